This is an optimization exercise on Yosys and OpenROAD, whose aim is small area, a short achievable clock period and few clock cycles per item, not a production implementation. Where RTL was checked, it was by simulation tests only, not by an equivalence proof against the original. Runs are listed by start time; runs that overlapped did not see each other's results, and the first one shown may already differ from the original design. The series may have gaps, and a smaller design here may also do less where the tests do not look. Function not checked in runs 3 to 6 and 9: the RTL went through the layout flow alone. Power and IR drop assume default switching activity.

==> design/flow/design.v <==
parameter DCT8_N          = 8;
parameter DCT8_IN_W       = 16;
parameter DCT8_COEFF_W    = 16;
parameter DCT8_OUT_W      = 18;
parameter DCT8_FRAC_BITS  = 15;
module dct8_kernel_comb #(
    parameter int N         = 8,
    parameter int IN_W      = 16,    
    parameter int COEFF_W   = 16,    
    parameter int OUT_W     = 16,    
    parameter int FRAC_BITS = 15     
)(
    input  logic signed [IN_W-1:0] x0,
    input  logic signed [IN_W-1:0] x1,
    input  logic signed [IN_W-1:0] x2,
    input  logic signed [IN_W-1:0] x3,
    input  logic signed [IN_W-1:0] x4,
    input  logic signed [IN_W-1:0] x5,
    input  logic signed [IN_W-1:0] x6,
    input  logic signed [IN_W-1:0] x7,
    output logic signed [OUT_W-1:0] X0,
    output logic signed [OUT_W-1:0] X1,
    output logic signed [OUT_W-1:0] X2,
    output logic signed [OUT_W-1:0] X3,
    output logic signed [OUT_W-1:0] X4,
    output logic signed [OUT_W-1:0] X5,
    output logic signed [OUT_W-1:0] X6,
    output logic signed [OUT_W-1:0] X7
);
    logic signed [IN_W-1:0] x   [0:N-1];
    localparam int ACC_W = IN_W + COEFF_W + $clog2(N);
    logic signed [ACC_W-1:0] acc [0:N-1];
    logic signed [OUT_W-1:0] X_int [0:N-1];
    localparam logic [N*N*COEFF_W-1:0] COS_LUT = {
        16'hf384, 16'h238e, 16'hcac9, 16'h3ec5, 16'hc13b, 16'h3537, 16'hdc72, 16'h0c7c,
        16'h187e, 16'hc4df, 16'h3b21, 16'he782, 16'he782, 16'h3b21, 16'hc4df, 16'h187e,
        16'hdc72, 16'h3ec5, 16'hf384, 16'hcac9, 16'h3537, 16'h0c7c, 16'hc13b, 16'h238e,
        16'h2d41, 16'hd2bf, 16'hd2bf, 16'h2d41, 16'h2d41, 16'hd2bf, 16'hd2bf, 16'h2d41,
        16'hcac9, 16'h0c7c, 16'h3ec5, 16'h238e, 16'hdc72, 16'hc13b, 16'hf384, 16'h3537,
        16'h3b21, 16'h187e, 16'he782, 16'hc4df, 16'hc4df, 16'he782, 16'h187e, 16'h3b21,
        16'hc13b, 16'hcac9, 16'hdc72, 16'hf384, 16'h0c7c, 16'h238e, 16'h3537, 16'h3ec5,
        16'h2d41, 16'h2d41, 16'h2d41, 16'h2d41, 16'h2d41, 16'h2d41, 16'h2d41, 16'h2d41
    };
    integer k, n;
    always_comb begin
        x[0] = x0;
        x[1] = x1;
        x[2] = x2;
        x[3] = x3;
        x[4] = x4;
        x[5] = x5;
        x[6] = x6;
        x[7] = x7;
        for (k = 0; k < N; k++) begin
            acc[k] = '0;
        end
        for (k = 0; k < N; k++) begin
            for (n = 0; n < N; n++) begin
                acc[k] += $signed(x[n]) * $signed(COS_LUT[(k*N+n)*COEFF_W +: COEFF_W]);
            end
        end
        for (k = 0; k < N; k++) begin
            X_int[k] = acc[k] >>> FRAC_BITS;
        end
    end
    assign X0 = X_int[0];
    assign X1 = X_int[1];
    assign X2 = X_int[2];
    assign X3 = X_int[3];
    assign X4 = X_int[4];
    assign X5 = X_int[5];
    assign X6 = X_int[6];
    assign X7 = X_int[7];
endmodule
module dct8_block #(
    parameter int N         = 8,
    parameter int IN_W      = 16,
    parameter int COEFF_W   = 16,
    parameter int OUT_W     = 16,
    parameter int FRAC_BITS = 15
)(
    input  logic                         clk,
    input  logic                         rst_n,
    input  logic                         start,
    input  logic signed [IN_W-1:0]       x0,
    input  logic signed [IN_W-1:0]       x1,
    input  logic signed [IN_W-1:0]       x2,
    input  logic signed [IN_W-1:0]       x3,
    input  logic signed [IN_W-1:0]       x4,
    input  logic signed [IN_W-1:0]       x5,
    input  logic signed [IN_W-1:0]       x6,
    input  logic signed [IN_W-1:0]       x7,
    output logic signed [OUT_W-1:0]      X0,
    output logic signed [OUT_W-1:0]      X1,
    output logic signed [OUT_W-1:0]      X2,
    output logic signed [OUT_W-1:0]      X3,
    output logic signed [OUT_W-1:0]      X4,
    output logic signed [OUT_W-1:0]      X5,
    output logic signed [OUT_W-1:0]      X6,
    output logic signed [OUT_W-1:0]      X7,
    output logic                         done
);
    logic signed [IN_W-1:0] x_reg[0:N-1];
    logic signed [OUT_W-1:0] X0_w, X1_w, X2_w, X3_w;
    logic signed [OUT_W-1:0] X4_w, X5_w, X6_w, X7_w;
    dct8_kernel_comb #(
        .N(N),
        .IN_W(IN_W),
        .COEFF_W(COEFF_W),
        .OUT_W(OUT_W),
        .FRAC_BITS(FRAC_BITS)
    ) u_kernel (
        .x0(x_reg[0]),
        .x1(x_reg[1]),
        .x2(x_reg[2]),
        .x3(x_reg[3]),
        .x4(x_reg[4]),
        .x5(x_reg[5]),
        .x6(x_reg[6]),
        .x7(x_reg[7]),
        .X0(X0_w),
        .X1(X1_w),
        .X2(X2_w),
        .X3(X3_w),
        .X4(X4_w),
        .X5(X5_w),
        .X6(X6_w),
        .X7(X7_w)
    );
    always_ff @(posedge clk or negedge rst_n) begin
        if (!rst_n) begin
            x_reg[0] <= '0;
            x_reg[1] <= '0;
            x_reg[2] <= '0;
            x_reg[3] <= '0;
            x_reg[4] <= '0;
            x_reg[5] <= '0;
            x_reg[6] <= '0;
            x_reg[7] <= '0;
            X0      <= '0;
            X1      <= '0;
            X2      <= '0;
            X3      <= '0;
            X4      <= '0;
            X5      <= '0;
            X6      <= '0;
            X7      <= '0;
            done    <= 1'b0;
        end else begin
            done <= 1'b0;
            if (start) begin
                x_reg[0] <= x0;
                x_reg[1] <= x1;
                x_reg[2] <= x2;
                x_reg[3] <= x3;
                x_reg[4] <= x4;
                x_reg[5] <= x5;
                x_reg[6] <= x6;
                x_reg[7] <= x7;
            end
            X0 <= X0_w;
            X1 <= X1_w;
            X2 <= X2_w;
            X3 <= X3_w;
            X4 <= X4_w;
            X5 <= X5_w;
            X6 <= X6_w;
            X7 <= X7_w;
            if (start)
                done <= 1'b1;
        end
    end
endmodule
module dct8_stream #(
    parameter int N         = 8,
    parameter int IN_W      = 16,
    parameter int COEFF_W   = 16,
    parameter int OUT_W     = 16,
    parameter int FRAC_BITS = 15
)(
    input  logic                    clk,
    input  logic                    rst_n,
    input  logic                    din_valid,
    input  logic signed [IN_W-1:0]  din,
    output logic                    din_ready,
    output logic                    dout_valid,
    output logic signed [OUT_W-1:0] dout,
    input  logic                    dout_ready
);
    typedef enum logic [1:0] {
        S_IDLE,
        S_LOAD,
        S_COMPUTE,
        S_OUTPUT
    } state_t;
    state_t state, state_next;
    logic signed [IN_W-1:0] sbuf [0:N-1];
    logic [2:0]             in_idx;
    logic [2:0]             out_idx;
    logic                   start_block;
    logic                   done_block;
    logic signed [OUT_W-1:0] X0, X1, X2, X3, X4, X5, X6, X7;
    dct8_block #(
        .N(N),
        .IN_W(IN_W),
        .COEFF_W(COEFF_W),
        .OUT_W(OUT_W),
        .FRAC_BITS(FRAC_BITS)
    ) u_block (
        .clk (clk),
        .rst_n (rst_n),
        .start (start_block),
        .x0 (sbuf[0]),
        .x1 (sbuf[1]),
        .x2 (sbuf[2]),
        .x3 (sbuf[3]),
        .x4 (sbuf[4]),
        .x5 (sbuf[5]),
        .x6 (sbuf[6]),
        .x7 (din),
        .X0 (X0),
        .X1 (X1),
        .X2 (X2),
        .X3 (X3),
        .X4 (X4),
        .X5 (X5),
        .X6 (X6),
        .X7 (X7),
        .done (done_block)
    );
    always_comb begin
        state_next  = state;
        din_ready   = 1'b0;
        start_block = 1'b0;
        dout_valid  = 1'b0;
        case (state)
            S_IDLE: begin
                din_ready  = 1'b1;
                if (din_valid) begin
                    state_next = S_LOAD;
                end
            end
            S_LOAD: begin
                din_ready = 1'b1;
                if (din_valid) begin
                    if (in_idx == 3'd7) begin
                        state_next  = S_COMPUTE;
                        start_block = 1'b1;
                    end
                end
            end
            S_COMPUTE: begin
                if (done_block) begin
                    state_next = S_OUTPUT;
                end
            end
            S_OUTPUT: begin
                if (dout_ready) begin
                    dout_valid = 1'b1;
                    if (out_idx == 3'd7) begin
                        state_next = S_IDLE;
                    end
                end
            end
            default: state_next = S_IDLE;
        endcase
    end
    always_comb begin
        case (out_idx)
            3'd0: dout = X0;
            3'd1: dout = X1;
            3'd2: dout = X2;
            3'd3: dout = X3;
            3'd4: dout = X4;
            3'd5: dout = X5;
            3'd6: dout = X6;
            3'd7: dout = X7;
            default: dout = '0;
        endcase
    end
    always_ff @(posedge clk or negedge rst_n) begin
        if (!rst_n) begin
            state   <= S_IDLE;
            in_idx  <= 3'd0;
            out_idx <= 3'd0;
            sbuf[0]  <= '0;
            sbuf[1]  <= '0;
            sbuf[2]  <= '0;
            sbuf[3]  <= '0;
            sbuf[4]  <= '0;
            sbuf[5]  <= '0;
            sbuf[6]  <= '0;
            sbuf[7]  <= '0;
        end else begin
            state <= state_next;
            case (state)
                S_IDLE: begin
                    in_idx  <= 3'd0;
                    out_idx <= 3'd0;
                    if (din_valid & din_ready) begin
                        sbuf[0] <= din;
                        in_idx <= 3'd1;
                    end
                end
                S_LOAD: begin
                    if (din_valid & din_ready) begin
                        sbuf[in_idx] <= din;
                        in_idx      <= in_idx + 3'd1;
                    end
                end
                S_COMPUTE: begin
                    out_idx <= 3'd0;
                end
                S_OUTPUT: begin
                    if (dout_ready) begin
                        out_idx <= out_idx + 3'd1;
                    end
                end
            endcase
        end
    end
endmodule
module dct8_top #(
    parameter N         = DCT8_N,
    parameter IN_W      = DCT8_IN_W,
    parameter COEFF_W   = DCT8_COEFF_W,
    parameter OUT_W     = DCT8_OUT_W,
    parameter FRAC_BITS = DCT8_FRAC_BITS
)(
    input  wire                    clk,
    input  wire                    rst_n,
    input  wire                    din_valid,
    input  wire signed [IN_W-1:0]  din,
    output wire                    din_ready,
    output wire                    dout_valid,
    output wire signed [OUT_W-1:0] dout,
    input  wire                    dout_ready
);
    dct8_stream #(
        .N        (N),
        .IN_W     (IN_W),
        .COEFF_W  (COEFF_W),
        .OUT_W    (OUT_W),
        .FRAC_BITS(FRAC_BITS)
    ) u_stream (
        .clk        (clk),
        .rst_n      (rst_n),
        .din_valid  (din_valid),
        .din        (din),
        .din_ready  (din_ready),
        .dout_valid (dout_valid),
        .dout       (dout),
        .dout_ready (dout_ready)
    );
endmodule
==> design/flow/run.sh <==
#!/bin/bash
# synth_recipe.tcl (not shown) runs the flow's synth.tcl, then flattens the netlist and writes it again
# the make line also repeats each setting of config.mk as NAME=value (left out here)
make -C /OpenROAD-flow-scripts/flow DESIGN_CONFIG=/design/flow/config.mk WORK_HOME=/design/flow/orfs CLKGATE_MAP_FILE= SYNTH_SCRIPT=/design/flow/synth_recipe.tcl finish
==> design/flow/config.mk <==
export PLATFORM = sky130hd
export DESIGN_NAME = dct8_top
export DESIGN_NICKNAME = dct8_top
export VERILOG_FILES = /design/flow/design.v
export SDC_FILE = /design/flow/constraint.sdc
export NUM_CORES = 4
export LEC_CHECK = 0
export CAP_MARGIN = 20
export CORE_MARGIN = 2
export CORE_UTILIZATION = 40
export SLEW_MARGIN = 20
==> design/flow/constraint.sdc <==
create_clock -name core_clock -period 14.0 [get_ports {clk}]
set_input_delay 2.8000 -clock core_clock [delete_from_list [all_inputs] [get_ports {clk}]]
set_output_delay 2.8000 -clock core_clock [all_outputs]
set_load 0.01 [all_outputs]
==> summary.txt, run 1 <==
Area Growth Syn to Fin = 9.38%
Power Dens Cells = 52.3 nW/um^2
Initial Utilization = 40.1%
clock skew = 0.131 ns
share of layout cells above drive strength 1 = 7.07%
drt pass-1 iters = 7
largest net degree at the start of global routing = 87
Synth Instances = 28.8k
post-synthesis async set-or-reset flop share = 100%
first-pass GRT wire length = 2190000 microns
DIE HEIGHT = 841 microns
total wire length = 1690000 microns
H-Tree Depth = 3
synth cell count leaders = 8598 x inv_1, 5672 x fa_1, 5418 x ha_1
wire per inst = 43.1 microns
Yosys top cell by area = fa_1
Post-DP Area = 303000 sq um
Finished Cell Area = 307000 sq um
Die Area = 707000 sq um
Post-synth EDFFs = 0
worst-margin pin slew = 1.35 ns
mapped cell area = 280000 sq um
run status = finished clean
fin. max-slew vios = 0
cell family with most CP delay = adder cells
via count = 223k
RR Startpoint = u_stream.u_block.x_reg[0][2]
Setup TNS Final = 0 ns
number of global-route vias before repair = 228k
Via-to-Cell Ratio = 5.67
final net count = 41.0k
HP Class = flop to flop
detailed placement HPWL = 1540000 microns
root buf cell = clkbuf_16
clock tree sinks = 393
sequential area share after synthesis = 3.51%
CTS clk-pin slew, worst paths = 0.06 ns
num ports = 40
PortBufs = 39
PnR Total Power = 16.0 mW
CTS tree = done
flops & latches, synth = 393
Yosys Warn Count = 10
routability cong. = 1.14
main area contributors after synthesis = fa_1 41%, ha_1 24%, inv_1 12%, xnor2_1 3.7%, dfrtp_1 3.5%
row count = 307
Fmax achieved = 0.0732 GHz
min-delay src = u_stream.sbuf[1][9]
Crit Path Class = flop to flop
die width = 841 microns
Netlist cell types = 100
Crit. Startpoint = u_stream.u_block.x_reg[0][2]
total CTS buffers = 82
Setup crit start kind = flop
later-pin clock latency in the skew report = 1.00 ns
largest fanout on the critical path = 6
CP required = 14.80 ns
Total Routing Usage GR = 47.7%
Max clock buf depth = 4
grt ovf = 0
Lkg Pwr = 173 nW
VDD IR-drop max = 164 uV
final hold violation count = 0
max incr delay on CP = 1.04 ns
syn_area_per_cell = 9.72 sq um
most common cell in the netlist = inv_1
Detail Route Antenna Nets = 0
Worst slew margin = 9.27%
Worst EP arrival = 14.46 ns
max reg flops = 128
initial antenna violation count = 167
DRC = 0
Period minus WS final = 13.66 ns
unrepaired setup endpoints after global routing = false
endpoints failing setup = 0
core footprint = 698000 sq um
Setup Buffers After CTS = 0
Buf/Inv on CP = 10
slowest stage cell, crit path = nor2_2
Final Cycle Share = 97.6%
top-area cell type share of the netlist area = 40.5%
Most common cell on crit path = fa_1
maxcap violations = 0
DRT iter0 DRCs = 24.0k
Worst setup EP type = flop
Main synth FF type = dfrtp_1
[kinds of logic (layout without fill, tap and decap cells)]
kind of cell             after synthesis  in the layout  synth area share, %
AO/OA/AOI/OAI                       3368           3368                 7.72
multiplexers                         351            351                 1.37
XOR/XNOR                            1845           1845                 5.77
adder cells (fa/ha/maj)            11100          11100                 64.7
buffers and inverters               8743           9839                 11.7
AND/OR/NAND/NOR                     3038           3038                 5.21
other                                  0            130                    0
flip-flops                           393            393                 3.51
[worst paths after layout]
kind                                            endpoint  slack, ns  depth (start not counted)
setup / recovery                 u_stream.u_block.X4[17]       0.34                         48
hold / removal              u_stream.u_block.x_reg[1][9]       0.49                          1
setup reg to reg                 u_stream.u_block.X4[17]       0.34                         48
hold reg to reg             u_stream.u_block.x_reg[1][9]       0.49                          1
max in group asynchronous   u_stream.u_block.x_reg[7][9]       9.92                          3
min in group asynchronous  u_stream.u_block.x_reg[2][13]       1.79                          1
[cells in the final DEF (no fill, tap or decap), drive strengths merged, types with 71 or more instances in the layout]
cell type,n
o21bai,126
clkbuf,109
o21ai,730
a21oi,1039
buf,1069
a21boi,74
nor3,297
a31oi,113
mux2,269
inv,8603
or3,106
fa,5672
and2,83
or2,71
dfrtp,393
nor2b,167
ha,5418
xnor2,1177
a21o,417
o21a,170
nor2,796
nand3,290
xor2,667
and3,128
nand2,743
a211oi,109
nand2b,205
mux2i,82
diode,130
[per-stage QoR]
stage | util (%) | setup slack (ns) | hold WS, ns | instances
floorplan | - | 1.48 | 0.474 | 28800
finish | 43.9 | 0.337 | 0.490 | 39300
CTS | 43.8 | 0.0612 | 0.493 | 39200
global route | 43.9 | 0.0573 | 0.503 | 39200
detailed placement | 43.4 | 0.218 | 0.487 | 39000
global placement | 43.3 | -0.0641 | 0.480 | 39000
[repair_timing]
action	4_1_cts	5_1_grt
endpoints found under the setup margin	0	5
hold buffers	0	0
resized for setup	0	6
[routing by layer]
layer  global-route usage, %  routed length [microns]  share of wire (%)  vias up
met5                       0                      827              0.049        -
met4                    43.8                   197000                 12       78
met3                    16.5                   181000                 11     3311
met2                    66.9                   680000                 40    11600
met1                    57.3                   634000                 37   116000
li1                        -                        -                  -    91500
[cell type report]
cell class                 count  area, sq um
fill                       68800       392000
multi-input combinational  19700       241000
inverter                    8602        32300
tap                         9270        11600
sequential                   393         9890
timing repair buffer        1094         8580
clock buffer                 108         2320
clock inverter                35          459
antenna                      130          325
[report_power, final]
group / leakage, nW / switching (mW) / internal (mW)
combinational: 166 / 7.98 / 4.13
clock: 1.35 / 1.01 / 1.31
sequential: 5.32 / 0.204 / 1.40
total: 173 / 9.19 / 6.84
Testbench counts, summed over its fixed seeds: cycles 13,056, items 768.
==> run 2: changes to the inputs <==
==> design/flow/design.v (replaced) <==
parameter DCT8_N          = 8;
parameter DCT8_IN_W       = 16;
parameter DCT8_COEFF_W    = 16;
parameter DCT8_OUT_W      = 18;
parameter DCT8_FRAC_BITS  = 15;
module dct8_fa (
    input  wire a,
    input  wire b,
    input  wire c,
    output wire s,
    output wire co
);
    assign s  = a ^ b ^ c;
    assign co = (a & b) | (a & c) | (b & c);
endmodule
module dct8_top #(
    parameter N         = DCT8_N,
    parameter IN_W      = DCT8_IN_W,
    parameter COEFF_W   = DCT8_COEFF_W,
    parameter OUT_W     = DCT8_OUT_W,
    parameter FRAC_BITS = DCT8_FRAC_BITS
)(
    input  wire                    clk,
    input  wire                    rst_n,
    input  wire                    din_valid,
    input  wire signed [IN_W-1:0]  din,
    output wire                    din_ready,
    output wire                    dout_valid,
    output wire signed [OUT_W-1:0] dout,
    input  wire                    dout_ready
);
    reg  [2:0] in_cnt;       
    reg        pend;         
    reg  [1:0] pi;           
    reg        o_v;          
    reg  [2:0] o_k;          
    reg        p1v, p2v;     
    reg  [2:0] cnt;          
    reg        dv;           
    reg  [15:0] xin;
    reg  [15:0] ws0;                   
    reg  [17:0] ws1;                   
    reg  [17:0] ws2;                   
    reg  [16:0] ws3;                   
    reg  [16:0] wd1, wd2, wd3;         
    reg  [16:0] od0, od1, od2, od3;    
    reg  [17:0] oa0, oa1, ob0, ob1;
    reg  [17:0] q0, q1, q2, q3;        
    reg        dr;           
    wire issue  = o_v & ((cnt + {2'b0, p1v} + {2'b0, p2v}) <= 3'd3);
    wire o_free = ~o_v | ((o_k == 3'd7) & issue);
    wire last   = pend & (pi == 2'd0);
    wire o_load = last & o_free;
    wire pdo    = pend & (~last | o_free);    
    assign din_ready  = dr;
    assign dout_valid = dv;
    assign dout       = q0;
    wire acc_in = din_valid & din_ready;
    wire pop    = dv & dout_ready;
    reg  [16:0] xp;
    always @(*) begin
        case (pi)
            2'd0: xp = {ws0[15], ws0};
            2'd1: xp = ws1[16:0];
            2'd2: xp = ws2[16:0];
            default: xp = ws3;
        endcase
    end
    wire [16:0] xinx = {xin[15], xin};
    wire [16:0] ps = xp + xinx;
    wire [16:0] pd = xp - xinx;
    wire [17:0] xpx  = {xp[16], xp};
    wire [17:0] xinw = {{2{xin[15]}}, xin};
    wire [17:0] pe   = pi[0] ? {ws2[16], ws2[16:0]} : {ws3[16], ws3};
    wire [17:0] psx  = {ps[16], ps};
    wire [17:0] fs_a, fc_a, fs_b, fc_b;
    genvar gi;
    generate for (gi = 0; gi < 18; gi = gi + 1) begin : g_e
        dct8_fa u_a (.a(xpx[gi]), .b(xinw[gi]), .c(pe[gi]),  .s(fs_a[gi]), .co(fc_a[gi]));
        dct8_fa u_b (.a(xpx[gi]), .b(xinw[gi]), .c(~pe[gi]), .s(fs_b[gi]), .co(fc_b[gi]));
    end endgenerate
    wire [17:0] ea   = fs_a + {fc_a[16:0], 1'b0};
    wire [17:0] eb   = fs_b + {fc_b[16:0], 1'b1};
    always @(posedge clk) begin
        if (acc_in) begin
            if (!in_cnt[2]) begin
                case (in_cnt[1:0])
                    2'd0: ws0 <= din;
                    2'd1: ws1 <= {{2{din[15]}}, din};
                    2'd2: ws2 <= {{2{din[15]}}, din};
                    default: ws3 <= {din[15], din};
                endcase
            end else begin
                xin <= din;
            end
        end
        if (pdo) begin
            case (pi)
                2'd3: begin ws3 <= ps; wd3 <= pd; end
                2'd2: begin ws2 <= psx; wd2 <= pd; end
                2'd1: begin ws1 <= ea; ws2 <= eb; wd1 <= pd; end
                default: ;
            endcase
        end
        if (o_load) begin
            od0 <= pd;  od1 <= wd1; od2 <= wd2; od3 <= wd3;
            oa0 <= ea;  oa1 <= ws1; ob0 <= eb;  ob1 <= ws2;
        end
    end
    wire [18:0] a0x = {oa0[17], oa0};
    wire [18:0] a1x = {oa1[17], oa1};
    wire [18:0] u   = o_k[2] ? a0x - a1x : a0x + a1x;
    wire [18:0] b0x = {ob0[17], ob0};
    wire [18:0] b1x = {ob1[17], ob1};
    reg  [18:0] la0;
    reg  [17:0] la1;
    reg  [18:0] la2;
    reg  [18:0] la3;
    always @(*) begin
        la0 = 19'd0; la1 = 18'd0; la2 = 19'd0; la3 = 19'd0;
        if (o_k[0]) begin
            case (o_k[2:1])
                2'd0: begin la0 = {{2{od0[16]}}, od0}; la1 = {od1[16], od1}; la2 = {{2{od2[16]}}, od2}; la3 = {{2{od3[16]}}, od3}; end
                2'd1: begin la0 = {{2{od2[16]}}, od2}; la1 = {od0[16], od0}; la2 = {{2{od3[16]}}, od3}; la3 = {{2{od1[16]}}, od1}; end
                2'd2: begin la0 = {{2{od1[16]}}, od1}; la1 = {od3[16], od3}; la2 = {{2{od0[16]}}, od0}; la3 = {{2{od2[16]}}, od2}; end
                default: begin la0 = {{2{od3[16]}}, od3}; la1 = {od2[16], od2}; la2 = {{2{od1[16]}}, od1}; la3 = {{2{od0[16]}}, od0}; end
            endcase
        end else if (!o_k[1]) begin
            la0 = u; la3 = u;
        end else if (!o_k[2]) begin
            la0 = b1x; la1 = ob1; la2 = {ob0, 1'b0}; la3 = b0x;
        end else begin
            la0 = b0x; la1 = ob0; la2 = {ob1, 1'b0}; la3 = b1x;
        end
    end
    wire an0 = (o_k == 3'd3) | (o_k == 3'd5) | (o_k == 3'd7);
    wire an1 = (o_k == 3'd2) | (o_k == 3'd6);
    wire an2 = (o_k == 3'd3) | (o_k == 3'd7) | (o_k == 3'd6);
    wire an3 = (o_k == 3'd3) | (o_k == 3'd2);
    reg  [2:0]  p1k;
    reg         e04, e26;
    reg  [18:0] lx0;
    reg  [17:0] lx1;
    reg  [18:0] lx2;
    reg  [18:0] lx3;
    always @(posedge clk) begin
        p1k <= o_k;
        e04 <= ~o_k[0] & ~o_k[1];
        e26 <= ~o_k[0] &  o_k[1];
        lx0 <= la0 ^ {19{an0}};
        lx1 <= la1 ^ {18{an1}};
        lx2 <= la2 ^ {19{an2}};
        lx3 <= la3 ^ {19{an3}};
    end
    reg  [32:0] kcv;
    always @(*) begin
        case (p1k)
            3'd0: kcv = 33'd3825350095;
            3'd1: kcv = 33'd6107043279;
            3'd2: kcv = 33'd4928198802;
            3'd3: kcv = 33'd6107071646;
            3'd4: kcv = 33'd3825350095;
            3'd5: kcv = 33'd6107059348;
            3'd6: kcv = 33'd4928204837;
            3'd7: kcv = 33'd6107068450;
            default: kcv = 33'd0;
        endcase
    end
    wire _s0_0 = (e26 & ~lx3[0]);
    wire _s0_1 = (e26 & ~lx3[1]);
    wire _s0_2 = (e26 & ~lx3[2]);
    wire _s0_3 = (e26 & ~lx3[3]);
    wire _s0_4 = (e26 & ~lx3[4]);
    wire _s0_5 = (e26 & ~lx3[5]);
    wire _s0_6 = (e26 & ~lx3[6]);
    wire _s0_7 = (e26 & ~lx3[7]);
    wire _s0_8 = (e26 & ~lx3[8]);
    wire _s0_9 = (e04 & lx0[0]) | (e26 & ~lx3[9]);
    wire _s0_10 = (e04 & lx0[1]) | (e26 & ~lx3[10]);
    wire _s0_11 = (e04 & lx0[2]) | (e26 & ~lx3[11]);
    wire _s0_12 = (e04 & lx0[3]) | (e26 & ~lx3[12]);
    wire _s0_13 = (e04 & lx0[4]) | (e26 & ~lx3[13]);
    wire _s0_14 = (e04 & lx0[5]) | (e26 & ~lx3[14]);
    wire _s0_15 = (e04 & lx0[6]) | (e26 & ~lx3[15]);
    wire _s0_16 = (e04 & lx0[7]) | (e26 & ~lx3[16]);
    wire _s0_17 = (e04 & lx0[8]) | (e26 & ~lx3[17]);
    wire _s0_18 = (e04 & lx0[9]) | (e26 & lx3[18]);
    wire _s0_19 = (e04 & lx0[10]);
    wire _s0_20 = (e04 & lx0[11]);
    wire _s0_21 = (e04 & lx0[12]);
    wire _s0_22 = (e04 & lx0[13]);
    wire _s0_23 = (e04 & lx0[14]);
    wire _s0_24 = (e04 & lx0[15]);
    wire _s0_25 = (e04 & lx0[16]);
    wire _s0_26 = (e04 & lx0[17]);
    wire _s0_27 = (e04 & ~lx0[18]);
    wire _s1_7 = (e26 & ~lx3[0]);
    wire _s1_8 = (e26 & ~lx3[1]);
    wire _s1_9 = (e26 & ~lx3[2]);
    wire _s1_10 = (e26 & ~lx3[3]);
    wire _s1_11 = (e26 & ~lx3[4]);
    wire _s1_12 = (e26 & ~lx3[5]);
    wire _s1_13 = (e04 & ~lx0[0]) | (e26 & ~lx3[6]);
    wire _s1_14 = (e04 & ~lx0[1]) | (e26 & ~lx3[7]);
    wire _s1_15 = (e04 & ~lx0[2]) | (e26 & ~lx3[8]);
    wire _s1_16 = (e04 & ~lx0[3]) | (e26 & ~lx3[9]);
    wire _s1_17 = (e04 & ~lx0[4]) | (e26 & ~lx3[10]);
    wire _s1_18 = (e04 & ~lx0[5]) | (e26 & ~lx3[11]);
    wire _s1_19 = (e04 & ~lx0[6]) | (e26 & ~lx3[12]);
    wire _s1_20 = (e04 & ~lx0[7]) | (e26 & ~lx3[13]);
    wire _s1_21 = (e04 & ~lx0[8]) | (e26 & ~lx3[14]);
    wire _s1_22 = (e04 & ~lx0[9]) | (e26 & ~lx3[15]);
    wire _s1_23 = (e04 & ~lx0[10]) | (e26 & ~lx3[16]);
    wire _s1_24 = (e04 & ~lx0[11]) | (e26 & ~lx3[17]);
    wire _s1_25 = (e04 & ~lx0[12]) | (e26 & lx3[18]);
    wire _s1_26 = (e04 & ~lx0[13]);
    wire _s1_27 = (e04 & ~lx0[14]);
    wire _s1_28 = (e04 & ~lx0[15]);
    wire _s1_29 = (e04 & ~lx0[16]);
    wire _s1_30 = (e04 & ~lx0[17]);
    wire _s1_31 = (e04 & lx0[18]);
    wire _s2_4 = (e26 & ~lx0[0]);
    wire _s2_5 = (e26 & ~lx0[1]);
    wire _s2_6 = (e26 & ~lx0[2]);
    wire _s2_7 = (e26 & ~lx0[3]);
    wire _s2_8 = (e26 & ~lx0[4]);
    wire _s2_9 = (e26 & ~lx0[5]);
    wire _s2_10 = (e26 & ~lx0[6]);
    wire _s2_11 = (e26 & ~lx0[7]);
    wire _s2_12 = (e26 & ~lx0[8]);
    wire _s2_13 = (e26 & ~lx0[9]);
    wire _s2_14 = (e26 & ~lx0[10]);
    wire _s2_15 = (e26 & ~lx0[11]);
    wire _s2_16 = (e26 & ~lx0[12]);
    wire _s2_17 = (e26 & ~lx0[13]);
    wire _s2_18 = (e26 & ~lx0[14]);
    wire _s2_19 = (e26 & ~lx0[15]);
    wire _s2_20 = (e26 & ~lx0[16]);
    wire _s2_21 = (e26 & ~lx0[17]);
    wire _s2_22 = (e26 & lx0[18]);
    wire _s3_8 = (e26 & ~lx0[0]);
    wire _s3_9 = (e26 & ~lx0[1]);
    wire _s3_10 = (e26 & ~lx0[2]);
    wire _s3_11 = (e26 & ~lx0[3]);
    wire _s3_12 = (e26 & ~lx0[4]);
    wire _s3_13 = (e26 & ~lx0[5]);
    wire _s3_14 = (e26 & ~lx0[6]);
    wire _s3_15 = (e26 & ~lx0[7]);
    wire _s3_16 = (e26 & ~lx0[8]);
    wire _s3_17 = (e26 & ~lx0[9]);
    wire _s3_18 = (e26 & ~lx0[10]);
    wire _s3_19 = (e26 & ~lx0[11]);
    wire _s3_20 = (e26 & ~lx0[12]);
    wire _s3_21 = (e26 & ~lx0[13]);
    wire _s3_22 = (e26 & ~lx0[14]);
    wire _s3_23 = (e26 & ~lx0[15]);
    wire _s3_24 = (e26 & ~lx0[16]);
    wire _s3_25 = (e26 & ~lx0[17]);
    wire _s3_26 = (e26 & lx0[18]);
    wire _s4_12 = (e26 & lx0[0]);
    wire _s4_13 = (e26 & lx0[1]);
    wire _s4_14 = (e26 & lx0[2]);
    wire _s4_15 = (e26 & lx0[3]);
    wire _s4_16 = (e26 & lx0[4]);
    wire _s4_17 = (e26 & lx0[5]);
    wire _s4_18 = (e26 & lx0[6]);
    wire _s4_19 = (e26 & lx0[7]);
    wire _s4_20 = (e26 & lx0[8]);
    wire _s4_21 = (e26 & lx0[9]);
    wire _s4_22 = (e26 & lx0[10]);
    wire _s4_23 = (e26 & lx0[11]);
    wire _s4_24 = (e26 & lx0[12]);
    wire _s4_25 = (e26 & lx0[13]);
    wire _s4_26 = (e26 & lx0[14]);
    wire _s4_27 = (e26 & lx0[15]);
    wire _s4_28 = (e26 & lx0[16]);
    wire _s4_29 = (e26 & lx0[17]);
    wire _s4_30 = (e26 & ~lx0[18]);
    wire _c1, _c2;
    dct8_fa u_c1 (.a(lx0[4]), .b(lx0[2]), .c(lx1[10]), .s(_c1), .co(_c2));
    wire _c3, _c4;
    dct8_fa u_c3 (.a(lx0[5]), .b(lx0[3]), .c(lx1[11]), .s(_c3), .co(_c4));
    wire _c5 = lx0[11] ^ lx0[9];
    wire _c6 = lx0[11] & lx0[9];
    wire _c7, _c8;
    dct8_fa u_c7 (.a(lx0[6]), .b(lx0[4]), .c(lx1[12]), .s(_c7), .co(_c8));
    wire _c9, _c10;
    dct8_fa u_c9 (.a(lx0[12]), .b(lx0[10]), .c(lx1[6]), .s(_c9), .co(_c10));
    wire _c11, _c12;
    dct8_fa u_c11 (.a(lx1[9]), .b(lx1[0]), .c(lx2[11]), .s(_c11), .co(_c12));
    wire _c13 = lx1[4] ^ lx1[2];
    wire _c14 = lx1[4] & lx1[2];
    wire _c15, _c16;
    dct8_fa u_c15 (.a(lx0[13]), .b(lx0[11]), .c(lx1[7]), .s(_c15), .co(_c16));
    wire _c17, _c18;
    dct8_fa u_c17 (.a(lx0[7]), .b(lx0[5]), .c(lx1[13]), .s(_c17), .co(_c18));
    wire _c19, _c20;
    dct8_fa u_c19 (.a(lx1[5]), .b(lx1[3]), .c(lx2[9]), .s(_c19), .co(_c20));
    wire _c21, _c22;
    dct8_fa u_c21 (.a(lx1[10]), .b(lx1[1]), .c(lx2[12]), .s(_c21), .co(_c22));
    wire _c23, _c24;
    dct8_fa u_c23 (.a(lx2[3]), .b(lx2[0]), .c(lx3[6]), .s(_c23), .co(_c24));
    wire _c25, _c26;
    dct8_fa u_c25 (.a(lx0[14]), .b(lx0[12]), .c(lx0[0]), .s(_c25), .co(_c26));
    wire _c27, _c28;
    dct8_fa u_c27 (.a(lx0[8]), .b(lx0[6]), .c(lx1[14]), .s(_c27), .co(_c28));
    wire _c29, _c30;
    dct8_fa u_c29 (.a(lx1[8]), .b(lx1[6]), .c(lx1[4]), .s(_c29), .co(_c30));
    wire _c31, _c32;
    dct8_fa u_c31 (.a(lx1[11]), .b(lx1[2]), .c(lx2[13]), .s(_c31), .co(_c32));
    wire _c33, _c34;
    dct8_fa u_c33 (.a(lx1[0]), .b(lx2[10]), .c(lx2[4]), .s(_c33), .co(_c34));
    wire _c35, _c36;
    dct8_fa u_c35 (.a(lx2[7]), .b(lx3[12]), .c(lx3[4]), .s(_c35), .co(_c36));
    wire _c37 = lx2[1] ^ lx3[7];
    wire _c38 = lx2[1] & lx3[7];
    wire _c39, _c40;
    dct8_fa u_c39 (.a(lx0[15]), .b(lx0[13]), .c(lx0[1]), .s(_c39), .co(_c40));
    wire _c41, _c42;
    dct8_fa u_c41 (.a(lx0[9]), .b(lx0[7]), .c(lx1[15]), .s(_c41), .co(_c42));
    wire _c43, _c44;
    dct8_fa u_c43 (.a(lx1[9]), .b(lx1[7]), .c(lx1[5]), .s(_c43), .co(_c44));
    wire _c45, _c46;
    dct8_fa u_c45 (.a(lx1[12]), .b(lx1[3]), .c(lx2[14]), .s(_c45), .co(_c46));
    wire _c47, _c48;
    dct8_fa u_c47 (.a(lx1[1]), .b(lx2[11]), .c(lx2[5]), .s(_c47), .co(_c48));
    wire _c49, _c50;
    dct8_fa u_c49 (.a(lx2[8]), .b(lx3[13]), .c(lx3[5]), .s(_c49), .co(_c50));
    wire _c51, _c52;
    dct8_fa u_c51 (.a(lx2[2]), .b(lx3[8]), .c(lx3[3]), .s(_c51), .co(_c52));
    wire _c53 = _s0_15 ^ _s1_15;
    wire _c54 = _s0_15 & _s1_15;
    wire _c55, _c56;
    dct8_fa u_c55 (.a(lx0[16]), .b(lx0[14]), .c(lx0[2]), .s(_c55), .co(_c56));
    wire _c57, _c58;
    dct8_fa u_c57 (.a(lx0[10]), .b(lx0[8]), .c(lx1[16]), .s(_c57), .co(_c58));
    wire _c59, _c60;
    dct8_fa u_c59 (.a(lx1[10]), .b(lx1[8]), .c(lx1[6]), .s(_c59), .co(_c60));
    wire _c61, _c62;
    dct8_fa u_c61 (.a(lx1[13]), .b(lx1[4]), .c(lx2[15]), .s(_c61), .co(_c62));
    wire _c63, _c64;
    dct8_fa u_c63 (.a(lx1[2]), .b(lx2[12]), .c(lx2[6]), .s(_c63), .co(_c64));
    wire _c65, _c66;
    dct8_fa u_c65 (.a(lx2[9]), .b(lx3[14]), .c(lx3[6]), .s(_c65), .co(_c66));
    wire _c67, _c68;
    dct8_fa u_c67 (.a(lx2[3]), .b(lx3[9]), .c(lx3[4]), .s(_c67), .co(_c68));
    wire _c69 = _s0_16 ^ _s1_16;
    wire _c70 = _s0_16 & _s1_16;
    wire _c71, _c72;
    dct8_fa u_c71 (.a(lx0[17]), .b(lx0[15]), .c(lx0[3]), .s(_c71), .co(_c72));
    wire _c73, _c74;
    dct8_fa u_c73 (.a(lx1[17]), .b(lx1[11]), .c(lx1[9]), .s(_c73), .co(_c74));
    wire _c75, _c76;
    dct8_fa u_c75 (.a(lx0[11]), .b(lx0[9]), .c(lx1[14]), .s(_c75), .co(_c76));
    wire _c77, _c78;
    dct8_fa u_c77 (.a(lx1[7]), .b(lx1[3]), .c(lx2[13]), .s(_c77), .co(_c78));
    wire _c79, _c80;
    dct8_fa u_c79 (.a(lx1[5]), .b(lx2[16]), .c(lx2[10]), .s(_c79), .co(_c80));
    wire _c81, _c82;
    dct8_fa u_c81 (.a(lx2[7]), .b(lx2[4]), .c(lx3[10]), .s(_c81), .co(_c82));
    wire _c83, _c84;
    dct8_fa u_c83 (.a(lx3[15]), .b(lx3[7]), .c(~lx3[5]), .s(_c83), .co(_c84));
    wire _c85, _c86;
    dct8_fa u_c85 (.a(1'b1), .b(_s0_17), .c(_s1_17), .s(_c85), .co(_c86));
    wire _c87, _c88;
    dct8_fa u_c87 (.a(lx0[16]), .b(lx0[4]), .c(lx1[12]), .s(_c87), .co(_c88));
    wire _c89, _c90;
    dct8_fa u_c89 (.a(lx0[18]), .b(lx0[12]), .c(lx0[10]), .s(_c89), .co(_c90));
    wire _c91, _c92;
    dct8_fa u_c91 (.a(lx1[10]), .b(lx1[8]), .c(lx1[4]), .s(_c91), .co(_c92));
    wire _c93, _c94;
    dct8_fa u_c93 (.a(lx1[15]), .b(lx1[6]), .c(lx2[17]), .s(_c93), .co(_c94));
    wire _c95, _c96;
    dct8_fa u_c95 (.a(lx2[14]), .b(lx2[8]), .c(lx2[5]), .s(_c95), .co(_c96));
    wire _c97, _c98;
    dct8_fa u_c97 (.a(lx2[11]), .b(lx3[16]), .c(lx3[8]), .s(_c97), .co(_c98));
    wire _c99, _c100;
    dct8_fa u_c99 (.a(lx3[11]), .b(lx3[6]), .c(_s0_18), .s(_c99), .co(_c100));
    wire _c101 = _s1_18 ^ _s2_18;
    wire _c102 = _s1_18 & _s2_18;
    wire _c103, _c104;
    dct8_fa u_c103 (.a(lx0[17]), .b(lx0[5]), .c(lx1[13]), .s(_c103), .co(_c104));
    wire _c105, _c106;
    dct8_fa u_c105 (.a(lx1[11]), .b(lx1[9]), .c(lx1[5]), .s(_c105), .co(_c106));
    wire _c107, _c108;
    dct8_fa u_c107 (.a(lx0[13]), .b(lx0[11]), .c(lx1[16]), .s(_c107), .co(_c108));
    wire _c109, _c110;
    dct8_fa u_c109 (.a(lx2[18]), .b(lx2[15]), .c(lx2[9]), .s(_c109), .co(_c110));
    wire _c111, _c112;
    dct8_fa u_c111 (.a(lx1[7]), .b(lx2[12]), .c(lx3[17]), .s(_c111), .co(_c112));
    wire _c113, _c114;
    dct8_fa u_c113 (.a(lx2[6]), .b(lx3[12]), .c(lx3[7]), .s(_c113), .co(_c114));
    wire _c115, _c116;
    dct8_fa u_c115 (.a(~lx3[9]), .b(_s0_19), .c(_s1_19), .s(_c115), .co(_c116));
    wire _c117, _c118;
    dct8_fa u_c117 (.a(lx0[6]), .b(lx1[17]), .c(lx1[14]), .s(_c117), .co(_c118));
    wire _c119, _c120;
    dct8_fa u_c119 (.a(lx1[12]), .b(lx1[10]), .c(lx1[6]), .s(_c119), .co(_c120));
    wire _c121, _c122;
    dct8_fa u_c121 (.a(lx0[18]), .b(lx0[14]), .c(lx0[12]), .s(_c121), .co(_c122));
    wire _c123, _c124;
    dct8_fa u_c123 (.a(lx2[16]), .b(lx2[10]), .c(lx2[7]), .s(_c123), .co(_c124));
    wire _c125, _c126;
    dct8_fa u_c125 (.a(lx1[8]), .b(lx2[13]), .c(lx3[10]), .s(_c125), .co(_c126));
    wire _c127, _c128;
    dct8_fa u_c127 (.a(lx3[18]), .b(lx3[13]), .c(lx3[8]), .s(_c127), .co(_c128));
    wire _c129, _c130;
    dct8_fa u_c129 (.a(lx0[7]), .b(lx1[15]), .c(lx1[13]), .s(_c129), .co(_c130));
    wire _c131, _c132;
    dct8_fa u_c131 (.a(lx1[11]), .b(lx1[7]), .c(lx2[17]), .s(_c131), .co(_c132));
    wire _c133, _c134;
    dct8_fa u_c133 (.a(lx0[15]), .b(lx0[13]), .c(lx1[9]), .s(_c133), .co(_c134));
    wire _c135, _c136;
    dct8_fa u_c135 (.a(lx2[11]), .b(lx2[8]), .c(lx3[14]), .s(_c135), .co(_c136));
    wire _c137, _c138;
    dct8_fa u_c137 (.a(lx0[8]), .b(lx1[16]), .c(lx1[14]), .s(_c137), .co(_c138));
    wire _c139, _c140;
    dct8_fa u_c139 (.a(lx0[16]), .b(lx0[14]), .c(lx1[10]), .s(_c139), .co(_c140));
    wire _c141 = lx1[12] ^ lx1[8];
    wire _c142 = lx1[12] & lx1[8];
    wire _c143, _c144;
    dct8_fa u_c143 (.a(lx0[9]), .b(lx1[15]), .c(lx1[13]), .s(_c143), .co(_c144));
    wire _c145 = lx1[9] ^ lx2[13];
    wire _c146 = lx1[9] & lx2[13];
    wire _c147 = lx0[18] ^ lx0[10];
    wire _c148 = lx0[18] & lx0[10];
    wire _c149, _c150;
    dct8_fa u_c149 (.a(lx0[1]), .b(lx1[7]), .c(lx1[4]), .s(_c149), .co(_c150));
    wire _c151, _c152;
    dct8_fa u_c151 (.a(lx0[2]), .b(lx0[0]), .c(lx1[8]), .s(_c151), .co(_c152));
    wire _c153, _c154;
    dct8_fa u_c153 (.a(lx0[8]), .b(lx0[6]), .c(lx1[2]), .s(_c153), .co(_c154));
    wire _c155, _c156;
    dct8_fa u_c155 (.a(lx1[5]), .b(lx2[7]), .c(lx2[1]), .s(_c155), .co(_c156));
    wire _c157, _c158;
    dct8_fa u_c157 (.a(lx0[3]), .b(lx0[1]), .c(lx1[9]), .s(_c157), .co(_c158));
    wire _c159, _c160;
    dct8_fa u_c159 (.a(lx0[9]), .b(lx0[7]), .c(lx1[3]), .s(_c159), .co(_c160));
    wire _c161, _c162;
    dct8_fa u_c161 (.a(lx1[6]), .b(lx2[8]), .c(lx2[2]), .s(_c161), .co(_c162));
    wire _c163 = lx1[1] ^ lx2[5];
    wire _c164 = lx1[1] & lx2[5];
    wire _c165, _c166;
    dct8_fa u_c165 (.a(lx0[10]), .b(lx0[8]), .c(lx1[4]), .s(_c165), .co(_c166));
    wire _c167, _c168;
    dct8_fa u_c167 (.a(lx1[7]), .b(lx2[9]), .c(lx2[3]), .s(_c167), .co(_c168));
    wire _c169, _c170;
    dct8_fa u_c169 (.a(lx1[2]), .b(lx1[0]), .c(lx2[6]), .s(_c169), .co(_c170));
    wire _c171, _c172;
    dct8_fa u_c171 (.a(lx3[8]), .b(lx3[0]), .c(~lx2[0]), .s(_c171), .co(_c172));
    wire _c173, _c174;
    dct8_fa u_c173 (.a(lx3[3]), .b(_s0_10), .c(_s1_10), .s(_c173), .co(_c174));
    wire _c175, _c176;
    dct8_fa u_c175 (.a(lx1[5]), .b(lx1[3]), .c(lx1[1]), .s(_c175), .co(_c176));
    wire _c177, _c178;
    dct8_fa u_c177 (.a(lx1[8]), .b(lx2[10]), .c(lx2[4]), .s(_c177), .co(_c178));
    wire _c179, _c180;
    dct8_fa u_c179 (.a(lx2[7]), .b(lx2[1]), .c(lx3[4]), .s(_c179), .co(_c180));
    wire _c181, _c182;
    dct8_fa u_c181 (.a(lx3[9]), .b(lx3[1]), .c(~_s0_11), .s(_c181), .co(_c182));
    wire _c183, _c184;
    dct8_fa u_c183 (.a(_s1_11), .b(_s2_11), .c(_s3_11), .s(_c183), .co(_c184));
    wire _c185 = kcv[11] ^ _c5;
    wire _c186 = kcv[11] & _c5;
    wire _c187, _c188;
    dct8_fa u_c187 (.a(lx2[8]), .b(lx2[2]), .c(lx3[5]), .s(_c187), .co(_c188));
    wire _c189, _c190;
    dct8_fa u_c189 (.a(lx2[5]), .b(lx3[10]), .c(lx3[2]), .s(_c189), .co(_c190));
    wire _c191, _c192;
    dct8_fa u_c191 (.a(lx3[0]), .b(_s0_12), .c(_s1_12), .s(_c191), .co(_c192));
    wire _c193, _c194;
    dct8_fa u_c193 (.a(_s2_12), .b(_s3_12), .c(_s4_12), .s(_c193), .co(_c194));
    wire _c195, _c196;
    dct8_fa u_c195 (.a(kcv[12]), .b(_c13), .c(_c6), .s(_c195), .co(_c196));
    wire _c197, _c198;
    dct8_fa u_c197 (.a(_c7), .b(_c11), .c(_c4), .s(_c197), .co(_c198));
    wire _c199, _c200;
    dct8_fa u_c199 (.a(lx2[6]), .b(lx3[11]), .c(lx3[3]), .s(_c199), .co(_c200));
    wire _c201, _c202;
    dct8_fa u_c201 (.a(lx3[1]), .b(_s0_13), .c(_s1_13), .s(_c201), .co(_c202));
    wire _c203, _c204;
    dct8_fa u_c203 (.a(_s2_13), .b(_s3_13), .c(_s4_13), .s(_c203), .co(_c204));
    wire _c205, _c206;
    dct8_fa u_c205 (.a(kcv[13]), .b(_c14), .c(_c15), .s(_c205), .co(_c206));
    wire _c207, _c208;
    dct8_fa u_c207 (.a(_c17), .b(_c21), .c(_c8), .s(_c207), .co(_c208));
    wire _c209, _c210;
    dct8_fa u_c209 (.a(_c19), .b(_c23), .c(_c10), .s(_c209), .co(_c210));
    wire _c211, _c212;
    dct8_fa u_c211 (.a(lx3[2]), .b(_s0_14), .c(_s1_14), .s(_c211), .co(_c212));
    wire _c213, _c214;
    dct8_fa u_c213 (.a(_s2_14), .b(_s3_14), .c(_s4_14), .s(_c213), .co(_c214));
    wire _c215, _c216;
    dct8_fa u_c215 (.a(kcv[14]), .b(_c37), .c(_c25), .s(_c215), .co(_c216));
    wire _c217, _c218;
    dct8_fa u_c217 (.a(_c27), .b(_c31), .c(_c35), .s(_c217), .co(_c218));
    wire _c219, _c220;
    dct8_fa u_c219 (.a(_c29), .b(_c33), .c(_c16), .s(_c219), .co(_c220));
    wire _c221, _c222;
    dct8_fa u_c221 (.a(_c18), .b(_c22), .c(~_c20), .s(_c221), .co(_c222));
    wire _c223, _c224;
    dct8_fa u_c223 (.a(_s2_15), .b(_s3_15), .c(_s4_15), .s(_c223), .co(_c224));
    wire _c225, _c226;
    dct8_fa u_c225 (.a(kcv[15]), .b(_c38), .c(_c39), .s(_c225), .co(_c226));
    wire _c227, _c228;
    dct8_fa u_c227 (.a(_c41), .b(_c45), .c(_c49), .s(_c227), .co(_c228));
    wire _c229, _c230;
    dct8_fa u_c229 (.a(_c43), .b(_c47), .c(_c51), .s(_c229), .co(_c230));
    wire _c231, _c232;
    dct8_fa u_c231 (.a(_c28), .b(_c32), .c(_c36), .s(_c231), .co(_c232));
    wire _c233, _c234;
    dct8_fa u_c233 (.a(_c26), .b(_c30), .c(_c34), .s(_c233), .co(_c234));
    wire _c235, _c236;
    dct8_fa u_c235 (.a(_s2_16), .b(_s3_16), .c(_s4_16), .s(_c235), .co(_c236));
    wire _c237, _c238;
    dct8_fa u_c237 (.a(_c55), .b(_c59), .c(_c63), .s(_c237), .co(_c238));
    wire _c239, _c240;
    dct8_fa u_c239 (.a(_c57), .b(_c61), .c(_c65), .s(_c239), .co(_c240));
    wire _c241, _c242;
    dct8_fa u_c241 (.a(_c67), .b(_c40), .c(_c44), .s(_c241), .co(_c242));
    wire _c243, _c244;
    dct8_fa u_c243 (.a(_c42), .b(_c46), .c(_c50), .s(_c243), .co(_c244));
    wire _c245, _c246;
    dct8_fa u_c245 (.a(_c48), .b(_c52), .c(_c69), .s(_c245), .co(_c246));
    wire _c247, _c248;
    dct8_fa u_c247 (.a(_s2_17), .b(_s3_17), .c(_s4_17), .s(_c247), .co(_c248));
    wire _c249, _c250;
    dct8_fa u_c249 (.a(_c71), .b(_c73), .c(_c77), .s(_c249), .co(_c250));
    wire _c251, _c252;
    dct8_fa u_c251 (.a(_c75), .b(_c79), .c(_c83), .s(_c251), .co(_c252));
    wire _c253, _c254;
    dct8_fa u_c253 (.a(_c81), .b(_c56), .c(_c60), .s(_c253), .co(_c254));
    wire _c255, _c256;
    dct8_fa u_c255 (.a(_c58), .b(_c62), .c(_c66), .s(_c255), .co(_c256));
    wire _c257, _c258;
    dct8_fa u_c257 (.a(_c64), .b(_c68), .c(_c70), .s(_c257), .co(_c258));
    wire _c259, _c260;
    dct8_fa u_c259 (.a(_s3_18), .b(_s4_18), .c(kcv[18]), .s(_c259), .co(_c260));
    wire _c261, _c262;
    dct8_fa u_c261 (.a(_c87), .b(_c91), .c(_c95), .s(_c261), .co(_c262));
    wire _c263, _c264;
    dct8_fa u_c263 (.a(_c89), .b(_c93), .c(_c97), .s(_c263), .co(_c264));
    wire _c265, _c266;
    dct8_fa u_c265 (.a(_c72), .b(_c74), .c(_c78), .s(_c265), .co(_c266));
    wire _c267, _c268;
    dct8_fa u_c267 (.a(_c76), .b(_c80), .c(_c84), .s(_c267), .co(_c268));
    wire _c269, _c270;
    dct8_fa u_c269 (.a(_c82), .b(_c101), .c(_c99), .s(_c269), .co(_c270));
    wire _c271, _c272;
    dct8_fa u_c271 (.a(_s2_19), .b(_s3_19), .c(_s4_19), .s(_c271), .co(_c272));
    wire _c273, _c274;
    dct8_fa u_c273 (.a(kcv[19]), .b(_c103), .c(_c105), .s(_c273), .co(_c274));
    wire _c275, _c276;
    dct8_fa u_c275 (.a(_c107), .b(_c111), .c(_c90), .s(_c275), .co(_c276));
    wire _c277, _c278;
    dct8_fa u_c277 (.a(_c109), .b(_c113), .c(_c88), .s(_c277), .co(_c278));
    wire _c279, _c280;
    dct8_fa u_c279 (.a(_c94), .b(_c98), .c(~_c92), .s(_c279), .co(_c280));
    wire _c281, _c282;
    dct8_fa u_c281 (.a(_c96), .b(_c102), .c(_c115), .s(_c281), .co(_c282));
    wire _c283, _c284;
    dct8_fa u_c283 (.a(_s0_20), .b(_s1_20), .c(_s2_20), .s(_c283), .co(_c284));
    wire _c285, _c286;
    dct8_fa u_c285 (.a(_s3_20), .b(_s4_20), .c(kcv[20]), .s(_c285), .co(_c286));
    wire _c287, _c288;
    dct8_fa u_c287 (.a(_c117), .b(_c119), .c(_c123), .s(_c287), .co(_c288));
    wire _c289, _c290;
    dct8_fa u_c289 (.a(_c127), .b(_c104), .c(_c106), .s(_c289), .co(_c290));
    wire _c291, _c292;
    dct8_fa u_c291 (.a(_c121), .b(_c125), .c(_c108), .s(_c291), .co(_c292));
    wire _c293, _c294;
    dct8_fa u_c293 (.a(_c110), .b(_c114), .c(~_c112), .s(_c293), .co(_c294));
    wire _c295, _c296;
    dct8_fa u_c295 (.a(lx2[14]), .b(lx3[11]), .c(~lx3[9]), .s(_c295), .co(_c296));
    wire _c297, _c298;
    dct8_fa u_c297 (.a(_s0_21), .b(_s1_21), .c(_s2_21), .s(_c297), .co(_c298));
    wire _c299, _c300;
    dct8_fa u_c299 (.a(_s3_21), .b(_s4_21), .c(kcv[21]), .s(_c299), .co(_c300));
    wire _c301, _c302;
    dct8_fa u_c301 (.a(_c129), .b(_c131), .c(_c135), .s(_c301), .co(_c302));
    wire _c303, _c304;
    dct8_fa u_c303 (.a(_c118), .b(_c120), .c(_c124), .s(_c303), .co(_c304));
    wire _c305, _c306;
    dct8_fa u_c305 (.a(_c133), .b(_c122), .c(_c126), .s(_c305), .co(_c306));
    wire _c307, _c308;
    dct8_fa u_c307 (.a(lx2[12]), .b(lx2[9]), .c(lx3[15]), .s(_c307), .co(_c308));
    wire _c309, _c310;
    dct8_fa u_c309 (.a(lx2[18]), .b(lx2[15]), .c(lx3[12]), .s(_c309), .co(_c310));
    wire _c311, _c312;
    dct8_fa u_c311 (.a(lx3[10]), .b(_s0_22), .c(_s1_22), .s(_c311), .co(_c312));
    wire _c313, _c314;
    dct8_fa u_c313 (.a(_s2_22), .b(_s3_22), .c(_s4_22), .s(_c313), .co(_c314));
    wire _c315, _c316;
    dct8_fa u_c315 (.a(_c141), .b(_c137), .c(_c130), .s(_c315), .co(_c316));
    wire _c317, _c318;
    dct8_fa u_c317 (.a(_c139), .b(_c134), .c(~_c132), .s(_c317), .co(_c318));
    wire _c319, _c320;
    dct8_fa u_c319 (.a(lx0[17]), .b(lx0[15]), .c(lx1[17]), .s(_c319), .co(_c320));
    wire _c321, _c322;
    dct8_fa u_c321 (.a(lx1[11]), .b(lx2[16]), .c(lx3[13]), .s(_c321), .co(_c322));
    wire _c323, _c324;
    dct8_fa u_c323 (.a(lx2[10]), .b(lx3[16]), .c(lx3[11]), .s(_c323), .co(_c324));
    wire _c325, _c326;
    dct8_fa u_c325 (.a(_s0_23), .b(_s1_23), .c(_s3_23), .s(_c325), .co(_c326));
    wire _c327, _c328;
    dct8_fa u_c327 (.a(_s4_23), .b(kcv[23]), .c(_c145), .s(_c327), .co(_c328));
    wire _c329, _c330;
    dct8_fa u_c329 (.a(_c142), .b(_c143), .c(_c138), .s(_c329), .co(_c330));
    wire _c331, _c332;
    dct8_fa u_c331 (.a(lx1[16]), .b(lx1[14]), .c(lx1[10]), .s(_c331), .co(_c332));
    wire _c333, _c334;
    dct8_fa u_c333 (.a(lx0[16]), .b(lx1[12]), .c(lx2[17]), .s(_c333), .co(_c334));
    wire _c335, _c336;
    dct8_fa u_c335 (.a(lx2[14]), .b(lx2[11]), .c(lx3[17]), .s(_c335), .co(_c336));
    wire _c337, _c338;
    dct8_fa u_c337 (.a(lx3[12]), .b(~lx3[14]), .c(_s0_24), .s(_c337), .co(_c338));
    wire _c339, _c340;
    dct8_fa u_c339 (.a(_s1_24), .b(_s3_24), .c(_s4_24), .s(_c339), .co(_c340));
    wire _c341, _c342;
    dct8_fa u_c341 (.a(kcv[24]), .b(_c147), .c(_c146), .s(_c341), .co(_c342));
    wire _c343, _c344;
    dct8_fa u_c343 (.a(lx0[11]), .b(lx1[15]), .c(lx1[11]), .s(_c343), .co(_c344));
    wire _c345, _c346;
    dct8_fa u_c345 (.a(lx0[17]), .b(lx1[17]), .c(lx1[13]), .s(_c345), .co(_c346));
    wire _c347, _c348;
    dct8_fa u_c347 (.a(lx2[18]), .b(lx2[15]), .c(lx2[12]), .s(_c347), .co(_c348));
    wire _c349, _c350;
    dct8_fa u_c349 (.a(lx3[18]), .b(lx3[15]), .c(~lx3[13]), .s(_c349), .co(_c350));
    wire _c351, _c352;
    dct8_fa u_c351 (.a(_s0_25), .b(_s1_25), .c(_s3_25), .s(_c351), .co(_c352));
    wire _c353, _c354;
    dct8_fa u_c353 (.a(lx0[18]), .b(lx0[12]), .c(lx1[16]), .s(_c353), .co(_c354));
    wire _c355, _c356;
    dct8_fa u_c355 (.a(lx1[12]), .b(lx2[16]), .c(lx2[13]), .s(_c355), .co(_c356));
    wire _c357, _c358;
    dct8_fa u_c357 (.a(lx1[14]), .b(lx3[16]), .c(~lx3[14]), .s(_c357), .co(_c358));
    wire _c359, _c360;
    dct8_fa u_c359 (.a(lx0[13]), .b(lx1[13]), .c(lx2[17]), .s(_c359), .co(_c360));
    wire _c361 = lx0[4] ^ lx0[2];
    wire _c362 = lx0[4] & lx0[2];
    wire _c363, _c364;
    dct8_fa u_c363 (.a(lx1[5]), .b(lx1[2]), .c(lx2[4]), .s(_c363), .co(_c364));
    wire _c365, _c366;
    dct8_fa u_c365 (.a(lx0[0]), .b(lx1[6]), .c(lx1[3]), .s(_c365), .co(_c366));
    wire _c367, _c368;
    dct8_fa u_c367 (.a(lx0[6]), .b(lx0[4]), .c(lx1[0]), .s(_c367), .co(_c368));
    wire _c369, _c370;
    dct8_fa u_c369 (.a(lx0[7]), .b(lx0[5]), .c(lx1[1]), .s(_c369), .co(_c370));
    wire _c371, _c372;
    dct8_fa u_c371 (.a(lx2[6]), .b(lx2[0]), .c(lx3[5]), .s(_c371), .co(_c372));
    wire _c373, _c374;
    dct8_fa u_c373 (.a(lx2[3]), .b(lx3[0]), .c(_s0_7), .s(_c373), .co(_c374));
    wire _c375, _c376;
    dct8_fa u_c375 (.a(lx1[0]), .b(lx2[4]), .c(lx3[1]), .s(_c375), .co(_c376));
    wire _c377, _c378;
    dct8_fa u_c377 (.a(~lx3[6]), .b(_s0_8), .c(_s1_8), .s(_c377), .co(_c378));
    wire _c379, _c380;
    dct8_fa u_c379 (.a(_s2_8), .b(_s3_8), .c(kcv[8]), .s(_c379), .co(_c380));
    wire _c381 = _c153 ^ ~_c151;
    wire _c382 = _c153 & ~_c151;
    wire _c383, _c384;
    dct8_fa u_c383 (.a(lx3[2]), .b(~lx3[7]), .c(_s0_9), .s(_c383), .co(_c384));
    wire _c385, _c386;
    dct8_fa u_c385 (.a(_s1_9), .b(_s2_9), .c(_s3_9), .s(_c385), .co(_c386));
    wire _c387, _c388;
    dct8_fa u_c387 (.a(_c163), .b(_c159), .c(_c154), .s(_c387), .co(_c388));
    wire _c389, _c390;
    dct8_fa u_c389 (.a(_c157), .b(_c161), .c(_c152), .s(_c389), .co(_c390));
    wire _c391, _c392;
    dct8_fa u_c391 (.a(_s2_10), .b(_s3_10), .c(kcv[10]), .s(_c391), .co(_c392));
    wire _c393, _c394;
    dct8_fa u_c393 (.a(_c164), .b(_c165), .c(_c169), .s(_c393), .co(_c394));
    wire _c395, _c396;
    dct8_fa u_c395 (.a(_c1), .b(_c167), .c(_c171), .s(_c395), .co(_c396));
    wire _c397, _c398;
    dct8_fa u_c397 (.a(_c158), .b(_c162), .c(~_c160), .s(_c397), .co(_c398));
    wire _c399, _c400;
    dct8_fa u_c399 (.a(_c3), .b(_c2), .c(_c177), .s(_c399), .co(_c400));
    wire _c401, _c402;
    dct8_fa u_c401 (.a(_c175), .b(_c179), .c(_c166), .s(_c401), .co(_c402));
    wire _c403, _c404;
    dct8_fa u_c403 (.a(_c168), .b(_c172), .c(~_c170), .s(_c403), .co(_c404));
    wire _c405, _c406;
    dct8_fa u_c405 (.a(_c185), .b(_c183), .c(_c174), .s(_c405), .co(_c406));
    wire _c407, _c408;
    dct8_fa u_c407 (.a(_c9), .b(_c187), .c(_c176), .s(_c407), .co(_c408));
    wire _c409, _c410;
    dct8_fa u_c409 (.a(_c189), .b(_c178), .c(~_c180), .s(_c409), .co(_c410));
    wire _c411, _c412;
    dct8_fa u_c411 (.a(_c186), .b(_c191), .c(_c193), .s(_c411), .co(_c412));
    wire _c413, _c414;
    dct8_fa u_c413 (.a(_c184), .b(~_c182), .c(_c195), .s(_c413), .co(_c414));
    wire _c415, _c416;
    dct8_fa u_c415 (.a(_c12), .b(_c199), .c(_c190), .s(_c415), .co(_c416));
    wire _c417, _c418;
    dct8_fa u_c417 (.a(_c188), .b(_c201), .c(_c203), .s(_c417), .co(_c418));
    wire _c419, _c420;
    dct8_fa u_c419 (.a(_c192), .b(_c194), .c(_c196), .s(_c419), .co(_c420));
    wire _c421, _c422;
    dct8_fa u_c421 (.a(_c207), .b(_c198), .c(~_c205), .s(_c421), .co(_c422));
    wire _c423, _c424;
    dct8_fa u_c423 (.a(_c24), .b(~_c200), .c(_c211), .s(_c423), .co(_c424));
    wire _c425, _c426;
    dct8_fa u_c425 (.a(_c213), .b(_c202), .c(_c204), .s(_c425), .co(_c426));
    wire _c427, _c428;
    dct8_fa u_c427 (.a(_c215), .b(_c219), .c(_c206), .s(_c427), .co(_c428));
    wire _c429, _c430;
    dct8_fa u_c429 (.a(_c217), .b(_c221), .c(_c208), .s(_c429), .co(_c430));
    wire _c431, _c432;
    dct8_fa u_c431 (.a(_c53), .b(_c223), .c(_c212), .s(_c431), .co(_c432));
    wire _c433, _c434;
    dct8_fa u_c433 (.a(_c214), .b(_c225), .c(_c229), .s(_c433), .co(_c434));
    wire _c435, _c436;
    dct8_fa u_c435 (.a(_c227), .b(_c231), .c(_c218), .s(_c435), .co(_c436));
    wire _c437, _c438;
    dct8_fa u_c437 (.a(_c233), .b(_c216), .c(_c220), .s(_c437), .co(_c438));
    wire _c439, _c440;
    dct8_fa u_c439 (.a(_c54), .b(_c235), .c(_c224), .s(_c439), .co(_c440));
    wire _c441, _c442;
    dct8_fa u_c441 (.a(_c237), .b(_c241), .c(_c226), .s(_c441), .co(_c442));
    wire _c443, _c444;
    dct8_fa u_c443 (.a(_c239), .b(_c243), .c(_c228), .s(_c443), .co(_c444));
    wire _c445, _c446;
    dct8_fa u_c445 (.a(_c230), .b(_c234), .c(~_c232), .s(_c445), .co(_c446));
    wire _c447, _c448;
    dct8_fa u_c447 (.a(_c85), .b(_c247), .c(_c236), .s(_c447), .co(_c448));
    wire _c449, _c450;
    dct8_fa u_c449 (.a(_c251), .b(_c255), .c(_c240), .s(_c449), .co(_c450));
    wire _c451, _c452;
    dct8_fa u_c451 (.a(_c249), .b(_c253), .c(_c238), .s(_c451), .co(_c452));
    wire _c453, _c454;
    dct8_fa u_c453 (.a(_c242), .b(~_c244), .c(_c257), .s(_c453), .co(_c454));
    wire _c455, _c456;
    dct8_fa u_c455 (.a(_c86), .b(_c259), .c(_c248), .s(_c455), .co(_c456));
    wire _c457, _c458;
    dct8_fa u_c457 (.a(_c263), .b(_c267), .c(_c252), .s(_c457), .co(_c458));
    wire _c459, _c460;
    dct8_fa u_c459 (.a(_c261), .b(_c265), .c(_c250), .s(_c459), .co(_c460));
    wire _c461, _c462;
    dct8_fa u_c461 (.a(_c254), .b(~_c256), .c(_c258), .s(_c461), .co(_c462));
    wire _c463, _c464;
    dct8_fa u_c463 (.a(_c100), .b(_c271), .c(_c260), .s(_c463), .co(_c464));
    wire _c465, _c466;
    dct8_fa u_c465 (.a(_c275), .b(_c279), .c(_c264), .s(_c465), .co(_c466));
    wire _c467, _c468;
    dct8_fa u_c467 (.a(_c273), .b(_c277), .c(_c262), .s(_c467), .co(_c468));
    wire _c469, _c470;
    dct8_fa u_c469 (.a(_c266), .b(~_c268), .c(_c281), .s(_c469), .co(_c470));
    wire _c471, _c472;
    dct8_fa u_c471 (.a(_c116), .b(_c283), .c(_c285), .s(_c471), .co(_c472));
    wire _c473, _c474;
    dct8_fa u_c473 (.a(_c272), .b(_c287), .c(_c289), .s(_c473), .co(_c474));
    wire _c475, _c476;
    dct8_fa u_c475 (.a(_c291), .b(_c276), .c(_c280), .s(_c475), .co(_c476));
    wire _c477, _c478;
    dct8_fa u_c477 (.a(_c293), .b(_c274), .c(_c278), .s(_c477), .co(_c478));
    wire _c479, _c480;
    dct8_fa u_c479 (.a(_c128), .b(~_c295), .c(_c297), .s(_c479), .co(_c480));
    wire _c481, _c482;
    dct8_fa u_c481 (.a(_c299), .b(_c284), .c(_c286), .s(_c481), .co(_c482));
    wire _c483, _c484;
    dct8_fa u_c483 (.a(_c301), .b(_c303), .c(_c288), .s(_c483), .co(_c484));
    wire _c485, _c486;
    dct8_fa u_c485 (.a(_c305), .b(_c292), .c(~_c290), .s(_c485), .co(_c486));
    wire _c487, _c488;
    dct8_fa u_c487 (.a(_c309), .b(_c296), .c(~_c136), .s(_c487), .co(_c488));
    wire _c489, _c490;
    dct8_fa u_c489 (.a(_c307), .b(_c311), .c(_c313), .s(_c489), .co(_c490));
    wire _c491, _c492;
    dct8_fa u_c491 (.a(_c298), .b(_c300), .c(_c315), .s(_c491), .co(_c492));
    wire _c493, _c494;
    dct8_fa u_c493 (.a(_c317), .b(_c306), .c(~_c302), .s(_c493), .co(_c494));
    wire _c495, _c496;
    dct8_fa u_c495 (.a(_c140), .b(_c319), .c(_c321), .s(_c495), .co(_c496));
    wire _c497, _c498;
    dct8_fa u_c497 (.a(_c323), .b(_c308), .c(~_c310), .s(_c497), .co(_c498));
    wire _c499, _c500;
    dct8_fa u_c499 (.a(_c325), .b(_c312), .c(_c314), .s(_c499), .co(_c500));
    wire _c501, _c502;
    dct8_fa u_c501 (.a(_c327), .b(_c329), .c(_c316), .s(_c501), .co(_c502));
    wire _c503, _c504;
    dct8_fa u_c503 (.a(_c144), .b(_c331), .c(_c335), .s(_c503), .co(_c504));
    wire _c505, _c506;
    dct8_fa u_c505 (.a(_c333), .b(_c320), .c(_c322), .s(_c505), .co(_c506));
    wire _c507, _c508;
    dct8_fa u_c507 (.a(_c324), .b(_c337), .c(_c339), .s(_c507), .co(_c508));
    wire _c509, _c510;
    dct8_fa u_c509 (.a(_c326), .b(_c341), .c(_c328), .s(_c509), .co(_c510));
    wire _c511, _c512;
    dct8_fa u_c511 (.a(_s4_25), .b(_c148), .c(_c343), .s(_c511), .co(_c512));
    wire _c513, _c514;
    dct8_fa u_c513 (.a(_c345), .b(_c349), .c(_c334), .s(_c513), .co(_c514));
    wire _c515, _c516;
    dct8_fa u_c515 (.a(_c347), .b(_c332), .c(_c336), .s(_c515), .co(_c516));
    wire _c517, _c518;
    dct8_fa u_c517 (.a(_c351), .b(_c338), .c(_c340), .s(_c517), .co(_c518));
    wire _c519, _c520;
    dct8_fa u_c519 (.a(1'b1), .b(_s0_26), .c(_s1_26), .s(_c519), .co(_c520));
    wire _c521, _c522;
    dct8_fa u_c521 (.a(_s3_26), .b(_s4_26), .c(_c353), .s(_c521), .co(_c522));
    wire _c523, _c524;
    dct8_fa u_c523 (.a(_c357), .b(_c346), .c(_c350), .s(_c523), .co(_c524));
    wire _c525, _c526;
    dct8_fa u_c525 (.a(_c355), .b(_c344), .c(_c348), .s(_c525), .co(_c526));
    wire _c527, _c528;
    dct8_fa u_c527 (.a(lx1[17]), .b(lx1[15]), .c(lx3[17]), .s(_c527), .co(_c528));
    wire _c529, _c530;
    dct8_fa u_c529 (.a(lx2[14]), .b(lx3[15]), .c(_s0_27), .s(_c529), .co(_c530));
    wire _c531, _c532;
    dct8_fa u_c531 (.a(_s1_27), .b(_s4_27), .c(kcv[27]), .s(_c531), .co(_c532));
    wire _c533, _c534;
    dct8_fa u_c533 (.a(_c359), .b(_c354), .c(_c356), .s(_c533), .co(_c534));
    wire _c535, _c536;
    dct8_fa u_c535 (.a(lx0[14]), .b(lx1[14]), .c(lx2[15]), .s(_c535), .co(_c536));
    wire _c537, _c538;
    dct8_fa u_c537 (.a(lx1[16]), .b(lx2[18]), .c(~lx3[18]), .s(_c537), .co(_c538));
    wire _c539 = lx3[16] ^ _s1_28;
    wire _c540 = lx3[16] & _s1_28;
    wire _c541, _c542;
    dct8_fa u_c541 (.a(lx0[15]), .b(lx1[17]), .c(lx1[15]), .s(_c541), .co(_c542));
    wire _c543 = lx0[2] ^ lx0[0];
    wire _c544 = lx0[2] & lx0[0];
    wire _c545, _c546;
    dct8_fa u_c545 (.a(lx1[3]), .b(lx1[0]), .c(lx2[2]), .s(_c545), .co(_c546));
    wire _c547 = lx0[3] ^ lx0[1];
    wire _c548 = lx0[3] & lx0[1];
    wire _c549, _c550;
    dct8_fa u_c549 (.a(lx1[4]), .b(lx1[1]), .c(lx2[3]), .s(_c549), .co(_c550));
    wire _c551, _c552;
    dct8_fa u_c551 (.a(lx2[0]), .b(~lx3[2]), .c(_s0_4), .s(_c551), .co(_c552));
    wire _c553 = _s2_4 ^ kcv[4];
    wire _c554 = _s2_4 & kcv[4];
    wire _c555, _c556;
    dct8_fa u_c555 (.a(lx0[5]), .b(lx0[3]), .c(lx2[1]), .s(_c555), .co(_c556));
    wire _c557, _c558;
    dct8_fa u_c557 (.a(~lx3[3]), .b(_s0_5), .c(_s2_5), .s(_c557), .co(_c558));
    wire _c559, _c560;
    dct8_fa u_c559 (.a(kcv[5]), .b(_c362), .c(~_c363), .s(_c559), .co(_c560));
    wire _c561, _c562;
    dct8_fa u_c561 (.a(lx2[5]), .b(lx3[4]), .c(~lx2[2]), .s(_c561), .co(_c562));
    wire _c563, _c564;
    dct8_fa u_c563 (.a(_s0_6), .b(_s2_6), .c(kcv[6]), .s(_c563), .co(_c564));
    wire _c565, _c566;
    dct8_fa u_c565 (.a(_c365), .b(_c364), .c(~_c367), .s(_c565), .co(_c566));
    wire _c567, _c568;
    dct8_fa u_c567 (.a(_s1_7), .b(_s2_7), .c(kcv[7]), .s(_c567), .co(_c568));
    wire _c569, _c570;
    dct8_fa u_c569 (.a(_c149), .b(_c371), .c(_c366), .s(_c569), .co(_c570));
    wire _c571, _c572;
    dct8_fa u_c571 (.a(_c369), .b(_c368), .c(_c373), .s(_c571), .co(_c572));
    wire _c573, _c574;
    dct8_fa u_c573 (.a(_c155), .b(_c150), .c(_c372), .s(_c573), .co(_c574));
    wire _c575, _c576;
    dct8_fa u_c575 (.a(_c375), .b(_c370), .c(_c377), .s(_c575), .co(_c576));
    wire _c577, _c578;
    dct8_fa u_c577 (.a(_c379), .b(_c374), .c(_c381), .s(_c577), .co(_c578));
    wire _c579, _c580;
    dct8_fa u_c579 (.a(_c376), .b(~_c156), .c(_c383), .s(_c579), .co(_c580));
    wire _c581, _c582;
    dct8_fa u_c581 (.a(_c385), .b(_c378), .c(_c380), .s(_c581), .co(_c582));
    wire _c583, _c584;
    dct8_fa u_c583 (.a(_c382), .b(_c387), .c(~_c389), .s(_c583), .co(_c584));
    wire _c585, _c586;
    dct8_fa u_c585 (.a(_c173), .b(_c391), .c(_c384), .s(_c585), .co(_c586));
    wire _c587, _c588;
    dct8_fa u_c587 (.a(_c386), .b(_c393), .c(_c388), .s(_c587), .co(_c588));
    wire _c589, _c590;
    dct8_fa u_c589 (.a(_c395), .b(_c397), .c(_c390), .s(_c589), .co(_c590));
    wire _c591, _c592;
    dct8_fa u_c591 (.a(_c392), .b(~_c181), .c(_c401), .s(_c591), .co(_c592));
    wire _c593, _c594;
    dct8_fa u_c593 (.a(_c399), .b(_c403), .c(_c396), .s(_c593), .co(_c594));
    wire _c595, _c596;
    dct8_fa u_c595 (.a(_c394), .b(~_c398), .c(_c405), .s(_c595), .co(_c596));
    wire _c597, _c598;
    dct8_fa u_c597 (.a(_c197), .b(_c409), .c(_c400), .s(_c597), .co(_c598));
    wire _c599, _c600;
    dct8_fa u_c599 (.a(_c407), .b(_c402), .c(~_c404), .s(_c599), .co(_c600));
    wire _c601, _c602;
    dct8_fa u_c601 (.a(_c411), .b(_c406), .c(_c413), .s(_c601), .co(_c602));
    wire _c603, _c604;
    dct8_fa u_c603 (.a(_c415), .b(_c410), .c(~_c209), .s(_c603), .co(_c604));
    wire _c605, _c606;
    dct8_fa u_c605 (.a(_c408), .b(_c417), .c(_c412), .s(_c605), .co(_c606));
    wire _c607, _c608;
    dct8_fa u_c607 (.a(_c419), .b(_c414), .c(~_c421), .s(_c607), .co(_c608));
    wire _c609, _c610;
    dct8_fa u_c609 (.a(_c210), .b(~_c416), .c(_c423), .s(_c609), .co(_c610));
    wire _c611, _c612;
    dct8_fa u_c611 (.a(_c425), .b(_c418), .c(_c420), .s(_c611), .co(_c612));
    wire _c613, _c614;
    dct8_fa u_c613 (.a(_c429), .b(_c422), .c(~_c427), .s(_c613), .co(_c614));
    wire _c615, _c616;
    dct8_fa u_c615 (.a(~_c222), .b(_c431), .c(_c424), .s(_c615), .co(_c616));
    wire _c617, _c618;
    dct8_fa u_c617 (.a(_c426), .b(_c433), .c(_c437), .s(_c617), .co(_c618));
    wire _c619, _c620;
    dct8_fa u_c619 (.a(_c435), .b(_c430), .c(~_c428), .s(_c619), .co(_c620));
    wire _c621, _c622;
    dct8_fa u_c621 (.a(_c245), .b(_c439), .c(_c432), .s(_c621), .co(_c622));
    wire _c623, _c624;
    dct8_fa u_c623 (.a(_c441), .b(_c445), .c(_c434), .s(_c623), .co(_c624));
    wire _c625, _c626;
    dct8_fa u_c625 (.a(_c443), .b(_c436), .c(~_c438), .s(_c625), .co(_c626));
    wire _c627, _c628;
    dct8_fa u_c627 (.a(_c246), .b(_c447), .c(_c440), .s(_c627), .co(_c628));
    wire _c629, _c630;
    dct8_fa u_c629 (.a(_c451), .b(_c442), .c(_c446), .s(_c629), .co(_c630));
    wire _c631, _c632;
    dct8_fa u_c631 (.a(_c449), .b(_c444), .c(~_c453), .s(_c631), .co(_c632));
    wire _c633, _c634;
    dct8_fa u_c633 (.a(_c269), .b(_c455), .c(_c448), .s(_c633), .co(_c634));
    wire _c635, _c636;
    dct8_fa u_c635 (.a(_c457), .b(_c450), .c(~_c459), .s(_c635), .co(_c636));
    wire _c637, _c638;
    dct8_fa u_c637 (.a(_c452), .b(_c461), .c(_c454), .s(_c637), .co(_c638));
    wire _c639, _c640;
    dct8_fa u_c639 (.a(_c270), .b(_c463), .c(_c456), .s(_c639), .co(_c640));
    wire _c641, _c642;
    dct8_fa u_c641 (.a(_c465), .b(_c458), .c(~_c467), .s(_c641), .co(_c642));
    wire _c643, _c644;
    dct8_fa u_c643 (.a(_c460), .b(_c462), .c(_c469), .s(_c643), .co(_c644));
    wire _c645, _c646;
    dct8_fa u_c645 (.a(_c282), .b(_c471), .c(_c464), .s(_c645), .co(_c646));
    wire _c647, _c648;
    dct8_fa u_c647 (.a(_c473), .b(_c477), .c(_c468), .s(_c647), .co(_c648));
    wire _c649, _c650;
    dct8_fa u_c649 (.a(_c475), .b(_c466), .c(~_c470), .s(_c649), .co(_c650));
    wire _c651, _c652;
    dct8_fa u_c651 (.a(_c294), .b(_c479), .c(_c481), .s(_c651), .co(_c652));
    wire _c653, _c654;
    dct8_fa u_c653 (.a(_c472), .b(_c483), .c(_c474), .s(_c653), .co(_c654));
    wire _c655, _c656;
    dct8_fa u_c655 (.a(_c485), .b(_c476), .c(~_c478), .s(_c655), .co(_c656));
    wire _c657, _c658;
    dct8_fa u_c657 (.a(_c304), .b(~_c487), .c(_c489), .s(_c657), .co(_c658));
    wire _c659, _c660;
    dct8_fa u_c659 (.a(_c480), .b(_c482), .c(_c491), .s(_c659), .co(_c660));
    wire _c661, _c662;
    dct8_fa u_c661 (.a(_c493), .b(_c486), .c(~_c484), .s(_c661), .co(_c662));
    wire _c663, _c664;
    dct8_fa u_c663 (.a(_c318), .b(_c495), .c(_c488), .s(_c663), .co(_c664));
    wire _c665, _c666;
    dct8_fa u_c665 (.a(_c497), .b(_c499), .c(_c490), .s(_c665), .co(_c666));
    wire _c667, _c668;
    dct8_fa u_c667 (.a(_c501), .b(_c492), .c(~_c494), .s(_c667), .co(_c668));
    wire _c669, _c670;
    dct8_fa u_c669 (.a(_c330), .b(_c503), .c(_c498), .s(_c669), .co(_c670));
    wire _c671, _c672;
    dct8_fa u_c671 (.a(_c505), .b(_c496), .c(~_c507), .s(_c671), .co(_c672));
    wire _c673, _c674;
    dct8_fa u_c673 (.a(_c500), .b(_c509), .c(_c502), .s(_c673), .co(_c674));
    wire _c675, _c676;
    dct8_fa u_c675 (.a(_c342), .b(_c511), .c(_c515), .s(_c675), .co(_c676));
    wire _c677, _c678;
    dct8_fa u_c677 (.a(_c513), .b(_c506), .c(~_c504), .s(_c677), .co(_c678));
    wire _c679, _c680;
    dct8_fa u_c679 (.a(_c517), .b(_c508), .c(_c510), .s(_c679), .co(_c680));
    wire _c681, _c682;
    dct8_fa u_c681 (.a(_c352), .b(_c519), .c(_c521), .s(_c681), .co(_c682));
    wire _c683, _c684;
    dct8_fa u_c683 (.a(_c525), .b(_c512), .c(_c516), .s(_c683), .co(_c684));
    wire _c685, _c686;
    dct8_fa u_c685 (.a(_c523), .b(_c514), .c(~_c518), .s(_c685), .co(_c686));
    wire _c687, _c688;
    dct8_fa u_c687 (.a(_c358), .b(_c527), .c(~_c529), .s(_c687), .co(_c688));
    wire _c689, _c690;
    dct8_fa u_c689 (.a(_c531), .b(_c520), .c(_c533), .s(_c689), .co(_c690));
    wire _c691, _c692;
    dct8_fa u_c691 (.a(_c522), .b(_c526), .c(~_c524), .s(_c691), .co(_c692));
    wire _c693, _c694;
    dct8_fa u_c693 (.a(_s4_28), .b(_c360), .c(_c535), .s(_c693), .co(_c694));
    wire _c695, _c696;
    dct8_fa u_c695 (.a(_c537), .b(_c528), .c(~_c539), .s(_c695), .co(_c696));
    wire _c697, _c698;
    dct8_fa u_c697 (.a(_c530), .b(_c532), .c(_c534), .s(_c697), .co(_c698));
    wire _c699, _c700;
    dct8_fa u_c699 (.a(lx2[16]), .b(lx3[17]), .c(1'b1), .s(_c699), .co(_c700));
    wire _c701, _c702;
    dct8_fa u_c701 (.a(_s1_29), .b(_s4_29), .c(_c541), .s(_c701), .co(_c702));
    wire _c703, _c704;
    dct8_fa u_c703 (.a(_c536), .b(~_c538), .c(_c540), .s(_c703), .co(_c704));
    wire _c705, _c706;
    dct8_fa u_c705 (.a(lx0[16]), .b(lx1[16]), .c(lx2[17]), .s(_c705), .co(_c706));
    wire _c707, _c708;
    dct8_fa u_c707 (.a(~lx3[18]), .b(_s1_30), .c(_s4_30), .s(_c707), .co(_c708));
    wire _c709 = kcv[30] ^ _c542;
    wire _c710 = kcv[30] & _c542;
    wire _c711, _c712;
    dct8_fa u_c711 (.a(lx1[17]), .b(lx2[18]), .c(~lx0[17]), .s(_c711), .co(_c712));
    wire _c713 = lx0[1] ^ ~lx1[1];
    wire _c714 = lx0[1] & ~lx1[1];
    wire _c715, _c716;
    dct8_fa u_c715 (.a(lx1[2]), .b(lx2[1]), .c(lx3[0]), .s(_c715), .co(_c716));
    wire _c717 = _s0_2 ^ kcv[2];
    wire _c718 = _s0_2 & kcv[2];
    wire _c719, _c720;
    dct8_fa u_c719 (.a(~lx3[1]), .b(_s0_3), .c(kcv[3]), .s(_c719), .co(_c720));
    wire _c721, _c722;
    dct8_fa u_c721 (.a(_c547), .b(_c544), .c(~_c545), .s(_c721), .co(_c722));
    wire _c723, _c724;
    dct8_fa u_c723 (.a(_c361), .b(_c548), .c(~_c549), .s(_c723), .co(_c724));
    wire _c725, _c726;
    dct8_fa u_c725 (.a(~_c546), .b(_c553), .c(_c551), .s(_c725), .co(_c726));
    wire _c727, _c728;
    dct8_fa u_c727 (.a(_c555), .b(~_c550), .c(_c554), .s(_c727), .co(_c728));
    wire _c729, _c730;
    dct8_fa u_c729 (.a(_c557), .b(_c552), .c(_c559), .s(_c729), .co(_c730));
    wire _c731, _c732;
    dct8_fa u_c731 (.a(_c556), .b(~_c561), .c(_c563), .s(_c731), .co(_c732));
    wire _c733, _c734;
    dct8_fa u_c733 (.a(_c558), .b(_c560), .c(~_c565), .s(_c733), .co(_c734));
    wire _c735, _c736;
    dct8_fa u_c735 (.a(~_c562), .b(_c567), .c(_c564), .s(_c735), .co(_c736));
    wire _c737, _c738;
    dct8_fa u_c737 (.a(_c569), .b(_c566), .c(~_c571), .s(_c737), .co(_c738));
    wire _c739, _c740;
    dct8_fa u_c739 (.a(~_c568), .b(_c573), .c(_c570), .s(_c739), .co(_c740));
    wire _c741, _c742;
    dct8_fa u_c741 (.a(_c575), .b(_c572), .c(_c577), .s(_c741), .co(_c742));
    wire _c743, _c744;
    dct8_fa u_c743 (.a(~_c574), .b(_c579), .c(_c581), .s(_c743), .co(_c744));
    wire _c745, _c746;
    dct8_fa u_c745 (.a(_c576), .b(_c578), .c(_c583), .s(_c745), .co(_c746));
    wire _c747, _c748;
    dct8_fa u_c747 (.a(_c585), .b(_c580), .c(_c582), .s(_c747), .co(_c748));
    wire _c749, _c750;
    dct8_fa u_c749 (.a(_c587), .b(_c584), .c(~_c589), .s(_c749), .co(_c750));
    wire _c751, _c752;
    dct8_fa u_c751 (.a(_c586), .b(_c591), .c(_c588), .s(_c751), .co(_c752));
    wire _c753, _c754;
    dct8_fa u_c753 (.a(_c593), .b(_c590), .c(~_c595), .s(_c753), .co(_c754));
    wire _c755, _c756;
    dct8_fa u_c755 (.a(_c597), .b(_c594), .c(~_c599), .s(_c755), .co(_c756));
    wire _c757, _c758;
    dct8_fa u_c757 (.a(_c592), .b(_c596), .c(_c601), .s(_c757), .co(_c758));
    wire _c759, _c760;
    dct8_fa u_c759 (.a(_c603), .b(_c598), .c(~_c600), .s(_c759), .co(_c760));
    wire _c761, _c762;
    dct8_fa u_c761 (.a(_c605), .b(_c602), .c(_c607), .s(_c761), .co(_c762));
    wire _c763, _c764;
    dct8_fa u_c763 (.a(~_c604), .b(_c609), .c(_c606), .s(_c763), .co(_c764));
    wire _c765, _c766;
    dct8_fa u_c765 (.a(_c611), .b(_c608), .c(~_c613), .s(_c765), .co(_c766));
    wire _c767, _c768;
    dct8_fa u_c767 (.a(_c615), .b(_c610), .c(_c612), .s(_c767), .co(_c768));
    wire _c769, _c770;
    dct8_fa u_c769 (.a(_c619), .b(_c614), .c(~_c617), .s(_c769), .co(_c770));
    wire _c771, _c772;
    dct8_fa u_c771 (.a(_c621), .b(_c616), .c(_c623), .s(_c771), .co(_c772));
    wire _c773, _c774;
    dct8_fa u_c773 (.a(_c625), .b(_c620), .c(~_c618), .s(_c773), .co(_c774));
    wire _c775, _c776;
    dct8_fa u_c775 (.a(_c627), .b(_c622), .c(_c629), .s(_c775), .co(_c776));
    wire _c777, _c778;
    dct8_fa u_c777 (.a(~_c624), .b(_c626), .c(_c631), .s(_c777), .co(_c778));
    wire _c779, _c780;
    dct8_fa u_c779 (.a(_c633), .b(_c628), .c(_c630), .s(_c779), .co(_c780));
    wire _c781, _c782;
    dct8_fa u_c781 (.a(_c635), .b(_c632), .c(~_c637), .s(_c781), .co(_c782));
    wire _c783, _c784;
    dct8_fa u_c783 (.a(_c639), .b(_c634), .c(~_c641), .s(_c783), .co(_c784));
    wire _c785, _c786;
    dct8_fa u_c785 (.a(~_c636), .b(_c638), .c(_c643), .s(_c785), .co(_c786));
    wire _c787, _c788;
    dct8_fa u_c787 (.a(_c645), .b(_c640), .c(_c647), .s(_c787), .co(_c788));
    wire _c789, _c790;
    dct8_fa u_c789 (.a(_c642), .b(_c649), .c(~_c644), .s(_c789), .co(_c790));
    wire _c791, _c792;
    dct8_fa u_c791 (.a(_c651), .b(_c646), .c(_c653), .s(_c791), .co(_c792));
    wire _c793, _c794;
    dct8_fa u_c793 (.a(~_c648), .b(_c655), .c(_c650), .s(_c793), .co(_c794));
    wire _c795, _c796;
    dct8_fa u_c795 (.a(_c657), .b(_c652), .c(_c659), .s(_c795), .co(_c796));
    wire _c797, _c798;
    dct8_fa u_c797 (.a(_c661), .b(_c656), .c(~_c654), .s(_c797), .co(_c798));
    wire _c799, _c800;
    dct8_fa u_c799 (.a(~_c663), .b(_c665), .c(_c658), .s(_c799), .co(_c800));
    wire _c801, _c802;
    dct8_fa u_c801 (.a(_c667), .b(_c660), .c(~_c662), .s(_c801), .co(_c802));
    wire _c803, _c804;
    dct8_fa u_c803 (.a(_c669), .b(~_c664), .c(_c666), .s(_c803), .co(_c804));
    wire _c805, _c806;
    dct8_fa u_c805 (.a(~_c671), .b(_c673), .c(_c668), .s(_c805), .co(_c806));
    wire _c807, _c808;
    dct8_fa u_c807 (.a(_c675), .b(_c670), .c(~_c677), .s(_c807), .co(_c808));
    wire _c809, _c810;
    dct8_fa u_c809 (.a(~_c672), .b(_c679), .c(_c674), .s(_c809), .co(_c810));
    wire _c811, _c812;
    dct8_fa u_c811 (.a(_c681), .b(_c683), .c(_c676), .s(_c811), .co(_c812));
    wire _c813, _c814;
    dct8_fa u_c813 (.a(_c678), .b(_c685), .c(~_c680), .s(_c813), .co(_c814));
    wire _c815, _c816;
    dct8_fa u_c815 (.a(~_c687), .b(_c689), .c(_c691), .s(_c815), .co(_c816));
    wire _c817, _c818;
    dct8_fa u_c817 (.a(_c682), .b(_c684), .c(~_c686), .s(_c817), .co(_c818));
    wire _c819, _c820;
    dct8_fa u_c819 (.a(~_c693), .b(_c695), .c(_c688), .s(_c819), .co(_c820));
    wire _c821, _c822;
    dct8_fa u_c821 (.a(_c697), .b(_c690), .c(_c692), .s(_c821), .co(_c822));
    wire _c823, _c824;
    dct8_fa u_c823 (.a(_c699), .b(_c701), .c(_c694), .s(_c823), .co(_c824));
    wire _c825, _c826;
    dct8_fa u_c825 (.a(_c703), .b(~_c696), .c(_c698), .s(_c825), .co(_c826));
    wire _c827, _c828;
    dct8_fa u_c827 (.a(_c705), .b(_c700), .c(_c707), .s(_c827), .co(_c828));
    wire _c829, _c830;
    dct8_fa u_c829 (.a(_c709), .b(_c702), .c(_c704), .s(_c829), .co(_c830));
    wire _c831, _c832;
    dct8_fa u_c831 (.a(_s1_31), .b(kcv[31]), .c(_c706), .s(_c831), .co(_c832));
    wire _c833, _c834;
    dct8_fa u_c833 (.a(~_c711), .b(_c708), .c(_c710), .s(_c833), .co(_c834));
    wire _c835 = ~lx0[18] ^ kcv[32];
    wire _c836 = ~lx0[18] & kcv[32];
    wire _c837 = lx0[0] ^ ~lx1[0];
    wire _c838 = lx0[0] & ~lx1[0];
    wire _c839, _c840;
    dct8_fa u_c839 (.a(~lx2[0]), .b(_s0_1), .c(kcv[1]), .s(_c839), .co(_c840));
    wire _c841, _c842;
    dct8_fa u_c841 (.a(_c543), .b(_c714), .c(~_c715), .s(_c841), .co(_c842));
    wire _c843, _c844;
    dct8_fa u_c843 (.a(~_c716), .b(_c718), .c(_c719), .s(_c843), .co(_c844));
    wire _c845, _c846;
    dct8_fa u_c845 (.a(_c720), .b(_c723), .c(_c722), .s(_c845), .co(_c846));
    wire _c847, _c848;
    dct8_fa u_c847 (.a(_c724), .b(_c727), .c(_c726), .s(_c847), .co(_c848));
    wire _c849, _c850;
    dct8_fa u_c849 (.a(_c728), .b(_c731), .c(_c733), .s(_c849), .co(_c850));
    wire _c851, _c852;
    dct8_fa u_c851 (.a(_c735), .b(_c732), .c(_c734), .s(_c851), .co(_c852));
    wire _c853, _c854;
    dct8_fa u_c853 (.a(~_c736), .b(_c739), .c(_c738), .s(_c853), .co(_c854));
    wire _c855, _c856;
    dct8_fa u_c855 (.a(~_c740), .b(_c743), .c(_c742), .s(_c855), .co(_c856));
    wire _c857, _c858;
    dct8_fa u_c857 (.a(_c747), .b(_c744), .c(_c749), .s(_c857), .co(_c858));
    wire _c859, _c860;
    dct8_fa u_c859 (.a(_c748), .b(_c751), .c(_c750), .s(_c859), .co(_c860));
    wire _c861, _c862;
    dct8_fa u_c861 (.a(~_c752), .b(_c755), .c(_c754), .s(_c861), .co(_c862));
    wire _c863, _c864;
    dct8_fa u_c863 (.a(_c759), .b(_c756), .c(~_c758), .s(_c863), .co(_c864));
    wire _c865, _c866;
    dct8_fa u_c865 (.a(~_c760), .b(_c763), .c(_c765), .s(_c865), .co(_c866));
    wire _c867, _c868;
    dct8_fa u_c867 (.a(_c764), .b(_c767), .c(_c766), .s(_c867), .co(_c868));
    wire _c869, _c870;
    dct8_fa u_c869 (.a(_c768), .b(_c771), .c(~_c773), .s(_c869), .co(_c870));
    wire _c871, _c872;
    dct8_fa u_c871 (.a(_c775), .b(_c772), .c(~_c774), .s(_c871), .co(_c872));
    wire _c873, _c874;
    dct8_fa u_c873 (.a(_c779), .b(_c776), .c(~_c781), .s(_c873), .co(_c874));
    wire _c875, _c876;
    dct8_fa u_c875 (.a(_c783), .b(_c780), .c(~_c782), .s(_c875), .co(_c876));
    wire _c877, _c878;
    dct8_fa u_c877 (.a(_c787), .b(_c784), .c(_c786), .s(_c877), .co(_c878));
    wire _c879, _c880;
    dct8_fa u_c879 (.a(_c791), .b(_c788), .c(~_c793), .s(_c879), .co(_c880));
    wire _c881, _c882;
    dct8_fa u_c881 (.a(_c795), .b(_c792), .c(~_c797), .s(_c881), .co(_c882));
    wire _c883, _c884;
    dct8_fa u_c883 (.a(_c799), .b(_c801), .c(_c796), .s(_c883), .co(_c884));
    wire _c885, _c886;
    dct8_fa u_c885 (.a(_c803), .b(_c800), .c(_c805), .s(_c885), .co(_c886));
    wire _c887, _c888;
    dct8_fa u_c887 (.a(_c807), .b(_c804), .c(_c809), .s(_c887), .co(_c888));
    wire _c889, _c890;
    dct8_fa u_c889 (.a(_c811), .b(_c808), .c(~_c813), .s(_c889), .co(_c890));
    wire _c891, _c892;
    dct8_fa u_c891 (.a(_c815), .b(_c812), .c(_c817), .s(_c891), .co(_c892));
    wire _c893, _c894;
    dct8_fa u_c893 (.a(~_c819), .b(_c821), .c(_c816), .s(_c893), .co(_c894));
    wire _c895, _c896;
    dct8_fa u_c895 (.a(_c823), .b(~_c820), .c(_c825), .s(_c895), .co(_c896));
    wire _c897, _c898;
    dct8_fa u_c897 (.a(_c827), .b(_c824), .c(_c829), .s(_c897), .co(_c898));
    wire _c899, _c900;
    dct8_fa u_c899 (.a(_c831), .b(_c828), .c(_c833), .s(_c899), .co(_c900));
    wire _c901, _c902;
    dct8_fa u_c901 (.a(~_c712), .b(_c835), .c(_c832), .s(_c901), .co(_c902));
    wire _c903 = _s0_0 ^ kcv[0];
    wire _c904 = _s0_0 & kcv[0];
    wire _c905, _c906;
    dct8_fa u_c905 (.a(_c713), .b(_c838), .c(_c839), .s(_c905), .co(_c906));
    wire _c907, _c908;
    dct8_fa u_c907 (.a(_c717), .b(_c840), .c(_c841), .s(_c907), .co(_c908));
    wire _c909, _c910;
    dct8_fa u_c909 (.a(_c721), .b(_c842), .c(_c843), .s(_c909), .co(_c910));
    wire _c911, _c912;
    dct8_fa u_c911 (.a(_c725), .b(_c844), .c(_c845), .s(_c911), .co(_c912));
    wire _c913, _c914;
    dct8_fa u_c913 (.a(_c729), .b(_c846), .c(_c847), .s(_c913), .co(_c914));
    wire _c915, _c916;
    dct8_fa u_c915 (.a(_c730), .b(_c848), .c(_c849), .s(_c915), .co(_c916));
    wire _c917, _c918;
    dct8_fa u_c917 (.a(~_c737), .b(_c851), .c(_c850), .s(_c917), .co(_c918));
    wire _c919, _c920;
    dct8_fa u_c919 (.a(_c741), .b(_c852), .c(~_c853), .s(_c919), .co(_c920));
    wire _c921, _c922;
    dct8_fa u_c921 (.a(_c745), .b(~_c854), .c(_c855), .s(_c921), .co(_c922));
    wire _c923, _c924;
    dct8_fa u_c923 (.a(_c746), .b(_c856), .c(_c857), .s(_c923), .co(_c924));
    wire _c925, _c926;
    dct8_fa u_c925 (.a(~_c753), .b(_c859), .c(_c858), .s(_c925), .co(_c926));
    wire _c927, _c928;
    dct8_fa u_c927 (.a(_c757), .b(_c860), .c(~_c861), .s(_c927), .co(_c928));
    wire _c929, _c930;
    dct8_fa u_c929 (.a(~_c761), .b(_c862), .c(_c863), .s(_c929), .co(_c930));
    wire _c931, _c932;
    dct8_fa u_c931 (.a(_c762), .b(~_c864), .c(_c865), .s(_c931), .co(_c932));
    wire _c933, _c934;
    dct8_fa u_c933 (.a(~_c769), .b(_c867), .c(_c866), .s(_c933), .co(_c934));
    wire _c935, _c936;
    dct8_fa u_c935 (.a(~_c770), .b(_c869), .c(_c868), .s(_c935), .co(_c936));
    wire _c937, _c938;
    dct8_fa u_c937 (.a(~_c777), .b(_c871), .c(_c870), .s(_c937), .co(_c938));
    wire _c939, _c940;
    dct8_fa u_c939 (.a(~_c778), .b(_c872), .c(_c873), .s(_c939), .co(_c940));
    wire _c941, _c942;
    dct8_fa u_c941 (.a(_c785), .b(_c875), .c(_c874), .s(_c941), .co(_c942));
    wire _c943, _c944;
    dct8_fa u_c943 (.a(~_c789), .b(_c876), .c(_c877), .s(_c943), .co(_c944));
    wire _c945, _c946;
    dct8_fa u_c945 (.a(~_c790), .b(_c879), .c(_c878), .s(_c945), .co(_c946));
    wire _c947, _c948;
    dct8_fa u_c947 (.a(~_c794), .b(_c881), .c(_c880), .s(_c947), .co(_c948));
    wire _c949, _c950;
    dct8_fa u_c949 (.a(~_c798), .b(_c883), .c(_c882), .s(_c949), .co(_c950));
    wire _c951, _c952;
    dct8_fa u_c951 (.a(_c802), .b(_c885), .c(_c884), .s(_c951), .co(_c952));
    wire _c953, _c954;
    dct8_fa u_c953 (.a(_c806), .b(_c887), .c(_c886), .s(_c953), .co(_c954));
    wire _c955, _c956;
    dct8_fa u_c955 (.a(_c810), .b(_c889), .c(_c888), .s(_c955), .co(_c956));
    wire _c957, _c958;
    dct8_fa u_c957 (.a(~_c814), .b(_c891), .c(_c890), .s(_c957), .co(_c958));
    wire _c959, _c960;
    dct8_fa u_c959 (.a(_c818), .b(_c893), .c(_c892), .s(_c959), .co(_c960));
    wire _c961, _c962;
    dct8_fa u_c961 (.a(_c822), .b(_c895), .c(_c894), .s(_c961), .co(_c962));
    wire _c963, _c964;
    dct8_fa u_c963 (.a(_c826), .b(_c897), .c(_c896), .s(_c963), .co(_c964));
    wire _c965, _c966;
    dct8_fa u_c965 (.a(_c830), .b(_c899), .c(_c898), .s(_c965), .co(_c966));
    wire _c967, _c968;
    dct8_fa u_c967 (.a(_c834), .b(_c901), .c(_c900), .s(_c967), .co(_c968));
    reg  [32:0] r2a, r2b;
    always @(posedge clk) begin
        r2a <= {_c967, _c965, _c963, _c961, _c959, _c957, _c955, _c953, _c951, _c949, _c947, _c945, _c943, _c941, _c939, _c937, _c935, _c933, _c931, ~_c929, _c927, _c925, _c923, _c921, _c919, _c917, _c915, _c913, _c911, _c909, _c907, _c905, _c837};
        r2b <= {_c966, _c964, _c962, _c960, _c958, _c956, _c954, _c952, _c950, _c948, _c946, _c944, _c942, _c940, _c938, _c936, _c934, _c932, ~_c930, _c928, _c926, _c924, _c922, _c920, _c918, _c916, _c914, _c912, _c910, _c908, _c906, _c904, _c903};
    end
    wire [32:0] acc = r2a + r2b;
    wire [17:0] res = acc[32:15];
    wire [2:0] cnt_p = cnt - {2'b0, pop};
    wire [2:0] cnt_n = cnt_p + {2'b0, p2v};
    wire       pend_n  = (acc_in & in_cnt[2]) | (pend & ~pdo);
    wire [1:0] pi_n    = (acc_in & in_cnt[2]) ? ~in_cnt[1:0] : pi;
    wire       o_v_n   = o_load | (o_v & ~(issue & (o_k == 3'd7)));
    wire [2:0] o_k_n   = o_load ? 3'd0 : (issue ? o_k + 3'd1 : o_k);
    wire       issue_n = o_v_n & ((cnt_n + {2'b0, issue} + {2'b0, p1v}) <= 3'd3);
    wire       dr_n    = ~(pend_n & (pi_n == 2'd0)) | ~o_v_n | ((o_k_n == 3'd7) & issue_n);
    always @(posedge clk) begin
        if (pop) begin
            q0 <= q1;
            q1 <= q2;
            q2 <= q3;
        end
        if (p2v) begin
            case (cnt_p[1:0])
                2'd0: q0 <= res;
                2'd1: q1 <= res;
                2'd2: q2 <= res;
                default: q3 <= res;
            endcase
        end
    end
    always @(posedge clk or negedge rst_n) begin
        if (!rst_n) begin
            in_cnt <= 3'd0;
            pend   <= 1'b0;
            pi     <= 2'd0;
            o_v    <= 1'b0;
            o_k    <= 3'd0;
            p1v    <= 1'b0;
            p2v    <= 1'b0;
            cnt    <= 3'd0;
            dv     <= 1'b0;
            dr     <= 1'b1;
        end else begin
            if (acc_in) in_cnt <= in_cnt + 3'd1;
            if (acc_in & in_cnt[2]) begin
                pend <= 1'b1;
                pi   <= ~in_cnt[1:0];
            end else if (pdo) begin
                pend <= 1'b0;
            end
            if (o_load) begin
                o_v <= 1'b1;
                o_k <= 3'd0;
            end else if (issue) begin
                o_k <= o_k + 3'd1;
                if (o_k == 3'd7) o_v <= 1'b0;
            end
            p1v <= issue;
            p2v <= p1v;
            cnt <= cnt_n;
            dv  <= (cnt_n != 3'd0);
            dr  <= dr_n;
        end
    end
endmodule
==> design/flow/flow/run.sh (new file) <==
#!/bin/bash
set -euo pipefail
export SETUP_SLACK_MARGIN=9.8
export DONT_USE_CELLS="sky130_fd_sc_hd__clkdlybuf4s15_1 sky130_fd_sc_hd__clkdlybuf4s15_2 sky130_fd_sc_hd__clkdlybuf4s18_1 sky130_fd_sc_hd__clkdlybuf4s18_2 sky130_fd_sc_hd__clkdlybuf4s25_1 sky130_fd_sc_hd__clkdlybuf4s25_2 sky130_fd_sc_hd__clkdlybuf4s50_1 sky130_fd_sc_hd__clkdlybuf4s50_2"
bash standard.sh > standard.log 2>&1
==> design/flow/standard.sh (new file) <==
#!/bin/bash
# synth_recipe.tcl (not shown) runs the flow's synth.tcl, then flattens the netlist and writes it again
# the make line also repeats each setting of config.mk as NAME=value (left out here)
make -C /OpenROAD-flow-scripts/flow DESIGN_CONFIG=/design/flow/config.mk WORK_HOME=/design/flow/orfs CLKGATE_MAP_FILE= SYNTH_SCRIPT=/design/flow/synth_recipe.tcl "${@:-finish}"
--- a/design/flow/config.mk
+++ b/design/flow/config.mk
@@ -9,3 +9,4 @@
 export CORE_MARGIN = 2
 export CORE_UTILIZATION = 40
 export SLEW_MARGIN = 20
+export SYNTH_HIERARCHICAL = 1
removed: design/flow/run.sh
==> run 2 against run 1 <==
  * Still clean on timing, DRC and antenna
  * Cell area fell by 86%
  * Non-clock buffer count fell by 867
  * Maximum frequency rose to 3.1 times the previous value
  * Critical path type unchanged
  * Largest cell class unchanged
==> summary.txt, run 2 <==
endpoints failing setup = 0
Worst Hold Depth = 0
Period minus WS final = 4.41 ns
clock tree sinks = 527
final hold violation count = 0
Synth Instances = 3089
Setup crit start kind = flop
CTS clk-pin slew, worst paths = 0.06 ns
worst-margin pin slew = 0.941 ns
r2r worst-path depth = 14
most common cell in the netlist = fa_1
Worst slew margin = 35.5%
top-area cell type share of the netlist area = 27.2%
row count = 111
root buf cell = clkbuf_16
num ports = 40
Area Growth Syn to Fin = 17.2%
DRC = 0
die width = 309 microns
PortBufs = 39
Fmax achieved = 0.227 GHz
post-synthesis async set-or-reset flop share = 3.23%
# diodes = 0
clock skew = 0.0331 ns
Initial Utilization = 40.4%
hold bufs inserted after CTS = 0
Worst EP arrival = 4.79 ns
first-pass GRT wire length = 153000 microns
Post-synth EDFFs = 241
flops & latches, synth = 527
sequential area share after synthesis = 35.2%
Post-DP Area = 39000 sq um
Die Area = 95200 sq um
final net count = 3946
Main synth FF type = dfxtp_1
Final Cycle Share = 31.5%
most frequent cells in the layout = 482 x fa_1, 258 x inv_1, 241 x edfxtp_1, 228 x nand2_1, 198 x dfxtp_1
wire per inst = 22.2 microns
grt ovf = 0
Filler cells = 8230
main area contributors after synthesis = fa_1 27%, edfxtp_1 19%, dfxtp_1 15%, ha_1 5.3%, mux4_2 3.9%
Yosys Warn Count = 7
total CTS buffers = 57
Finished Cell Area = 43500 sq um
number of global-route vias before repair = 25.2k
CP required = 14.38 ns
detailed placement HPWL = 74900 microns
synth cell count leaders = 504 x fa_1, 271 x inv_1, 269 x dfxtp_1
Yosys top cell by area = fa_1
initial antenna violation count = 0
via count = 24.4k
run status = finished clean
drt pass-1 iters = 7
H-Tree Depth = 2
HP Class = flop to flop
routability cong. = 0.916
maxcap violations = 0
CTS tree = done
core footprint = 91800 sq um
Setup TNS Final = 0 ns
Via-to-Cell Ratio = 5.35
syn_area_per_cell = 12.0 sq um
Worst setup EP type = flop
Netlist cell types = 76
unrepaired setup endpoints after global routing = true
Detail Route Antenna Nets = 0
mapped cell area = 37100 sq um
largest net degree at the start of global routing = 76
later-pin clock latency in the skew report = 0.65 ns
hold_ws = 0.415 ns
Max clock buf depth = 3
largest fanout on the critical path = 9
most common cell after layout, fill and taps aside = fa_1
DIE HEIGHT = 309 microns
total wire length = 101000 microns
fin. max-slew vios = 0
Crit Path Class = flop to flop
share of layout cells above drive strength 1 = 20.4%
Total Routing Usage GR = 21.4%
DRT iter0 DRCs = 1902
-- run 2: cell type report --
class / count / area [sq um] / area share (%)
tap: 1243 / 1560 / 3.58
sequential: 527 / 13300 / 30.6
timing repair buffer: 227 / 2070 / 4.77
inverter: 275 / 1050 / 2.42
clock buffer: 84 / 1640 / 3.77
multi-input combinational: 2176 / 23600 / 54.4
timing repair inverter: 1 / 7.51 / 0.0173
clock inverter: 22 / 220 / 0.506
-- run 2: worst max-delay path: stages, from the launching register on --
cell and delay (ns):
dfrtp_2 0.42, buf_12 0.14, ha_4 0.16, buf_12 0.15, buf_12 0.14, a222oi_1 0.50
mux2i_2 0.23, fa_1 0.54, ha_1 0.25, or3_1 0.40, a2111oi_4 0.42, nor3_2 0.08
a2111oi_2 0.27, mux2i_1 0.33, nor2b_1 0.10
-- run 2: logic make-up (layout without fill, tap and decap cells) --
logic type / after synthesis / after routing / synth area share, %
AOI/OAI and AO/OA: 533 / 533 / 8.90
other: 1 / 3 / 0.0101
muxes: 221 / 221 / 8.38
and+or+nand+nor: 580 / 582 / 6.94
adders and majority gates: 661 / 661 / 32.5
buffers and inverters: 390 / 609 / 3.98
xor gates and xnor gates: 176 / 176 / 4.15
DFF: 527 / 527 / 35.2
-- run 2: through the flow --
step | setup WS (ns) | utilization [%] | instances
finish | 9.59 | 47.4 | 4555
global placement | 8.12 | 42.5 | 4285
detailed placement | 8.07 | 42.5 | 4285
global route | 9.47 | 47.4 | 4555
CTS | 9.46 | 46.1 | 4481
floorplan | 9.39 | - | 3091
-- run 2: what timing repair did --
| action | in CTS | in global routing |
|---|---|---|
| cloned | 6 | 2 |
| pin swaps | 44 | 127 |
| setup endpoints to repair | 343 | 257 |
| setup buffers | 84 | 72 |
| gates resized for setup | 262 | 133 |
-- run 2: layer usage --
metal / share of wire, % / vias up / track usage, %
met1: 42 / 12300 / 28.8
met5: 0 / - / 0
met4: 3.7 / 0 / 7.23
li1: - / 11000 / -
met2: 48 / 873 / 35.4
met3: 6.8 / 213 / 3.38
-- run 2: path summary, 6_finish.rpt --
kind / startpoint / to / slack, ns
max in group asynchronous: rst_n / o_k[1] / 11.43
worst max-delay path: pi[0] / oa0[17] / 9.59
min in group asynchronous: rst_n / in_cnt[0] / 2.15
worst min register to register: wd1[12] / od1[12] / 0.42
worst max register to register: pi[0] / oa0[17] / 9.59
worst min-delay path: wd1[12] / od1[12] / 0.42
-- run 2: Yosys stat by module (local to each module, per instance) --
| module | area (sq um) | copies in the design | flip-flops and latches | cells |
|---|---|---|---|---|
| dct8_fa | 20.0 | 497 | 0 | 1 |
| dct8_top | 27200 | 1 | 527 | 2592 |
Testbench counts for the RTL of run 2, summed over its fixed seeds: cycles 6,240, items 768.
Power of run 2 is left out: the tool's default activity adds up to more than one toggle a clock period on the data nets, which glitch-free logic cannot reach.
==> run 3: changes to the inputs <==
--- a/design/flow/design.v
+++ b/design/flow/design.v
@@ -1178,78 +1178,17 @@
     dct8_fa u_c899 (.a(_c831), .b(_c828), .c(_c833), .s(_c899), .co(_c900));
     wire _c901, _c902;
     dct8_fa u_c901 (.a(~_c712), .b(_c835), .c(_c832), .s(_c901), .co(_c902));
-    wire _c903 = _s0_0 ^ kcv[0];
-    wire _c904 = _s0_0 & kcv[0];
-    wire _c905, _c906;
-    dct8_fa u_c905 (.a(_c713), .b(_c838), .c(_c839), .s(_c905), .co(_c906));
-    wire _c907, _c908;
-    dct8_fa u_c907 (.a(_c717), .b(_c840), .c(_c841), .s(_c907), .co(_c908));
-    wire _c909, _c910;
-    dct8_fa u_c909 (.a(_c721), .b(_c842), .c(_c843), .s(_c909), .co(_c910));
-    wire _c911, _c912;
-    dct8_fa u_c911 (.a(_c725), .b(_c844), .c(_c845), .s(_c911), .co(_c912));
-    wire _c913, _c914;
-    dct8_fa u_c913 (.a(_c729), .b(_c846), .c(_c847), .s(_c913), .co(_c914));
-    wire _c915, _c916;
-    dct8_fa u_c915 (.a(_c730), .b(_c848), .c(_c849), .s(_c915), .co(_c916));
-    wire _c917, _c918;
-    dct8_fa u_c917 (.a(~_c737), .b(_c851), .c(_c850), .s(_c917), .co(_c918));
-    wire _c919, _c920;
-    dct8_fa u_c919 (.a(_c741), .b(_c852), .c(~_c853), .s(_c919), .co(_c920));
-    wire _c921, _c922;
-    dct8_fa u_c921 (.a(_c745), .b(~_c854), .c(_c855), .s(_c921), .co(_c922));
-    wire _c923, _c924;
-    dct8_fa u_c923 (.a(_c746), .b(_c856), .c(_c857), .s(_c923), .co(_c924));
-    wire _c925, _c926;
-    dct8_fa u_c925 (.a(~_c753), .b(_c859), .c(_c858), .s(_c925), .co(_c926));
-    wire _c927, _c928;
-    dct8_fa u_c927 (.a(_c757), .b(_c860), .c(~_c861), .s(_c927), .co(_c928));
-    wire _c929, _c930;
-    dct8_fa u_c929 (.a(~_c761), .b(_c862), .c(_c863), .s(_c929), .co(_c930));
-    wire _c931, _c932;
-    dct8_fa u_c931 (.a(_c762), .b(~_c864), .c(_c865), .s(_c931), .co(_c932));
-    wire _c933, _c934;
-    dct8_fa u_c933 (.a(~_c769), .b(_c867), .c(_c866), .s(_c933), .co(_c934));
-    wire _c935, _c936;
-    dct8_fa u_c935 (.a(~_c770), .b(_c869), .c(_c868), .s(_c935), .co(_c936));
-    wire _c937, _c938;
-    dct8_fa u_c937 (.a(~_c777), .b(_c871), .c(_c870), .s(_c937), .co(_c938));
-    wire _c939, _c940;
-    dct8_fa u_c939 (.a(~_c778), .b(_c872), .c(_c873), .s(_c939), .co(_c940));
-    wire _c941, _c942;
-    dct8_fa u_c941 (.a(_c785), .b(_c875), .c(_c874), .s(_c941), .co(_c942));
-    wire _c943, _c944;
-    dct8_fa u_c943 (.a(~_c789), .b(_c876), .c(_c877), .s(_c943), .co(_c944));
-    wire _c945, _c946;
-    dct8_fa u_c945 (.a(~_c790), .b(_c879), .c(_c878), .s(_c945), .co(_c946));
-    wire _c947, _c948;
-    dct8_fa u_c947 (.a(~_c794), .b(_c881), .c(_c880), .s(_c947), .co(_c948));
-    wire _c949, _c950;
-    dct8_fa u_c949 (.a(~_c798), .b(_c883), .c(_c882), .s(_c949), .co(_c950));
-    wire _c951, _c952;
-    dct8_fa u_c951 (.a(_c802), .b(_c885), .c(_c884), .s(_c951), .co(_c952));
-    wire _c953, _c954;
-    dct8_fa u_c953 (.a(_c806), .b(_c887), .c(_c886), .s(_c953), .co(_c954));
-    wire _c955, _c956;
-    dct8_fa u_c955 (.a(_c810), .b(_c889), .c(_c888), .s(_c955), .co(_c956));
-    wire _c957, _c958;
-    dct8_fa u_c957 (.a(~_c814), .b(_c891), .c(_c890), .s(_c957), .co(_c958));
-    wire _c959, _c960;
-    dct8_fa u_c959 (.a(_c818), .b(_c893), .c(_c892), .s(_c959), .co(_c960));
-    wire _c961, _c962;
-    dct8_fa u_c961 (.a(_c822), .b(_c895), .c(_c894), .s(_c961), .co(_c962));
-    wire _c963, _c964;
-    dct8_fa u_c963 (.a(_c826), .b(_c897), .c(_c896), .s(_c963), .co(_c964));
-    wire _c965, _c966;
-    dct8_fa u_c965 (.a(_c830), .b(_c899), .c(_c898), .s(_c965), .co(_c966));
-    wire _c967, _c968;
-    dct8_fa u_c967 (.a(_c834), .b(_c901), .c(_c900), .s(_c967), .co(_c968));
-    reg  [32:0] r2a, r2b;
+    reg  [32:0] r2a, r2b, r2c;
     always @(posedge clk) begin
-        r2a <= {_c967, _c965, _c963, _c961, _c959, _c957, _c955, _c953, _c951, _c949, _c947, _c945, _c943, _c941, _c939, _c937, _c935, _c933, _c931, ~_c929, _c927, _c925, _c923, _c921, _c919, _c917, _c915, _c913, _c911, _c909, _c907, _c905, _c837};
-        r2b <= {_c966, _c964, _c962, _c960, _c958, _c956, _c954, _c952, _c950, _c948, _c946, _c944, _c942, _c940, _c938, _c936, _c934, _c932, ~_c930, _c928, _c926, _c924, _c922, _c920, _c918, _c916, _c914, _c912, _c910, _c908, _c906, _c904, _c903};
+        r2a <= {_c834, _c830, _c826, _c822, _c818, ~_c814, _c810, _c806, _c802, ~_c798, ~_c794, ~_c790, ~_c789, _c785, ~_c778, ~_c777, ~_c770, ~_c769, _c762, _c761, _c757, ~_c753, _c746, _c745, _c741, ~_c737, _c730, _c729, _c725, _c721, _c717, _c713, _s0_0};
+        r2b <= {_c901, _c899, _c897, _c895, _c893, _c891, _c889, _c887, _c885, _c883, _c881, _c879, _c877, _c875, _c873, _c871, _c869, _c867, _c865, ~_c863, ~_c861, _c859, _c857, _c855, ~_c853, _c851, _c849, _c847, _c845, _c843, _c841, _c839, kcv[0]};
+        r2c <= {_c900, _c898, _c896, _c894, _c892, _c890, _c888, _c886, _c884, _c882, _c880, _c878, _c876, _c874, _c872, _c870, _c868, _c866, ~_c864, ~_c862, _c860, _c858, _c856, ~_c854, _c852, _c850, _c848, _c846, _c844, _c842, _c840, _c838, _c837};
     end
-    wire [32:0] acc = r2a + r2b;
+    wire [32:0] cs_s, cs_c;
+    generate for (gi = 0; gi < 33; gi = gi + 1) begin : g_c
+        dct8_fa u_c (.a(r2a[gi]), .b(r2b[gi]), .c(r2c[gi]), .s(cs_s[gi]), .co(cs_c[gi]));
+    end endgenerate
+    wire [32:0] acc = cs_s + {cs_c[31:0], 1'b0};
     wire [17:0] res = acc[32:15];
     wire [2:0] cnt_p = cnt - {2'b0, pop};
     wire [2:0] cnt_n = cnt_p + {2'b0, p2v};
==> run 3 against run 2 <==
  * Clock skew up 0.0013 ns
  * Still clean on timing, DRC and antenna
  * Utilization down 0.95 points
  * Critical path type unchanged
  * Sequential share of layout area up 1.1 points
  * Global-route usage down 0.61 points
  * Synthesized area up 1.4%
  * Die area up 1.4%
  * Via count down 2.0%
  * Hold slack worse by 0.074 ns
  * Maximum frequency up 2.4%
  * Count of clock-buffer cells in the layout up 8
  * Cell area down 0.38%
==> summary.txt, run 3 <==
HP Class = flop to flop
slowest stage cell, crit path = fa_2
Worst slew margin = 37.3%
synth cell count leaders = 505 x fa_1, 302 x dfxtp_1, 269 x inv_1
clock skew = 0.0344 ns
total wire length = 100000 microns
final net count = 3861
clock tree sinks = 560
max incr delay on CP = 0.45 ns
share of layout cells above drive strength 1 = 16.7%
Yosys Warn Count = 7
CTS clk-pin slew, worst paths = 0.06 ns
syn_area_per_cell = 12.2 sq um
Main synth FF type = dfxtp_1
routability cong. = 0.933
Area Growth Syn to Fin = 15.1%
Yosys top cell by area = fa_1
Synth Instances = 3076
unrepaired setup endpoints after global routing = true
post-synthesis compound-gate area fraction = 8.83%
crit path cell chain = buf_12 > clkinvlp_4 > buf_6 > ha_4 > buf_6 > nand2_1 > nand2_1 > mux2_4 > buf_4 > fa_2 > fa_2 > a21o_1 > a21oi_2 > o21bai_4 > a22o_4 > o41ai_4 > o21ai_2 > xor2_1 > buf_4
synthesized-area fraction occupied by and/or/nand/nor cells = 6.58%
most common cell after layout, fill and taps aside = fa_1
Setup TNS Final = 0 ns
drt pass-1 iters = 8
grt ovf = 0
Die Area = 96600 sq um
Period minus WS final = 4.31 ns
number of global-route vias before repair = 24.6k
Setup crit start kind = flop
Max clock buf depth = 3
CTS tree = done
flops & latches, synth = 560
Via-to-Cell Ratio = 5.32
fin. max-slew vios = 0
wire per inst = 22.3 microns
run status = finished clean
initial antenna violation count = 3
via count = 23.9k
final hold violation count = 0
endpoints failing setup = 0
Fmax achieved = 0.232 GHz
largest family of logic cells by synthesized area = adder cells
most frequent cells in the layout = 499 x fa_1, 287 x dfxtp_1, 258 x inv_1, 241 x edfxtp_1, 197 x nor2_1
Filler cells = 8482
die width = 311 microns
Synth Area in XOR/XNOR = 4.14%
Crit Path Class = flop to flop
Worst setup EP type = flop
maxcap violations = 0
Synth Area in Adders = 32.0%
Initial Utilization = 40.3%
H-Tree Depth = 3
sequential area share after synthesis = 36.4%
Netlist cell types = 88
Total Routing Usage GR = 20.8%
Final Cycle Share = 30.8%
root buf cell = clkbuf_16
mapped cell area = 37600 sq um
PortBufs = 39
row count = 112
top-area cell type share of the netlist area = 26.9%
DIE HEIGHT = 311 microns
later-pin clock latency in the skew report = 0.63 ns
Detail Route Antenna Nets = 0
largest net degree at the start of global routing = 75
Post-synth EDFFs = 241
DRT iter0 DRCs = 1879
DRC = 0
detailed placement HPWL = 75400 microns
largest fanout on the critical path = 6
most common cell in the netlist = fa_1
Worst EP arrival = 4.67 ns
core footprint = 93300 sq um
# diodes = 0
main area contributors after synthesis = fa_1 27%, edfxtp_1 19%, dfxtp_1 16%, ha_1 5.2%, mux4_2 4.0%
total CTS buffers = 66
post-synthesis async set-or-reset flop share = 3.04%
num ports = 40
first-pass GRT wire length = 153000 microns
worst-margin pin slew = 0.940 ns
CP required = 14.36 ns
post-synthesis mux area share = 8.19%
[run 3: cell count changes in the layout (fill, tap and decap cells not counted), sizes merged, moves of 16 or more]
cell,delta
buf,-87
nor2,+41
dfxtp,+33
nand2,-31
o21ai,-16
[run 3: kinds of logic after synthesis]
logic type / Yosys count
XOR/XNOR: 177
buffers and inverters: 379
AO/OA/AOI/OAI: 518
flip-flops: 560
AND/OR/NAND/NOR: 565
multiplexers: 216
other: 1
adder cells (fa/ha/maj): 660
[run 3: cell type report]
type	count	area [sq um]	share of cell area [%]
repair inverters	1	7.51	0.0173
flip-flops and latches	560	13700	31.7
well taps	1254	1570	3.62
clock inverters	29	374	0.863
inverters	272	1050	2.42
repair buffers	139	1280	2.95
multi-input cells	2141	23400	54.1
clock buffers	92	1870	4.31
[run 3: per-stage QoR]
stage | utilization (%) | hold slack, ns | setup WS, ns | instances | instance area [sq um]
2_1_floorplan | - | 0.310 | 9.53 | 3078 | 37800
3_3_place_gp | 42.4 | 0.312 | 8.34 | 4292 | 39500
3_5_place_dp | 42.4 | 0.328 | 8.28 | 4292 | 39600
4_1_cts | 45.8 | 0.342 | 9.64 | 4459 | 42700
5_1_grt | 46.4 | 0.355 | 9.49 | 4488 | 43300
6_report | 46.4 | 0.342 | 9.69 | 4488 | 43300
[run 3: what timing repair did]
| action | in CTS | in global routing |
|---|---|---|
| setup buffers | 40 | 29 |
| setup endpoints to repair | 387 | 169 |
| hold buffers | 0 | 0 |
| pin swaps | 41 | 60 |
| resized for setup | 138 | 94 |
| gates cloned | 6 | 0 |
[run 3: final timing paths]
kind / from / to / slack [ns] / cells after the start
worst max-delay path: pi[0] / ob0[16] / 9.69 / 19
worst max register to register: pi[0] / ob0[16] / 9.69 / 19
worst min-delay path: kcv[0] / r2b[0] / 0.34 / 0
min in group asynchronous: rst_n / p1v / 2.56 / 2
max in group asynchronous: rst_n / dr / 11.13 / 2
worst min register to register: kcv[0] / r2b[0] / 0.34 / 0
[run 3: routing by layer]
| layer | vias to the layer above | global-route usage [%] | part of all wire (%) | wire length, microns |
|---|---|---|---|---|
| met5 | - | 0 | 0 | 0 |
| met4 | 0 | 6.04 | 3.1 | 3150 |
| met3 | 188 | 3.61 | 6.8 | 6800 |
| met2 | 798 | 34.0 | 48 | 47600 |
| met1 | 12200 | 28.5 | 42 | 42500 |
| li1 | 10700 | - | - | - |
[run 3: modules after synthesis, one instance, submodules excluded]
module / cell area [sq um] / copies in the design / cells inside
dct8_fa: 20.0 / 498 / 1
dct8_top: 27700 / 1 / 2578
[run 3: critical path: cells and delay by family (launching register included)]
family,cells,cell delay (ns)
AOI/OAI and AO/OA,6,1.17
adders and majority gates,3,1.05
buffers and inverters,6,0.84
DFF,1,0.38
muxes,1,0.29
xor gates and xnor gates,1,0.17
and+or+nand+nor,2,0.13
Power of run 3 is left out for the same reason.
==> run 4: changes to the inputs <==
==> design/flow/design.v (replaced) <==
parameter DCT8_N          = 8;
parameter DCT8_IN_W       = 16;
parameter DCT8_COEFF_W    = 16;
parameter DCT8_OUT_W      = 18;
parameter DCT8_FRAC_BITS  = 15;
module dct8_fa (
    input  wire a,
    input  wire b,
    input  wire c,
    output wire s,
    output wire co
);
    assign s  = a ^ b ^ c;
    assign co = (a & b) | (a & c) | (b & c);
endmodule
module dct8_top #(
    parameter N         = DCT8_N,
    parameter IN_W      = DCT8_IN_W,
    parameter COEFF_W   = DCT8_COEFF_W,
    parameter OUT_W     = DCT8_OUT_W,
    parameter FRAC_BITS = DCT8_FRAC_BITS
)(
    input  wire                    clk,
    input  wire                    rst_n,
    input  wire                    din_valid,
    input  wire signed [IN_W-1:0]  din,
    output wire                    din_ready,
    output wire                    dout_valid,
    output wire signed [OUT_W-1:0] dout,
    input  wire                    dout_ready
);
    reg  [2:0] in_cnt;       
    reg        pend;         
    reg  [1:0] pi;           
    reg        o_v;          
    reg  [2:0] o_k;          
    reg        p1v, p2v;     
    reg  [2:0] cnt;          
    reg        dv;           
    reg  [15:0] xin;
    reg  [17:0] r0, r1, r2, r3;        
    reg  [16:0] wd1, wd2, wd3;         
    reg  [16:0] od0, od1, od2, od3;    
    reg  [17:0] oa0, oa1, ob0, ob1;
    reg  [17:0] q0, q1, q2, q3;        
    reg        dnr;          
    wire issue  = o_v & ((cnt + {2'b0, p1v} + {2'b0, p2v}) <= 3'd3);
    wire o_free = ~o_v | ((o_k == 3'd7) & issue);
    wire last   = pend & (pi == 2'd0);
    wire o_load = last & o_free;
    wire pdo    = pend & (~last | o_free);    
    assign din_ready  = ~dnr;
    assign dout_valid = dv;
    assign dout       = q0;
    wire acc_in = din_valid & din_ready;
    wire pop    = dv & dout_ready;
    wire        push = acc_in & ~in_cnt[2];
    wire [17:0] dinw = {{2{din[15]}}, din};
    wire [16:0] xp   = r0[16:0];
    wire [16:0] xinx = {xin[15], xin};
    wire [16:0] pd   = xp - xinx;
    wire [17:0] xpx  = {xp[16], xp};
    wire [17:0] xinw = {{2{xin[15]}}, xin};
    wire [17:0] pe   = pi[1] ? 18'd0 : pi[0] ? r3 : r1;
    wire [17:0] fs_a, fc_a, fs_b, fc_b;
    genvar gi;
    generate for (gi = 0; gi < 18; gi = gi + 1) begin : g_e
        dct8_fa u_a (.a(xpx[gi]), .b(xinw[gi]), .c(pe[gi]),  .s(fs_a[gi]), .co(fc_a[gi]));
        dct8_fa u_b (.a(xpx[gi]), .b(xinw[gi]), .c(~pe[gi]), .s(fs_b[gi]), .co(fc_b[gi]));
    end endgenerate
    wire [17:0] ea   = fs_a + {fc_a[16:0], 1'b0};
    wire [17:0] eb   = fs_b + {fc_b[16:0], 1'b1};
    always @(posedge clk) begin
        if (acc_in & in_cnt[2]) xin <= din;
        if (push) begin
            r0 <= dinw; r1 <= r0; r2 <= r1; r3 <= r2;
        end else if (pdo) begin
            r0 <= r1;
            r1 <= r2;
            r2 <= pi[1] ? r3 : ea;
            r3 <= pi[1] ? ea : eb;
        end
        if (pdo) begin
            case (pi)
                2'd3: wd3 <= pd;
                2'd2: wd2 <= pd;
                2'd1: wd1 <= pd;
                default: ;
            endcase
        end
        if (o_load) begin
            od0 <= pd;  od1 <= wd1; od2 <= wd2; od3 <= wd3;
            oa0 <= ea;  oa1 <= r2;  ob0 <= eb;  ob1 <= r3;
        end
    end
    reg  [17:0] la0;
    reg  [17:0] la1;
    reg  [18:0] la2;
    reg  [17:0] la3;
    always @(*) begin
        la0 = 18'd0; la1 = 18'd0; la2 = 19'd0; la3 = 18'd0;
        if (o_k[0]) begin
            case (o_k[2:1])
                2'd0: begin la0 = {od0[16], od0}; la1 = {od1[16], od1}; la2 = {{2{od2[16]}}, od2}; la3 = {od3[16], od3}; end
                2'd1: begin la0 = {od2[16], od2}; la1 = {od0[16], od0}; la2 = {{2{od3[16]}}, od3}; la3 = {od1[16], od1}; end
                2'd2: begin la0 = {od1[16], od1}; la1 = {od3[16], od3}; la2 = {{2{od0[16]}}, od0}; la3 = {od2[16], od2}; end
                default: begin la0 = {od3[16], od3}; la1 = {od2[16], od2}; la2 = {{2{od1[16]}}, od1}; la3 = {od0[16], od0}; end
            endcase
        end else if (!o_k[1]) begin
            la0 = oa0; la1 = oa1; la3 = oa0;
        end else if (!o_k[2]) begin
            la0 = ob1; la1 = ob1; la2 = {ob0, 1'b0}; la3 = ob0;
        end else begin
            la0 = ob0; la1 = ob0; la2 = {ob1, 1'b0}; la3 = ob1;
        end
    end
    wire an0 = (o_k == 3'd3) | (o_k == 3'd5) | (o_k == 3'd7);
    wire an1 = (o_k == 3'd2) | (o_k == 3'd6) | (o_k == 3'd4);
    wire an2 = (o_k == 3'd3) | (o_k == 3'd7) | (o_k == 3'd6);
    wire an3 = (o_k == 3'd3) | (o_k == 3'd2);
    reg  [2:0]  p1k;
    reg         e04, e26;
    reg  [17:0] lx0;
    reg  [17:0] lx1;
    reg  [18:0] lx2;
    reg  [17:0] lx3;
    always @(posedge clk) begin
        p1k <= o_k;
        e04 <= ~o_k[0] & ~o_k[1];
        e26 <= ~o_k[0] &  o_k[1];
        lx0 <= la0 ^ {18{an0}};
        lx1 <= la1 ^ {18{an1}};
        lx2 <= la2 ^ {19{an2}};
        lx3 <= la3 ^ {18{an3}};
    end
    reg  [32:0] kcv;
    always @(*) begin
        case (p1k)
            3'd0: kcv = 33'd7574928847;
            3'd1: kcv = 33'd395580879;
            3'd2: kcv = 33'd8396101778;
            3'd3: kcv = 33'd395609246;
            3'd4: kcv = 33'd7574940432;
            3'd5: kcv = 33'd395596948;
            3'd6: kcv = 33'd8396107813;
            3'd7: kcv = 33'd395606050;
            default: kcv = 33'd0;
        endcase
    end
    wire _s0_0 = (e26 & ~lx3[0]);
    wire _s0_1 = (e26 & ~lx3[1]);
    wire _s0_2 = (e26 & ~lx3[2]);
    wire _s0_3 = (e26 & ~lx3[3]);
    wire _s0_4 = (e26 & ~lx3[4]);
    wire _s0_5 = (e26 & ~lx3[5]);
    wire _s0_6 = (e26 & ~lx3[6]);
    wire _s0_7 = (e26 & ~lx3[7]);
    wire _s0_8 = (e26 & ~lx3[8]);
    wire _s0_9 = (e04 & lx0[0]) | (e26 & ~lx3[9]);
    wire _s0_10 = (e04 & lx0[1]) | (e26 & ~lx3[10]);
    wire _s0_11 = (e04 & lx0[2]) | (e26 & ~lx3[11]);
    wire _s0_12 = (e04 & lx0[3]) | (e26 & ~lx3[12]);
    wire _s0_13 = (e04 & lx0[4]) | (e26 & ~lx3[13]);
    wire _s0_14 = (e04 & lx0[5]) | (e26 & ~lx3[14]);
    wire _s0_15 = (e04 & lx0[6]) | (e26 & ~lx3[15]);
    wire _s0_16 = (e04 & lx0[7]) | (e26 & ~lx3[16]);
    wire _s0_17 = (e04 & lx0[8]) | (e26 & lx3[17]);
    wire _s0_18 = (e04 & lx0[9]);
    wire _s0_19 = (e04 & lx0[10]);
    wire _s0_20 = (e04 & lx0[11]);
    wire _s0_21 = (e04 & lx0[12]);
    wire _s0_22 = (e04 & lx0[13]);
    wire _s0_23 = (e04 & lx0[14]);
    wire _s0_24 = (e04 & lx0[15]);
    wire _s0_25 = (e04 & lx0[16]);
    wire _s0_26 = (e04 & ~lx0[17]);
    wire _s1_7 = (e26 & ~lx3[0]);
    wire _s1_8 = (e26 & ~lx3[1]);
    wire _s1_9 = (e26 & ~lx3[2]);
    wire _s1_10 = (e26 & ~lx3[3]);
    wire _s1_11 = (e26 & ~lx3[4]);
    wire _s1_12 = (e26 & ~lx3[5]);
    wire _s1_13 = (e04 & ~lx0[0]) | (e26 & ~lx3[6]);
    wire _s1_14 = (e04 & ~lx0[1]) | (e26 & ~lx3[7]);
    wire _s1_15 = (e04 & ~lx0[2]) | (e26 & ~lx3[8]);
    wire _s1_16 = (e04 & ~lx0[3]) | (e26 & ~lx3[9]);
    wire _s1_17 = (e04 & ~lx0[4]) | (e26 & ~lx3[10]);
    wire _s1_18 = (e04 & ~lx0[5]) | (e26 & ~lx3[11]);
    wire _s1_19 = (e04 & ~lx0[6]) | (e26 & ~lx3[12]);
    wire _s1_20 = (e04 & ~lx0[7]) | (e26 & ~lx3[13]);
    wire _s1_21 = (e04 & ~lx0[8]) | (e26 & ~lx3[14]);
    wire _s1_22 = (e04 & ~lx0[9]) | (e26 & ~lx3[15]);
    wire _s1_23 = (e04 & ~lx0[10]) | (e26 & ~lx3[16]);
    wire _s1_24 = (e04 & ~lx0[11]) | (e26 & lx3[17]);
    wire _s1_25 = (e04 & ~lx0[12]);
    wire _s1_26 = (e04 & ~lx0[13]);
    wire _s1_27 = (e04 & ~lx0[14]);
    wire _s1_28 = (e04 & ~lx0[15]);
    wire _s1_29 = (e04 & ~lx0[16]);
    wire _s1_30 = (e04 & lx0[17]);
    wire _s2_1 = (e04 & lx1[0]);
    wire _s2_2 = (e04 & lx1[1]);
    wire _s2_3 = (e04 & lx1[2]);
    wire _s2_4 = (e04 & lx1[3]) | (e26 & ~lx0[0]);
    wire _s2_5 = (e04 & lx1[4]) | (e26 & ~lx0[1]);
    wire _s2_6 = (e04 & lx1[5]) | (e26 & ~lx0[2]);
    wire _s2_7 = (e04 & lx1[6]) | (e26 & ~lx0[3]);
    wire _s2_8 = (e04 & lx1[7]) | (e26 & ~lx0[4]);
    wire _s2_9 = (e04 & lx1[8]) | (e26 & ~lx0[5]);
    wire _s2_10 = (e04 & lx1[9]) | (e26 & ~lx0[6]);
    wire _s2_11 = (e04 & lx1[10]) | (e26 & ~lx0[7]);
    wire _s2_12 = (e04 & lx1[11]) | (e26 & ~lx0[8]);
    wire _s2_13 = (e04 & lx1[12]) | (e26 & ~lx0[9]);
    wire _s2_14 = (e04 & lx1[13]) | (e26 & ~lx0[10]);
    wire _s2_15 = (e04 & lx1[14]) | (e26 & ~lx0[11]);
    wire _s2_16 = (e04 & lx1[15]) | (e26 & ~lx0[12]);
    wire _s2_17 = (e04 & lx1[16]) | (e26 & ~lx0[13]);
    wire _s2_18 = (e04 & ~lx1[17]) | (e26 & ~lx0[14]);
    wire _s2_19 = (e26 & ~lx0[15]);
    wire _s2_20 = (e26 & ~lx0[16]);
    wire _s2_21 = (e26 & lx0[17]);
    wire _s3_3 = (e04 & lx1[0]);
    wire _s3_4 = (e04 & lx1[1]);
    wire _s3_5 = (e04 & lx1[2]);
    wire _s3_6 = (e04 & lx1[3]);
    wire _s3_7 = (e04 & lx1[4]);
    wire _s3_8 = (e04 & lx1[5]) | (e26 & ~lx0[0]);
    wire _s3_9 = (e04 & lx1[6]) | (e26 & ~lx0[1]);
    wire _s3_10 = (e04 & lx1[7]) | (e26 & ~lx0[2]);
    wire _s3_11 = (e04 & lx1[8]) | (e26 & ~lx0[3]);
    wire _s3_12 = (e04 & lx1[9]) | (e26 & ~lx0[4]);
    wire _s3_13 = (e04 & lx1[10]) | (e26 & ~lx0[5]);
    wire _s3_14 = (e04 & lx1[11]) | (e26 & ~lx0[6]);
    wire _s3_15 = (e04 & lx1[12]) | (e26 & ~lx0[7]);
    wire _s3_16 = (e04 & lx1[13]) | (e26 & ~lx0[8]);
    wire _s3_17 = (e04 & lx1[14]) | (e26 & ~lx0[9]);
    wire _s3_18 = (e04 & lx1[15]) | (e26 & ~lx0[10]);
    wire _s3_19 = (e04 & lx1[16]) | (e26 & ~lx0[11]);
    wire _s3_20 = (e04 & ~lx1[17]) | (e26 & ~lx0[12]);
    wire _s3_21 = (e26 & ~lx0[13]);
    wire _s3_22 = (e26 & ~lx0[14]);
    wire _s3_23 = (e26 & ~lx0[15]);
    wire _s3_24 = (e26 & ~lx0[16]);
    wire _s3_25 = (e26 & lx0[17]);
    wire _s4_11 = (e04 & ~lx1[0]);
    wire _s4_12 = (e04 & ~lx1[1]) | (e26 & lx0[0]);
    wire _s4_13 = (e04 & ~lx1[2]) | (e26 & lx0[1]);
    wire _s4_14 = (e04 & ~lx1[3]) | (e26 & lx0[2]);
    wire _s4_15 = (e04 & ~lx1[4]) | (e26 & lx0[3]);
    wire _s4_16 = (e04 & ~lx1[5]) | (e26 & lx0[4]);
    wire _s4_17 = (e04 & ~lx1[6]) | (e26 & lx0[5]);
    wire _s4_18 = (e04 & ~lx1[7]) | (e26 & lx0[6]);
    wire _s4_19 = (e04 & ~lx1[8]) | (e26 & lx0[7]);
    wire _s4_20 = (e04 & ~lx1[9]) | (e26 & lx0[8]);
    wire _s4_21 = (e04 & ~lx1[10]) | (e26 & lx0[9]);
    wire _s4_22 = (e04 & ~lx1[11]) | (e26 & lx0[10]);
    wire _s4_23 = (e04 & ~lx1[12]) | (e26 & lx0[11]);
    wire _s4_24 = (e04 & ~lx1[13]) | (e26 & lx0[12]);
    wire _s4_25 = (e04 & ~lx1[14]) | (e26 & lx0[13]);
    wire _s4_26 = (e04 & ~lx1[15]) | (e26 & lx0[14]);
    wire _s4_27 = (e04 & ~lx1[16]) | (e26 & lx0[15]);
    wire _s4_28 = (e04 & lx1[17]) | (e26 & lx0[16]);
    wire _s4_29 = (e26 & ~lx0[17]);
    wire _c1, _c2;
    dct8_fa u_c1 (.a(lx0[4]), .b(lx0[2]), .c(lx1[10]), .s(_c1), .co(_c2));
    wire _c3, _c4;
    dct8_fa u_c3 (.a(lx0[5]), .b(lx0[3]), .c(lx1[11]), .s(_c3), .co(_c4));
    wire _c5, _c6;
    dct8_fa u_c5 (.a(lx0[11]), .b(lx0[9]), .c(lx1[5]), .s(_c5), .co(_c6));
    wire _c7, _c8;
    dct8_fa u_c7 (.a(lx0[6]), .b(lx0[4]), .c(lx1[12]), .s(_c7), .co(_c8));
    wire _c9, _c10;
    dct8_fa u_c9 (.a(lx0[12]), .b(lx0[10]), .c(lx1[6]), .s(_c9), .co(_c10));
    wire _c11, _c12;
    dct8_fa u_c11 (.a(lx1[9]), .b(lx1[0]), .c(lx2[11]), .s(_c11), .co(_c12));
    wire _c13 = lx1[4] ^ lx1[2];
    wire _c14 = lx1[4] & lx1[2];
    wire _c15, _c16;
    dct8_fa u_c15 (.a(lx0[13]), .b(lx0[11]), .c(lx1[7]), .s(_c15), .co(_c16));
    wire _c17, _c18;
    dct8_fa u_c17 (.a(lx0[7]), .b(lx0[5]), .c(lx1[13]), .s(_c17), .co(_c18));
    wire _c19, _c20;
    dct8_fa u_c19 (.a(lx1[5]), .b(lx1[3]), .c(lx2[9]), .s(_c19), .co(_c20));
    wire _c21, _c22;
    dct8_fa u_c21 (.a(lx1[10]), .b(lx1[1]), .c(lx2[12]), .s(_c21), .co(_c22));
    wire _c23, _c24;
    dct8_fa u_c23 (.a(lx2[3]), .b(lx2[0]), .c(lx3[6]), .s(_c23), .co(_c24));
    wire _c25, _c26;
    dct8_fa u_c25 (.a(lx0[14]), .b(lx0[12]), .c(lx0[0]), .s(_c25), .co(_c26));
    wire _c27, _c28;
    dct8_fa u_c27 (.a(lx0[8]), .b(lx0[6]), .c(lx1[14]), .s(_c27), .co(_c28));
    wire _c29, _c30;
    dct8_fa u_c29 (.a(lx1[8]), .b(lx1[6]), .c(lx1[4]), .s(_c29), .co(_c30));
    wire _c31, _c32;
    dct8_fa u_c31 (.a(lx1[11]), .b(lx1[2]), .c(lx2[13]), .s(_c31), .co(_c32));
    wire _c33, _c34;
    dct8_fa u_c33 (.a(lx1[0]), .b(lx2[10]), .c(lx2[4]), .s(_c33), .co(_c34));
    wire _c35, _c36;
    dct8_fa u_c35 (.a(lx2[7]), .b(lx3[12]), .c(lx3[4]), .s(_c35), .co(_c36));
    wire _c37 = lx2[1] ^ lx3[7];
    wire _c38 = lx2[1] & lx3[7];
    wire _c39, _c40;
    dct8_fa u_c39 (.a(lx0[15]), .b(lx0[13]), .c(lx0[1]), .s(_c39), .co(_c40));
    wire _c41, _c42;
    dct8_fa u_c41 (.a(lx0[9]), .b(lx0[7]), .c(lx1[15]), .s(_c41), .co(_c42));
    wire _c43, _c44;
    dct8_fa u_c43 (.a(lx1[9]), .b(lx1[7]), .c(lx1[5]), .s(_c43), .co(_c44));
    wire _c45, _c46;
    dct8_fa u_c45 (.a(lx1[12]), .b(lx1[3]), .c(lx2[14]), .s(_c45), .co(_c46));
    wire _c47, _c48;
    dct8_fa u_c47 (.a(lx1[1]), .b(lx2[11]), .c(lx2[5]), .s(_c47), .co(_c48));
    wire _c49, _c50;
    dct8_fa u_c49 (.a(lx2[8]), .b(lx3[13]), .c(lx3[5]), .s(_c49), .co(_c50));
    wire _c51, _c52;
    dct8_fa u_c51 (.a(lx2[2]), .b(lx3[8]), .c(lx3[3]), .s(_c51), .co(_c52));
    wire _c53 = _s0_15 ^ _s1_15;
    wire _c54 = _s0_15 & _s1_15;
    wire _c55, _c56;
    dct8_fa u_c55 (.a(lx0[16]), .b(lx0[14]), .c(lx0[2]), .s(_c55), .co(_c56));
    wire _c57, _c58;
    dct8_fa u_c57 (.a(lx0[10]), .b(lx0[8]), .c(lx1[16]), .s(_c57), .co(_c58));
    wire _c59, _c60;
    dct8_fa u_c59 (.a(lx1[10]), .b(lx1[8]), .c(lx1[6]), .s(_c59), .co(_c60));
    wire _c61, _c62;
    dct8_fa u_c61 (.a(lx1[13]), .b(lx1[4]), .c(lx2[15]), .s(_c61), .co(_c62));
    wire _c63, _c64;
    dct8_fa u_c63 (.a(lx1[2]), .b(lx2[12]), .c(lx2[6]), .s(_c63), .co(_c64));
    wire _c65, _c66;
    dct8_fa u_c65 (.a(lx2[9]), .b(lx3[14]), .c(lx3[6]), .s(_c65), .co(_c66));
    wire _c67, _c68;
    dct8_fa u_c67 (.a(lx2[3]), .b(lx3[9]), .c(lx3[4]), .s(_c67), .co(_c68));
    wire _c69 = _s0_16 ^ _s1_16;
    wire _c70 = _s0_16 & _s1_16;
    wire _c71, _c72;
    dct8_fa u_c71 (.a(lx0[15]), .b(lx0[3]), .c(lx1[17]), .s(_c71), .co(_c72));
    wire _c73, _c74;
    dct8_fa u_c73 (.a(lx0[17]), .b(lx0[11]), .c(lx0[9]), .s(_c73), .co(_c74));
    wire _c75, _c76;
    dct8_fa u_c75 (.a(lx1[11]), .b(lx1[9]), .c(lx1[7]), .s(_c75), .co(_c76));
    wire _c77, _c78;
    dct8_fa u_c77 (.a(lx1[14]), .b(lx1[5]), .c(lx2[16]), .s(_c77), .co(_c78));
    wire _c79, _c80;
    dct8_fa u_c79 (.a(lx1[3]), .b(lx2[13]), .c(lx2[7]), .s(_c79), .co(_c80));
    wire _c81, _c82;
    dct8_fa u_c81 (.a(lx2[10]), .b(lx3[15]), .c(lx3[7]), .s(_c81), .co(_c82));
    wire _c83, _c84;
    dct8_fa u_c83 (.a(lx2[4]), .b(lx3[10]), .c(lx3[5]), .s(_c83), .co(_c84));
    wire _c85, _c86;
    dct8_fa u_c85 (.a(_s0_17), .b(_s1_17), .c(_s2_17), .s(_c85), .co(_c86));
    wire _c87, _c88;
    dct8_fa u_c87 (.a(lx0[16]), .b(lx0[4]), .c(lx1[12]), .s(_c87), .co(_c88));
    wire _c89, _c90;
    dct8_fa u_c89 (.a(lx0[12]), .b(lx0[10]), .c(lx1[15]), .s(_c89), .co(_c90));
    wire _c91, _c92;
    dct8_fa u_c91 (.a(lx1[10]), .b(lx1[8]), .c(lx1[4]), .s(_c91), .co(_c92));
    wire _c93, _c94;
    dct8_fa u_c93 (.a(lx1[6]), .b(lx2[17]), .c(lx2[11]), .s(_c93), .co(_c94));
    wire _c95, _c96;
    dct8_fa u_c95 (.a(lx2[14]), .b(lx2[8]), .c(lx2[5]), .s(_c95), .co(_c96));
    wire _c97, _c98;
    dct8_fa u_c97 (.a(lx3[16]), .b(lx3[8]), .c(~lx3[11]), .s(_c97), .co(_c98));
    wire _c99, _c100;
    dct8_fa u_c99 (.a(lx3[6]), .b(_s0_18), .c(_s1_18), .s(_c99), .co(_c100));
    wire _c101, _c102;
    dct8_fa u_c101 (.a(lx0[5]), .b(lx1[13]), .c(lx1[11]), .s(_c101), .co(_c102));
    wire _c103, _c104;
    dct8_fa u_c103 (.a(lx1[9]), .b(lx1[5]), .c(lx2[18]), .s(_c103), .co(_c104));
    wire _c105, _c106;
    dct8_fa u_c105 (.a(lx0[17]), .b(lx0[13]), .c(lx0[11]), .s(_c105), .co(_c106));
    wire _c107, _c108;
    dct8_fa u_c107 (.a(lx2[15]), .b(lx2[9]), .c(lx2[6]), .s(_c107), .co(_c108));
    wire _c109, _c110;
    dct8_fa u_c109 (.a(lx1[16]), .b(lx1[7]), .c(lx2[12]), .s(_c109), .co(_c110));
    wire _c111, _c112;
    dct8_fa u_c111 (.a(lx3[17]), .b(lx3[12]), .c(lx3[7]), .s(_c111), .co(_c112));
    wire _c113, _c114;
    dct8_fa u_c113 (.a(lx0[6]), .b(lx1[17]), .c(lx1[14]), .s(_c113), .co(_c114));
    wire _c115, _c116;
    dct8_fa u_c115 (.a(lx1[12]), .b(lx1[10]), .c(lx1[6]), .s(_c115), .co(_c116));
    wire _c117, _c118;
    dct8_fa u_c117 (.a(lx0[14]), .b(lx0[12]), .c(lx1[8]), .s(_c117), .co(_c118));
    wire _c119, _c120;
    dct8_fa u_c119 (.a(lx2[16]), .b(lx2[10]), .c(lx2[7]), .s(_c119), .co(_c120));
    wire _c121 = lx3[13] ^ lx3[8];
    wire _c122 = lx3[13] & lx3[8];
    wire _c123, _c124;
    dct8_fa u_c123 (.a(lx0[7]), .b(lx1[15]), .c(lx1[13]), .s(_c123), .co(_c124));
    wire _c125, _c126;
    dct8_fa u_c125 (.a(lx1[11]), .b(lx1[7]), .c(lx2[17]), .s(_c125), .co(_c126));
    wire _c127, _c128;
    dct8_fa u_c127 (.a(lx0[15]), .b(lx0[13]), .c(lx1[9]), .s(_c127), .co(_c128));
    wire _c129 = lx2[11] ^ lx2[8];
    wire _c130 = lx2[11] & lx2[8];
    wire _c131, _c132;
    dct8_fa u_c131 (.a(lx0[8]), .b(lx1[16]), .c(lx1[14]), .s(_c131), .co(_c132));
    wire _c133, _c134;
    dct8_fa u_c133 (.a(lx0[16]), .b(lx0[14]), .c(lx1[10]), .s(_c133), .co(_c134));
    wire _c135 = lx1[12] ^ lx1[8];
    wire _c136 = lx1[12] & lx1[8];
    wire _c137, _c138;
    dct8_fa u_c137 (.a(lx0[17]), .b(lx0[9]), .c(lx1[15]), .s(_c137), .co(_c138));
    wire _c139 = lx1[13] ^ lx1[9];
    wire _c140 = lx1[13] & lx1[9];
    wire _c141, _c142;
    dct8_fa u_c141 (.a(lx0[1]), .b(lx1[7]), .c(lx1[4]), .s(_c141), .co(_c142));
    wire _c143 = lx0[7] ^ lx0[5];
    wire _c144 = lx0[7] & lx0[5];
    wire _c145, _c146;
    dct8_fa u_c145 (.a(lx0[2]), .b(lx0[0]), .c(lx1[8]), .s(_c145), .co(_c146));
    wire _c147, _c148;
    dct8_fa u_c147 (.a(lx0[8]), .b(lx0[6]), .c(lx1[2]), .s(_c147), .co(_c148));
    wire _c149, _c150;
    dct8_fa u_c149 (.a(lx1[5]), .b(lx2[7]), .c(lx2[1]), .s(_c149), .co(_c150));
    wire _c151 = lx1[0] ^ lx2[4];
    wire _c152 = lx1[0] & lx2[4];
    wire _c153, _c154;
    dct8_fa u_c153 (.a(lx0[3]), .b(lx0[1]), .c(lx1[9]), .s(_c153), .co(_c154));
    wire _c155, _c156;
    dct8_fa u_c155 (.a(lx0[9]), .b(lx0[7]), .c(lx1[3]), .s(_c155), .co(_c156));
    wire _c157, _c158;
    dct8_fa u_c157 (.a(lx1[6]), .b(lx2[8]), .c(lx2[2]), .s(_c157), .co(_c158));
    wire _c159, _c160;
    dct8_fa u_c159 (.a(lx1[1]), .b(lx2[5]), .c(lx3[2]), .s(_c159), .co(_c160));
    wire _c161 = ~lx3[7] ^ _s0_9;
    wire _c162 = ~lx3[7] & _s0_9;
    wire _c163, _c164;
    dct8_fa u_c163 (.a(lx0[10]), .b(lx0[8]), .c(lx1[4]), .s(_c163), .co(_c164));
    wire _c165, _c166;
    dct8_fa u_c165 (.a(lx1[7]), .b(lx2[9]), .c(lx2[3]), .s(_c165), .co(_c166));
    wire _c167, _c168;
    dct8_fa u_c167 (.a(lx1[2]), .b(lx1[0]), .c(lx2[6]), .s(_c167), .co(_c168));
    wire _c169, _c170;
    dct8_fa u_c169 (.a(lx3[8]), .b(lx3[0]), .c(~lx2[0]), .s(_c169), .co(_c170));
    wire _c171, _c172;
    dct8_fa u_c171 (.a(lx3[3]), .b(_s0_10), .c(_s1_10), .s(_c171), .co(_c172));
    wire _c173 = _s2_10 ^ _s3_10;
    wire _c174 = _s2_10 & _s3_10;
    wire _c175, _c176;
    dct8_fa u_c175 (.a(lx1[8]), .b(lx2[10]), .c(lx2[4]), .s(_c175), .co(_c176));
    wire _c177, _c178;
    dct8_fa u_c177 (.a(lx1[3]), .b(lx1[1]), .c(lx2[7]), .s(_c177), .co(_c178));
    wire _c179, _c180;
    dct8_fa u_c179 (.a(lx3[9]), .b(lx3[1]), .c(~lx2[1]), .s(_c179), .co(_c180));
    wire _c181, _c182;
    dct8_fa u_c181 (.a(lx3[4]), .b(_s0_11), .c(_s1_11), .s(_c181), .co(_c182));
    wire _c183, _c184;
    dct8_fa u_c183 (.a(_s2_11), .b(_s3_11), .c(_s4_11), .s(_c183), .co(_c184));
    wire _c185, _c186;
    dct8_fa u_c185 (.a(kcv[11]), .b(_c5), .c(~_c3), .s(_c185), .co(_c186));
    wire _c187, _c188;
    dct8_fa u_c187 (.a(lx2[8]), .b(lx2[2]), .c(lx3[5]), .s(_c187), .co(_c188));
    wire _c189, _c190;
    dct8_fa u_c189 (.a(lx2[5]), .b(lx3[10]), .c(lx3[2]), .s(_c189), .co(_c190));
    wire _c191, _c192;
    dct8_fa u_c191 (.a(lx3[0]), .b(_s0_12), .c(_s1_12), .s(_c191), .co(_c192));
    wire _c193, _c194;
    dct8_fa u_c193 (.a(_s2_12), .b(_s3_12), .c(_s4_12), .s(_c193), .co(_c194));
    wire _c195, _c196;
    dct8_fa u_c195 (.a(kcv[12]), .b(_c13), .c(_c9), .s(_c195), .co(_c196));
    wire _c197, _c198;
    dct8_fa u_c197 (.a(_c7), .b(_c11), .c(_c4), .s(_c197), .co(_c198));
    wire _c199, _c200;
    dct8_fa u_c199 (.a(lx2[6]), .b(lx3[11]), .c(lx3[3]), .s(_c199), .co(_c200));
    wire _c201, _c202;
    dct8_fa u_c201 (.a(lx3[1]), .b(_s0_13), .c(_s1_13), .s(_c201), .co(_c202));
    wire _c203, _c204;
    dct8_fa u_c203 (.a(_s2_13), .b(_s3_13), .c(_s4_13), .s(_c203), .co(_c204));
    wire _c205, _c206;
    dct8_fa u_c205 (.a(kcv[13]), .b(_c14), .c(_c15), .s(_c205), .co(_c206));
    wire _c207, _c208;
    dct8_fa u_c207 (.a(_c17), .b(_c21), .c(_c8), .s(_c207), .co(_c208));
    wire _c209, _c210;
    dct8_fa u_c209 (.a(_c19), .b(_c23), .c(_c10), .s(_c209), .co(_c210));
    wire _c211, _c212;
    dct8_fa u_c211 (.a(lx3[2]), .b(_s0_14), .c(_s1_14), .s(_c211), .co(_c212));
    wire _c213, _c214;
    dct8_fa u_c213 (.a(_s2_14), .b(_s3_14), .c(_s4_14), .s(_c213), .co(_c214));
    wire _c215, _c216;
    dct8_fa u_c215 (.a(kcv[14]), .b(_c37), .c(_c25), .s(_c215), .co(_c216));
    wire _c217, _c218;
    dct8_fa u_c217 (.a(_c27), .b(_c31), .c(_c35), .s(_c217), .co(_c218));
    wire _c219, _c220;
    dct8_fa u_c219 (.a(_c29), .b(_c33), .c(_c16), .s(_c219), .co(_c220));
    wire _c221, _c222;
    dct8_fa u_c221 (.a(_c18), .b(_c22), .c(~_c20), .s(_c221), .co(_c222));
    wire _c223, _c224;
    dct8_fa u_c223 (.a(_s2_15), .b(_s3_15), .c(_s4_15), .s(_c223), .co(_c224));
    wire _c225, _c226;
    dct8_fa u_c225 (.a(kcv[15]), .b(_c38), .c(_c39), .s(_c225), .co(_c226));
    wire _c227, _c228;
    dct8_fa u_c227 (.a(_c41), .b(_c45), .c(_c49), .s(_c227), .co(_c228));
    wire _c229, _c230;
    dct8_fa u_c229 (.a(_c43), .b(_c47), .c(_c51), .s(_c229), .co(_c230));
    wire _c231, _c232;
    dct8_fa u_c231 (.a(_c28), .b(_c32), .c(_c36), .s(_c231), .co(_c232));
    wire _c233, _c234;
    dct8_fa u_c233 (.a(_c26), .b(_c30), .c(_c34), .s(_c233), .co(_c234));
    wire _c235, _c236;
    dct8_fa u_c235 (.a(_s2_16), .b(_s3_16), .c(_s4_16), .s(_c235), .co(_c236));
    wire _c237, _c238;
    dct8_fa u_c237 (.a(_c55), .b(_c59), .c(_c63), .s(_c237), .co(_c238));
    wire _c239, _c240;
    dct8_fa u_c239 (.a(_c57), .b(_c61), .c(_c65), .s(_c239), .co(_c240));
    wire _c241, _c242;
    dct8_fa u_c241 (.a(_c67), .b(_c40), .c(_c44), .s(_c241), .co(_c242));
    wire _c243, _c244;
    dct8_fa u_c243 (.a(_c42), .b(_c46), .c(_c50), .s(_c243), .co(_c244));
    wire _c245, _c246;
    dct8_fa u_c245 (.a(_c48), .b(_c52), .c(_c69), .s(_c245), .co(_c246));
    wire _c247, _c248;
    dct8_fa u_c247 (.a(_s3_17), .b(_s4_17), .c(kcv[17]), .s(_c247), .co(_c248));
    wire _c249, _c250;
    dct8_fa u_c249 (.a(_c71), .b(_c75), .c(_c79), .s(_c249), .co(_c250));
    wire _c251, _c252;
    dct8_fa u_c251 (.a(_c73), .b(_c77), .c(_c81), .s(_c251), .co(_c252));
    wire _c253, _c254;
    dct8_fa u_c253 (.a(_c83), .b(_c56), .c(_c60), .s(_c253), .co(_c254));
    wire _c255, _c256;
    dct8_fa u_c255 (.a(_c58), .b(_c62), .c(_c66), .s(_c255), .co(_c256));
    wire _c257, _c258;
    dct8_fa u_c257 (.a(_c64), .b(_c68), .c(_c70), .s(_c257), .co(_c258));
    wire _c259, _c260;
    dct8_fa u_c259 (.a(_s2_18), .b(_s3_18), .c(_s4_18), .s(_c259), .co(_c260));
    wire _c261, _c262;
    dct8_fa u_c261 (.a(kcv[18]), .b(_c87), .c(_c91), .s(_c261), .co(_c262));
    wire _c263, _c264;
    dct8_fa u_c263 (.a(_c89), .b(_c93), .c(_c97), .s(_c263), .co(_c264));
    wire _c265, _c266;
    dct8_fa u_c265 (.a(_c95), .b(_c72), .c(_c76), .s(_c265), .co(_c266));
    wire _c267, _c268;
    dct8_fa u_c267 (.a(_c74), .b(_c78), .c(_c82), .s(_c267), .co(_c268));
    wire _c269, _c270;
    dct8_fa u_c269 (.a(_c80), .b(_c84), .c(_c99), .s(_c269), .co(_c270));
    wire _c271, _c272;
    dct8_fa u_c271 (.a(~lx3[9]), .b(_s0_19), .c(_s1_19), .s(_c271), .co(_c272));
    wire _c273, _c274;
    dct8_fa u_c273 (.a(_s2_19), .b(_s3_19), .c(_s4_19), .s(_c273), .co(_c274));
    wire _c275, _c276;
    dct8_fa u_c275 (.a(_c101), .b(_c103), .c(_c107), .s(_c275), .co(_c276));
    wire _c277, _c278;
    dct8_fa u_c277 (.a(_c105), .b(_c109), .c(_c90), .s(_c277), .co(_c278));
    wire _c279, _c280;
    dct8_fa u_c279 (.a(_c111), .b(_c88), .c(_c92), .s(_c279), .co(_c280));
    wire _c281, _c282;
    dct8_fa u_c281 (.a(_c94), .b(_c98), .c(~_c96), .s(_c281), .co(_c282));
    wire _c283, _c284;
    dct8_fa u_c283 (.a(lx2[13]), .b(lx3[10]), .c(~_s0_20), .s(_c283), .co(_c284));
    wire _c285, _c286;
    dct8_fa u_c285 (.a(_s1_20), .b(_s2_20), .c(_s3_20), .s(_c285), .co(_c286));
    wire _c287, _c288;
    dct8_fa u_c287 (.a(_s4_20), .b(kcv[20]), .c(_c121), .s(_c287), .co(_c288));
    wire _c289, _c290;
    dct8_fa u_c289 (.a(_c113), .b(_c115), .c(_c119), .s(_c289), .co(_c290));
    wire _c291, _c292;
    dct8_fa u_c291 (.a(_c102), .b(_c104), .c(_c108), .s(_c291), .co(_c292));
    wire _c293, _c294;
    dct8_fa u_c293 (.a(_c117), .b(_c106), .c(_c110), .s(_c293), .co(_c294));
    wire _c295, _c296;
    dct8_fa u_c295 (.a(lx2[14]), .b(lx3[11]), .c(~lx3[14]), .s(_c295), .co(_c296));
    wire _c297, _c298;
    dct8_fa u_c297 (.a(lx3[9]), .b(_s0_21), .c(_s1_21), .s(_c297), .co(_c298));
    wire _c299, _c300;
    dct8_fa u_c299 (.a(_s2_21), .b(_s3_21), .c(_s4_21), .s(_c299), .co(_c300));
    wire _c301, _c302;
    dct8_fa u_c301 (.a(kcv[21]), .b(_c129), .c(_c122), .s(_c301), .co(_c302));
    wire _c303, _c304;
    dct8_fa u_c303 (.a(_c123), .b(_c125), .c(_c114), .s(_c303), .co(_c304));
    wire _c305, _c306;
    dct8_fa u_c305 (.a(_c127), .b(_c118), .c(~_c116), .s(_c305), .co(_c306));
    wire _c307, _c308;
    dct8_fa u_c307 (.a(lx2[12]), .b(lx2[9]), .c(lx3[15]), .s(_c307), .co(_c308));
    wire _c309, _c310;
    dct8_fa u_c309 (.a(lx2[18]), .b(lx2[15]), .c(lx3[12]), .s(_c309), .co(_c310));
    wire _c311, _c312;
    dct8_fa u_c311 (.a(lx3[10]), .b(_s0_22), .c(_s1_22), .s(_c311), .co(_c312));
    wire _c313, _c314;
    dct8_fa u_c313 (.a(_s3_22), .b(_s4_22), .c(kcv[22]), .s(_c313), .co(_c314));
    wire _c315, _c316;
    dct8_fa u_c315 (.a(_c135), .b(_c130), .c(_c131), .s(_c315), .co(_c316));
    wire _c317, _c318;
    dct8_fa u_c317 (.a(_c133), .b(_c128), .c(~_c124), .s(_c317), .co(_c318));
    wire _c319, _c320;
    dct8_fa u_c319 (.a(lx0[15]), .b(lx1[17]), .c(lx1[11]), .s(_c319), .co(_c320));
    wire _c321, _c322;
    dct8_fa u_c321 (.a(lx2[13]), .b(lx2[10]), .c(lx3[16]), .s(_c321), .co(_c322));
    wire _c323, _c324;
    dct8_fa u_c323 (.a(lx2[16]), .b(lx3[13]), .c(~lx3[11]), .s(_c323), .co(_c324));
    wire _c325, _c326;
    dct8_fa u_c325 (.a(_s0_23), .b(_s1_23), .c(_s3_23), .s(_c325), .co(_c326));
    wire _c327, _c328;
    dct8_fa u_c327 (.a(_s4_23), .b(kcv[23]), .c(_c139), .s(_c327), .co(_c328));
    wire _c329, _c330;
    dct8_fa u_c329 (.a(_c136), .b(_c137), .c(_c132), .s(_c329), .co(_c330));
    wire _c331, _c332;
    dct8_fa u_c331 (.a(lx0[10]), .b(lx1[16]), .c(lx1[14]), .s(_c331), .co(_c332));
    wire _c333, _c334;
    dct8_fa u_c333 (.a(lx0[16]), .b(lx1[12]), .c(lx2[17]), .s(_c333), .co(_c334));
    wire _c335, _c336;
    dct8_fa u_c335 (.a(lx1[10]), .b(lx2[14]), .c(lx2[11]), .s(_c335), .co(_c336));
    wire _c337, _c338;
    dct8_fa u_c337 (.a(lx3[17]), .b(lx3[14]), .c(~lx3[12]), .s(_c337), .co(_c338));
    wire _c339, _c340;
    dct8_fa u_c339 (.a(_s0_24), .b(_s1_24), .c(_s3_24), .s(_c339), .co(_c340));
    wire _c341, _c342;
    dct8_fa u_c341 (.a(_s4_24), .b(kcv[24]), .c(_c140), .s(_c341), .co(_c342));
    wire _c343, _c344;
    dct8_fa u_c343 (.a(lx0[17]), .b(lx0[11]), .c(lx1[15]), .s(_c343), .co(_c344));
    wire _c345, _c346;
    dct8_fa u_c345 (.a(lx1[11]), .b(lx2[18]), .c(lx2[15]), .s(_c345), .co(_c346));
    wire _c347, _c348;
    dct8_fa u_c347 (.a(lx1[17]), .b(lx1[13]), .c(lx3[15]), .s(_c347), .co(_c348));
    wire _c349, _c350;
    dct8_fa u_c349 (.a(lx2[12]), .b(lx3[13]), .c(_s0_25), .s(_c349), .co(_c350));
    wire _c351 = _s1_25 ^ _s3_25;
    wire _c352 = _s1_25 & _s3_25;
    wire _c353, _c354;
    dct8_fa u_c353 (.a(lx0[12]), .b(lx1[16]), .c(lx1[12]), .s(_c353), .co(_c354));
    wire _c355, _c356;
    dct8_fa u_c355 (.a(lx2[16]), .b(lx2[13]), .c(lx3[14]), .s(_c355), .co(_c356));
    wire _c357 = lx0[3] ^ lx0[1];
    wire _c358 = lx0[3] & lx0[1];
    wire _c359, _c360;
    dct8_fa u_c359 (.a(lx1[4]), .b(lx1[1]), .c(lx2[3]), .s(_c359), .co(_c360));
    wire _c361 = lx0[4] ^ lx0[2];
    wire _c362 = lx0[4] & lx0[2];
    wire _c363, _c364;
    dct8_fa u_c363 (.a(lx1[5]), .b(lx1[2]), .c(lx2[4]), .s(_c363), .co(_c364));
    wire _c365, _c366;
    dct8_fa u_c365 (.a(lx0[5]), .b(lx0[3]), .c(lx2[1]), .s(_c365), .co(_c366));
    wire _c367, _c368;
    dct8_fa u_c367 (.a(lx0[0]), .b(lx1[6]), .c(lx1[3]), .s(_c367), .co(_c368));
    wire _c369, _c370;
    dct8_fa u_c369 (.a(lx0[6]), .b(lx0[4]), .c(lx1[0]), .s(_c369), .co(_c370));
    wire _c371, _c372;
    dct8_fa u_c371 (.a(lx2[5]), .b(lx3[4]), .c(~lx2[2]), .s(_c371), .co(_c372));
    wire _c373, _c374;
    dct8_fa u_c373 (.a(lx2[6]), .b(lx2[0]), .c(lx3[5]), .s(_c373), .co(_c374));
    wire _c375, _c376;
    dct8_fa u_c375 (.a(lx1[1]), .b(lx2[3]), .c(lx3[0]), .s(_c375), .co(_c376));
    wire _c377, _c378;
    dct8_fa u_c377 (.a(_s0_7), .b(_s1_7), .c(_s2_7), .s(_c377), .co(_c378));
    wire _c379 = _s3_7 ^ kcv[7];
    wire _c380 = _s3_7 & kcv[7];
    wire _c381, _c382;
    dct8_fa u_c381 (.a(lx3[1]), .b(~lx3[6]), .c(_s0_8), .s(_c381), .co(_c382));
    wire _c383, _c384;
    dct8_fa u_c383 (.a(_s1_8), .b(_s2_8), .c(_s3_8), .s(_c383), .co(_c384));
    wire _c385, _c386;
    dct8_fa u_c385 (.a(kcv[8]), .b(_c151), .c(_c144), .s(_c385), .co(_c386));
    wire _c387, _c388;
    dct8_fa u_c387 (.a(_c145), .b(_c149), .c(_c142), .s(_c387), .co(_c388));
    wire _c389, _c390;
    dct8_fa u_c389 (.a(_s1_9), .b(_s2_9), .c(_s3_9), .s(_c389), .co(_c390));
    wire _c391, _c392;
    dct8_fa u_c391 (.a(kcv[9]), .b(_c152), .c(_c155), .s(_c391), .co(_c392));
    wire _c393, _c394;
    dct8_fa u_c393 (.a(_c153), .b(_c157), .c(_c146), .s(_c393), .co(_c394));
    wire _c395, _c396;
    dct8_fa u_c395 (.a(_c159), .b(_c148), .c(~_c150), .s(_c395), .co(_c396));
    wire _c397, _c398;
    dct8_fa u_c397 (.a(kcv[10]), .b(_c163), .c(_c167), .s(_c397), .co(_c398));
    wire _c399, _c400;
    dct8_fa u_c399 (.a(_c1), .b(_c165), .c(_c169), .s(_c399), .co(_c400));
    wire _c401, _c402;
    dct8_fa u_c401 (.a(_c154), .b(_c158), .c(~_c156), .s(_c401), .co(_c402));
    wire _c403, _c404;
    dct8_fa u_c403 (.a(_c160), .b(_c173), .c(_c162), .s(_c403), .co(_c404));
    wire _c405, _c406;
    dct8_fa u_c405 (.a(_c2), .b(_c175), .c(_c179), .s(_c405), .co(_c406));
    wire _c407, _c408;
    dct8_fa u_c407 (.a(_c177), .b(_c164), .c(_c168), .s(_c407), .co(_c408));
    wire _c409, _c410;
    dct8_fa u_c409 (.a(_c166), .b(_c170), .c(~_c174), .s(_c409), .co(_c410));
    wire _c411, _c412;
    dct8_fa u_c411 (.a(_c181), .b(_c183), .c(_c172), .s(_c411), .co(_c412));
    wire _c413, _c414;
    dct8_fa u_c413 (.a(_c189), .b(_c176), .c(_c180), .s(_c413), .co(_c414));
    wire _c415, _c416;
    dct8_fa u_c415 (.a(_c6), .b(_c187), .c(_c178), .s(_c415), .co(_c416));
    wire _c417, _c418;
    dct8_fa u_c417 (.a(_c191), .b(_c193), .c(_c182), .s(_c417), .co(_c418));
    wire _c419, _c420;
    dct8_fa u_c419 (.a(_c184), .b(_c195), .c(_c186), .s(_c419), .co(_c420));
    wire _c421, _c422;
    dct8_fa u_c421 (.a(_c12), .b(_c199), .c(_c190), .s(_c421), .co(_c422));
    wire _c423, _c424;
    dct8_fa u_c423 (.a(_c188), .b(_c201), .c(_c203), .s(_c423), .co(_c424));
    wire _c425, _c426;
    dct8_fa u_c425 (.a(_c192), .b(_c194), .c(_c205), .s(_c425), .co(_c426));
    wire _c427, _c428;
    dct8_fa u_c427 (.a(_c207), .b(_c198), .c(~_c209), .s(_c427), .co(_c428));
    wire _c429, _c430;
    dct8_fa u_c429 (.a(_c24), .b(~_c200), .c(_c211), .s(_c429), .co(_c430));
    wire _c431, _c432;
    dct8_fa u_c431 (.a(_c213), .b(_c202), .c(_c204), .s(_c431), .co(_c432));
    wire _c433, _c434;
    dct8_fa u_c433 (.a(_c215), .b(_c219), .c(_c206), .s(_c433), .co(_c434));
    wire _c435, _c436;
    dct8_fa u_c435 (.a(_c217), .b(_c221), .c(_c208), .s(_c435), .co(_c436));
    wire _c437, _c438;
    dct8_fa u_c437 (.a(_c53), .b(_c223), .c(_c212), .s(_c437), .co(_c438));
    wire _c439, _c440;
    dct8_fa u_c439 (.a(_c214), .b(_c225), .c(_c229), .s(_c439), .co(_c440));
    wire _c441, _c442;
    dct8_fa u_c441 (.a(_c227), .b(_c231), .c(_c218), .s(_c441), .co(_c442));
    wire _c443, _c444;
    dct8_fa u_c443 (.a(_c233), .b(_c216), .c(_c220), .s(_c443), .co(_c444));
    wire _c445, _c446;
    dct8_fa u_c445 (.a(_c54), .b(_c235), .c(_c224), .s(_c445), .co(_c446));
    wire _c447, _c448;
    dct8_fa u_c447 (.a(_c237), .b(_c241), .c(_c226), .s(_c447), .co(_c448));
    wire _c449, _c450;
    dct8_fa u_c449 (.a(_c239), .b(_c243), .c(_c228), .s(_c449), .co(_c450));
    wire _c451, _c452;
    dct8_fa u_c451 (.a(_c230), .b(_c234), .c(~_c232), .s(_c451), .co(_c452));
    wire _c453, _c454;
    dct8_fa u_c453 (.a(_c85), .b(_c247), .c(_c236), .s(_c453), .co(_c454));
    wire _c455, _c456;
    dct8_fa u_c455 (.a(_c251), .b(_c255), .c(_c240), .s(_c455), .co(_c456));
    wire _c457, _c458;
    dct8_fa u_c457 (.a(_c249), .b(_c253), .c(_c238), .s(_c457), .co(_c458));
    wire _c459, _c460;
    dct8_fa u_c459 (.a(_c242), .b(~_c244), .c(_c257), .s(_c459), .co(_c460));
    wire _c461, _c462;
    dct8_fa u_c461 (.a(_c86), .b(_c259), .c(_c248), .s(_c461), .co(_c462));
    wire _c463, _c464;
    dct8_fa u_c463 (.a(_c263), .b(_c267), .c(_c252), .s(_c463), .co(_c464));
    wire _c465, _c466;
    dct8_fa u_c465 (.a(_c261), .b(_c265), .c(_c250), .s(_c465), .co(_c466));
    wire _c467, _c468;
    dct8_fa u_c467 (.a(_c254), .b(~_c256), .c(_c258), .s(_c467), .co(_c468));
    wire _c469, _c470;
    dct8_fa u_c469 (.a(_c100), .b(_c271), .c(_c273), .s(_c469), .co(_c470));
    wire _c471, _c472;
    dct8_fa u_c471 (.a(_c260), .b(_c275), .c(_c279), .s(_c471), .co(_c472));
    wire _c473, _c474;
    dct8_fa u_c473 (.a(_c277), .b(_c281), .c(_c264), .s(_c473), .co(_c474));
    wire _c475, _c476;
    dct8_fa u_c475 (.a(_c262), .b(_c266), .c(~_c268), .s(_c475), .co(_c476));
    wire _c477, _c478;
    dct8_fa u_c477 (.a(_c112), .b(_c285), .c(_c272), .s(_c477), .co(_c478));
    wire _c479, _c480;
    dct8_fa u_c479 (.a(_c274), .b(~_c283), .c(_c287), .s(_c479), .co(_c480));
    wire _c481, _c482;
    dct8_fa u_c481 (.a(_c289), .b(_c291), .c(_c276), .s(_c481), .co(_c482));
    wire _c483, _c484;
    dct8_fa u_c483 (.a(_c293), .b(_c278), .c(_c282), .s(_c483), .co(_c484));
    wire _c485, _c486;
    dct8_fa u_c485 (.a(_c120), .b(~_c295), .c(_c297), .s(_c485), .co(_c486));
    wire _c487, _c488;
    dct8_fa u_c487 (.a(_c299), .b(_c286), .c(~_c284), .s(_c487), .co(_c488));
    wire _c489, _c490;
    dct8_fa u_c489 (.a(_c301), .b(_c288), .c(_c303), .s(_c489), .co(_c490));
    wire _c491, _c492;
    dct8_fa u_c491 (.a(_c305), .b(_c294), .c(~_c290), .s(_c491), .co(_c492));
    wire _c493, _c494;
    dct8_fa u_c493 (.a(_c309), .b(_c296), .c(~_c126), .s(_c493), .co(_c494));
    wire _c495, _c496;
    dct8_fa u_c495 (.a(_c307), .b(_c311), .c(_c313), .s(_c495), .co(_c496));
    wire _c497, _c498;
    dct8_fa u_c497 (.a(_c298), .b(_c300), .c(_c302), .s(_c497), .co(_c498));
    wire _c499, _c500;
    dct8_fa u_c499 (.a(_c317), .b(_c306), .c(~_c315), .s(_c499), .co(_c500));
    wire _c501, _c502;
    dct8_fa u_c501 (.a(_c134), .b(_c319), .c(_c323), .s(_c501), .co(_c502));
    wire _c503, _c504;
    dct8_fa u_c503 (.a(_c321), .b(_c308), .c(~_c310), .s(_c503), .co(_c504));
    wire _c505, _c506;
    dct8_fa u_c505 (.a(_c325), .b(_c312), .c(_c314), .s(_c505), .co(_c506));
    wire _c507, _c508;
    dct8_fa u_c507 (.a(_c327), .b(_c329), .c(_c316), .s(_c507), .co(_c508));
    wire _c509, _c510;
    dct8_fa u_c509 (.a(_c333), .b(_c337), .c(_c320), .s(_c509), .co(_c510));
    wire _c511, _c512;
    dct8_fa u_c511 (.a(_c138), .b(_c331), .c(_c335), .s(_c511), .co(_c512));
    wire _c513, _c514;
    dct8_fa u_c513 (.a(_c322), .b(~_c324), .c(_c339), .s(_c513), .co(_c514));
    wire _c515, _c516;
    dct8_fa u_c515 (.a(_c326), .b(_c341), .c(_c328), .s(_c515), .co(_c516));
    wire _c517, _c518;
    dct8_fa u_c517 (.a(_s4_25), .b(kcv[25]), .c(_c343), .s(_c517), .co(_c518));
    wire _c519, _c520;
    dct8_fa u_c519 (.a(_c347), .b(_c334), .c(_c338), .s(_c519), .co(_c520));
    wire _c521, _c522;
    dct8_fa u_c521 (.a(_c345), .b(_c332), .c(_c336), .s(_c521), .co(_c522));
    wire _c523, _c524;
    dct8_fa u_c523 (.a(_c351), .b(_c349), .c(_c340), .s(_c523), .co(_c524));
    wire _c525, _c526;
    dct8_fa u_c525 (.a(lx1[14]), .b(lx3[16]), .c(~_s0_26), .s(_c525), .co(_c526));
    wire _c527, _c528;
    dct8_fa u_c527 (.a(_s1_26), .b(_s4_26), .c(kcv[26]), .s(_c527), .co(_c528));
    wire _c529, _c530;
    dct8_fa u_c529 (.a(_c353), .b(_c355), .c(_c344), .s(_c529), .co(_c530));
    wire _c531, _c532;
    dct8_fa u_c531 (.a(_c346), .b(~_c348), .c(_c352), .s(_c531), .co(_c532));
    wire _c533, _c534;
    dct8_fa u_c533 (.a(lx0[13]), .b(lx1[13]), .c(lx2[17]), .s(_c533), .co(_c534));
    wire _c535, _c536;
    dct8_fa u_c535 (.a(lx2[14]), .b(lx3[17]), .c(lx3[15]), .s(_c535), .co(_c536));
    wire _c537, _c538;
    dct8_fa u_c537 (.a(lx1[17]), .b(lx1[15]), .c(~_s1_27), .s(_c537), .co(_c538));
    wire _c539 = _s4_27 ^ _c354;
    wire _c540 = _s4_27 & _c354;
    wire _c541, _c542;
    dct8_fa u_c541 (.a(lx0[14]), .b(lx1[14]), .c(lx2[15]), .s(_c541), .co(_c542));
    wire _c543, _c544;
    dct8_fa u_c543 (.a(lx1[16]), .b(lx2[18]), .c(~lx3[16]), .s(_c543), .co(_c544));
    wire _c545 = lx0[15] ^ lx1[17];
    wire _c546 = lx0[15] & lx1[17];
    wire _c547, _c548;
    dct8_fa u_c547 (.a(lx1[2]), .b(lx2[1]), .c(lx3[0]), .s(_c547), .co(_c548));
    wire _c549, _c550;
    dct8_fa u_c549 (.a(lx1[3]), .b(lx1[0]), .c(lx2[2]), .s(_c549), .co(_c550));
    wire _c551, _c552;
    dct8_fa u_c551 (.a(~lx3[1]), .b(_s0_3), .c(_s2_3), .s(_c551), .co(_c552));
    wire _c553, _c554;
    dct8_fa u_c553 (.a(lx2[0]), .b(~lx3[2]), .c(_s0_4), .s(_c553), .co(_c554));
    wire _c555, _c556;
    dct8_fa u_c555 (.a(_s2_4), .b(_s3_4), .c(kcv[4]), .s(_c555), .co(_c556));
    wire _c557 = _c361 ^ _c358;
    wire _c558 = _c361 & _c358;
    wire _c559, _c560;
    dct8_fa u_c559 (.a(~lx3[3]), .b(_s0_5), .c(_s2_5), .s(_c559), .co(_c560));
    wire _c561, _c562;
    dct8_fa u_c561 (.a(_s3_5), .b(kcv[5]), .c(_c362), .s(_c561), .co(_c562));
    wire _c563, _c564;
    dct8_fa u_c563 (.a(_c363), .b(_c360), .c(~_c365), .s(_c563), .co(_c564));
    wire _c565, _c566;
    dct8_fa u_c565 (.a(_s0_6), .b(_s2_6), .c(_s3_6), .s(_c565), .co(_c566));
    wire _c567, _c568;
    dct8_fa u_c567 (.a(kcv[6]), .b(_c369), .c(_c366), .s(_c567), .co(_c568));
    wire _c569, _c570;
    dct8_fa u_c569 (.a(_c367), .b(_c371), .c(_c364), .s(_c569), .co(_c570));
    wire _c571, _c572;
    dct8_fa u_c571 (.a(_c143), .b(_c375), .c(_c370), .s(_c571), .co(_c572));
    wire _c573, _c574;
    dct8_fa u_c573 (.a(_c141), .b(_c373), .c(_c368), .s(_c573), .co(_c574));
    wire _c575, _c576;
    dct8_fa u_c575 (.a(~_c372), .b(_c379), .c(_c377), .s(_c575), .co(_c576));
    wire _c577, _c578;
    dct8_fa u_c577 (.a(_c147), .b(_c376), .c(~_c374), .s(_c577), .co(_c578));
    wire _c579, _c580;
    dct8_fa u_c579 (.a(_c380), .b(_c381), .c(_c383), .s(_c579), .co(_c580));
    wire _c581, _c582;
    dct8_fa u_c581 (.a(_c378), .b(_c385), .c(~_c387), .s(_c581), .co(_c582));
    wire _c583, _c584;
    dct8_fa u_c583 (.a(_c161), .b(_c389), .c(_c382), .s(_c583), .co(_c584));
    wire _c585, _c586;
    dct8_fa u_c585 (.a(_c384), .b(_c386), .c(_c391), .s(_c585), .co(_c586));
    wire _c587, _c588;
    dct8_fa u_c587 (.a(_c393), .b(_c388), .c(~_c395), .s(_c587), .co(_c588));
    wire _c589, _c590;
    dct8_fa u_c589 (.a(_c171), .b(_c390), .c(_c397), .s(_c589), .co(_c590));
    wire _c591, _c592;
    dct8_fa u_c591 (.a(_c399), .b(_c401), .c(_c394), .s(_c591), .co(_c592));
    wire _c593, _c594;
    dct8_fa u_c593 (.a(_c392), .b(_c396), .c(_c403), .s(_c593), .co(_c594));
    wire _c595, _c596;
    dct8_fa u_c595 (.a(_c405), .b(_c400), .c(_c402), .s(_c595), .co(_c596));
    wire _c597, _c598;
    dct8_fa u_c597 (.a(_c185), .b(_c407), .c(_c398), .s(_c597), .co(_c598));
    wire _c599, _c600;
    dct8_fa u_c599 (.a(_c404), .b(~_c409), .c(_c411), .s(_c599), .co(_c600));
    wire _c601, _c602;
    dct8_fa u_c601 (.a(_c197), .b(_c413), .c(_c406), .s(_c601), .co(_c602));
    wire _c603, _c604;
    dct8_fa u_c603 (.a(_c415), .b(_c408), .c(~_c410), .s(_c603), .co(_c604));
    wire _c605, _c606;
    dct8_fa u_c605 (.a(_c417), .b(_c412), .c(_c419), .s(_c605), .co(_c606));
    wire _c607, _c608;
    dct8_fa u_c607 (.a(_c421), .b(_c414), .c(~_c196), .s(_c607), .co(_c608));
    wire _c609, _c610;
    dct8_fa u_c609 (.a(_c416), .b(_c423), .c(_c418), .s(_c609), .co(_c610));
    wire _c611, _c612;
    dct8_fa u_c611 (.a(_c425), .b(_c420), .c(~_c427), .s(_c611), .co(_c612));
    wire _c613, _c614;
    dct8_fa u_c613 (.a(_c210), .b(~_c422), .c(_c429), .s(_c613), .co(_c614));
    wire _c615, _c616;
    dct8_fa u_c615 (.a(_c431), .b(_c424), .c(_c433), .s(_c615), .co(_c616));
    wire _c617, _c618;
    dct8_fa u_c617 (.a(_c435), .b(_c428), .c(~_c426), .s(_c617), .co(_c618));
    wire _c619, _c620;
    dct8_fa u_c619 (.a(~_c222), .b(_c437), .c(_c430), .s(_c619), .co(_c620));
    wire _c621, _c622;
    dct8_fa u_c621 (.a(_c432), .b(_c439), .c(_c443), .s(_c621), .co(_c622));
    wire _c623, _c624;
    dct8_fa u_c623 (.a(_c441), .b(_c436), .c(~_c434), .s(_c623), .co(_c624));
    wire _c625, _c626;
    dct8_fa u_c625 (.a(_c245), .b(_c445), .c(_c438), .s(_c625), .co(_c626));
    wire _c627, _c628;
    dct8_fa u_c627 (.a(_c447), .b(_c451), .c(_c440), .s(_c627), .co(_c628));
    wire _c629, _c630;
    dct8_fa u_c629 (.a(_c449), .b(_c442), .c(~_c444), .s(_c629), .co(_c630));
    wire _c631, _c632;
    dct8_fa u_c631 (.a(_c246), .b(_c453), .c(_c446), .s(_c631), .co(_c632));
    wire _c633, _c634;
    dct8_fa u_c633 (.a(_c457), .b(_c448), .c(_c452), .s(_c633), .co(_c634));
    wire _c635, _c636;
    dct8_fa u_c635 (.a(_c455), .b(_c450), .c(~_c459), .s(_c635), .co(_c636));
    wire _c637, _c638;
    dct8_fa u_c637 (.a(_c269), .b(_c461), .c(_c454), .s(_c637), .co(_c638));
    wire _c639, _c640;
    dct8_fa u_c639 (.a(_c463), .b(_c456), .c(~_c465), .s(_c639), .co(_c640));
    wire _c641, _c642;
    dct8_fa u_c641 (.a(_c458), .b(_c467), .c(_c460), .s(_c641), .co(_c642));
    wire _c643, _c644;
    dct8_fa u_c643 (.a(_c270), .b(_c469), .c(_c462), .s(_c643), .co(_c644));
    wire _c645, _c646;
    dct8_fa u_c645 (.a(_c471), .b(_c475), .c(_c466), .s(_c645), .co(_c646));
    wire _c647, _c648;
    dct8_fa u_c647 (.a(_c473), .b(_c464), .c(~_c468), .s(_c647), .co(_c648));
    wire _c649, _c650;
    dct8_fa u_c649 (.a(_c280), .b(_c477), .c(_c470), .s(_c649), .co(_c650));
    wire _c651, _c652;
    dct8_fa u_c651 (.a(_c479), .b(_c481), .c(_c472), .s(_c651), .co(_c652));
    wire _c653, _c654;
    dct8_fa u_c653 (.a(_c483), .b(_c474), .c(~_c476), .s(_c653), .co(_c654));
    wire _c655, _c656;
    dct8_fa u_c655 (.a(_c292), .b(_c485), .c(_c487), .s(_c655), .co(_c656));
    wire _c657, _c658;
    dct8_fa u_c657 (.a(_c478), .b(_c480), .c(_c489), .s(_c657), .co(_c658));
    wire _c659, _c660;
    dct8_fa u_c659 (.a(_c491), .b(_c484), .c(~_c482), .s(_c659), .co(_c660));
    wire _c661, _c662;
    dct8_fa u_c661 (.a(_c304), .b(~_c493), .c(_c495), .s(_c661), .co(_c662));
    wire _c663, _c664;
    dct8_fa u_c663 (.a(_c486), .b(_c488), .c(_c497), .s(_c663), .co(_c664));
    wire _c665, _c666;
    dct8_fa u_c665 (.a(_c499), .b(_c492), .c(~_c490), .s(_c665), .co(_c666));
    wire _c667, _c668;
    dct8_fa u_c667 (.a(_c318), .b(_c501), .c(_c494), .s(_c667), .co(_c668));
    wire _c669, _c670;
    dct8_fa u_c669 (.a(_c503), .b(_c505), .c(_c496), .s(_c669), .co(_c670));
    wire _c671, _c672;
    dct8_fa u_c671 (.a(_c498), .b(_c507), .c(~_c500), .s(_c671), .co(_c672));
    wire _c673, _c674;
    dct8_fa u_c673 (.a(_c330), .b(_c511), .c(_c504), .s(_c673), .co(_c674));
    wire _c675, _c676;
    dct8_fa u_c675 (.a(_c509), .b(_c502), .c(~_c513), .s(_c675), .co(_c676));
    wire _c677, _c678;
    dct8_fa u_c677 (.a(_c506), .b(_c515), .c(_c508), .s(_c677), .co(_c678));
    wire _c679, _c680;
    dct8_fa u_c679 (.a(_c342), .b(_c517), .c(_c521), .s(_c679), .co(_c680));
    wire _c681, _c682;
    dct8_fa u_c681 (.a(_c519), .b(_c510), .c(~_c512), .s(_c681), .co(_c682));
    wire _c683, _c684;
    dct8_fa u_c683 (.a(_c523), .b(_c514), .c(_c516), .s(_c683), .co(_c684));
    wire _c685, _c686;
    dct8_fa u_c685 (.a(_c350), .b(_c527), .c(~_c525), .s(_c685), .co(_c686));
    wire _c687, _c688;
    dct8_fa u_c687 (.a(_c529), .b(_c518), .c(_c522), .s(_c687), .co(_c688));
    wire _c689, _c690;
    dct8_fa u_c689 (.a(~_c520), .b(_c531), .c(_c524), .s(_c689), .co(_c690));
    wire _c691, _c692;
    dct8_fa u_c691 (.a(_c356), .b(_c533), .c(_c535), .s(_c691), .co(_c692));
    wire _c693, _c694;
    dct8_fa u_c693 (.a(_c537), .b(_c526), .c(~_c528), .s(_c693), .co(_c694));
    wire _c695, _c696;
    dct8_fa u_c695 (.a(_c539), .b(_c530), .c(_c532), .s(_c695), .co(_c696));
    wire _c697, _c698;
    dct8_fa u_c697 (.a(_s1_28), .b(_s4_28), .c(kcv[28]), .s(_c697), .co(_c698));
    wire _c699, _c700;
    dct8_fa u_c699 (.a(_c541), .b(_c534), .c(_c536), .s(_c699), .co(_c700));
    wire _c701, _c702;
    dct8_fa u_c701 (.a(_c543), .b(_c538), .c(~_c540), .s(_c701), .co(_c702));
    wire _c703, _c704;
    dct8_fa u_c703 (.a(lx1[15]), .b(lx2[16]), .c(~lx3[17]), .s(_c703), .co(_c704));
    wire _c705, _c706;
    dct8_fa u_c705 (.a(_s1_29), .b(_s4_29), .c(kcv[29]), .s(_c705), .co(_c706));
    wire _c707, _c708;
    dct8_fa u_c707 (.a(_c545), .b(_c542), .c(~_c544), .s(_c707), .co(_c708));
    wire _c709, _c710;
    dct8_fa u_c709 (.a(lx0[16]), .b(lx1[16]), .c(lx2[17]), .s(_c709), .co(_c710));
    wire _c711 = _s1_30 ^ kcv[30];
    wire _c712 = _s1_30 & kcv[30];
    wire _c713, _c714;
    dct8_fa u_c713 (.a(lx1[1]), .b(lx2[0]), .c(~lx0[1]), .s(_c713), .co(_c714));
    wire _c715, _c716;
    dct8_fa u_c715 (.a(lx0[2]), .b(lx0[0]), .c(_s0_2), .s(_c715), .co(_c716));
    wire _c717 = _s2_2 ^ kcv[2];
    wire _c718 = _s2_2 & kcv[2];
    wire _c719, _c720;
    dct8_fa u_c719 (.a(_s3_3), .b(kcv[3]), .c(_c357), .s(_c719), .co(_c720));
    wire _c721, _c722;
    dct8_fa u_c721 (.a(_c549), .b(_c548), .c(~_c551), .s(_c721), .co(_c722));
    wire _c723, _c724;
    dct8_fa u_c723 (.a(_c359), .b(_c550), .c(~_c557), .s(_c723), .co(_c724));
    wire _c725, _c726;
    dct8_fa u_c725 (.a(_c553), .b(_c555), .c(_c552), .s(_c725), .co(_c726));
    wire _c727, _c728;
    dct8_fa u_c727 (.a(_c558), .b(_c559), .c(_c554), .s(_c727), .co(_c728));
    wire _c729, _c730;
    dct8_fa u_c729 (.a(_c556), .b(_c561), .c(~_c563), .s(_c729), .co(_c730));
    wire _c731, _c732;
    dct8_fa u_c731 (.a(_c565), .b(_c560), .c(_c562), .s(_c731), .co(_c732));
    wire _c733, _c734;
    dct8_fa u_c733 (.a(_c569), .b(_c564), .c(~_c567), .s(_c733), .co(_c734));
    wire _c735, _c736;
    dct8_fa u_c735 (.a(_c566), .b(_c571), .c(_c568), .s(_c735), .co(_c736));
    wire _c737, _c738;
    dct8_fa u_c737 (.a(_c573), .b(_c570), .c(~_c575), .s(_c737), .co(_c738));
    wire _c739, _c740;
    dct8_fa u_c739 (.a(_c577), .b(_c572), .c(~_c574), .s(_c739), .co(_c740));
    wire _c741, _c742;
    dct8_fa u_c741 (.a(_c579), .b(_c576), .c(_c581), .s(_c741), .co(_c742));
    wire _c743, _c744;
    dct8_fa u_c743 (.a(_c578), .b(_c583), .c(_c580), .s(_c743), .co(_c744));
    wire _c745, _c746;
    dct8_fa u_c745 (.a(_c585), .b(_c582), .c(~_c587), .s(_c745), .co(_c746));
    wire _c747, _c748;
    dct8_fa u_c747 (.a(_c584), .b(_c589), .c(_c586), .s(_c747), .co(_c748));
    wire _c749, _c750;
    dct8_fa u_c749 (.a(_c591), .b(_c588), .c(~_c593), .s(_c749), .co(_c750));
    wire _c751, _c752;
    dct8_fa u_c751 (.a(_c595), .b(_c592), .c(~_c597), .s(_c751), .co(_c752));
    wire _c753, _c754;
    dct8_fa u_c753 (.a(_c590), .b(_c594), .c(_c599), .s(_c753), .co(_c754));
    wire _c755, _c756;
    dct8_fa u_c755 (.a(_c601), .b(_c596), .c(~_c598), .s(_c755), .co(_c756));
    wire _c757, _c758;
    dct8_fa u_c757 (.a(_c603), .b(_c600), .c(_c605), .s(_c757), .co(_c758));
    wire _c759, _c760;
    dct8_fa u_c759 (.a(_c607), .b(_c602), .c(~_c604), .s(_c759), .co(_c760));
    wire _c761, _c762;
    dct8_fa u_c761 (.a(_c609), .b(_c611), .c(_c606), .s(_c761), .co(_c762));
    wire _c763, _c764;
    dct8_fa u_c763 (.a(~_c608), .b(_c613), .c(_c610), .s(_c763), .co(_c764));
    wire _c765, _c766;
    dct8_fa u_c765 (.a(_c615), .b(_c612), .c(~_c617), .s(_c765), .co(_c766));
    wire _c767, _c768;
    dct8_fa u_c767 (.a(_c619), .b(_c614), .c(_c621), .s(_c767), .co(_c768));
    wire _c769, _c770;
    dct8_fa u_c769 (.a(_c623), .b(_c618), .c(~_c616), .s(_c769), .co(_c770));
    wire _c771, _c772;
    dct8_fa u_c771 (.a(_c625), .b(_c620), .c(_c627), .s(_c771), .co(_c772));
    wire _c773, _c774;
    dct8_fa u_c773 (.a(_c629), .b(_c624), .c(~_c622), .s(_c773), .co(_c774));
    wire _c775, _c776;
    dct8_fa u_c775 (.a(_c631), .b(_c626), .c(_c633), .s(_c775), .co(_c776));
    wire _c777, _c778;
    dct8_fa u_c777 (.a(~_c628), .b(_c630), .c(_c635), .s(_c777), .co(_c778));
    wire _c779, _c780;
    dct8_fa u_c779 (.a(_c637), .b(_c632), .c(_c634), .s(_c779), .co(_c780));
    wire _c781, _c782;
    dct8_fa u_c781 (.a(_c639), .b(_c636), .c(~_c641), .s(_c781), .co(_c782));
    wire _c783, _c784;
    dct8_fa u_c783 (.a(_c643), .b(_c638), .c(_c645), .s(_c783), .co(_c784));
    wire _c785, _c786;
    dct8_fa u_c785 (.a(_c640), .b(_c647), .c(~_c642), .s(_c785), .co(_c786));
    wire _c787, _c788;
    dct8_fa u_c787 (.a(_c649), .b(_c644), .c(_c651), .s(_c787), .co(_c788));
    wire _c789, _c790;
    dct8_fa u_c789 (.a(~_c646), .b(_c653), .c(_c648), .s(_c789), .co(_c790));
    wire _c791, _c792;
    dct8_fa u_c791 (.a(_c655), .b(_c650), .c(_c657), .s(_c791), .co(_c792));
    wire _c793, _c794;
    dct8_fa u_c793 (.a(_c659), .b(_c654), .c(~_c652), .s(_c793), .co(_c794));
    wire _c795, _c796;
    dct8_fa u_c795 (.a(_c661), .b(_c656), .c(_c663), .s(_c795), .co(_c796));
    wire _c797, _c798;
    dct8_fa u_c797 (.a(_c665), .b(_c660), .c(~_c658), .s(_c797), .co(_c798));
    wire _c799, _c800;
    dct8_fa u_c799 (.a(~_c667), .b(_c669), .c(_c662), .s(_c799), .co(_c800));
    wire _c801, _c802;
    dct8_fa u_c801 (.a(_c664), .b(_c671), .c(~_c666), .s(_c801), .co(_c802));
    wire _c803, _c804;
    dct8_fa u_c803 (.a(_c673), .b(~_c668), .c(_c670), .s(_c803), .co(_c804));
    wire _c805, _c806;
    dct8_fa u_c805 (.a(~_c675), .b(_c677), .c(_c672), .s(_c805), .co(_c806));
    wire _c807, _c808;
    dct8_fa u_c807 (.a(_c679), .b(_c674), .c(~_c681), .s(_c807), .co(_c808));
    wire _c809, _c810;
    dct8_fa u_c809 (.a(~_c676), .b(_c683), .c(_c678), .s(_c809), .co(_c810));
    wire _c811, _c812;
    dct8_fa u_c811 (.a(_c685), .b(_c687), .c(_c680), .s(_c811), .co(_c812));
    wire _c813, _c814;
    dct8_fa u_c813 (.a(~_c682), .b(_c689), .c(_c684), .s(_c813), .co(_c814));
    wire _c815, _c816;
    dct8_fa u_c815 (.a(_c691), .b(_c686), .c(~_c693), .s(_c815), .co(_c816));
    wire _c817, _c818;
    dct8_fa u_c817 (.a(_c688), .b(_c695), .c(_c690), .s(_c817), .co(_c818));
    wire _c819, _c820;
    dct8_fa u_c819 (.a(_c697), .b(_c699), .c(_c692), .s(_c819), .co(_c820));
    wire _c821, _c822;
    dct8_fa u_c821 (.a(_c694), .b(_c701), .c(~_c696), .s(_c821), .co(_c822));
    wire _c823, _c824;
    dct8_fa u_c823 (.a(_c703), .b(_c705), .c(_c698), .s(_c823), .co(_c824));
    wire _c825, _c826;
    dct8_fa u_c825 (.a(_c707), .b(_c700), .c(~_c702), .s(_c825), .co(_c826));
    wire _c827, _c828;
    dct8_fa u_c827 (.a(_c546), .b(_c709), .c(_c704), .s(_c827), .co(_c828));
    wire _c829, _c830;
    dct8_fa u_c829 (.a(_c711), .b(_c706), .c(_c708), .s(_c829), .co(_c830));
    wire _c831, _c832;
    dct8_fa u_c831 (.a(lx0[17]), .b(lx1[17]), .c(lx2[18]), .s(_c831), .co(_c832));
    wire _c833, _c834;
    dct8_fa u_c833 (.a(kcv[31]), .b(_c710), .c(_c712), .s(_c833), .co(_c834));
    wire _c835 = lx0[0] ^ ~lx1[0];
    wire _c836 = lx0[0] & ~lx1[0];
    wire _c837, _c838;
    dct8_fa u_c837 (.a(_s0_1), .b(_s2_1), .c(kcv[1]), .s(_c837), .co(_c838));
    wire _c839, _c840;
    dct8_fa u_c839 (.a(_c547), .b(_c714), .c(~_c717), .s(_c839), .co(_c840));
    wire _c841, _c842;
    dct8_fa u_c841 (.a(_c718), .b(_c716), .c(_c719), .s(_c841), .co(_c842));
    wire _c843, _c844;
    dct8_fa u_c843 (.a(_c720), .b(~_c723), .c(_c725), .s(_c843), .co(_c844));
    wire _c845, _c846;
    dct8_fa u_c845 (.a(~_c724), .b(_c727), .c(_c726), .s(_c845), .co(_c846));
    wire _c847, _c848;
    dct8_fa u_c847 (.a(_c728), .b(_c731), .c(_c730), .s(_c847), .co(_c848));
    wire _c849, _c850;
    dct8_fa u_c849 (.a(_c732), .b(_c735), .c(~_c734), .s(_c849), .co(_c850));
    wire _c851, _c852;
    dct8_fa u_c851 (.a(_c739), .b(_c736), .c(~_c738), .s(_c851), .co(_c852));
    wire _c853, _c854;
    dct8_fa u_c853 (.a(_c740), .b(_c743), .c(_c745), .s(_c853), .co(_c854));
    wire _c855, _c856;
    dct8_fa u_c855 (.a(_c744), .b(_c747), .c(_c746), .s(_c855), .co(_c856));
    wire _c857, _c858;
    dct8_fa u_c857 (.a(~_c748), .b(_c751), .c(_c750), .s(_c857), .co(_c858));
    wire _c859, _c860;
    dct8_fa u_c859 (.a(_c755), .b(_c752), .c(~_c754), .s(_c859), .co(_c860));
    wire _c861, _c862;
    dct8_fa u_c861 (.a(_c756), .b(_c759), .c(~_c761), .s(_c861), .co(_c862));
    wire _c863, _c864;
    dct8_fa u_c863 (.a(~_c760), .b(_c763), .c(_c765), .s(_c863), .co(_c864));
    wire _c865, _c866;
    dct8_fa u_c865 (.a(_c764), .b(_c767), .c(_c766), .s(_c865), .co(_c866));
    wire _c867, _c868;
    dct8_fa u_c867 (.a(_c773), .b(_c770), .c(~_c771), .s(_c867), .co(_c868));
    wire _c869, _c870;
    dct8_fa u_c869 (.a(_c775), .b(_c772), .c(~_c774), .s(_c869), .co(_c870));
    wire _c871, _c872;
    dct8_fa u_c871 (.a(_c779), .b(_c776), .c(~_c781), .s(_c871), .co(_c872));
    wire _c873, _c874;
    dct8_fa u_c873 (.a(_c783), .b(_c780), .c(~_c785), .s(_c873), .co(_c874));
    wire _c875, _c876;
    dct8_fa u_c875 (.a(_c787), .b(_c784), .c(~_c789), .s(_c875), .co(_c876));
    wire _c877, _c878;
    dct8_fa u_c877 (.a(_c791), .b(_c788), .c(~_c793), .s(_c877), .co(_c878));
    wire _c879, _c880;
    dct8_fa u_c879 (.a(_c795), .b(_c792), .c(~_c797), .s(_c879), .co(_c880));
    wire _c881, _c882;
    dct8_fa u_c881 (.a(_c799), .b(_c796), .c(_c801), .s(_c881), .co(_c882));
    wire _c883, _c884;
    dct8_fa u_c883 (.a(_c803), .b(_c800), .c(_c805), .s(_c883), .co(_c884));
    wire _c885, _c886;
    dct8_fa u_c885 (.a(_c807), .b(_c804), .c(_c809), .s(_c885), .co(_c886));
    wire _c887, _c888;
    dct8_fa u_c887 (.a(_c811), .b(_c808), .c(_c813), .s(_c887), .co(_c888));
    wire _c889, _c890;
    dct8_fa u_c889 (.a(_c815), .b(_c812), .c(_c817), .s(_c889), .co(_c890));
    wire _c891, _c892;
    dct8_fa u_c891 (.a(_c819), .b(_c816), .c(~_c821), .s(_c891), .co(_c892));
    wire _c893, _c894;
    dct8_fa u_c893 (.a(_c823), .b(_c820), .c(_c825), .s(_c893), .co(_c894));
    wire _c895, _c896;
    dct8_fa u_c895 (.a(_c827), .b(_c824), .c(_c829), .s(_c895), .co(_c896));
    wire _c897, _c898;
    dct8_fa u_c897 (.a(~_c831), .b(_c828), .c(_c833), .s(_c897), .co(_c898));
    wire _c899 = kcv[32] ^ ~_c832;
    wire _c900 = kcv[32] & ~_c832;
    reg  [32:0] r2a, r2b, r2c;
    always @(posedge clk) begin
        r2a <= {_c834, _c830, _c826, ~_c822, _c818, _c814, _c810, _c806, _c802, ~_c798, ~_c794, ~_c790, ~_c786, ~_c782, ~_c778, ~_c777, _c768, ~_c769, _c762, _c758, _c757, _c753, ~_c749, _c742, _c741, ~_c737, ~_c733, _c729, ~_c722, ~_c721, _c715, ~_c713, _s0_0};
        r2b <= {_c899, _c897, _c895, _c893, _c891, _c889, _c887, _c885, _c883, _c881, _c879, _c877, _c875, _c873, _c871, _c869, ~_c867, _c865, _c863, ~_c861, ~_c859, ~_c857, _c855, _c853, _c851, _c849, _c847, _c845, _c843, _c841, ~_c839, _c837, kcv[0]};
        r2c <= {_c898, _c896, _c894, _c892, _c890, _c888, _c886, _c884, _c882, _c880, _c878, _c876, _c874, _c872, _c870, ~_c868, _c866, _c864, ~_c862, ~_c860, ~_c858, _c856, _c854, _c852, _c850, _c848, _c846, _c844, _c842, ~_c840, _c838, _c836, _c835};
    end
    wire [32:0] cs_s, cs_c;
    generate for (gi = 0; gi < 33; gi = gi + 1) begin : g_c
        dct8_fa u_c (.a(r2a[gi]), .b(r2b[gi]), .c(r2c[gi]), .s(cs_s[gi]), .co(cs_c[gi]));
    end endgenerate
    wire [32:0] acc = cs_s + {cs_c[31:0], 1'b0};
    wire [17:0] res = acc[32:15];
    wire [2:0] cnt_p = cnt - {2'b0, pop};
    wire [2:0] cnt_n = cnt_p + {2'b0, p2v};
    wire       pend_n  = (acc_in & in_cnt[2]) | (pend & ~pdo);
    wire [1:0] pi_n    = (acc_in & in_cnt[2]) ? ~in_cnt[1:0] : pi;
    wire       o_v_n   = o_load | (o_v & ~(issue & (o_k == 3'd7)));
    wire [2:0] o_k_n   = o_load ? 3'd0 : (issue ? o_k + 3'd1 : o_k);
    wire       issue_n = o_v_n & ((cnt_n + {2'b0, issue} + {2'b0, p1v}) <= 3'd3);
    wire       dr_n    = ~(pend_n & (pi_n == 2'd0)) | ~o_v_n | ((o_k_n == 3'd7) & issue_n);
    always @(posedge clk) begin
        if (pop) begin
            q0 <= q1;
            q1 <= q2;
            q2 <= q3;
        end
        if (p2v) begin
            case (cnt_p[1:0])
                2'd0: q0 <= res;
                2'd1: q1 <= res;
                2'd2: q2 <= res;
                default: q3 <= res;
            endcase
        end
    end
    always @(posedge clk or negedge rst_n) begin
        if (!rst_n) begin
            in_cnt <= 3'd0;
            pend   <= 1'b0;
            pi     <= 2'd0;
            o_v    <= 1'b0;
            o_k    <= 3'd0;
            p1v    <= 1'b0;
            p2v    <= 1'b0;
            cnt    <= 3'd0;
            dv     <= 1'b0;
            dnr    <= 1'b0;
        end else begin
            if (acc_in) in_cnt <= in_cnt + 3'd1;
            if (acc_in & in_cnt[2]) begin
                pend <= 1'b1;
                pi   <= ~in_cnt[1:0];
            end else if (pdo) begin
                pend <= 1'b0;
            end
            if (o_load) begin
                o_v <= 1'b1;
                o_k <= 3'd0;
            end else if (issue) begin
                o_k <= o_k + 3'd1;
                if (o_k == 3'd7) o_v <= 1'b0;
            end
            p1v <= issue;
            p2v <= p1v;
            cnt <= cnt_n;
            dv  <= (cnt_n != 3'd0);
            dnr <= ~dr_n;
        end
    end
endmodule
==> design/flow/flow/run.sh (replaced) <==
#!/bin/bash
set -euo pipefail
export SETUP_SLACK_MARGIN=9.8
export DONT_USE_CELLS="sky130_fd_sc_hd__clkdlybuf4s15_1 sky130_fd_sc_hd__clkdlybuf4s15_2 sky130_fd_sc_hd__clkdlybuf4s18_1 sky130_fd_sc_hd__clkdlybuf4s18_2 sky130_fd_sc_hd__clkdlybuf4s25_1 sky130_fd_sc_hd__clkdlybuf4s25_2 sky130_fd_sc_hd__clkdlybuf4s50_1 sky130_fd_sc_hd__clkdlybuf4s50_2 sky130_fd_sc_hd__dlygate4sd1_1 sky130_fd_sc_hd__dlygate4sd2_1 sky130_fd_sc_hd__dlygate4sd3_1 sky130_fd_sc_hd__dlymetal6s2s_1 sky130_fd_sc_hd__dlymetal6s4s_1 sky130_fd_sc_hd__dlymetal6s6s_1"
bash standard.sh > standard.log 2>&1
==> run 4 against run 3 <==
  * Still clean on timing, DRC and antenna
  * Utilization fell by 1.3 points
  * First-iteration DRC count rose by 29%
  * Critical path depth fell by 12
  * Die area fell by 2.3%
  * Global-route usage fell by 0.38 points
  * Clock skew barely moved
  * Highest routed layer unchanged
==> summary.txt, run 4 <==
Detail Route Antenna Nets = 0
most common cell after layout, fill and taps aside = fa_1
final hold violation count = 0
r2r worst-path depth = 8
dpl cells = 4218
Worst Hold Depth = 0
RR Startpoint = lx1[11]
CTS clk-pin slew, worst paths = 0.06 ns
Synth Area in Adders = 31.4%
CP required = 14.36 ns
top-area cell type share of the netlist area = 27.3%
later-pin clock latency in the skew report = 0.63 ns
min-delay src = kcv[0]
H-Tree Depth = 3
main area contributors after synthesis = fa_1 27%, edfxtp_1 24%, dfxtp_1 14%, ha_1 4.1%, nand2_1 3.4%
Buf/Inv on CP = 2
Worst slew margin = 26.0%
Die Area = 94400 sq um
largest fanout on the critical path = 42
worst-margin pin slew = 1.09 ns
Setup crit start kind = input port
mapped cell area = 36800 sq um
clock skew = 0.0342 ns
die width = 307 microns
Setup TNS Final = 0 ns
worst reg2reg endpoint = r2b[18]
via count = 23.6k
Hold Path Sink = r2b[0]
wire per inst = 21.6 microns
total wire length = 94600 microns
crit path cell chain = clkdlybuf4s50_1 > nor2b_4 > nor2b_4 > buf_12 > nor2_1 > a22o_1 > a21o_1
root buf cell = clkbuf_16
final net count = 3775
Synth Area in XOR/XNOR = 3.24%
footprint of the multi-input gates = 21300 sq um
Final Non-Filler Cells = 4373
total CTS buffers = 66
max incr delay on CP = 0.45 ns
cell family with most CP delay = buffers and inverters
post-synthesis compound-gate area fraction = 11.3%
most common cell in the netlist = fa_1
Synth Instances = 3113
Crit Path Class = input port to flop
endpoints failing setup = 0
Area Growth Syn to Fin = 12.2%
number of global-route vias before repair = 24.6k
core footprint = 91400 sq um
Max clock buf depth = 3
Post-synth EDFFs = 297
Post-Place Worst Slack = 8.04 ns
synthesized-area fraction occupied by and/or/nand/nor cells = 8.47%
Via-to-Cell Ratio = 5.40
unrepaired setup endpoints after global routing = true
Period minus WS final = 4.18 ns
clock tree sinks = 563
fin. max-slew vios = 0
Yosys Warn Count = 7
Most common cell on crit path = nor2b_4
# diodes = 0
R2R Setup Slk = 9.85 ns
flops & latches, synth = 563
Filler cells = 8450
largest family of logic cells by synthesized area = adder cells
Total Routing Usage GR = 20.4%
PortBufs = 39
drt pass-1 iters = 11
Worst setup EP type = flop
initial antenna violation count = 0
maxcap violations = 0
DRC = 0
DRT iter0 DRCs = 2433
final setup margin = 9.82 ns
row count = 111
detailed placement HPWL = 69500 microns
num ports = 40
Main synth FF type = edfxtp_1
Final Cycle Share = 29.8%
run status = finished clean
Fmax achieved = 0.239 GHz
Worst EP arrival = 4.54 ns
CTS tree = done
post-synthesis async set-or-reset flop share = 3.02%
Netlist cell types = 71
share of layout cells above drive strength 1 = 8.79%
sequential area share after synthesis = 39.0%
Yosys top cell by area = fa_1
Register Area = 14400 sq um
syn_area_per_cell = 11.8 sq um
synth cell count leaders = 501 x fa_1, 332 x nand2_1, 297 x edfxtp_1
HP Class = flop to flop
post-synthesis mux area share = 2.68%
Initial Utilization = 40.2%
first-pass GRT wire length = 147000 microns
DIE HEIGHT = 307 microns
slowest stage cell, crit path = clkdlybuf4s50_1
grt ovf = 0
most frequent cells in the layout = 499 x fa_1, 330 x nand2_1, 297 x edfxtp_1, 232 x inv_1, 220 x dfxtp_1
hold_ws = 0.333 ns
routability cong. = 0.922
largest net degree at the start of global routing = 99
## run 4: changes by cell type in the layout (fill, tap and decap cells not counted), sizes merged, moves of 34 or more
cell    change
a211oi     +86
a222oi     +53
buf        -47
dfxtp      -53
edfxtp     +56
ha         -35
inv        -34
mux2       -61
mux4       -67
nand2     +134
nand2b     +52
nor2       -67
xnor2      -93
xor2       +52
## run 4: kinds of logic (layout without fill, tap and decap cells)
| kind of cell | Yosys count | count (layout) |
|---|---|---|
| multiplexers | 98 | 98 |
| buffers and inverters | 383 | 453 |
| adder cells (fa/ha/maj) | 621 | 621 |
| flip-flops | 563 | 563 |
| AO/OA/AOI/OAI | 624 | 624 |
| AND/OR/NAND/NOR | 688 | 692 |
| XOR/XNOR | 136 | 136 |
## run 4: Yosys stat by module, one instance, submodules excluded
module	area, sq um	flip-flops and latches
dct8_top	26800	563
dct8_fa	20.0	0
## run 4: what timing repair did
item                                    CTS  global route
hold buffers                              0             0
resized for setup                        52            40
setup buffers                            14            12
pin swaps                                 8            10
endpoints found under the setup margin  171           101
gates cloned                              7             1
## run 4: routing by layer
layer	routed length, microns	track usage [%]	part of all wire, %	up-vias
met5	0	0	0	-
met4	3130	6.84	3.3	0
met3	7530	4.18	8.0	174
met2	43800	32.9	46	898
met1	40100	27.6	42	11800
li1	-	-	-	10800
## run 4: area by class of cell
| cell class | count | share of cell area [%] |
|---|---|---|
| multi-input combinational | 2171 | 51.7 |
| sequential | 563 | 34.9 |
| clock buffer | 84 | 4.45 |
| tap | 1186 | 3.60 |
| inverter | 238 | 2.27 |
| timing repair buffer | 92 | 2.18 |
| clock inverter | 37 | 0.846 |
| timing repair inverter | 2 | 0.0788 |
## run 4: how the worst max path moves through the flow
stage / startpoint / slack [ns] / to / cells after the start
3_5_place_dp: dout_ready / 8.04 / q1[15] / 10
5_1_grt: pi[1] / 9.74 / r3[15] / 16
3_3_place_gp: dout_ready / 8.03 / q0[15] / 10
2_1_floorplan: dout_ready / 9.38 / dnr / 11
6_report: din_valid / 9.82 / r3[15] / 7
4_1_cts: din_valid / 9.70 / r3[15] / 7
## run 4: per-stage QoR
step,cell area [sq um],utilization [%]
after floorplan,36900,-
after global placement,38500,42.1
after detailed placement,38500,42.1
after CTS,41000,44.9
after global routing,41300,45.2
final,41300,45.2
Power of run 4 is left out for the same reason.
==> run 5: changes to the inputs <==
--- a/design/flow/config.mk
+++ b/design/flow/config.mk
@@ -8,5 +8,7 @@
 export CAP_MARGIN = 20
 export CORE_MARGIN = 2
 export CORE_UTILIZATION = 40
+export CTS_BUF_LIST = sky130_fd_sc_hd__clkbuf_4 sky130_fd_sc_hd__clkbuf_8
+export CTS_CLUSTER_SIZE = 24
 export SLEW_MARGIN = 20
 export SYNTH_HIERARCHICAL = 1
==> run 5 against run 4 <==
  * Maximum frequency is 0.28% higher
  * First-iteration DRC count fell by 12%
  * Via count grew 0.49%
  * Critical path depth is 6 higher
  * Cell count rose by 1.1%
  * Sequential share of layout area up 0.16 points
  * Sequential cell count is the same
  * Count of clock-buffer cells in the layout is 54 higher
  * Largest cell class unchanged
==> summary.txt, run 5 <==
largest net degree at the start of global routing = 99
initial antenna violation count = 1
Post-synth EDFFs = 297
Yosys Warn Count = 7
Filler cells = 8498
Period minus WS final = 4.16 ns
root buf cell = clkbuf_8
HP Class = flop to flop
most frequent cells in the layout = 499 x fa_1, 330 x nand2_1, 297 x edfxtp_1, 233 x inv_1, 215 x dfxtp_1
DRC = 0
clock skew = 0.0526 ns
worst reg2reg endpoint = r3[15]
Main synth FF type = edfxtp_1
routability cong. = 0.922
drt pass-1 iters = 13
crit path cell chain = buf_6 > buf_8 > or2_2 > inv_1 > fa_1 > ha_1 > nor2b_1 > a2111oi_2 > a211oi_4 > mux2i_1 > nand2_1 > a22o_1 > a21o_1
clock tree sinks = 563
wire per inst = 21.5 microns
r2r worst-path depth = 13
Worst slew margin = 25.8%
via count = 23.7k
num ports = 40
most common cell in the netlist = fa_1
die width = 307 microns
max incr delay on CP = 0.70 ns
Fmax achieved = 0.240 GHz
met2 Track Usage GR = 33.0%
GR peak layer = met2
worst-margin pin slew = 1.10 ns
RR Startpoint = pi[1]
DRT iter0 DRCs = 2143
Max clock buf depth = 3
post-synthesis async set-or-reset flop share = 3.02%
Post-DP Area = 38500 sq um
CTS clk-pin slew, worst paths = 0.06 ns
min-delay src = kcv[0]
CTS tree = done
number of global-route vias before repair = 24.9k
final hold violation count = 0
syn_area_per_cell = 11.8 sq um
R2R Setup Slk = 9.84 ns
Crit Path Class = flop to flop
Area Growth Syn to Fin = 11.7%
final net count = 3801
H-Tree Depth = 3
main area contributors after synthesis = fa_1 27%, edfxtp_1 24%, dfxtp_1 14%, ha_1 4.1%, nand2_1 3.4%
flops & latches, synth = 563
most common cell after layout, fill and taps aside = fa_1
Setup crit start kind = flop
endpoints failing setup = 0
run status = finished clean
detailed placement HPWL = 69500 microns
Final Cycle Share = 29.7%
total CTS buffers = 95
largest fanout on the critical path = 39
mapped cell area = 36800 sq um
total wire length = 94900 microns
fin. max-slew vios = 0
hold bufs inserted after CTS = 0
CP required = 14.48 ns
Synth Instances = 3113
Die Area = 94400 sq um
Hold Path Sink = r2b[0]
Netlist cell types = 71
Yosys top cell by area = fa_1
Via-to-Cell Ratio = 5.36
grt ovf = 0
share of layout cells above drive strength 1 = 10.4%
DIE HEIGHT = 307 microns
later-pin clock latency in the skew report = 0.72 ns
synth cell count leaders = 501 x fa_1, 332 x nand2_1, 297 x edfxtp_1
Worst EP arrival = 4.64 ns
Initial Utilization = 40.2%
top-area cell type share of the netlist area = 27.3%
PortBufs = 39
Finished Cell Area = 41100 sq um
met1 GRT Util = 27.3%
sequential area share after synthesis = 39.0%
unrepaired setup endpoints after global routing = true
slowest stage cell, crit path = a2111oi_2
Setup TNS Final = 0 ns
GRT met3 Usage = 4.43%
Worst Hold Depth = 0
core footprint = 91400 sq um
maxcap violations = 0
Total Routing Usage GR = 20.4%
first-pass GRT wire length = 147000 microns
Worst setup EP type = flop
Detail Route Antenna Nets = 0
row count = 111
[run 5: cell counts after synthesis]
Identical to the previous run, type by type.
[run 5: stage by stage]
stage	util, %	std cells	setup slack (ns)	hold slack [ns]
final	45.0	4422	9.84	0.335
after global routing	45.0	4422	9.71	0.345
after CTS	44.6	4404	9.79	0.336
after detailed placement	42.1	4218	8.04	0.318
after global placement	42.1	4217	8.03	0.314
after floorplan	-	3113	9.38	0.310
[run 5: what timing repair did]
item / in CTS / in global routing
gates cloned: 5 / 3
endpoints found under the setup margin: 129 / 130
resized for setup: 56 / 48
hold endpoints to repair: 0 / 0
setup buffers: 10 / 12
pin swaps: 6 / 9
[run 5: cells by family after synthesis]
family	Yosys count	share of synthesized area [%]
AND/OR/NAND/NOR	688	8.47
AO/OA/AOI/OAI	624	11.3
adder cells (fa/ha/maj)	621	31.4
flip-flops	563	39.0
buffers and inverters	383	3.95
XOR/XNOR	136	3.24
multiplexers	98	2.68
[run 5: cell type report]
type | instances | area [sq um] | area share [%]
clock inverters | 33 | 353 | 0.859
repair buffers | 89 | 878 | 2.14
multi-input cells | 2171 | 21300 | 51.9
flip-flops and latches | 563 | 14400 | 35.0
repair inverters | 2 | 22.5 | 0.0548
inverters | 238 | 931 | 2.27
diodes | 2 | 5.00 | 0.0122
clock buffers | 138 | 1710 | 4.15
well taps | 1186 | 1480 | 3.61
[run 5: worst max path at each step]
stage,from,endpoint,depth (start not counted)
CTS,pi[1],r3[15],16
floorplan,dout_ready,dnr,11
detailed placement,dout_ready,q1[15],10
global route,pi[1],r3[15],13
finish,pi[1],r3[15],13
global placement,dout_ready,q0[15],10
[run 5: metal layers]
layer | routed length (microns) | part of all wire, %
met4 | 3020 | 3.2
met1 | 40400 | 43
met2 | 44400 | 47
met5 | 0 | 0
met3 | 7160 | 7.5
[run 5: Yosys stat by module, one instance, submodules excluded]
module / area (sq um) / copies in the design / cells inside
dct8_top: 26800 / 1 / 2617
dct8_fa: 20.0 / 496 / 1
[run 5: critical path: cells and delay by family (launching register included)]
kind	cells	cell delay (ns)
compound gates	4	1.21
fa+ha+maj	2	0.82
buf+inv	3	0.53
flops	1	0.40
mux	1	0.24
simple gates	3	0.67
Power of run 5 is left out for the same reason.
==> run 6: changes to the inputs <==
--- a/design/flow/design.v
+++ b/design/flow/design.v
@@ -1095,83 +1095,20 @@
     dct8_fa u_c831 (.a(lx0[17]), .b(lx1[17]), .c(lx2[18]), .s(_c831), .co(_c832));
     wire _c833, _c834;
     dct8_fa u_c833 (.a(kcv[31]), .b(_c710), .c(_c712), .s(_c833), .co(_c834));
-    wire _c835 = lx0[0] ^ ~lx1[0];
-    wire _c836 = lx0[0] & ~lx1[0];
-    wire _c837, _c838;
-    dct8_fa u_c837 (.a(_s0_1), .b(_s2_1), .c(kcv[1]), .s(_c837), .co(_c838));
-    wire _c839, _c840;
-    dct8_fa u_c839 (.a(_c547), .b(_c714), .c(~_c717), .s(_c839), .co(_c840));
-    wire _c841, _c842;
-    dct8_fa u_c841 (.a(_c718), .b(_c716), .c(_c719), .s(_c841), .co(_c842));
-    wire _c843, _c844;
-    dct8_fa u_c843 (.a(_c720), .b(~_c723), .c(_c725), .s(_c843), .co(_c844));
-    wire _c845, _c846;
-    dct8_fa u_c845 (.a(~_c724), .b(_c727), .c(_c726), .s(_c845), .co(_c846));
-    wire _c847, _c848;
-    dct8_fa u_c847 (.a(_c728), .b(_c731), .c(_c730), .s(_c847), .co(_c848));
-    wire _c849, _c850;
-    dct8_fa u_c849 (.a(_c732), .b(_c735), .c(~_c734), .s(_c849), .co(_c850));
-    wire _c851, _c852;
-    dct8_fa u_c851 (.a(_c739), .b(_c736), .c(~_c738), .s(_c851), .co(_c852));
-    wire _c853, _c854;
-    dct8_fa u_c853 (.a(_c740), .b(_c743), .c(_c745), .s(_c853), .co(_c854));
-    wire _c855, _c856;
-    dct8_fa u_c855 (.a(_c744), .b(_c747), .c(_c746), .s(_c855), .co(_c856));
-    wire _c857, _c858;
-    dct8_fa u_c857 (.a(~_c748), .b(_c751), .c(_c750), .s(_c857), .co(_c858));
-    wire _c859, _c860;
-    dct8_fa u_c859 (.a(_c755), .b(_c752), .c(~_c754), .s(_c859), .co(_c860));
-    wire _c861, _c862;
-    dct8_fa u_c861 (.a(_c756), .b(_c759), .c(~_c761), .s(_c861), .co(_c862));
-    wire _c863, _c864;
-    dct8_fa u_c863 (.a(~_c760), .b(_c763), .c(_c765), .s(_c863), .co(_c864));
-    wire _c865, _c866;
-    dct8_fa u_c865 (.a(_c764), .b(_c767), .c(_c766), .s(_c865), .co(_c866));
-    wire _c867, _c868;
-    dct8_fa u_c867 (.a(_c773), .b(_c770), .c(~_c771), .s(_c867), .co(_c868));
-    wire _c869, _c870;
-    dct8_fa u_c869 (.a(_c775), .b(_c772), .c(~_c774), .s(_c869), .co(_c870));
-    wire _c871, _c872;
-    dct8_fa u_c871 (.a(_c779), .b(_c776), .c(~_c781), .s(_c871), .co(_c872));
-    wire _c873, _c874;
-    dct8_fa u_c873 (.a(_c783), .b(_c780), .c(~_c785), .s(_c873), .co(_c874));
-    wire _c875, _c876;
-    dct8_fa u_c875 (.a(_c787), .b(_c784), .c(~_c789), .s(_c875), .co(_c876));
-    wire _c877, _c878;
-    dct8_fa u_c877 (.a(_c791), .b(_c788), .c(~_c793), .s(_c877), .co(_c878));
-    wire _c879, _c880;
-    dct8_fa u_c879 (.a(_c795), .b(_c792), .c(~_c797), .s(_c879), .co(_c880));
-    wire _c881, _c882;
-    dct8_fa u_c881 (.a(_c799), .b(_c796), .c(_c801), .s(_c881), .co(_c882));
-    wire _c883, _c884;
-    dct8_fa u_c883 (.a(_c803), .b(_c800), .c(_c805), .s(_c883), .co(_c884));
-    wire _c885, _c886;
-    dct8_fa u_c885 (.a(_c807), .b(_c804), .c(_c809), .s(_c885), .co(_c886));
-    wire _c887, _c888;
-    dct8_fa u_c887 (.a(_c811), .b(_c808), .c(_c813), .s(_c887), .co(_c888));
-    wire _c889, _c890;
-    dct8_fa u_c889 (.a(_c815), .b(_c812), .c(_c817), .s(_c889), .co(_c890));
-    wire _c891, _c892;
-    dct8_fa u_c891 (.a(_c819), .b(_c816), .c(~_c821), .s(_c891), .co(_c892));
-    wire _c893, _c894;
-    dct8_fa u_c893 (.a(_c823), .b(_c820), .c(_c825), .s(_c893), .co(_c894));
-    wire _c895, _c896;
-    dct8_fa u_c895 (.a(_c827), .b(_c824), .c(_c829), .s(_c895), .co(_c896));
-    wire _c897, _c898;
-    dct8_fa u_c897 (.a(~_c831), .b(_c828), .c(_c833), .s(_c897), .co(_c898));
-    wire _c899 = kcv[32] ^ ~_c832;
-    wire _c900 = kcv[32] & ~_c832;
-    reg  [32:0] r2a, r2b, r2c;
+    reg  [32:0] r2a, r2b, r2c, r2d;
     always @(posedge clk) begin
-        r2a <= {_c834, _c830, _c826, ~_c822, _c818, _c814, _c810, _c806, _c802, ~_c798, ~_c794, ~_c790, ~_c786, ~_c782, ~_c778, ~_c777, _c768, ~_c769, _c762, _c758, _c757, _c753, ~_c749, _c742, _c741, ~_c737, ~_c733, _c729, ~_c722, ~_c721, _c715, ~_c713, _s0_0};
-        r2b <= {_c899, _c897, _c895, _c893, _c891, _c889, _c887, _c885, _c883, _c881, _c879, _c877, _c875, _c873, _c871, _c869, ~_c867, _c865, _c863, ~_c861, ~_c859, ~_c857, _c855, _c853, _c851, _c849, _c847, _c845, _c843, _c841, ~_c839, _c837, kcv[0]};
-        r2c <= {_c898, _c896, _c894, _c892, _c890, _c888, _c886, _c884, _c882, _c880, _c878, _c876, _c874, _c872, _c870, ~_c868, _c866, _c864, ~_c862, ~_c860, ~_c858, _c856, _c854, _c852, _c850, _c848, _c846, _c844, _c842, ~_c840, _c838, _c836, _c835};
+        r2a <= {kcv[32], ~_c831, _c827, _c823, _c819, _c815, _c811, _c807, _c803, _c799, _c795, _c791, _c787, _c783, _c779, _c775, _c771, _c767, _c763, ~_c759, ~_c755, ~_c751, _c747, _c743, _c739, _c735, _c731, _c727, ~_c723, _c719, ~_c547, _s0_1, lx0[0]};
+        r2b <= {~_c832, _c833, _c829, _c825, ~_c821, _c817, _c813, _c809, _c805, _c801, ~_c797, ~_c793, ~_c789, ~_c785, ~_c781, ~_c777, ~_c773, ~_c769, _c765, _c761, _c757, _c753, ~_c749, _c745, _c741, ~_c737, ~_c733, _c729, _c725, ~_c721, _c715, _s2_1, ~lx1[0]};
+        r2c <= {_c834, _c828, _c824, _c820, _c816, _c812, _c808, _c804, _c800, _c796, _c792, _c788, _c784, _c780, _c776, _c772, _c768, _c764, ~_c760, ~_c756, ~_c752, _c748, _c744, _c740, _c736, _c732, _c728, ~_c724, _c720, _c716, _c717, kcv[1], _s0_0};
+        r2d <= {1'b0, _c830, _c826, ~_c822, _c818, _c814, _c810, _c806, _c802, ~_c798, ~_c794, ~_c790, ~_c786, ~_c782, ~_c778, ~_c774, ~_c770, _c766, _c762, _c758, _c754, ~_c750, _c746, _c742, ~_c738, ~_c734, _c730, _c726, ~_c722, _c718, ~_c714, ~_c713, kcv[0]};
     end
-    wire [32:0] cs_s, cs_c;
+    wire [32:0] cs_s, cs_c, ct_s, ct_c;
+    wire [32:0] cs_cx = {cs_c[31:0], 1'b0};
     generate for (gi = 0; gi < 33; gi = gi + 1) begin : g_c
         dct8_fa u_c (.a(r2a[gi]), .b(r2b[gi]), .c(r2c[gi]), .s(cs_s[gi]), .co(cs_c[gi]));
+        dct8_fa u_d (.a(cs_s[gi]), .b(cs_cx[gi]), .c(r2d[gi]), .s(ct_s[gi]), .co(ct_c[gi]));
     end endgenerate
-    wire [32:0] acc = cs_s + {cs_c[31:0], 1'b0};
+    wire [32:0] acc = ct_s + {ct_c[31:0], 1'b0};
     wire [17:0] res = acc[32:15];
     wire [2:0] cnt_p = cnt - {2'b0, pop};
     wire [2:0] cnt_n = cnt_p + {2'b0, p2v};
==> design/flow/flow/run.sh (replaced) <==
#!/bin/bash
set -euo pipefail
export SETUP_SLACK_MARGIN=10.1
PLATFORM_DONT_USE="$(make -s -C "$FLOW_HOME" DESIGN_CONFIG="$PWD/config.mk" WORK_HOME="$PWD/print_tmp" print-DONT_USE_CELLS | sed -n 's/^DONT_USE_CELLS: *//p')"
EXTRA="sky130_fd_sc_hd__clkdlybuf4s15_1 sky130_fd_sc_hd__clkdlybuf4s15_2 sky130_fd_sc_hd__clkdlybuf4s18_1 sky130_fd_sc_hd__clkdlybuf4s18_2 sky130_fd_sc_hd__clkdlybuf4s25_1 sky130_fd_sc_hd__clkdlybuf4s25_2 sky130_fd_sc_hd__clkdlybuf4s50_1 sky130_fd_sc_hd__clkdlybuf4s50_2 sky130_fd_sc_hd__dlygate4sd1_1 sky130_fd_sc_hd__dlygate4sd2_1 sky130_fd_sc_hd__dlygate4sd3_1 sky130_fd_sc_hd__dlymetal6s2s_1 sky130_fd_sc_hd__dlymetal6s4s_1 sky130_fd_sc_hd__dlymetal6s6s_1"
echo "DONT_USE_CELLS=$PLATFORM_DONT_USE $EXTRA" > dont_use.log
bash standard.sh "DONT_USE_CELLS=$PLATFORM_DONT_USE $EXTRA" finish > standard.log 2>&1
--- a/design/flow/config.mk
+++ b/design/flow/config.mk
@@ -8,7 +8,5 @@
 export CAP_MARGIN = 20
 export CORE_MARGIN = 2
 export CORE_UTILIZATION = 40
-export CTS_BUF_LIST = sky130_fd_sc_hd__clkbuf_4 sky130_fd_sc_hd__clkbuf_8
-export CTS_CLUSTER_SIZE = 24
 export SLEW_MARGIN = 20
 export SYNTH_HIERARCHICAL = 1
==> run 6 against run 5 <==
  * Still clean on timing, DRC and antenna
  * Count of clock-buffer cells in the layout fell by 52
  * Maximum frequency grew 2.5%
  * Die area up 1.8%
  * Critical path type is now input port to flop
  * Synthesized area is 1.8% higher
  * First-iteration DRC count grew 5.0%
  * Clock skew fell by 0.016 ns
==> summary.txt, run 6 <==
core footprint = 93000 sq um
RR Startpoint = pi[0]
unrepaired setup endpoints after global routing = true
number of global-route vias before repair = 24.4k
total CTS buffers = 67
crit path cell chain = buf_12 > nand2_8 > clkinv_16 > ha_4 > inv_8 > ha_4 > fa_2 > ha_4 > xor2_4 > nor4_4 > nor3_2
clock tree sinks = 595
root buf cell = clkbuf_16
Post-synth EDFFs = 297
HP Class = flop to flop
hold_ws = 0.341 ns
num ports = 40
row count = 112
share of layout cells above drive strength 1 = 10.7%
maxcap violations = 0
largest fanout on the critical path = 2
Main synth FF type = edfxtp_1
sequential area share after synthesis = 40.0%
Most common cell on crit path = ha_4
worst-margin pin slew = 1.10 ns
H-Tree Depth = 3
slowest stage cell, crit path = fa_2
Detail Route Antenna Nets = 0
post-synthesis async set-or-reset flop share = 2.86%
Via-to-Cell Ratio = 5.30
grt ovf = 0
Yosys top cell by area = fa_1
flops & latches, synth = 595
run status = finished clean
Synth Instances = 3143
Worst EP arrival = 4.54 ns
wire per inst = 21.2 microns
PortBufs = 39
Fmax achieved = 0.246 GHz
later-pin clock latency in the skew report = 0.62 ns
final hold violation count = 0
CP required = 14.47 ns
Die Area = 96100 sq um
post-synthesis mux area share = 2.63%
Setup TNS Final = 0 ns
post-synthesis compound-gate area fraction = 11.2%
CTS clk-pin slew, worst paths = 0.06 ns
die width = 310 microns
CTS tree = done
most frequent cells in the layout = 500 x fa_1, 328 x nand2_1, 297 x edfxtp_1, 261 x dfxtp_1, 225 x inv_1
Worst slew margin = 26.7%
Setup crit start kind = input port
Netlist cell types = 73
drt pass-1 iters = 10
fin. max-slew vios = 0
DIE HEIGHT = 310 microns
max incr delay on CP = 0.35 ns
largest net degree at the start of global routing = 81
Final Cycle Share = 29.0%
Synth Area in XOR/XNOR = 3.16%
Period minus WS final = 4.06 ns
Area Growth Syn to Fin = 13.8%
initial antenna violation count = 0
largest family of logic cells by synthesized area = adder cells
main area contributors after synthesis = fa_1 27%, edfxtp_1 24%, dfxtp_1 15%, ha_1 4.0%, nand2_1 3.3%
synthesized-area fraction occupied by and/or/nand/nor cells = 8.28%
worst reg2reg endpoint = r2[15]
Yosys Warn Count = 7
mapped cell area = 37400 sq um
Total Routing Usage GR = 20.1%
Synth Area in Adders = 30.9%
routability cong. = 0.942
detailed placement HPWL = 70400 microns
first-pass GRT wire length = 146000 microns
most common cell in the netlist = fa_1
total wire length = 95900 microns
via count = 23.9k
most common cell after layout, fill and taps aside = fa_1
hold bufs inserted after CTS = 0
Worst setup EP type = flop
Initial Utilization = 40.2%
r2r worst-path depth = 16
# diodes = 0
Crit. Startpoint = dout_ready
syn_area_per_cell = 11.9 sq um
Crit Path Class = input port to flop
DRT iter0 DRCs = 2251
top-area cell type share of the netlist area = 26.9%
Max clock buf depth = 3
DRC = 0
worst setup path end = dnr
clock skew = 0.0370 ns
dpl cells = 4322
Final Util = 45.8%
final net count = 3855
endpoints failing setup = 0
synth cell count leaders = 503 x fa_1, 330 x nand2_1, 297 x edfxtp_1
Final Non-Filler Cells = 4518
R2R Setup Slk = 10.11 ns
[run 6: worst max-delay path, delay by kind of cell]
family | cells | cell delay [ns]
xor gates and xnor gates | 1 | 0.19
adders and majority gates | 4 | 1.03
buffers and inverters | 3 | 0.19
and+or+nand+nor | 3 | 0.33
[run 6: metrics by stage]
| stage | area (sq um) | worst slack [ns] |
|---|---|---|
| 2_1_floorplan | 37600 | 9.38 |
| 4_1_cts | 41800 | 9.87 |
| 6_report | 42600 | 9.94 |
| 5_1_grt | 42600 | 9.89 |
| 3_3_place_gp | 39000 | 8.33 |
| 3_5_place_dp | 39000 | 8.54 |
[run 6: area by class of cell]
| cell class | count | area [sq um] |
|---|---|---|
| Clock inverter | 34 | 443 |
| Clock buffer | 86 | 1890 |
| Sequential cell | 595 | 15000 |
| Timing Repair inverter | 3 | 40.0 |
| Inverter | 236 | 928 |
| Fill cell | 8510 | 50500 |
| Multi-Input combinational cell | 2174 | 21800 |
| Tap cell | 1254 | 1570 |
| Timing Repair Buffer | 136 | 938 |
[run 6: worst min path at each step]
stage | from | end | slack [ns] | cells after the start
finish | kcv[0] | r2d[0] | 0.34 | 0
detailed placement | kcv[0] | r2d[0] | 0.33 | 0
global route | kcv[0] | r2d[0] | 0.35 | 0
global placement | kcv[1] | r2c[1] | 0.32 | 0
floorplan | kcv[1] | r2c[1] | 0.31 | 0
CTS | kcv[0] | r2d[0] | 0.34 | 0
[run 6: logic make-up after synthesis]
logic type      after synthesis
fa+ha+maj                   622
simple gates                685
buf+inv                     382
compound gates              625
xor+xnor                    135
other cells                   1
flops                       595
mux                          98
[run 6: layer usage]
layer  global-route usage [%]  share of wire (%)  vias up
met2                     31.8                 46      951
met5                        0                  0        -
met4                     7.89                4.6        0
li1                         -                  -    11000
met1                     26.8                 42    11800
met3                     4.67                7.5      233
[run 6: what timing repair did]
item | 4_1_cts | 5_1_grt
pin swaps | 18 | 38
resized for setup | 88 | 115
buffers inserted | 23 | 41
gates cloned | 8 | 3
setup endpoints to repair | 366 | 237
[run 6: Yosys stat by module (local to each module, per instance)]
module	copies in the design	area, sq um
dct8_fa	498	20.0
dct8_top	1	27500
Power of run 6 is left out for the same reason.
==> run 7: changes to the inputs <==
--- a/design/flow/design.v
+++ b/design/flow/design.v
@@ -35,8 +35,7 @@
     reg        o_v;          
     reg  [2:0] o_k;          
     reg        p1v, p2v;     
-    reg  [2:0] cnt;          
-    reg        dv;           
+    reg        qv0, qv1, qv2, qv3;   
     reg  [15:0] xin;
     reg  [17:0] r0, r1, r2, r3;        
     reg  [16:0] wd1, wd2, wd3;         
@@ -44,16 +43,16 @@
     reg  [17:0] oa0, oa1, ob0, ob1;
     reg  [17:0] q0, q1, q2, q3;        
     reg        dnr;          
-    wire issue  = o_v & ((cnt + {2'b0, p1v} + {2'b0, p2v}) <= 3'd3);
+    wire issue  = o_v & ~qv3 & ~(qv2 & (p1v | p2v)) & ~(qv1 & p1v & p2v);
     wire o_free = ~o_v | ((o_k == 3'd7) & issue);
     wire last   = pend & (pi == 2'd0);
     wire o_load = last & o_free;
     wire pdo    = pend & (~last | o_free);    
     assign din_ready  = ~dnr;
-    assign dout_valid = dv;
+    assign dout_valid = qv0;
     assign dout       = q0;
     wire acc_in = din_valid & din_ready;
-    wire pop    = dv & dout_ready;
+    wire pop    = qv0 & dout_ready;
     wire        push = acc_in & ~in_cnt[2];
     wire [17:0] dinw = {{2{din[15]}}, din};
     wire [16:0] xp   = r0[16:0];
@@ -93,31 +92,25 @@
             oa0 <= ea;  oa1 <= r2;  ob0 <= eb;  ob1 <= r3;
         end
     end
+    wire [17:0] d0x = {od0[16], od0}, d1x = {od1[16], od1};
+    wire [17:0] d2x = {od2[16], od2}, d3x = {od3[16], od3};
+    wire [18:0] b0d = {ob0, 1'b0},    b1d = {ob1, 1'b0};
     reg  [17:0] la0;
     reg  [17:0] la1;
     reg  [18:0] la2;
     reg  [17:0] la3;
     always @(*) begin
-        la0 = 18'd0; la1 = 18'd0; la2 = 19'd0; la3 = 18'd0;
-        if (o_k[0]) begin
-            case (o_k[2:1])
-                2'd0: begin la0 = {od0[16], od0}; la1 = {od1[16], od1}; la2 = {{2{od2[16]}}, od2}; la3 = {od3[16], od3}; end
-                2'd1: begin la0 = {od2[16], od2}; la1 = {od0[16], od0}; la2 = {{2{od3[16]}}, od3}; la3 = {od1[16], od1}; end
-                2'd2: begin la0 = {od1[16], od1}; la1 = {od3[16], od3}; la2 = {{2{od0[16]}}, od0}; la3 = {od2[16], od2}; end
-                default: begin la0 = {od3[16], od3}; la1 = {od2[16], od2}; la2 = {{2{od1[16]}}, od1}; la3 = {od0[16], od0}; end
-            endcase
-        end else if (!o_k[1]) begin
-            la0 = oa0; la1 = oa1; la3 = oa0;
-        end else if (!o_k[2]) begin
-            la0 = ob1; la1 = ob1; la2 = {ob0, 1'b0}; la3 = ob0;
-        end else begin
-            la0 = ob0; la1 = ob0; la2 = {ob1, 1'b0}; la3 = ob1;
-        end
+        case (o_k)
+            3'd1: begin la0 = d0x;  la1 = d1x;  la2 = {d2x[17], d2x};   la3 = d3x;  end
+            3'd3: begin la0 = ~d2x; la1 = d0x;  la2 = ~{d3x[17], d3x};  la3 = ~d1x; end
+            3'd5: begin la0 = ~d1x; la1 = d3x;  la2 = {d0x[17], d0x};   la3 = d2x;  end
+            3'd7: begin la0 = ~d3x; la1 = d2x;  la2 = ~{d1x[17], d1x};  la3 = d0x;  end
+            3'd0: begin la0 = oa0;  la1 = oa1;  la2 = 19'd0;            la3 = oa0;  end
+            3'd4: begin la0 = oa0;  la1 = ~oa1; la2 = 19'd0;            la3 = oa0;  end
+            3'd2: begin la0 = ob1;  la1 = ~ob1; la2 = b0d;              la3 = ~ob0; end
+            default: begin la0 = ob0; la1 = ~ob0; la2 = ~b1d;           la3 = ob1;  end
+        endcase
     end
-    wire an0 = (o_k == 3'd3) | (o_k == 3'd5) | (o_k == 3'd7);
-    wire an1 = (o_k == 3'd2) | (o_k == 3'd6) | (o_k == 3'd4);
-    wire an2 = (o_k == 3'd3) | (o_k == 3'd7) | (o_k == 3'd6);
-    wire an3 = (o_k == 3'd3) | (o_k == 3'd2);
     reg  [2:0]  p1k;
     reg         e04, e26;
     reg  [17:0] lx0;
@@ -128,10 +121,10 @@
         p1k <= o_k;
         e04 <= ~o_k[0] & ~o_k[1];
         e26 <= ~o_k[0] &  o_k[1];
-        lx0 <= la0 ^ {18{an0}};
-        lx1 <= la1 ^ {18{an1}};
-        lx2 <= la2 ^ {19{an2}};
-        lx3 <= la3 ^ {18{an3}};
+        lx0 <= la0;
+        lx1 <= la1;
+        lx2 <= la2;
+        lx3 <= la3;
     end
     reg  [32:0] kcv;
     always @(*) begin
@@ -1110,28 +1103,27 @@
     end endgenerate
     wire [32:0] acc = ct_s + {ct_c[31:0], 1'b0};
     wire [17:0] res = acc[32:15];
-    wire [2:0] cnt_p = cnt - {2'b0, pop};
-    wire [2:0] cnt_n = cnt_p + {2'b0, p2v};
+    wire q_up   = p2v & ~pop;
+    wire q_down = pop & ~p2v;
+    wire qv0_n  = q_up | (q_down ? qv1 : qv0);
+    wire qv1_n  = q_up ? qv0 : (q_down ? qv2 : qv1);
+    wire qv2_n  = q_up ? qv1 : (q_down ? qv3 : qv2);
+    wire qv3_n  = q_up ? qv2 : (~q_down & qv3);
+    wire w0 = pop ? (qv0 & ~qv1) : ~qv0;
+    wire w1 = pop ? (qv1 & ~qv2) : (qv0 & ~qv1);
+    wire w2 = pop ? (qv2 & ~qv3) : (qv1 & ~qv2);
+    wire w3 = pop ? qv3 : (qv2 & ~qv3);
     wire       pend_n  = (acc_in & in_cnt[2]) | (pend & ~pdo);
     wire [1:0] pi_n    = (acc_in & in_cnt[2]) ? ~in_cnt[1:0] : pi;
     wire       o_v_n   = o_load | (o_v & ~(issue & (o_k == 3'd7)));
     wire [2:0] o_k_n   = o_load ? 3'd0 : (issue ? o_k + 3'd1 : o_k);
-    wire       issue_n = o_v_n & ((cnt_n + {2'b0, issue} + {2'b0, p1v}) <= 3'd3);
+    wire       issue_n = o_v_n & ~qv3_n & ~(qv2_n & (issue | p1v)) & ~(qv1_n & issue & p1v);
     wire       dr_n    = ~(pend_n & (pi_n == 2'd0)) | ~o_v_n | ((o_k_n == 3'd7) & issue_n);
     always @(posedge clk) begin
-        if (pop) begin
-            q0 <= q1;
-            q1 <= q2;
-            q2 <= q3;
-        end
-        if (p2v) begin
-            case (cnt_p[1:0])
-                2'd0: q0 <= res;
-                2'd1: q1 <= res;
-                2'd2: q2 <= res;
-                default: q3 <= res;
-            endcase
-        end
+        if (p2v & w0) q0 <= res; else if (pop) q0 <= q1;
+        if (p2v & w1) q1 <= res; else if (pop) q1 <= q2;
+        if (p2v & w2) q2 <= res; else if (pop) q2 <= q3;
+        if (p2v & w3) q3 <= res;
     end
     always @(posedge clk or negedge rst_n) begin
         if (!rst_n) begin
@@ -1142,8 +1134,10 @@
             o_k    <= 3'd0;
             p1v    <= 1'b0;
             p2v    <= 1'b0;
-            cnt    <= 3'd0;
-            dv     <= 1'b0;
+            qv0    <= 1'b0;
+            qv1    <= 1'b0;
+            qv2    <= 1'b0;
+            qv3    <= 1'b0;
             dnr    <= 1'b0;
         end else begin
             if (acc_in) in_cnt <= in_cnt + 3'd1;
@@ -1162,8 +1156,10 @@
             end
             p1v <= issue;
             p2v <= p1v;
-            cnt <= cnt_n;
-            dv  <= (cnt_n != 3'd0);
+            qv0 <= qv0_n;
+            qv1 <= qv1_n;
+            qv2 <= qv2_n;
+            qv3 <= qv3_n;
             dnr <= ~dr_n;
         end
     end
==> run 7 against run 6 <==
  * Utilization is 0.99 points lower
  * Sequential cell count unchanged
  * Non-clock buffer count decreased by 36
  * Die area is 0.34% lower
  * Clock skew down 0.012 ns
  * Critical path type is now flop to output port
  * Critical endpoint is now dout[12]
  * Highest routed layer unchanged
==> summary.txt, run 7 <==
Setup TNS Final = 0 ns
mapped cell area = 37300 sq um
detailed placement HPWL = 75100 microns
later-pin clock latency in the skew report = 0.63 ns
num ports = 40
root buf cell = clkbuf_16
max incr delay on CP = 0.40 ns
final net count = 3787
post-synthesis async set-or-reset flop share = 2.86%
main area contributors after synthesis = edfxtp_1 28%, fa_1 27%, dfxtp_1 12%, nand2_1 4.0%, ha_1 3.6%
largest fanout on the critical path = 1
core footprint = 92900 sq um
Total Routing Usage GR = 21.7%
initial antenna violation count = 1
total wire length = 103000 microns
# diodes = 0
fin. max-slew vios = 0
share of layout cells above drive strength 1 = 9.16%
run status = finished clean
GRT met3 Usage = 4.25%
Crit Path Class = flop to output port
Netlist cell types = 81
drt pass-1 iters = 11
most common cell in the netlist = fa_1
PortBufs = 39
largest net degree at the start of global routing = 79
Main synth FF type = edfxtp_1
total CTS buffers = 66
DIE HEIGHT = 309 microns
routability cong. = 0.931
cell family with most CP delay = flip-flops
CP required = 11.20 ns
final hold violation count = 0
maxcap violations = 0
Period minus WS final = 3.97 ns
met2 Track Usage GR = 35.2%
syn_area_per_cell = 12.0 sq um
first-pass GRT wire length = 156000 microns
Post-synth EDFFs = 351
met1 GRT Util = 29.4%
worst reg2reg endpoint = r3[17]
Yosys Warn Count = 7
Die Area = 95700 sq um
CTS tree = done
R2R Setup Slk = 10.07 ns
Filler cells = 8554
Worst slew margin = 27.2%
Buf/Inv on CP = 1
top-area cell type share of the netlist area = 28.3%
Hold Path Sink = r2d[0]
Via-to-Cell Ratio = 5.53
RR Startpoint = pi[0]
sequential area share after synthesis = 41.6%
wire per inst = 23.1 microns
flops & latches, synth = 595
clock skew = 0.0254 ns
grt ovf = 0
Synth Instances = 3120
via count = 24.7k
most common cell after layout, fill and taps aside = fa_1
Worst setup EP type = output port
min-delay src = kcv[0]
synth cell count leaders = 501 x fa_1, 399 x nand2_1, 351 x edfxtp_1
endpoints failing setup = 0
Yosys top cell by area = edfxtp_1
H-Tree Depth = 3
crit path cell chain = clkbuf_2
Fmax achieved = 0.252 GHz
HP Class = flop to flop
GR peak layer = met2
Final Cycle Share = 28.4%
Area Growth Syn to Fin = 11.5%
Max clock buf depth = 3
CTS clk-pin slew, worst paths = 0.06 ns
worst-margin pin slew = 1.09 ns
most frequent cells in the layout = 497 x fa_1, 390 x nand2_1, 351 x edfxtp_1, 246 x inv_1, 224 x dfxtp_1
DRT iter0 DRCs = 2216
Worst EP arrival = 1.17 ns
number of global-route vias before repair = 25.1k
Initial Utilization = 40.2%
die width = 309 microns
DRC = 0
row count = 112
Worst Hold Depth = 0
Detail Route Antenna Nets = 0
unrepaired setup endpoints after global routing = true
clock tree sinks = 595
r2r worst-path depth = 12
slowest stage cell, crit path = edfxtp_1
Setup crit start kind = flop
[run 7: metal layers]
| layer | routed length, microns | part of all wire (%) |
|---|---|---|
| met1 | 42600 | 41 |
| met3 | 8230 | 8.0 |
| met2 | 48700 | 47 |
| met4 | 3540 | 3.4 |
| met5 | 0 | 0 |
[run 7: Yosys stat by module (local to each module, per instance)]
| module | copies in the design | area (sq um) | cells |
|---|---|---|---|
| dct8_fa | 498 | 20.0 | 1 |
| dct8_top | 1 | 27300 | 2622 |
[run 7: kinds of logic after synthesis]
family          share of synthesized area [%]
buf+inv                                  4.14
other cells                            0.0101
simple gates                             8.82
flops                                    41.6
xor+xnor                                 1.69
fa+ha+maj                                30.5
mux                                      1.41
compound gates                           11.8
[run 7: what timing repair did]
| item | 4_1_cts | 5_1_grt |
|---|---|---|
| cloned | 6 | 2 |
| pin swaps | 12 | 17 |
| endpoints found under the setup margin | 353 | 194 |
| resized for setup | 57 | 81 |
| hold buffers | 0 | 0 |
| setup buffers | 21 | 14 |
[run 7: worst max-delay path by stage]
| stage | startpoint | endpoint | cells after the start |
|---|---|---|---|
| global placement | din_valid | r3[17] | 8 |
| CTS | q0[12] | dout[12] | 1 |
| finish | q0[12] | dout[12] | 1 |
| floorplan | din_valid | r0[0] | 5 |
| detailed placement | din_valid | r3[17] | 8 |
| global route | q0[12] | dout[12] | 1 |
[run 7: area by class of cell]
class | count | area [sq um] | area share (%)
well taps | 1254 | 1570 | 3.77
repair inverters | 1 | 5.00 | 0.0120
flip-flops and latches | 595 | 15500 | 37.3
inverters | 251 | 953 | 2.29
clock buffers | 85 | 1770 | 4.26
multi-input cells | 2143 | 20900 | 50.2
repair buffers | 100 | 538 | 1.29
clock inverters | 33 | 363 | 0.872
[run 7: per-stage QoR]
| step | hold WS [ns] | util [%] | std cells | setup slack (ns) | area (sq um) |
|---|---|---|---|---|---|
| 2_1_floorplan | 0.310 | - | 3121 | 9.95 | 37600 |
| 3_3_place_gp | 0.316 | 41.7 | 4300 | 8.41 | 38700 |
| 3_5_place_dp | 0.312 | 41.7 | 4301 | 8.40 | 38700 |
| 4_1_cts | 0.326 | 44.4 | 4446 | 9.98 | 41200 |
| 5_1_grt | 0.339 | 44.8 | 4462 | 9.98 | 41600 |
| 6_report | 0.327 | 44.8 | 4462 | 10.03 | 41600 |
Testbench counts for the RTL of run 7, summed over its fixed seeds: cycles 6,240, items 768.
Power of run 7 is left out for the same reason.
==> run 8: changes to the inputs <==
--- a/design/flow/config.mk
+++ b/design/flow/config.mk
@@ -7,6 +7,8 @@
 export LEC_CHECK = 0
 export CAP_MARGIN = 20
 export CORE_MARGIN = 2
-export CORE_UTILIZATION = 40
+export CORE_UTILIZATION = 30
+export CTS_CLUSTER_DIAMETER = 150
+export CTS_CLUSTER_SIZE = 30
 export SLEW_MARGIN = 20
 export SYNTH_HIERARCHICAL = 1
==> run 8 against run 7 <==
  * Still clean
  * Wire length shrank 1.4%
  * Critical path depth up 1
  * Register-to-register slack got worse by 0.02 ns
  * Clock skew is 0.034 ns higher
  * Non-clock buffer count rose by 17
  * Cell area down 2.0%
  * Maximum frequency down 2.0%
  * Worst setup slack worse by 0.080 ns
  * Cell count rose by 7.2%
==> summary.txt, run 8 <==
first-pass GRT wire length = 155000 microns
num ports = 40
later-pin clock latency in the skew report = 0.65 ns
final hold violation count = 0
via count = 24.5k
Post-synth EDFFs = 351
CTS tree = done
crit path cell chain = inv_2 > buf_6
slowest stage cell, crit path = dfrtp_1
DIE HEIGHT = 357 microns
max incr delay on CP = 0.43 ns
Area Growth Syn to Fin = 9.30%
Final Cycle Share = 28.9%
routability cong. = 0.936
worst-margin pin slew = 1.05 ns
drt pass-1 iters = 10
mapped cell area = 37300 sq um
Fmax achieved = 0.247 GHz
Setup crit start kind = flop
Worst setup EP type = output port
fin. max-slew vios = 0
core footprint = 123000 sq um
most common cell after layout, fill and taps aside = fa_1
HP Class = flop to flop
number of global-route vias before repair = 24.9k
final net count = 3757
post-synthesis compound-gate area fraction = 11.8%
Finished Cell Area = 40800 sq um
maxcap violations = 0
flops & latches, synth = 595
largest net degree at the start of global routing = 79
row count = 129
CTS clk-pin slew, worst paths = 0.12 ns
H-Tree Depth = 1
Yosys Warn Count = 7
clock tree sinks = 595
main area contributors after synthesis = edfxtp_1 28%, fa_1 27%, dfxtp_1 12%, nand2_1 4.0%, ha_1 3.6%
root buf cell = clkbuf_16
syn_area_per_cell = 12.0 sq um
Synth Area in Adders = 30.5%
Synth Area in XOR/XNOR = 1.69%
most frequent cells in the layout = 496 x fa_1, 391 x nand2_1, 351 x edfxtp_1, 248 x inv_1, 214 x dfxtp_1
synthesized-area fraction occupied by and/or/nand/nor cells = 8.82%
detailed placement HPWL = 75300 microns
clock skew = 0.0597 ns
Initial Utilization = 30.2%
Setup TNS Final = 0 ns
top-area cell type share of the netlist area = 28.3%
Synth Instances = 3120
most common cell in the netlist = fa_1
Die Area = 127000 sq um
DRT iter0 DRCs = 2959
largest fanout on the critical path = 2
grt ovf = 0
Yosys top cell by area = edfxtp_1
Main synth FF type = edfxtp_1
total wire length = 102000 microns
Via-to-Cell Ratio = 5.12
DRC = 0
CP required = 11.20 ns
initial antenna violation count = 0
Crit Path Class = flop to output port
run status = finished clean
hold bufs inserted after CTS = 0
final setup margin = 9.95 ns
R2R Setup Slk = 10.05 ns
Worst slew margin = 30.0%
PortBufs = 39
largest family of logic cells by synthesized area = adder cells
Post-DP Area = 39200 sq um
endpoints failing setup = 0
Period minus WS final = 4.05 ns
Total Routing Usage GR = 15.8%
unrepaired setup endpoints after global routing = true
Netlist cell types = 81
total CTS buffers = 24
post-synthesis async set-or-reset flop share = 2.86%
sequential area share after synthesis = 41.6%
post-synthesis mux area share = 1.41%
Detail Route Antenna Nets = 0
Max clock buf depth = 3
wire per inst = 21.2 microns
# diodes = 0
Post-Place Worst Slack = 8.67 ns
synth cell count leaders = 501 x fa_1, 399 x nand2_1, 351 x edfxtp_1
die width = 357 microns
share of layout cells above drive strength 1 = 7.50%
Worst EP arrival = 1.25 ns
run 8: cell counts after synthesis:
Identical to the previous run, type by type.
run 8: routing by layer:
| layer | up-vias | GRT usage (%) | share of wire (%) |
|---|---|---|---|
| met1 | 12300 | 21.5 | 43 |
| li1 | 10800 | - | - |
| met3 | 242 | 2.48 | 7.2 |
| met5 | - | 0 | 0 |
| met2 | 1114 | 25.2 | 46 |
| met4 | 0 | 6.04 | 4.5 |
run 8: kinds of logic after synthesis:
kind of cell / Yosys count
simple gates: 739
xor+xnor: 72
other cells: 1
flops: 595
mux: 52
buf+inv: 390
compound gates: 661
fa+ha+maj: 610
run 8: what timing repair did:
| action | in CTS | in global routing |
|---|---|---|
| resized for setup | 64 | 86 |
| gates cloned | 3 | 0 |
| pin swaps | 8 | 25 |
| setup buffers | 25 | 24 |
| endpoints found under the setup margin | 330 | 170 |
run 8: path summary, 6_finish.rpt:
check / depth (start not counted) / to / from
max in group asynchronous: 2 / p1v / rst_n
worst min register to register: 0 / r2c[1] / kcv[1]
worst max register to register: 15 / r3[15] / pi[0]
worst max-delay path: 2 / din_ready / dnr
min in group asynchronous: 1 / in_cnt[0] / rst_n
worst min-delay path: 0 / r2c[1] / kcv[1]
run 8: final cells by class:
class	count	area [sq um]
fillers	12200	82700
multi-input cells	2139	20800
flip-flops and latches	595	15500
well taps	1637	2050
inverters	251	946
repair buffers	117	676
clock buffers	39	657
clock inverters	4	83.8
run 8: modules after synthesis, one instance, submodules excluded:
module | flip-flops and latches | cells | times used | cell area (sq um)
dct8_fa | 0 | 1 | 498 | 20.0
dct8_top | 595 | 2622 | 1 | 27300
run 8: worst max-delay path, delay by kind of cell, from the launching register on:
family | cells | cell delay, ns
buffers and inverters | 2 | 0.18
flip-flops | 1 | 0.43
run 8: per-stage QoR:
step / utilization (%) / hold WS (ns) / std cells
after floorplan: - / 0.310 / 3121
after global placement: 31.8 / 0.315 / 4687
after detailed placement: 31.8 / 0.313 / 4687
after CTS: 32.7 / 0.385 / 4758
after global routing: 33.0 / 0.393 / 4782
final: 33.0 / 0.383 / 4782
Power of run 8 is left out for the same reason.
==> run 9: changes to the inputs <==
--- a/design/flow/design.v
+++ b/design/flow/design.v
@@ -34,17 +34,18 @@
     reg  [1:0] pi;           
     reg        o_v;          
     reg  [2:0] o_k;          
-    reg        p1v, p2v;     
-    reg        qv0, qv1, qv2, qv3;   
+    reg  [7:0] kk;           
+    reg        p2v;          
+    reg        qv0, qv1, qv2;   
     reg  [15:0] xin;
     reg  [17:0] r0, r1, r2, r3;        
     reg  [16:0] wd1, wd2, wd3;         
     reg  [16:0] od0, od1, od2, od3;    
     reg  [17:0] oa0, oa1, ob0, ob1;
-    reg  [17:0] q0, q1, q2, q3;        
+    reg  [17:0] q0, q1, q2;            
     reg        dnr;          
-    wire issue  = o_v & ~qv3 & ~(qv2 & (p1v | p2v)) & ~(qv1 & p1v & p2v);
-    wire o_free = ~o_v | ((o_k == 3'd7) & issue);
+    wire issue  = o_v & ~qv2 & ~(qv1 & p2v);
+    wire o_free = ~o_v | (kk[7] & issue);
     wire last   = pend & (pi == 2'd0);
     wire o_load = last & o_free;
     wire pdo    = pend & (~last | o_free);    
@@ -95,51 +96,28 @@
     wire [17:0] d0x = {od0[16], od0}, d1x = {od1[16], od1};
     wire [17:0] d2x = {od2[16], od2}, d3x = {od3[16], od3};
     wire [18:0] b0d = {ob0, 1'b0},    b1d = {ob1, 1'b0};
-    reg  [17:0] la0;
-    reg  [17:0] la1;
-    reg  [18:0] la2;
-    reg  [17:0] la3;
-    always @(*) begin
-        case (o_k)
-            3'd1: begin la0 = d0x;  la1 = d1x;  la2 = {d2x[17], d2x};   la3 = d3x;  end
-            3'd3: begin la0 = ~d2x; la1 = d0x;  la2 = ~{d3x[17], d3x};  la3 = ~d1x; end
-            3'd5: begin la0 = ~d1x; la1 = d3x;  la2 = {d0x[17], d0x};   la3 = d2x;  end
-            3'd7: begin la0 = ~d3x; la1 = d2x;  la2 = ~{d1x[17], d1x};  la3 = d0x;  end
-            3'd0: begin la0 = oa0;  la1 = oa1;  la2 = 19'd0;            la3 = oa0;  end
-            3'd4: begin la0 = oa0;  la1 = ~oa1; la2 = 19'd0;            la3 = oa0;  end
-            3'd2: begin la0 = ob1;  la1 = ~ob1; la2 = b0d;              la3 = ~ob0; end
-            default: begin la0 = ob0; la1 = ~ob0; la2 = ~b1d;           la3 = ob1;  end
-        endcase
-    end
-    reg  [2:0]  p1k;
-    reg         e04, e26;
-    reg  [17:0] lx0;
-    reg  [17:0] lx1;
-    reg  [18:0] lx2;
-    reg  [17:0] lx3;
-    always @(posedge clk) begin
-        p1k <= o_k;
-        e04 <= ~o_k[0] & ~o_k[1];
-        e26 <= ~o_k[0] &  o_k[1];
-        lx0 <= la0;
-        lx1 <= la1;
-        lx2 <= la2;
-        lx3 <= la3;
-    end
-    reg  [32:0] kcv;
-    always @(*) begin
-        case (p1k)
-            3'd0: kcv = 33'd7574928847;
-            3'd1: kcv = 33'd395580879;
-            3'd2: kcv = 33'd8396101778;
-            3'd3: kcv = 33'd395609246;
-            3'd4: kcv = 33'd7574940432;
-            3'd5: kcv = 33'd395596948;
-            3'd6: kcv = 33'd8396107813;
-            3'd7: kcv = 33'd395606050;
-            default: kcv = 33'd0;
-        endcase
-    end
+    wire [17:0] lx0 = ({18{kk[1]}} & d0x)  | ({18{kk[3]}} & ~d2x) | ({18{kk[5]}} & ~d1x)
+                    | ({18{kk[7]}} & ~d3x) | ({18{kk[0] | kk[4]}} & oa0)
+                    | ({18{kk[2]}} & ob1)  | ({18{kk[6]}} & ob0);
+    wire [17:0] lx1 = ({18{kk[1]}} & d1x)  | ({18{kk[3]}} & d0x)  | ({18{kk[5]}} & d3x)
+                    | ({18{kk[7]}} & d2x)  | ({18{kk[0]}} & oa1)  | ({18{kk[4]}} & ~oa1)
+                    | ({18{kk[2]}} & ~ob1) | ({18{kk[6]}} & ~ob0);
+    wire [18:0] lx2 = ({19{kk[1]}} & {d2x[17], d2x})  | ({19{kk[3]}} & ~{d3x[17], d3x})
+                    | ({19{kk[5]}} & {d0x[17], d0x})  | ({19{kk[7]}} & ~{d1x[17], d1x})
+                    | ({19{kk[2]}} & b0d)             | ({19{kk[6]}} & ~b1d);
+    wire [17:0] lx3 = ({18{kk[1]}} & d3x)  | ({18{kk[3]}} & ~d1x) | ({18{kk[5]}} & d2x)
+                    | ({18{kk[7]}} & d0x)  | ({18{kk[0] | kk[4]}} & oa0)
+                    | ({18{kk[2]}} & ~ob0) | ({18{kk[6]}} & ob1);
+    wire        e04 = kk[0] | kk[4];
+    wire        e26 = kk[2] | kk[6];
+    wire [32:0] kcv = ({33{kk[0]}} & 33'd7574928847)
+                    | ({33{kk[1]}} & 33'd395580879)
+                    | ({33{kk[2]}} & 33'd8396101778)
+                    | ({33{kk[3]}} & 33'd395609246)
+                    | ({33{kk[4]}} & 33'd7574940432)
+                    | ({33{kk[5]}} & 33'd395596948)
+                    | ({33{kk[6]}} & 33'd8396107813)
+                    | ({33{kk[7]}} & 33'd395606050);
     wire _s0_0 = (e26 & ~lx3[0]);
     wire _s0_1 = (e26 & ~lx3[1]);
     wire _s0_2 = (e26 & ~lx3[2]);
@@ -1107,23 +1085,20 @@
     wire q_down = pop & ~p2v;
     wire qv0_n  = q_up | (q_down ? qv1 : qv0);
     wire qv1_n  = q_up ? qv0 : (q_down ? qv2 : qv1);
-    wire qv2_n  = q_up ? qv1 : (q_down ? qv3 : qv2);
-    wire qv3_n  = q_up ? qv2 : (~q_down & qv3);
+    wire qv2_n  = q_up ? qv1 : (~q_down & qv2);
     wire w0 = pop ? (qv0 & ~qv1) : ~qv0;
     wire w1 = pop ? (qv1 & ~qv2) : (qv0 & ~qv1);
-    wire w2 = pop ? (qv2 & ~qv3) : (qv1 & ~qv2);
-    wire w3 = pop ? qv3 : (qv2 & ~qv3);
+    wire w2 = pop ? qv2 : (qv1 & ~qv2);
     wire       pend_n  = (acc_in & in_cnt[2]) | (pend & ~pdo);
     wire [1:0] pi_n    = (acc_in & in_cnt[2]) ? ~in_cnt[1:0] : pi;
     wire       o_v_n   = o_load | (o_v & ~(issue & (o_k == 3'd7)));
     wire [2:0] o_k_n   = o_load ? 3'd0 : (issue ? o_k + 3'd1 : o_k);
-    wire       issue_n = o_v_n & ~qv3_n & ~(qv2_n & (issue | p1v)) & ~(qv1_n & issue & p1v);
+    wire       issue_n = o_v_n & ~qv2_n & ~(qv1_n & issue);
     wire       dr_n    = ~(pend_n & (pi_n == 2'd0)) | ~o_v_n | ((o_k_n == 3'd7) & issue_n);
     always @(posedge clk) begin
         if (p2v & w0) q0 <= res; else if (pop) q0 <= q1;
         if (p2v & w1) q1 <= res; else if (pop) q1 <= q2;
-        if (p2v & w2) q2 <= res; else if (pop) q2 <= q3;
-        if (p2v & w3) q3 <= res;
+        if (p2v & w2) q2 <= res;
     end
     always @(posedge clk or negedge rst_n) begin
         if (!rst_n) begin
@@ -1132,12 +1107,11 @@
             pi     <= 2'd0;
             o_v    <= 1'b0;
             o_k    <= 3'd0;
-            p1v    <= 1'b0;
+            kk     <= 8'd1;
             p2v    <= 1'b0;
             qv0    <= 1'b0;
             qv1    <= 1'b0;
             qv2    <= 1'b0;
-            qv3    <= 1'b0;
             dnr    <= 1'b0;
         end else begin
             if (acc_in) in_cnt <= in_cnt + 3'd1;
@@ -1150,16 +1124,16 @@
             if (o_load) begin
                 o_v <= 1'b1;
                 o_k <= 3'd0;
+                kk  <= 8'd1;
             end else if (issue) begin
                 o_k <= o_k + 3'd1;
+                kk  <= {kk[6:0], kk[7]};
                 if (o_k == 3'd7) o_v <= 1'b0;
             end
-            p1v <= issue;
-            p2v <= p1v;
+            p2v <= issue;
             qv0 <= qv0_n;
             qv1 <= qv1_n;
             qv2 <= qv2_n;
-            qv3 <= qv3_n;
             dnr <= ~dr_n;
         end
     end
==> design/flow/flow/run.sh (replaced) <==
#!/bin/bash
set -euo pipefail
export SETUP_SLACK_MARGIN=10.0
PLATFORM_DONT_USE="$(make -s -C "$FLOW_HOME" DESIGN_CONFIG="$PWD/config.mk" WORK_HOME="$PWD/print_tmp" print-DONT_USE_CELLS | sed -n 's/^DONT_USE_CELLS: *//p')"
EXTRA="sky130_fd_sc_hd__clkdlybuf4s15_1 sky130_fd_sc_hd__clkdlybuf4s15_2 sky130_fd_sc_hd__clkdlybuf4s18_1 sky130_fd_sc_hd__clkdlybuf4s18_2 sky130_fd_sc_hd__clkdlybuf4s25_1 sky130_fd_sc_hd__clkdlybuf4s25_2 sky130_fd_sc_hd__clkdlybuf4s50_1 sky130_fd_sc_hd__clkdlybuf4s50_2 sky130_fd_sc_hd__dlygate4sd1_1 sky130_fd_sc_hd__dlygate4sd2_1 sky130_fd_sc_hd__dlygate4sd3_1 sky130_fd_sc_hd__dlymetal6s2s_1 sky130_fd_sc_hd__dlymetal6s4s_1 sky130_fd_sc_hd__dlymetal6s6s_1"
echo "DONT_USE_CELLS=$PLATFORM_DONT_USE $EXTRA" > dont_use.log
bash standard.sh "DONT_USE_CELLS=$PLATFORM_DONT_USE $EXTRA" finish > standard.log 2>&1
--- a/design/flow/config.mk
+++ b/design/flow/config.mk
@@ -8,7 +8,7 @@
 export CAP_MARGIN = 20
 export CORE_MARGIN = 2
 export CORE_UTILIZATION = 30
-export CTS_CLUSTER_DIAMETER = 150
-export CTS_CLUSTER_SIZE = 30
+export CTS_CLUSTER_DIAMETER = 120
+export CTS_CLUSTER_SIZE = 24
 export SLEW_MARGIN = 20
 export SYNTH_HIERARCHICAL = 1
==> run 9 against run 8 <==
  * Still clean on timing, DRC and antenna
  * Synthesized area fell by 11%
  * Sequential cell count fell by 108
  * Cell area fell by 2.1%
  * Synthesized cell count fell by 13%
  * Die area fell by 11%
  * Via count fell by 6.0%
==> summary.txt, run 9 <==
most frequent cells in the layout = 398 x fa_1, 333 x edfxtp_1, 328 x nand2_1, 232 x inv_1, 190 x buf_1
Setup crit start kind = flop
fin. max-slew vios = 0
Total Routing Usage GR = 16.6%
largest net degree at the start of global routing = 75
first-pass GRT wire length = 144000 microns
total CTS buffers = 24
DRC = 0
main area contributors after synthesis = fa_1 30%, edfxtp_1 30%, dfxtp_1 7.9%, nand2_1 4.0%, ha_1 3.8%
root buf cell = clkbuf_16
min-delay src = wd3[11]
most common cell in the netlist = fa_1
number of global-route vias before repair = 23.7k
synth cell count leaders = 501 x fa_1, 353 x nand2_1, 333 x edfxtp_1
mapped cell area = 33300 sq um
sequential area share after synthesis = 39.7%
most common cell after layout, fill and taps aside = fa_1
Netlist cell types = 69
flops & latches, synth = 487
Setup TNS Final = 0 ns
top-area cell type share of the netlist area = 30.1%
total wire length = 95700 microns
CTS clk-pin slew, worst paths = 0.09 ns
Post-synth EDFFs = 333
run status = finished clean
cell family with most CP delay = adder cells
Crit Path Class = flop to flop
footprint of the multi-input gates = 20400 sq um
largest fanout on the critical path = 6
worst-margin pin slew = 1.03 ns
CTS tree = done
Initial Utilization = 30.2%
die width = 337 microns
core footprint = 110000 sq um
Register Area = 13200 sq um
Buf/Inv on CP = 4
H-Tree Depth = 1
Yosys Warn Count = 7
GRT met3 Usage = 3.57%
slowest stage cell, crit path = fa_1
Yosys top cell by area = fa_1
DRT iter0 DRCs = 2973
RR Startpoint = kk[4]
hold bufs inserted after CTS = 0
HP Class = flop to flop
Worst slew margin = 31.0%
GR peak layer = met2
routability cong. = 0.942
max incr delay on CP = 0.62 ns
maxcap violations = 0
row count = 122
clock tree sinks = 487
unrepaired setup endpoints after global routing = true
PortBufs = 39
final net count = 3648
met1 GRT Util = 22.4%
Fmax achieved = 0.228 GHz
endpoints failing setup = 0
final hold violation count = 0
num ports = 40
met2 Track Usage GR = 25.6%
Most common cell on crit path = fa_1
via count = 23.0k
grt ovf = 0
drt pass-1 iters = 8
Via-to-Cell Ratio = 5.08
Detail Route Antenna Nets = 0
wire per inst = 21.1 microns
Area Growth Syn to Fin = 19.9%
Die Area = 114000 sq um
DIE HEIGHT = 337 microns
clock skew = 0.0180 ns
Worst EP arrival = 4.89 ns
initial antenna violation count = 1
Synth Instances = 2719
Worst setup EP type = flop
share of layout cells above drive strength 1 = 20.5%
Period minus WS final = 4.38 ns
Crit. Startpoint = kk[4]
post-synthesis async set-or-reset flop share = 4.72%
detailed placement HPWL = 65900 microns
syn_area_per_cell = 12.2 sq um
CP required = 14.51 ns
Filler cells = 10.6k
Max clock buf depth = 3
crit path cell chain = buf_6 > buf_12 > or2_4 > a222oi_1 > and2_4 > inv_1 > fa_1 > fa_1 > fa_1 > fa_2 > fa_2 > inv_1
Final Cycle Share = 31.3%
later-pin clock latency in the skew report = 0.60 ns
Main synth FF type = edfxtp_1
==> run 9: cell count changes in the layout (fill, tap and decap cells not counted), sizes merged, moves of 22 or more <==
| cell | delta |
|---|---|
| a21oi | -57 |
| a222oi | -27 |
| a22oi | +61 |
| buf | +254 |
| dfxtp | -96 |
| nand2 | -44 |
| nand2b | -26 |
| nor2 | -65 |
| o211ai | -29 |
| o21ai | -37 |
| o22ai | +22 |
==> run 9: through the flow <==
stage               setup WS, ns  util [%]  hold WS (ns)  cells  instance area (sq um)
global route                9.52      36.2         0.431   4530                  39900
detailed placement          8.36      32.1         0.405   4159                  35400
CTS                         9.64      35.0         0.422   4431                  38600
finish                      9.62      36.2         0.423   4531                  39900
global placement            8.48      32.1         0.401   4158                  35400
floorplan                   9.67         -         0.400   2720                  33900
==> run 9: worst paths after layout <==
check                           to  slack (ns)  cells after the start
max reg2reg                r2b[18]        9.62                     12
min in group asynchronous      qv2        2.23                      1
min                        od3[11]        0.42                      0
min reg2reg                od3[11]        0.42                      0
max in group asynchronous    pi[1]       11.21                      1
max                        r2b[18]        9.62                     12
==> run 9: cells by family after synthesis <==
kind of cell	after synthesis	synth area share [%]
DFF	487	39.7
and+or+nand+nor	588	7.85
AOI/OAI and AO/OA	516	10.3
adders and majority gates	603	34.0
other	1	0.0113
xor gates and xnor gates	67	1.76
buffers and inverters	388	4.39
muxes	69	2.08
==> run 9: per-layer routing <==
layer  up-vias  share of wire (%)
li1       9993                  -
met1     11400                 41
met2      1272                 44
met3       365                9.3
met4         0                5.9
met5         -                  0
==> run 9: per-module statistics from Yosys, one instance, submodules excluded <==
module / flops+latches / copies in the design
dct8_top: 487 / 1
dct8_fa: 0 / 498
==> run 9: repair_timing <==
| action | CTS | global route |
|---|---|---|
| pin swaps | 135 | 161 |
| cloned | 13 | 4 |
| gates resized for setup | 369 | 268 |
| buffers inserted | 216 | 95 |
| endpoints found under the setup margin | 297 | 200 |
==> run 9: cell type report <==
class	instances	share of cell area (%)
Timing Repair inverter	2	0.0407
Multi-Input combinational cell	1855	51.2
Tap cell	1488	4.66
Antenna cell	1	0.00627
Inverter	276	2.90
Clock inverter	4	0.132
Timing Repair Buffer	379	6.25
Clock buffer	39	1.65
Sequential cell	487	33.2
Power of run 9 is left out for the same reason.
==> run 10: changes to the inputs <==
==> design/flow/design.v: back to that of run 7 <==
==> run 10 against run 9 <==
  * Cell area is 1.6% higher
  * Synthesized cell count rose by 15%
  * Synthesized area is 12% higher
  * Hold slack worse by 0.086 ns
  * Critical path depth fell by 10
==> summary.txt, run 10 <==
run status = finished clean
Post-DP Area = 39100 sq um
clock tree sinks = 595
dpl cells = 4688
Via-to-Cell Ratio = 5.12
Final Non-Filler Cells = 4775
Die Area = 127000 sq um
mapped cell area = 37300 sq um
Period minus WS final = 4.05 ns
Crit. Startpoint = dnr
Detail Route Antenna Nets = 0
syn_area_per_cell = 12.0 sq um
crit path cell chain = inv_2 > buf_6
largest fanout on the critical path = 2
die width = 357 microns
Filler cells = 12.3k
final hold violation count = 0
Yosys top cell by area = edfxtp_1
RR Startpoint = e26
min-delay src = kcv[1]
DIE HEIGHT = 357 microns
most common cell after layout, fill and taps aside = fa_1
synth cell count leaders = 501 x fa_1, 399 x nand2_1, 351 x edfxtp_1
core footprint = 123000 sq um
endpoints failing setup = 0
hold bufs inserted after CTS = 0
Setup crit start kind = flop
later-pin clock latency in the skew report = 0.68 ns
most frequent cells in the layout = 498 x fa_1, 392 x nand2_1, 351 x edfxtp_1, 246 x inv_1, 226 x dfxtp_1
Worst setup EP type = output port
CTS tree = done
clock skew = 0.0674 ns
Final Util = 32.8%
drt pass-1 iters = 9
number of global-route vias before repair = 24.5k
post-synthesis async set-or-reset flop share = 2.86%
Yosys Warn Count = 7
Worst EP arrival = 1.25 ns
Total Routing Usage GR = 15.7%
largest net degree at the start of global routing = 113
Crit Path Class = flop to output port
routability cong. = 0.960
final net count = 3743
HP Class = flop to flop
num ports = 40
total CTS buffers = 30
unrepaired setup endpoints after global routing = true
sequential area share after synthesis = 41.6%
root buf cell = clkbuf_16
H-Tree Depth = 1
Initial Utilization = 30.2%
wire per inst = 21.4 microns
Max clock buf depth = 3
detailed placement HPWL = 75700 microns
Fmax achieved = 0.247 GHz
slowest stage cell, crit path = dfrtp_2
Synth Instances = 3120
worst-margin pin slew = 1.12 ns
total wire length = 102000 microns
grt ovf = 0
PortBufs = 39
DRT iter0 DRCs = 2662
main area contributors after synthesis = edfxtp_1 28%, fa_1 27%, dfxtp_1 12%, nand2_1 4.0%, ha_1 3.6%
initial antenna violation count = 0
DRC = 0
Netlist cell types = 81
Main synth FF type = edfxtp_1
footprint of the multi-input gates = 20600 sq um
Area Growth Syn to Fin = 8.68%
max incr delay on CP = 0.44 ns
Setup TNS Final = 0 ns
cell family with most CP delay = flip-flops
fin. max-slew vios = 0
Post-synth EDFFs = 351
CP required = 11.20 ns
Register Area = 15500 sq um
most common cell in the netlist = fa_1
first-pass GRT wire length = 154000 microns
row count = 129
Worst slew margin = 25.3%
flops & latches, synth = 595
maxcap violations = 0
Buf/Inv on CP = 2
Final Cycle Share = 29.0%
via count = 24.5k
share of layout cells above drive strength 1 = 5.48%
Finished Cell Area = 40500 sq um
CTS clk-pin slew, worst paths = 0.10 ns
top-area cell type share of the netlist area = 28.3%
## run 10: cell types whose count changed in the layout (fill, tap and decap cells not counted), sizes merged, moves of 22 or more
| cell | previous run | this run |
|---|---|---|
| o22ai | 38 | 16 |
| a21oi | 75 | 133 |
| o211ai | 2 | 31 |
| nor2 | 73 | 138 |
| nand2b | 8 | 34 |
| a222oi | 11 | 38 |
| o21ai | 153 | 190 |
| a22oi | 79 | 18 |
| nand2 | 355 | 399 |
| buf | 350 | 85 |
| dfxtp | 131 | 227 |
## run 10: cell families (layout without fill, tap and decap cells)
| family | count (synthesis) | in the layout | synth area share (%) |
|---|---|---|---|
| simple gates | 739 | 743 | 8.82 |
| xor+xnor | 72 | 72 | 1.69 |
| mux | 52 | 52 | 1.41 |
| flops | 595 | 595 | 41.6 |
| other cells | 1 | 3 | 0.0101 |
| compound gates | 661 | 662 | 11.8 |
| fa+ha+maj | 610 | 610 | 30.5 |
| buf+inv | 390 | 401 | 4.14 |
## run 10: routing by layer
metal  track usage [%]  wire length, microns
met2              25.1                 46900
met3              2.35                  7970
met1              22.1                 43600
met4              4.59                  3450
met5                 0                     0
## run 10: cell type report
cell class / instances / area share [%]
repair buffers: 93 / 1.23
clock buffers: 50 / 2.04
multi-input cells: 2141 / 50.8
clock inverters: 5 / 0.225
well taps: 1637 / 5.05
diodes: 1 / 0.00617
inverters: 251 / 2.35
flip-flops and latches: 595 / 38.3
repair inverters: 2 / 0.0247
## run 10: final timing paths
kind	to	cells past startpoint	slack, ns
setup reg to reg	r2b[17]	10	10.06
hold / removal	r2c[1]	0	0.34
max in group asynchronous	o_k[2]	2	10.71
setup / recovery	din_ready	2	9.95
hold reg to reg	r2c[1]	0	0.34
min in group asynchronous	in_cnt[1]	1	1.95
## run 10: modules after synthesis (local to each module, per instance)
| module | flip-flops and latches | cells inside |
|---|---|---|
| dct8_fa | 0 | 1 |
| dct8_top | 595 | 2622 |
## run 10: metrics by stage
| step | hold WS, ns | setup slack (ns) |
|---|---|---|
| after detailed placement | 0.316 | 8.63 |
| after global placement | 0.319 | 8.68 |
| after floorplan | 0.310 | 9.92 |
| after global routing | 0.354 | 9.89 |
| final | 0.336 | 9.95 |
| after CTS | 0.339 | 9.83 |
## run 10: worst register-to-register path: stages (launching register included)
cell and delay, ns:
dfxtp_1 0.76, buf_4 0.47, nand2_1 0.22, o21ai_0 0.15, ha_1 0.22, fa_1 0.43, fa_1 0.49, inv_1 0.05
fa_1 0.49, fa_1 0.52, inv_1 0.05
## run 10: timing repair
item                       in CTS  in global routing
gates cloned                    6                  2
setup buffers                   9                 14
setup endpoints to repair     390                184
gates resized for setup        42                 40
pin swaps                       5                 13
Testbench counts for the RTL of run 10, summed over its fixed seeds: cycles 6,240, items 768.
Power of run 10 is left out for the same reason.
==> run 11: changes to the inputs <==
--- a/design/flow/design.v
+++ b/design/flow/design.v
@@ -42,13 +42,13 @@
     reg  [16:0] od0, od1, od2, od3;    
     reg  [17:0] oa0, oa1, ob0, ob1;
     reg  [17:0] q0, q1, q2, q3;        
-    reg        dnr;          
+    reg        dr;           
     wire issue  = o_v & ~qv3 & ~(qv2 & (p1v | p2v)) & ~(qv1 & p1v & p2v);
     wire o_free = ~o_v | ((o_k == 3'd7) & issue);
     wire last   = pend & (pi == 2'd0);
     wire o_load = last & o_free;
     wire pdo    = pend & (~last | o_free);    
-    assign din_ready  = ~dnr;
+    assign din_ready  = dr;
     assign dout_valid = qv0;
     assign dout       = q0;
     wire acc_in = din_valid & din_ready;
@@ -1138,7 +1138,7 @@
             qv1    <= 1'b0;
             qv2    <= 1'b0;
             qv3    <= 1'b0;
-            dnr    <= 1'b0;
+            dr     <= 1'b0;
         end else begin
             if (acc_in) in_cnt <= in_cnt + 3'd1;
             if (acc_in & in_cnt[2]) begin
@@ -1160,7 +1160,7 @@
             qv1 <= qv1_n;
             qv2 <= qv2_n;
             qv3 <= qv3_n;
-            dnr <= ~dr_n;
+            dr  <= dr_n;
         end
     end
 endmodule
==> run 11 against run 10 <==
  * Still clean on timing, DRC and antenna
  * Worst setup slack improved by 0.016 ns
  * Cell area fell by 1.5%
  * Maximum frequency up 0.41%
  * Non-clock buffer count shrank 20
  * Cell count down 2.2%
  * Register-to-register slack barely moved
  * Highest routed layer unchanged
==> summary.txt, run 11 <==
Fmax achieved = 0.248 GHz
Total Routing Usage GR = 15.2%
worst reg2reg endpoint = r2b[19]
Crit. Startpoint = dr
main area contributors after synthesis = edfxtp_1 29%, fa_1 27%, dfxtp_1 12%, nand2_1 3.8%, ha_1 3.7%
run status = finished clean
# diodes = 0
Yosys top cell by area = edfxtp_1
synthesized-area fraction occupied by and/or/nand/nor cells = 8.06%
sequential area share after synthesis = 42.1%
most common cell after layout, fill and taps aside = fa_1
detailed placement HPWL = 72700 microns
maxcap violations = 0
number of global-route vias before repair = 24.0k
final net count = 3654
Worst EP arrival = 1.24 ns
Final Cycle Share = 28.8%
via count = 23.6k
max incr delay on CP = 0.45 ns
later-pin clock latency in the skew report = 0.66 ns
mapped cell area = 36900 sq um
Main synth FF type = edfxtp_1
PortBufs = 39
DRT iter0 DRCs = 2524
DIE HEIGHT = 355 microns
Worst setup EP type = output port
Initial Utilization = 30.3%
RR Startpoint = lx0[13]
slowest stage cell, crit path = dfrtp_2
synth cell count leaders = 501 x fa_1, 369 x nand2_1, 351 x edfxtp_1
Max clock buf depth = 3
footprint of the multi-input gates = 20200 sq um
Setup TNS Final = 0 ns
most frequent cells in the layout = 501 x fa_1, 364 x nand2_1, 351 x edfxtp_1, 252 x inv_1, 224 x dfxtp_1
most common cell in the netlist = fa_1
Worst slew margin = 25.0%
row count = 128
clock skew = 0.0374 ns
worst setup path end = din_ready
Post-synth EDFFs = 351
post-synthesis mux area share = 1.29%
crit path cell chain = buf_6
post-synthesis compound-gate area fraction = 12.0%
root buf cell = clkbuf_16
CP required = 11.20 ns
final hold violation count = 0
drt pass-1 iters = 10
largest fanout on the critical path = 2
unrepaired setup endpoints after global routing = true
Synth Area in XOR/XNOR = 1.77%
Area Growth Syn to Fin = 8.33%
largest net degree at the start of global routing = 77
die width = 355 microns
initial antenna violation count = 1
total CTS buffers = 29
Finished Cell Area = 39900 sq um
CTS clk-pin slew, worst paths = 0.10 ns
clock tree sinks = 595
Synth Instances = 3042
R2R Setup Slk = 10.07 ns
r2r worst-path depth = 6
grt ovf = 0
Die Area = 126000 sq um
Post-DP Area = 38800 sq um
fin. max-slew vios = 0
Yosys Warn Count = 7
cell family with most CP delay = flip-flops
total wire length = 97000 microns
post-synthesis async set-or-reset flop share = 2.86%
Register Area = 15500 sq um
Setup crit start kind = flop
DRC = 0
core footprint = 122000 sq um
largest family of logic cells by synthesized area = adder cells
H-Tree Depth = 1
top-area cell type share of the netlist area = 28.6%
Synth Area in Adders = 30.9%
share of layout cells above drive strength 1 = 5.68%
routability cong. = 0.941
WP depth = 1
num ports = 40
Filler cells = 12.0k
worst-margin pin slew = 1.12 ns
endpoints failing setup = 0
Via-to-Cell Ratio = 5.05
Crit Path Class = flop to output port
HP Class = flop to flop
flops & latches, synth = 595
Detail Route Antenna Nets = 0
Buf/Inv on CP = 1
wire per inst = 20.8 microns
CTS tree = done
Netlist cell types = 88
syn_area_per_cell = 12.1 sq um
Period minus WS final = 4.04 ns
first-pass GRT wire length = 149000 microns
run 11: cell count changes in the layout (fill, tap and decap cells not counted), sizes merged, moves of 6 or more:
cell | before | now
inv | 251 | 257
or3 | 9 | 3
nor3 | 25 | 13
nor2 | 138 | 144
nand4 | 19 | 13
nand2 | 399 | 370
buf | 85 | 59
a21o | 40 | 24
nand3 | 23 | 31
a21oi | 133 | 141
o211ai | 31 | 19
mux2i | 49 | 43
o21a | 9 | 17
run 11: what timing repair did:
action | CTS | global route
resized for setup | 29 | 42
buffers inserted | 3 | 5
hold buffers | 0 | 0
cloned | 3 | 0
pin swaps | 1 | 2
setup endpoints to repair | 276 | 94
run 11: modules after synthesis, one instance, submodules excluded:
module | times used | flops+latches | area, sq um
dct8_top | 1 | 595 | 26900
dct8_fa | 498 | 0 | 20.0
run 11: cell type report:
class	count	share of cell area, %
Multi-Input combinational cell	2070	50.5
Sequential cell	595	38.9
Tap cell	1625	5.09
Inverter	255	2.41
Clock buffer	47	2.04
Timing Repair Buffer	73	0.933
Clock inverter	5	0.132
Timing Repair inverter	1	0.0125
run 11: layer usage:
metal,track usage (%),part of all wire [%],up-vias
li1,-,-,10500
met2,23.8,45,1123
met4,4.67,3.6,0
met5,0,0,-
met1,21.5,44,11800
met3,2.67,8.2,188
run 11: how the worst min path moves through the flow:
stage | startpoint | to | cells after the start
after floorplan | kcv[1] | r2c[1] | 0
after global placement | kcv[1] | r2c[1] | 0
after detailed placement | kcv[0] | r2d[0] | 0
after CTS | kcv[1] | r2c[1] | 0
after global routing | kcv[1] | r2c[1] | 0
final | kcv[1] | r2c[1] | 0
run 11: metrics by stage:
step | worst slack, ns | utilization [%] | hold WS [ns] | cells
after global placement | 8.85 | 31.8 | 0.315 | 4608
after CTS | 9.91 | 32.6 | 0.339 | 4666
final | 9.96 | 32.8 | 0.334 | 4671
after floorplan | 9.94 | - | 0.310 | 3043
after detailed placement | 8.81 | 31.8 | 0.316 | 4608
after global routing | 9.91 | 32.8 | 0.343 | 4671
run 11: cell families (layout without fill, tap and decap cells):
group,Yosys count,in the layout
buffers and inverters,380,381
multiplexers,47,47
adder cells (fa/ha/maj),610,610
AND/OR/NAND/NOR,683,685
flip-flops,595,595
other,1,2
XOR/XNOR,73,73
AO/OA/AOI/OAI,653,653
Testbench counts for the RTL of run 11, summed over its fixed seeds: cycles 6,248, items 768.
Power of run 11 is left out for the same reason.
==> run 12: changes to the inputs <==
==> design/flow/flow/run.sh (replaced) <==
#!/bin/bash
set -euo pipefail
export SETUP_SLACK_MARGIN=9.95
PLATFORM_DONT_USE="$(make -s -C "$FLOW_HOME" DESIGN_CONFIG="$PWD/config.mk" WORK_HOME="$PWD/print_tmp" print-DONT_USE_CELLS | sed -n 's/^DONT_USE_CELLS: *//p')"
EXTRA="sky130_fd_sc_hd__clkdlybuf4s15_1 sky130_fd_sc_hd__clkdlybuf4s15_2 sky130_fd_sc_hd__clkdlybuf4s18_1 sky130_fd_sc_hd__clkdlybuf4s18_2 sky130_fd_sc_hd__clkdlybuf4s25_1 sky130_fd_sc_hd__clkdlybuf4s25_2 sky130_fd_sc_hd__clkdlybuf4s50_1 sky130_fd_sc_hd__clkdlybuf4s50_2 sky130_fd_sc_hd__dlygate4sd1_1 sky130_fd_sc_hd__dlygate4sd2_1 sky130_fd_sc_hd__dlygate4sd3_1 sky130_fd_sc_hd__dlymetal6s2s_1 sky130_fd_sc_hd__dlymetal6s4s_1 sky130_fd_sc_hd__dlymetal6s6s_1"
echo "DONT_USE_CELLS=$PLATFORM_DONT_USE $EXTRA" > dont_use.log
bash standard.sh "DONT_USE_CELLS=$PLATFORM_DONT_USE $EXTRA" finish > standard.log 2>&1
--- a/design/flow/config.mk
+++ b/design/flow/config.mk
@@ -8,7 +8,7 @@
 export CAP_MARGIN = 20
 export CORE_MARGIN = 2
 export CORE_UTILIZATION = 30
-export CTS_CLUSTER_DIAMETER = 120
-export CTS_CLUSTER_SIZE = 24
+export CTS_CLUSTER_DIAMETER = 130
+export CTS_CLUSTER_SIZE = 28
 export SLEW_MARGIN = 20
 export SYNTH_HIERARCHICAL = 1
==> run 12 against run 11 <==
  * Still clean on timing, DRC and antenna
  * Synthesized cell count unchanged
  * Register-to-register slack worse by 0.09 ns
  * Sequential cell count unchanged
  * Sequential share of layout area up 0.21 points
  * Die area unchanged
  * Wire length up 0.17%
  * Non-clock buffer count up 1
  * Highest routed layer unchanged
==> summary.txt, run 12 <==
synthesized-area fraction occupied by and/or/nand/nor cells = 8.06%
Setup TNS Final = 0 ns
Period minus WS final = 4.02 ns
Post-synth EDFFs = 351
Via-to-Cell Ratio = 5.08
Crit Path Class = flop to flop
CP required = 14.37 ns
via count = 23.7k
DIE HEIGHT = 355 microns
most frequent cells in the layout = 501 x fa_1, 364 x nand2_1, 351 x edfxtp_1, 252 x inv_1, 226 x dfxtp_1
Area Growth Syn to Fin = 7.73%
die width = 355 microns
num ports = 40
Fmax achieved = 0.249 GHz
post-synthesis mux area share = 1.29%
Crit. Startpoint = r2a[3]
syn_area_per_cell = 12.1 sq um
PortBufs = 39
largest net degree at the start of global routing = 76
mapped cell area = 36900 sq um
Total Routing Usage GR = 15.3%
Worst EP arrival = 4.39 ns
Synth Area in Adders = 30.9%
Yosys Warn Count = 7
top-area cell type share of the netlist area = 28.6%
Initial Utilization = 30.3%
Max clock buf depth = 3
hold bufs inserted after CTS = 0
Worst slew margin = 25.0%
HP Class = flop to flop
main area contributors after synthesis = edfxtp_1 29%, fa_1 27%, dfxtp_1 12%, nand2_1 3.8%, ha_1 3.7%
maxcap violations = 0
grt ovf = 0
worst-margin pin slew = 1.12 ns
final net count = 3651
root buf cell = clkbuf_16
wire per inst = 20.8 microns
Worst Hold Depth = 0
R2R Setup Slk = 9.98 ns
core footprint = 122000 sq um
later-pin clock latency in the skew report = 0.64 ns
H-Tree Depth = 1
most common cell in the netlist = fa_1
final hold violation count = 0
post-synthesis compound-gate area fraction = 12.0%
CTS tree = done
Hold Path Sink = r2c[1]
Synth Instances = 3042
CTS clk-pin slew, worst paths = 0.11 ns
Detail Route Antenna Nets = 0
flops & latches, synth = 595
Setup crit start kind = flop
number of global-route vias before repair = 24.3k
RR Startpoint = r2a[3]
post-synthesis async set-or-reset flop share = 2.86%
largest fanout on the critical path = 7
initial antenna violation count = 1
# diodes = 0
Synth Area in XOR/XNOR = 1.77%
Main synth FF type = edfxtp_1
share of layout cells above drive strength 1 = 4.67%
largest family of logic cells by synthesized area = adder cells
r2r worst-path depth = 10
worst reg2reg endpoint = q1[13]
unrepaired setup endpoints after global routing = true
sequential area share after synthesis = 42.1%
fin. max-slew vios = 0
endpoints failing setup = 0
Worst setup EP type = flop
total wire length = 97100 microns
most common cell after layout, fill and taps aside = fa_1
run status = finished clean
row count = 128
drt pass-1 iters = 9
clock skew = 0.0295 ns
synth cell count leaders = 501 x fa_1, 369 x nand2_1, 351 x edfxtp_1
Final Cycle Share = 28.7%
min-delay src = kcv[1]
DRT iter0 DRCs = 2743
first-pass GRT wire length = 149000 microns
Die Area = 126000 sq um
DRC = 0
routability cong. = 0.953
Netlist cell types = 88
clock tree sinks = 595
total CTS buffers = 25
Yosys top cell by area = edfxtp_1
detailed placement HPWL = 73100 microns
run 12: layout make-up:
cell class / instances / area [sq um]
Tap cell: 1625 / 2030
Fill cell: 12000 / 82100
Inverter: 255 / 961
Multi-Input combinational cell: 2071 / 20100
Clock buffer: 40 / 682
Timing Repair Buffer: 74 / 353
Sequential cell: 595 / 15500
Clock inverter: 3 / 45.0
run 12: cells by family after synthesis:
group                    Yosys count
multiplexers                      47
AO/OA/AOI/OAI                    653
other                              1
buffers and inverters            380
flip-flops                       595
AND/OR/NAND/NOR                  683
adder cells (fa/ha/maj)          610
XOR/XNOR                          73
run 12: what timing repair did:
item                                    4_1_cts  5_1_grt
pin swaps                                     1        2
gates resized for setup                      21       20
setup buffers                                 3        4
endpoints found under the setup margin      190      130
hold endpoints to repair                      0        0
cloned                                        3        0
run 12: per-module statistics from Yosys, one instance, submodules excluded:
module	copies in the design	flip-flops and latches	cells inside
dct8_top	1	595	2544
dct8_fa	498	0	1
run 12: worst max-delay path by stage:
stage          slack [ns]  endpoint  depth (start not counted)
2_1_floorplan        9.94     r0[0]                          5
3_3_place_gp         8.81    r2[17]                          7
3_5_place_dp         8.77    r2[17]                          7
4_1_cts              9.93    r3[17]                         14
5_1_grt              9.88     q1[5]                         10
6_report             9.98    q1[13]                         10
run 12: critical path, stage by stage (launching register included):
cell and delay [ns]:
dfxtp_1 0.33, fa_1 0.50, fa_1 0.49, ha_1 0.32, a21oi_1 0.29, a21oi_1 0.17
o31ai_1 0.68, a211oi_2 0.30, o21ai_4 0.34, xor2_2 0.26, o21ai_1 0.10
run 12: per-layer routing:
metal	vias to the layer above	routed length, microns	track usage [%]	share of wire, %
met5	-	0	0	0
li1	10500	-	-	-
met4	0	3040	4.22	3.1
met3	177	7840	2.46	8.1
met2	1179	43900	24.2	45
met1	11900	42400	21.6	44
run 12: metrics by stage:
| step | area [sq um] | hold WS (ns) | std cells | setup slack, ns | utilization, % |
|---|---|---|---|---|---|
| after floorplan | 37000 | 0.310 | 3043 | 9.94 | - |
| after global placement | 38800 | 0.322 | 4609 | 8.81 | 31.8 |
| after detailed placement | 38800 | 0.323 | 4610 | 8.77 | 31.8 |
| after CTS | 39600 | 0.348 | 4659 | 9.93 | 32.5 |
| after global routing | 39700 | 0.352 | 4663 | 9.88 | 32.6 |
| final | 39700 | 0.344 | 4663 | 9.98 | 32.6 |
Power of run 12 is left out for the same reason.

-- separate check: timing with driven ports --
How much do the figures lean on ideal ports? The routed layouts below were timed once more, with nothing changed but the port constraints. Step 1 assumes that a clkbuf_16 drives the clock port and a buf_2 every other input. Step 2 adds t to the input delays and takes it off the output delays; t is the mean of the earliest and latest rising clock arrival at the registers after step 1. Input paths then give back, and output paths get back, about the clock's delay inside the block. a / b / c = no drivers / after step 1 / after step 2; a / b = the first two.
run | t (ns) | setup slack, ns | clock arrival spread, ns
run 1 | 1.065 | 0.337 / 0.337 / 0.337 | 0.134 / 0.133
run 2 | 0.705 | 9.588 / 9.588 / 9.119 | 0.036 / 0.035
run 3 | 0.683 | 9.693 / 9.693 / 9.232 | 0.039 / 0.039
run 4 | 0.683 | 9.824 / 9.792 / 9.185 | 0.034 / 0.034
run 5 | 0.765 | 9.835 / 9.803 / 9.144 | 0.070 / 0.070
run 6 | 0.666 | 9.936 / 9.952 / 9.286 | 0.040 / 0.040
run 7 | 0.678 | 10.027 / 9.968 / 9.533 | 0.026 / 0.026
run 8 | 0.693 | 9.948 / 9.875 / 9.507 | 0.060 / 0.060
run 9 | 0.661 | 9.621 / 9.621 / 9.399 | 0.021 / 0.022
run 10 | 0.719 | 9.947 / 9.870 / 9.494 | 0.080 / 0.080
run 11 | 0.713 | 9.963 / 9.898 / 9.395 | 0.044 / 0.044
run 12 | 0.684 | 9.978 / 9.917 / 9.360 | 0.036 / 0.036
After both steps every run listed still meets setup and hold. For run 5, which loses most, drivers alone change the setup slack by -0.032 ns; drivers and shift together by -0.691 ns.
